What follows belongs to an exercise in optimizing a design on an open flow for small area, a short achievable clock period and few clock cycles per item; a production flow would make more cautious choices.
Where RTL was checked, it was by simulation tests only, not by an equivalence proof against the original.
Order is by start time. A run may have started before the one above it ended, and the first run may already hold edits.
Some runs may be left out. An edit can pass the tests and still lose a function that they never use.
Only the layout flow was run in runs 2 to 8, 11, 12, 14 to 17, 19, 20, 22 to 24 and 28; the RTL was not checked for function there.
The clock cells of runs 30 to 39 come from the design's own scripts or RTL, not from TritonCTS.
The flow treats the clock pin as an ideal source. Dropping or thinning the clock tree relies on that and would not hold on a real chip.
No activity file was given, so power comes from the tool's default toggle rates.

<file path="design/flow/constraint.sdc">
create_clock -name core_clock -period 10.0 [get_ports {clk}]
set_input_delay 2.0000 -clock core_clock [delete_from_list [all_inputs] [get_ports {clk}]]
set_output_delay 2.0000 -clock core_clock [all_outputs]
set_load 0.01 [all_outputs]
</file>
<file path="design/flow/run.sh">
#!/bin/bash
# synth_recipe.tcl (not shown) runs the flow's synth.tcl, then flattens the netlist and writes it again
# the make line also repeats each setting of config.mk as NAME=value (left out here)
make -C /OpenROAD-flow-scripts/flow DESIGN_CONFIG=/design/flow/config.mk WORK_HOME=/design/flow/orfs CLKGATE_MAP_FILE= SYNTH_SCRIPT=/design/flow/synth_recipe.tcl finish
</file>
<file path="design/flow/config.mk">
export PLATFORM = sky130hd
export DESIGN_NAME = CompMul
export DESIGN_NICKNAME = CompMul
export VERILOG_FILES = /design/flow/design.v
export SDC_FILE = /design/flow/constraint.sdc
export NUM_CORES = 4
export LEC_CHECK = 0
export CAP_MARGIN = 20
export CORE_MARGIN = 2
export CORE_UTILIZATION = 40
export SLEW_MARGIN = 20
</file>
<file path="design/flow/design.v">
module ALU(
	input clk,  
	input [31:0] Source1,  
	input [31:0] Source2,  
	input [5:0] funct,  
	input [4:0] shamt,  
	output reg [31:0] result,  
	output zero,	 
	output reg carry  
	);
	reg [31:0] result_hold; 
	reg carry_hold; 
	reg [31:0] result_new;
	reg carry_new;
	reg hit;
	assign zero=(result==0)?1:0; 
	always@(*)begin
		hit=1'b1;
		carry_new=carry_hold;
		result_new=result_hold;
		case(funct[5:0]) 
			6'd27: {carry_new,result_new}=Source1+Source2; 
			6'd28: result_new=Source1-Source2; 
			6'd29: result_new=Source1>>shamt; 
			6'd30: result_new=Source1<<shamt; 
			6'd31: result_new=Source1^Source2; 
			6'd32: result_new=Source1&Source2; 
			default: hit=1'b0; 
		endcase
		result=result_new;
		carry=carry_new;
	end
	always@(posedge clk)begin
		if(hit)begin
			result_hold<=result_new;
			carry_hold<=carry_new;
		end
	end
endmodule
module Multiplicand(
	input clk,  
	input [31:0] Multiplicand_input,  
	input rst,  
	input wrctrl,  
	output reg [31:0] Multiplicand_output  
	);
always@(posedge clk or posedge rst)begin
	if(rst)Multiplicand_output<=32'd0; 
	else if(wrctrl)Multiplicand_output<=Multiplicand_input; 
end
endmodule
module Control(
	input run, 
	input rst, 
	input clk, 
	input lsb, 
	output reg ready, 
	output reg strctrl,  
	output reg wrctrl, 
	output reg [5:0] addctrl  
	);
	reg [2:0]state; 
	reg [2:0]next_state; 
	reg strctrl_wait; 
	reg [5:0]i; 
	always@(posedge clk or posedge rst)begin
		if(rst)begin 
			i<=0;
			ready<=0;
			strctrl<=0;
			strctrl_wait<=0;
			wrctrl<=0;
			addctrl<=6'd0;
			state<=3'd0;
			next_state<=3'd0;
		end
		else begin
			ready<=0; 
			strctrl<=0;
			wrctrl<=0;
			addctrl<=6'd0;
			state<=next_state;
			case(next_state)				
				3'd0:begin 
					i<=0;
					if(run) begin
						wrctrl<=1;
						next_state<=3'd1;
					end
				end
				3'd1:next_state<=3'd2;
				3'd2:begin 
					if(lsb) begin
						addctrl<=6'd27;
						strctrl_wait<=1;
					end
					next_state<=3'd3;
				end
				3'd3:begin 
					if(strctrl_wait) begin
						strctrl<=1;
						strctrl_wait<=0;
					end
					next_state<=3'd4;
				end
				3'd4:begin 
					i<=i+1;
					if(i==31) begin
						ready<=1;
						next_state<=3'd5;
					end
					else next_state<=3'd2;
				end
				3'd5:ready<=1; 
				default:;
			endcase
		end		
	end
endmodule
module Product(
	input [63:0] Product_input,  
	input wrctrl, 
	input strctrl, 
	input ready, 
	input rst, 
	input clk, 
	output reg [63:0] Product_output  
	);
	reg [2:0]state; 
	reg [2:0]next_state; 
	always@(posedge clk or posedge rst)begin
		if(rst)begin 
			Product_output<=64'd0;
			state<=3'd0;
	 		next_state<=3'd0;
		end
		else begin
			state<=next_state;
			case(next_state)
				3'd0:begin 
					if(wrctrl) begin
						Product_output[31:0]<=Product_input[31:0];
						Product_output[63:32]<=32'd0;
						next_state<=3'd1;
					end
				end
				3'd1:next_state<=3'd2; 
				3'd2:begin 
					Product_output<=Product_output>>1;
					next_state<=3'd3;
				end
				3'd3:begin 
					if(strctrl) Product_output[63:31]<=Product_input[63:31];
					next_state<=3'd4;
				end
				3'd4:begin 
					if(ready) begin
						Product_output<=Product_output;
						next_state<=3'd5;
					end
					else 	next_state<=3'd2;
				end
				3'd5:Product_output<=Product_output; 
				default:;
			endcase
		end
	end
endmodule
module CompMul(
	input [31:0] Multiplicand_input,  
	input [31:0] Multiplier_input,  
	input run,  
	input rst,  
	input clk,  
	output ready,  
	output [63:0] Product_output  
	);
	wire [31:0]Multiplicand_output; 
	wire [63:0]Product_input; 
	wire [32:0]Product_input_new;
	wire [5:0]addctrl; 
	wire [4:0]shamt=5'd0; 
	wire zero; 
	wire strctrl; 
	wire wrctrl; 
	reg state; 
	reg next_state; 
	assign Product_input=(state)?{Product_input_new[32:0],Product_output[30:0]}:{32'd0,Multiplier_input}; 
	Control ctr(run,rst,clk,Product_output[0],ready,strctrl,wrctrl,addctrl); 
	Multiplicand Mult(clk,Multiplicand_input,rst,wrctrl,Multiplicand_output); 
	Product Product(Product_input,wrctrl,strctrl,ready,rst,clk,Product_output); 
	ALU uut(clk,Multiplicand_output,Product_output[63:32],addctrl,shamt,Product_input_new[31:0],zero,Product_input_new[32]); 
	always@(posedge clk or posedge rst)begin
		if(rst)begin 
			state<=0;
			next_state<=0;
		end
		else begin
			state<=next_state;
			case(next_state)
				1'd0:if(run)next_state<=1'd1; 
				1'd1:if(ready) next_state<=1'd0; 
			endcase
		end
	end
endmodule
</file>
==> results.txt, run 1 <==
status=no timing/DRC/antenna violations; total CTS buffers=17; DP Area=0.00986 sq mm; fin crit period=3.47 ns; register area share after synthesis=46.4%; Yosys warning count=5; Worst Hold Endpoint=state; Worst Tran Pin Value=0.951 ns; Setup TNS Final=0 ns; async set-reset flop share out of synthesis=77.7%; Syn Area/Cell=9.91 sq um; post-DR vias/cell=5.51; io pins=132; clock latency on the worst-skew pair=0.44 ns; fillcell total=1910; post-synth cell types=69; first-pass GRT wire length=34100 um; # hold bufs at CTS=0; layout cell share with drive strength beyond 1=12.3%; Static Leakage=4.37 nW; post-route DRC violation count=0; Critical path buffers and inverters=1; Reg2Reg Depth=10; r2r setup slk=6.93 ns; die width=148 um; clk sinks=148; core area=0.0204 sq mm; hpwl dp=14500 um; Post-Syn Area=0.00834 sq mm; biggest cell delay along the critical path=0.59 ns; Hold Crit Start=next_state; Hold Slack=0.399 ns; DR WL/cell=17.2 um; critical path arrival=1.47 ns; Seq cells post-synth=148; Starting DRT DRC Count=370; largest net degree at the start of global routing=97; final hold violations=0; crit path cell chain=clkdlybuf4s50_1; Clock Skews=0.0161 ns; Worst setup SP type=register; Clock Pin Slew Worst Setup and Hold Paths=0.06 ns; VDD IR max=170 uV; Syn Inst Count=842; unrepaired setup endpoints after global routing=false; clk buf depth=2; setup bufs post-CTS=0; vias in the first global route=6436; CP Class=register to primary output; Remaining Overflow, GRT=0; TritonCTS clock tree=built; chip height=148 um; f_max=288 MHz; root buf cell=clkbuf_16; post-route ant nets=0; I/O Buffers=131; fin nets=1046; R2R Path End=uut.result_hold[30]; DR vias=6769; MaxCap Viol Count=0; die area=0.0220 sq mm; Std-Cell Rows=52; CP required=8.00 ns; Post-synth EDFFs=33; Power Density=244 mW/mm^2; ys flop type=dfrtp_1; CP Capture Type=primary output; Worst slew margin=36.6%; slowest CP cell=clkdlybuf4s50_1; Initial Utilization=41.0%; total wire length=21200 um; hold crit path type=register to register; Total Routing Usage GR=19.6%; Crit Path Max Fanout=5; routability congestion estimate=0.845; Area Overhead vs Synth=26.3%; RR Startpoint=Product.Product_output[32]; Slew Viols, Final=0; post-CTS sizing=0; Largest delay share family, worst path=buffers and inverters; first drt pass iteration count=5; initial antenna violation count=0; hold path depth=0; Final Setup Violations=0; fin crit share=34.7%; final instance area=0.0105 sq mm; Diodes inserted=0; Max H-tree Level=4
registers in the layout (all words and copies together), names as in the netlist, 3 cells and up:
register,cells
Mult.Multiplicand_output,32
Product.Product_output,64
Product.next_state,3
ctr.i,6
ctr.next_state,3
uut.result_hold,32
area by class of cell:
| class | count | area (sq um) | share of cell area, % |
|---|---|---|---|
| Clock buffer | 24 | 547 | 5.19 |
| Tap cell | 270 | 338 | 3.21 |
| Clock inverter | 8 | 104 | 0.986 |
| Multi-Input combinational cell | 626 | 4230 | 40.1 |
| Timing Repair Buffer | 141 | 1410 | 13.3 |
| Inverter | 11 | 43.8 | 0.416 |
| Sequential cell | 148 | 3870 | 36.7 |
worst max path at each step:
stage          startpoint                          end  slack, ns  cells past startpoint
2_1_floorplan         rst  Mult.Multiplicand_output[0]       4.96                      1
3_3_place_gp          rst               ctr.addctrl[3]       6.05                      3
3_5_place_dp          rst               ctr.addctrl[3]       6.08                      3
4_1_cts         ctr.ready                        ready       6.48                      1
5_1_grt               rst               ctr.addctrl[3]       6.34                      3
6_report        ctr.ready                        ready       6.53                      1
cell families (layout without fill, tap and decap cells):
| kind of cell | count (synthesis) | after routing | synth area share, % |
|---|---|---|---|
| simple gates | 260 | 260 | 15.4 |
| compound gates | 255 | 255 | 20.1 |
| flops | 148 | 148 | 46.4 |
| buf+inv | 68 | 184 | 3.30 |
| mux | 53 | 53 | 7.18 |
| fa+ha+maj | 34 | 34 | 5.19 |
| xor+xnor | 24 | 24 | 2.52 |
where the power goes:
group	total [W]	internal, W	switching, W
logic	0.00107	0.000448	0.000623
clock network	0.000699	0.000436	0.000263
registers	0.000804	0.000699	0.000105
cells in the mapped netlist (all sizes together) (3+ instances only):
master	count	share of area, %
a211oi	6	0.72
a21o	28	2.5
a21oi	79	4.9
a221oi	22	2.5
a22o	7	0.73
a22oi	5	0.45
a31oi	6	0.60
and2	3	0.22
and3	9	0.67
buf	11	0.73
clkbuf	46	2.1
dfrtp	115	34
edfxtp	33	12
ha	33	4.9
inv	11	0.49
mux2	49	6.7
mux2i	4	0.48
nand2	88	4.0
nand3	18	1.1
nand4	9	0.67
nor2	66	3.0
nor2b	13	0.97
nor3	8	0.48
nor3b	33	3.0
o21a	3	0.27
o21ai	65	3.9
o21bai	5	0.45
o2bb2ai	4	0.42
o31ai	6	0.60
or2	3	0.22
xnor2	16	1.7
xor2	8	0.84
through the flow:
stage / std cells / total power (W) / util [%] / setup slack, ns
floorplan: 842 / 0.00150 / - / 4.96
global placement: 1195 / 0.00186 / 48.4 / 6.05
detailed placement: 1195 / 0.00187 / 48.4 / 6.08
CTS: 1227 / 0.00257 / 51.6 / 6.48
global route: 1228 / 0.00274 / 51.7 / 6.34
finish: 1228 / 0.00257 / 51.7 / 6.53
layout by cell type (no fill, tap or decap), types with 5 or more instances in the layout:
master	netlist	routed
a22oi_1	5	5
xor2_1	8	8
xnor2_1	16	16
a22o_1	7	7
nor2b_1	13	13
mux2_2	47	47
and3_1	9	9
inv_1	11	10
nand4_1	9	9
edfxtp_1	33	33
dfrtp_1	115	114
o21bai_1	5	5
nor3b_1	33	33
a21o_1	28	28
nor3_1	8	7
nor2_1	65	65
buf_4	1	9
o31ai_1	5	5
a221oi_1	19	19
clkdlybuf4s50_1	0	131
clkbuf_16	0	21
o21ai_1	8	7
nand3_1	18	18
o21ai_0	57	57
ha_1	33	33
nand2_1	86	86
a21oi_1	76	75
layer usage:
| metal | global-route usage [%] | vias to the layer above | routed length, um |
|---|---|---|---|
| met2 | 31.1 | 144 | 10000 |
| met1 | 27.3 | 3314 | 9920 |
| met5 | 0 | - | 0 |
| li1 | - | 3292 | - |
| met4 | 5.86 | 0 | 255 |
| met3 | 4.05 | 19 | 978 |
Testbench counts, summed over its fixed seeds: cycles 235,200, items 2,400.
==> run 2: changes to the inputs <==
==> design/flow/design.v (replaced) <==
module CompMul(
	input [31:0] Multiplicand_input,
	input [31:0] Multiplier_input,
	input run,
	input rst,
	input clk,
	output ready,
	output [63:0] Product_output
	);
	reg [31:0] M;         
	reg [31:0] PL;        
	reg [31:0] S;         
	reg [31:0] C;         
	reg [7:0] LC;        
	reg iter, fin, done;
	reg [1:0] cnt;
	assign ready = done;
	assign Product_output = {S, PL};
	wire [8:0] lo_sum = {1'b0, PL[31:24]} + {1'b0, LC};
	wire lo_cout = lo_sum[8];
	wire [31:0] hi_sum = S + C + {31'd0, lo_cout};
  wire [31:0] pp0 = M & {32{PL[0]}};
  wire [31:0] pp1 = M & {32{PL[1]}};
  wire [31:0] pp2 = M & {32{PL[2]}};
  wire [31:0] pp3 = M & {32{PL[3]}};
  wire [31:0] pp4 = M & {32{PL[4]}};
  wire [31:0] pp5 = M & {32{PL[5]}};
  wire [31:0] pp6 = M & {32{PL[6]}};
  wire [31:0] pp7 = M & {32{PL[7]}};
  wire fs0, fc0;
  assign fs0 = C[0] ^ S[0] ^ pp0[0];
  assign fc0 = (C[0] & S[0]) | (C[0] & pp0[0]) | (S[0] & pp0[0]);
  wire fs1, fc1;
  assign fs1 = C[1] ^ S[1] ^ pp0[1];
  assign fc1 = (C[1] & S[1]) | (C[1] & pp0[1]) | (S[1] & pp0[1]);
  wire fs2, fc2;
  assign fs2 = pp1[0] ^ fc0 ^ fs1;
  assign fc2 = (pp1[0] & fc0) | (pp1[0] & fs1) | (fc0 & fs1);
  wire fs3, fc3;
  assign fs3 = C[2] ^ S[2] ^ pp0[2];
  assign fc3 = (C[2] & S[2]) | (C[2] & pp0[2]) | (S[2] & pp0[2]);
  wire fs4, fc4;
  assign fs4 = pp1[1] ^ pp2[0] ^ fc1;
  assign fc4 = (pp1[1] & pp2[0]) | (pp1[1] & fc1) | (pp2[0] & fc1);
  wire fs5, fc5;
  assign fs5 = fs3 ^ fs4 ^ fc2;
  assign fc5 = (fs3 & fs4) | (fs3 & fc2) | (fs4 & fc2);
  wire fs6, fc6;
  assign fs6 = C[3] ^ S[3] ^ pp0[3];
  assign fc6 = (C[3] & S[3]) | (C[3] & pp0[3]) | (S[3] & pp0[3]);
  wire fs7, fc7;
  assign fs7 = pp1[2] ^ pp2[1] ^ pp3[0];
  assign fc7 = (pp1[2] & pp2[1]) | (pp1[2] & pp3[0]) | (pp2[1] & pp3[0]);
  wire fs8, fc8;
  assign fs8 = fc3 ^ fs6 ^ fs7;
  assign fc8 = (fc3 & fs6) | (fc3 & fs7) | (fs6 & fs7);
  wire fs9, fc9;
  assign fs9 = fc4 ^ fs8 ^ fc5;
  assign fc9 = (fc4 & fs8) | (fc4 & fc5) | (fs8 & fc5);
  wire fs10, fc10;
  assign fs10 = C[4] ^ S[4] ^ pp0[4];
  assign fc10 = (C[4] & S[4]) | (C[4] & pp0[4]) | (S[4] & pp0[4]);
  wire fs11, fc11;
  assign fs11 = pp1[3] ^ pp2[2] ^ pp3[1];
  assign fc11 = (pp1[3] & pp2[2]) | (pp1[3] & pp3[1]) | (pp2[2] & pp3[1]);
  wire fs12, fc12;
  assign fs12 = pp4[0] ^ fc6 ^ fc7;
  assign fc12 = (pp4[0] & fc6) | (pp4[0] & fc7) | (fc6 & fc7);
  wire fs13, fc13;
  assign fs13 = fs10 ^ fs11 ^ fs12;
  assign fc13 = (fs10 & fs11) | (fs10 & fs12) | (fs11 & fs12);
  wire fs14, fc14;
  assign fs14 = fc8 ^ fs13 ^ fc9;
  assign fc14 = (fc8 & fs13) | (fc8 & fc9) | (fs13 & fc9);
  wire fs15, fc15;
  assign fs15 = C[5] ^ S[5] ^ pp0[5];
  assign fc15 = (C[5] & S[5]) | (C[5] & pp0[5]) | (S[5] & pp0[5]);
  wire fs16, fc16;
  assign fs16 = pp1[4] ^ pp2[3] ^ pp3[2];
  assign fc16 = (pp1[4] & pp2[3]) | (pp1[4] & pp3[2]) | (pp2[3] & pp3[2]);
  wire fs17, fc17;
  assign fs17 = pp4[1] ^ pp5[0] ^ fc10;
  assign fc17 = (pp4[1] & pp5[0]) | (pp4[1] & fc10) | (pp5[0] & fc10);
  wire fs18, fc18;
  assign fs18 = fc11 ^ fs15 ^ fs16;
  assign fc18 = (fc11 & fs15) | (fc11 & fs16) | (fs15 & fs16);
  wire fs19, fc19;
  assign fs19 = fc12 ^ fs17 ^ fs18;
  assign fc19 = (fc12 & fs17) | (fc12 & fs18) | (fs17 & fs18);
  wire fs20, fc20;
  assign fs20 = fc13 ^ fs19 ^ fc14;
  assign fc20 = (fc13 & fs19) | (fc13 & fc14) | (fs19 & fc14);
  wire fs21, fc21;
  assign fs21 = C[6] ^ S[6] ^ pp0[6];
  assign fc21 = (C[6] & S[6]) | (C[6] & pp0[6]) | (S[6] & pp0[6]);
  wire fs22, fc22;
  assign fs22 = pp1[5] ^ pp2[4] ^ pp3[3];
  assign fc22 = (pp1[5] & pp2[4]) | (pp1[5] & pp3[3]) | (pp2[4] & pp3[3]);
  wire fs23, fc23;
  assign fs23 = pp4[2] ^ pp5[1] ^ pp6[0];
  assign fc23 = (pp4[2] & pp5[1]) | (pp4[2] & pp6[0]) | (pp5[1] & pp6[0]);
  wire fs24, fc24;
  assign fs24 = fc15 ^ fc16 ^ fs21;
  assign fc24 = (fc15 & fc16) | (fc15 & fs21) | (fc16 & fs21);
  wire fs25, fc25;
  assign fs25 = fs22 ^ fs23 ^ fc17;
  assign fc25 = (fs22 & fs23) | (fs22 & fc17) | (fs23 & fc17);
  wire fs26, fc26;
  assign fs26 = fc18 ^ fs24 ^ fs25;
  assign fc26 = (fc18 & fs24) | (fc18 & fs25) | (fs24 & fs25);
  wire fs27, fc27;
  assign fs27 = fc19 ^ fs26 ^ fc20;
  assign fc27 = (fc19 & fs26) | (fc19 & fc20) | (fs26 & fc20);
  wire fs28, fc28;
  assign fs28 = C[7] ^ S[7] ^ pp0[7];
  assign fc28 = (C[7] & S[7]) | (C[7] & pp0[7]) | (S[7] & pp0[7]);
  wire fs29, fc29;
  assign fs29 = pp1[6] ^ pp2[5] ^ pp3[4];
  assign fc29 = (pp1[6] & pp2[5]) | (pp1[6] & pp3[4]) | (pp2[5] & pp3[4]);
  wire fs30, fc30;
  assign fs30 = pp4[3] ^ pp5[2] ^ pp6[1];
  assign fc30 = (pp4[3] & pp5[2]) | (pp4[3] & pp6[1]) | (pp5[2] & pp6[1]);
  wire fs31, fc31;
  assign fs31 = pp7[0] ^ fc21 ^ fc22;
  assign fc31 = (pp7[0] & fc21) | (pp7[0] & fc22) | (fc21 & fc22);
  wire fs32, fc32;
  assign fs32 = fc23 ^ fs28 ^ fs29;
  assign fc32 = (fc23 & fs28) | (fc23 & fs29) | (fs28 & fs29);
  wire fs33, fc33;
  assign fs33 = fs30 ^ fs31 ^ fc24;
  assign fc33 = (fs30 & fs31) | (fs30 & fc24) | (fs31 & fc24);
  wire fs34, fc34;
  assign fs34 = fs32 ^ fc25 ^ fs33;
  assign fc34 = (fs32 & fc25) | (fs32 & fs33) | (fc25 & fs33);
  wire fs35, fc35;
  assign fs35 = fc26 ^ fs34 ^ fc27;
  assign fc35 = (fc26 & fs34) | (fc26 & fc27) | (fs34 & fc27);
  wire fs36, fc36;
  assign fs36 = C[8] ^ S[8] ^ pp0[8];
  assign fc36 = (C[8] & S[8]) | (C[8] & pp0[8]) | (S[8] & pp0[8]);
  wire fs37, fc37;
  assign fs37 = pp1[7] ^ pp2[6] ^ pp3[5];
  assign fc37 = (pp1[7] & pp2[6]) | (pp1[7] & pp3[5]) | (pp2[6] & pp3[5]);
  wire fs38, fc38;
  assign fs38 = pp4[4] ^ pp5[3] ^ pp6[2];
  assign fc38 = (pp4[4] & pp5[3]) | (pp4[4] & pp6[2]) | (pp5[3] & pp6[2]);
  wire fs39, fc39;
  assign fs39 = pp7[1] ^ fc28 ^ fc29;
  assign fc39 = (pp7[1] & fc28) | (pp7[1] & fc29) | (fc28 & fc29);
  wire fs40, fc40;
  assign fs40 = fc30 ^ fs36 ^ fs37;
  assign fc40 = (fc30 & fs36) | (fc30 & fs37) | (fs36 & fs37);
  wire fs41, fc41;
  assign fs41 = fs38 ^ fc31 ^ fs39;
  assign fc41 = (fs38 & fc31) | (fs38 & fs39) | (fc31 & fs39);
  wire fs42, fc42;
  assign fs42 = fc32 ^ fs40 ^ fc33;
  assign fc42 = (fc32 & fs40) | (fc32 & fc33) | (fs40 & fc33);
  wire fs43, fc43;
  assign fs43 = fs41 ^ fc34 ^ fs42;
  assign fc43 = (fs41 & fc34) | (fs41 & fs42) | (fc34 & fs42);
  wire fs44, fc44;
  assign fs44 = C[9] ^ S[9] ^ pp0[9];
  assign fc44 = (C[9] & S[9]) | (C[9] & pp0[9]) | (S[9] & pp0[9]);
  wire fs45, fc45;
  assign fs45 = pp1[8] ^ pp2[7] ^ pp3[6];
  assign fc45 = (pp1[8] & pp2[7]) | (pp1[8] & pp3[6]) | (pp2[7] & pp3[6]);
  wire fs46, fc46;
  assign fs46 = pp4[5] ^ pp5[4] ^ pp6[3];
  assign fc46 = (pp4[5] & pp5[4]) | (pp4[5] & pp6[3]) | (pp5[4] & pp6[3]);
  wire fs47, fc47;
  assign fs47 = pp7[2] ^ fc36 ^ fc37;
  assign fc47 = (pp7[2] & fc36) | (pp7[2] & fc37) | (fc36 & fc37);
  wire fs48, fc48;
  assign fs48 = fc38 ^ fs44 ^ fs45;
  assign fc48 = (fc38 & fs44) | (fc38 & fs45) | (fs44 & fs45);
  wire fs49, fc49;
  assign fs49 = fs46 ^ fc39 ^ fs47;
  assign fc49 = (fs46 & fc39) | (fs46 & fs47) | (fc39 & fs47);
  wire fs50, fc50;
  assign fs50 = fc40 ^ fs48 ^ fc41;
  assign fc50 = (fc40 & fs48) | (fc40 & fc41) | (fs48 & fc41);
  wire fs51, fc51;
  assign fs51 = fs49 ^ fc42 ^ fs50;
  assign fc51 = (fs49 & fc42) | (fs49 & fs50) | (fc42 & fs50);
  wire fs52, fc52;
  assign fs52 = C[10] ^ S[10] ^ pp0[10];
  assign fc52 = (C[10] & S[10]) | (C[10] & pp0[10]) | (S[10] & pp0[10]);
  wire fs53, fc53;
  assign fs53 = pp1[9] ^ pp2[8] ^ pp3[7];
  assign fc53 = (pp1[9] & pp2[8]) | (pp1[9] & pp3[7]) | (pp2[8] & pp3[7]);
  wire fs54, fc54;
  assign fs54 = pp4[6] ^ pp5[5] ^ pp6[4];
  assign fc54 = (pp4[6] & pp5[5]) | (pp4[6] & pp6[4]) | (pp5[5] & pp6[4]);
  wire fs55, fc55;
  assign fs55 = pp7[3] ^ fc44 ^ fc45;
  assign fc55 = (pp7[3] & fc44) | (pp7[3] & fc45) | (fc44 & fc45);
  wire fs56, fc56;
  assign fs56 = fc46 ^ fs52 ^ fs53;
  assign fc56 = (fc46 & fs52) | (fc46 & fs53) | (fs52 & fs53);
  wire fs57, fc57;
  assign fs57 = fs54 ^ fc47 ^ fs55;
  assign fc57 = (fs54 & fc47) | (fs54 & fs55) | (fc47 & fs55);
  wire fs58, fc58;
  assign fs58 = fc48 ^ fs56 ^ fc49;
  assign fc58 = (fc48 & fs56) | (fc48 & fc49) | (fs56 & fc49);
  wire fs59, fc59;
  assign fs59 = fs57 ^ fc50 ^ fs58;
  assign fc59 = (fs57 & fc50) | (fs57 & fs58) | (fc50 & fs58);
  wire fs60, fc60;
  assign fs60 = C[11] ^ S[11] ^ pp0[11];
  assign fc60 = (C[11] & S[11]) | (C[11] & pp0[11]) | (S[11] & pp0[11]);
  wire fs61, fc61;
  assign fs61 = pp1[10] ^ pp2[9] ^ pp3[8];
  assign fc61 = (pp1[10] & pp2[9]) | (pp1[10] & pp3[8]) | (pp2[9] & pp3[8]);
  wire fs62, fc62;
  assign fs62 = pp4[7] ^ pp5[6] ^ pp6[5];
  assign fc62 = (pp4[7] & pp5[6]) | (pp4[7] & pp6[5]) | (pp5[6] & pp6[5]);
  wire fs63, fc63;
  assign fs63 = pp7[4] ^ fc52 ^ fc53;
  assign fc63 = (pp7[4] & fc52) | (pp7[4] & fc53) | (fc52 & fc53);
  wire fs64, fc64;
  assign fs64 = fc54 ^ fs60 ^ fs61;
  assign fc64 = (fc54 & fs60) | (fc54 & fs61) | (fs60 & fs61);
  wire fs65, fc65;
  assign fs65 = fs62 ^ fc55 ^ fs63;
  assign fc65 = (fs62 & fc55) | (fs62 & fs63) | (fc55 & fs63);
  wire fs66, fc66;
  assign fs66 = fc56 ^ fs64 ^ fc57;
  assign fc66 = (fc56 & fs64) | (fc56 & fc57) | (fs64 & fc57);
  wire fs67, fc67;
  assign fs67 = fs65 ^ fc58 ^ fs66;
  assign fc67 = (fs65 & fc58) | (fs65 & fs66) | (fc58 & fs66);
  wire fs68, fc68;
  assign fs68 = C[12] ^ S[12] ^ pp0[12];
  assign fc68 = (C[12] & S[12]) | (C[12] & pp0[12]) | (S[12] & pp0[12]);
  wire fs69, fc69;
  assign fs69 = pp1[11] ^ pp2[10] ^ pp3[9];
  assign fc69 = (pp1[11] & pp2[10]) | (pp1[11] & pp3[9]) | (pp2[10] & pp3[9]);
  wire fs70, fc70;
  assign fs70 = pp4[8] ^ pp5[7] ^ pp6[6];
  assign fc70 = (pp4[8] & pp5[7]) | (pp4[8] & pp6[6]) | (pp5[7] & pp6[6]);
  wire fs71, fc71;
  assign fs71 = pp7[5] ^ fc60 ^ fc61;
  assign fc71 = (pp7[5] & fc60) | (pp7[5] & fc61) | (fc60 & fc61);
  wire fs72, fc72;
  assign fs72 = fc62 ^ fs68 ^ fs69;
  assign fc72 = (fc62 & fs68) | (fc62 & fs69) | (fs68 & fs69);
  wire fs73, fc73;
  assign fs73 = fs70 ^ fc63 ^ fs71;
  assign fc73 = (fs70 & fc63) | (fs70 & fs71) | (fc63 & fs71);
  wire fs74, fc74;
  assign fs74 = fc64 ^ fs72 ^ fc65;
  assign fc74 = (fc64 & fs72) | (fc64 & fc65) | (fs72 & fc65);
  wire fs75, fc75;
  assign fs75 = fs73 ^ fc66 ^ fs74;
  assign fc75 = (fs73 & fc66) | (fs73 & fs74) | (fc66 & fs74);
  wire fs76, fc76;
  assign fs76 = C[13] ^ S[13] ^ pp0[13];
  assign fc76 = (C[13] & S[13]) | (C[13] & pp0[13]) | (S[13] & pp0[13]);
  wire fs77, fc77;
  assign fs77 = pp1[12] ^ pp2[11] ^ pp3[10];
  assign fc77 = (pp1[12] & pp2[11]) | (pp1[12] & pp3[10]) | (pp2[11] & pp3[10]);
  wire fs78, fc78;
  assign fs78 = pp4[9] ^ pp5[8] ^ pp6[7];
  assign fc78 = (pp4[9] & pp5[8]) | (pp4[9] & pp6[7]) | (pp5[8] & pp6[7]);
  wire fs79, fc79;
  assign fs79 = pp7[6] ^ fc68 ^ fc69;
  assign fc79 = (pp7[6] & fc68) | (pp7[6] & fc69) | (fc68 & fc69);
  wire fs80, fc80;
  assign fs80 = fc70 ^ fs76 ^ fs77;
  assign fc80 = (fc70 & fs76) | (fc70 & fs77) | (fs76 & fs77);
  wire fs81, fc81;
  assign fs81 = fs78 ^ fc71 ^ fs79;
  assign fc81 = (fs78 & fc71) | (fs78 & fs79) | (fc71 & fs79);
  wire fs82, fc82;
  assign fs82 = fc72 ^ fs80 ^ fc73;
  assign fc82 = (fc72 & fs80) | (fc72 & fc73) | (fs80 & fc73);
  wire fs83, fc83;
  assign fs83 = fs81 ^ fc74 ^ fs82;
  assign fc83 = (fs81 & fc74) | (fs81 & fs82) | (fc74 & fs82);
  wire fs84, fc84;
  assign fs84 = C[14] ^ S[14] ^ pp0[14];
  assign fc84 = (C[14] & S[14]) | (C[14] & pp0[14]) | (S[14] & pp0[14]);
  wire fs85, fc85;
  assign fs85 = pp1[13] ^ pp2[12] ^ pp3[11];
  assign fc85 = (pp1[13] & pp2[12]) | (pp1[13] & pp3[11]) | (pp2[12] & pp3[11]);
  wire fs86, fc86;
  assign fs86 = pp4[10] ^ pp5[9] ^ pp6[8];
  assign fc86 = (pp4[10] & pp5[9]) | (pp4[10] & pp6[8]) | (pp5[9] & pp6[8]);
  wire fs87, fc87;
  assign fs87 = pp7[7] ^ fc76 ^ fc77;
  assign fc87 = (pp7[7] & fc76) | (pp7[7] & fc77) | (fc76 & fc77);
  wire fs88, fc88;
  assign fs88 = fc78 ^ fs84 ^ fs85;
  assign fc88 = (fc78 & fs84) | (fc78 & fs85) | (fs84 & fs85);
  wire fs89, fc89;
  assign fs89 = fs86 ^ fc79 ^ fs87;
  assign fc89 = (fs86 & fc79) | (fs86 & fs87) | (fc79 & fs87);
  wire fs90, fc90;
  assign fs90 = fc80 ^ fs88 ^ fc81;
  assign fc90 = (fc80 & fs88) | (fc80 & fc81) | (fs88 & fc81);
  wire fs91, fc91;
  assign fs91 = fs89 ^ fc82 ^ fs90;
  assign fc91 = (fs89 & fc82) | (fs89 & fs90) | (fc82 & fs90);
  wire fs92, fc92;
  assign fs92 = C[15] ^ S[15] ^ pp0[15];
  assign fc92 = (C[15] & S[15]) | (C[15] & pp0[15]) | (S[15] & pp0[15]);
  wire fs93, fc93;
  assign fs93 = pp1[14] ^ pp2[13] ^ pp3[12];
  assign fc93 = (pp1[14] & pp2[13]) | (pp1[14] & pp3[12]) | (pp2[13] & pp3[12]);
  wire fs94, fc94;
  assign fs94 = pp4[11] ^ pp5[10] ^ pp6[9];
  assign fc94 = (pp4[11] & pp5[10]) | (pp4[11] & pp6[9]) | (pp5[10] & pp6[9]);
  wire fs95, fc95;
  assign fs95 = pp7[8] ^ fc84 ^ fc85;
  assign fc95 = (pp7[8] & fc84) | (pp7[8] & fc85) | (fc84 & fc85);
  wire fs96, fc96;
  assign fs96 = fc86 ^ fs92 ^ fs93;
  assign fc96 = (fc86 & fs92) | (fc86 & fs93) | (fs92 & fs93);
  wire fs97, fc97;
  assign fs97 = fs94 ^ fc87 ^ fs95;
  assign fc97 = (fs94 & fc87) | (fs94 & fs95) | (fc87 & fs95);
  wire fs98, fc98;
  assign fs98 = fc88 ^ fs96 ^ fc89;
  assign fc98 = (fc88 & fs96) | (fc88 & fc89) | (fs96 & fc89);
  wire fs99, fc99;
  assign fs99 = fs97 ^ fc90 ^ fs98;
  assign fc99 = (fs97 & fc90) | (fs97 & fs98) | (fc90 & fs98);
  wire fs100, fc100;
  assign fs100 = C[16] ^ S[16] ^ pp0[16];
  assign fc100 = (C[16] & S[16]) | (C[16] & pp0[16]) | (S[16] & pp0[16]);
  wire fs101, fc101;
  assign fs101 = pp1[15] ^ pp2[14] ^ pp3[13];
  assign fc101 = (pp1[15] & pp2[14]) | (pp1[15] & pp3[13]) | (pp2[14] & pp3[13]);
  wire fs102, fc102;
  assign fs102 = pp4[12] ^ pp5[11] ^ pp6[10];
  assign fc102 = (pp4[12] & pp5[11]) | (pp4[12] & pp6[10]) | (pp5[11] & pp6[10]);
  wire fs103, fc103;
  assign fs103 = pp7[9] ^ fc92 ^ fc93;
  assign fc103 = (pp7[9] & fc92) | (pp7[9] & fc93) | (fc92 & fc93);
  wire fs104, fc104;
  assign fs104 = fc94 ^ fs100 ^ fs101;
  assign fc104 = (fc94 & fs100) | (fc94 & fs101) | (fs100 & fs101);
  wire fs105, fc105;
  assign fs105 = fs102 ^ fc95 ^ fs103;
  assign fc105 = (fs102 & fc95) | (fs102 & fs103) | (fc95 & fs103);
  wire fs106, fc106;
  assign fs106 = fc96 ^ fs104 ^ fc97;
  assign fc106 = (fc96 & fs104) | (fc96 & fc97) | (fs104 & fc97);
  wire fs107, fc107;
  assign fs107 = fs105 ^ fc98 ^ fs106;
  assign fc107 = (fs105 & fc98) | (fs105 & fs106) | (fc98 & fs106);
  wire fs108, fc108;
  assign fs108 = C[17] ^ S[17] ^ pp0[17];
  assign fc108 = (C[17] & S[17]) | (C[17] & pp0[17]) | (S[17] & pp0[17]);
  wire fs109, fc109;
  assign fs109 = pp1[16] ^ pp2[15] ^ pp3[14];
  assign fc109 = (pp1[16] & pp2[15]) | (pp1[16] & pp3[14]) | (pp2[15] & pp3[14]);
  wire fs110, fc110;
  assign fs110 = pp4[13] ^ pp5[12] ^ pp6[11];
  assign fc110 = (pp4[13] & pp5[12]) | (pp4[13] & pp6[11]) | (pp5[12] & pp6[11]);
  wire fs111, fc111;
  assign fs111 = pp7[10] ^ fc100 ^ fc101;
  assign fc111 = (pp7[10] & fc100) | (pp7[10] & fc101) | (fc100 & fc101);
  wire fs112, fc112;
  assign fs112 = fc102 ^ fs108 ^ fs109;
  assign fc112 = (fc102 & fs108) | (fc102 & fs109) | (fs108 & fs109);
  wire fs113, fc113;
  assign fs113 = fs110 ^ fc103 ^ fs111;
  assign fc113 = (fs110 & fc103) | (fs110 & fs111) | (fc103 & fs111);
  wire fs114, fc114;
  assign fs114 = fc104 ^ fs112 ^ fc105;
  assign fc114 = (fc104 & fs112) | (fc104 & fc105) | (fs112 & fc105);
  wire fs115, fc115;
  assign fs115 = fs113 ^ fc106 ^ fs114;
  assign fc115 = (fs113 & fc106) | (fs113 & fs114) | (fc106 & fs114);
  wire fs116, fc116;
  assign fs116 = C[18] ^ S[18] ^ pp0[18];
  assign fc116 = (C[18] & S[18]) | (C[18] & pp0[18]) | (S[18] & pp0[18]);
  wire fs117, fc117;
  assign fs117 = pp1[17] ^ pp2[16] ^ pp3[15];
  assign fc117 = (pp1[17] & pp2[16]) | (pp1[17] & pp3[15]) | (pp2[16] & pp3[15]);
  wire fs118, fc118;
  assign fs118 = pp4[14] ^ pp5[13] ^ pp6[12];
  assign fc118 = (pp4[14] & pp5[13]) | (pp4[14] & pp6[12]) | (pp5[13] & pp6[12]);
  wire fs119, fc119;
  assign fs119 = pp7[11] ^ fc108 ^ fc109;
  assign fc119 = (pp7[11] & fc108) | (pp7[11] & fc109) | (fc108 & fc109);
  wire fs120, fc120;
  assign fs120 = fc110 ^ fs116 ^ fs117;
  assign fc120 = (fc110 & fs116) | (fc110 & fs117) | (fs116 & fs117);
  wire fs121, fc121;
  assign fs121 = fs118 ^ fc111 ^ fs119;
  assign fc121 = (fs118 & fc111) | (fs118 & fs119) | (fc111 & fs119);
  wire fs122, fc122;
  assign fs122 = fc112 ^ fs120 ^ fc113;
  assign fc122 = (fc112 & fs120) | (fc112 & fc113) | (fs120 & fc113);
  wire fs123, fc123;
  assign fs123 = fs121 ^ fc114 ^ fs122;
  assign fc123 = (fs121 & fc114) | (fs121 & fs122) | (fc114 & fs122);
  wire fs124, fc124;
  assign fs124 = C[19] ^ S[19] ^ pp0[19];
  assign fc124 = (C[19] & S[19]) | (C[19] & pp0[19]) | (S[19] & pp0[19]);
  wire fs125, fc125;
  assign fs125 = pp1[18] ^ pp2[17] ^ pp3[16];
  assign fc125 = (pp1[18] & pp2[17]) | (pp1[18] & pp3[16]) | (pp2[17] & pp3[16]);
  wire fs126, fc126;
  assign fs126 = pp4[15] ^ pp5[14] ^ pp6[13];
  assign fc126 = (pp4[15] & pp5[14]) | (pp4[15] & pp6[13]) | (pp5[14] & pp6[13]);
  wire fs127, fc127;
  assign fs127 = pp7[12] ^ fc116 ^ fc117;
  assign fc127 = (pp7[12] & fc116) | (pp7[12] & fc117) | (fc116 & fc117);
  wire fs128, fc128;
  assign fs128 = fc118 ^ fs124 ^ fs125;
  assign fc128 = (fc118 & fs124) | (fc118 & fs125) | (fs124 & fs125);
  wire fs129, fc129;
  assign fs129 = fs126 ^ fc119 ^ fs127;
  assign fc129 = (fs126 & fc119) | (fs126 & fs127) | (fc119 & fs127);
  wire fs130, fc130;
  assign fs130 = fc120 ^ fs128 ^ fc121;
  assign fc130 = (fc120 & fs128) | (fc120 & fc121) | (fs128 & fc121);
  wire fs131, fc131;
  assign fs131 = fs129 ^ fc122 ^ fs130;
  assign fc131 = (fs129 & fc122) | (fs129 & fs130) | (fc122 & fs130);
  wire fs132, fc132;
  assign fs132 = C[20] ^ S[20] ^ pp0[20];
  assign fc132 = (C[20] & S[20]) | (C[20] & pp0[20]) | (S[20] & pp0[20]);
  wire fs133, fc133;
  assign fs133 = pp1[19] ^ pp2[18] ^ pp3[17];
  assign fc133 = (pp1[19] & pp2[18]) | (pp1[19] & pp3[17]) | (pp2[18] & pp3[17]);
  wire fs134, fc134;
  assign fs134 = pp4[16] ^ pp5[15] ^ pp6[14];
  assign fc134 = (pp4[16] & pp5[15]) | (pp4[16] & pp6[14]) | (pp5[15] & pp6[14]);
  wire fs135, fc135;
  assign fs135 = pp7[13] ^ fc124 ^ fc125;
  assign fc135 = (pp7[13] & fc124) | (pp7[13] & fc125) | (fc124 & fc125);
  wire fs136, fc136;
  assign fs136 = fc126 ^ fs132 ^ fs133;
  assign fc136 = (fc126 & fs132) | (fc126 & fs133) | (fs132 & fs133);
  wire fs137, fc137;
  assign fs137 = fs134 ^ fc127 ^ fs135;
  assign fc137 = (fs134 & fc127) | (fs134 & fs135) | (fc127 & fs135);
  wire fs138, fc138;
  assign fs138 = fc128 ^ fs136 ^ fc129;
  assign fc138 = (fc128 & fs136) | (fc128 & fc129) | (fs136 & fc129);
  wire fs139, fc139;
  assign fs139 = fs137 ^ fc130 ^ fs138;
  assign fc139 = (fs137 & fc130) | (fs137 & fs138) | (fc130 & fs138);
  wire fs140, fc140;
  assign fs140 = C[21] ^ S[21] ^ pp0[21];
  assign fc140 = (C[21] & S[21]) | (C[21] & pp0[21]) | (S[21] & pp0[21]);
  wire fs141, fc141;
  assign fs141 = pp1[20] ^ pp2[19] ^ pp3[18];
  assign fc141 = (pp1[20] & pp2[19]) | (pp1[20] & pp3[18]) | (pp2[19] & pp3[18]);
  wire fs142, fc142;
  assign fs142 = pp4[17] ^ pp5[16] ^ pp6[15];
  assign fc142 = (pp4[17] & pp5[16]) | (pp4[17] & pp6[15]) | (pp5[16] & pp6[15]);
  wire fs143, fc143;
  assign fs143 = pp7[14] ^ fc132 ^ fc133;
  assign fc143 = (pp7[14] & fc132) | (pp7[14] & fc133) | (fc132 & fc133);
  wire fs144, fc144;
  assign fs144 = fc134 ^ fs140 ^ fs141;
  assign fc144 = (fc134 & fs140) | (fc134 & fs141) | (fs140 & fs141);
  wire fs145, fc145;
  assign fs145 = fs142 ^ fc135 ^ fs143;
  assign fc145 = (fs142 & fc135) | (fs142 & fs143) | (fc135 & fs143);
  wire fs146, fc146;
  assign fs146 = fc136 ^ fs144 ^ fc137;
  assign fc146 = (fc136 & fs144) | (fc136 & fc137) | (fs144 & fc137);
  wire fs147, fc147;
  assign fs147 = fs145 ^ fc138 ^ fs146;
  assign fc147 = (fs145 & fc138) | (fs145 & fs146) | (fc138 & fs146);
  wire fs148, fc148;
  assign fs148 = C[22] ^ S[22] ^ pp0[22];
  assign fc148 = (C[22] & S[22]) | (C[22] & pp0[22]) | (S[22] & pp0[22]);
  wire fs149, fc149;
  assign fs149 = pp1[21] ^ pp2[20] ^ pp3[19];
  assign fc149 = (pp1[21] & pp2[20]) | (pp1[21] & pp3[19]) | (pp2[20] & pp3[19]);
  wire fs150, fc150;
  assign fs150 = pp4[18] ^ pp5[17] ^ pp6[16];
  assign fc150 = (pp4[18] & pp5[17]) | (pp4[18] & pp6[16]) | (pp5[17] & pp6[16]);
  wire fs151, fc151;
  assign fs151 = pp7[15] ^ fc140 ^ fc141;
  assign fc151 = (pp7[15] & fc140) | (pp7[15] & fc141) | (fc140 & fc141);
  wire fs152, fc152;
  assign fs152 = fc142 ^ fs148 ^ fs149;
  assign fc152 = (fc142 & fs148) | (fc142 & fs149) | (fs148 & fs149);
  wire fs153, fc153;
  assign fs153 = fs150 ^ fc143 ^ fs151;
  assign fc153 = (fs150 & fc143) | (fs150 & fs151) | (fc143 & fs151);
  wire fs154, fc154;
  assign fs154 = fc144 ^ fs152 ^ fc145;
  assign fc154 = (fc144 & fs152) | (fc144 & fc145) | (fs152 & fc145);
  wire fs155, fc155;
  assign fs155 = fs153 ^ fc146 ^ fs154;
  assign fc155 = (fs153 & fc146) | (fs153 & fs154) | (fc146 & fs154);
  wire fs156, fc156;
  assign fs156 = C[23] ^ S[23] ^ pp0[23];
  assign fc156 = (C[23] & S[23]) | (C[23] & pp0[23]) | (S[23] & pp0[23]);
  wire fs157, fc157;
  assign fs157 = pp1[22] ^ pp2[21] ^ pp3[20];
  assign fc157 = (pp1[22] & pp2[21]) | (pp1[22] & pp3[20]) | (pp2[21] & pp3[20]);
  wire fs158, fc158;
  assign fs158 = pp4[19] ^ pp5[18] ^ pp6[17];
  assign fc158 = (pp4[19] & pp5[18]) | (pp4[19] & pp6[17]) | (pp5[18] & pp6[17]);
  wire fs159, fc159;
  assign fs159 = pp7[16] ^ fc148 ^ fc149;
  assign fc159 = (pp7[16] & fc148) | (pp7[16] & fc149) | (fc148 & fc149);
  wire fs160, fc160;
  assign fs160 = fc150 ^ fs156 ^ fs157;
  assign fc160 = (fc150 & fs156) | (fc150 & fs157) | (fs156 & fs157);
  wire fs161, fc161;
  assign fs161 = fs158 ^ fc151 ^ fs159;
  assign fc161 = (fs158 & fc151) | (fs158 & fs159) | (fc151 & fs159);
  wire fs162, fc162;
  assign fs162 = fc152 ^ fs160 ^ fc153;
  assign fc162 = (fc152 & fs160) | (fc152 & fc153) | (fs160 & fc153);
  wire fs163, fc163;
  assign fs163 = fs161 ^ fc154 ^ fs162;
  assign fc163 = (fs161 & fc154) | (fs161 & fs162) | (fc154 & fs162);
  wire fs164, fc164;
  assign fs164 = C[24] ^ S[24] ^ pp0[24];
  assign fc164 = (C[24] & S[24]) | (C[24] & pp0[24]) | (S[24] & pp0[24]);
  wire fs165, fc165;
  assign fs165 = pp1[23] ^ pp2[22] ^ pp3[21];
  assign fc165 = (pp1[23] & pp2[22]) | (pp1[23] & pp3[21]) | (pp2[22] & pp3[21]);
  wire fs166, fc166;
  assign fs166 = pp4[20] ^ pp5[19] ^ pp6[18];
  assign fc166 = (pp4[20] & pp5[19]) | (pp4[20] & pp6[18]) | (pp5[19] & pp6[18]);
  wire fs167, fc167;
  assign fs167 = pp7[17] ^ fc156 ^ fc157;
  assign fc167 = (pp7[17] & fc156) | (pp7[17] & fc157) | (fc156 & fc157);
  wire fs168, fc168;
  assign fs168 = fc158 ^ fs164 ^ fs165;
  assign fc168 = (fc158 & fs164) | (fc158 & fs165) | (fs164 & fs165);
  wire fs169, fc169;
  assign fs169 = fs166 ^ fc159 ^ fs167;
  assign fc169 = (fs166 & fc159) | (fs166 & fs167) | (fc159 & fs167);
  wire fs170, fc170;
  assign fs170 = fc160 ^ fs168 ^ fc161;
  assign fc170 = (fc160 & fs168) | (fc160 & fc161) | (fs168 & fc161);
  wire fs171, fc171;
  assign fs171 = fs169 ^ fc162 ^ fs170;
  assign fc171 = (fs169 & fc162) | (fs169 & fs170) | (fc162 & fs170);
  wire fs172, fc172;
  assign fs172 = C[25] ^ S[25] ^ pp0[25];
  assign fc172 = (C[25] & S[25]) | (C[25] & pp0[25]) | (S[25] & pp0[25]);
  wire fs173, fc173;
  assign fs173 = pp1[24] ^ pp2[23] ^ pp3[22];
  assign fc173 = (pp1[24] & pp2[23]) | (pp1[24] & pp3[22]) | (pp2[23] & pp3[22]);
  wire fs174, fc174;
  assign fs174 = pp4[21] ^ pp5[20] ^ pp6[19];
  assign fc174 = (pp4[21] & pp5[20]) | (pp4[21] & pp6[19]) | (pp5[20] & pp6[19]);
  wire fs175, fc175;
  assign fs175 = pp7[18] ^ fc164 ^ fc165;
  assign fc175 = (pp7[18] & fc164) | (pp7[18] & fc165) | (fc164 & fc165);
  wire fs176, fc176;
  assign fs176 = fc166 ^ fs172 ^ fs173;
  assign fc176 = (fc166 & fs172) | (fc166 & fs173) | (fs172 & fs173);
  wire fs177, fc177;
  assign fs177 = fs174 ^ fc167 ^ fs175;
  assign fc177 = (fs174 & fc167) | (fs174 & fs175) | (fc167 & fs175);
  wire fs178, fc178;
  assign fs178 = fc168 ^ fs176 ^ fc169;
  assign fc178 = (fc168 & fs176) | (fc168 & fc169) | (fs176 & fc169);
  wire fs179, fc179;
  assign fs179 = fs177 ^ fc170 ^ fs178;
  assign fc179 = (fs177 & fc170) | (fs177 & fs178) | (fc170 & fs178);
  wire fs180, fc180;
  assign fs180 = C[26] ^ S[26] ^ pp0[26];
  assign fc180 = (C[26] & S[26]) | (C[26] & pp0[26]) | (S[26] & pp0[26]);
  wire fs181, fc181;
  assign fs181 = pp1[25] ^ pp2[24] ^ pp3[23];
  assign fc181 = (pp1[25] & pp2[24]) | (pp1[25] & pp3[23]) | (pp2[24] & pp3[23]);
  wire fs182, fc182;
  assign fs182 = pp4[22] ^ pp5[21] ^ pp6[20];
  assign fc182 = (pp4[22] & pp5[21]) | (pp4[22] & pp6[20]) | (pp5[21] & pp6[20]);
  wire fs183, fc183;
  assign fs183 = pp7[19] ^ fc172 ^ fc173;
  assign fc183 = (pp7[19] & fc172) | (pp7[19] & fc173) | (fc172 & fc173);
  wire fs184, fc184;
  assign fs184 = fc174 ^ fs180 ^ fs181;
  assign fc184 = (fc174 & fs180) | (fc174 & fs181) | (fs180 & fs181);
  wire fs185, fc185;
  assign fs185 = fs182 ^ fc175 ^ fs183;
  assign fc185 = (fs182 & fc175) | (fs182 & fs183) | (fc175 & fs183);
  wire fs186, fc186;
  assign fs186 = fc176 ^ fs184 ^ fc177;
  assign fc186 = (fc176 & fs184) | (fc176 & fc177) | (fs184 & fc177);
  wire fs187, fc187;
  assign fs187 = fs185 ^ fc178 ^ fs186;
  assign fc187 = (fs185 & fc178) | (fs185 & fs186) | (fc178 & fs186);
  wire fs188, fc188;
  assign fs188 = C[27] ^ S[27] ^ pp0[27];
  assign fc188 = (C[27] & S[27]) | (C[27] & pp0[27]) | (S[27] & pp0[27]);
  wire fs189, fc189;
  assign fs189 = pp1[26] ^ pp2[25] ^ pp3[24];
  assign fc189 = (pp1[26] & pp2[25]) | (pp1[26] & pp3[24]) | (pp2[25] & pp3[24]);
  wire fs190, fc190;
  assign fs190 = pp4[23] ^ pp5[22] ^ pp6[21];
  assign fc190 = (pp4[23] & pp5[22]) | (pp4[23] & pp6[21]) | (pp5[22] & pp6[21]);
  wire fs191, fc191;
  assign fs191 = pp7[20] ^ fc180 ^ fc181;
  assign fc191 = (pp7[20] & fc180) | (pp7[20] & fc181) | (fc180 & fc181);
  wire fs192, fc192;
  assign fs192 = fc182 ^ fs188 ^ fs189;
  assign fc192 = (fc182 & fs188) | (fc182 & fs189) | (fs188 & fs189);
  wire fs193, fc193;
  assign fs193 = fs190 ^ fc183 ^ fs191;
  assign fc193 = (fs190 & fc183) | (fs190 & fs191) | (fc183 & fs191);
  wire fs194, fc194;
  assign fs194 = fc184 ^ fs192 ^ fc185;
  assign fc194 = (fc184 & fs192) | (fc184 & fc185) | (fs192 & fc185);
  wire fs195, fc195;
  assign fs195 = fs193 ^ fc186 ^ fs194;
  assign fc195 = (fs193 & fc186) | (fs193 & fs194) | (fc186 & fs194);
  wire fs196, fc196;
  assign fs196 = C[28] ^ S[28] ^ pp0[28];
  assign fc196 = (C[28] & S[28]) | (C[28] & pp0[28]) | (S[28] & pp0[28]);
  wire fs197, fc197;
  assign fs197 = pp1[27] ^ pp2[26] ^ pp3[25];
  assign fc197 = (pp1[27] & pp2[26]) | (pp1[27] & pp3[25]) | (pp2[26] & pp3[25]);
  wire fs198, fc198;
  assign fs198 = pp4[24] ^ pp5[23] ^ pp6[22];
  assign fc198 = (pp4[24] & pp5[23]) | (pp4[24] & pp6[22]) | (pp5[23] & pp6[22]);
  wire fs199, fc199;
  assign fs199 = pp7[21] ^ fc188 ^ fc189;
  assign fc199 = (pp7[21] & fc188) | (pp7[21] & fc189) | (fc188 & fc189);
  wire fs200, fc200;
  assign fs200 = fc190 ^ fs196 ^ fs197;
  assign fc200 = (fc190 & fs196) | (fc190 & fs197) | (fs196 & fs197);
  wire fs201, fc201;
  assign fs201 = fs198 ^ fc191 ^ fs199;
  assign fc201 = (fs198 & fc191) | (fs198 & fs199) | (fc191 & fs199);
  wire fs202, fc202;
  assign fs202 = fc192 ^ fs200 ^ fc193;
  assign fc202 = (fc192 & fs200) | (fc192 & fc193) | (fs200 & fc193);
  wire fs203, fc203;
  assign fs203 = fs201 ^ fc194 ^ fs202;
  assign fc203 = (fs201 & fc194) | (fs201 & fs202) | (fc194 & fs202);
  wire fs204, fc204;
  assign fs204 = C[29] ^ S[29] ^ pp0[29];
  assign fc204 = (C[29] & S[29]) | (C[29] & pp0[29]) | (S[29] & pp0[29]);
  wire fs205, fc205;
  assign fs205 = pp1[28] ^ pp2[27] ^ pp3[26];
  assign fc205 = (pp1[28] & pp2[27]) | (pp1[28] & pp3[26]) | (pp2[27] & pp3[26]);
  wire fs206, fc206;
  assign fs206 = pp4[25] ^ pp5[24] ^ pp6[23];
  assign fc206 = (pp4[25] & pp5[24]) | (pp4[25] & pp6[23]) | (pp5[24] & pp6[23]);
  wire fs207, fc207;
  assign fs207 = pp7[22] ^ fc196 ^ fc197;
  assign fc207 = (pp7[22] & fc196) | (pp7[22] & fc197) | (fc196 & fc197);
  wire fs208, fc208;
  assign fs208 = fc198 ^ fs204 ^ fs205;
  assign fc208 = (fc198 & fs204) | (fc198 & fs205) | (fs204 & fs205);
  wire fs209, fc209;
  assign fs209 = fs206 ^ fc199 ^ fs207;
  assign fc209 = (fs206 & fc199) | (fs206 & fs207) | (fc199 & fs207);
  wire fs210, fc210;
  assign fs210 = fc200 ^ fs208 ^ fc201;
  assign fc210 = (fc200 & fs208) | (fc200 & fc201) | (fs208 & fc201);
  wire fs211, fc211;
  assign fs211 = fs209 ^ fc202 ^ fs210;
  assign fc211 = (fs209 & fc202) | (fs209 & fs210) | (fc202 & fs210);
  wire fs212, fc212;
  assign fs212 = C[30] ^ S[30] ^ pp0[30];
  assign fc212 = (C[30] & S[30]) | (C[30] & pp0[30]) | (S[30] & pp0[30]);
  wire fs213, fc213;
  assign fs213 = pp1[29] ^ pp2[28] ^ pp3[27];
  assign fc213 = (pp1[29] & pp2[28]) | (pp1[29] & pp3[27]) | (pp2[28] & pp3[27]);
  wire fs214, fc214;
  assign fs214 = pp4[26] ^ pp5[25] ^ pp6[24];
  assign fc214 = (pp4[26] & pp5[25]) | (pp4[26] & pp6[24]) | (pp5[25] & pp6[24]);
  wire fs215, fc215;
  assign fs215 = pp7[23] ^ fc204 ^ fc205;
  assign fc215 = (pp7[23] & fc204) | (pp7[23] & fc205) | (fc204 & fc205);
  wire fs216, fc216;
  assign fs216 = fc206 ^ fs212 ^ fs213;
  assign fc216 = (fc206 & fs212) | (fc206 & fs213) | (fs212 & fs213);
  wire fs217, fc217;
  assign fs217 = fs214 ^ fc207 ^ fs215;
  assign fc217 = (fs214 & fc207) | (fs214 & fs215) | (fc207 & fs215);
  wire fs218, fc218;
  assign fs218 = fc208 ^ fs216 ^ fc209;
  assign fc218 = (fc208 & fs216) | (fc208 & fc209) | (fs216 & fc209);
  wire fs219, fc219;
  assign fs219 = fs217 ^ fc210 ^ fs218;
  assign fc219 = (fs217 & fc210) | (fs217 & fs218) | (fc210 & fs218);
  wire fs220, fc220;
  assign fs220 = C[31] ^ S[31] ^ pp0[31];
  assign fc220 = (C[31] & S[31]) | (C[31] & pp0[31]) | (S[31] & pp0[31]);
  wire fs221, fc221;
  assign fs221 = pp1[30] ^ pp2[29] ^ pp3[28];
  assign fc221 = (pp1[30] & pp2[29]) | (pp1[30] & pp3[28]) | (pp2[29] & pp3[28]);
  wire fs222, fc222;
  assign fs222 = pp4[27] ^ pp5[26] ^ pp6[25];
  assign fc222 = (pp4[27] & pp5[26]) | (pp4[27] & pp6[25]) | (pp5[26] & pp6[25]);
  wire fs223, fc223;
  assign fs223 = pp7[24] ^ fc212 ^ fc213;
  assign fc223 = (pp7[24] & fc212) | (pp7[24] & fc213) | (fc212 & fc213);
  wire fs224, fc224;
  assign fs224 = fc214 ^ fs220 ^ fs221;
  assign fc224 = (fc214 & fs220) | (fc214 & fs221) | (fs220 & fs221);
  wire fs225, fc225;
  assign fs225 = fs222 ^ fc215 ^ fs223;
  assign fc225 = (fs222 & fc215) | (fs222 & fs223) | (fc215 & fs223);
  wire fs226, fc226;
  assign fs226 = fc216 ^ fs224 ^ fc217;
  assign fc226 = (fc216 & fs224) | (fc216 & fc217) | (fs224 & fc217);
  wire fs227, fc227;
  assign fs227 = fs225 ^ fc218 ^ fs226;
  assign fc227 = (fs225 & fc218) | (fs225 & fs226) | (fc218 & fs226);
  wire fs228, fc228;
  assign fs228 = pp1[31] ^ pp2[30] ^ pp3[29];
  assign fc228 = (pp1[31] & pp2[30]) | (pp1[31] & pp3[29]) | (pp2[30] & pp3[29]);
  wire fs229, fc229;
  assign fs229 = pp4[28] ^ pp5[27] ^ pp6[26];
  assign fc229 = (pp4[28] & pp5[27]) | (pp4[28] & pp6[26]) | (pp5[27] & pp6[26]);
  wire fs230, fc230;
  assign fs230 = pp7[25] ^ fc220 ^ fc221;
  assign fc230 = (pp7[25] & fc220) | (pp7[25] & fc221) | (fc220 & fc221);
  wire fs231, fc231;
  assign fs231 = fc222 ^ fs228 ^ fs229;
  assign fc231 = (fc222 & fs228) | (fc222 & fs229) | (fs228 & fs229);
  wire fs232, fc232;
  assign fs232 = fc223 ^ fs230 ^ fc224;
  assign fc232 = (fc223 & fs230) | (fc223 & fc224) | (fs230 & fc224);
  wire fs233, fc233;
  assign fs233 = fs231 ^ fc225 ^ fs232;
  assign fc233 = (fs231 & fc225) | (fs231 & fs232) | (fc225 & fs232);
  wire fs234, fc234;
  assign fs234 = fc226 ^ fs233 ^ fc227;
  assign fc234 = (fc226 & fs233) | (fc226 & fc227) | (fs233 & fc227);
  wire fs235, fc235;
  assign fs235 = pp2[31] ^ pp3[30] ^ pp4[29];
  assign fc235 = (pp2[31] & pp3[30]) | (pp2[31] & pp4[29]) | (pp3[30] & pp4[29]);
  wire fs236, fc236;
  assign fs236 = pp5[28] ^ pp6[27] ^ pp7[26];
  assign fc236 = (pp5[28] & pp6[27]) | (pp5[28] & pp7[26]) | (pp6[27] & pp7[26]);
  wire fs237, fc237;
  assign fs237 = fc228 ^ fc229 ^ fs235;
  assign fc237 = (fc228 & fc229) | (fc228 & fs235) | (fc229 & fs235);
  wire fs238, fc238;
  assign fs238 = fs236 ^ fc230 ^ fc231;
  assign fc238 = (fs236 & fc230) | (fs236 & fc231) | (fc230 & fc231);
  wire fs239, fc239;
  assign fs239 = fs237 ^ fc232 ^ fs238;
  assign fc239 = (fs237 & fc232) | (fs237 & fs238) | (fc232 & fs238);
  wire fs240, fc240;
  assign fs240 = fc233 ^ fs239 ^ fc234;
  assign fc240 = (fc233 & fs239) | (fc233 & fc234) | (fs239 & fc234);
  wire fs241, fc241;
  assign fs241 = pp3[31] ^ pp4[30] ^ pp5[29];
  assign fc241 = (pp3[31] & pp4[30]) | (pp3[31] & pp5[29]) | (pp4[30] & pp5[29]);
  wire fs242, fc242;
  assign fs242 = pp6[28] ^ pp7[27] ^ fc235;
  assign fc242 = (pp6[28] & pp7[27]) | (pp6[28] & fc235) | (pp7[27] & fc235);
  wire fs243, fc243;
  assign fs243 = fc236 ^ fs241 ^ fs242;
  assign fc243 = (fc236 & fs241) | (fc236 & fs242) | (fs241 & fs242);
  wire fs244, fc244;
  assign fs244 = fc237 ^ fc238 ^ fs243;
  assign fc244 = (fc237 & fc238) | (fc237 & fs243) | (fc238 & fs243);
  wire fs245, fc245;
  assign fs245 = fc239 ^ fs244 ^ fc240;
  assign fc245 = (fc239 & fs244) | (fc239 & fc240) | (fs244 & fc240);
  wire fs246, fc246;
  assign fs246 = pp4[31] ^ pp5[30] ^ pp6[29];
  assign fc246 = (pp4[31] & pp5[30]) | (pp4[31] & pp6[29]) | (pp5[30] & pp6[29]);
  wire fs247, fc247;
  assign fs247 = pp7[28] ^ fc241 ^ fs246;
  assign fc247 = (pp7[28] & fc241) | (pp7[28] & fs246) | (fc241 & fs246);
  wire fs248, fc248;
  assign fs248 = fc242 ^ fs247 ^ fc243;
  assign fc248 = (fc242 & fs247) | (fc242 & fc243) | (fs247 & fc243);
  wire fs249, fc249;
  assign fs249 = fc244 ^ fs248 ^ fc245;
  assign fc249 = (fc244 & fs248) | (fc244 & fc245) | (fs248 & fc245);
  wire fs250, fc250;
  assign fs250 = pp5[31] ^ pp6[30] ^ pp7[29];
  assign fc250 = (pp5[31] & pp6[30]) | (pp5[31] & pp7[29]) | (pp6[30] & pp7[29]);
  wire fs251, fc251;
  assign fs251 = fc246 ^ fs250 ^ fc247;
  assign fc251 = (fc246 & fs250) | (fc246 & fc247) | (fs250 & fc247);
  wire fs252, fc252;
  assign fs252 = fs251 ^ fc248 ^ fc249;
  assign fc252 = (fs251 & fc248) | (fs251 & fc249) | (fc248 & fc249);
  wire fs253, fc253;
  assign fs253 = pp6[31] ^ pp7[30] ^ fc250;
  assign fc253 = (pp6[31] & pp7[30]) | (pp6[31] & fc250) | (pp7[30] & fc250);
  wire fs254, fc254;
  assign fs254 = fs253 ^ fc251 ^ fc252;
  assign fc254 = (fs253 & fc251) | (fs253 & fc252) | (fc251 & fc252);
  wire fs255, fc255;
  assign fs255 = pp7[31] ^ fc253 ^ fc254;
  assign fc255 = (pp7[31] & fc253) | (pp7[31] & fc254) | (fc253 & fc254);
	wire [39:0] TS = {fc255, fs255, fs254, fs252, fs249, fs245, fs240, fs234, fc219, fc211, fc203, fc195, fc187, fc179, fc171, fc163, fc155, fc147, fc139, fc131, fc123, fc115, fc107, fc99, fc91, fc83, fc75, fc67, fc59, fc51, fc43, fs43, fs35, fs27, fs20, fs14, fs9, fs5, fs2, fs0};
	wire [39:0] TC = {1'b0, 1'b0, 1'b0, 1'b0, 1'b0, 1'b0, 1'b0, 1'b0, fs227, fs219, fs211, fs203, fs195, fs187, fs179, fs171, fs163, fs155, fs147, fs139, fs131, fs123, fs115, fs107, fs99, fs91, fs83, fs75, fs67, fs59, fs51, fc35, 1'b0, 1'b0, 1'b0, 1'b0, 1'b0, 1'b0, 1'b0, lo_cout};
	always @(posedge clk or posedge rst) begin
		if (rst) begin
			iter <= 1'b0;
			fin <= 1'b0;
			done <= 1'b0;
			cnt <= 2'd0;
			S <= 32'd0;
		end else begin
			if (iter) S <= TS[39:8];
			else S <= hi_sum;
			if (!iter && !fin && !done) begin
				if (run) iter <= 1'b1;
				cnt <= 2'd0;
			end else if (iter) begin
				cnt <= cnt + 2'd1;
				if (cnt == 2'd3) begin
					iter <= 1'b0;
					fin <= 1'b1;
				end
			end else if (fin) begin
				fin <= 1'b0;
				done <= 1'b1;
			end
		end
	end
	always @(posedge clk) begin
		M <= Multiplicand_input;
		C <= iter ? TC[39:8] : 32'd0;
		LC <= iter ? TC[7:0] : 8'd0;
		if (iter) PL <= {TS[7:0], lo_sum[7:0], PL[23:8]};
		else if (fin || done) PL[31:24] <= lo_sum[7:0];
		else PL <= Multiplier_input;
	end
endmodule
==> results.txt, run 2 <==
setup bufs post-CTS=0; top post-synthesis cells by count=inv_1, fa_1, nand2_1; Max H-tree Level=4; Place WS=2.68 ns; Slew Viols, Final=0; Levels on crit path=19; Diodes inserted=0; crit path cell chain=nand2_1 > fa_1 > fa_1 > fa_1 > fa_1 > inv_1 > fa_1 > inv_1 > fa_1 > inv_1 > fa_1 > fa_1 > fa_1 > fa_1 > fa_1 > fa_1 > nand2_1 > o31a_1 > o311ai_2; net switching power=0.00121 W; fin nets=1792; total CTS buffers=17; Post-synth EDFFs=24; unrepaired setup endpoints after global routing=false; Crit Path Max Fanout=33; CP dominant cell by count=fa_1; root buf cell=clkbuf_16; async set-reset flop share out of synthesis=29.4%; Setup TNS Final=0 ns; Flop pwr share=26.3%; TritonCTS clock tree=built; Worst slew margin=36.2%; largest net degree at the start of global routing=91; CP Capture Type=register; clk buf depth=2; die width=185 um; DR WL/cell=19.1 um; top cell type by total area after synthesis=fa_1; hpwl dp=27800 um; most frequent cells in the layout=inv_1, fa_1, nand2_1; first drt pass iteration count=5; hold path depth=1; register area share after synthesis=22.6%; f_max=138 MHz; die area=0.0341 sq mm; Seq cells post-synth=126; post-route ant nets=0; Syn Inst Count=1330; biggest cell delay along the critical path=0.96 ns; clk sinks=126; status=no timing/DRC/antenna violations; ys flop type=dfxtp_1; post-route DRC violation count=0; Std-Cell Rows=66; Static Leakage=7.02 nW; Post-Syn Area=0.0131 sq mm; slowest CP cell=edfxtp_1; grt met2 use=38.2%; Critical path buffers and inverters=3; CP required=10.29 ns; DR vias=9327; Final Setup Violations=0; fillcell total=3119; post-synth top area share=38.3%; hold crit path type=register to register; Switching Share=42.6%; vias in the first global route=10400; Syn Area/Cell=9.81 sq um; Total Routing Usage GR=23.1%; post-CTS sizing=0; routability congestion estimate=0.835; first-pass GRT wire length=58300 um; post-synth cell types=57; core area=0.0324 sq mm; Clock Pin Slew Worst Setup and Hold Paths=0.07 ns; top post-synthesis cells by area=fa_1, dfxtp_1, and2_1; Worst Slack Setup Final=2.76 ns; critical path arrival=7.53 ns; Clock Skews=0.0151 ns; most common cell in the netlist=inv_1; Int Pwr=0.00163 W; Area Overhead vs Synth=17.8%; fin crit share=72.4%; Top Usage Layer GRT=met2; clock latency on the worst-skew pair=0.45 ns; Reg2Reg Depth=19; clock group share of total power=22.3%; Initial Utilization=40.3%; io pins=132; initial antenna violation count=0; met3 global-route usage=4.05%; Yosys warning count=1; fin crit period=7.24 ns; Comb pwr share=51.4%; grt met1 use=30.6%; layout cell share with drive strength beyond 1=5.16%; Largest regs=M (32), PL (32), S (32); final hold violations=0; Worst Tran Pin Value=0.958 ns; MaxCap Viol Count=0; # hold bufs at CTS=0; VDD IR max=120 uV; Power Density=185 mW/mm^2; Power, Total=0.00285 W; Largest delay share family, worst path=adder cells; total wire length=36300 um; Remaining Overflow, GRT=0; I/O Buffers=131; chip height=185 um; final core occ=47.5%; CP Class=register to register; post-DR vias/cell=4.92; Worst setup SP type=register; Starting DRT DRC Count=577
-- run 2: changes by cell type in the layout (fill, tap and decap cells not counted), moves of 17 or more --
| cell | change |
|---|---|
| nand2_1 | +97 |
| nor3b_1 | -33 |
| fa_1 | +249 |
| a221oi_1 | -18 |
| and2_1 | +171 |
| mux2_2 | -26 |
| dfxtp_1 | +65 |
| dfrtp_1 | -78 |
| inv_1 | +240 |
| a21oi_1 | -41 |
| a21o_1 | -17 |
| nor2_1 | -31 |
-- run 2: cell families after synthesis --
family          synth area share, %
compound gates                 7.19
flops                          22.6
buf+inv                        8.67
simple gates                   16.5
xor+xnor                       1.68
fa+ha+maj                      41.6
mux                            1.81
-- run 2: cell type report --
| class | instances | area [sq um] | share of cell area (%) |
|---|---|---|---|
| sequential | 126 | 2950 | 19.2 |
| multi-input combinational | 905 | 8970 | 58.4 |
| timing repair buffer | 139 | 1370 | 8.92 |
| inverter | 252 | 947 | 6.16 |
| tap | 442 | 553 | 3.60 |
| clock inverter | 15 | 150 | 0.977 |
| clock buffer | 17 | 425 | 2.77 |
-- run 2: through the flow --
step	hold WS [ns]	std cells	area, sq um
after floorplan	0.467	1330	13100
after global placement	0.481	1864	14800
after detailed placement	0.482	1864	14800
after CTS	0.498	1896	15400
after global routing	0.513	1896	15400
final	0.494	1896	15400
-- run 2: metal layers --
| metal | wire length (um) | vias up |
|---|---|---|
| met1 | 15600 | 4734 |
| met4 | 978 | 0 |
| met2 | 17600 | 282 |
| met3 | 1990 | 51 |
| met5 | 0 | - |
| li1 | - | 4260 |
-- run 2: final timing paths --
path | from | endpoint | slack, ns
max in group asynchronous | rst | iter | 7.37
hold / removal | done | done | 0.49
hold reg to reg | done | done | 0.49
min in group asynchronous | rst | S[6] | 2.03
setup reg to reg | PL[3] | S[30] | 2.76
setup / recovery | PL[3] | S[30] | 2.76
-- run 2: power by group through the flow --
stage	sequential [W]	combinational [W]	clock [W]
4_1_cts	0.000752	0.00148	0.000649
2_1_floorplan	0.000740	0.000902	0
3_3_place_gp	0.000764	0.00146	0
6_report	0.000749	0.00146	0.000636
3_5_place_dp	0.000762	0.00147	0
5_1_grt	0.000766	0.00168	0.000672
==> run 3: changes to the inputs <==
==> design/flow/design.v (replaced) <==
module CompMul(
	input [31:0] Multiplicand_input,
	input [31:0] Multiplier_input,
	input run,
	input rst,
	input clk,
	output ready,
	output [63:0] Product_output
	);
	reg [31:0] M;         
	reg [31:0] PL;        
	reg [31:0] S;         
	reg [31:0] C;         
	reg [3:0] LC;        
	reg CF;               
	reg iter, fin, done;
	reg [2:0] cnt;
	assign ready = done;
	assign Product_output = {S, PL};
	wire [4:0] lo_sum = {1'b0, PL[31:28]} + {1'b0, LC} + {4'd0, CF};
	wire lo_cout = lo_sum[4];
	wire [32:0] hi_sum = {S, 1'b1} + {C, lo_cout};
	wire [31:0] pp0 = M & {32{PL[0]}};
	wire [31:0] pp1 = M & {32{PL[1]}};
	wire [31:0] pp2 = M & {32{PL[2]}};
	wire [31:0] pp3 = M & {32{PL[3]}};
	wire hs0, hc0;
	HA u_hs0 (.a(C[2]), .b(S[2]), .s(hs0), .co(hc0));
	wire fs0, fc0;
	FA u_fs0 (.a(C[3]), .b(S[3]), .c(pp0[3]), .s(fs0), .co(fc0));
	wire hs1, hc1;
	HA u_hs1 (.a(pp1[2]), .b(pp2[1]), .s(hs1), .co(hc1));
	wire fs1, fc1;
	FA u_fs1 (.a(C[4]), .b(S[4]), .c(pp0[4]), .s(fs1), .co(fc1));
	wire fs2, fc2;
	FA u_fs2 (.a(pp1[3]), .b(pp2[2]), .c(pp3[1]), .s(fs2), .co(fc2));
	wire fs3, fc3;
	FA u_fs3 (.a(C[5]), .b(S[5]), .c(pp0[5]), .s(fs3), .co(fc3));
	wire fs4, fc4;
	FA u_fs4 (.a(pp1[4]), .b(pp2[3]), .c(pp3[2]), .s(fs4), .co(fc4));
	wire fs5, fc5;
	FA u_fs5 (.a(C[6]), .b(S[6]), .c(pp0[6]), .s(fs5), .co(fc5));
	wire fs6, fc6;
	FA u_fs6 (.a(pp1[5]), .b(pp2[4]), .c(pp3[3]), .s(fs6), .co(fc6));
	wire fs7, fc7;
	FA u_fs7 (.a(C[7]), .b(S[7]), .c(pp0[7]), .s(fs7), .co(fc7));
	wire fs8, fc8;
	FA u_fs8 (.a(pp1[6]), .b(pp2[5]), .c(pp3[4]), .s(fs8), .co(fc8));
	wire fs9, fc9;
	FA u_fs9 (.a(C[8]), .b(S[8]), .c(pp0[8]), .s(fs9), .co(fc9));
	wire fs10, fc10;
	FA u_fs10 (.a(pp1[7]), .b(pp2[6]), .c(pp3[5]), .s(fs10), .co(fc10));
	wire fs11, fc11;
	FA u_fs11 (.a(C[9]), .b(S[9]), .c(pp0[9]), .s(fs11), .co(fc11));
	wire fs12, fc12;
	FA u_fs12 (.a(pp1[8]), .b(pp2[7]), .c(pp3[6]), .s(fs12), .co(fc12));
	wire fs13, fc13;
	FA u_fs13 (.a(C[10]), .b(S[10]), .c(pp0[10]), .s(fs13), .co(fc13));
	wire fs14, fc14;
	FA u_fs14 (.a(pp1[9]), .b(pp2[8]), .c(pp3[7]), .s(fs14), .co(fc14));
	wire fs15, fc15;
	FA u_fs15 (.a(C[11]), .b(S[11]), .c(pp0[11]), .s(fs15), .co(fc15));
	wire fs16, fc16;
	FA u_fs16 (.a(pp1[10]), .b(pp2[9]), .c(pp3[8]), .s(fs16), .co(fc16));
	wire fs17, fc17;
	FA u_fs17 (.a(C[12]), .b(S[12]), .c(pp0[12]), .s(fs17), .co(fc17));
	wire fs18, fc18;
	FA u_fs18 (.a(pp1[11]), .b(pp2[10]), .c(pp3[9]), .s(fs18), .co(fc18));
	wire fs19, fc19;
	FA u_fs19 (.a(C[13]), .b(S[13]), .c(pp0[13]), .s(fs19), .co(fc19));
	wire fs20, fc20;
	FA u_fs20 (.a(pp1[12]), .b(pp2[11]), .c(pp3[10]), .s(fs20), .co(fc20));
	wire fs21, fc21;
	FA u_fs21 (.a(C[14]), .b(S[14]), .c(pp0[14]), .s(fs21), .co(fc21));
	wire fs22, fc22;
	FA u_fs22 (.a(pp1[13]), .b(pp2[12]), .c(pp3[11]), .s(fs22), .co(fc22));
	wire fs23, fc23;
	FA u_fs23 (.a(C[15]), .b(S[15]), .c(pp0[15]), .s(fs23), .co(fc23));
	wire fs24, fc24;
	FA u_fs24 (.a(pp1[14]), .b(pp2[13]), .c(pp3[12]), .s(fs24), .co(fc24));
	wire fs25, fc25;
	FA u_fs25 (.a(C[16]), .b(S[16]), .c(pp0[16]), .s(fs25), .co(fc25));
	wire fs26, fc26;
	FA u_fs26 (.a(pp1[15]), .b(pp2[14]), .c(pp3[13]), .s(fs26), .co(fc26));
	wire fs27, fc27;
	FA u_fs27 (.a(C[17]), .b(S[17]), .c(pp0[17]), .s(fs27), .co(fc27));
	wire fs28, fc28;
	FA u_fs28 (.a(pp1[16]), .b(pp2[15]), .c(pp3[14]), .s(fs28), .co(fc28));
	wire fs29, fc29;
	FA u_fs29 (.a(C[18]), .b(S[18]), .c(pp0[18]), .s(fs29), .co(fc29));
	wire fs30, fc30;
	FA u_fs30 (.a(pp1[17]), .b(pp2[16]), .c(pp3[15]), .s(fs30), .co(fc30));
	wire fs31, fc31;
	FA u_fs31 (.a(C[19]), .b(S[19]), .c(pp0[19]), .s(fs31), .co(fc31));
	wire fs32, fc32;
	FA u_fs32 (.a(pp1[18]), .b(pp2[17]), .c(pp3[16]), .s(fs32), .co(fc32));
	wire fs33, fc33;
	FA u_fs33 (.a(C[20]), .b(S[20]), .c(pp0[20]), .s(fs33), .co(fc33));
	wire fs34, fc34;
	FA u_fs34 (.a(pp1[19]), .b(pp2[18]), .c(pp3[17]), .s(fs34), .co(fc34));
	wire fs35, fc35;
	FA u_fs35 (.a(C[21]), .b(S[21]), .c(pp0[21]), .s(fs35), .co(fc35));
	wire fs36, fc36;
	FA u_fs36 (.a(pp1[20]), .b(pp2[19]), .c(pp3[18]), .s(fs36), .co(fc36));
	wire fs37, fc37;
	FA u_fs37 (.a(C[22]), .b(S[22]), .c(pp0[22]), .s(fs37), .co(fc37));
	wire fs38, fc38;
	FA u_fs38 (.a(pp1[21]), .b(pp2[20]), .c(pp3[19]), .s(fs38), .co(fc38));
	wire fs39, fc39;
	FA u_fs39 (.a(C[23]), .b(S[23]), .c(pp0[23]), .s(fs39), .co(fc39));
	wire fs40, fc40;
	FA u_fs40 (.a(pp1[22]), .b(pp2[21]), .c(pp3[20]), .s(fs40), .co(fc40));
	wire fs41, fc41;
	FA u_fs41 (.a(C[24]), .b(S[24]), .c(pp0[24]), .s(fs41), .co(fc41));
	wire fs42, fc42;
	FA u_fs42 (.a(pp1[23]), .b(pp2[22]), .c(pp3[21]), .s(fs42), .co(fc42));
	wire fs43, fc43;
	FA u_fs43 (.a(C[25]), .b(S[25]), .c(pp0[25]), .s(fs43), .co(fc43));
	wire fs44, fc44;
	FA u_fs44 (.a(pp1[24]), .b(pp2[23]), .c(pp3[22]), .s(fs44), .co(fc44));
	wire fs45, fc45;
	FA u_fs45 (.a(C[26]), .b(S[26]), .c(pp0[26]), .s(fs45), .co(fc45));
	wire fs46, fc46;
	FA u_fs46 (.a(pp1[25]), .b(pp2[24]), .c(pp3[23]), .s(fs46), .co(fc46));
	wire fs47, fc47;
	FA u_fs47 (.a(C[27]), .b(S[27]), .c(pp0[27]), .s(fs47), .co(fc47));
	wire fs48, fc48;
	FA u_fs48 (.a(pp1[26]), .b(pp2[25]), .c(pp3[24]), .s(fs48), .co(fc48));
	wire fs49, fc49;
	FA u_fs49 (.a(C[28]), .b(S[28]), .c(pp0[28]), .s(fs49), .co(fc49));
	wire fs50, fc50;
	FA u_fs50 (.a(pp1[27]), .b(pp2[26]), .c(pp3[25]), .s(fs50), .co(fc50));
	wire fs51, fc51;
	FA u_fs51 (.a(C[29]), .b(S[29]), .c(pp0[29]), .s(fs51), .co(fc51));
	wire fs52, fc52;
	FA u_fs52 (.a(pp1[28]), .b(pp2[27]), .c(pp3[26]), .s(fs52), .co(fc52));
	wire fs53, fc53;
	FA u_fs53 (.a(C[30]), .b(S[30]), .c(pp0[30]), .s(fs53), .co(fc53));
	wire fs54, fc54;
	FA u_fs54 (.a(pp1[29]), .b(pp2[28]), .c(pp3[27]), .s(fs54), .co(fc54));
	wire fs55, fc55;
	FA u_fs55 (.a(C[31]), .b(S[31]), .c(pp0[31]), .s(fs55), .co(fc55));
	wire fs56, fc56;
	FA u_fs56 (.a(pp1[30]), .b(pp2[29]), .c(pp3[28]), .s(fs56), .co(fc56));
	wire hs2, hc2;
	HA u_hs2 (.a(pp1[31]), .b(pp2[30]), .s(hs2), .co(hc2));
	wire hs3, hc3;
	HA u_hs3 (.a(C[1]), .b(S[1]), .s(hs3), .co(hc3));
	wire fs57, fc57;
	FA u_fs57 (.a(hs0), .b(pp0[2]), .c(pp1[1]), .s(fs57), .co(fc57));
	wire fs58, fc58;
	FA u_fs58 (.a(hc0), .b(pp3[0]), .c(hs1), .s(fs58), .co(fc58));
	wire fs59, fc59;
	FA u_fs59 (.a(hc1), .b(fc0), .c(fs1), .s(fs59), .co(fc59));
	wire fs60, fc60;
	FA u_fs60 (.a(fc1), .b(fc2), .c(fs3), .s(fs60), .co(fc60));
	wire fs61, fc61;
	FA u_fs61 (.a(fc3), .b(fc4), .c(fs5), .s(fs61), .co(fc61));
	wire fs62, fc62;
	FA u_fs62 (.a(fc5), .b(fc6), .c(fs7), .s(fs62), .co(fc62));
	wire fs63, fc63;
	FA u_fs63 (.a(fc7), .b(fc8), .c(fs10), .s(fs63), .co(fc63));
	wire fs64, fc64;
	FA u_fs64 (.a(fc10), .b(fc9), .c(fs11), .s(fs64), .co(fc64));
	wire fs65, fc65;
	FA u_fs65 (.a(fc11), .b(fc12), .c(fs13), .s(fs65), .co(fc65));
	wire fs66, fc66;
	FA u_fs66 (.a(fc13), .b(fc14), .c(fs15), .s(fs66), .co(fc66));
	wire fs67, fc67;
	FA u_fs67 (.a(fc15), .b(fc16), .c(fs17), .s(fs67), .co(fc67));
	wire fs68, fc68;
	FA u_fs68 (.a(fc17), .b(fc18), .c(fs19), .s(fs68), .co(fc68));
	wire fs69, fc69;
	FA u_fs69 (.a(fc19), .b(fc20), .c(fs21), .s(fs69), .co(fc69));
	wire fs70, fc70;
	FA u_fs70 (.a(fc21), .b(fc22), .c(fs23), .s(fs70), .co(fc70));
	wire fs71, fc71;
	FA u_fs71 (.a(fc23), .b(fc24), .c(fs25), .s(fs71), .co(fc71));
	wire fs72, fc72;
	FA u_fs72 (.a(fc25), .b(fc26), .c(fs27), .s(fs72), .co(fc72));
	wire fs73, fc73;
	FA u_fs73 (.a(fc27), .b(fc28), .c(fs29), .s(fs73), .co(fc73));
	wire fs74, fc74;
	FA u_fs74 (.a(fc29), .b(fc30), .c(fs31), .s(fs74), .co(fc74));
	wire fs75, fc75;
	FA u_fs75 (.a(fc31), .b(fc32), .c(fs33), .s(fs75), .co(fc75));
	wire fs76, fc76;
	FA u_fs76 (.a(fc33), .b(fc34), .c(fs35), .s(fs76), .co(fc76));
	wire fs77, fc77;
	FA u_fs77 (.a(fc35), .b(fc36), .c(fs37), .s(fs77), .co(fc77));
	wire fs78, fc78;
	FA u_fs78 (.a(fc37), .b(fc38), .c(fs39), .s(fs78), .co(fc78));
	wire fs79, fc79;
	FA u_fs79 (.a(fc39), .b(fc40), .c(fs41), .s(fs79), .co(fc79));
	wire fs80, fc80;
	FA u_fs80 (.a(fc41), .b(fc42), .c(fs43), .s(fs80), .co(fc80));
	wire fs81, fc81;
	FA u_fs81 (.a(fc43), .b(fc44), .c(fs45), .s(fs81), .co(fc81));
	wire fs82, fc82;
	FA u_fs82 (.a(fc45), .b(fc46), .c(fs47), .s(fs82), .co(fc82));
	wire fs83, fc83;
	FA u_fs83 (.a(fc47), .b(fc48), .c(fs49), .s(fs83), .co(fc83));
	wire fs84, fc84;
	FA u_fs84 (.a(fc49), .b(fc50), .c(fs51), .s(fs84), .co(fc84));
	wire fs85, fc85;
	FA u_fs85 (.a(fc51), .b(fc52), .c(fs53), .s(fs85), .co(fc85));
	wire fs86, fc86;
	FA u_fs86 (.a(fc53), .b(fc54), .c(fs55), .s(fs86), .co(fc86));
	wire fs87, fc87;
	FA u_fs87 (.a(pp3[29]), .b(hs2), .c(fc55), .s(fs87), .co(fc87));
	wire hs4, hc4;
	HA u_hs4 (.a(pp2[31]), .b(pp3[30]), .s(hs4), .co(hc4));
	wire hs5, hc5;
	HA u_hs5 (.a(C[0]), .b(S[0]), .s(hs5), .co(hc5));
	wire fs88, fc88;
	FA u_fs88 (.a(hs3), .b(pp0[1]), .c(pp1[0]), .s(fs88), .co(fc88));
	wire fs89, fc89;
	FA u_fs89 (.a(hc3), .b(pp2[0]), .c(fs57), .s(fs89), .co(fc89));
	wire fs90, fc90;
	FA u_fs90 (.a(fc57), .b(fs0), .c(fs58), .s(fs90), .co(fc90));
	wire fs91, fc91;
	FA u_fs91 (.a(fs2), .b(fc58), .c(fs59), .s(fs91), .co(fc91));
	wire fs92, fc92;
	FA u_fs92 (.a(fs4), .b(fc59), .c(fs60), .s(fs92), .co(fc92));
	wire fs93, fc93;
	FA u_fs93 (.a(fs6), .b(fc60), .c(fs61), .s(fs93), .co(fc93));
	wire fs94, fc94;
	FA u_fs94 (.a(fs8), .b(fc61), .c(fs62), .s(fs94), .co(fc94));
	wire fs95, fc95;
	FA u_fs95 (.a(fs9), .b(fc62), .c(fs63), .s(fs95), .co(fc95));
	wire fs96, fc96;
	FA u_fs96 (.a(fs12), .b(fc63), .c(fs64), .s(fs96), .co(fc96));
	wire fs97, fc97;
	FA u_fs97 (.a(fs14), .b(fc64), .c(fs65), .s(fs97), .co(fc97));
	wire fs98, fc98;
	FA u_fs98 (.a(fs16), .b(fc65), .c(fs66), .s(fs98), .co(fc98));
	wire fs99, fc99;
	FA u_fs99 (.a(fs18), .b(fc66), .c(fs67), .s(fs99), .co(fc99));
	wire fs100, fc100;
	FA u_fs100 (.a(fs20), .b(fc67), .c(fs68), .s(fs100), .co(fc100));
	wire fs101, fc101;
	FA u_fs101 (.a(fs22), .b(fc68), .c(fs69), .s(fs101), .co(fc101));
	wire fs102, fc102;
	FA u_fs102 (.a(fs24), .b(fc69), .c(fs70), .s(fs102), .co(fc102));
	wire fs103, fc103;
	FA u_fs103 (.a(fs26), .b(fc70), .c(fs71), .s(fs103), .co(fc103));
	wire fs104, fc104;
	FA u_fs104 (.a(fs28), .b(fc71), .c(fs72), .s(fs104), .co(fc104));
	wire fs105, fc105;
	FA u_fs105 (.a(fs30), .b(fc72), .c(fs73), .s(fs105), .co(fc105));
	wire fs106, fc106;
	FA u_fs106 (.a(fs32), .b(fc73), .c(fs74), .s(fs106), .co(fc106));
	wire fs107, fc107;
	FA u_fs107 (.a(fs34), .b(fc74), .c(fs75), .s(fs107), .co(fc107));
	wire fs108, fc108;
	FA u_fs108 (.a(fs36), .b(fc75), .c(fs76), .s(fs108), .co(fc108));
	wire fs109, fc109;
	FA u_fs109 (.a(fs38), .b(fc76), .c(fs77), .s(fs109), .co(fc109));
	wire fs110, fc110;
	FA u_fs110 (.a(fs40), .b(fc77), .c(fs78), .s(fs110), .co(fc110));
	wire fs111, fc111;
	FA u_fs111 (.a(fs42), .b(fc78), .c(fs79), .s(fs111), .co(fc111));
	wire fs112, fc112;
	FA u_fs112 (.a(fs44), .b(fc79), .c(fs80), .s(fs112), .co(fc112));
	wire fs113, fc113;
	FA u_fs113 (.a(fs46), .b(fc80), .c(fs81), .s(fs113), .co(fc113));
	wire fs114, fc114;
	FA u_fs114 (.a(fs48), .b(fc81), .c(fs82), .s(fs114), .co(fc114));
	wire fs115, fc115;
	FA u_fs115 (.a(fs50), .b(fc82), .c(fs83), .s(fs115), .co(fc115));
	wire fs116, fc116;
	FA u_fs116 (.a(fs52), .b(fc83), .c(fs84), .s(fs116), .co(fc116));
	wire fs117, fc117;
	FA u_fs117 (.a(fs54), .b(fc84), .c(fs85), .s(fs117), .co(fc117));
	wire fs118, fc118;
	FA u_fs118 (.a(fs56), .b(fc85), .c(fs86), .s(fs118), .co(fc118));
	wire fs119, fc119;
	FA u_fs119 (.a(fc56), .b(fc86), .c(fs87), .s(fs119), .co(fc119));
	wire fs120, fc120;
	FA u_fs120 (.a(hc2), .b(hs4), .c(fc87), .s(fs120), .co(fc120));
	wire hs6, hc6;
	HA u_hs6 (.a(pp3[31]), .b(hc4), .s(hs6), .co(hc6));
	wire [35:0] TS = {hc6, fc120, fc119, fc118, fc117, fc116, fc115, fc114, fc113, fc112, fc111, fc110, fc109, fc108, fc107, fc106, fc105, fc104, fc103, fc102, fc101, fc100, fc99, fc98, fc97, fc96, fc95, fc94, fc93, fc92, fc91, fc90, fc89, fc88, hc5, hs5};
	wire [35:0] TC = {1'b0, hs6, fs120, fs119, fs118, fs117, fs116, fs115, fs114, fs113, fs112, fs111, fs110, fs109, fs108, fs107, fs106, fs105, fs104, fs103, fs102, fs101, fs100, fs99, fs98, fs97, fs96, fs95, fs94, fs93, fs92, fs91, fs90, fs89, fs88, pp0[0]};
	always @(posedge clk or posedge rst) begin
		if (rst) begin
			iter <= 1'b0;
			fin <= 1'b0;
			done <= 1'b0;
			cnt <= 3'd0;
			S <= 32'd0;
		end else begin
			if (iter) S <= TS[35:4];
			else S <= hi_sum[32:1];
			if (!iter && !fin && !done) begin
				if (run) iter <= 1'b1;
				cnt <= 3'd0;
			end else if (iter) begin
				cnt <= cnt + 3'd1;
				if (cnt == 3'd7) begin
					iter <= 1'b0;
					fin <= 1'b1;
				end
			end else if (fin) begin
				fin <= 1'b0;
				done <= 1'b1;
			end
		end
	end
	always @(posedge clk) begin
		M <= Multiplicand_input;
		C <= iter ? TC[35:4] : 32'd0;
		LC <= iter ? TC[3:0] : 4'd0;
		CF <= iter & lo_cout;
		if (iter) PL <= {TS[3:0], lo_sum[3:0], PL[27:4]};
		else if (fin || done) PL[31:28] <= lo_sum[3:0];
		else PL <= Multiplier_input;
	end
endmodule
module FA(input a, input b, input c, output s, output co);
	assign s = a ^ b ^ c;
	assign co = (a & b) | (a & c) | (b & c);
endmodule
module HA(input a, input b, output s, output co);
	assign s = a ^ b;
	assign co = a & b;
endmodule
--- a/design/flow/config.mk
+++ b/design/flow/config.mk
@@ -9,3 +9,5 @@
 export CORE_MARGIN = 2
 export CORE_UTILIZATION = 40
 export SLEW_MARGIN = 20
+export SYNTH_HIERARCHICAL = 1
+export SYNTH_MINIMUM_KEEP_SIZE = 0
==> results.txt, run 3 <==
Int Pwr=0.00138 W; core area=0.0236 sq mm; Diodes inserted=0; Place WS=6.43 ns; most frequent cells in the layout=and2_1, clkdlybuf4s50_1, fa_1; post-CTS sizing=0; setup bufs post-CTS=0; CP required=8.00 ns; io pins=132; initial antenna violation count=0; Largest regs=M (32), PL (32), S (32); Slew Viols, Final=0; clk buf depth=2; first-pass GRT wire length=38500 um; Syn Inst Count=870; VDD IR max=84.9 uV; DR vias=6660; register area share after synthesis=33.4%; die width=160 um; Area Overhead vs Synth=23.4%; post-synth cell types=55; Syn Area/Cell=11.1 sq um; hold path depth=1; Crit Path Max Fanout=21; DR WL/cell=17.2 um; top post-synthesis cells by area=fa_1, dfxtp_1, and2_1; Final Setup Violations=0; f_max=251 MHz; CP Class=register to primary output; hpwl dp=17000 um; Worst Tran Pin Value=0.767 ns; Worst setup SP type=register; Worst slew margin=48.8%; post-route ant nets=0; die area=0.0255 sq mm; post-DR vias/cell=5.04; clock latency on the worst-skew pair=0.44 ns; Flop pwr share=33.5%; Clock Pin Slew Worst Setup and Hold Paths=0.07 ns; Std-Cell Rows=56; critical path arrival=1.99 ns; net switching power=0.000816 W; Switching Share=37.2%; Starting DRT DRC Count=286; fin crit share=39.9%; fin crit period=3.99 ns; Max H-tree Level=4; # hold bufs at CTS=0; TritonCTS clock tree=built; Power Density=184 mW/mm^2; r2r setup slk=6.39 ns; hold crit path type=register to register; MaxCap Viol Count=0; Worst Slack Setup Final=6.01 ns; status=no timing/DRC/antenna violations; Worst Hold Endpoint=cnt[0]; largest net degree at the start of global routing=70; clk sinks=138; Comb pwr share=36.6%; fin nets=1224; top cell type by total area after synthesis=fa_1; Hold Crit Start=cnt[0]; Total Routing Usage GR=18.8%; Reg2Reg Depth=14; Yosys warning count=7; first drt pass iteration count=5; Post-Syn Area=0.00968 sq mm; routability congestion estimate=0.818; most common cell in the netlist=and2_1; async set-reset flop share out of synthesis=27.5%; root buf cell=clkbuf_16; Clock Skews=0.0197 ns; most common cell after layout, fill and taps aside=and2_1; total CTS buffers=17; Static Leakage=4.99 nW; Hold Slack=0.495 ns; total wire length=22800 um; Seq cells post-synth=138; vias in the first global route=7353; CP Capture Type=primary output; unrepaired setup endpoints after global routing=false; I/O Buffers=131; clock group share of total power=30.0%; R2R Path End=S[17]; chip height=160 um; Remaining Overflow, GRT=0; layout cell share with drive strength beyond 1=7.68%; Post-synth EDFFs=28; final hold violations=0; top post-synthesis cells by count=and2_1, fa_1, dfxtp_1; Setup TNS Final=0 ns; Initial Utilization=41.0%; RR Startpoint=PL[28]; post-synth top area share=25.6%; ys flop type=dfxtp_1; post-route DRC violation count=0
-- run 3: changes by cell type in the layout (fill, tap and decap cells not counted), moves of 7 or more --
cell      change
mux2_2        +8
nand3_1       -7
fa_1        -126
and2_1       -10
dfxtp_1       +7
ha_1          +9
a21oi_1       +7
clkinv_8      +7
inv_1       -236
nor2_1        +9
nand2_1     -120
-- run 3: power groups by stage --
stage          registers (W)  clock network [W]  logic, W
6_report            0.000734           0.000658  0.000803
5_1_grt             0.000749           0.000693  0.000917
4_1_cts             0.000739           0.000672  0.000816
3_5_place_dp        0.000751                  0  0.000804
3_3_place_gp        0.000752                  0  0.000800
2_1_floorplan       0.000748                  0  0.000473
-- run 3: cell families after synthesis --
family / count (synthesis) / synth area share (%)
simple gates: 300 / 16.6
fa+ha+maj: 167 / 31.2
compound gates: 159 / 11.1
flops: 138 / 33.4
buf+inv: 51 / 1.99
mux: 32 / 3.68
xor+xnor: 22 / 1.99
other cells: 1 / 0.0387
-- run 3: critical path: stages, from the launching register on --
cell             delay [ns]
edfxtp_1               0.77
buf_16                 0.23
clkdlybuf4s50_1        0.55
-- run 3: area by class of cell --
class	count	area [sq um]
flip-flops and latches	138	3240
clock inverters	15	196
inverters	15	56.3
well taps	319	399
fillers	2124	11700
repair buffers	137	1380
multi-input cells	681	6250
clock buffers	17	425
-- run 3: per-module statistics from Yosys, one instance, submodules excluded --
module | area [sq um] | flip-flops and latches | copies in the design | cells inside
CompMul | 7170 | 138 | 1 | 742
FA | 20.0 | 0 | 121 | 1
HA | 12.5 | 0 | 7 | 1
-- run 3: per-layer routing --
metal / GRT usage [%] / vias up / part of all wire [%]
li1: - / 3200 / -
met1: 25.5 / 3277 / 46
met2: 30.2 / 158 / 47
met3: 4.79 / 25 / 5.5
met4: 5.12 / 0 / 1.3
met5: 0 / - / 0
-- run 3: worst max path at each step --
stage               slack (ns)   start                end
finish                    6.01   PL[1]  Product_output[1]
global route              5.95   PL[1]  Product_output[1]
CTS                       5.99   PL[1]  Product_output[1]
detailed placement        6.43  PL[28]              S[29]
global placement          6.14   PL[1]  Product_output[1]
floorplan                 6.64  PL[28]              S[17]
-- run 3: through the flow --
step	std cells	util (%)	instance area (sq um)	power, W
2_1_floorplan	870	-	9680	0.00122
3_5_place_dp	1290	47.9	11300	0.00155
3_3_place_gp	1289	47.8	11300	0.00155
6_report	1322	50.6	11900	0.00219
5_1_grt	1322	50.6	11900	0.00236
4_1_cts	1322	50.6	11900	0.00223
## Run 4: large edit since run 3, in outline
design/flow/design.v: 327 -> 587 lines; modules unchanged: 2
  CompMul: edited, 319 -> 579 lines, shown in part
==> module CompMul, changes in run 4, first 46 of 715 lines <==
@@ -11,293 +11,553 @@
 	reg [31:0] PL;        
 	reg [31:0] S;         
 	reg [31:0] C;         
-	reg [3:0] LC;        
+	reg [7:0] LC;        
 	reg CF;               
 	reg iter, fin, done;
-	reg [2:0] cnt;
+	reg [1:0] cnt;
 	assign ready = done;
 	assign Product_output = {S, PL};
-	wire [4:0] lo_sum = {1'b0, PL[31:28]} + {1'b0, LC} + {4'd0, CF};
-	wire lo_cout = lo_sum[4];
+	wire [8:0] lo_sum = {1'b0, PL[31:24]} + {1'b0, LC} + {8'd0, CF};
+	wire lo_cout = lo_sum[8];
 	wire [32:0] hi_sum = {S, 1'b1} + {C, lo_cout};
 	wire [31:0] pp0 = M & {32{PL[0]}};
 	wire [31:0] pp1 = M & {32{PL[1]}};
 	wire [31:0] pp2 = M & {32{PL[2]}};
 	wire [31:0] pp3 = M & {32{PL[3]}};
+	wire [31:0] pp4 = M & {32{PL[4]}};
+	wire [31:0] pp5 = M & {32{PL[5]}};
+	wire [31:0] pp6 = M & {32{PL[6]}};
+	wire [31:0] pp7 = M & {32{PL[7]}};
 	wire hs0, hc0;
-	HA u_hs0 (.a(C[2]), .b(S[2]), .s(hs0), .co(hc0));
+	HA u_hs0 (.a(C[7]), .b(S[7]), .s(hs0), .co(hc0));
 	wire fs0, fc0;
-	FA u_fs0 (.a(C[3]), .b(S[3]), .c(pp0[3]), .s(fs0), .co(fc0));
-	wire hs1, hc1;
-	HA u_hs1 (.a(pp1[2]), .b(pp2[1]), .s(hs1), .co(hc1));
+	FA u_fs0 (.a(C[8]), .b(S[8]), .c(pp0[8]), .s(fs0), .co(fc0));
 	wire fs1, fc1;
-	FA u_fs1 (.a(C[4]), .b(S[4]), .c(pp0[4]), .s(fs1), .co(fc1));
+	FA u_fs1 (.a(C[9]), .b(S[9]), .c(pp0[9]), .s(fs1), .co(fc1));
 	wire fs2, fc2;
-	FA u_fs2 (.a(pp1[3]), .b(pp2[2]), .c(pp3[1]), .s(fs2), .co(fc2));
+	FA u_fs2 (.a(C[10]), .b(S[10]), .c(pp0[10]), .s(fs2), .co(fc2));
 	wire fs3, fc3;
-	FA u_fs3 (.a(C[5]), .b(S[5]), .c(pp0[5]), .s(fs3), .co(fc3));
+	FA u_fs3 (.a(C[11]), .b(S[11]), .c(pp0[11]), .s(fs3), .co(fc3));
 	wire fs4, fc4;
-	FA u_fs4 (.a(pp1[4]), .b(pp2[3]), .c(pp3[2]), .s(fs4), .co(fc4));
+	FA u_fs4 (.a(C[12]), .b(S[12]), .c(pp0[12]), .s(fs4), .co(fc4));
 	wire fs5, fc5;
==> results.txt, run 4 <==
Initial Utilization=40.7%; most frequent cells in the layout=and2_1, fa_1, clkdlybuf4s50_1; Crit Path Max Fanout=5; hold crit path type=register to register; post-synth cell types=70; Power, Total=0.00265 W; Post-Syn Area=0.0133 sq mm; clk buf depth=2; fin nets=1637; CP Class=register to register; Largest regs=M (32), PL (32), S (32); Largest delay share family, worst path=compound AO/OA/AOI/OAI gates; post-route DRC violation count=0; Setup TNS Final=0 ns; Slew Viols, Final=0; CP Capture Type=register; Syn Area/Cell=11.4 sq um; area occupied by multi-input gates=0.00979 sq mm; die width=186 um; biggest cell delay along the critical path=0.46 ns; total CTS buffers=17; die area=0.0348 sq mm; DR WL/cell=20.3 um; Post-synth EDFFs=24; chip height=186 um; fin crit period=4.27 ns; post-CTS sizing=0; Clock Pin Slew Worst Setup and Hold Paths=0.07 ns; top cell type by total area after synthesis=fa_1; first-pass GRT wire length=56800 um; Yosys warning count=7; Max H-tree Level=4; Power Density=169 mW/mm^2; routability congestion estimate=0.877; DR vias=9018; MaxCap Viol Count=0; unrepaired setup endpoints after global routing=false; top post-synthesis cells by area=fa_1, and2_1, dfxtp_1; Worst slew margin=32.5%; Diodes inserted=0; Total Routing Usage GR=21.1%; Worst Tran Pin Value=1.01 ns; DP Area=0.0150 sq mm; hpwl dp=26700 um; Seq cells post-synth=141; top post-synthesis cells by count=and2_1, fa_1, dfxtp_1; Syn Inst Count=1164; Static Leakage=6.63 nW; clk sinks=141; Std-Cell Rows=66; I/O Buffers=131; post-DR vias/cell=5.22; Area Overhead vs Synth=17.6%; post-synth top area share=36.7%; # hold bufs at CTS=0; Worst setup SP type=register; Starting DRT DRC Count=481; layout cell share with drive strength beyond 1=6.85%; VDD IR max=139 uV; status=no timing/DRC/antenna violations; ys flop type=dfxtp_1; fillcell total=3035; first drt pass iteration count=5; most common cell after layout, fill and taps aside=and2_1; crit path cell chain=inv_1 > fa_1 > inv_1 > fa_1 > a21o_1 > a21oi_1 > o21ai_1 > a21boi_0 > fa_1 > a21oi_1 > o211a_1 > o21ai_2 > a221oi_4 > o31ai_2 > a211oi_2 > a21oi_1 > o221a_2; core area=0.0327 sq mm; final hold violations=0; CP required=10.32 ns; fin crit share=42.7%; critical path arrival=4.59 ns; register area share after synthesis=24.4%; root buf cell=clkbuf_16; Clock Skews=0.0194 ns; Final Setup Violations=0; most common cell in the netlist=and2_1; Remaining Overflow, GRT=0; Critical path buffers and inverters=2; vias in the first global route=9967; total wire length=35100 um; io pins=132; largest net degree at the start of global routing=74; final instance area=0.0157 sq mm; clock latency on the worst-skew pair=0.44 ns; sequential cell area=0.00325 sq mm; slowest CP cell=a221oi_4; f_max=234 MHz; final core occ=47.9%; setup bufs post-CTS=0; initial antenna violation count=1; async set-reset flop share out of synthesis=26.2%; post-route ant nets=0; TritonCTS clock tree=built
-- run 4: cell families (layout without fill, tap and decap cells) --
kind of cell	Yosys count	after routing	share of synthesized area [%]
AOI/OAI and AO/OA	171	171	8.86
muxes	34	34	2.79
other	1	1	0.0282
xor gates and xnor gates	26	26	1.71
and+or+nand+nor	420	420	18.4
adders and majority gates	298	298	41.8
DFF	141	141	24.4
buffers and inverters	73	194	2.10
-- run 4: per-stage QoR --
step	hold WS, ns	setup slack [ns]	instances
after floorplan	0.467	6.12	1164
after global placement	0.481	5.85	1693
after detailed placement	0.492	5.73	1693
after CTS	0.508	5.52	1725
after global routing	0.526	5.36	1727
final	0.504	5.73	1727
-- run 4: per-layer routing --
layer  share of wire, %  global-route usage (%)  vias up
met4               0.68                    3.63        0
met1                 46                    29.3     4747
met3                3.5                    3.35       15
li1                   -                       -     4077
met5                  0                       0        -
met2                 50                    35.5      179
-- run 4: layout make-up --
class | count | area share [%]
multi-input cells | 950 | 62.5
flip-flops and latches | 141 | 20.8
repair buffers | 140 | 8.90
well taps | 442 | 3.53
clock buffers | 17 | 2.72
clock inverters | 15 | 1.05
inverters | 22 | 0.527
-- run 4: final timing paths --
path	start	to	slack, ns	cells past startpoint
min	done	done	0.50	1
max reg2reg	PL[24]	S[31]	5.73	17
max	PL[24]	S[31]	5.73	17
min reg2reg	done	done	0.50	1
min in group asynchronous	rst	fin	2.06	2
max in group asynchronous	rst	iter	7.29	2
-- run 4: report_power, final --
part	internal [W]	switching [W]	total [W]	leakage (nW)
Sequential	0.000655	0.000122	0.000776	1.31
Combinational	0.000601	0.000613	0.00121	5.03
Clock	0.000357	0.000303	0.000661	0.292
-- run 4: modules after synthesis, one instance, submodules excluded --
module / cells / times used
CompMul: 908 / 1
FA: 1 / 241
HA: 1 / 15
==> run 5: changes to the inputs <==
--- a/design/flow/design.v
+++ b/design/flow/design.v
@@ -17,9 +17,12 @@
 	reg [1:0] cnt;
 	assign ready = done;
 	assign Product_output = {S, PL};
-	wire [8:0] lo_sum = {1'b0, PL[31:24]} + {1'b0, LC} + {8'd0, CF};
+	wire [9:0] lo_sum2 = {1'b0, PL[31:24], 1'b1} + {1'b0, LC, CF};
+	wire [8:0] lo_sum = lo_sum2[9:1];
 	wire lo_cout = lo_sum[8];
-	wire [32:0] hi_sum = {S, 1'b1} + {C, lo_cout};
+	wire [40:0] fin_sum2 = {S, PL[31:24], 1'b1} + {C, LC, CF};
+	wire [31:0] hi_sum = fin_sum2[40:9];
+	wire [7:0] fin_lo = fin_sum2[8:1];
 	wire [31:0] pp0 = M & {32{PL[0]}};
 	wire [31:0] pp1 = M & {32{PL[1]}};
 	wire [31:0] pp2 = M & {32{PL[2]}};
@@ -551,7 +554,7 @@
 			S <= 32'd0;
 		end else begin
 			if (iter) S <= TS[39:8];
-			else S <= hi_sum[32:1];
+			else S <= hi_sum;
 			if (!iter && !fin && !done) begin
 				if (run) iter <= 1'b1;
 				cnt <= 2'd0;
@@ -573,7 +576,7 @@
 		LC <= iter ? TC[7:0] : 8'd0;
 		CF <= iter & lo_cout;
 		if (iter) PL <= {TS[7:0], lo_sum[7:0], PL[23:8]};
-		else if (fin || done) PL[31:24] <= lo_sum[7:0];
+		else if (fin || done) PL[31:24] <= fin_lo;
 		else PL <= Multiplier_input;
 	end
 endmodule
==> design/flow/flow/run.sh (new file) <==
#!/bin/bash
# Own layout flow: the standard layout (standard.sh), with two changes:
#  - the port buffers that buffer_ports inserts are of the cell named in flow/knobs
#    (PORT_BUF) instead of the default pick;
#  - repair_timing aims for the setup margin named in flow/knobs (SETUP_MARGIN).
# Each make run writes its full output to a log file in this folder; ORFS's own
# per-step logs stay under orfs/logs/.
set -euo pipefail
source flow/knobs
bash standard.sh \
  "BUFFER_PORTS_ARGS=-buffer_cell $PORT_BUF" \
  "SETUP_SLACK_MARGIN=$SETUP_MARGIN" \
  finish > make_finish.log 2>&1
==> design/flow/flow/knobs (new file) <==
PORT_BUF=sky130_fd_sc_hd__buf_2
SETUP_MARGIN=6.5
==> design/flow/standard.sh (new file) <==
#!/bin/bash
# synth_recipe.tcl (not shown) runs the flow's synth.tcl, then flattens the netlist and writes it again
# the make line also repeats each setting of config.mk as NAME=value (left out here)
make -C /OpenROAD-flow-scripts/flow DESIGN_CONFIG=/design/flow/config.mk WORK_HOME=/design/flow/orfs CLKGATE_MAP_FILE= SYNTH_SCRIPT=/design/flow/synth_recipe.tcl "${@:-finish}"
removed: design/flow/run.sh
==> results.txt, run 5 <==
total CTS buffers=17; Total Routing Usage GR=21.7%; status=no timing/DRC/antenna violations; Starting DRT DRC Count=518; Area Overhead vs Synth=13.7%; routability congestion estimate=0.876; Std-Cell Rows=67; Clock Skews=0.0129 ns; CP dominant cell by count=fa_1; CP required=10.30 ns; post-synth cell types=66; Flop pwr share=29.2%; # hold bufs at CTS=0; Post-Syn Area=0.0134 sq mm; total wire length=36600 um; CP Class=register to register; hold path depth=1; clk buf depth=2; top cell type by total area after synthesis=fa_1; net switching power=0.00113 W; post-DR vias/cell=5.25; Final Setup Violations=0; Seq cells post-synth=141; first drt pass iteration count=4; Worst slew margin=32.9%; io pins=132; top post-synthesis cells by count=and2_1, fa_1, dfxtp_1; hpwl dp=27900 um; critical path arrival=3.75 ns; Comb pwr share=46.8%; DR WL/cell=20.7 um; chip height=187 um; crit path cell chain=buf_4 > clkbuf_16 > and2_1 > fa_1 > fa_1 > fa_1 > fa_1 > fa_1 > a21oi_1 > a211oi_1; most common cell in the netlist=and2_1; initial antenna violation count=2; Setup TNS Final=0 ns; layout cell share with drive strength beyond 1=17.7%; most frequent cells in the layout=and2_1, fa_1, buf_2; hold crit path type=register to register; Reg2Reg Depth=10; async set-reset flop share out of synthesis=26.2%; Yosys warning count=7; most common cell after layout, fill and taps aside=and2_1; Syn Inst Count=1191; Hold Slack=0.480 ns; fin crit period=3.45 ns; Static Leakage=6.68 nW; DR vias=9309; post-synth top area share=36.1%; post-route ant nets=0; core area=0.0333 sq mm; Remaining Overflow, GRT=0; slowest CP cell=fa_1; ys flop type=dfxtp_1; Power Density=178 mW/mm^2; Switching Share=41.6%; Initial Utilization=40.3%; final hold violations=0; die area=0.0350 sq mm; clk sinks=141; CP Capture Type=register; unrepaired setup endpoints after global routing=true; MaxCap Viol Count=0; Max H-tree Level=4; biggest cell delay along the critical path=0.51 ns; VDD IR max=118 uV; root buf cell=clkbuf_16; Clock Pin Slew Worst Setup and Hold Paths=0.06 ns; die width=187 um; register area share after synthesis=24.2%; vias in the first global route=10200; first-pass GRT wire length=58300 um; largest net degree at the start of global routing=73; clock group share of total power=23.9%; post-route DRC violation count=0; fin crit share=34.5%; f_max=290 MHz; Post-synth EDFFs=24; fin nets=1675; TritonCTS clock tree=built; Syn Area/Cell=11.3 sq um; Worst setup SP type=register; I/O Buffers=131; top post-synthesis cells by area=fa_1, and2_1, dfxtp_1; Worst Tran Pin Value=1.00 ns; Int Pwr=0.00159 W; Largest regs=M (32), PL (32), S (32); Crit Path Max Fanout=6; clock latency on the worst-skew pair=0.44 ns; Slew Viols, Final=0
## run 5: path summary, 6_finish.rpt
path,slack [ns],to,from
min in group asynchronous,1.73,done,rst
max in group asynchronous,7.62,iter,rst
worst min-delay path,0.48,cnt[0],cnt[0]
worst max-delay path,6.55,S[20],PL[0]
worst max register to register,6.55,S[20],PL[0]
worst min register to register,0.48,cnt[0],cnt[0]
## run 5: stage by stage
stage          cell area, sq um  total power, W  utilization, %  std cells  setup slack [ns]
3_5_place_dp              14600         0.00207            43.7       1726              6.21
4_1_cts                   15200         0.00274            45.7       1769              6.51
5_1_grt                   15300         0.00294            45.9       1773              6.47
6_report                  15300         0.00271            45.9       1773              6.55
3_3_place_gp              14500         0.00205            43.6       1724              6.04
2_1_floorplan             13400         0.00163               -       1191              6.73
## run 5: cells by family (layout without fill, tap and decap cells)
kind of cell             Yosys count  after routing  share of synthesized area, %
multiplexers                      33             33                          2.69
XOR/XNOR                          34             34                          2.22
AO/OA/AOI/OAI                    170            170                          8.30
adder cells (fa/ha/maj)          297            297                          41.2
flip-flops                       141            141                          24.2
AND/OR/NAND/NOR                  446            446                          19.3
other                              1              2                        0.0279
buffers and inverters             69            202                          1.99
## run 5: power by group through the flow
stage	Clock, W	Sequential, W	Combinational [W]
6_report	0.000649	0.000793	0.00127
5_1_grt	0.000684	0.000806	0.00145
2_1_floorplan	0	0.000782	0.000848
3_5_place_dp	0	0.000809	0.00126
3_3_place_gp	0	0.000809	0.00124
4_1_cts	0.000660	0.000797	0.00128
## run 5: per-layer routing
metal	track usage (%)	wire length, um	up-vias
li1	-	-	4211
met1	29.3	16400	4869
met2	36.2	18200	190
met3	3.79	1280	39
met4	5.34	743	0
met5	0	0	-
## run 5: layout make-up
cell class	count	area, sq um
Timing Repair Buffer	155	893
Fill cell	3165	18000
Antenna cell	1	2.50
Multi-Input combinational cell	981	9920
Sequential cell	141	3250
Clock buffer	17	425
Tap cell	448	561
Inverter	15	56.3
Clock inverter	15	153
## run 5: per-module statistics from Yosys, one instance, submodules excluded
| module | flops+latches | cells inside | cell area, sq um | copies in the design |
|---|---|---|---|---|
| FA | 0 | 1 | 20.0 | 241 |
| CompMul | 141 | 935 | 8410 | 1 |
| HA | 0 | 1 | 12.5 | 15 |
## run 5: worst max-delay path: cells and delay by family (launching register included)
kind	cells	cell delay [ns]
AO/OA/AOI/OAI	2	0.23
adder cells (fa/ha/maj)	5	2.22
AND/OR/NAND/NOR	1	0.17
buffers and inverters	2	0.35
flip-flops	1	0.35
## run 5: what timing repair did
action,CTS,global route
pin swaps,0,1
endpoints found under the setup margin,60,21
resized for setup,0,7
buffers inserted,11,1
hold endpoints to repair,0,0
gates cloned,0,2
==> run 6: changes to the inputs <==
==> design/flow/flow/knobs (replaced) <==
PORT_BUF=sky130_fd_sc_hd__buf_2
SETUP_MARGIN=0
==> results.txt, run 6 <==
status=no timing/DRC/antenna violations; Starting DRT DRC Count=460; Critical path buffers and inverters=2; Max H-tree Level=4; fin crit share=39.9%; final hold violations=0; clock latency on the worst-skew pair=0.44 ns; setup bufs post-CTS=0; clock group share of total power=24.0%; post-synth top area share=36.1%; Syn Inst Count=1191; Worst setup SP type=register; Largest delay share family, worst path=flip-flops; RR Startpoint=PL[1]; post-synth cell types=66; Levels on crit path=2; register area share after synthesis=24.2%; Top Usage Layer GRT=met2; Syn Area/Cell=11.3 sq um; fillcell total=3171; routability congestion estimate=0.876; clk sinks=141; CP Class=register to primary output; Hold Slack=0.482 ns; mux contribution to synthesized area=2.69%; Power Density=179 mW/mm^2; post-route DRC violation count=0; f_max=251 MHz; Initial Utilization=40.3%; DR vias=9236; ys flop type=dfxtp_1; grt met1 use=29.3%; largest net degree at the start of global routing=73; MaxCap Viol Count=0; I/O Buffers=131; CP Capture Type=primary output; CP required=8.00 ns; Int Pwr=0.00158 W; chip height=187 um; Diodes inserted=0; Clock Skews=0.0127 ns; die area=0.0350 sq mm; most common cell after layout, fill and taps aside=and2_1; Worst Tran Pin Value=0.986 ns; Std-Cell Rows=67; largest family of logic cells by synthesized area=adder cells; top post-synthesis cells by count=and2_1, fa_1, dfxtp_1; layout cell share with drive strength beyond 1=16.4%; DR WL/cell=20.6 um; unrepaired setup endpoints after global routing=false; Area Overhead vs Synth=12.7%; top post-synthesis cells by area=fa_1, and2_1, dfxtp_1; r2r setup slk=6.20 ns; net switching power=0.00112 W; crit path from=PL[1]; Remaining Overflow, GRT=0; Clock Pin Slew Worst Setup and Hold Paths=0.07 ns; async set-reset flop share out of synthesis=26.2%; most common cell in the netlist=and2_1; met3 global-route usage=3.79%; core area=0.0333 sq mm; die width=187 um; Compound-Gate Fraction of Synth Area=8.30%; first-pass GRT wire length=58100 um; Static Leakage=6.61 nW; post-DR vias/cell=5.25; root buf cell=clkbuf_16; hold crit path type=register to register; Crit Path Max Fanout=19; post-CTS sizing=0; grt met2 use=36.1%; Post-Syn Area=0.0134 sq mm; Post-synth EDFFs=24; Synth Area in Adders=41.2%; slowest CP cell=edfxtp_1; Largest regs=M (32), PL (32), S (32); post-route ant nets=0; top cell type by total area after synthesis=fa_1; Total Routing Usage GR=21.6%; Worst Setup EP=Product_output[1]; XOR/XNOR Fraction of Synth Area=2.22%; Comb pwr share=46.7%; fin nets=1661; Seq cells post-synth=141; critical path arrival=1.99 ns; Final Setup Violations=0; VDD IR max=118 uV; Switching Share=41.5%; hpwl dp=27900 um; Reg2Reg Depth=7; first drt pass iteration count=5; simple-gate area share of the yosys netlist=19.3%; Yosys warning count=7; total CTS buffers=17; clk buf depth=2; Slew Viols, Final=0; vias in the first global route=10200; # hold bufs at CTS=0; total wire length=36200 um; initial antenna violation count=0; biggest cell delay along the critical path=0.96 ns; Flop pwr share=29.4%; fin crit period=3.99 ns; io pins=132; Worst slew margin=34.0%; TritonCTS clock tree=built; Setup TNS Final=0 ns; most frequent cells in the layout=and2_1, fa_1, buf_2; crit path cell chain=buf_4 > buf_2; R2R Path End=C[0]
## run 6: cell counts after synthesis
Identical to the previous run, type by type.
## run 6: power groups by stage
stage / Clock (W) / Sequential, W / Combinational, W
after floorplan: 0 / 0.000782 / 0.000848
after global placement: 0 / 0.000809 / 0.00124
after detailed placement: 0 / 0.000809 / 0.00126
after CTS: 0.000660 / 0.000797 / 0.00128
after global routing: 0.000685 / 0.000806 / 0.00144
final: 0.000647 / 0.000794 / 0.00126
## run 6: worst min-delay path by stage
stage | from | endpoint | slack, ns | cells after the start
after floorplan | cnt[0] | cnt[0] | 0.46 | 1
after global placement | cnt[0] | cnt[0] | 0.47 | 1
after detailed placement | cnt[0] | cnt[0] | 0.48 | 1
after CTS | cnt[0] | cnt[0] | 0.49 | 1
after global routing | cnt[0] | cnt[0] | 0.49 | 1
final | cnt[0] | cnt[0] | 0.48 | 1
## run 6: Yosys stat by module, one instance, submodules excluded
module | area [sq um] | flops+latches | copies in the design | cells
HA | 12.5 | 0 | 15 | 1
FA | 20.0 | 0 | 241 | 1
CompMul | 8410 | 141 | 1 | 935
## run 6: logic make-up (layout without fill, tap and decap cells)
logic type | Yosys count | count (layout)
AND/OR/NAND/NOR | 446 | 446
flip-flops | 141 | 141
buffers and inverters | 69 | 188
multiplexers | 33 | 33
other | 1 | 1
adder cells (fa/ha/maj) | 297 | 297
XOR/XNOR | 34 | 34
AO/OA/AOI/OAI | 170 | 170
## run 6: stage by stage
stage / utilization [%] / power, W / setup slack [ns] / std cells / area [sq um]
2_1_floorplan: - / 0.00163 / 6.73 / 1191 / 13400
3_5_place_dp: 43.7 / 0.00207 / 6.21 / 1726 / 14600
5_1_grt: 45.5 / 0.00293 / 5.97 / 1758 / 15100
4_1_cts: 45.5 / 0.00274 / 6.08 / 1758 / 15100
3_3_place_gp: 43.6 / 0.00205 / 6.04 / 1724 / 14500
6_report: 45.5 / 0.00270 / 6.01 / 1758 / 15100
## run 6: worst reg2reg max path, stage by stage, from the launching register on
cell,delay (ns)
edfxtp_1,0.96
buf_4,0.40
and2_1,0.19
fa_1,0.45
fa_1,0.46
fa_1,0.57
fa_1,0.48
and2_1,0.18
## run 6: cell type report
class                   instances  area (sq um)  share of cell area [%]
flip-flops and latches        141          3250                    21.5
repair buffers                141           771                    5.09
multi-input cells             981          9910                    65.5
well taps                     448           561                    3.70
clock buffers                  17           425                    2.81
inverters                      15          56.3                   0.372
clock inverters                15           153                    1.01
## run 6: per-layer routing
| layer | share of wire [%] | up-vias | wire length [um] |
|---|---|---|---|
| li1 | - | 4177 | - |
| met4 | 1.9 | 0 | 672 |
| met5 | 0 | - | 0 |
| met1 | 45 | 4812 | 16200 |
| met2 | 49 | 210 | 17800 |
| met3 | 4.1 | 37 | 1490 |
==> run 7: changes to the inputs <==
==> design/flow/flow/knobs (replaced) <==
PORT_BUF=sky130_fd_sc_hd__buf_2
SETUP_MARGIN=7.2
--- a/design/flow/config.mk
+++ b/design/flow/config.mk
@@ -8,6 +8,7 @@
 export CAP_MARGIN = 20
 export CORE_MARGIN = 2
 export CORE_UTILIZATION = 40
+export CTS_BUF_LIST = sky130_fd_sc_hd__clkbuf_4 sky130_fd_sc_hd__clkbuf_8
 export SLEW_MARGIN = 20
 export SYNTH_HIERARCHICAL = 1
 export SYNTH_MINIMUM_KEEP_SIZE = 0
==> results.txt, run 7 <==
status=no timing/DRC/antenna violations; Worst Hold Endpoint=cnt[0]; Area Overhead vs Synth=21.6%; total wire length=38500 um; Post-synth EDFFs=24; Worst slew margin=30.4%; die area=0.0350 sq mm; post-DR vias/cell=5.24; unrepaired setup endpoints after global routing=true; RR Startpoint=PL[0]; top post-synthesis cells by area=fa_1, and2_1, dfxtp_1; final hold violations=0; CP required=10.38 ns; fin crit period=3.39 ns; MaxCap Viol Count=0; CP Capture Type=register; vias in the first global route=10300; clock latency on the worst-skew pair=0.48 ns; Setup TNS Final=0 ns; Total Routing Usage GR=22.6%; Worst Tran Pin Value=1.04 ns; Initial Utilization=40.3%; R2R Path End=S[24]; Clock Skews=0.0165 ns; CP Class=register to register; Final Setup Violations=0; initial antenna violation count=1; clk buf depth=2; Hold Crit Start=cnt[0]; I/O Buffers=131; DR vias=9544; root buf cell=clkbuf_8; post-synth cell types=66; post-route ant nets=0; most common cell in the netlist=and2_1; fin crit share=33.9%; Syn Inst Count=1191; post-synth top area share=36.1%; hold crit path type=register to register; routability congestion estimate=0.842; chip height=187 um; layout cell share with drive strength beyond 1=28.8%; core area=0.0333 sq mm; Crit Path Max Fanout=17; DR WL/cell=21.1 um; most common cell after layout, fill and taps aside=and2_1; critical path arrival=3.76 ns; first-pass GRT wire length=60300 um; Post-Syn Area=0.0134 sq mm; area occupied by multi-input gates=0.0102 sq mm; Std-Cell Rows=67; Reg2Reg Depth=9; Diodes inserted=0; hpwl dp=27500 um; register area share after synthesis=24.2%; Max H-tree Level=4; die width=187 um; Power Density=174 mW/mm^2; Starting DRT DRC Count=491; hold path depth=1; Largest regs=M (32), PL (32), S (32); Slew Viols, Final=0; first drt pass iteration count=5; f_max=295 MHz; ys flop type=dfxtp_1; async set-reset flop share out of synthesis=26.2%; Hold Slack=0.505 ns; VDD IR max=105 uV; Remaining Overflow, GRT=0; io pins=132; Yosys warning count=7; Seq cells post-synth=141; TritonCTS clock tree=built; fin nets=1725; post-route DRC violation count=0; most frequent cells in the layout=and2_1, fa_1, buf_2; top cell type by total area after synthesis=fa_1; fillcell total=2984; sequential cell area=0.00329 sq mm; largest net degree at the start of global routing=111; Syn Area/Cell=11.3 sq um; Static Leakage=6.98 nW; Worst setup SP type=register; total CTS buffers=17; clk sinks=141; r2r setup slk=6.61 ns; top post-synthesis cells by count=and2_1, fa_1, dfxtp_1; Clock Pin Slew Worst Setup and Hold Paths=0.10 ns
==> run 7: cells by family after synthesis <==
| group | count (synthesis) | synth area share, % |
|---|---|---|
| adder cells (fa/ha/maj) | 297 | 41.2 |
| XOR/XNOR | 34 | 2.22 |
| AO/OA/AOI/OAI | 170 | 8.30 |
| flip-flops | 141 | 24.2 |
| AND/OR/NAND/NOR | 446 | 19.3 |
| multiplexers | 33 | 2.69 |
| other | 1 | 0.0279 |
| buffers and inverters | 69 | 1.99 |
==> run 7: where the power goes <==
part / internal, W / switching, W
clock: 0.000276 / 0.000265
combinational: 0.000744 / 0.000755
sequential: 0.000674 / 0.000130
==> run 7: per-layer routing <==
layer	GRT usage (%)	wire length, um	vias up
met5	0	0	-
met4	3.69	444	0
met3	3.28	1420	33
met2	38.5	19400	231
met1	31.1	17200	4978
li1	-	-	4302
==> run 7: how the worst max path moves through the flow <==
stage / startpoint / end / slack [ns] / cells after the start
after global routing: PL[0] / S[24] / 6.50 / 9
after detailed placement: PL[0] / S[8] / 6.21 / 8
after floorplan: PL[0] / S[8] / 6.78 / 8
after CTS: PL[0] / C[24] / 6.62 / 8
final: PL[0] / S[24] / 6.61 / 9
after global placement: PL[0] / S[8] / 6.28 / 8
==> run 7: area by class of cell <==
cell class,instances,area share (%)
flip-flops and latches,141,20.2
repair buffers,205,10.6
inverters,15,0.368
clock buffers,17,1.43
multi-input cells,981,62.7
well taps,448,3.43
clock inverters,15,1.30
==> run 7: worst max-delay path: stages, from the launching register on <==
cell and delay (ns):
edfxtp_1 0.45, buf_6 0.19, and2_1 0.17, fa_1 0.51
fa_2 0.46, fa_2 0.35, fa_1 0.47, fa_1 0.43
o22ai_2 0.19, nor3_2 0.05
==> run 7: per-module statistics from Yosys, one instance, submodules excluded <==
| module | cell area [sq um] | flops+latches |
|---|---|---|
| FA | 20.0 | 0 |
| HA | 12.5 | 0 |
| CompMul | 8410 | 141 |
==> run 7: timing repair <==
item / CTS / global route
pin swaps: 9 / 18
gates cloned: 4 / 1
endpoints found under the setup margin: 135 / 128
setup buffers: 45 / 14
hold buffers: 0 / 0
gates resized for setup: 113 / 50
==> run 7: stage by stage <==
stage	instance area, sq um	instances	util, %	total power, W	setup slack, ns
after floorplan	13500	1191	-	0.00165	6.78
after global placement	14600	1725	43.9	0.00209	6.28
after detailed placement	14600	1726	44.0	0.00211	6.21
after CTS	16000	1807	47.9	0.00284	6.62
after global routing	16300	1822	49.1	0.00308	6.50
final	16300	1822	49.1	0.00284	6.61
==> run 8: changes to the inputs <==
--- a/design/flow/config.mk
+++ b/design/flow/config.mk
@@ -8,7 +8,6 @@
 export CAP_MARGIN = 20
 export CORE_MARGIN = 2
 export CORE_UTILIZATION = 40
-export CTS_BUF_LIST = sky130_fd_sc_hd__clkbuf_4 sky130_fd_sc_hd__clkbuf_8
 export SLEW_MARGIN = 20
 export SYNTH_HIERARCHICAL = 1
 export SYNTH_MINIMUM_KEEP_SIZE = 0
==> results.txt, run 8 <==
status=no timing/DRC/antenna violations; register area share after synthesis=24.2%; DP Area=0.0146 sq mm; Diodes inserted=0; first-pass GRT wire length=60500 um; Worst Slack Setup Final=6.61 ns; sequential cell area=0.00330 sq mm; routability congestion estimate=0.842; Starting DRT DRC Count=513; fin nets=1729; Post-Syn Area=0.0134 sq mm; top post-synthesis cells by area=fa_1, and2_1, dfxtp_1; final hold violations=0; Post-synth EDFFs=24; fin crit period=3.39 ns; Syn Inst Count=1191; Setup TNS Final=0 ns; Area Overhead vs Synth=24.5%; total wire length=39600 um; initial antenna violation count=1; largest net degree at the start of global routing=111; ys flop type=dfxtp_1; post-synth cell types=66; post-route ant nets=0; largest family of logic cells by synthesized area=adder cells; Largest regs=M (32), PL (32), S (32); Worst setup SP type=register; post-route DRC violation count=0; MaxCap Viol Count=0; Slew Viols, Final=0; die width=187 um; most common cell in the netlist=and2_1; Flop pwr share=27.0%; # hold bufs at CTS=0; Remaining Overflow, GRT=0; Clock Pin Slew Worst Setup and Hold Paths=0.06 ns; DR vias=9620; fin crit share=33.9%; Synth Area in Adders=41.2%; Worst slew margin=26.7%; Std-Cell Rows=67; unrepaired setup endpoints after global routing=true; most common cell after layout, fill and taps aside=and2_1; clock group share of total power=23.2%; CP Capture Type=register; XOR/XNOR Fraction of Synth Area=2.22%; Seq cells post-synth=141; post-DR vias/cell=5.27; Top Usage Layer GRT=met2; total CTS buffers=17; Static Leakage=7.12 nW; met3 global-route usage=3.28%; area occupied by multi-input gates=0.0103 sq mm; most frequent cells in the layout=and2_1, fa_1, buf_2; layout cell share with drive strength beyond 1=31.3%; Power Density=180 mW/mm^2; Total Routing Usage GR=22.6%; top post-synthesis cells by count=and2_1, fa_1, dfxtp_1; Syn Area/Cell=11.3 sq um; Switching Share=39.1%; hold crit path type=register to register; f_max=295 MHz; net switching power=0.00118 W; Int Pwr=0.00183 W; Worst Tran Pin Value=1.10 ns; clk sinks=141; chip height=187 um; clk buf depth=2; top cell type by total area after synthesis=fa_1; root buf cell=clkbuf_16; Clock Skews=0.0100 ns; Initial Utilization=40.3%; Crit Path Max Fanout=5; die area=0.0350 sq mm; Worst Hold Endpoint=cnt[0]; r2r setup slk=6.61 ns; I/O Buffers=131; Power, Total=0.00301 W; CP required=10.33 ns; final instance area=0.0167 sq mm; Reg2Reg Depth=9; hpwl dp=27500 um; VDD IR max=137 uV; async set-reset flop share out of synthesis=26.2%; vias in the first global route=10300; first drt pass iteration count=5; Place WS=6.21 ns; Final Setup Violations=0; RR Startpoint=PL[0]; grt met2 use=38.4%; io pins=132; Compound-Gate Fraction of Synth Area=8.30%; post-synth top area share=36.1%; Yosys warning count=7; simple-gate area share of the yosys netlist=19.3%; core area=0.0333 sq mm; grt met1 use=31.2%; Comb pwr share=49.8%; fillcell total=2916; critical path arrival=3.71 ns; mux contribution to synthesized area=2.69%; Hold Crit Start=cnt[0]; final core occ=50.2%; DR WL/cell=21.7 um; CP Class=register to register; clock latency on the worst-skew pair=0.43 ns; hold path depth=1; R2R Path End=C[4]; TritonCTS clock tree=built; Max H-tree Level=4
==> run 8: cell counts after synthesis <==
No cell type changed its count.
==> run 8: worst max path at each step <==
| stage | start | endpoint | slack [ns] |
|---|---|---|---|
| after floorplan | PL[0] | S[8] | 6.78 |
| after global placement | PL[0] | S[8] | 6.28 |
| after detailed placement | PL[0] | S[8] | 6.21 |
| after CTS | PL[0] | C[24] | 6.61 |
| after global routing | PL[0] | S[24] | 6.54 |
| final | PL[0] | C[4] | 6.61 |
==> run 8: timing repair <==
item / CTS / global route
gates resized for setup: 104 / 105
pin swaps: 6 / 31
setup endpoints to repair: 134 / 130
setup buffers: 37 / 21
gates cloned: 5 / 5
==> run 8: cells by family (layout without fill, tap and decap cells) <==
| family | count (synthesis) | in the layout |
|---|---|---|
| adder cells (fa/ha/maj) | 297 | 297 |
| XOR/XNOR | 34 | 34 |
| AO/OA/AOI/OAI | 170 | 170 |
| buffers and inverters | 69 | 256 |
| AND/OR/NAND/NOR | 446 | 446 |
| other | 1 | 1 |
| multiplexers | 33 | 33 |
| flip-flops | 141 | 141 |
==> run 8: critical path, cell delays in order (launching register included) <==
cell,delay (ns)
edfxtp_1,0.42
buf_6,0.16
clkbuf_16,0.15
and2_4,0.15
fa_1,0.50
fa_2,0.45
fa_2,0.35
fa_2,0.54
fa_1,0.40
and2_1,0.16
==> run 8: cell type report <==
type                    count  share of cell area (%)
multi-input cells         981                    61.6
flip-flops and latches    141                    19.7
repair buffers            209                    11.2
well taps                 448                    3.35
clock buffers              18                    2.70
clock inverters            14                    1.09
inverters                  15                   0.359
==> run 8: power by group through the flow <==
stage | Sequential (W) | Clock [W] | Combinational [W]
floorplan | 0.000782 | 0 | 0.000872
global placement | 0.000805 | 0 | 0.00128
detailed placement | 0.000805 | 0 | 0.00131
CTS | 0.000808 | 0.000711 | 0.00145
global route | 0.000823 | 0.000731 | 0.00169
finish | 0.000812 | 0.000697 | 0.00150
==> run 8: metrics by stage <==
| stage | cells | hold slack, ns |
|---|---|---|
| after floorplan | 1191 | 0.457 |
| after global placement | 1725 | 0.477 |
| after detailed placement | 1726 | 0.486 |
| after CTS | 1800 | 0.501 |
| after global routing | 1826 | 0.534 |
| final | 1826 | 0.501 |
==> run 8: routing by layer <==
metal / wire length (um) / part of all wire [%] / vias up
met3: 1660 / 4.2 / 27
met4: 420 / 1.1 / 0
li1: - / - / 4317
met1: 17600 / 44 / 5020
met2: 19900 / 50 / 256
met5: 0 / 0 / -
==> run 8: modules after synthesis (local to each module, per instance) <==
module   area, sq um  cells inside  times used
CompMul         8410           935           1
FA              20.0             1         241
HA              12.5             1          15
==> run 9: changes to the inputs <==
--- a/design/flow/design.v
+++ b/design/flow/design.v
@@ -7,12 +7,13 @@
 	output ready,
 	output [63:0] Product_output
 	);
-	reg [31:0] M;         
+	reg [31:0] Mn;        
 	reg [31:0] PL;        
 	reg [31:0] S;         
 	reg [31:0] C;         
 	reg [7:0] LC;        
 	reg CF;               
+	reg [7:0] BBn;       
 	reg iter, fin, done;
 	reg [1:0] cnt;
 	assign ready = done;
@@ -23,14 +24,14 @@
 	wire [40:0] fin_sum2 = {S, PL[31:24], 1'b1} + {C, LC, CF};
 	wire [31:0] hi_sum = fin_sum2[40:9];
 	wire [7:0] fin_lo = fin_sum2[8:1];
-	wire [31:0] pp0 = M & {32{PL[0]}};
-	wire [31:0] pp1 = M & {32{PL[1]}};
-	wire [31:0] pp2 = M & {32{PL[2]}};
-	wire [31:0] pp3 = M & {32{PL[3]}};
-	wire [31:0] pp4 = M & {32{PL[4]}};
-	wire [31:0] pp5 = M & {32{PL[5]}};
-	wire [31:0] pp6 = M & {32{PL[6]}};
-	wire [31:0] pp7 = M & {32{PL[7]}};
+	wire [31:0] pp0 = ~(Mn | {32{BBn[0]}});
+	wire [31:0] pp1 = ~(Mn | {32{BBn[1]}});
+	wire [31:0] pp2 = ~(Mn | {32{BBn[2]}});
+	wire [31:0] pp3 = ~(Mn | {32{BBn[3]}});
+	wire [31:0] pp4 = ~(Mn | {32{BBn[4]}});
+	wire [31:0] pp5 = ~(Mn | {32{BBn[5]}});
+	wire [31:0] pp6 = ~(Mn | {32{BBn[6]}});
+	wire [31:0] pp7 = ~(Mn | {32{BBn[7]}});
 	wire hs0, hc0;
 	HA u_hs0 (.a(C[7]), .b(S[7]), .s(hs0), .co(hc0));
 	wire fs0, fc0;
@@ -571,10 +572,11 @@
 		end
 	end
 	always @(posedge clk) begin
-		M <= Multiplicand_input;
+		Mn <= ~Multiplicand_input;
 		C <= iter ? TC[39:8] : 32'd0;
 		LC <= iter ? TC[7:0] : 8'd0;
 		CF <= iter & lo_cout;
+		BBn <= (iter || fin || done) ? ~PL[15:8] : ~Multiplier_input[7:0];
 		if (iter) PL <= {TS[7:0], lo_sum[7:0], PL[23:8]};
 		else if (fin || done) PL[31:24] <= fin_lo;
 		else PL <= Multiplier_input;
@@ -584,6 +586,9 @@
 	assign s = a ^ b ^ c;
 	assign co = (a & b) | (a & c) | (b & c);
 endmodule
+module INV(input a, output y);
+	assign y = ~a;
+endmodule
 module HA(input a, input b, output s, output co);
 	assign s = a ^ b;
 	assign co = a & b;
==> design/flow/flow/knobs (replaced) <==
PORT_BUF=sky130_fd_sc_hd__buf_2
SETUP_MARGIN=6.8
--- a/design/flow/config.mk
+++ b/design/flow/config.mk
@@ -8,6 +8,7 @@
 export CAP_MARGIN = 20
 export CORE_MARGIN = 2
 export CORE_UTILIZATION = 40
+export CTS_BUF_LIST = sky130_fd_sc_hd__clkbuf_4 sky130_fd_sc_hd__clkbuf_8
 export SLEW_MARGIN = 20
 export SYNTH_HIERARCHICAL = 1
 export SYNTH_MINIMUM_KEEP_SIZE = 0
==> results.txt, run 9 <==
Setup TNS Final=0 ns; Starting DRT DRC Count=612; Switching Share=43.1%; fin nets=1713; fin cells=1804; Syn Inst Count=1275; Std-Cell Rows=66; clock latency on the worst-skew pair=0.49 ns; chip height=186 um; post-synth cell types=65; slowest CP cell=fa_2; Total Routing Usage GR=21.8%; Seq cells post-synth=149; critical path arrival=3.65 ns; biggest cell delay along the critical path=0.56 ns; vias in the first global route=10200; Post-Syn Area=0.0133 sq mm; Int Pwr=0.00148 W; io pins=132; total CTS buffers=17; top post-synthesis cells by area=fa_1, dfxtp_1, nor2_1; DR vias=9603; post-synth top area share=36.5%; TritonCTS clock tree=built; total wire length=37800 um; Post-synth EDFFs=24; clock group share of total power=19.3%; Clock Pin Slew Worst Setup and Hold Paths=0.10 ns; top cell type by total area after synthesis=fa_1; Remaining Overflow, GRT=0; unrepaired setup endpoints after global routing=true; r2r setup slk=6.72 ns; fillcell total=3071; Area Overhead vs Synth=12.7%; ys flop type=dfxtp_1; fin crit period=3.28 ns; die area=0.0347 sq mm; Initial Utilization=40.7%; hold crit path type=register to register; Largest regs=Mn (32), PL (32), S (32); post-route DRC violation count=0; Synth Area in Adders=41.7%; MaxCap Viol Count=0; root buf cell=clkbuf_8; Compound-Gate Fraction of Synth Area=8.39%; die width=186 um; core area=0.0326 sq mm; Static Leakage=6.63 nW; status=no timing/DRC/antenna violations; post-DR vias/cell=5.32; Worst Tran Pin Value=1.05 ns; area occupied by multi-input gates=0.00946 sq mm; layout cell share with drive strength beyond 1=20.4%; clk buf depth=2; Final Setup Violations=0; Worst Slack Setup Final=6.72 ns; top post-synthesis cells by count=nor2_1, fa_1, dfxtp_1; CP Capture Type=register; most common cell after layout, fill and taps aside=nor2_1; Diodes inserted=0; Power, Total=0.00259 W; Slew Viols, Final=0; largest family of logic cells by synthesized area=adder cells; Syn Area/Cell=10.4 sq um; Yosys warning count=7; most common cell in the netlist=nor2_1; f_max=305 MHz; CP required=10.37 ns; most frequent cells in the layout=nor2_1, fa_1, buf_2; Clock Skews=0.0271 ns; CP dominant cell by count=fa_2; VDD IR max=84.7 uV; Power Density=173 mW/mm^2; register area share after synthesis=25.7%; hpwl dp=26900 um; clk sinks=149; mux contribution to synthesized area=3.33%; largest net degree at the start of global routing=73; CP Class=register to register; simple-gate area share of the yosys netlist=14.8%; Worst setup SP type=register; Worst slew margin=29.6%; Place WS=6.58 ns; async set-reset flop share out of synthesis=24.8%; I/O Buffers=131; post-route ant nets=0; crit path cell chain=buf_12 > nor2_1 > fa_1 > fa_2 > fa_2 > fa_2 > fa_2 > and2_1; placed cell count=1762; first drt pass iteration count=5; net switching power=0.00112 W; Crit Path Max Fanout=8; final core occ=45.9%; routability congestion estimate=0.868; first-pass GRT wire length=57000 um; Max H-tree Level=4; Comb pwr share=48.9%; final hold violations=0; Flop pwr share=31.8%; sequential cell area=0.00347 sq mm; XOR/XNOR Fraction of Synth Area=2.24%; initial antenna violation count=1; fin crit share=32.8%; DR WL/cell=21.0 um
==> run 9: cell count changes after synthesis <==
cell	before	now
and2_1	298	43
nor2_1	22	277
inv_1	14	47
buf_1	2	32
dfxtp_1	80	88
mux2i_1	8	16
clkbuf_1	49	53
nor3_1	6	8
and3_1	3	2
buf_2	1	2
clkinv_1	1	0
==> run 9: path summary, 6_finish.rpt <==
check,from,end,cells past startpoint
min in group asynchronous,rst,done,2
hold reg to reg,PL[12],BBn[4],1
setup reg to reg,BBn[0],C[22],8
hold / removal,PL[12],BBn[4],1
setup / recovery,BBn[0],C[22],8
max in group asynchronous,rst,iter,2
==> run 9: final cells by class <==
type                    count  share of cell area (%)
multi-input cells         990                    63.2
flip-flops and latches    149                    23.2
repair buffers            144                    5.97
inverters                  47                    1.18
well taps                 442                    3.70
clock inverters            15                    1.22
clock buffers              17                    1.56
==> run 9: routing by layer <==
| metal | vias to the layer above | GRT usage, % | share of wire [%] |
|---|---|---|---|
| li1 | 4305 | - | - |
| met1 | 4919 | 30.0 | 45 |
| met2 | 335 | 36.7 | 48 |
| met3 | 42 | 3.43 | 5.5 |
| met4 | 2 | 4.47 | 1.6 |
| met5 | - | 0 | 0.026 |
==> run 9: critical path: cells and delay by family (launching register included) <==
kind	cells	cell delay, ns
fa+ha+maj	5	2.34
simple gates	2	0.22
buf+inv	1	0.17
flops	1	0.44
==> run 9: power by group through the flow <==
stage | clock network [W] | logic, W | registers, W
2_1_floorplan | 0 | 0.000857 | 0.000809
3_3_place_gp | 0 | 0.00122 | 0.000839
3_5_place_dp | 0 | 0.00125 | 0.000838
4_1_cts | 0.000509 | 0.00126 | 0.000823
5_1_grt | 0.000535 | 0.00145 | 0.000837
6_report | 0.000499 | 0.00127 | 0.000824
==> run 9: kinds of logic (layout without fill, tap and decap cells) <==
| kind of cell | Yosys count | after routing |
|---|---|---|
| flops | 149 | 149 |
| simple gates | 447 | 447 |
| fa+ha+maj | 297 | 297 |
| compound gates | 170 | 170 |
| xor+xnor | 34 | 34 |
| buf+inv | 136 | 223 |
| other cells | 1 | 1 |
| mux | 41 | 41 |
==> run 9: Yosys stat by module, one instance, submodules excluded <==
module | area (sq um) | flops+latches | times used
CompMul | 8270 | 149 | 1
HA | 12.5 | 0 | 15
FA | 20.0 | 0 | 241
==> run 9: through the flow <==
step / cell area, sq um / hold WS, ns
2_1_floorplan: 13300 / 0.451
3_3_place_gp: 14200 / 0.454
3_5_place_dp: 14200 / 0.465
4_1_cts: 14700 / 0.492
5_1_grt: 15000 / 0.509
6_report: 15000 / 0.490
==> run 9: timing repair <==
| item | CTS | global route |
|---|---|---|
| setup endpoints to repair | 58 | 55 |
| buffers inserted | 0 | 8 |
| cloned | 1 | 1 |
| pin swaps | 0 | 2 |
| resized for setup | 22 | 45 |
| hold buffers | 0 | 0 |
Testbench counts for the RTL of run 9, summed over its fixed seeds: cycles 14,400, items 2,400.
==> run 10: changes to the inputs <==
==> design/flow/flow/knobs (replaced) <==
PORT_BUF=sky130_fd_sc_hd__buf_2
SETUP_MARGIN=6.5
==> results.txt, run 10 <==
clk buf depth=2; slowest CP cell=dfxtp_2; net switching power=0.00110 W; Initial Utilization=40.7%; post-synth top area share=36.5%; Diodes inserted=0; Worst Tran Pin Value=1.06 ns; fillcell total=3121; VDD IR max=84.0 uV; top post-synthesis cells by count=nor2_1, fa_1, dfxtp_1; clk sinks=149; crit path from=BBn[5]; unrepaired setup endpoints after global routing=true; CP Class=register to register; first-pass GRT wire length=56600 um; RR Startpoint=BBn[5]; final instance area=0.0146 sq mm; Slew Viols, Final=0; Area Overhead vs Synth=10.1%; register area share after synthesis=25.7%; initial antenna violation count=1; most common cell in the netlist=nor2_1; Power Density=175 mW/mm^2; die area=0.0347 sq mm; core area=0.0326 sq mm; Remaining Overflow, GRT=0; total CTS buffers=17; Hold Slack=0.491 ns; setup bufs post-CTS=0; root buf cell=clkbuf_8; Starting DRT DRC Count=570; fin nets=1703; DR WL/cell=19.7 um; Switching Share=43.0%; Post-Syn Area=0.0133 sq mm; Crit Path Max Fanout=32; Final Setup Violations=0; io pins=132; Total Routing Usage GR=21.6%; crit path cell chain=nor2_1 > fa_1 > fa_1 > fa_1 > fa_1 > and2_1; Int Pwr=0.00146 W; Hold Crit Start=cnt[0]; Power, Total=0.00256 W; I/O Buffers=131; post-route DRC violation count=0; Comb pwr share=48.5%; post-route ant nets=0; top cell type by total area after synthesis=fa_1; fin crit share=33.6%; hpwl dp=26900 um; critical path arrival=3.72 ns; MaxCap Viol Count=0; TritonCTS clock tree=built; fin cells=1794; status=no timing/DRC/antenna violations; routed wl met3=1670 um; Std-Cell Rows=66; Syn Area/Cell=10.4 sq um; f_max=298 MHz; chip height=186 um; most common cell after layout, fill and taps aside=nor2_1; clock latency on the worst-skew pair=0.49 ns; most frequent cells in the layout=nor2_1, fa_1, buf_2; routability congestion estimate=0.868; top post-synthesis cells by area=fa_1, dfxtp_1, nor2_1; Worst slew margin=29.2%; post-synth cell types=65; clock group share of total power=19.4%; Static Leakage=6.55 nW; Post-synth EDFFs=24; biggest cell delay along the critical path=0.93 ns; placed cell count=1762; DP Area=0.0142 sq mm; Max H-tree Level=4; die width=186 um; total wire length=35400 um; Yosys warning count=7; Worst setup SP type=register; r2r setup slk=6.64 ns; Syn Inst Count=1275; first drt pass iteration count=5; CP Capture Type=register; Setup TNS Final=0 ns; Flop pwr share=32.1%; metal2 WL=17100 um; ys flop type=dfxtp_1; Seq cells post-synth=149; Clock Skews=0.0257 ns; CP required=10.37 ns; vias in the first global route=10200; Largest regs=Mn (32), PL (32), S (32); Clock Pin Slew Worst Setup and Hold Paths=0.11 ns; DR vias=9490; final hold violations=0; post-DR vias/cell=5.29; fin crit period=3.36 ns; CP dominant cell by count=fa_1; hold crit path type=register to register; max layer used=met5; layout cell share with drive strength beyond 1=16.0%; met1 WL=16200 um; largest net degree at the start of global routing=73; async set-reset flop share out of synthesis=24.8%
run 10: cell counts after synthesis:
No cell type changed its count.
run 10: area by class of cell:
type	instances	area (sq um)	area share (%)
well taps	442	553	3.78
inverters	47	176	1.21
multi-input cells	990	9360	64.0
flip-flops and latches	149	3430	23.5
clock buffers	17	234	1.60
repair buffers	134	682	4.66
clock inverters	15	183	1.25
run 10: through the flow:
step | setup WS (ns) | utilization (%)
final | 6.64 | 44.8
after global routing | 6.50 | 44.8
after CTS | 6.55 | 44.8
after detailed placement | 6.58 | 43.5
after global placement | 6.60 | 43.5
after floorplan | 6.82 | -
run 10: what timing repair did:
item                                    CTS  global route
endpoints found under the setup margin    0            36
gates resized for setup                   0             5
endpoints found under the hold margin     0             0
hold buffers                              0             0
run 10: per-module statistics from Yosys (local to each module, per instance):
module	times used	flops+latches
FA	241	0
CompMul	1	149
HA	15	0
run 10: worst paths after layout:
kind                          end  cells past startpoint
max in group asynchronous    iter                      2
setup reg to reg            C[25]                      6
min in group asynchronous    done                      2
hold reg to reg            cnt[0]                      1
hold / removal             cnt[0]                      1
setup / recovery            C[25]                      6
run 10: cell families after synthesis:
group | count (synthesis) | synth area share (%)
AND/OR/NAND/NOR | 447 | 14.8
adder cells (fa/ha/maj) | 297 | 41.7
AO/OA/AOI/OAI | 170 | 8.39
flip-flops | 149 | 25.7
buffers and inverters | 136 | 3.92
multiplexers | 41 | 3.33
XOR/XNOR | 34 | 2.24
other | 1 | 0.0282
run 10: power groups by stage:
stage | clock network (W) | registers [W] | logic (W)
detailed placement | 0 | 0.000838 | 0.00125
global placement | 0 | 0.000839 | 0.00122
global route | 0.000536 | 0.000836 | 0.00142
floorplan | 0 | 0.000809 | 0.000857
CTS | 0.000509 | 0.000825 | 0.00126
finish | 0.000495 | 0.000822 | 0.00124
run 10: worst max-delay path: cells and delay by family (launching register included):
kind,cells,cell delay [ns]
flip-flops,1,0.93
AND/OR/NAND/NOR,2,0.32
adder cells (fa/ha/maj),4,1.98
run 10: routing by layer:
metal | vias to the layer above | GRT usage (%)
li1 | 4284 | -
met1 | 4891 | 29.7
met2 | 277 | 36.3
met3 | 36 | 3.35
met4 | 2 | 4.57
met5 | - | 0
==> run 11: changes to the inputs <==
--- a/design/flow/design.v
+++ b/design/flow/design.v
@@ -14,8 +14,10 @@
 	reg [7:0] LC;        
 	reg CF;               
 	reg [7:0] BBn;       
+	reg [7:0] BBp;       
 	reg iter, fin, done;
 	reg [1:0] cnt;
+	wire idle = ~(iter | fin | done);
 	assign ready = done;
 	assign Product_output = {S, PL};
 	wire [9:0] lo_sum2 = {1'b0, PL[31:24], 1'b1} + {1'b0, LC, CF};
@@ -24,14 +26,14 @@
 	wire [40:0] fin_sum2 = {S, PL[31:24], 1'b1} + {C, LC, CF};
 	wire [31:0] hi_sum = fin_sum2[40:9];
 	wire [7:0] fin_lo = fin_sum2[8:1];
-	wire [31:0] pp0 = ~(Mn | {32{BBn[0]}});
-	wire [31:0] pp1 = ~(Mn | {32{BBn[1]}});
-	wire [31:0] pp2 = ~(Mn | {32{BBn[2]}});
-	wire [31:0] pp3 = ~(Mn | {32{BBn[3]}});
-	wire [31:0] pp4 = ~(Mn | {32{BBn[4]}});
-	wire [31:0] pp5 = ~(Mn | {32{BBn[5]}});
-	wire [31:0] pp6 = ~(Mn | {32{BBn[6]}});
-	wire [31:0] pp7 = ~(Mn | {32{BBn[7]}});
+	wire [31:0] pp0 = {~Mn[31:16] & {16{BBp[0]}}, ~(Mn[15:0] | {16{BBn[0]}})};
+	wire [31:0] pp1 = {~Mn[31:16] & {16{BBp[1]}}, ~(Mn[15:0] | {16{BBn[1]}})};
+	wire [31:0] pp2 = {~Mn[31:16] & {16{BBp[2]}}, ~(Mn[15:0] | {16{BBn[2]}})};
+	wire [31:0] pp3 = {~Mn[31:16] & {16{BBp[3]}}, ~(Mn[15:0] | {16{BBn[3]}})};
+	wire [31:0] pp4 = {~Mn[31:16] & {16{BBp[4]}}, ~(Mn[15:0] | {16{BBn[4]}})};
+	wire [31:0] pp5 = {~Mn[31:16] & {16{BBp[5]}}, ~(Mn[15:0] | {16{BBn[5]}})};
+	wire [31:0] pp6 = {~Mn[31:16] & {16{BBp[6]}}, ~(Mn[15:0] | {16{BBn[6]}})};
+	wire [31:0] pp7 = {~Mn[31:16] & {16{BBp[7]}}, ~(Mn[15:0] | {16{BBn[7]}})};
 	wire hs0, hc0;
 	HA u_hs0 (.a(C[7]), .b(S[7]), .s(hs0), .co(hc0));
 	wire fs0, fc0;
@@ -552,11 +554,8 @@
 			fin <= 1'b0;
 			done <= 1'b0;
 			cnt <= 2'd0;
-			S <= 32'd0;
 		end else begin
-			if (iter) S <= TS[39:8];
-			else S <= hi_sum;
-			if (!iter && !fin && !done) begin
+			if (idle) begin
 				if (run) iter <= 1'b1;
 				cnt <= 2'd0;
 			end else if (iter) begin
@@ -573,22 +572,33 @@
 	end
 	always @(posedge clk) begin
 		Mn <= ~Multiplicand_input;
-		C <= iter ? TC[39:8] : 32'd0;
-		LC <= iter ? TC[7:0] : 8'd0;
-		CF <= iter & lo_cout;
-		BBn <= (iter || fin || done) ? ~PL[15:8] : ~Multiplier_input[7:0];
-		if (iter) PL <= {TS[7:0], lo_sum[7:0], PL[23:8]};
-		else if (fin || done) PL[31:24] <= fin_lo;
-		else PL <= Multiplier_input;
+		BBn <= idle ? ~Multiplier_input[7:0] : ~PL[15:8];
+		BBp <= idle ? Multiplier_input[7:0] : PL[15:8];
+		if (iter) begin
+			S <= TS[39:8];
+			C <= TC[39:8];
+			LC <= TC[7:0];
+			CF <= lo_cout;
+			PL <= {TS[7:0], lo_sum[7:0], PL[23:8]};
+		end else if (idle) begin
+			S <= 32'd0;
+			C <= 32'd0;
+			LC <= 8'd0;
+			CF <= 1'b0;
+			PL <= Multiplier_input;
+		end else begin
+			S <= hi_sum;
+			C <= 32'd0;
+			LC <= 8'd0;
+			CF <= 1'b0;
+			PL[31:24] <= fin_lo;
+		end
 	end
 endmodule
 module FA(input a, input b, input c, output s, output co);
 	assign s = a ^ b ^ c;
 	assign co = (a & b) | (a & c) | (b & c);
 endmodule
-module INV(input a, output y);
-	assign y = ~a;
-endmodule
 module HA(input a, input b, output s, output co);
 	assign s = a ^ b;
 	assign co = a & b;
==> results.txt, run 11 <==
status=no timing/DRC/antenna violations; Worst slew margin=29.8%; Yosys warning count=7; Setup TNS Final=0 ns; Worst Setup EP=C[9]; first-pass GRT wire length=55400 um; ys flop type=dfxtp_1; post-route DRC violation count=0; CP dominant cell by count=fa_1; post-route ant nets=0; routability congestion estimate=0.857; clock group share of total power=18.6%; io pins=132; top post-synthesis cells by area=fa_1, dfxtp_1, nor2b_1; hpwl dp=27100 um; crit path from=BBp[0]; f_max=295 MHz; Remaining Overflow, GRT=0; Critical path buffers and inverters=1; Post-Syn Area=0.0135 sq mm; first drt pass iteration count=5; largest net degree at the start of global routing=60; total CTS buffers=17; Final Setup Violations=0; RR Startpoint=BBp[0]; total wire length=35000 um; Total Routing Usage GR=20.4%; most common cell in the netlist=fa_1; top post-synthesis cells by count=fa_1, nor2_1, nor2b_1; unrepaired setup endpoints after global routing=false; slowest CP cell=fa_1; DR vias=9356; Std-Cell Rows=67; biggest cell delay along the critical path=0.51 ns; Diodes inserted=0; Switching Share=43.2%; Power, Total=0.00265 W; Initial Utilization=40.4%; post-DR vias/cell=5.19; Syn Area/Cell=10.7 sq um; Static Leakage=6.72 nW; TritonCTS clock tree=built; Area Overhead vs Synth=10.5%; CP Capture Type=register; core area=0.0334 sq mm; CP Class=register to register; sequential cell area=0.00343 sq mm; Hold Slack=0.503 ns; fin nets=1706; most common cell after layout, fill and taps aside=fa_1; vias in the first global route=10100; Largest delay share family, worst path=adder cells; Clock Skews=0.0257 ns; CP required=10.38 ns; Slew Viols, Final=0; Post-synth EDFFs=24; fillcell total=3232; clk sinks=157; Seq cells post-synth=157; Starting DRT DRC Count=524; Worst setup SP type=register; post-synth top area share=35.9%; hold crit path type=register to register; top cell type by total area after synthesis=fa_1; net switching power=0.00114 W; MaxCap Viol Count=0; VDD IR max=87.2 uV; Comb pwr share=48.8%; DR WL/cell=19.4 um; layout cell share with drive strength beyond 1=17.3%; area occupied by multi-input gates=0.00960 sq mm; clk buf depth=2; chip height=188 um; root buf cell=clkbuf_8; critical path arrival=3.78 ns; Worst Tran Pin Value=1.05 ns; register area share after synthesis=25.3%; final hold violations=0; Max H-tree Level=4; clock latency on the worst-skew pair=0.49 ns; fin crit period=3.39 ns; Largest regs=Mn (32), PL (32), S (32); Flop pwr share=32.6%; async set-reset flop share out of synthesis=3.18%; most frequent cells in the layout=fa_1, nor2_1, buf_2; post-synth cell types=69; Syn Inst Count=1256; Levels on crit path=8; Reg2Reg Depth=8; I/O Buffers=131; initial antenna violation count=0; R2R Path End=C[9]; die area=0.0352 sq mm; Int Pwr=0.00151 W; Clock Pin Slew Worst Setup and Hold Paths=0.10 ns; Power Density=178 mW/mm^2; die width=188 um; r2r setup slk=6.61 ns; fin crit share=33.9%; crit path cell chain=buf_2 > nor2b_1 > fa_1 > fa_1 > fa_1 > fa_1 > fa_1 > and2_1; Crit Path Max Fanout=7
[run 11: cell types whose count changed in the layout (fill, tap and decap cells not counted), moves of 6 or more]
cell and delta:
o21ai_1 +8, a211oi_1 -8, dfrtp_1 -32, a21oi_1 +6, o21ai_0 -18, inv_1 +10
a21o_1 +7, dfxtp_2 +9, dfxtp_1 +34, nor2b_1 +126, nor2_1 -131, nand4_1 -8
o31ai_1 +6
[run 11: what timing repair did]
item                                    in CTS  in global routing
endpoints found under the setup margin       4                  1
buffers inserted                             0                  3
gates resized for setup                      2                 13
hold buffers                                 0                  0
gates cloned                                 0                  0
[run 11: cell families after synthesis]
logic type,Yosys count,synth area share (%)
simple gates,421,15.7
fa+ha+maj,297,41.0
compound gates,179,8.99
flops,157,25.3
buf+inv,127,3.64
mux,39,3.12
xor+xnor,35,2.27
other cells,1,0.0278
[run 11: layer usage]
layer	up-vias	share of wire [%]	global-route usage (%)
met4	0	1.7	5.18
li1	4254	-	-
met5	-	0	0
met3	42	4.3	3.48
met1	4830	44	27.2
met2	230	50	34.6
[run 11: metrics by stage]
step	setup slack, ns	std cells	area [sq um]	utilization [%]
4_1_cts	6.50	1800	14900	44.6
2_1_floorplan	6.70	1256	13500	-
6_report	6.61	1803	14900	44.7
3_5_place_dp	6.31	1768	14500	43.3
5_1_grt	6.50	1803	14900	44.7
3_3_place_gp	6.34	1768	14500	43.3
[run 11: power groups by stage]
stage / Sequential, W / Combinational (W) / Clock, W
after floorplan: 0.000850 / 0.000864 / 0
after global placement: 0.000880 / 0.00128 / 0
after detailed placement: 0.000878 / 0.00131 / 0
after CTS: 0.000864 / 0.00131 / 0.000506
after global routing: 0.000876 / 0.00148 / 0.000533
final: 0.000864 / 0.00130 / 0.000493
[run 11: worst min path at each step]
stage            from     end  depth (start not counted)
2_1_floorplan  cnt[0]  cnt[0]                          1
3_3_place_gp   cnt[0]  cnt[0]                          1
3_5_place_dp   cnt[0]  cnt[0]                          1
4_1_cts        cnt[0]  cnt[0]                          1
5_1_grt        cnt[0]  cnt[0]                          1
6_report       cnt[0]  cnt[0]                          1
[run 11: worst reg2reg max path: cells and delay by family (launching register included)]
kind	cells	cell delay, ns
DFF	1	0.42
buffers and inverters	1	0.21
and+or+nand+nor	2	0.41
adders and majority gates	5	2.26
[run 11: final cells by class]
cell class	instances	share of cell area, %
Sequential cell	157	23.0
Multi-Input combinational cell	972	64.4
Clock inverter	15	1.15
Clock buffer	17	1.57
Timing Repair Buffer	137	4.68
Inverter	57	1.44
Tap cell	448	3.76
[run 11: Yosys stat by module, one instance, submodules excluded]
module | cells | cell area (sq um) | copies in the design | flops+latches
FA | 1 | 20.0 | 241 | 0
HA | 1 | 12.5 | 15 | 0
CompMul | 1000 | 8480 | 1 | 157
==> run 12: changes to the inputs <==
==> design/flow/design.v (replaced) <==
module CompMul(
	input [31:0] Multiplicand_input,
	input [31:0] Multiplier_input,
	input run,
	input rst,
	input clk,
	output ready,
	output [63:0] Product_output
	);
	reg [31:0] Mn;        
	reg [31:0] PL;        
	reg [31:0] S;         
	reg [31:0] C;         
	reg [5:0] LC;        
	reg CF;               
	reg [5:0] BBn;       
	reg [5:0] BBp;       
	reg iter, fin, done;
	reg [2:0] cnt;
	wire idle = ~(iter | fin | done);
	assign ready = done;
	assign Product_output = {S, PL};
	wire [7:0] lo_sum2 = {1'b0, PL[31:26], 1'b1} + {1'b0, LC, CF};
	wire [6:0] lo_sum = lo_sum2[7:1];
	wire lo_cout = lo_sum[6];
	wire [38:0] fin_sum2 = {S, PL[31:26], 1'b1} + {C, LC, CF};
	wire [31:0] hi_sum = fin_sum2[38:7];
	wire [5:0] fin_lo = fin_sum2[6:1];
	wire [31:0] pp0 = {~Mn[31:16] & {16{BBp[0]}}, ~(Mn[15:0] | {16{BBn[0]}})};
	wire [31:0] pp1 = {~Mn[31:16] & {16{BBp[1]}}, ~(Mn[15:0] | {16{BBn[1]}})};
	wire [31:0] pp2 = {~Mn[31:16] & {16{BBp[2]}}, ~(Mn[15:0] | {16{BBn[2]}})};
	wire [31:0] pp3 = {~Mn[31:16] & {16{BBp[3]}}, ~(Mn[15:0] | {16{BBn[3]}})};
	wire [31:0] pp4 = {~Mn[31:16] & {16{BBp[4]}}, ~(Mn[15:0] | {16{BBn[4]}})};
	wire [31:0] pp5 = {~Mn[31:16] & {16{BBp[5]}}, ~(Mn[15:0] | {16{BBn[5]}})};
	wire hs0, hc0;
	HA u_hs0 (.a(C[4]), .b(S[4]), .s(hs0), .co(hc0));
	wire fs0, fc0;
	FA u_fs0 (.a(C[5]), .b(S[5]), .c(pp0[5]), .s(fs0), .co(fc0));
	wire hs1, hc1;
	HA u_hs1 (.a(pp1[4]), .b(pp2[3]), .s(hs1), .co(hc1));
	wire fs1, fc1;
	FA u_fs1 (.a(C[6]), .b(S[6]), .c(pp0[6]), .s(fs1), .co(fc1));
	wire fs2, fc2;
	FA u_fs2 (.a(pp1[5]), .b(pp2[4]), .c(pp3[3]), .s(fs2), .co(fc2));
	wire fs3, fc3;
	FA u_fs3 (.a(C[7]), .b(S[7]), .c(pp0[7]), .s(fs3), .co(fc3));
	wire fs4, fc4;
	FA u_fs4 (.a(pp1[6]), .b(pp2[5]), .c(pp3[4]), .s(fs4), .co(fc4));
	wire fs5, fc5;
	FA u_fs5 (.a(C[8]), .b(S[8]), .c(pp0[8]), .s(fs5), .co(fc5));
	wire fs6, fc6;
	FA u_fs6 (.a(pp1[7]), .b(pp2[6]), .c(pp3[5]), .s(fs6), .co(fc6));
	wire fs7, fc7;
	FA u_fs7 (.a(C[9]), .b(S[9]), .c(pp0[9]), .s(fs7), .co(fc7));
	wire fs8, fc8;
	FA u_fs8 (.a(pp1[8]), .b(pp2[7]), .c(pp3[6]), .s(fs8), .co(fc8));
	wire fs9, fc9;
	FA u_fs9 (.a(C[10]), .b(S[10]), .c(pp0[10]), .s(fs9), .co(fc9));
	wire fs10, fc10;
	FA u_fs10 (.a(pp1[9]), .b(pp2[8]), .c(pp3[7]), .s(fs10), .co(fc10));
	wire fs11, fc11;
	FA u_fs11 (.a(C[11]), .b(S[11]), .c(pp0[11]), .s(fs11), .co(fc11));
	wire fs12, fc12;
	FA u_fs12 (.a(pp1[10]), .b(pp2[9]), .c(pp3[8]), .s(fs12), .co(fc12));
	wire fs13, fc13;
	FA u_fs13 (.a(C[12]), .b(S[12]), .c(pp0[12]), .s(fs13), .co(fc13));
	wire fs14, fc14;
	FA u_fs14 (.a(pp1[11]), .b(pp2[10]), .c(pp3[9]), .s(fs14), .co(fc14));
	wire fs15, fc15;
	FA u_fs15 (.a(C[13]), .b(S[13]), .c(pp0[13]), .s(fs15), .co(fc15));
	wire fs16, fc16;
	FA u_fs16 (.a(pp1[12]), .b(pp2[11]), .c(pp3[10]), .s(fs16), .co(fc16));
	wire fs17, fc17;
	FA u_fs17 (.a(C[14]), .b(S[14]), .c(pp0[14]), .s(fs17), .co(fc17));
	wire fs18, fc18;
	FA u_fs18 (.a(pp1[13]), .b(pp2[12]), .c(pp3[11]), .s(fs18), .co(fc18));
	wire fs19, fc19;
	FA u_fs19 (.a(C[15]), .b(S[15]), .c(pp0[15]), .s(fs19), .co(fc19));
	wire fs20, fc20;
	FA u_fs20 (.a(pp1[14]), .b(pp2[13]), .c(pp3[12]), .s(fs20), .co(fc20));
	wire fs21, fc21;
	FA u_fs21 (.a(C[16]), .b(S[16]), .c(pp0[16]), .s(fs21), .co(fc21));
	wire fs22, fc22;
	FA u_fs22 (.a(pp1[15]), .b(pp2[14]), .c(pp3[13]), .s(fs22), .co(fc22));
	wire fs23, fc23;
	FA u_fs23 (.a(C[17]), .b(S[17]), .c(pp0[17]), .s(fs23), .co(fc23));
	wire fs24, fc24;
	FA u_fs24 (.a(pp1[16]), .b(pp2[15]), .c(pp3[14]), .s(fs24), .co(fc24));
	wire fs25, fc25;
	FA u_fs25 (.a(C[18]), .b(S[18]), .c(pp0[18]), .s(fs25), .co(fc25));
	wire fs26, fc26;
	FA u_fs26 (.a(pp1[17]), .b(pp2[16]), .c(pp3[15]), .s(fs26), .co(fc26));
	wire fs27, fc27;
	FA u_fs27 (.a(C[19]), .b(S[19]), .c(pp0[19]), .s(fs27), .co(fc27));
	wire fs28, fc28;
	FA u_fs28 (.a(pp1[18]), .b(pp2[17]), .c(pp3[16]), .s(fs28), .co(fc28));
	wire fs29, fc29;
	FA u_fs29 (.a(C[20]), .b(S[20]), .c(pp0[20]), .s(fs29), .co(fc29));
	wire fs30, fc30;
	FA u_fs30 (.a(pp1[19]), .b(pp2[18]), .c(pp3[17]), .s(fs30), .co(fc30));
	wire fs31, fc31;
	FA u_fs31 (.a(C[21]), .b(S[21]), .c(pp0[21]), .s(fs31), .co(fc31));
	wire fs32, fc32;
	FA u_fs32 (.a(pp1[20]), .b(pp2[19]), .c(pp3[18]), .s(fs32), .co(fc32));
	wire fs33, fc33;
	FA u_fs33 (.a(C[22]), .b(S[22]), .c(pp0[22]), .s(fs33), .co(fc33));
	wire fs34, fc34;
	FA u_fs34 (.a(pp1[21]), .b(pp2[20]), .c(pp3[19]), .s(fs34), .co(fc34));
	wire fs35, fc35;
	FA u_fs35 (.a(C[23]), .b(S[23]), .c(pp0[23]), .s(fs35), .co(fc35));
	wire fs36, fc36;
	FA u_fs36 (.a(pp1[22]), .b(pp2[21]), .c(pp3[20]), .s(fs36), .co(fc36));
	wire fs37, fc37;
	FA u_fs37 (.a(C[24]), .b(S[24]), .c(pp0[24]), .s(fs37), .co(fc37));
	wire fs38, fc38;
	FA u_fs38 (.a(pp1[23]), .b(pp2[22]), .c(pp3[21]), .s(fs38), .co(fc38));
	wire fs39, fc39;
	FA u_fs39 (.a(C[25]), .b(S[25]), .c(pp0[25]), .s(fs39), .co(fc39));
	wire fs40, fc40;
	FA u_fs40 (.a(pp1[24]), .b(pp2[23]), .c(pp3[22]), .s(fs40), .co(fc40));
	wire fs41, fc41;
	FA u_fs41 (.a(C[26]), .b(S[26]), .c(pp0[26]), .s(fs41), .co(fc41));
	wire fs42, fc42;
	FA u_fs42 (.a(pp1[25]), .b(pp2[24]), .c(pp3[23]), .s(fs42), .co(fc42));
	wire fs43, fc43;
	FA u_fs43 (.a(C[27]), .b(S[27]), .c(pp0[27]), .s(fs43), .co(fc43));
	wire fs44, fc44;
	FA u_fs44 (.a(pp1[26]), .b(pp2[25]), .c(pp3[24]), .s(fs44), .co(fc44));
	wire fs45, fc45;
	FA u_fs45 (.a(C[28]), .b(S[28]), .c(pp0[28]), .s(fs45), .co(fc45));
	wire fs46, fc46;
	FA u_fs46 (.a(pp1[27]), .b(pp2[26]), .c(pp3[25]), .s(fs46), .co(fc46));
	wire fs47, fc47;
	FA u_fs47 (.a(C[29]), .b(S[29]), .c(pp0[29]), .s(fs47), .co(fc47));
	wire fs48, fc48;
	FA u_fs48 (.a(pp1[28]), .b(pp2[27]), .c(pp3[26]), .s(fs48), .co(fc48));
	wire fs49, fc49;
	FA u_fs49 (.a(C[30]), .b(S[30]), .c(pp0[30]), .s(fs49), .co(fc49));
	wire fs50, fc50;
	FA u_fs50 (.a(pp1[29]), .b(pp2[28]), .c(pp3[27]), .s(fs50), .co(fc50));
	wire fs51, fc51;
	FA u_fs51 (.a(C[31]), .b(S[31]), .c(pp0[31]), .s(fs51), .co(fc51));
	wire fs52, fc52;
	FA u_fs52 (.a(pp1[30]), .b(pp2[29]), .c(pp3[28]), .s(fs52), .co(fc52));
	wire hs2, hc2;
	HA u_hs2 (.a(pp1[31]), .b(pp2[30]), .s(hs2), .co(hc2));
	wire hs3, hc3;
	HA u_hs3 (.a(C[2]), .b(S[2]), .s(hs3), .co(hc3));
	wire fs53, fc53;
	FA u_fs53 (.a(C[3]), .b(S[3]), .c(pp0[3]), .s(fs53), .co(fc53));
	wire hs4, hc4;
	HA u_hs4 (.a(pp1[2]), .b(pp2[1]), .s(hs4), .co(hc4));
	wire fs54, fc54;
	FA u_fs54 (.a(hs0), .b(pp0[4]), .c(pp1[3]), .s(fs54), .co(fc54));
	wire fs55, fc55;
	FA u_fs55 (.a(pp2[2]), .b(pp3[1]), .c(pp4[0]), .s(fs55), .co(fc55));
	wire fs56, fc56;
	FA u_fs56 (.a(hc0), .b(pp3[2]), .c(pp4[1]), .s(fs56), .co(fc56));
	wire fs57, fc57;
	FA u_fs57 (.a(pp5[0]), .b(hs1), .c(fs0), .s(fs57), .co(fc57));
	wire fs58, fc58;
	FA u_fs58 (.a(pp4[2]), .b(pp5[1]), .c(hc1), .s(fs58), .co(fc58));
	wire fs59, fc59;
	FA u_fs59 (.a(fc0), .b(fs1), .c(fs2), .s(fs59), .co(fc59));
	wire fs60, fc60;
	FA u_fs60 (.a(pp4[3]), .b(pp5[2]), .c(fc1), .s(fs60), .co(fc60));
	wire fs61, fc61;
	FA u_fs61 (.a(fc2), .b(fs3), .c(fs4), .s(fs61), .co(fc61));
	wire fs62, fc62;
	FA u_fs62 (.a(pp4[4]), .b(pp5[3]), .c(fc3), .s(fs62), .co(fc62));
	wire fs63, fc63;
	FA u_fs63 (.a(fc4), .b(fs5), .c(fs6), .s(fs63), .co(fc63));
	wire fs64, fc64;
	FA u_fs64 (.a(pp4[5]), .b(pp5[4]), .c(fc5), .s(fs64), .co(fc64));
	wire fs65, fc65;
	FA u_fs65 (.a(fc6), .b(fs7), .c(fs8), .s(fs65), .co(fc65));
	wire fs66, fc66;
	FA u_fs66 (.a(pp4[6]), .b(pp5[5]), .c(fc7), .s(fs66), .co(fc66));
	wire fs67, fc67;
	FA u_fs67 (.a(fc8), .b(fs10), .c(fs9), .s(fs67), .co(fc67));
	wire fs68, fc68;
	FA u_fs68 (.a(pp4[7]), .b(pp5[6]), .c(fc10), .s(fs68), .co(fc68));
	wire fs69, fc69;
	FA u_fs69 (.a(fc9), .b(fs11), .c(fs12), .s(fs69), .co(fc69));
	wire fs70, fc70;
	FA u_fs70 (.a(pp4[8]), .b(pp5[7]), .c(fc11), .s(fs70), .co(fc70));
	wire fs71, fc71;
	FA u_fs71 (.a(fc12), .b(fs13), .c(fs14), .s(fs71), .co(fc71));
	wire fs72, fc72;
	FA u_fs72 (.a(pp4[9]), .b(pp5[8]), .c(fc13), .s(fs72), .co(fc72));
	wire fs73, fc73;
	FA u_fs73 (.a(fc14), .b(fs15), .c(fs16), .s(fs73), .co(fc73));
	wire fs74, fc74;
	FA u_fs74 (.a(pp4[10]), .b(pp5[9]), .c(fc15), .s(fs74), .co(fc74));
	wire fs75, fc75;
	FA u_fs75 (.a(fc16), .b(fs17), .c(fs18), .s(fs75), .co(fc75));
	wire fs76, fc76;
	FA u_fs76 (.a(pp4[11]), .b(pp5[10]), .c(fc17), .s(fs76), .co(fc76));
	wire fs77, fc77;
	FA u_fs77 (.a(fc18), .b(fs19), .c(fs20), .s(fs77), .co(fc77));
	wire fs78, fc78;
	FA u_fs78 (.a(pp4[12]), .b(pp5[11]), .c(fc19), .s(fs78), .co(fc78));
	wire fs79, fc79;
	FA u_fs79 (.a(fc20), .b(fs21), .c(fs22), .s(fs79), .co(fc79));
	wire fs80, fc80;
	FA u_fs80 (.a(pp4[13]), .b(pp5[12]), .c(fc21), .s(fs80), .co(fc80));
	wire fs81, fc81;
	FA u_fs81 (.a(fc22), .b(fs23), .c(fs24), .s(fs81), .co(fc81));
	wire fs82, fc82;
	FA u_fs82 (.a(pp4[14]), .b(pp5[13]), .c(fc23), .s(fs82), .co(fc82));
	wire fs83, fc83;
	FA u_fs83 (.a(fc24), .b(fs25), .c(fs26), .s(fs83), .co(fc83));
	wire fs84, fc84;
	FA u_fs84 (.a(pp4[15]), .b(pp5[14]), .c(fc25), .s(fs84), .co(fc84));
	wire fs85, fc85;
	FA u_fs85 (.a(fc26), .b(fs27), .c(fs28), .s(fs85), .co(fc85));
	wire fs86, fc86;
	FA u_fs86 (.a(pp4[16]), .b(pp5[15]), .c(fc27), .s(fs86), .co(fc86));
	wire fs87, fc87;
	FA u_fs87 (.a(fc28), .b(fs29), .c(fs30), .s(fs87), .co(fc87));
	wire fs88, fc88;
	FA u_fs88 (.a(pp4[17]), .b(pp5[16]), .c(fc29), .s(fs88), .co(fc88));
	wire fs89, fc89;
	FA u_fs89 (.a(fc30), .b(fs31), .c(fs32), .s(fs89), .co(fc89));
	wire fs90, fc90;
	FA u_fs90 (.a(pp4[18]), .b(pp5[17]), .c(fc31), .s(fs90), .co(fc90));
	wire fs91, fc91;
	FA u_fs91 (.a(fc32), .b(fs33), .c(fs34), .s(fs91), .co(fc91));
	wire fs92, fc92;
	FA u_fs92 (.a(pp4[19]), .b(pp5[18]), .c(fc33), .s(fs92), .co(fc92));
	wire fs93, fc93;
	FA u_fs93 (.a(fc34), .b(fs35), .c(fs36), .s(fs93), .co(fc93));
	wire fs94, fc94;
	FA u_fs94 (.a(pp4[20]), .b(pp5[19]), .c(fc35), .s(fs94), .co(fc94));
	wire fs95, fc95;
	FA u_fs95 (.a(fc36), .b(fs37), .c(fs38), .s(fs95), .co(fc95));
	wire fs96, fc96;
	FA u_fs96 (.a(pp4[21]), .b(pp5[20]), .c(fc37), .s(fs96), .co(fc96));
	wire fs97, fc97;
	FA u_fs97 (.a(fc38), .b(fs39), .c(fs40), .s(fs97), .co(fc97));
	wire fs98, fc98;
	FA u_fs98 (.a(pp4[22]), .b(pp5[21]), .c(fc39), .s(fs98), .co(fc98));
	wire fs99, fc99;
	FA u_fs99 (.a(fc40), .b(fs41), .c(fs42), .s(fs99), .co(fc99));
	wire fs100, fc100;
	FA u_fs100 (.a(pp4[23]), .b(pp5[22]), .c(fc41), .s(fs100), .co(fc100));
	wire fs101, fc101;
	FA u_fs101 (.a(fc42), .b(fs43), .c(fs44), .s(fs101), .co(fc101));
	wire fs102, fc102;
	FA u_fs102 (.a(pp4[24]), .b(pp5[23]), .c(fc43), .s(fs102), .co(fc102));
	wire fs103, fc103;
	FA u_fs103 (.a(fc44), .b(fs45), .c(fs46), .s(fs103), .co(fc103));
	wire fs104, fc104;
	FA u_fs104 (.a(pp4[25]), .b(pp5[24]), .c(fc45), .s(fs104), .co(fc104));
	wire fs105, fc105;
	FA u_fs105 (.a(fc46), .b(fs47), .c(fs48), .s(fs105), .co(fc105));
	wire fs106, fc106;
	FA u_fs106 (.a(pp4[26]), .b(pp5[25]), .c(fc47), .s(fs106), .co(fc106));
	wire fs107, fc107;
	FA u_fs107 (.a(fc48), .b(fs49), .c(fs50), .s(fs107), .co(fc107));
	wire fs108, fc108;
	FA u_fs108 (.a(pp4[27]), .b(pp5[26]), .c(fc49), .s(fs108), .co(fc108));
	wire fs109, fc109;
	FA u_fs109 (.a(fc50), .b(fs51), .c(fs52), .s(fs109), .co(fc109));
	wire fs110, fc110;
	FA u_fs110 (.a(pp3[29]), .b(pp4[28]), .c(pp5[27]), .s(fs110), .co(fc110));
	wire fs111, fc111;
	FA u_fs111 (.a(hs2), .b(fc51), .c(fc52), .s(fs111), .co(fc111));
	wire fs112, fc112;
	FA u_fs112 (.a(pp2[31]), .b(pp3[30]), .c(pp4[29]), .s(fs112), .co(fc112));
	wire hs5, hc5;
	HA u_hs5 (.a(pp5[28]), .b(hc2), .s(hs5), .co(hc5));
	wire hs6, hc6;
	HA u_hs6 (.a(pp3[31]), .b(pp4[30]), .s(hs6), .co(hc6));
	wire hs7, hc7;
	HA u_hs7 (.a(C[1]), .b(S[1]), .s(hs7), .co(hc7));
	wire fs113, fc113;
	FA u_fs113 (.a(hs3), .b(pp0[2]), .c(pp1[1]), .s(fs113), .co(fc113));
	wire fs114, fc114;
	FA u_fs114 (.a(hc3), .b(pp3[0]), .c(hs4), .s(fs114), .co(fc114));
	wire fs115, fc115;
	FA u_fs115 (.a(hc4), .b(fc53), .c(fs54), .s(fs115), .co(fc115));
	wire fs116, fc116;
	FA u_fs116 (.a(fc54), .b(fc55), .c(fs56), .s(fs116), .co(fc116));
	wire fs117, fc117;
	FA u_fs117 (.a(fc56), .b(fs58), .c(fc57), .s(fs117), .co(fc117));
	wire fs118, fc118;
	FA u_fs118 (.a(fc58), .b(fc59), .c(fs60), .s(fs118), .co(fc118));
	wire fs119, fc119;
	FA u_fs119 (.a(fc60), .b(fc61), .c(fs62), .s(fs119), .co(fc119));
	wire fs120, fc120;
	FA u_fs120 (.a(fc62), .b(fc63), .c(fs64), .s(fs120), .co(fc120));
	wire fs121, fc121;
	FA u_fs121 (.a(fc64), .b(fc65), .c(fs66), .s(fs121), .co(fc121));
	wire fs122, fc122;
	FA u_fs122 (.a(fc66), .b(fc67), .c(fs68), .s(fs122), .co(fc122));
	wire fs123, fc123;
	FA u_fs123 (.a(fc68), .b(fc69), .c(fs70), .s(fs123), .co(fc123));
	wire fs124, fc124;
	FA u_fs124 (.a(fc70), .b(fc71), .c(fs72), .s(fs124), .co(fc124));
	wire fs125, fc125;
	FA u_fs125 (.a(fc72), .b(fc73), .c(fs74), .s(fs125), .co(fc125));
	wire fs126, fc126;
	FA u_fs126 (.a(fc74), .b(fc75), .c(fs76), .s(fs126), .co(fc126));
	wire fs127, fc127;
	FA u_fs127 (.a(fc76), .b(fc77), .c(fs78), .s(fs127), .co(fc127));
	wire fs128, fc128;
	FA u_fs128 (.a(fc78), .b(fc79), .c(fs80), .s(fs128), .co(fc128));
	wire fs129, fc129;
	FA u_fs129 (.a(fc80), .b(fc81), .c(fs82), .s(fs129), .co(fc129));
	wire fs130, fc130;
	FA u_fs130 (.a(fc82), .b(fc83), .c(fs84), .s(fs130), .co(fc130));
	wire fs131, fc131;
	FA u_fs131 (.a(fc84), .b(fc85), .c(fs86), .s(fs131), .co(fc131));
	wire fs132, fc132;
	FA u_fs132 (.a(fc86), .b(fc87), .c(fs88), .s(fs132), .co(fc132));
	wire fs133, fc133;
	FA u_fs133 (.a(fc88), .b(fc89), .c(fs90), .s(fs133), .co(fc133));
	wire fs134, fc134;
	FA u_fs134 (.a(fc90), .b(fc91), .c(fs92), .s(fs134), .co(fc134));
	wire fs135, fc135;
	FA u_fs135 (.a(fc92), .b(fc93), .c(fs94), .s(fs135), .co(fc135));
	wire fs136, fc136;
	FA u_fs136 (.a(fc94), .b(fc95), .c(fs96), .s(fs136), .co(fc136));
	wire fs137, fc137;
	FA u_fs137 (.a(fc96), .b(fc97), .c(fs98), .s(fs137), .co(fc137));
	wire fs138, fc138;
	FA u_fs138 (.a(fc98), .b(fc99), .c(fs100), .s(fs138), .co(fc138));
	wire fs139, fc139;
	FA u_fs139 (.a(fc100), .b(fc101), .c(fs102), .s(fs139), .co(fc139));
	wire fs140, fc140;
	FA u_fs140 (.a(fc102), .b(fc103), .c(fs104), .s(fs140), .co(fc140));
	wire fs141, fc141;
	FA u_fs141 (.a(fc104), .b(fc105), .c(fs106), .s(fs141), .co(fc141));
	wire fs142, fc142;
	FA u_fs142 (.a(fc106), .b(fc107), .c(fs108), .s(fs142), .co(fc142));
	wire fs143, fc143;
	FA u_fs143 (.a(fs110), .b(fc108), .c(fc109), .s(fs143), .co(fc143));
	wire fs144, fc144;
	FA u_fs144 (.a(fc110), .b(fs112), .c(hs5), .s(fs144), .co(fc144));
	wire fs145, fc145;
	FA u_fs145 (.a(pp5[29]), .b(hs6), .c(fc112), .s(fs145), .co(fc145));
	wire hs8, hc8;
	HA u_hs8 (.a(pp4[31]), .b(pp5[30]), .s(hs8), .co(hc8));
	wire hs9, hc9;
	HA u_hs9 (.a(C[0]), .b(S[0]), .s(hs9), .co(hc9));
	wire fs146, fc146;
	FA u_fs146 (.a(hs7), .b(pp0[1]), .c(pp1[0]), .s(fs146), .co(fc146));
	wire fs147, fc147;
	FA u_fs147 (.a(hc7), .b(pp2[0]), .c(fs113), .s(fs147), .co(fc147));
	wire fs148, fc148;
	FA u_fs148 (.a(fc113), .b(fs53), .c(fs114), .s(fs148), .co(fc148));
	wire fs149, fc149;
	FA u_fs149 (.a(fs55), .b(fc114), .c(fs115), .s(fs149), .co(fc149));
	wire fs150, fc150;
	FA u_fs150 (.a(fc115), .b(fs116), .c(fs57), .s(fs150), .co(fc150));
	wire fs151, fc151;
	FA u_fs151 (.a(fc116), .b(fs59), .c(fs117), .s(fs151), .co(fc151));
	wire fs152, fc152;
	FA u_fs152 (.a(fs61), .b(fc117), .c(fs118), .s(fs152), .co(fc152));
	wire fs153, fc153;
	FA u_fs153 (.a(fs63), .b(fc118), .c(fs119), .s(fs153), .co(fc153));
	wire fs154, fc154;
	FA u_fs154 (.a(fs65), .b(fc119), .c(fs120), .s(fs154), .co(fc154));
	wire fs155, fc155;
	FA u_fs155 (.a(fs67), .b(fc120), .c(fs121), .s(fs155), .co(fc155));
	wire fs156, fc156;
	FA u_fs156 (.a(fs69), .b(fc121), .c(fs122), .s(fs156), .co(fc156));
	wire fs157, fc157;
	FA u_fs157 (.a(fs71), .b(fc122), .c(fs123), .s(fs157), .co(fc157));
	wire fs158, fc158;
	FA u_fs158 (.a(fs73), .b(fc123), .c(fs124), .s(fs158), .co(fc158));
	wire fs159, fc159;
	FA u_fs159 (.a(fs75), .b(fc124), .c(fs125), .s(fs159), .co(fc159));
	wire fs160, fc160;
	FA u_fs160 (.a(fs77), .b(fc125), .c(fs126), .s(fs160), .co(fc160));
	wire fs161, fc161;
	FA u_fs161 (.a(fs79), .b(fc126), .c(fs127), .s(fs161), .co(fc161));
	wire fs162, fc162;
	FA u_fs162 (.a(fs81), .b(fc127), .c(fs128), .s(fs162), .co(fc162));
	wire fs163, fc163;
	FA u_fs163 (.a(fs83), .b(fc128), .c(fs129), .s(fs163), .co(fc163));
	wire fs164, fc164;
	FA u_fs164 (.a(fs85), .b(fc129), .c(fs130), .s(fs164), .co(fc164));
	wire fs165, fc165;
	FA u_fs165 (.a(fs87), .b(fc130), .c(fs131), .s(fs165), .co(fc165));
	wire fs166, fc166;
	FA u_fs166 (.a(fs89), .b(fc131), .c(fs132), .s(fs166), .co(fc166));
	wire fs167, fc167;
	FA u_fs167 (.a(fs91), .b(fc132), .c(fs133), .s(fs167), .co(fc167));
	wire fs168, fc168;
	FA u_fs168 (.a(fs93), .b(fc133), .c(fs134), .s(fs168), .co(fc168));
	wire fs169, fc169;
	FA u_fs169 (.a(fs95), .b(fc134), .c(fs135), .s(fs169), .co(fc169));
	wire fs170, fc170;
	FA u_fs170 (.a(fs97), .b(fc135), .c(fs136), .s(fs170), .co(fc170));
	wire fs171, fc171;
	FA u_fs171 (.a(fs99), .b(fc136), .c(fs137), .s(fs171), .co(fc171));
	wire fs172, fc172;
	FA u_fs172 (.a(fs101), .b(fc137), .c(fs138), .s(fs172), .co(fc172));
	wire fs173, fc173;
	FA u_fs173 (.a(fs103), .b(fc138), .c(fs139), .s(fs173), .co(fc173));
	wire fs174, fc174;
	FA u_fs174 (.a(fs105), .b(fc139), .c(fs140), .s(fs174), .co(fc174));
	wire fs175, fc175;
	FA u_fs175 (.a(fs107), .b(fc140), .c(fs141), .s(fs175), .co(fc175));
	wire fs176, fc176;
	FA u_fs176 (.a(fs109), .b(fc141), .c(fs142), .s(fs176), .co(fc176));
	wire fs177, fc177;
	FA u_fs177 (.a(fs111), .b(fc142), .c(fs143), .s(fs177), .co(fc177));
	wire fs178, fc178;
	FA u_fs178 (.a(fc111), .b(fs144), .c(fc143), .s(fs178), .co(fc178));
	wire fs179, fc179;
	FA u_fs179 (.a(hc5), .b(fs145), .c(fc144), .s(fs179), .co(fc179));
	wire fs180, fc180;
	FA u_fs180 (.a(hc6), .b(hs8), .c(fc145), .s(fs180), .co(fc180));
	wire hs10, hc10;
	HA u_hs10 (.a(pp5[31]), .b(hc8), .s(hs10), .co(hc10));
	wire [37:0] TS = {hc10, fc180, fc179, fc178, fc177, fc176, fc175, fc174, fc173, fc172, fc171, fc170, fc169, fc168, fc167, fc166, fc165, fc164, fc163, fc162, fc161, fc160, fc159, fc158, fc157, fc156, fc155, fc154, fc153, fc152, fc151, fc150, fc149, fc148, fc147, fc146, hc9, hs9};
	wire [37:0] TC = {1'b0, hs10, fs180, fs179, fs178, fs177, fs176, fs175, fs174, fs173, fs172, fs171, fs170, fs169, fs168, fs167, fs166, fs165, fs164, fs163, fs162, fs161, fs160, fs159, fs158, fs157, fs156, fs155, fs154, fs153, fs152, fs151, fs150, fs149, fs148, fs147, fs146, pp0[0]};
	always @(posedge clk or posedge rst) begin
		if (rst) begin
			iter <= 1'b0;
			fin <= 1'b0;
			done <= 1'b0;
			cnt <= 3'd0;
		end else begin
			if (idle) begin
				if (run) iter <= 1'b1;
				cnt <= 3'd0;
			end else if (iter) begin
				cnt <= cnt + 3'd1;
				if (cnt == 3'd4) begin
					iter <= 1'b0;
					fin <= 1'b1;
				end
			end else if (fin) begin
				fin <= 1'b0;
				done <= 1'b1;
			end
		end
	end
	always @(posedge clk) begin
		Mn <= ~Multiplicand_input;
		BBn <= idle ? ~Multiplier_input[7:2] : ~PL[11:6];
		BBp <= idle ? Multiplier_input[7:2] : PL[11:6];
		if (iter) begin
			S <= TS[37:6];
			C <= TC[37:6];
			LC <= TC[5:0];
			CF <= lo_cout;
			PL <= {TS[5:0], lo_sum[5:0], PL[25:6]};
		end else if (idle) begin
			S <= {2'b00, Multiplicand_input[31:2] & {30{Multiplier_input[0]}}};
			C <= {1'b0, Multiplicand_input[31:1] & {31{Multiplier_input[1]}}};
			LC <= {Multiplicand_input[0] & Multiplier_input[1], 5'd0};
			CF <= 1'b0;
			PL <= {Multiplicand_input[1] & Multiplier_input[0], Multiplicand_input[0] & Multiplier_input[0], Multiplier_input[31:2]};
		end else begin
			S <= hi_sum;
			C <= 32'd0;
			LC <= 6'd0;
			CF <= 1'b0;
			PL[31:26] <= fin_lo;
		end
	end
endmodule
module FA(input a, input b, input c, output s, output co);
	assign s = a ^ b ^ c;
	assign co = (a & b) | (a & c) | (b & c);
endmodule
module HA(input a, input b, output s, output co);
	assign s = a ^ b;
	assign co = a & b;
endmodule
==> results.txt, run 12 <==
Static Leakage=5.81 nW; layout cell share with drive strength beyond 1=17.1%; biggest cell delay along the critical path=0.83 ns; CP required=10.34 ns; metal2 WL=15500 um; DR vias=8475; most frequent cells in the layout=fa_1, buf_2, dfxtp_1; Worst Tran Pin Value=0.837 ns; met1 WL=14300 um; clk sinks=152; # hold bufs at CTS=0; hold crit path type=register to register; Syn Inst Count=1091; Slew Viols, Final=0; Starting DRT DRC Count=640; fin crit share=33.0%; post-synth top area share=31.1%; unrepaired setup endpoints after global routing=false; final hold violations=0; root buf cell=clkbuf_8; Syn Area/Cell=10.8 sq um; Max H-tree Level=4; first drt pass iteration count=5; post-route DRC violation count=0; Crit Path Max Fanout=16; max layer used=met4; die width=175 um; final core occ=45.8%; routed wl met3=1220 um; VDD IR max=99.5 uV; fin nets=1493; I/O Buffers=131; most common cell after layout, fill and taps aside=fa_1; CP Capture Type=register; routability congestion estimate=0.847; Total Routing Usage GR=21.3%; Post-Syn Area=0.0117 sq mm; chip height=175 um; hpwl dp=24100 um; f_max=303 MHz; io pins=132; most common cell in the netlist=fa_1; Yosys warning count=7; setup bufs post-CTS=0; Seq cells post-synth=152; Area Overhead vs Synth=12.4%; Worst setup SP type=register; TritonCTS clock tree=built; vias in the first global route=9171; Worst slew margin=44.1%; first-pass GRT wire length=50600 um; total wire length=31400 um; CP Class=register to register; slowest CP cell=dfxtp_1; post-route ant nets=0; Std-Cell Rows=62; Final Setup Violations=0; Clock Pin Slew Worst Setup and Hold Paths=0.09 ns; async set-reset flop share out of synthesis=3.95%; top cell type by total area after synthesis=fa_1; initial antenna violation count=0; fin cells=1592; post-synth cell types=62; clk buf depth=2; CP dominant cell by count=fa_1; Hold Slack=0.506 ns; die area=0.0307 sq mm; clock latency on the worst-skew pair=0.48 ns; Largest regs=Mn (32), PL (32), S (32); post-DR vias/cell=5.32; DR WL/cell=19.7 um; status=no timing/DRC/antenna violations; ys flop type=dfxtp_1; register area share after synthesis=28.4%; core area=0.0288 sq mm; top post-synthesis cells by count=fa_1, dfxtp_1, nor2_1; Remaining Overflow, GRT=0; post-CTS sizing=0; placed cell count=1559; top post-synthesis cells by area=fa_1, dfxtp_1, edfxtp_1; Setup TNS Final=0 ns; crit path cell chain=nor2b_1 > fa_1 > fa_1 > fa_1 > fa_1 > a22oi_1 > o21ai_0; fin crit period=3.30 ns; Power Density=192 mW/mm^2; Post-synth EDFFs=26; Clock Skews=0.0211 ns; total CTS buffers=17; critical path arrival=3.64 ns; Initial Utilization=40.8%; MaxCap Viol Count=0; r2r setup slk=6.70 ns; largest net degree at the start of global routing=60; Power, Total=0.00253 W
==> run 12: cell types whose count changed in the layout (fill, tap and decap cells not counted), moves of 10 or more <==
| cell | delta |
|---|---|
| nor2b_1 | -34 |
| a22o_1 | +29 |
| a21oi_1 | -10 |
| dfxtp_2 | -12 |
| fa_1 | -59 |
| o21ai_0 | +16 |
| nand2_1 | -19 |
| nor2_1 | -28 |
| a22oi_1 | +24 |
| and2_1 | -35 |
==> run 12: logic make-up after synthesis <==
logic type / count (synthesis) / synth area share (%)
AND/OR/NAND/NOR: 307 / 13.0
other: 1 / 0.0320
buffers and inverters: 104 / 3.37
AO/OA/AOI/OAI: 224 / 12.8
XOR/XNOR: 37 / 2.76
flip-flops: 152 / 28.4
multiplexers: 34 / 3.18
adder cells (fa/ha/maj): 232 / 36.4
==> run 12: power breakdown <==
part	internal [W]	total (W)	switching, W
Combinational	0.000500	0.00111	0.000611
Clock	0.000317	0.000582	0.000265
Sequential	0.000712	0.000837	0.000125
==> run 12: critical path, delay by kind of cell (launching register included) <==
family / cells / cell delay [ns]
flip-flops: 1 / 0.83
AO/OA/AOI/OAI: 2 / 0.33
AND/OR/NAND/NOR: 1 / 0.29
adder cells (fa/ha/maj): 4 / 1.71
==> run 12: final cells by class <==
class	count	area, sq um
multi-input combinational	835	8010
clock buffer	21	277
sequential	152	3340
fill	2729	15600
antenna	1	2.50
inverter	53	199
clock inverter	11	195
tap	384	480
timing repair buffer	135	686
==> run 12: per-stage QoR <==
stage               worst slack (ns)  cell area [sq um]
global placement                6.53              12700
CTS                             6.70              13200
finish                          6.70              13200
global route                    6.55              13200
detailed placement              6.41              12700
floorplan                       6.94              11700
==> run 12: path summary, 6_finish.rpt <==
check	start	endpoint	cells after the start
min in group asynchronous	rst	cnt[0]	2
hold / removal	done	done	1
setup / recovery	BBp[1]	S[25]	7
max in group asynchronous	rst	iter	2
hold reg to reg	done	done	1
setup reg to reg	BBp[1]	S[25]	7
==> run 12: Yosys stat by module (local to each module, per instance) <==
module   cell area (sq um)  flops+latches  cells  times used
HA                    12.5              0      1          11
FA                    20.0              0      1         181
CompMul               7970            152    899           1
==> run 12: routing by layer <==
metal  up-vias  global-route usage [%]
li1       3894                       -
met1      4362                    29.2
met2       184                    35.5
met3        35                    3.46
met4         0                    5.17
met5         -                       0
==> run 13: changes to the inputs <==
==> design/flow/design.v: back to that of run 9 <==
--- a/design/flow/config.mk
+++ b/design/flow/config.mk
@@ -7,7 +7,7 @@
 export LEC_CHECK = 0
 export CAP_MARGIN = 20
 export CORE_MARGIN = 2
-export CORE_UTILIZATION = 40
+export CORE_UTILIZATION = 65
 export CTS_BUF_LIST = sky130_fd_sc_hd__clkbuf_4 sky130_fd_sc_hd__clkbuf_8
 export SLEW_MARGIN = 20
 export SYNTH_HIERARCHICAL = 1
==> results.txt, run 13 <==
CP Class=register to register; Total Routing Usage GR=32.8%; Worst slew margin=38.0%; unrepaired setup endpoints after global routing=false; critical path arrival=3.73 ns; post-DR vias/cell=5.98; most common cell after layout, fill and taps aside=nor2_1; final hold violations=0; most common cell in the netlist=nor2_1; initial antenna violation count=0; fillcell total=1530; register area share after synthesis=25.7%; MaxCap Viol Count=0; total CTS buffers=17; I/O Buffers=131; ys flop type=dfxtp_1; first drt pass iteration count=5; top cell type by total area after synthesis=fa_1; total wire length=33400 um; largest net degree at the start of global routing=77; die width=147 um; post-synth cell types=65; Hold Crit Start=PL[13]; Syn Inst Count=1275; post-route DRC violation count=0; Syn Area/Cell=10.4 sq um; most frequent cells in the layout=nor2_1, fa_1, buf_2; chip height=147 um; routability congestion estimate=0.910; TritonCTS clock tree=built; post-synth top area share=36.5%; Post-synth EDFFs=24; fin crit period=3.37 ns; f_max=296 MHz; async set-reset flop share out of synthesis=24.8%; vias in the first global route=10400; Setup TNS Final=0 ns; Worst Tran Pin Value=0.927 ns; Diodes inserted=0; Crit Path Max Fanout=32; Post-Syn Area=0.0133 sq mm; fin crit share=33.7%; Yosys warning count=7; root buf cell=clkbuf_8; crit path from=BBn[0]; top post-synthesis cells by count=nor2_1, fa_1, dfxtp_1; post-route ant nets=0; Slew Viols, Final=0; Remaining Overflow, GRT=0; Std-Cell Rows=52; CP Capture Type=register; clock latency on the worst-skew pair=0.48 ns; Initial Utilization=65.9%; first-pass GRT wire length=54600 um; fin nets=1707; die area=0.0216 sq mm; Power, Total=0.00260 W; clk buf depth=2; layout cell share with drive strength beyond 1=16.0%; DR WL/cell=20.6 um; fin cells=1626; Starting DRT DRC Count=617; VDD IR max=84.1 uV; CP required=10.35 ns; Seq cells post-synth=149; Max H-tree Level=4; top post-synthesis cells by area=fa_1, dfxtp_1, nor2_1; placed cell count=1594; Clock Skews=0.0209 ns; hpwl dp=25000 um; Static Leakage=6.59 nW; setup bufs post-CTS=0; Largest regs=Mn (32), PL (32), S (32); io pins=132; DR vias=9725; Final Setup Violations=0; clk sinks=149; Clock Pin Slew Worst Setup and Hold Paths=0.10 ns; Worst setup SP type=register; Power Density=180 mW/mm^2; hold crit path type=register to register; status=no timing/DRC/antenna violations; RR Startpoint=BBn[0]; Area Overhead vs Synth=8.86%; core area=0.0202 sq mm
## run 13: layer usage
metal	up-vias	GRT usage, %	wire length [um]
met1	5029	44.7	13900
li1	4290	-	-
met5	-	0	0
met4	0	9.86	798
met2	344	54.8	16700
met3	62	5.71	1970
## run 13: final cells by class
class	instances	area [sq um]	area share, %
Multi-Input combinational cell	990	9360	64.7
Clock inverter	15	214	1.48
Inverter	47	176	1.22
Sequential cell	149	3420	23.7
Timing Repair Buffer	138	716	4.95
Clock buffer	17	234	1.62
Tap cell	270	338	2.34
## run 13: worst max-delay path: stages (launching register included)
cell     delay [ns]
dfxtp_1        0.36
buf_8          0.26
nor2_1         0.09
fa_1           0.54
fa_1           0.45
fa_1           0.40
fa_1           0.54
fa_1           0.42
and2_1         0.18
## run 13: final timing paths
kind,to,slack [ns],cells after the start
worst min-delay path,BBn[5],0.47,1
max in group asynchronous,iter,7.90,3
worst max register to register,C[16],6.63,8
worst max-delay path,C[16],6.63,8
worst min register to register,BBn[5],0.47,1
min in group asynchronous,S[30],1.66,3
## run 13: what timing repair did
| action | in CTS | in global routing |
|---|---|---|
| hold buffers | 0 | 0 |
| setup endpoints to repair | 0 | 39 |
| gates resized for setup | 0 | 6 |
## run 13: Yosys stat by module (local to each module, per instance)
| module | cells | flip-flops and latches |
|---|---|---|
| HA | 1 | 0 |
| CompMul | 1019 | 149 |
| FA | 1 | 0 |
## run 13: cell families after synthesis
kind of cell / share of synthesized area (%)
flops: 25.7
mux: 3.33
buf+inv: 3.92
other cells: 0.0282
simple gates: 14.8
xor+xnor: 2.24
fa+ha+maj: 41.7
compound gates: 8.39
## run 13: power by group
part	leakage, nW	switching [W]	total [W]	internal [W]
registers	1.39	0.000127	0.000819	0.000692
clock network	0.226	0.000277	0.000536	0.000259
logic	4.98	0.000688	0.00124	0.000554
total	6.59	0.00109	0.00260	0.00151
## run 13: stage by stage
stage	util (%)	hold slack, ns	area, sq um	setup WS (ns)
5_1_grt	71.7	0.500	14500	6.51
4_1_cts	71.6	0.477	14400	6.52
3_3_place_gp	69.4	0.450	14000	6.63
6_report	71.7	0.471	14500	6.63
3_5_place_dp	69.4	0.459	14000	6.59
2_1_floorplan	-	0.451	13300	6.82
Testbench counts for the RTL of run 13, summed over its fixed seeds: cycles 14,400, items 2,400.
==> run 14: changes to the inputs <==
==> design/flow/design.v: back to that of run 12 <==
==> design/flow/flow/knobs (replaced) <==
PORT_BUF=sky130_fd_sc_hd__buf_2
SETUP_MARGIN=7.0
--- a/design/flow/config.mk
+++ b/design/flow/config.mk
@@ -7,7 +7,7 @@
 export LEC_CHECK = 0
 export CAP_MARGIN = 20
 export CORE_MARGIN = 2
-export CORE_UTILIZATION = 65
+export CORE_UTILIZATION = 40
 export CTS_BUF_LIST = sky130_fd_sc_hd__clkbuf_4 sky130_fd_sc_hd__clkbuf_8
 export SLEW_MARGIN = 20
 export SYNTH_HIERARCHICAL = 1
==> results.txt, run 14 <==
status=no timing/DRC/antenna violations; Flop pwr share=31.5%; core area=0.0288 sq mm; clk buf depth=2; clock group share of total power=18.3%; R2R Path End=S[18]; Area Overhead vs Synth=20.5%; Power Density=193 mW/mm^2; VDD IR max=116 uV; die area=0.0307 sq mm; ys flop type=dfxtp_1; Static Leakage=6.14 nW; first-pass GRT wire length=51200 um; CP required=8.00 ns; most common cell in the netlist=fa_1; first drt pass iteration count=5; final hold violations=0; Levels on crit path=1; critical path arrival=1.06 ns; fin crit period=3.06 ns; layout cell share with drive strength beyond 1=29.2%; Slew Viols, Final=0; Worst setup SP type=register; unrepaired setup endpoints after global routing=true; fin cells=1647; net switching power=0.00107 W; Worst slew margin=55.2%; Total Routing Usage GR=21.8%; routability congestion estimate=0.836; Max H-tree Level=4; fin crit share=30.6%; vias in the first global route=9172; Clock Pin Slew Worst Setup and Hold Paths=0.09 ns; Final Setup Violations=0; chip height=175 um; crit path cell chain=buf_2; Post-Syn Area=0.0117 sq mm; io pins=132; Yosys warning count=7; Comb pwr share=50.2%; async set-reset flop share out of synthesis=3.95%; Clock Skews=0.0170 ns; post-route DRC violation count=0; Int Pwr=0.00166 W; root buf cell=clkbuf_8; slowest CP cell=edfxtp_1; Critical path buffers and inverters=1; RR Startpoint=BBp[1]; MaxCap Viol Count=0; Post-synth EDFFs=26; r2r setup slk=7.06 ns; Std-Cell Rows=62; final core occ=49.1%; total CTS buffers=17; f_max=327 MHz; hpwl dp=24100 um; # hold bufs at CTS=0; Place WS=6.38 ns; Starting DRT DRC Count=473; die width=175 um; Largest delay share family, worst path=flip-flops; hold path depth=1; TritonCTS clock tree=built; total wire length=32800 um; placed cell count=1559; I/O Buffers=131; post-DR vias/cell=5.26; hold crit path type=register to register; Worst Setup EP=Product_output[20]; DR WL/cell=19.9 um; clock latency on the worst-skew pair=0.49 ns; Power, Total=0.00273 W; Hold Crit Start=cnt[0]; post-synth top area share=31.1%; top post-synthesis cells by count=fa_1, dfxtp_1, nor2_1; most frequent cells in the layout=fa_1, nor2_1, buf_2; DR vias=8665; Remaining Overflow, GRT=0; post-synth cell types=62; Setup TNS Final=0 ns; crit path from=PL[20]; Initial Utilization=40.8%; Syn Area/Cell=10.8 sq um; top cell type by total area after synthesis=fa_1; Seq cells post-synth=152; Worst Slack Setup Final=6.94 ns; area occupied by multi-input gates=0.00821 sq mm; register area share after synthesis=28.4%; Syn Inst Count=1091; Reg2Reg Depth=8; fin nets=1548; largest net degree at the start of global routing=59; most common cell after layout, fill and taps aside=fa_1; initial antenna violation count=1; Largest regs=Mn (32), PL (32), S (32); post-route ant nets=0; Switching Share=39.3%; CP Capture Type=primary output; Worst Tran Pin Value=0.673 ns; biggest cell delay along the critical path=0.42 ns; sequential cell area=0.00349 sq mm; top post-synthesis cells by area=fa_1, dfxtp_1, edfxtp_1; CP Class=register to primary output; clk sinks=152; fillcell total=2631; Crit Path Max Fanout=2
## run 14: worst min path at each step
stage / to
floorplan: cnt[0]
global placement: done
detailed placement: done
CTS: cnt[0]
global route: cnt[0]
finish: cnt[0]
## run 14: power by group through the flow
stage	logic (W)	registers [W]	clock network (W)
final	0.00137	0.000859	0.000500
after global routing	0.00152	0.000869	0.000539
after CTS	0.00133	0.000854	0.000512
after detailed placement	0.00112	0.000855	0
after global placement	0.00112	0.000856	0
after floorplan	0.000729	0.000845	0
## run 14: per-stage QoR
step                hold WS, ns  area, sq um
global placement          0.475        12700
floorplan                 0.475        11700
detailed placement        0.483        12700
global route              0.566        14100
CTS                       0.525        13700
finish                    0.527        14100
## run 14: metal layers
| metal | routed length [um] | vias to the layer above | global-route usage [%] |
|---|---|---|---|
| li1 | - | 4009 | - |
| met1 | 14600 | 4401 | 29.2 |
| met2 | 16200 | 214 | 35.8 |
| met3 | 1360 | 41 | 4.44 |
| met4 | 638 | 0 | 6.67 |
| met5 | 0 | - | 0 |
## run 14: what timing repair did
action | 4_1_cts | 5_1_grt
hold endpoints to repair | 0 | 0
endpoints found under the setup margin | 120 | 107
pin swaps | 0 | 11
resized for setup | 103 | 93
setup buffers | 39 | 16
## run 14: logic make-up after synthesis
logic type / after synthesis / synth area share [%]
AND/OR/NAND/NOR: 307 / 13.0
adder cells (fa/ha/maj): 232 / 36.4
AO/OA/AOI/OAI: 224 / 12.8
flip-flops: 152 / 28.4
buffers and inverters: 104 / 3.37
XOR/XNOR: 37 / 2.76
multiplexers: 34 / 3.18
other: 1 / 0.0320
## run 14: modules after synthesis, one instance, submodules excluded
module   cells inside  copies in the design
CompMul           899                     1
HA                  1                    11
FA                  1                   181
## run 14: cell type report
class	instances	area share, %
tap	384	3.40
timing repair buffer	190	9.54
multi-input combinational	835	58.1
inverter	53	1.41
clock inverter	13	1.03
clock buffer	19	1.81
antenna	1	0.0177
sequential	152	24.7
## Run 15: large edit since run 14, in outline
design/flow/design.v: 475 -> 608 lines; modules unchanged: 2
  CompMul: edited, 467 -> 600 lines, shown in part
==> module CompMul, changes in run 15, first 42 of 819 lines <==
@@ -11,426 +11,557 @@
 	reg [31:0] PL;        
 	reg [31:0] S;         
 	reg [31:0] C;         
-	reg [5:0] LC;        
+	reg [7:0] LC;        
 	reg CF;               
-	reg [5:0] BBn;       
-	reg [5:0] BBp;       
+	reg [7:0] BBn;       
+	reg [7:0] BBp;       
+	reg B0pz, B0nz;       
 	reg iter, fin, done;
-	reg [2:0] cnt;
+	reg [1:0] cnt;
 	wire idle = ~(iter | fin | done);
 	assign ready = done;
 	assign Product_output = {S, PL};
-	wire [7:0] lo_sum2 = {1'b0, PL[31:26], 1'b1} + {1'b0, LC, CF};
-	wire [6:0] lo_sum = lo_sum2[7:1];
-	wire lo_cout = lo_sum[6];
-	wire [38:0] fin_sum2 = {S, PL[31:26], 1'b1} + {C, LC, CF};
-	wire [31:0] hi_sum = fin_sum2[38:7];
-	wire [5:0] fin_lo = fin_sum2[6:1];
-	wire [31:0] pp0 = {~Mn[31:16] & {16{BBp[0]}}, ~(Mn[15:0] | {16{BBn[0]}})};
+	wire [9:0] lo_sum2 = {1'b0, PL[31:24], 1'b1} + {1'b0, LC, CF};
+	wire [8:0] lo_sum = lo_sum2[9:1];
+	wire lo_cout = lo_sum[8];
+	wire [40:0] fin_sum2 = {S, PL[31:24], 1'b1} + {C, LC, CF};
+	wire [31:0] hi_sum = fin_sum2[40:9];
+	wire [7:0] fin_lo = fin_sum2[8:1];
+	wire [31:0] pp0 = {~Mn[31:24] & {8{B0pz}}, ~(Mn[23:16] | {8{B0nz}}), ~Mn[15:8] & {8{BBp[0]}}, ~(Mn[7:0] | {8{BBn[0]}})};
 	wire [31:0] pp1 = {~Mn[31:16] & {16{BBp[1]}}, ~(Mn[15:0] | {16{BBn[1]}})};
 	wire [31:0] pp2 = {~Mn[31:16] & {16{BBp[2]}}, ~(Mn[15:0] | {16{BBn[2]}})};
 	wire [31:0] pp3 = {~Mn[31:16] & {16{BBp[3]}}, ~(Mn[15:0] | {16{BBn[3]}})};
 	wire [31:0] pp4 = {~Mn[31:16] & {16{BBp[4]}}, ~(Mn[15:0] | {16{BBn[4]}})};
 	wire [31:0] pp5 = {~Mn[31:16] & {16{BBp[5]}}, ~(Mn[15:0] | {16{BBn[5]}})};
-	wire hs0, hc0;
-	HA u_hs0 (.a(C[4]), .b(S[4]), .s(hs0), .co(hc0));
+	wire [31:0] pp6 = {~Mn[31:16] & {16{BBp[6]}}, ~(Mn[15:0] | {16{BBn[6]}})};
+	wire [31:0] pp7 = {~Mn[31:16] & {16{BBp[7]}}, ~(Mn[15:0] | {16{BBn[7]}})};
 	wire fs0, fc0;
==> results.txt, run 15 <==
largest net degree at the start of global routing=88; io pins=132; Worst slew margin=40.0%; final instance area=0.0161 sq mm; placed cell count=1788; post-route ant nets=0; Synth Area in Adders=40.8%; Starting DRT DRC Count=460; Area Overhead vs Synth=19.3%; routability congestion estimate=0.880; post-DR vias/cell=5.18; Crit Path Max Fanout=8; Power Density=182 mW/mm^2; Compound-Gate Fraction of Synth Area=9.16%; fin crit period=3.22 ns; Slew Viols, Final=0; total CTS buffers=17; DR WL/cell=19.9 um; unrepaired setup endpoints after global routing=true; Setup TNS Final=0 ns; r2r setup slk=6.78 ns; simple-gate area share of the yosys netlist=16.3%; Post-Syn Area=0.0135 sq mm; CP Capture Type=register; initial antenna violation count=3; register area share after synthesis=25.3%; Std-Cell Rows=67; RR Startpoint=B0nz; final core occ=48.3%; XOR/XNOR Fraction of Synth Area=2.07%; Worst setup SP type=register; R2R Path End=C[12]; fillcell total=3063; CP Class=register to register; vias in the first global route=10500; ys flop type=dfxtp_1; Syn Inst Count=1281; mux contribution to synthesized area=2.87%; VDD IR max=118 uV; most common cell after layout, fill and taps aside=nor2_1; top post-synthesis cells by area=fa_1, dfxtp_1, nor2b_1; total wire length=36800 um; post-synth top area share=35.8%; Worst Setup EP=C[12]; critical path arrival=3.61 ns; Max H-tree Level=4; TritonCTS clock tree=built; Syn Area/Cell=10.6 sq um; DR vias=9573; Clock Pin Slew Worst Setup and Hold Paths=0.11 ns; status=no timing/DRC/antenna violations; first drt pass iteration count=5; first-pass GRT wire length=58900 um; clock latency on the worst-skew pair=0.50 ns; Total Routing Usage GR=21.7%; most common cell in the netlist=fa_1; Reg2Reg Depth=8; hold crit path type=register to register; DP Area=0.0148 sq mm; final hold violations=0; chip height=188 um; die width=188 um; largest family of logic cells by synthesized area=adder cells; CP required=10.39 ns; fin cells=1848; fin crit share=32.2%; Remaining Overflow, GRT=0; I/O Buffers=131; Yosys warning count=7; f_max=311 MHz; Largest regs=Mn (32), PL (32), S (32); Post-synth EDFFs=24; Seq cells post-synth=158; clk buf depth=2; die area=0.0353 sq mm; crit path from=B0nz; async set-reset flop share out of synthesis=3.16%; most frequent cells in the layout=nor2_1, fa_2, fa_1; MaxCap Viol Count=0; clk sinks=158; Static Leakage=6.81 nW; Final Setup Violations=0; post-route DRC violation count=0; hpwl dp=27700 um; top cell type by total area after synthesis=fa_1; post-synth cell types=57; Initial Utilization=40.5%; layout cell share with drive strength beyond 1=33.9%; core area=0.0334 sq mm; Clock Skews=0.0197 ns; root buf cell=clkbuf_8; top post-synthesis cells by count=fa_1, nor2_1, nor2b_1; Worst Tran Pin Value=0.897 ns; fin nets=1749
==> run 15: cell types whose count changed in the layout (fill, tap and decap cells not counted), sizes merged, moves of 24 or more <==
cell / delta
a22o: -31
a22oi: -24
and2: +33
buf: -30
fa: +60
nor2: +36
nor2b: +35
==> run 15: metrics by stage <==
step	hold WS (ns)	worst slack (ns)	total power, W
2_1_floorplan	0.468	6.97	0.00176
3_3_place_gp	0.479	6.64	0.00221
3_5_place_dp	0.483	6.61	0.00221
4_1_cts	0.529	6.80	0.00293
5_1_grt	0.563	6.71	0.00318
6_report	0.526	6.78	0.00293
==> run 15: how the worst min path moves through the flow <==
| stage | slack [ns] | cells past startpoint | startpoint | end |
|---|---|---|---|---|
| after global placement | 0.48 | 1 | done | done |
| final | 0.53 | 1 | cnt[0] | cnt[0] |
| after CTS | 0.53 | 1 | cnt[0] | cnt[0] |
| after floorplan | 0.47 | 1 | cnt[0] | cnt[0] |
| after detailed placement | 0.48 | 1 | done | done |
| after global routing | 0.56 | 1 | cnt[0] | cnt[0] |
==> run 15: layout make-up <==
cell class	instances	area, sq um	area share [%]
Antenna cell	1	2.50	0.0155
Clock inverter	15	195	1.21
Clock buffer	17	234	1.45
Sequential cell	158	3680	22.8
Timing Repair Buffer	159	1110	6.86
Multi-Input combinational cell	996	10200	62.9
Inverter	54	205	1.27
Tap cell	448	561	3.47
==> run 15: worst max-delay path, cell delays in order (launching register included) <==
cell and delay [ns]:
dfxtp_4 0.46, buf_6 0.13, nor2_4 0.03, fa_1 0.52, fa_2 0.46, fa_2 0.38
fa_2 0.56, fa_2 0.42, and2_1 0.14
==> run 15: cells by family (layout without fill, tap and decap cells) <==
group           Yosys count  after routing
flops                   158            158
other cells               1              2
buf+inv                 127            245
simple gates            441            441
mux                      36             36
xor+xnor                 32             32
compound gates          190            190
fa+ha+maj               296            296
==> run 15: timing repair <==
action,4_1_cts,5_1_grt
resized for setup,220,58
hold buffers,0,0
buffers inserted,15,12
pin swaps,79,22
endpoints found under the setup margin,124,120
==> run 15: routing by layer <==
metal  vias up  GRT usage [%]  routed length [um]
li1       4402              -                   -
met1      4913           29.4               16300
met2       219           36.2               18200
met3        39           3.61                1550
met4         0           5.78                 701
met5         -              0                   0
==> run 15: power by group <==
part	switching, W	internal (W)	leakage, nW
Combinational	0.000758	0.000730	5.23
Sequential	0.000149	0.000775	1.37
Clock	0.000305	0.000216	0.217
Total	0.00121	0.00172	6.81
==> run 15: modules after synthesis, one instance, submodules excluded <==
module,copies in the design,cells inside
CompMul,1,1025
FA,242,1
HA,14,1
==> run 16: changes to the inputs <==
==> design/flow/design.v: back to that of run 12 <==
--- a/design/flow/config.mk
+++ b/design/flow/config.mk
@@ -8,7 +8,9 @@
 export CAP_MARGIN = 20
 export CORE_MARGIN = 2
 export CORE_UTILIZATION = 40
-export CTS_BUF_LIST = sky130_fd_sc_hd__clkbuf_4 sky130_fd_sc_hd__clkbuf_8
+export CTS_BUF_LIST = sky130_fd_sc_hd__clkbuf_16
+export CTS_CLUSTER_DIAMETER = 300
+export CTS_CLUSTER_SIZE = 40
 export SLEW_MARGIN = 20
 export SYNTH_HIERARCHICAL = 1
 export SYNTH_MINIMUM_KEEP_SIZE = 0
==> results.txt, run 16 <==
status=no timing/DRC/antenna violations; Yosys warning count=7; Initial Utilization=40.8%; first-pass GRT wire length=49900 um; clk buf depth=2; RR Startpoint=BBp[0]; DR vias=8456; die area=0.0307 sq mm; most frequent cells in the layout=fa_1, buf_2, nor2_1; met1 WL=14400 um; crit path from=PL[6]; hpwl dp=24100 um; net switching power=0.00104 W; CP Capture Type=primary output; Int Pwr=0.00160 W; post-route DRC violation count=0; slowest CP cell=edfxtp_1; clk sinks=152; layout cell share with drive strength beyond 1=25.7%; critical path arrival=1.03 ns; Post-synth EDFFs=26; top cell type by total area after synthesis=fa_1; unrepaired setup endpoints after global routing=true; CP required=8.00 ns; Total Routing Usage GR=21.1%; total wire length=32000 um; Comb pwr share=43.5%; Worst Tran Pin Value=0.798 ns; fin nets=1514; Syn Inst Count=1091; root buf cell=clkbuf_16; most common cell after layout, fill and taps aside=fa_1; initial antenna violation count=1; XOR/XNOR Fraction of Synth Area=2.76%; register area share after synthesis=28.4%; routability congestion estimate=0.836; fin crit share=30.3%; Worst setup SP type=register; Compound-Gate Fraction of Synth Area=12.8%; Clock Pin Slew Worst Setup and Hold Paths=0.07 ns; post-synth cell types=62; f_max=330 MHz; post-route ant nets=0; Final Setup Violations=0; routed wl met3=1240 um; mux contribution to synthesized area=3.18%; sequential cell area=0.00343 sq mm; I/O Buffers=131; VDD IR max=107 uV; metal2 WL=15700 um; Power Density=192 mW/mm^2; Flop pwr share=32.6%; fillcell total=2656; crit path cell chain=buf_6; Starting DRT DRC Count=501; vias in the first global route=8942; clock group share of total power=24.0%; Crit Path Max Fanout=3; Hold Crit Start=cnt[0]; largest family of logic cells by synthesized area=adder cells; top post-synthesis cells by count=fa_1, dfxtp_1, nor2_1; Syn Area/Cell=10.8 sq um; Worst slew margin=46.7%; CP Class=register to primary output; Post-Syn Area=0.0117 sq mm; Largest delay share family, worst path=flip-flops; chip height=175 um; area occupied by multi-input gates=0.00817 sq mm; die width=175 um; Seq cells post-synth=152; TritonCTS clock tree=built; hold crit path type=register to register; most common cell in the netlist=fa_1; Remaining Overflow, GRT=0; largest net degree at the start of global routing=59; Max H-tree Level=4; core area=0.0288 sq mm; Hold Slack=0.524 ns; # hold bufs at CTS=0; DR WL/cell=19.8 um; r2r setup slk=7.08 ns; Switching Share=39.3%; biggest cell delay along the critical path=0.44 ns; final hold violations=0; Clock Skews=0.0133 ns; Critical path buffers and inverters=1; post-DR vias/cell=5.24; MaxCap Viol Count=0; total CTS buffers=17; fin crit period=3.03 ns; simple-gate area share of the yosys netlist=13.0%; Synth Area in Adders=36.4%; post-synth top area share=31.1%; top post-synthesis cells by area=fa_1, dfxtp_1, edfxtp_1; clock latency on the worst-skew pair=0.44 ns; first drt pass iteration count=4; io pins=132; Std-Cell Rows=62; ys flop type=dfxtp_1; Static Leakage=5.98 nW; Slew Viols, Final=0; max layer used=met4; Area Overhead vs Synth=17.2%; async set-reset flop share out of synthesis=3.95%; Largest regs=Mn (32), PL (32), S (32); Setup TNS Final=0 ns
-- run 16: changes by cell type in the layout (fill, tap and decap cells not counted), moves of 20 or more --
cell     delta
and2_1     -33
dfxtp_1    +35
fa_2      -104
a22oi_1    +20
nor2b_1    -41
fa_1       +44
buf_2      +34
buf_6      -39
dfxtp_4    -40
nor2_1     -25
a22o_1     +31
-- run 16: final cells by class --
class | instances | area share (%)
multi-input cells | 835 | 59.4
flip-flops and latches | 152 | 24.9
repair buffers | 156 | 6.53
well taps | 384 | 3.49
clock buffers | 19 | 3.46
inverters | 53 | 1.45
clock inverters | 13 | 0.673
diodes | 1 | 0.0182
-- run 16: modules after synthesis, one instance, submodules excluded --
| module | times used | area [sq um] | cells inside |
|---|---|---|---|
| CompMul | 1 | 7970 | 899 |
| FA | 181 | 20.0 | 1 |
| HA | 11 | 12.5 | 1 |
-- run 16: per-stage QoR --
stage | cell area, sq um | total power (W) | utilization (%) | setup WS (ns) | std cells
6_report | 13700 | 0.00264 | 47.8 | 6.97 | 1613
4_1_cts | 13400 | 0.00264 | 46.5 | 6.97 | 1597
3_3_place_gp | 12700 | 0.00198 | 44.2 | 6.51 | 1559
3_5_place_dp | 12700 | 0.00198 | 44.2 | 6.38 | 1559
5_1_grt | 13700 | 0.00283 | 47.8 | 6.94 | 1613
2_1_floorplan | 11700 | 0.00157 | - | 7.01 | 1091
-- run 16: path summary, 6_finish.rpt --
kind / to / cells past startpoint
max reg2reg: C[12] / 7
max: Product_output[6] / 1
min reg2reg: cnt[0] / 1
max in group asynchronous: iter / 2
min: cnt[0] / 1
min in group asynchronous: iter / 2
-- run 16: cell families (layout without fill, tap and decap cells) --
kind of cell / count (synthesis) / count (layout)
adders and majority gates: 232 / 232
other: 1 / 2
AOI/OAI and AO/OA: 224 / 224
DFF: 152 / 152
muxes: 34 / 34
and+or+nand+nor: 307 / 307
buffers and inverters: 104 / 241
xor gates and xnor gates: 37 / 37
-- run 16: power groups by stage --
stage	Sequential, W	Clock [W]	Combinational [W]
3_5_place_dp	0.000855	0	0.00112
5_1_grt	0.000872	0.000670	0.00129
2_1_floorplan	0.000845	0	0.000729
6_report	0.000859	0.000632	0.00115
4_1_cts	0.000857	0.000645	0.00113
3_3_place_gp	0.000856	0	0.00112
-- run 16: metal layers --
metal,vias up,global-route usage [%]
met3,37,4.26
met1,4279,28.3
li1,3939,-
met4,0,4.90
met5,-,0
met2,201,35.3
-- run 16: what timing repair did --
action                                  4_1_cts  5_1_grt
gates cloned                                  0        0
gates resized for setup                      46       71
endpoints found under the setup margin      100       77
buffers inserted                              6       15
pin swaps                                     0       15
==> run 17: changes to the inputs <==
--- a/design/flow/config.mk
+++ b/design/flow/config.mk
@@ -7,10 +7,10 @@
 export LEC_CHECK = 0
 export CAP_MARGIN = 20
 export CORE_MARGIN = 2
-export CORE_UTILIZATION = 40
+export CORE_UTILIZATION = 60
 export CTS_BUF_LIST = sky130_fd_sc_hd__clkbuf_16
-export CTS_CLUSTER_DIAMETER = 300
-export CTS_CLUSTER_SIZE = 40
+export CTS_CLUSTER_DIAMETER = 500
+export CTS_CLUSTER_SIZE = 50
 export SLEW_MARGIN = 20
 export SYNTH_HIERARCHICAL = 1
 export SYNTH_MINIMUM_KEEP_SIZE = 0
==> results.txt, run 17 <==
Syn Inst Count=1091; initial antenna violation count=0; clk sinks=152; post-route DRC violation count=0; Largest regs=Mn (32), PL (32), S (32); met3 global-route usage=7.16%; vias in the first global route=8971; most common cell after layout, fill and taps aside=fa_1; most common cell in the netlist=fa_1; Slew Viols, Final=0; async set-reset flop share out of synthesis=3.95%; register area share after synthesis=28.4%; post-synth top area share=31.1%; Diodes inserted=0; Top Usage Layer GRT=met2; Worst slew margin=41.6%; CP Capture Type=primary output; DP Area=0.0126 sq mm; top cell type by total area after synthesis=fa_1; CP Class=register to primary output; top post-synthesis cells by count=fa_1, dfxtp_1, nor2_1; Seq cells post-synth=152; first-pass GRT wire length=48400 um; CP required=8.00 ns; critical path arrival=1.07 ns; f_max=326 MHz; die width=144 um; fin nets=1519; core area=0.0193 sq mm; die area=0.0207 sq mm; Syn Area/Cell=10.8 sq um; fin crit share=30.7%; slowest CP cell=edfxtp_1; post-route ant nets=0; most frequent cells in the layout=fa_1, buf_2, nor2_1; Max H-tree Level=4; first drt pass iteration count=5; fin crit period=3.07 ns; hold crit path type=register to register; top post-synthesis cells by area=fa_1, dfxtp_1, edfxtp_1; unrepaired setup endpoints after global routing=true; crit path cell chain=buf_2; Yosys warning count=7; Setup TNS Final=0 ns; VDD IR max=140 uV; io pins=132; Remaining Overflow, GRT=0; DR WL/cell=20.5 um; grt met2 use=49.9%; Static Leakage=6.02 nW; Area Overhead vs Synth=16.1%; Total Routing Usage GR=31.0%; post-DR vias/cell=5.78; Worst setup SP type=register; ys flop type=dfxtp_1; Largest delay share family, worst path=flip-flops; Starting DRT DRC Count=515; routability congestion estimate=0.873; Initial Utilization=60.7%; final instance area=0.0136 sq mm; Final Setup Violations=0; Clock Pin Slew Worst Setup and Hold Paths=0.07 ns; layout cell share with drive strength beyond 1=24.5%; chip height=144 um; largest net degree at the start of global routing=80; final core occ=70.5%; clock latency on the worst-skew pair=0.45 ns; clk buf depth=2; Std-Cell Rows=51; total wire length=30700 um; Power Density=197 mW/mm^2; final hold violations=0; hpwl dp=23100 um; total CTS buffers=17; Critical path buffers and inverters=1; DR vias=8655; status=no timing/DRC/antenna violations; MaxCap Viol Count=0; I/O Buffers=131; Crit Path Max Fanout=2; post-synth cell types=62; biggest cell delay along the critical path=0.45 ns; Post-synth EDFFs=26; TritonCTS clock tree=built; Worst Tran Pin Value=0.876 ns; Clock Skews=0.0156 ns; grt met1 use=42.1%; Post-Syn Area=0.0117 sq mm; root buf cell=clkbuf_16
run 17: cell counts after synthesis:
No cell type changed its count.
run 17: area by class of cell:
class	count	area [sq um]
flip-flops and latches	152	3450
clock inverters	15	203
fillers	1502	5710
clock buffers	17	425
repair buffers	161	931
multi-input cells	835	8090
inverters	53	199
well taps	265	332
run 17: modules after synthesis, one instance, submodules excluded:
module	times used	cell area, sq um	flip-flops and latches	cells
FA	181	20.0	0	1
CompMul	1	7970	152	899
HA	11	12.5	0	1
run 17: per-stage QoR:
stage               total power, W  worst slack (ns)  hold slack (ns)  std cells
floorplan                  0.00157              7.01            0.475       1091
global placement           0.00197              6.58            0.481       1440
detailed placement         0.00197              6.45            0.491       1440
CTS                        0.00266              6.94            0.527       1483
global route               0.00288              6.92            0.570       1498
finish                     0.00268              6.93            0.530       1498
run 17: per-layer routing:
layer / wire [um] / vias up / share of wire (%)
li1: - / 3947 / -
met1: 13600 / 4406 / 44
met2: 14800 / 252 / 48
met3: 1780 / 50 / 5.8
met4: 598 / 0 / 1.9
met5: 0 / - / 0
run 17: timing repair:
| item | 4_1_cts | 5_1_grt |
|---|---|---|
| hold buffers | 0 | 0 |
| endpoints found under the setup margin | 110 | 89 |
| hold endpoints to repair | 0 | 0 |
| pin swaps | 0 | 6 |
| setup buffers | 11 | 15 |
| resized for setup | 43 | 55 |
run 17: path summary, 6_finish.rpt:
kind / start / end / slack, ns / depth (start not counted)
worst max-delay path: PL[24] / Product_output[24] / 6.93 / 1
worst min-delay path: cnt[0] / cnt[0] / 0.53 / 1
worst max register to register: BBp[2] / S[19] / 7.05 / 9
worst min register to register: cnt[0] / cnt[0] / 0.53 / 1
max in group asynchronous: rst / iter / 8.30 / 2
min in group asynchronous: rst / cnt[1] / 1.47 / 2
run 17: cell families after synthesis:
group                    synth area share, %
buffers and inverters                   3.37
other                                 0.0320
flip-flops                              28.4
AND/OR/NAND/NOR                         13.0
adder cells (fa/ha/maj)                 36.4
XOR/XNOR                                2.76
multiplexers                            3.18
AO/OA/AOI/OAI                           12.8
run 17: where the power goes:
part           switching [W]  leakage, nW  internal (W)
clock network       0.000325        0.297      0.000341
logic               0.000628         4.42      0.000516
registers           0.000128         1.31      0.000740
==> run 18: changes to the inputs <==
==> design/flow/design.v: back to that of run 9 <==
==> design/flow/flow/knobs (replaced) <==
PORT_BUF=sky130_fd_sc_hd__buf_2
SETUP_MARGIN=6.8
--- a/design/flow/config.mk
+++ b/design/flow/config.mk
@@ -7,10 +7,10 @@
 export LEC_CHECK = 0
 export CAP_MARGIN = 20
 export CORE_MARGIN = 2
-export CORE_UTILIZATION = 60
+export CORE_UTILIZATION = 40
 export CTS_BUF_LIST = sky130_fd_sc_hd__clkbuf_16
-export CTS_CLUSTER_DIAMETER = 500
-export CTS_CLUSTER_SIZE = 50
+export CTS_CLUSTER_DIAMETER = 300
+export CTS_CLUSTER_SIZE = 40
 export SLEW_MARGIN = 20
 export SYNTH_HIERARCHICAL = 1
 export SYNTH_MINIMUM_KEEP_SIZE = 0
==> results.txt, run 18 <==
# hold bufs at CTS=0; post-synth top area share=36.5%; post-synth cell types=65; die width=186 um; Post-synth EDFFs=24; root buf cell=clkbuf_16; total wire length=38000 um; CP Capture Type=register; Worst setup SP type=register; Remaining Overflow, GRT=0; Post-Syn Area=0.0133 sq mm; CP required=10.33 ns; critical path arrival=3.62 ns; TritonCTS clock tree=built; VDD IR max=129 uV; Std-Cell Rows=66; clk sinks=149; Clock Pin Slew Worst Setup and Hold Paths=0.07 ns; Static Leakage=6.72 nW; fin nets=1716; unrepaired setup endpoints after global routing=true; most frequent cells in the layout=nor2_1, fa_1, buf_2; vias in the first global route=10300; Power Density=183 mW/mm^2; die area=0.0347 sq mm; ys flop type=dfxtp_1; Yosys warning count=7; sequential cell area=0.00346 sq mm; initial antenna violation count=1; biggest cell delay along the critical path=0.57 ns; top post-synthesis cells by area=fa_1, dfxtp_1, nor2_1; top post-synthesis cells by count=nor2_1, fa_1, dfxtp_1; Max H-tree Level=4; most common cell after layout, fill and taps aside=nor2_1; CP Class=register to register; Total Routing Usage GR=22.0%; Syn Inst Count=1275; first drt pass iteration count=5; Largest regs=Mn (32), PL (32), S (32); DR vias=9619; Slew Viols, Final=0; layout cell share with drive strength beyond 1=21.6%; fin crit share=32.9%; post-route DRC violation count=0; Crit Path Max Fanout=8; hpwl dp=26900 um; clk buf depth=2; Initial Utilization=40.7%; async set-reset flop share out of synthesis=24.8%; slowest CP cell=fa_2; Worst slew margin=29.7%; register area share after synthesis=25.7%; Area Overhead vs Synth=14.7%; top cell type by total area after synthesis=fa_1; first-pass GRT wire length=57400 um; largest net degree at the start of global routing=73; Flop pwr share=29.6%; fillcell total=3054; Syn Area/Cell=10.4 sq um; Seq cells post-synth=149; Clock Skews=0.0170 ns; hold crit path type=register to register; Setup TNS Final=0 ns; clock group share of total power=24.1%; Diodes inserted=0; most common cell in the netlist=nor2_1; chip height=186 um; core area=0.0326 sq mm; io pins=132; total CTS buffers=17; CP dominant cell by count=fa_2; routability congestion estimate=0.868; Int Pwr=0.00164 W; Comb pwr share=46.4%; Worst Tran Pin Value=1.05 ns; placed cell count=1762; post-route ant nets=0; Final Setup Violations=0; Switching Share=41.3%; DR WL/cell=21.0 um; fin crit period=3.29 ns; fin cells=1807; area occupied by multi-input gates=0.00951 sq mm; crit path cell chain=buf_12 > nor2_1 > fa_1 > fa_2 > fa_2 > fa_2 > fa_2 > and2_1; clock latency on the worst-skew pair=0.45 ns; final hold violations=0; f_max=304 MHz; status=no timing/DRC/antenna violations; post-DR vias/cell=5.32; MaxCap Viol Count=0; net switching power=0.00115 W; Starting DRT DRC Count=653; I/O Buffers=131
## run 18: cell types whose count changed in the layout (fill, tap and decap cells not counted), sizes merged, moves of 6 or more
cell,delta
nor2,+159
nor2b,-92
fa,+60
and2,+37
a22o,-32
dfxtp,-32
dfrtp,+31
a22oi,-25
nand2,+21
buf,-15
nand4,+10
mux2i,+8
clkinv,-6
## run 18: per-stage QoR
step           power (W)  setup slack (ns)  instance area [sq um]  hold WS (ns)  util, %
2_1_floorplan    0.00167              6.82                  13300         0.451        -
3_3_place_gp     0.00206              6.60                  14200         0.454     43.5
3_5_place_dp     0.00209              6.58                  14200         0.465     43.5
4_1_cts          0.00277              6.73                  14900         0.488     45.6
5_1_grt          0.00302              6.64                  15200         0.504     46.7
6_report         0.00279              6.71                  15200         0.488     46.7
## run 18: cell families (layout without fill, tap and decap cells)
kind of cell	after synthesis	count (layout)	share of synthesized area, %
AND/OR/NAND/NOR	447	447	14.8
adder cells (fa/ha/maj)	297	297	41.7
AO/OA/AOI/OAI	170	170	8.39
flip-flops	149	149	25.7
buffers and inverters	136	226	3.92
multiplexers	41	41	3.33
XOR/XNOR	34	34	2.24
other	1	1	0.0282
## run 18: path summary, 6_finish.rpt
| path | cells after the start | startpoint | endpoint | slack [ns] |
|---|---|---|---|---|
| max in group asynchronous | 2 | rst | iter | 7.59 |
| max | 8 | BBn[0] | C[22] | 6.71 |
| min reg2reg | 1 | PL[10] | BBn[2] | 0.49 |
| min | 1 | PL[10] | BBn[2] | 0.49 |
| max reg2reg | 8 | BBn[0] | C[22] | 6.71 |
| min in group asynchronous | 2 | rst | done | 1.75 |
## run 18: metal layers
| metal | GRT usage (%) | vias to the layer above | routed length, um |
|---|---|---|---|
| met5 | 0 | - | 10 |
| met4 | 5.17 | 2 | 795 |
| met3 | 4.09 | 48 | 2380 |
| met2 | 36.8 | 301 | 18200 |
| met1 | 29.9 | 4961 | 16700 |
| li1 | - | 4307 | - |
## run 18: critical path, delay by kind of cell, from the launching register on
kind / cells / cell delay (ns)
flops: 1 / 0.43
fa+ha+maj: 5 / 2.36
simple gates: 2 / 0.22
buf+inv: 1 / 0.17
## run 18: repair_timing
item | in CTS | in global routing
pin swaps | 0 | 4
setup buffers | 0 | 11
cloned | 1 | 1
resized for setup | 21 | 62
endpoints found under the setup margin | 58 | 51
## run 18: final cells by class
cell class	count	share of cell area [%]
Timing Repair Buffer	147	6.09
Sequential cell	149	22.7
Inverter	47	1.16
Tap cell	442	3.63
Clock inverter	15	1.20
Multi-Input combinational cell	990	62.4
Clock buffer	17	2.79
## run 18: power groups by stage
| stage | Sequential, W | Combinational (W) | Clock [W] |
|---|---|---|---|
| 6_report | 0.000824 | 0.00129 | 0.000671 |
| 3_3_place_gp | 0.000839 | 0.00122 | 0 |
| 2_1_floorplan | 0.000809 | 0.000857 | 0 |
| 5_1_grt | 0.000837 | 0.00148 | 0.000710 |
| 3_5_place_dp | 0.000838 | 0.00125 | 0 |
| 4_1_cts | 0.000824 | 0.00126 | 0.000682 |
## run 18: per-module statistics from Yosys (local to each module, per instance)
module   cells  flops+latches
CompMul   1019            149
HA           1              0
FA           1              0
Testbench counts for the RTL of run 18, summed over its fixed seeds: cycles 14,400, items 2,400.
==> run 19: changes to the inputs <==
==> design/flow/design.v: back to that of run 12 <==
==> design/flow/flow/knobs (replaced) <==
PORT_BUF=sky130_fd_sc_hd__buf_1
SETUP_MARGIN=7.0
==> results.txt, run 19 <==
status=no timing/DRC/antenna violations; Total Routing Usage GR=21.1%; Crit Path Max Fanout=2; die width=175 um; post-DR vias/cell=5.33; most common cell in the netlist=fa_1; Area Overhead vs Synth=15.8%; Setup TNS Final=0 ns; fin nets=1516; hpwl dp=24200 um; vias in the first global route=9150; slowest CP cell=edfxtp_1; Initial Utilization=40.8%; CP Class=register to primary output; post-synth top area share=31.1%; sequential cell area=0.00342 sq mm; Largest regs=Mn (32), PL (32), S (32); initial antenna violation count=0; clk sinks=152; final hold violations=0; Worst slew margin=46.8%; Final Setup Violations=0; root buf cell=clkbuf_16; max layer used=met4; metal2 WL=16100 um; Largest delay share family, worst path=flip-flops; TritonCTS clock tree=built; total wire length=32100 um; post-route DRC violation count=0; Remaining Overflow, GRT=0; fillcell total=2739; Slew Viols, Final=0; Max H-tree Level=4; Diodes inserted=0; Post-synth EDFFs=26; largest net degree at the start of global routing=65; chip height=175 um; post-route ant nets=0; VDD IR max=108 uV; Std-Cell Rows=62; Post-Syn Area=0.0117 sq mm; DR vias=8600; first-pass GRT wire length=50300 um; Clock Skews=0.0134 ns; top post-synthesis cells by count=fa_1, dfxtp_1, nor2_1; top post-synthesis cells by area=fa_1, dfxtp_1, edfxtp_1; Worst setup SP type=register; clk buf depth=2; CP required=8.00 ns; layout cell share with drive strength beyond 1=16.3%; top cell type by total area after synthesis=fa_1; fin crit period=3.00 ns; met1 WL=14200 um; clock latency on the worst-skew pair=0.43 ns; async set-reset flop share out of synthesis=3.95%; critical path arrival=1.00 ns; I/O Buffers=131; final instance area=0.0136 sq mm; die area=0.0307 sq mm; unrepaired setup endpoints after global routing=true; r2r setup slk=7.06 ns; most common cell after layout, fill and taps aside=fa_1; crit path cell chain=buf_6; ys flop type=dfxtp_1; DP Area=0.0125 sq mm; # hold bufs at CTS=0; Critical path buffers and inverters=1; io pins=132; Syn Area/Cell=10.8 sq um; hold crit path type=register to register; Yosys warning count=7; register area share after synthesis=28.4%; Worst Tran Pin Value=0.798 ns; post-synth cell types=62; CP Capture Type=primary output; most frequent cells in the layout=fa_1, nor2_1, buf_1; Static Leakage=5.75 nW; DR WL/cell=19.9 um; routability congestion estimate=0.852; area occupied by multi-input gates=0.00809 sq mm; routed wl met3=1230 um; core area=0.0288 sq mm; Starting DRT DRC Count=539; Clock Pin Slew Worst Setup and Hold Paths=0.07 ns; Power, Total=0.00262 W; fin crit share=30.0%; Syn Inst Count=1091; total CTS buffers=17; first drt pass iteration count=5; MaxCap Viol Count=0; biggest cell delay along the critical path=0.42 ns; Seq cells post-synth=152; f_max=333 MHz; Power Density=193 mW/mm^2
run 19: through the flow:
| step | hold slack (ns) | worst slack [ns] | util (%) | cells |
|---|---|---|---|---|
| finish | 0.517 | 7.00 | 47.2 | 1614 |
| global route | 0.538 | 6.96 | 47.2 | 1614 |
| CTS | 0.520 | 6.95 | 46.0 | 1596 |
| detailed placement | 0.488 | 6.17 | 43.6 | 1559 |
| global placement | 0.476 | 6.36 | 43.6 | 1559 |
| floorplan | 0.475 | 7.01 | - | 1091 |
run 19: logic make-up (layout without fill, tap and decap cells):
logic type	after synthesis	in the layout	share of synthesized area, %
flip-flops	152	152	28.4
buffers and inverters	104	243	3.37
XOR/XNOR	37	37	2.76
multiplexers	34	34	3.18
AND/OR/NAND/NOR	307	307	13.0
AO/OA/AOI/OAI	224	224	12.8
adder cells (fa/ha/maj)	232	232	36.4
other	1	1	0.0320
run 19: power by group:
| group | switching [W] | internal (W) | leakage [nW] |
|---|---|---|---|
| Clock | 0.000281 | 0.000342 | 0.263 |
| Sequential | 0.000126 | 0.000733 | 1.30 |
| Combinational | 0.000628 | 0.000506 | 4.18 |
run 19: Yosys stat by module, one instance, submodules excluded:
module / cell area [sq um] / flops+latches / times used / cells
HA: 12.5 / 0 / 11 / 1
FA: 20.0 / 0 / 181 / 1
CompMul: 7970 / 152 / 1 / 899
run 19: final timing paths:
check,from,cells after the start,end
max,PL[6],1,Product_output[6]
min,cnt[0],1,cnt[0]
max reg2reg,PL[29],10,S[28]
min reg2reg,cnt[0],1,cnt[0]
max in group asynchronous,rst,2,iter
min in group asynchronous,rst,2,cnt[0]
run 19: timing repair:
item	4_1_cts	5_1_grt
gates cloned	0	0
gates resized for setup	68	64
pin swaps	0	3
setup buffers	5	18
setup endpoints to repair	101	83
run 19: layer usage:
metal | vias up | GRT usage [%]
met5 | - | 0
met4 | 0 | 5.56
met3 | 31 | 3.38
met2 | 205 | 35.5
met1 | 4430 | 28.4
li1 | 3934 | -
run 19: layout make-up:
type	count	area share, %
Sequential cell	152	25.2
Inverter	53	1.46
Multi-Input combinational cell	835	59.5
Clock inverter	15	0.949
Tap cell	384	3.54
Clock buffer	17	3.13
Timing Repair Buffer	158	6.17
## Run 20: large edit since run 19, in outline
design/flow/design.v: 475 -> 764 lines; modules unchanged: 2
  CompMul: edited, 467 -> 756 lines, shown in part
==> module CompMul, changes in run 20, first 45 of 991 lines <==
@@ -7,430 +7,716 @@
 	output ready,
 	output [63:0] Product_output
 	);
-	reg [31:0] Mn;        
+	reg [31:0] M;         
 	reg [31:0] PL;        
-	reg [31:0] S;         
-	reg [31:0] C;         
-	reg [5:0] LC;        
+	reg [32:0] S;         
+	reg [32:0] C;         
+	reg [15:0] LC;        
 	reg CF;               
-	reg [5:0] BBn;       
-	reg [5:0] BBp;       
+	reg [7:0] ONE, TWO, NEG;    
+	reg LAST;             
+	reg T31;              
 	reg iter, fin, done;
-	reg [2:0] cnt;
+	reg [0:0] cnt;
 	wire idle = ~(iter | fin | done);
 	assign ready = done;
-	assign Product_output = {S, PL};
-	wire [7:0] lo_sum2 = {1'b0, PL[31:26], 1'b1} + {1'b0, LC, CF};
-	wire [6:0] lo_sum = lo_sum2[7:1];
-	wire lo_cout = lo_sum[6];
-	wire [38:0] fin_sum2 = {S, PL[31:26], 1'b1} + {C, LC, CF};
-	wire [31:0] hi_sum = fin_sum2[38:7];
-	wire [5:0] fin_lo = fin_sum2[6:1];
-	wire [31:0] pp0 = {~Mn[31:16] & {16{BBp[0]}}, ~(Mn[15:0] | {16{BBn[0]}})};
-	wire [31:0] pp1 = {~Mn[31:16] & {16{BBp[1]}}, ~(Mn[15:0] | {16{BBn[1]}})};
-	wire [31:0] pp2 = {~Mn[31:16] & {16{BBp[2]}}, ~(Mn[15:0] | {16{BBn[2]}})};
-	wire [31:0] pp3 = {~Mn[31:16] & {16{BBp[3]}}, ~(Mn[15:0] | {16{BBn[3]}})};
-	wire [31:0] pp4 = {~Mn[31:16] & {16{BBp[4]}}, ~(Mn[15:0] | {16{BBn[4]}})};
-	wire [31:0] pp5 = {~Mn[31:16] & {16{BBp[5]}}, ~(Mn[15:0] | {16{BBn[5]}})};
+	assign Product_output = {S[31:0], PL};
+	wire [17:0] lo_sum2 = {1'b0, PL[31:16], 1'b1} + {1'b0, LC, CF};
+	wire [16:0] lo_sum = lo_sum2[17:1];
+	wire lo_cout = lo_sum[16];
+	wire [48:0] fin_sum2 = {S[31:0], PL[31:16], 1'b1} + {C[31:0], LC, CF};
+	wire [31:0] hi_sum = fin_sum2[48:17];
+	wire [15:0] fin_lo = fin_sum2[16:1];
+	wire [33:0] r0 = {~NEG[0], {33{NEG[0]}} ^ (({33{ONE[0]}} & {1'b0, M}) | ({33{TWO[0]}} & {M, 1'b0}))};
==> design/flow/flow/knobs (replaced) <==
PORT_BUF=sky130_fd_sc_hd__buf_1
SETUP_MARGIN=6.8
==> results.txt, run 20 <==
status=no timing/DRC/antenna violations; die area=0.0512 sq mm; Remaining Overflow, GRT=0; f_max=273 MHz; fin nets=2380; layout cell share with drive strength beyond 1=21.8%; ys flop type=dfxtp_1; MaxCap Viol Count=0; Post-synth EDFFs=16; Worst setup SP type=register; fin crit period=3.66 ns; fin crit share=36.6%; TritonCTS clock tree=built; met3 global-route usage=6.66%; Syn Inst Count=1910; grt met1 use=36.6%; post-route DRC violation count=0; Clock Pin Slew Worst Setup and Hold Paths=0.08 ns; most common cell after layout, fill and taps aside=xnor2_1; total wire length=77000 um; Clock Skews=0.0204 ns; post-synth top area share=30.2%; post-synth cell types=71; Initial Utilization=40.5%; I/O Buffers=131; CP dominant cell by count=fa_1; routability congestion estimate=0.958; vias in the first global route=16400; clk sinks=176; async set-reset flop share out of synthesis=2.27%; Yosys warning count=7; register area share after synthesis=18.7%; Final Setup Violations=0; Critical path buffers and inverters=1; DR vias=16000; fillcell total=4561; die width=226 um; first drt pass iteration count=5; biggest cell delay along the critical path=0.57 ns; total CTS buffers=17; Diodes inserted=0; Std-Cell Rows=81; Max H-tree Level=4; largest net degree at the start of global routing=80; slowest CP cell=fa_1; first-pass GRT wire length=109000 um; final hold violations=0; Largest delay share family, worst path=adder cells; sequential cell area=0.00389 sq mm; grt met2 use=47.4%; post-route ant nets=0; Crit Path Max Fanout=16; top cell type by total area after synthesis=fa_1; Top Usage Layer GRT=met2; CP Capture Type=register; post-DR vias/cell=6.14; chip height=226 um; top post-synthesis cells by area=fa_1, dfxtp_1, xnor2_1; unrepaired setup endpoints after global routing=true; Worst slew margin=50.7%; top post-synthesis cells by count=fa_1, xnor2_1, a22oi_1; Post-Syn Area=0.0198 sq mm; Seq cells post-synth=176; crit path cell chain=bufbuf_16 > a22oi_2 > xnor2_1 > fa_1 > fa_1 > fa_2 > fa_1 > fa_2 > and2_1; CP Class=register to register; critical path arrival=4.06 ns; clock latency on the worst-skew pair=0.51 ns; io pins=132; hpwl dp=48600 um; Largest Register=S; most frequent cells in the layout=xnor2_1, fa_1, a22oi_1; DR WL/cell=29.5 um; initial antenna violation count=0; Area Overhead vs Synth=16.9%; most common cell in the netlist=fa_1; Total Routing Usage GR=29.6%; Syn Area/Cell=10.3 sq um; root buf cell=clkbuf_16; area occupied by multi-input gates=0.0158 sq mm; Setup TNS Final=0 ns; Slew Viols, Final=0; Worst Tran Pin Value=0.739 ns; Starting DRT DRC Count=1825; hold crit path type=register to register; CP required=10.40 ns; clk buf depth=2; core area=0.0488 sq mm; # hold bufs at CTS=0; max reg flops=33
==> run 20: cell types whose count changed in the layout (fill, tap and decap cells not counted), moves of 24 or more <==
cell     delta
a22o_1     -32
ha_1       +35
dfxtp_4    +24
fa_2       +86
xnor2_2    +24
a22oi_2    +63
nor2b_1    -80
nand2_1    +47
a22oi_1   +162
nor2_1     -93
xnor2_1   +239
buf_1      +42
and2_1     +76
fa_1       +30
==> run 20: worst paths after layout <==
path                             start   end  slack, ns  cells after the start
min in group asynchronous          rst  iter       1.33                      2
worst min-delay path               cnt  LAST       0.50                      1
max in group asynchronous          rst  iter       8.49                      2
worst min register to register     cnt  LAST       0.50                      1
worst max register to register  ONE[0]  C[5]       6.34                      9
worst max-delay path            ONE[0]  C[5]       6.34                      9
==> run 20: layer usage <==
| layer | up-vias | routed length [um] |
|---|---|---|
| met5 | - | 0 |
| met4 | 0 | 5190 |
| met3 | 248 | 7290 |
| met2 | 1025 | 35200 |
| met1 | 8116 | 29300 |
| li1 | 6594 | - |
==> run 20: kinds of logic after synthesis <==
family / Yosys count / synth area share (%)
other: 1 / 0.0190
flip-flops: 176 / 18.7
AO/OA/AOI/OAI: 463 / 16.7
buffers and inverters: 251 / 5.61
adder cells (fa/ha/maj): 385 / 35.7
multiplexers: 46 / 2.44
AND/OR/NAND/NOR: 284 / 7.35
XOR/XNOR: 304 / 13.5
==> run 20: per-stage QoR <==
step | setup WS (ns) | area, sq um | instances | hold slack (ns) | util (%)
final | 6.34 | 23100 | 2605 | 0.499 | 47.3
after floorplan | 6.63 | 20700 | 1910 | 0.456 | -
after global placement | 5.94 | 20700 | 2519 | 0.489 | 42.4
after global routing | 6.29 | 23100 | 2605 | 0.532 | 47.3
after detailed placement | 5.95 | 20700 | 2519 | 0.492 | 42.4
after CTS | 6.37 | 22400 | 2578 | 0.498 | 46.0
==> run 20: layout make-up <==
cell class	instances	area share (%)
clock buffers	17	1.84
clock inverters	15	0.693
inverters	37	0.612
multi-input cells	1483	68.3
flip-flops and latches	176	16.8
well taps	664	3.60
repair buffers	213	8.13
==> run 20: what timing repair did <==
item | 4_1_cts | 5_1_grt
setup endpoints to repair | 108 | 86
pin swaps | 43 | 45
setup buffers | 14 | 21
cloned | 13 | 6
gates resized for setup | 216 | 78
==> run 20: modules after synthesis (local to each module, per instance) <==
| module | flip-flops and latches | cells | times used | area [sq um] |
|---|---|---|---|---|
| CompMul | 176 | 1581 | 1 | 13400 |
| HA | 0 | 1 | 32 | 12.5 |
| FA | 0 | 1 | 297 | 20.0 |
Power of run 20 is left out: the tool's default activity adds up to more than one toggle a clock period on the data nets, which glitch-free logic cannot reach.
## Run 21: large edit since run 20, in outline
design/flow/design.v: 764 -> 492 lines; modules unchanged: 2
  CompMul: edited, 756 -> 484 lines, shown in part
==> module CompMul, changes in run 21, first 36 of 991 lines <==
@@ -11,712 +11,440 @@
 	reg [31:0] PL;        
 	reg [32:0] S;         
 	reg [32:0] C;         
-	reg [15:0] LC;        
+	reg [7:0] LC;        
 	reg CF;               
-	reg [7:0] ONE, TWO, NEG;    
+	reg [3:0] ONE, TWO, NEG;    
 	reg LAST;             
 	reg T31;              
 	reg iter, fin, done;
-	reg [0:0] cnt;
+	reg [1:0] cnt;
 	wire idle = ~(iter | fin | done);
 	assign ready = done;
 	assign Product_output = {S[31:0], PL};
-	wire [17:0] lo_sum2 = {1'b0, PL[31:16], 1'b1} + {1'b0, LC, CF};
-	wire [16:0] lo_sum = lo_sum2[17:1];
-	wire lo_cout = lo_sum[16];
-	wire [48:0] fin_sum2 = {S[31:0], PL[31:16], 1'b1} + {C[31:0], LC, CF};
-	wire [31:0] hi_sum = fin_sum2[48:17];
-	wire [15:0] fin_lo = fin_sum2[16:1];
+	wire [9:0] lo_sum2 = {1'b0, PL[31:24], 1'b1} + {1'b0, LC, CF};
+	wire [8:0] lo_sum = lo_sum2[9:1];
+	wire lo_cout = lo_sum[8];
+	wire [40:0] fin_sum2 = {S[31:0], PL[31:24], 1'b1} + {C[31:0], LC, CF};
+	wire [31:0] hi_sum = fin_sum2[40:9];
+	wire [7:0] fin_lo = fin_sum2[8:1];
 	wire [33:0] r0 = {~NEG[0], {33{NEG[0]}} ^ (({33{ONE[0]}} & {1'b0, M}) | ({33{TWO[0]}} & {M, 1'b0}))};
 	wire [33:0] r1 = {~NEG[1], {33{NEG[1]}} ^ (({33{ONE[1]}} & {1'b0, M}) | ({33{TWO[1]}} & {M, 1'b0}))};
 	wire [33:0] r2 = {~NEG[2], {33{NEG[2]}} ^ (({33{ONE[2]}} & {1'b0, M}) | ({33{TWO[2]}} & {M, 1'b0}))};
 	wire [33:0] r3 = {~NEG[3], {33{NEG[3]}} ^ (({33{ONE[3]}} & {1'b0, M}) | ({33{TWO[3]}} & {M, 1'b0}))};
-	wire [33:0] r4 = {~NEG[4], {33{NEG[4]}} ^ (({33{ONE[4]}} & {1'b0, M}) | ({33{TWO[4]}} & {M, 1'b0}))};
-	wire [33:0] r5 = {~NEG[5], {33{NEG[5]}} ^ (({33{ONE[5]}} & {1'b0, M}) | ({33{TWO[5]}} & {M, 1'b0}))};
-	wire [33:0] r6 = {~NEG[6], {33{NEG[6]}} ^ (({33{ONE[6]}} & {1'b0, M}) | ({33{TWO[6]}} & {M, 1'b0}))};
==> design/flow/flow/knobs (replaced) <==
PORT_BUF=sky130_fd_sc_hd__buf_1
SETUP_MARGIN=7.0
==> results.txt, run 21 <==
top post-synthesis cells by count=fa_1, xnor2_1, dfxtp_1; most common cell after layout, fill and taps aside=fa_1; most frequent cells in the layout=fa_1, xnor2_1, a22oi_1; Int Pwr=0.00163 W; Crit Path Max Fanout=2; status=no timing/DRC/antenna violations; async set-reset flop share out of synthesis=3.18%; Worst Tran Pin Value=0.918 ns; DR WL/cell=22.7 um; die area=0.0355 sq mm; Slew Viols, Final=0; io pins=132; core area=0.0335 sq mm; Std-Cell Rows=67; Worst slew margin=38.5%; top post-synthesis cells by area=fa_1, dfxtp_1, xnor2_1; chip height=188 um; Switching Share=39.8%; post-synth cell types=56; final hold violations=0; top cell type by total area after synthesis=fa_1; RR Startpoint=TWO[0]; first drt pass iteration count=6; CP required=8.00 ns; Syn Inst Count=1307; f_max=329 MHz; Post-Syn Area=0.0136 sq mm; max reg flops=33; crit path cell chain=clkbuf_2; fin crit share=30.4%; hpwl dp=29400 um; Largest Register=S; Power Density=173 mW/mm^2; biggest cell delay along the critical path=0.43 ns; Clock Pin Slew Worst Setup and Hold Paths=0.07 ns; Area Overhead vs Synth=14.6%; slowest CP cell=edfxtp_1; Worst Setup EP=Product_output[14]; hold crit path type=register to register; VDD IR max=135 uV; post-route DRC violation count=0; Syn Area/Cell=10.4 sq um; fin crit period=3.04 ns; area occupied by multi-input gates=0.00962 sq mm; Power, Total=0.00270 W; final core occ=46.5%; r2r setup slk=6.99 ns; MaxCap Viol Count=0; vias in the first global route=10800; # hold bufs at CTS=0; Critical path buffers and inverters=1; I/O Buffers=131; unrepaired setup endpoints after global routing=true; first-pass GRT wire length=64100 um; Initial Utilization=40.5%; R2R Path End=C[17]; post-DR vias/cell=5.62; CP Capture Type=primary output; initial antenna violation count=1; total wire length=41800 um; register area share after synthesis=25.1%; Total Routing Usage GR=23.9%; most common cell in the netlist=fa_1; Post-synth EDFFs=24; Largest delay share family, worst path=flip-flops; Max H-tree Level=4; clk sinks=157; total CTS buffers=17; clock group share of total power=24.9%; post-route ant nets=0; Setup TNS Final=0 ns; root buf cell=clkbuf_16; Final Setup Violations=0; Clock Skews=0.0131 ns; sequential cell area=0.00358 sq mm; DR vias=10400; critical path arrival=1.04 ns; Worst setup SP type=register; fillcell total=3175; clock latency on the worst-skew pair=0.46 ns; Flop pwr share=33.5%; Hold Slack=0.558 ns; post-synth top area share=25.6%; Remaining Overflow, GRT=0; Static Leakage=6.27 nW; crit path from=PL[14]; TritonCTS clock tree=built; largest net degree at the start of global routing=73; Starting DRT DRC Count=789; fin nets=1689; net switching power=0.00108 W; layout cell share with drive strength beyond 1=20.4%; die width=188 um; CP Class=register to primary output; Levels on crit path=1; Reg2Reg Depth=8; Comb pwr share=41.6%; ys flop type=dfxtp_1; routability congestion estimate=0.911; Seq cells post-synth=157; clk buf depth=2; Yosys warning count=7
run 21: area by class of cell:
| type | instances | area share (%) |
|---|---|---|
| Multi-Input combinational cell | 992 | 61.7 |
| Sequential cell | 157 | 23.0 |
| Timing Repair Buffer | 186 | 7.39 |
| Tap cell | 448 | 3.60 |
| Clock buffer | 17 | 2.73 |
| Clock inverter | 15 | 0.972 |
| Inverter | 25 | 0.602 |
| Antenna cell | 2 | 0.0321 |
run 21: stage by stage:
stage	cells	cell area, sq um	setup slack, ns
6_report	1842	15600	6.96
5_1_grt	1840	15600	6.91
4_1_cts	1823	15200	6.95
3_5_place_dp	1765	14100	6.34
3_3_place_gp	1765	14100	6.34
2_1_floorplan	1307	13600	7.03
run 21: cells by family after synthesis:
| kind of cell | Yosys count | share of synthesized area (%) |
|---|---|---|
| other cells | 1 | 0.0276 |
| xor+xnor | 165 | 10.6 |
| simple gates | 245 | 9.16 |
| mux | 40 | 3.18 |
| buf+inv | 158 | 5.25 |
| flops | 157 | 25.1 |
| fa+ha+maj | 243 | 32.0 |
| compound gates | 298 | 14.7 |
run 21: repair_timing:
| action | in CTS | in global routing |
|---|---|---|
| endpoints found under the hold margin | 0 | 0 |
| setup endpoints to repair | 115 | 98 |
| pin swaps | 9 | 15 |
| resized for setup | 131 | 78 |
| cloned | 1 | 2 |
| buffers inserted | 25 | 15 |
run 21: modules after synthesis (local to each module, per instance):
| module | flip-flops and latches | times used | cells |
|---|---|---|---|
| FA | 0 | 173 | 1 |
| CompMul | 157 | 1 | 1110 |
| HA | 0 | 24 | 1 |
run 21: layer usage:
| layer | global-route usage, % | up-vias | share of wire (%) |
|---|---|---|---|
| met1 | 32.8 | 5192 | 43 |
| met3 | 4.75 | 73 | 7.7 |
| met5 | 0 | - | 0 |
| met2 | 38.3 | 462 | 47 |
| met4 | 7.24 | 0 | 2.7 |
| li1 | - | 4632 | - |
run 21: worst min-delay path by stage:
stage          endpoint  cells after the start  slack, ns    from
6_report         cnt[0]                      1       0.56  cnt[0]
5_1_grt          cnt[0]                      1       0.58  cnt[0]
4_1_cts          cnt[1]                      2       0.56  cnt[1]
3_5_place_dp     cnt[0]                      1       0.54  cnt[0]
3_3_place_gp     cnt[0]                      1       0.51  cnt[0]
2_1_floorplan    cnt[0]                      1       0.49  cnt[0]
run 21: power groups by stage:
stage | registers, W | clock network (W) | logic, W
2_1_floorplan | 0.000819 | 0 | 0.000835
4_1_cts | 0.000895 | 0.000686 | 0.00109
3_5_place_dp | 0.000888 | 0 | 0.00105
6_report | 0.000904 | 0.000673 | 0.00112
3_3_place_gp | 0.000891 | 0 | 0.00104
5_1_grt | 0.000913 | 0.000713 | 0.00127
Testbench counts for the RTL of run 21, summed over its fixed seeds: cycles 14,400, items 2,400.
## Run 22: large edit since run 21, in outline
design/flow/design.v: 492 -> 556 lines; modules unchanged: 2
  CompMul: edited, 484 -> 548 lines, shown in part
==> module CompMul, changes in run 22, first 41 of 777 lines <==
@@ -11,9 +11,9 @@
 	reg [31:0] PL;        
 	reg [32:0] S;         
 	reg [32:0] C;         
-	reg [7:0] LC;        
+	reg [9:0] LC;        
 	reg CF;               
-	reg [3:0] ONE, TWO, NEG;    
+	reg [4:0] ONE, TWO, NEG;    
 	reg LAST;             
 	reg T31;              
 	reg iter, fin, done;
@@ -21,417 +21,481 @@
 	wire idle = ~(iter | fin | done);
 	assign ready = done;
 	assign Product_output = {S[31:0], PL};
-	wire [9:0] lo_sum2 = {1'b0, PL[31:24], 1'b1} + {1'b0, LC, CF};
-	wire [8:0] lo_sum = lo_sum2[9:1];
-	wire lo_cout = lo_sum[8];
-	wire [40:0] fin_sum2 = {S[31:0], PL[31:24], 1'b1} + {C[31:0], LC, CF};
-	wire [31:0] hi_sum = fin_sum2[40:9];
-	wire [7:0] fin_lo = fin_sum2[8:1];
+	wire [11:0] lo_sum2 = {1'b0, PL[31:22], 1'b1} + {1'b0, LC, CF};
+	wire [10:0] lo_sum = lo_sum2[11:1];
+	wire lo_cout = lo_sum[10];
+	wire [42:0] fin_sum2 = {S[31:0], PL[31:22], 1'b1} + {C[31:0], LC, CF};
+	wire [31:0] hi_sum = fin_sum2[42:11];
+	wire [9:0] fin_lo = fin_sum2[10:1];
 	wire [33:0] r0 = {~NEG[0], {33{NEG[0]}} ^ (({33{ONE[0]}} & {1'b0, M}) | ({33{TWO[0]}} & {M, 1'b0}))};
 	wire [33:0] r1 = {~NEG[1], {33{NEG[1]}} ^ (({33{ONE[1]}} & {1'b0, M}) | ({33{TWO[1]}} & {M, 1'b0}))};
 	wire [33:0] r2 = {~NEG[2], {33{NEG[2]}} ^ (({33{ONE[2]}} & {1'b0, M}) | ({33{TWO[2]}} & {M, 1'b0}))};
 	wire [33:0] r3 = {~NEG[3], {33{NEG[3]}} ^ (({33{ONE[3]}} & {1'b0, M}) | ({33{TWO[3]}} & {M, 1'b0}))};
+	wire [33:0] r4 = {~NEG[4], {33{NEG[4]}} ^ (({33{ONE[4]}} & {1'b0, M}) | ({33{TWO[4]}} & {M, 1'b0}))};
 	wire [31:0] lr = M & {32{T31}};
 	wire hs0, hc0;
 	HA u_hs0 (.a(C[6]), .b(S[6]), .s(hs0), .co(hc0));
 	wire hs1, hc1;
 	HA u_hs1 (.a(C[7]), .b(S[7]), .s(hs1), .co(hc1));
 	wire fs0, fc0;
-	FA u_fs0 (.a(C[8]), .b(S[8]), .c(lr[0]), .s(fs0), .co(fc0));
-	wire fs1, fc1;
==> results.txt, run 22 <==
sequential cell area=0.00374 sq mm; Total Routing Usage GR=27.5%; Post-Syn Area=0.0155 sq mm; register area share after synthesis=22.4%; # hold bufs at CTS=0; async set-reset flop share out of synthesis=3.09%; post-DR vias/cell=6.13; top cell type by total area after synthesis=fa_1; fin crit share=31.7%; ys flop type=dfxtp_1; hpwl dp=37300 um; Power Density=155 mW/mm^2; Worst setup SP type=register; root buf cell=clkbuf_16; DR WL/cell=27.3 um; Slew Viols, Final=0; most frequent cells in the layout=fa_1, xnor2_1, a22oi_2; post-synth top area share=26.3%; clock latency on the worst-skew pair=0.46 ns; unrepaired setup endpoints after global routing=true; Syn Inst Count=1479; slowest CP cell=fa_2; Static Leakage=7.60 nW; CP dominant cell by count=fa_2; Std-Cell Rows=72; CP required=10.34 ns; largest net degree at the start of global routing=86; die area=0.0405 sq mm; most common cell in the netlist=fa_1; final hold violations=0; max reg flops=33; routability congestion estimate=0.873; post-route DRC violation count=0; total wire length=57400 um; die width=201 um; most common cell after layout, fill and taps aside=fa_1; fin crit period=3.17 ns; Clock Pin Slew Worst Setup and Hold Paths=0.07 ns; final core occ=50.7%; Setup TNS Final=0 ns; Final Setup Violations=0; VDD IR max=101 uV; Area Overhead vs Synth=25.4%; fin nets=1910; Seq cells post-synth=162; DR vias=12900; I/O Buffers=131; top post-synthesis cells by count=fa_1, xnor2_1, a22oi_1; post-synth cell types=72; Post-synth EDFFs=22; area occupied by multi-input gates=0.0125 sq mm; vias in the first global route=13000; fillcell total=3383; initial antenna violation count=1; Max H-tree Level=4; Worst slew margin=26.9%; Initial Utilization=40.4%; post-route ant nets=0; Syn Area/Cell=10.5 sq um; Largest Register=S; core area=0.0385 sq mm; biggest cell delay along the critical path=0.52 ns; TritonCTS clock tree=built; clk sinks=162; crit path cell chain=buf_12 > a22oi_2 > xnor2_1 > fa_2 > fa_2 > fa_1 > fa_2 > a22o_1; f_max=315 MHz; critical path arrival=3.51 ns; total CTS buffers=17; Yosys warning count=7; Clock Skews=0.0161 ns; Crit Path Max Fanout=8; chip height=201 um; MaxCap Viol Count=0; CP Capture Type=register; Remaining Overflow, GRT=0; first-pass GRT wire length=83600 um; hold crit path type=register to register; CP Class=register to register; top post-synthesis cells by area=fa_1, dfxtp_1, xnor2_1; Worst Tran Pin Value=1.09 ns; io pins=132; Starting DRT DRC Count=1471; first drt pass iteration count=7; status=no timing/DRC/antenna violations; layout cell share with drive strength beyond 1=36.2%; clk buf depth=2
==> run 22: cell types whose count changed after synthesis, moves of 30 or more <==
cell,delta
a22o_1,+32
a22oi_1,+53
and2_1,-30
clkbuf_1,+42
xnor2_1,+34
fa_1,+30
==> run 22: cells by family after synthesis <==
| group | share of synthesized area (%) |
|---|---|
| xor gates and xnor gates | 11.4 |
| other | 0.0241 |
| adders and majority gates | 32.2 |
| AOI/OAI and AO/OA | 18.9 |
| DFF | 22.4 |
| and+or+nand+nor | 6.46 |
| buffers and inverters | 5.71 |
| muxes | 2.91 |
==> run 22: final cells by class <==
cell class	instances	share of cell area, %
Timing Repair Buffer	227	9.78
Sequential cell	162	19.2
Clock inverter	15	0.802
Tap cell	518	3.33
Inverter	28	0.539
Multi-Input combinational cell	1130	64.2
Clock buffer	17	2.18
Antenna cell	1	0.0128
==> run 22: metal layers <==
layer | GRT usage [%] | vias to the layer above | wire, um
met5 | 0 | - | 0
li1 | - | 5376 | -
met2 | 44.3 | 758 | 26700
met4 | 12.4 | 0 | 2940
met1 | 36.3 | 6557 | 22500
met3 | 4.91 | 172 | 5200
==> run 22: worst max-delay path, delay by kind of cell (launching register included) <==
| family | cells | cell delay (ns) |
|---|---|---|
| adder cells (fa/ha/maj) | 4 | 1.84 |
| flip-flops | 1 | 0.45 |
| AO/OA/AOI/OAI | 2 | 0.34 |
| XOR/XNOR | 1 | 0.26 |
| buffers and inverters | 1 | 0.17 |
==> run 22: final timing paths <==
kind                             start  slack, ns  depth (start not counted)      to
worst max-delay path            ONE[1]       6.83                          8    C[8]
worst min-delay path            cnt[0]       0.52                          1  cnt[0]
worst max register to register  ONE[1]       6.83                          8    C[8]
worst min register to register  cnt[0]       0.52                          1  cnt[0]
max in group asynchronous          rst       8.38                          2    iter
min in group asynchronous          rst       1.41                          2  cnt[1]
==> run 22: power by group <==
group	internal [W]	switching, W	total (W)
combinational	0.000619	0.000750	0.00137
sequential	0.000785	0.000162	0.000947
clock	0.000371	0.000326	0.000697
==> run 22: repair_timing <==
item                                    in CTS  in global routing
cloned                                      12                  4
resized for setup                          303                226
endpoints found under the setup margin     115                100
pin swaps                                   85                113
endpoints found under the hold margin        0                  0
buffers inserted                            38                 21
==> run 22: per-module statistics from Yosys, one instance, submodules excluded <==
module / cells / flip-flops and latches / times used / cell area [sq um]
FA: 1 / 0 / 203 / 20.0
HA: 1 / 0 / 25 / 12.5
CompMul: 1251 / 162 / 1 / 11200
==> run 22: through the flow <==
stage          instances  hold WS, ns  cell area, sq um  setup WS, ns  total power, W
6_report            2098        0.518             19500          6.83         0.00301
4_1_cts             2071        0.528             18200          6.87         0.00290
3_5_place_dp        1989        0.495             16100          6.29         0.00212
2_1_floorplan       1479        0.475             15600          6.98         0.00176
5_1_grt             2098        0.555             19500          6.78         0.00320
3_3_place_gp        1989        0.491             16100          6.26         0.00211
## Run 23: large edit since run 22, in outline
design/flow/design.v: 556 -> 496 lines; modules unchanged: 2
  CompMul: edited, 548 -> 488 lines, shown in part
==> module CompMul, changes in run 23, first 35 of 785 lines <==
@@ -11,9 +11,10 @@
 	reg [31:0] PL;        
 	reg [32:0] S;         
 	reg [32:0] C;         
-	reg [9:0] LC;        
+	reg [7:0] LC;        
 	reg CF;               
-	reg [4:0] ONE, TWO, NEG;    
+	reg [3:0] ONE, TWO, NEG;    
+	reg [3:0] ONEn, TWOn, NEGn;    
 	reg LAST;             
 	reg T31;              
 	reg iter, fin, done;
@@ -21,481 +22,417 @@
 	wire idle = ~(iter | fin | done);
 	assign ready = done;
 	assign Product_output = {S[31:0], PL};
-	wire [11:0] lo_sum2 = {1'b0, PL[31:22], 1'b1} + {1'b0, LC, CF};
-	wire [10:0] lo_sum = lo_sum2[11:1];
-	wire lo_cout = lo_sum[10];
-	wire [42:0] fin_sum2 = {S[31:0], PL[31:22], 1'b1} + {C[31:0], LC, CF};
-	wire [31:0] hi_sum = fin_sum2[42:11];
-	wire [9:0] fin_lo = fin_sum2[10:1];
-	wire [33:0] r0 = {~NEG[0], {33{NEG[0]}} ^ (({33{ONE[0]}} & {1'b0, M}) | ({33{TWO[0]}} & {M, 1'b0}))};
-	wire [33:0] r1 = {~NEG[1], {33{NEG[1]}} ^ (({33{ONE[1]}} & {1'b0, M}) | ({33{TWO[1]}} & {M, 1'b0}))};
-	wire [33:0] r2 = {~NEG[2], {33{NEG[2]}} ^ (({33{ONE[2]}} & {1'b0, M}) | ({33{TWO[2]}} & {M, 1'b0}))};
-	wire [33:0] r3 = {~NEG[3], {33{NEG[3]}} ^ (({33{ONE[3]}} & {1'b0, M}) | ({33{TWO[3]}} & {M, 1'b0}))};
-	wire [33:0] r4 = {~NEG[4], {33{NEG[4]}} ^ (({33{ONE[4]}} & {1'b0, M}) | ({33{TWO[4]}} & {M, 1'b0}))};
+	wire [9:0] lo_sum2 = {1'b0, PL[31:24], 1'b1} + {1'b0, LC, CF};
+	wire [8:0] lo_sum = lo_sum2[9:1];
+	wire lo_cout = lo_sum[8];
+	wire [40:0] fin_sum2 = {S[31:0], PL[31:24], 1'b1} + {C[31:0], LC, CF};
+	wire [31:0] hi_sum = fin_sum2[40:9];
+	wire [7:0] fin_lo = fin_sum2[8:1];
+	wire [33:0] r0 = {NEGn[0], ~({16{NEGn[0]}} ^ (~({16{ONEn[0]}} | ~{1'b0, M[31:17]}) | ~({16{TWOn[0]}} | ~M[31:16]))), {17{NEG[0]}} ^ (({17{ONE[0]}} & M[16:0]) | ({17{TWO[0]}} & {M[15:0], 1'b0}))};
==> results.txt, run 23 <==
status=no timing/DRC/antenna violations; Yosys warning count=7; first drt pass iteration count=6; fin crit share=30.2%; hpwl dp=30200 um; Starting DRT DRC Count=758; largest net degree at the start of global routing=63; Largest delay share family, worst path=flip-flops; Initial Utilization=40.6%; critical path arrival=1.02 ns; register area share after synthesis=26.1%; Worst slew margin=53.2%; Post-Syn Area=0.0140 sq mm; Total Routing Usage GR=22.7%; layout cell share with drive strength beyond 1=20.2%; root buf cell=clkbuf_16; Reg2Reg Depth=8; first-pass GRT wire length=62200 um; top cell type by total area after synthesis=fa_1; Max H-tree Level=4; DP Area=0.0146 sq mm; Syn Inst Count=1337; clk sinks=169; post-synth cell types=73; area occupied by multi-input gates=0.00970 sq mm; post-route ant nets=0; most common cell in the netlist=fa_1; f_max=332 MHz; async set-reset flop share out of synthesis=2.96%; Final Setup Violations=0; DR vias=10400; Worst Tran Pin Value=0.699 ns; Worst setup SP type=register; slowest CP cell=edfxtp_1; Clock Skews=0.0138 ns; fin nets=1726; clock latency on the worst-skew pair=0.45 ns; max reg flops=33; post-DR vias/cell=5.51; routability congestion estimate=0.904; MaxCap Viol Count=0; crit path cell chain=buf_2; Std-Cell Rows=68; Power Density=174 mW/mm^2; CP Capture Type=primary output; CP required=8.00 ns; Largest Register=S; sequential cell area=0.00383 sq mm; Syn Area/Cell=10.5 sq um; Clock Pin Slew Worst Setup and Hold Paths=0.07 ns; die area=0.0365 sq mm; post-synth top area share=24.9%; most frequent cells in the layout=fa_1, xnor2_1, nand2_1, and2_1, buf_1; DR WL/cell=21.8 um; hold path depth=1; unrepaired setup endpoints after global routing=true; Power, Total=0.00276 W; io pins=132; Levels on crit path=1; Area Overhead vs Synth=13.6%; fin crit period=3.02 ns; chip height=191 um; Remaining Overflow, GRT=0; vias in the first global route=10700; die width=191 um; initial antenna violation count=0; top post-synthesis cells by count=fa_1, xnor2_1, dfxtp_1; Static Leakage=6.48 nW; # hold bufs at CTS=0; VDD IR max=124 uV; total wire length=41000 um; Post-synth EDFFs=24; total CTS buffers=17; Seq cells post-synth=169; clk buf depth=2; I/O Buffers=131; top post-synthesis cells by area=fa_1, dfxtp_1, xnor2_1; post-route DRC violation count=0; final instance area=0.0159 sq mm; TritonCTS clock tree=built; Setup TNS Final=0 ns; Slew Viols, Final=0; fillcell total=3282; most common cell after layout, fill and taps aside=fa_1; Critical path buffers and inverters=1; Crit Path Max Fanout=2; biggest cell delay along the critical path=0.40 ns; Diodes inserted=0; core area=0.0345 sq mm; final hold violations=0; CP Class=register to primary output; ys flop type=dfxtp_1; hold crit path type=register to register
[run 23: changes by cell type after synthesis, sizes merged, moves of 11 or more]
cell / before / now
a22o: 32 / 1
a22oi: 177 / 64
and2: 45 / 78
buf: 49 / 38
clkbuf: 108 / 85
fa: 204 / 174
inv: 27 / 47
nand2: 59 / 77
o22ai: 4 / 62
xnor2: 187 / 150
[run 23: per-layer routing]
| layer | wire, um | vias to the layer above | global-route usage (%) |
|---|---|---|---|
| met5 | 0 | - | 0 |
| met4 | 1130 | 0 | 7.72 |
| met3 | 2460 | 75 | 4.50 |
| met2 | 20100 | 396 | 37.9 |
| met1 | 17300 | 5157 | 29.5 |
| li1 | - | 4744 | - |
[run 23: worst paths after layout]
| path | start | endpoint | slack [ns] |
|---|---|---|---|
| setup / recovery | PL[9] | Product_output[9] | 6.98 |
| setup reg to reg | ONEn[0] | S[23] | 7.00 |
| max in group asynchronous | rst | iter | 8.41 |
| hold / removal | fin | done | 0.53 |
| hold reg to reg | fin | done | 0.53 |
| min in group asynchronous | rst | cnt[1] | 1.40 |
[run 23: logic make-up after synthesis]
family,count (synthesis),share of synthesized area (%)
compound gates,297,14.6
simple gates,254,9.49
fa+ha+maj,243,31.1
buf+inv,170,5.43
flops,169,26.1
xor+xnor,163,10.2
mux,40,3.10
other cells,1,0.0268
[run 23: timing repair]
action | in CTS | in global routing
setup buffers | 16 | 25
pin swaps | 0 | 9
setup endpoints to repair | 105 | 96
cloned | 1 | 0
gates resized for setup | 128 | 84
[run 23: per-stage QoR]
stage / hold slack (ns) / instances / util (%) / setup WS, ns
4_1_cts: 0.527 / 1859 / 45.0 / 6.95
2_1_floorplan: 0.475 / 1337 / - / 7.00
5_1_grt: 0.557 / 1884 / 46.1 / 6.91
6_report: 0.527 / 1884 / 46.1 / 6.98
3_3_place_gp: 0.479 / 1810 / 42.2 / 6.65
3_5_place_dp: 0.504 / 1810 / 42.2 / 6.54
[run 23: where the power goes]
group / leakage, nW / internal (W) / switching, W / total [W]
Sequential: 1.46 / 0.000814 / 0.000121 / 0.000935
Combinational: 4.75 / 0.000521 / 0.000647 / 0.00117
Clock: 0.282 / 0.000348 / 0.000313 / 0.000661
[run 23: final cells by class]
cell class / count / share of cell area [%]
flip-flops and latches: 169 / 24.1
multi-input cells: 998 / 61.0
clock buffers: 17 / 2.68
well taps: 455 / 3.58
repair buffers: 183 / 6.54
clock inverters: 15 / 0.874
inverters: 47 / 1.24
[run 23: per-module statistics from Yosys (local to each module, per instance)]
module | cell area, sq um | cells
CompMul | 10200 | 1140
FA | 20.0 | 1
HA | 12.5 | 1
==> run 24: changes to the inputs <==
==> design/flow/design.v: back to that of run 22 <==
==> design/flow/flow/knobs (replaced) <==
PORT_BUF=sky130_fd_sc_hd__buf_1
SETUP_MARGIN=6.7
==> results.txt, run 24 <==
first drt pass iteration count=6; Yosys warning count=7; total wire length=52600 um; clock latency on the worst-skew pair=0.46 ns; Syn Area/Cell=10.5 sq um; Starting DRT DRC Count=1269; grt met1 use=35.2%; clk buf depth=2; Slew Viols, Final=0; status=no timing/DRC/antenna violations; Std-Cell Rows=72; max reg flops=33; core area=0.0385 sq mm; Remaining Overflow, GRT=0; hpwl dp=37700 um; DR WL/cell=25.8 um; root buf cell=clkbuf_16; Clock Pin Slew Worst Setup and Hold Paths=0.07 ns; post-synth top area share=26.3%; Clock Skews=0.0190 ns; CP Class=input port to register; Static Leakage=6.73 nW; fin crit period=3.31 ns; f_max=302 MHz; most frequent cells in the layout=fa_1, xnor2_1, a22oi_1; grt met2 use=41.7%; Power Density=163 mW/mm^2; first-pass GRT wire length=78300 um; VDD IR max=97.8 uV; post-route ant nets=0; Area Overhead vs Synth=10.4%; total CTS buffers=17; unrepaired setup endpoints after global routing=true; critical path arrival=3.70 ns; Worst slew margin=41.8%; initial antenna violation count=0; io pins=132; largest net degree at the start of global routing=73; Total Routing Usage GR=25.7%; most common cell in the netlist=fa_1; CP required=10.38 ns; CP Capture Type=register; fin nets=1850; Top Usage Layer GRT=met2; Crit Path Max Fanout=14; post-DR vias/cell=6.01; Seq cells post-synth=162; die area=0.0405 sq mm; met3 global-route usage=3.50%; Max H-tree Level=4; clock group share of total power=24.3%; ys flop type=dfxtp_1; r2r setup slk=6.77 ns; Int Pwr=0.00160 W; async set-reset flop share out of synthesis=3.09%; vias in the first global route=12400; hold crit path type=register to register; chip height=201 um; Post-synth EDFFs=22; top post-synthesis cells by count=fa_1, xnor2_1, a22oi_1; top post-synthesis cells by area=fa_1, dfxtp_1, xnor2_1; post-route DRC violation count=0; final core occ=44.6%; routability congestion estimate=0.918; fillcell total=3642; I/O Buffers=131; # hold bufs at CTS=0; Worst setup SP type=input port; register area share after synthesis=22.4%; Syn Inst Count=1479; net switching power=0.00120 W; top cell type by total area after synthesis=fa_1; Diodes inserted=0; final hold violations=0; Initial Utilization=40.4%; die width=201 um; fin cells=2037; fin crit share=33.1%; post-synth cell types=72; Comb pwr share=42.8%; Largest Register=S; Flop pwr share=32.8%; most common cell after layout, fill and taps aside=fa_1; MaxCap Viol Count=0; Switching Share=42.9%; Final Setup Violations=0; Worst Tran Pin Value=0.867 ns; layout cell share with drive strength beyond 1=10.7%; Post-Syn Area=0.0155 sq mm; Setup TNS Final=0 ns; DR vias=12200; TritonCTS clock tree=built; clk sinks=162; placed cell count=1990
## run 24: changes by cell type in the layout (fill, tap and decap cells not counted), moves of 33 or more
cell	change
a22oi_1	+107
dfxtp_4	-33
buf_1	+56
o22ai_1	-52
fa_1	+36
xnor2_1	+41
and2_1	-33
## run 24: timing repair
item,CTS,global route
gates resized for setup,35,52
setup endpoints to repair,58,53
pin swaps,2,10
buffers inserted,4,6
cloned,0,5
## run 24: modules after synthesis (local to each module, per instance)
module / copies in the design / cell area [sq um] / flip-flops and latches
HA: 25 / 12.5 / 0
CompMul: 1 / 11200 / 162
FA: 203 / 20.0 / 0
## run 24: path summary, 6_finish.rpt
| path | from | to | cells after the start |
|---|---|---|---|
| setup / recovery | Multiplier_input[0] | S[13] | 5 |
| hold / removal | done | done | 1 |
| hold reg to reg | done | done | 1 |
| min in group asynchronous | rst | iter | 2 |
| setup reg to reg | PL[30] | S[30] | 10 |
| max in group asynchronous | rst | iter | 2 |
## run 24: power by group through the flow
| stage | Sequential (W) | Clock (W) | Combinational (W) |
|---|---|---|---|
| floorplan | 0.000840 | 0 | 0.000923 |
| global placement | 0.000932 | 0 | 0.00118 |
| detailed placement | 0.000933 | 0 | 0.00119 |
| CTS | 0.000918 | 0.000687 | 0.00120 |
| global route | 0.000930 | 0.000715 | 0.00134 |
| finish | 0.000918 | 0.000680 | 0.00120 |
## run 24: cell type report
class | instances | area, sq um | share of cell area (%)
timing repair buffer | 167 | 1020 | 5.97
tap | 518 | 648 | 3.78
clock inverter | 15 | 163 | 0.948
inverter | 28 | 105 | 0.612
multi-input combinational | 1130 | 11200 | 65.5
clock buffer | 17 | 425 | 2.48
sequential | 162 | 3550 | 20.7
## run 24: per-layer routing
metal	share of wire, %	vias to the layer above	routed length, um
li1	-	5247	-
met1	42	6311	22200
met2	47	579	24800
met3	7.0	102	3690
met4	3.6	0	1910
met5	0	-	0
## run 24: worst max-delay path, cell delays in order
cell	delay (ns)
buf_1	0.55
and3_2	0.53
buf_4	0.32
a221oi_1	0.13
a21oi_1	0.14
## run 24: cells by family after synthesis
logic type / after synthesis / synth area share, %
AOI/OAI and AO/OA: 409 / 18.9
xor gates and xnor gates: 202 / 11.4
adders and majority gates: 277 / 32.2
buffers and inverters: 187 / 5.71
DFF: 162 / 22.4
muxes: 42 / 2.91
other: 1 / 0.0241
and+or+nand+nor: 199 / 6.46
## run 24: metrics by stage
| stage | total power (W) | setup slack (ns) | cell area [sq um] | hold slack (ns) |
|---|---|---|---|---|
| detailed placement | 0.00213 | 6.16 | 16100 | 0.500 |
| global placement | 0.00211 | 6.24 | 16100 | 0.493 |
| CTS | 0.00280 | 6.66 | 16800 | 0.516 |
| floorplan | 0.00176 | 6.70 | 15600 | 0.475 |
| global route | 0.00298 | 6.67 | 17200 | 0.535 |
| finish | 0.00280 | 6.69 | 17200 | 0.507 |
==> run 25: changes to the inputs <==
==> design/flow/design.v: back to that of run 21 <==
==> design/flow/flow/knobs (replaced) <==
PORT_BUF=sky130_fd_sc_hd__buf_1
SETUP_MARGIN=6.85
==> results.txt, run 25 <==
Diodes inserted=0; VDD IR max=124 uV; biggest cell delay along the critical path=0.48 ns; area occupied by multi-input gates=0.00953 sq mm; Post-Syn Area=0.0136 sq mm; Syn Area/Cell=10.4 sq um; Total Routing Usage GR=22.8%; CP Class=register to primary output; largest net degree at the start of global routing=71; Area Overhead vs Synth=10.2%; Syn Inst Count=1307; Critical path buffers and inverters=1; most common cell in the netlist=fa_1; Setup TNS Final=0 ns; Max H-tree Level=4; Hold Slack=0.527 ns; top cell type by total area after synthesis=fa_1; hpwl dp=29300 um; fin crit period=3.13 ns; Crit Path Max Fanout=3; Seq cells post-synth=157; most common cell after layout, fill and taps aside=fa_1; io pins=132; Largest Register=S; max reg flops=33; root buf cell=clkbuf_16; Comb pwr share=40.8%; vias in the first global route=10600; Post-synth EDFFs=24; final instance area=0.0150 sq mm; crit path cell chain=buf_1; Std-Cell Rows=67; post-route ant nets=0; register area share after synthesis=25.1%; Largest delay share family, worst path=flip-flops; slowest CP cell=dfxtp_1; Static Leakage=5.92 nW; post-synth cell types=56; Clock Skews=0.0168 ns; Clock Pin Slew Worst Setup and Hold Paths=0.07 ns; most frequent cells in the layout=fa_1, xnor2_1, buf_1; post-synth top area share=25.6%; I/O Buffers=131; Worst setup SP type=register; Worst Slack Setup Final=6.87 ns; die area=0.0355 sq mm; async set-reset flop share out of synthesis=3.18%; sequential cell area=0.00345 sq mm; Final Setup Violations=0; CP required=8.00 ns; Place WS=6.54 ns; unrepaired setup endpoints after global routing=true; chip height=188 um; Int Pwr=0.00153 W; Power, Total=0.00261 W; core area=0.0335 sq mm; DP Area=0.0142 sq mm; Switching Share=41.6%; fillcell total=3259; clk sinks=157; net switching power=0.00109 W; hold crit path type=register to register; layout cell share with drive strength beyond 1=9.35%; fin nets=1655; die width=188 um; Power Density=174 mW/mm^2; fin crit share=31.3%; DR vias=10100; clock latency on the worst-skew pair=0.47 ns; total CTS buffers=17; Remaining Overflow, GRT=0; post-DR vias/cell=5.59; first drt pass iteration count=5; Yosys warning count=7; CP Capture Type=primary output; routability congestion estimate=0.970; critical path arrival=1.13 ns; DR WL/cell=22.0 um; clk buf depth=2; initial antenna violation count=0; Worst Tran Pin Value=0.899 ns; MaxCap Viol Count=0; Initial Utilization=40.5%; Starting DRT DRC Count=710; status=no timing/DRC/antenna violations; Worst slew margin=39.8%; post-route DRC violation count=0; Slew Viols, Final=0; final hold violations=0; Flop pwr share=33.4%; clock group share of total power=25.8%; ys flop type=dfxtp_1; f_max=320 MHz; top post-synthesis cells by count=fa_1, xnor2_1, dfxtp_1; TritonCTS clock tree=built; total wire length=39800 um; top post-synthesis cells by area=fa_1, dfxtp_1, xnor2_1; first-pass GRT wire length=61700 um
-- run 25: cell types whose count changed in the layout (fill, tap and decap cells not counted), sizes merged, moves of 7 or more --
cell,delta
a21o,-7
dfxtp,-7
a22o,-32
buf,-10
nand3,-9
nand2,+21
a22oi,-53
fa,-30
and2,+29
xnor2,-34
-- run 25: logic make-up (layout without fill, tap and decap cells) --
logic type                 Yosys count  in the layout  share of synthesized area, %
buffers and inverters              158            209                          5.25
AOI/OAI and AO/OA                  298            298                          14.7
xor gates and xnor gates           165            165                          10.6
adders and majority gates          243            243                          32.0
other                                1              1                        0.0276
and+or+nand+nor                    245            245                          9.16
DFF                                157            157                          25.1
muxes                               40             40                          3.18
-- run 25: per-stage QoR --
step / cells / utilization (%)
6_report: 1806 / 44.7
5_1_grt: 1806 / 44.7
4_1_cts: 1801 / 44.1
3_5_place_dp: 1769 / 42.2
3_3_place_gp: 1769 / 42.2
2_1_floorplan: 1307 / -
-- run 25: power groups by stage --
stage / Combinational (W) / Sequential (W) / Clock, W
finish: 0.00107 / 0.000872 / 0.000674
global route: 0.00122 / 0.000881 / 0.000719
CTS: 0.00107 / 0.000867 / 0.000689
detailed placement: 0.00107 / 0.000882 / 0
global placement: 0.00106 / 0.000882 / 0
floorplan: 0.000835 / 0.000819 / 0
-- run 25: path summary, 6_finish.rpt --
kind                             start            endpoint  slack, ns  cells after the start
worst max register to register  PL[24]               S[25]       6.91                     11
max in group asynchronous          rst                iter       8.41                      2
worst max-delay path             S[25]  Product_output[57]       6.87                      1
min in group asynchronous          rst                done       1.40                      2
worst min-delay path            cnt[0]              cnt[0]       0.53                      1
worst min register to register  cnt[0]              cnt[0]       0.53                      1
-- run 25: Yosys stat by module (local to each module, per instance) --
| module | cells inside | flops+latches |
|---|---|---|
| CompMul | 1110 | 157 |
| FA | 1 | 0 |
| HA | 1 | 0 |
-- run 25: layout make-up --
cell class | count | area share, %
clock buffers | 17 | 2.84
inverters | 25 | 0.626
clock inverters | 15 | 1.12
repair buffers | 152 | 5.06
flip-flops and latches | 157 | 23.0
well taps | 448 | 3.74
multi-input cells | 992 | 63.6
-- run 25: what timing repair did --
| item | CTS | global route |
|---|---|---|
| setup buffers | 0 | 4 |
| gates cloned | 0 | 1 |
| endpoints found under the setup margin | 53 | 51 |
| hold buffers | 0 | 0 |
| endpoints found under the hold margin | 0 | 0 |
| gates resized for setup | 12 | 41 |
| pin swaps | 0 | 3 |
-- run 25: routing by layer --
| metal | share of wire [%] | vias to the layer above | track usage, % |
|---|---|---|---|
| li1 | - | 4548 | - |
| met1 | 43 | 5105 | 30.3 |
| met2 | 48 | 382 | 37.3 |
| met3 | 6.7 | 56 | 4.88 |
| met4 | 2.1 | 0 | 7.15 |
| met5 | 0 | - | 0 |
Testbench counts for the RTL of run 25, summed over its fixed seeds: cycles 14,400, items 2,400.
==> run 26: changes to the inputs <==
==> design/flow/design.v (replaced) <==
module CompMul(
	input [31:0] Multiplicand_input,
	input [31:0] Multiplier_input,
	input run,
	input rst,
	input clk,
	output ready,
	output [63:0] Product_output
	);
	reg [31:0] M;         
	reg [31:0] PL;        
	reg [33:0] S;         
	reg [33:0] C;         
	reg [7:0] LC;        
	reg CF;               
	reg [3:0] ONE, TWO, NEG;    
	reg LAST;             
	reg iter, fin, done;
	reg [1:0] cnt;
	wire idle = ~(iter | fin | done);
	wire lastn = iter & (cnt == 2'd2);    
	assign ready = done;
	assign Product_output = {S[31:0], PL};
	wire [9:0] lo_sum2 = {1'b0, PL[31:24], 1'b1} + {1'b0, LC, CF};
	wire [8:0] lo_sum = lo_sum2[9:1];
	wire lo_cout = lo_sum[8];
	wire [40:0] fin_sum2 = {S[31:0], PL[31:24], 1'b1} + {C[31:0], LC, CF};
	wire [31:0] hi_sum = fin_sum2[40:9];
	wire [7:0] fin_lo = fin_sum2[8:1];
	wire [33:0] r0 = {~NEG[0], {33{NEG[0]}} ^ (({33{ONE[0]}} & {1'b0, M}) | ({33{TWO[0]}} & {M, 1'b0}))};
	wire [33:0] r1 = {~NEG[1], {33{NEG[1]}} ^ (({33{ONE[1]}} & {1'b0, M}) | ({33{TWO[1]}} & {M, 1'b0}))};
	wire [33:0] r2 = {~NEG[2], {33{NEG[2]}} ^ (({33{ONE[2]}} & {1'b0, M}) | ({33{TWO[2]}} & {M, 1'b0}))};
	wire [33:0] r3 = {~NEG[3], {33{NEG[3]}} ^ (({33{ONE[3]}} & {1'b0, M}) | ({33{TWO[3]}} & {M, 1'b0}))};
	wire hs0, hc0;
	HA u_hs0 (.a(C[7]), .b(S[7]), .s(hs0), .co(hc0));
	wire hs1, hc1;
	HA u_hs1 (.a(C[8]), .b(S[8]), .s(hs1), .co(hc1));
	wire hs2, hc2;
	HA u_hs2 (.a(C[9]), .b(S[9]), .s(hs2), .co(hc2));
	wire fs0, fc0;
	FA u_fs0 (.a(C[10]), .b(LAST), .c(S[10]), .s(fs0), .co(fc0));
	wire fs1, fc1;
	FA u_fs1 (.a(C[11]), .b(LAST), .c(S[11]), .s(fs1), .co(fc1));
	wire hs3, hc3;
	HA u_hs3 (.a(C[12]), .b(S[12]), .s(hs3), .co(hc3));
	wire fs2, fc2;
	FA u_fs2 (.a(C[13]), .b(LAST), .c(S[13]), .s(fs2), .co(fc2));
	wire hs4, hc4;
	HA u_hs4 (.a(C[14]), .b(S[14]), .s(hs4), .co(hc4));
	wire fs3, fc3;
	FA u_fs3 (.a(C[15]), .b(LAST), .c(S[15]), .s(fs3), .co(fc3));
	wire hs5, hc5;
	HA u_hs5 (.a(C[16]), .b(S[16]), .s(hs5), .co(hc5));
	wire fs4, fc4;
	FA u_fs4 (.a(C[17]), .b(LAST), .c(S[17]), .s(fs4), .co(fc4));
	wire hs6, hc6;
	HA u_hs6 (.a(C[18]), .b(S[18]), .s(hs6), .co(hc6));
	wire fs5, fc5;
	FA u_fs5 (.a(C[19]), .b(LAST), .c(S[19]), .s(fs5), .co(fc5));
	wire hs7, hc7;
	HA u_hs7 (.a(C[20]), .b(S[20]), .s(hs7), .co(hc7));
	wire fs6, fc6;
	FA u_fs6 (.a(C[21]), .b(LAST), .c(S[21]), .s(fs6), .co(fc6));
	wire hs8, hc8;
	HA u_hs8 (.a(C[22]), .b(S[22]), .s(hs8), .co(hc8));
	wire fs7, fc7;
	FA u_fs7 (.a(C[23]), .b(LAST), .c(S[23]), .s(fs7), .co(fc7));
	wire hs9, hc9;
	HA u_hs9 (.a(C[24]), .b(S[24]), .s(hs9), .co(hc9));
	wire fs8, fc8;
	FA u_fs8 (.a(C[25]), .b(LAST), .c(S[25]), .s(fs8), .co(fc8));
	wire hs10, hc10;
	HA u_hs10 (.a(C[26]), .b(S[26]), .s(hs10), .co(hc10));
	wire fs9, fc9;
	FA u_fs9 (.a(C[27]), .b(LAST), .c(S[27]), .s(fs9), .co(fc9));
	wire hs11, hc11;
	HA u_hs11 (.a(C[28]), .b(S[28]), .s(hs11), .co(hc11));
	wire fs10, fc10;
	FA u_fs10 (.a(C[29]), .b(LAST), .c(S[29]), .s(fs10), .co(fc10));
	wire hs12, hc12;
	HA u_hs12 (.a(C[30]), .b(S[30]), .s(hs12), .co(hc12));
	wire fs11, fc11;
	FA u_fs11 (.a(C[31]), .b(LAST), .c(S[31]), .s(fs11), .co(fc11));
	wire hs13, hc13;
	HA u_hs13 (.a(C[32]), .b(S[32]), .s(hs13), .co(hc13));
	wire fs12, fc12;
	FA u_fs12 (.a(C[33]), .b(LAST), .c(S[33]), .s(fs12), .co(fc12));
	wire hs14, hc14;
	HA u_hs14 (.a(C[3]), .b(S[3]), .s(hs14), .co(hc14));
	wire hs15, hc15;
	HA u_hs15 (.a(C[4]), .b(S[4]), .s(hs15), .co(hc15));
	wire fs13, fc13;
	FA u_fs13 (.a(C[5]), .b(S[5]), .c(NEG[2]), .s(fs13), .co(fc13));
	wire hs16, hc16;
	HA u_hs16 (.a(r0[4]), .b(r1[2]), .s(hs16), .co(hc16));
	wire fs14, fc14;
	FA u_fs14 (.a(C[6]), .b(S[6]), .c(r0[5]), .s(fs14), .co(fc14));
	wire hs17, hc17;
	HA u_hs17 (.a(r1[3]), .b(r2[1]), .s(hs17), .co(hc17));
	wire fs15, fc15;
	FA u_fs15 (.a(NEG[3]), .b(hs0), .c(r0[6]), .s(fs15), .co(fc15));
	wire fs16, fc16;
	FA u_fs16 (.a(r1[4]), .b(r2[2]), .c(r3[0]), .s(fs16), .co(fc16));
	wire fs17, fc17;
	FA u_fs17 (.a(hc0), .b(hs1), .c(r0[7]), .s(fs17), .co(fc17));
	wire fs18, fc18;
	FA u_fs18 (.a(r1[5]), .b(r2[3]), .c(r3[1]), .s(fs18), .co(fc18));
	wire fs19, fc19;
	FA u_fs19 (.a(hc1), .b(hs2), .c(r0[8]), .s(fs19), .co(fc19));
	wire fs20, fc20;
	FA u_fs20 (.a(r1[6]), .b(r2[4]), .c(r3[2]), .s(fs20), .co(fc20));
	wire fs21, fc21;
	FA u_fs21 (.a(hc2), .b(fs0), .c(r0[9]), .s(fs21), .co(fc21));
	wire fs22, fc22;
	FA u_fs22 (.a(r1[7]), .b(r2[5]), .c(r3[3]), .s(fs22), .co(fc22));
	wire fs23, fc23;
	FA u_fs23 (.a(fc0), .b(fs1), .c(r0[10]), .s(fs23), .co(fc23));
	wire fs24, fc24;
	FA u_fs24 (.a(r1[8]), .b(r2[6]), .c(r3[4]), .s(fs24), .co(fc24));
	wire fs25, fc25;
	FA u_fs25 (.a(hs3), .b(fc1), .c(r0[11]), .s(fs25), .co(fc25));
	wire fs26, fc26;
	FA u_fs26 (.a(r1[9]), .b(r2[7]), .c(r3[5]), .s(fs26), .co(fc26));
	wire fs27, fc27;
	FA u_fs27 (.a(hc3), .b(fs2), .c(r0[12]), .s(fs27), .co(fc27));
	wire fs28, fc28;
	FA u_fs28 (.a(r1[10]), .b(r2[8]), .c(r3[6]), .s(fs28), .co(fc28));
	wire fs29, fc29;
	FA u_fs29 (.a(hs4), .b(fc2), .c(r0[13]), .s(fs29), .co(fc29));
	wire fs30, fc30;
	FA u_fs30 (.a(r1[11]), .b(r2[9]), .c(r3[7]), .s(fs30), .co(fc30));
	wire fs31, fc31;
	FA u_fs31 (.a(hc4), .b(fs3), .c(r0[14]), .s(fs31), .co(fc31));
	wire fs32, fc32;
	FA u_fs32 (.a(r1[12]), .b(r2[10]), .c(r3[8]), .s(fs32), .co(fc32));
	wire fs33, fc33;
	FA u_fs33 (.a(hs5), .b(fc3), .c(r0[15]), .s(fs33), .co(fc33));
	wire fs34, fc34;
	FA u_fs34 (.a(r1[13]), .b(r2[11]), .c(r3[9]), .s(fs34), .co(fc34));
	wire fs35, fc35;
	FA u_fs35 (.a(hc5), .b(fs4), .c(r0[16]), .s(fs35), .co(fc35));
	wire fs36, fc36;
	FA u_fs36 (.a(r1[14]), .b(r2[12]), .c(r3[10]), .s(fs36), .co(fc36));
	wire fs37, fc37;
	FA u_fs37 (.a(hs6), .b(fc4), .c(r0[17]), .s(fs37), .co(fc37));
	wire fs38, fc38;
	FA u_fs38 (.a(r1[15]), .b(r2[13]), .c(r3[11]), .s(fs38), .co(fc38));
	wire fs39, fc39;
	FA u_fs39 (.a(hc6), .b(fs5), .c(r0[18]), .s(fs39), .co(fc39));
	wire fs40, fc40;
	FA u_fs40 (.a(r1[16]), .b(r2[14]), .c(r3[12]), .s(fs40), .co(fc40));
	wire fs41, fc41;
	FA u_fs41 (.a(hs7), .b(fc5), .c(r0[19]), .s(fs41), .co(fc41));
	wire fs42, fc42;
	FA u_fs42 (.a(r1[17]), .b(r2[15]), .c(r3[13]), .s(fs42), .co(fc42));
	wire fs43, fc43;
	FA u_fs43 (.a(hc7), .b(fs6), .c(r0[20]), .s(fs43), .co(fc43));
	wire fs44, fc44;
	FA u_fs44 (.a(r1[18]), .b(r2[16]), .c(r3[14]), .s(fs44), .co(fc44));
	wire fs45, fc45;
	FA u_fs45 (.a(hs8), .b(fc6), .c(r0[21]), .s(fs45), .co(fc45));
	wire fs46, fc46;
	FA u_fs46 (.a(r1[19]), .b(r2[17]), .c(r3[15]), .s(fs46), .co(fc46));
	wire fs47, fc47;
	FA u_fs47 (.a(hc8), .b(fs7), .c(r0[22]), .s(fs47), .co(fc47));
	wire fs48, fc48;
	FA u_fs48 (.a(r1[20]), .b(r2[18]), .c(r3[16]), .s(fs48), .co(fc48));
	wire fs49, fc49;
	FA u_fs49 (.a(hs9), .b(fc7), .c(r0[23]), .s(fs49), .co(fc49));
	wire fs50, fc50;
	FA u_fs50 (.a(r1[21]), .b(r2[19]), .c(r3[17]), .s(fs50), .co(fc50));
	wire fs51, fc51;
	FA u_fs51 (.a(hc9), .b(fs8), .c(r0[24]), .s(fs51), .co(fc51));
	wire fs52, fc52;
	FA u_fs52 (.a(r1[22]), .b(r2[20]), .c(r3[18]), .s(fs52), .co(fc52));
	wire fs53, fc53;
	FA u_fs53 (.a(hs10), .b(fc8), .c(r0[25]), .s(fs53), .co(fc53));
	wire fs54, fc54;
	FA u_fs54 (.a(r1[23]), .b(r2[21]), .c(r3[19]), .s(fs54), .co(fc54));
	wire fs55, fc55;
	FA u_fs55 (.a(hc10), .b(fs9), .c(r0[26]), .s(fs55), .co(fc55));
	wire fs56, fc56;
	FA u_fs56 (.a(r1[24]), .b(r2[22]), .c(r3[20]), .s(fs56), .co(fc56));
	wire fs57, fc57;
	FA u_fs57 (.a(hs11), .b(fc9), .c(r0[27]), .s(fs57), .co(fc57));
	wire fs58, fc58;
	FA u_fs58 (.a(r1[25]), .b(r2[23]), .c(r3[21]), .s(fs58), .co(fc58));
	wire fs59, fc59;
	FA u_fs59 (.a(hc11), .b(fs10), .c(r0[28]), .s(fs59), .co(fc59));
	wire fs60, fc60;
	FA u_fs60 (.a(r1[26]), .b(r2[24]), .c(r3[22]), .s(fs60), .co(fc60));
	wire fs61, fc61;
	FA u_fs61 (.a(hs12), .b(fc10), .c(r0[29]), .s(fs61), .co(fc61));
	wire fs62, fc62;
	FA u_fs62 (.a(r1[27]), .b(r2[25]), .c(r3[23]), .s(fs62), .co(fc62));
	wire fs63, fc63;
	FA u_fs63 (.a(hc12), .b(fs11), .c(r0[30]), .s(fs63), .co(fc63));
	wire fs64, fc64;
	FA u_fs64 (.a(r1[28]), .b(r2[26]), .c(r3[24]), .s(fs64), .co(fc64));
	wire fs65, fc65;
	FA u_fs65 (.a(hs13), .b(fc11), .c(r0[31]), .s(fs65), .co(fc65));
	wire fs66, fc66;
	FA u_fs66 (.a(r1[29]), .b(r2[27]), .c(r3[25]), .s(fs66), .co(fc66));
	wire fs67, fc67;
	FA u_fs67 (.a(hc13), .b(fs12), .c(r0[32]), .s(fs67), .co(fc67));
	wire fs68, fc68;
	FA u_fs68 (.a(r1[30]), .b(r2[28]), .c(r3[26]), .s(fs68), .co(fc68));
	wire fs69, fc69;
	FA u_fs69 (.a(fc12), .b(r0[33]), .c(r1[31]), .s(fs69), .co(fc69));
	wire hs18, hc18;
	HA u_hs18 (.a(r2[29]), .b(r3[27]), .s(hs18), .co(hc18));
	wire fs70, fc70;
	FA u_fs70 (.a(LAST), .b(r1[32]), .c(r2[30]), .s(fs70), .co(fc70));
	wire hs19, hc19;
	HA u_hs19 (.a(C[1]), .b(S[1]), .s(hs19), .co(hc19));
	wire hs20, hc20;
	HA u_hs20 (.a(C[2]), .b(S[2]), .s(hs20), .co(hc20));
	wire fs71, fc71;
	FA u_fs71 (.a(NEG[1]), .b(hs14), .c(r0[2]), .s(fs71), .co(fc71));
	wire fs72, fc72;
	FA u_fs72 (.a(hc14), .b(hs15), .c(r0[3]), .s(fs72), .co(fc72));
	wire fs73, fc73;
	FA u_fs73 (.a(hc15), .b(r2[0]), .c(fs13), .s(fs73), .co(fc73));
	wire fs74, fc74;
	FA u_fs74 (.a(fc13), .b(hc16), .c(hs17), .s(fs74), .co(fc74));
	wire fs75, fc75;
	FA u_fs75 (.a(hc17), .b(fc14), .c(fs15), .s(fs75), .co(fc75));
	wire fs76, fc76;
	FA u_fs76 (.a(fc15), .b(fc16), .c(fs17), .s(fs76), .co(fc76));
	wire fs77, fc77;
	FA u_fs77 (.a(fc17), .b(fc18), .c(fs19), .s(fs77), .co(fc77));
	wire fs78, fc78;
	FA u_fs78 (.a(fc19), .b(fc20), .c(fs21), .s(fs78), .co(fc78));
	wire fs79, fc79;
	FA u_fs79 (.a(fc21), .b(fc22), .c(fs23), .s(fs79), .co(fc79));
	wire fs80, fc80;
	FA u_fs80 (.a(fc23), .b(fc24), .c(fs25), .s(fs80), .co(fc80));
	wire fs81, fc81;
	FA u_fs81 (.a(fc25), .b(fc26), .c(fs27), .s(fs81), .co(fc81));
	wire fs82, fc82;
	FA u_fs82 (.a(fc27), .b(fc28), .c(fs29), .s(fs82), .co(fc82));
	wire fs83, fc83;
	FA u_fs83 (.a(fc29), .b(fc30), .c(fs31), .s(fs83), .co(fc83));
	wire fs84, fc84;
	FA u_fs84 (.a(fc31), .b(fc32), .c(fs33), .s(fs84), .co(fc84));
	wire fs85, fc85;
	FA u_fs85 (.a(fc33), .b(fc34), .c(fs35), .s(fs85), .co(fc85));
	wire fs86, fc86;
	FA u_fs86 (.a(fc35), .b(fc36), .c(fs37), .s(fs86), .co(fc86));
	wire fs87, fc87;
	FA u_fs87 (.a(fc37), .b(fc38), .c(fs39), .s(fs87), .co(fc87));
	wire fs88, fc88;
	FA u_fs88 (.a(fc39), .b(fc40), .c(fs41), .s(fs88), .co(fc88));
	wire fs89, fc89;
	FA u_fs89 (.a(fc41), .b(fc42), .c(fs43), .s(fs89), .co(fc89));
	wire fs90, fc90;
	FA u_fs90 (.a(fc43), .b(fc44), .c(fs45), .s(fs90), .co(fc90));
	wire fs91, fc91;
	FA u_fs91 (.a(fc45), .b(fc46), .c(fs47), .s(fs91), .co(fc91));
	wire fs92, fc92;
	FA u_fs92 (.a(fc47), .b(fc48), .c(fs49), .s(fs92), .co(fc92));
	wire fs93, fc93;
	FA u_fs93 (.a(fc49), .b(fc50), .c(fs51), .s(fs93), .co(fc93));
	wire fs94, fc94;
	FA u_fs94 (.a(fc51), .b(fc52), .c(fs53), .s(fs94), .co(fc94));
	wire fs95, fc95;
	FA u_fs95 (.a(fc53), .b(fc54), .c(fs55), .s(fs95), .co(fc95));
	wire fs96, fc96;
	FA u_fs96 (.a(fc55), .b(fc56), .c(fs57), .s(fs96), .co(fc96));
	wire fs97, fc97;
	FA u_fs97 (.a(fc57), .b(fc58), .c(fs59), .s(fs97), .co(fc97));
	wire fs98, fc98;
	FA u_fs98 (.a(fc59), .b(fc60), .c(fs61), .s(fs98), .co(fc98));
	wire fs99, fc99;
	FA u_fs99 (.a(fc61), .b(fc62), .c(fs63), .s(fs99), .co(fc99));
	wire fs100, fc100;
	FA u_fs100 (.a(fc63), .b(fc64), .c(fs65), .s(fs100), .co(fc100));
	wire fs101, fc101;
	FA u_fs101 (.a(fc65), .b(fc66), .c(fs67), .s(fs101), .co(fc101));
	wire fs102, fc102;
	FA u_fs102 (.a(hs18), .b(fc67), .c(fc68), .s(fs102), .co(fc102));
	wire fs103, fc103;
	FA u_fs103 (.a(r3[28]), .b(hc18), .c(fc69), .s(fs103), .co(fc103));
	wire fs104, fc104;
	FA u_fs104 (.a(r1[33]), .b(r2[31]), .c(r3[29]), .s(fs104), .co(fc104));
	wire hs21, hc21;
	HA u_hs21 (.a(LAST), .b(r2[32]), .s(hs21), .co(hc21));
	wire hs22, hc22;
	HA u_hs22 (.a(NEG[0]), .b(hs19), .s(hs22), .co(hc22));
	wire fs105, fc105;
	FA u_fs105 (.a(hc19), .b(hs20), .c(r0[1]), .s(fs105), .co(fc105));
	wire fs106, fc106;
	FA u_fs106 (.a(hc20), .b(r1[0]), .c(fs71), .s(fs106), .co(fc106));
	wire fs107, fc107;
	FA u_fs107 (.a(r1[1]), .b(fc71), .c(fs72), .s(fs107), .co(fc107));
	wire fs108, fc108;
	FA u_fs108 (.a(hs16), .b(fc72), .c(fs73), .s(fs108), .co(fc108));
	wire fs109, fc109;
	FA u_fs109 (.a(fs14), .b(fc73), .c(fs74), .s(fs109), .co(fc109));
	wire fs110, fc110;
	FA u_fs110 (.a(fs16), .b(fc74), .c(fs75), .s(fs110), .co(fc110));
	wire fs111, fc111;
	FA u_fs111 (.a(fs18), .b(fc75), .c(fs76), .s(fs111), .co(fc111));
	wire fs112, fc112;
	FA u_fs112 (.a(fs20), .b(fc76), .c(fs77), .s(fs112), .co(fc112));
	wire fs113, fc113;
	FA u_fs113 (.a(fs22), .b(fc77), .c(fs78), .s(fs113), .co(fc113));
	wire fs114, fc114;
	FA u_fs114 (.a(fs24), .b(fc78), .c(fs79), .s(fs114), .co(fc114));
	wire fs115, fc115;
	FA u_fs115 (.a(fs26), .b(fc79), .c(fs80), .s(fs115), .co(fc115));
	wire fs116, fc116;
	FA u_fs116 (.a(fs28), .b(fc80), .c(fs81), .s(fs116), .co(fc116));
	wire fs117, fc117;
	FA u_fs117 (.a(fs30), .b(fc81), .c(fs82), .s(fs117), .co(fc117));
	wire fs118, fc118;
	FA u_fs118 (.a(fs32), .b(fc82), .c(fs83), .s(fs118), .co(fc118));
	wire fs119, fc119;
	FA u_fs119 (.a(fs34), .b(fc83), .c(fs84), .s(fs119), .co(fc119));
	wire fs120, fc120;
	FA u_fs120 (.a(fs36), .b(fc84), .c(fs85), .s(fs120), .co(fc120));
	wire fs121, fc121;
	FA u_fs121 (.a(fs38), .b(fc85), .c(fs86), .s(fs121), .co(fc121));
	wire fs122, fc122;
	FA u_fs122 (.a(fs40), .b(fc86), .c(fs87), .s(fs122), .co(fc122));
	wire fs123, fc123;
	FA u_fs123 (.a(fs42), .b(fc87), .c(fs88), .s(fs123), .co(fc123));
	wire fs124, fc124;
	FA u_fs124 (.a(fs44), .b(fc88), .c(fs89), .s(fs124), .co(fc124));
	wire fs125, fc125;
	FA u_fs125 (.a(fs46), .b(fc89), .c(fs90), .s(fs125), .co(fc125));
	wire fs126, fc126;
	FA u_fs126 (.a(fs48), .b(fc90), .c(fs91), .s(fs126), .co(fc126));
	wire fs127, fc127;
	FA u_fs127 (.a(fs50), .b(fc91), .c(fs92), .s(fs127), .co(fc127));
	wire fs128, fc128;
	FA u_fs128 (.a(fs52), .b(fc92), .c(fs93), .s(fs128), .co(fc128));
	wire fs129, fc129;
	FA u_fs129 (.a(fs54), .b(fc93), .c(fs94), .s(fs129), .co(fc129));
	wire fs130, fc130;
	FA u_fs130 (.a(fs56), .b(fc94), .c(fs95), .s(fs130), .co(fc130));
	wire fs131, fc131;
	FA u_fs131 (.a(fs58), .b(fc95), .c(fs96), .s(fs131), .co(fc131));
	wire fs132, fc132;
	FA u_fs132 (.a(fs60), .b(fc96), .c(fs97), .s(fs132), .co(fc132));
	wire fs133, fc133;
	FA u_fs133 (.a(fs62), .b(fc97), .c(fs98), .s(fs133), .co(fc133));
	wire fs134, fc134;
	FA u_fs134 (.a(fs64), .b(fc98), .c(fs99), .s(fs134), .co(fc134));
	wire fs135, fc135;
	FA u_fs135 (.a(fs66), .b(fc99), .c(fs100), .s(fs135), .co(fc135));
	wire fs136, fc136;
	FA u_fs136 (.a(fs68), .b(fc100), .c(fs101), .s(fs136), .co(fc136));
	wire fs137, fc137;
	FA u_fs137 (.a(fs69), .b(fc101), .c(fs102), .s(fs137), .co(fc137));
	wire fs138, fc138;
	FA u_fs138 (.a(fs70), .b(fc102), .c(fs103), .s(fs138), .co(fc138));
	wire fs139, fc139;
	FA u_fs139 (.a(fc70), .b(fs104), .c(fc103), .s(fs139), .co(fc139));
	wire fs140, fc140;
	FA u_fs140 (.a(r3[30]), .b(hs21), .c(fc104), .s(fs140), .co(fc140));
	wire fs141, fc141;
	FA u_fs141 (.a(r2[33]), .b(r3[31]), .c(hc21), .s(fs141), .co(fc141));
	wire hs23, hc23;
	HA u_hs23 (.a(LAST), .b(r3[32]), .s(hs23), .co(hc23));
	wire [41:0] TS = {1'b0, hc23, fc141, fc140, fc139, fc138, fc137, fc136, fc135, fc134, fc133, fc132, fc131, fc130, fc129, fc128, fc127, fc126, fc125, fc124, fc123, fc122, fc121, fc120, fc119, fc118, fc117, fc116, fc115, fc114, fc113, fc112, fc111, fc110, fc109, fc108, fc107, fc106, fc105, hc22, hs22, C[0]};
	wire [41:0] TC = {1'b0, r3[33], hs23, fs141, fs140, fs139, fs138, fs137, fs136, fs135, fs134, fs133, fs132, fs131, fs130, fs129, fs128, fs127, fs126, fs125, fs124, fs123, fs122, fs121, fs120, fs119, fs118, fs117, fs116, fs115, fs114, fs113, fs112, fs111, fs110, fs109, fs108, fs107, fs106, fs105, r0[0], S[0]};
	wire [2:0] dn0 = idle ? {Multiplier_input[2], Multiplier_input[1], 1'b0} : {PL[10], PL[9], PL[8]};
	wire [2:0] dn1 = idle ? {Multiplier_input[4], Multiplier_input[3], Multiplier_input[2]} : {PL[12], PL[11], PL[10]};
	wire [2:0] dn2 = idle ? {Multiplier_input[6], Multiplier_input[5], Multiplier_input[4]} : {PL[14], PL[13], PL[12]};
	wire [2:0] dn3 = idle ? {Multiplier_input[8], Multiplier_input[7], Multiplier_input[6]} : {(~lastn & PL[16]), PL[15], PL[14]};
	always @(posedge clk or posedge rst) begin
		if (rst) begin
			iter <= 1'b0;
			fin <= 1'b0;
			done <= 1'b0;
			cnt <= 2'd0;
		end else begin
			if (idle) begin
				if (run) iter <= 1'b1;
				cnt <= 2'd0;
			end else if (iter) begin
				cnt <= cnt + 2'd1;
				if (cnt == 2'd3) begin
					iter <= 1'b0;
					fin <= 1'b1;
				end
			end else if (fin) begin
				fin <= 1'b0;
				done <= 1'b1;
			end
		end
	end
	always @(posedge clk) begin
		M <= Multiplicand_input;
		ONE <= {dn3[1] ^ dn3[0], dn2[1] ^ dn2[0], dn1[1] ^ dn1[0], dn0[1] ^ dn0[0]};
		TWO <= {(dn3[2] & ~dn3[1] & ~dn3[0]) | (~dn3[2] & dn3[1] & dn3[0]), (dn2[2] & ~dn2[1] & ~dn2[0]) | (~dn2[2] & dn2[1] & dn2[0]), (dn1[2] & ~dn1[1] & ~dn1[0]) | (~dn1[2] & dn1[1] & dn1[0]), (dn0[2] & ~dn0[1] & ~dn0[0]) | (~dn0[2] & dn0[1] & dn0[0])};
		NEG <= {dn3[2] & ~(dn3[1] & dn3[0]), dn2[2] & ~(dn2[1] & dn2[0]), dn1[2] & ~(dn1[1] & dn1[0]), dn0[2] & ~(dn0[1] & dn0[0])};
		LAST <= lastn;
		if (iter) begin
			S <= TS[41:8];
			C <= TC[41:8];
			LC <= TC[7:0];
			CF <= lo_cout;
			PL <= {TS[7:0], lo_sum[7:0], PL[23:8]};
		end else if (idle) begin
			S <= 34'd0;
			C <= {2'd0, Multiplicand_input & {32{Multiplier_input[0]}}};
			LC <= 8'd0;
			CF <= 1'b0;
			PL <= Multiplier_input;
		end else begin
			S <= {2'd0, hi_sum};
			C <= 34'd0;
			LC <= 8'd0;
			CF <= 1'b0;
			PL[31:24] <= fin_lo;
		end
	end
endmodule
module FA(input a, input b, input c, output s, output co);
	assign s = a ^ b ^ c;
	assign co = (a & b) | (a & c) | (b & c);
endmodule
module HA(input a, input b, output s, output co);
	assign s = a ^ b;
	assign co = a & b;
endmodule
==> results.txt, run 26 <==
Comb pwr share=42.8%; TritonCTS clock tree=built; fin crit period=3.13 ns; post-DR vias/cell=5.65; layout cell share with drive strength beyond 1=7.84%; post-route ant nets=0; die area=0.0342 sq mm; register area share after synthesis=26.0%; hold crit path type=register to register; top post-synthesis cells by count=xnor2_1, fa_1, dfxtp_1; hpwl dp=28900 um; die width=185 um; CP Capture Type=primary output; top cell type by total area after synthesis=fa_1; crit path cell chain=buf_1; Area Overhead vs Synth=8.05%; met1 WL=16400 um; Initial Utilization=40.5%; max reg flops=33; critical path arrival=1.13 ns; net switching power=0.00106 W; most common cell after layout, fill and taps aside=xnor2_1; Max H-tree Level=4; initial antenna violation count=0; DR vias=9927; Switching Share=40.8%; Syn Area/Cell=10.3 sq um; slowest CP cell=dfxtp_1; Worst setup SP type=register; MaxCap Viol Count=0; Post-Syn Area=0.0131 sq mm; top post-synthesis cells by area=fa_1, dfxtp_1, xnor2_1; post-synth top area share=21.8%; DR WL/cell=22.0 um; clock group share of total power=24.5%; Yosys warning count=7; Largest delay share family, worst path=flip-flops; Power Density=183 mW/mm^2; clk buf depth=2; CP required=8.00 ns; Flop pwr share=32.7%; DP Area=0.0136 sq mm; RR Startpoint=ONE[1]; Remaining Overflow, GRT=0; post-synth cell types=67; setup bufs post-CTS=0; Seq cells post-synth=157; Static Leakage=5.43 nW; first-pass GRT wire length=60100 um; I/O Buffers=131; Final Setup Violations=0; Worst slew margin=44.3%; unrepaired setup endpoints after global routing=true; Setup TNS Final=0 ns; core area=0.0324 sq mm; io pins=132; fin nets=1580; Worst Tran Pin Value=0.835 ns; most frequent cells in the layout=xnor2_1, fa_1, buf_1; Clock Skews=0.0169 ns; total CTS buffers=17; async set-reset flop share out of synthesis=3.18%; Critical path buffers and inverters=1; Largest Register=C; routed wl met3=2480 um; root buf cell=clkbuf_16; final instance area=0.0142 sq mm; biggest cell delay along the critical path=0.42 ns; largest net degree at the start of global routing=72; VDD IR max=94.4 uV; Post-synth EDFFs=24; Clock Pin Slew Worst Setup and Hold Paths=0.07 ns; clk sinks=157; CP Class=register to primary output; Crit Path Max Fanout=3; clock latency on the worst-skew pair=0.45 ns; fin crit share=31.3%; crit path from=Product_output[61]; most common cell in the netlist=xnor2_1; Int Pwr=0.00154 W; # hold bufs at CTS=0; f_max=320 MHz; Std-Cell Rows=66; metal2 WL=18900 um; ys flop type=dfxtp_1; Syn Inst Count=1271; vias in the first global route=10400; routability congestion estimate=0.887; chip height=185 um; Starting DRT DRC Count=960; status=no timing/DRC/antenna violations; post-route DRC violation count=0; Diodes inserted=0; first drt pass iteration count=6; Slew Viols, Final=0; total wire length=38600 um; Total Routing Usage GR=23.1%; max layer used=met4; Hold Crit Start=done; final hold violations=0
[run 26: cell type report]
| type | count | area [sq um] |
|---|---|---|
| inverters | 25 | 93.8 |
| multi-input cells | 954 | 8910 |
| flip-flops and latches | 157 | 3440 |
| well taps | 442 | 553 |
| clock buffers | 18 | 450 |
| fillers | 3169 | 18200 |
| repair buffers | 146 | 604 |
| clock inverters | 14 | 105 |
[run 26: per-module statistics from Yosys, one instance, submodules excluded]
module   flops+latches  cells  area [sq um]
FA                   0      1          20.0
CompMul            157   1105          9960
HA                   0      1          12.5
[run 26: kinds of logic (layout without fill, tap and decap cells)]
group | after synthesis | in the layout | share of synthesized area [%]
compound gates | 339 | 339 | 18.4
xor+xnor | 168 | 168 | 11.2
fa+ha+maj | 212 | 212 | 28.4
buf+inv | 161 | 203 | 6.00
flops | 157 | 157 | 26.0
mux | 37 | 37 | 3.07
other cells | 1 | 2 | 0.0286
simple gates | 196 | 196 | 6.87
[run 26: power groups by stage]
| stage | logic, W | clock network (W) | registers, W |
|---|---|---|---|
| 5_1_grt | 0.00125 | 0.000669 | 0.000860 |
| 3_3_place_gp | 0.00108 | 0 | 0.000863 |
| 3_5_place_dp | 0.00110 | 0 | 0.000862 |
| 2_1_floorplan | 0.000871 | 0 | 0.000811 |
| 6_report | 0.00111 | 0.000636 | 0.000849 |
| 4_1_cts | 0.00111 | 0.000644 | 0.000848 |
[run 26: worst paths after layout]
check                                      to  slack, ns  cells past startpoint
max                        Product_output[61]       6.87                      1
min                                      done       0.50                      1
max reg2reg                              C[7]       6.91                      7
min reg2reg                              done       0.50                      1
max in group asynchronous                iter       8.38                      2
min in group asynchronous                done       1.42                      2
[run 26: metal layers]
metal | track usage, % | vias to the layer above
li1 | - | 4500
met1 | 30.3 | 4977
met2 | 39.3 | 399
met3 | 3.83 | 51
met4 | 6.67 | 0
met5 | 0 | -
[run 26: through the flow]
step	util (%)	std cells	setup WS [ns]	power (W)	hold WS, ns
6_report	43.7	1756	6.87	0.00260	0.499
5_1_grt	43.7	1756	6.84	0.00278	0.527
4_1_cts	43.7	1756	6.87	0.00261	0.503
3_5_place_dp	42.0	1724	6.74	0.00197	0.487
3_3_place_gp	42.0	1724	6.79	0.00194	0.490
2_1_floorplan	-	1272	7.02	0.00168	0.462
[run 26: repair_timing]
item,in CTS,in global routing
gates resized for setup,4,5
pin swaps,0,0
endpoints found under the setup margin,39,38
Testbench counts for the RTL of run 26, summed over its fixed seeds: cycles 14,400, items 2,400.
==> run 27: changes to the inputs <==
==> design/flow/flow/knobs (replaced) <==
PORT_BUF=sky130_fd_sc_hd__buf_1
SETUP_MARGIN=7.0
==> results.txt, run 27 <==
Clock Skews=0.0156 ns; most common cell after layout, fill and taps aside=xnor2_1; hpwl dp=28900 um; CP Capture Type=primary output; unrepaired setup endpoints after global routing=true; final core occ=44.5%; TritonCTS clock tree=built; CP required=8.00 ns; VDD IR max=95.1 uV; fin crit share=30.3%; fin nets=1592; post-route DRC violation count=0; Final Setup Violations=0; max reg flops=33; Total Routing Usage GR=23.2%; Critical path buffers and inverters=1; fin crit period=3.03 ns; clock latency on the worst-skew pair=0.44 ns; clk buf depth=2; critical path arrival=1.03 ns; root buf cell=clkbuf_16; initial antenna violation count=0; ys flop type=dfxtp_1; post-synth top area share=21.8%; chip height=185 um; hold crit path type=register to register; total wire length=38700 um; Diodes inserted=0; total CTS buffers=17; fillcell total=3143; Clock Pin Slew Worst Setup and Hold Paths=0.07 ns; Largest Register=C; layout cell share with drive strength beyond 1=15.1%; Largest delay share family, worst path=flip-flops; top post-synthesis cells by area=fa_1, dfxtp_1, xnor2_1; Yosys warning count=7; top cell type by total area after synthesis=fa_1; post-synth cell types=67; post-route ant nets=0; DP Area=0.0136 sq mm; Setup TNS Final=0 ns; top post-synthesis cells by count=xnor2_1, fa_1, dfxtp_1; first-pass GRT wire length=60300 um; biggest cell delay along the critical path=0.42 ns; die width=185 um; Worst Tran Pin Value=0.801 ns; Worst setup SP type=register; MaxCap Viol Count=0; post-DR vias/cell=5.64; DR WL/cell=21.9 um; Remaining Overflow, GRT=0; I/O Buffers=131; die area=0.0342 sq mm; largest net degree at the start of global routing=72; core area=0.0324 sq mm; Slew Viols, Final=0; Syn Inst Count=1271; Starting DRT DRC Count=870; Seq cells post-synth=157; CP Class=register to primary output; Static Leakage=5.64 nW; slowest CP cell=edfxtp_1; vias in the first global route=10400; Max H-tree Level=4; Power Density=183 mW/mm^2; DR vias=9970; status=no timing/DRC/antenna violations; clk sinks=157; io pins=132; final hold violations=0; Crit Path Max Fanout=3; Post-synth EDFFs=24; most common cell in the netlist=xnor2_1; Initial Utilization=40.5%; register area share after synthesis=26.0%; async set-reset flop share out of synthesis=3.18%; Power, Total=0.00263 W; crit path cell chain=buf_1; Worst Slack Setup Final=6.97 ns; Std-Cell Rows=66; Worst slew margin=46.4%; most frequent cells in the layout=xnor2_1, fa_1, a22oi_1; first drt pass iteration count=6; Post-Syn Area=0.0131 sq mm; # hold bufs at CTS=0; f_max=330 MHz; Syn Area/Cell=10.3 sq um; final instance area=0.0144 sq mm; routability congestion estimate=0.887; Area Overhead vs Synth=9.85%; Place WS=6.74 ns
==> run 27: cell counts after synthesis <==
Identical to the previous run, type by type.
==> run 27: final timing paths <==
kind	from	to	slack, ns	cells past startpoint
max	PL[16]	Product_output[16]	6.97	1
min	fin	done	0.52	1
max reg2reg	LAST	C[23]	7.06	5
min reg2reg	fin	done	0.52	1
max in group asynchronous	rst	iter	8.38	2
min in group asynchronous	rst	done	1.42	2
==> run 27: logic make-up after synthesis <==
logic type / Yosys count / share of synthesized area [%]
muxes: 37 / 3.07
and+or+nand+nor: 196 / 6.87
DFF: 157 / 26.0
adders and majority gates: 212 / 28.4
AOI/OAI and AO/OA: 339 / 18.4
xor gates and xnor gates: 168 / 11.2
buffers and inverters: 161 / 6.00
other: 1 / 0.0286
==> run 27: modules after synthesis, one instance, submodules excluded <==
module	copies in the design	cell area, sq um	cells	flops+latches
CompMul	1	9960	1105	157
FA	142	20.0	1	0
HA	24	12.5	1	0
==> run 27: what timing repair did <==
item	CTS	global route
resized for setup	58	48
buffers inserted	8	4
endpoints found under the setup margin	107	63
==> run 27: through the flow <==
step                      cells  hold WS, ns
after floorplan            1272        0.462
after global placement     1724        0.490
after detailed placement   1724        0.487
after CTS                  1764        0.517
after global routing       1768        0.540
final                      1768        0.515
==> run 27: power by group <==
group          switching [W]  total, W  internal [W]  leakage, nW
Combinational       0.000643   0.00113      0.000489         4.02
Clock               0.000299  0.000636      0.000337        0.283
Sequential          0.000116  0.000864      0.000748         1.34
==> run 27: cell type report <==
class | count | area, sq um | share of cell area, %
inverter | 25 | 93.8 | 0.652
clock buffer | 18 | 450 | 3.13
multi-input combinational | 954 | 8910 | 61.9
sequential | 157 | 3490 | 24.2
clock inverter | 14 | 105 | 0.730
timing repair buffer | 158 | 788 | 5.48
tap | 442 | 553 | 3.84
==> run 27: metal layers <==
metal / vias to the layer above / part of all wire, % / GRT usage [%]
li1: 4530 / - / -
met1: 4995 / 43 / 30.6
met2: 398 / 49 / 39.3
met3: 47 / 6.0 / 3.91
met4: 0 / 1.8 / 6.29
met5: - / 0 / 0
==> run 28: changes to the inputs <==
--- a/design/flow/design.v
+++ b/design/flow/design.v
@@ -404,8 +404,8 @@
 			CF <= lo_cout;
 			PL <= {TS[7:0], lo_sum[7:0], PL[23:8]};
 		end else if (idle) begin
-			S <= 34'd0;
-			C <= {2'd0, Multiplicand_input & {32{Multiplier_input[0]}}};
+			S <= {2'd0, Multiplicand_input & {32{Multiplier_input[0]}}};
+			C <= 34'd0;
 			LC <= 8'd0;
 			CF <= 1'b0;
 			PL <= Multiplier_input;
==> results.txt, run 28 <==
Syn Area/Cell=10.2 sq um; Final Setup Violations=0; clk buf depth=2; total CTS buffers=17; largest net degree at the start of global routing=61; fin crit share=30.4%; chip height=186 um; initial antenna violation count=0; Crit Path Max Fanout=3; most common cell in the netlist=xnor2_1; fin nets=1618; Max H-tree Level=4; Worst Setup EP=Product_output[12]; Area Overhead vs Synth=11.1%; root buf cell=clkbuf_16; f_max=329 MHz; crit path cell chain=buf_1; Largest delay share family, worst path=flip-flops; ys flop type=dfxtp_1; crit path from=PL[12]; Critical path buffers and inverters=1; biggest cell delay along the critical path=0.44 ns; CP Capture Type=primary output; placed cell count=1742; die width=186 um; Diodes inserted=0; max reg flops=33; fin cells=1794; post-route ant nets=0; fillcell total=3084; post-DR vias/cell=5.64; slowest CP cell=edfxtp_1; Std-Cell Rows=66; clk sinks=157; Worst Tran Pin Value=0.718 ns; final hold violations=0; Post-Syn Area=0.0133 sq mm; Total Routing Usage GR=23.5%; clock latency on the worst-skew pair=0.45 ns; top post-synthesis cells by count=xnor2_1, fa_1, a22oi_1; Slew Viols, Final=0; Clock Pin Slew Worst Setup and Hold Paths=0.07 ns; io pins=132; routability congestion estimate=0.879; TritonCTS clock tree=built; post-route DRC violation count=0; layout cell share with drive strength beyond 1=15.2%; Setup TNS Final=0 ns; fin crit period=3.04 ns; core area=0.0326 sq mm; Reg2Reg Depth=7; RR Startpoint=LAST; Syn Inst Count=1296; r2r setup slk=7.06 ns; total wire length=39800 um; Worst slew margin=51.8%; CP required=8.00 ns; area occupied by multi-input gates=0.00906 sq mm; async set-reset flop share out of synthesis=3.18%; Static Leakage=5.88 nW; Clock Skews=0.0170 ns; DR WL/cell=22.2 um; final core occ=45.2%; top post-synthesis cells by area=fa_1, dfxtp_1, xnor2_1; die area=0.0346 sq mm; status=no timing/DRC/antenna violations; DR vias=10100; I/O Buffers=131; most common cell after layout, fill and taps aside=xnor2_1; post-synth top area share=21.6%; VDD IR max=101 uV; MaxCap Viol Count=0; register area share after synthesis=25.7%; Post-synth EDFFs=24; Initial Utilization=40.6%; Yosys warning count=7; unrepaired setup endpoints after global routing=true; Worst setup SP type=register; Seq cells post-synth=157; first drt pass iteration count=5; R2R Path End=Product_output[53]; hpwl dp=29100 um; first-pass GRT wire length=60900 um; Largest Register=C; post-synth cell types=71; vias in the first global route=10300; Levels on crit path=1; sequential cell area=0.00349 sq mm; top cell type by total area after synthesis=fa_1; most frequent cells in the layout=xnor2_1, a22oi_1, fa_1; Power Density=176 mW/mm^2; Starting DRT DRC Count=914; hold crit path type=register to register; CP Class=register to primary output; critical path arrival=1.04 ns; Remaining Overflow, GRT=0
==> run 28: per-module statistics from Yosys, one instance, submodules excluded <==
module | flip-flops and latches | area [sq um] | cells
CompMul | 157 | 10100 | 1130
HA | 0 | 12.5 | 1
FA | 0 | 20.0 | 1
==> run 28: cell type report <==
type	instances	share of cell area, %
multi-input combinational	965	61.5
sequential	157	23.7
timing repair buffer	167	6.43
tap	442	3.75
clock buffer	17	2.89
clock inverter	15	0.926
inverter	31	0.807
==> run 28: per-stage QoR <==
stage / power (W) / hold WS [ns] / setup slack, ns / cell area (sq um)
2_1_floorplan: 0.00160 / 0.462 / 7.04 / 13300
3_3_place_gp: 0.00190 / 0.501 / 6.32 / 13700
3_5_place_dp: 0.00190 / 0.507 / 6.31 / 13700
4_1_cts: 0.00259 / 0.517 / 6.93 / 14600
5_1_grt: 0.00276 / 0.535 / 6.93 / 14700
6_report: 0.00259 / 0.513 / 6.96 / 14700
==> run 28: metal layers <==
metal	vias up	GRT usage (%)	wire length, um
met3	43	4.11	2700
met5	-	0	0
met2	366	37.6	18700
li1	4598	-	-
met1	5105	32.6	17600
met4	0	6.93	780
==> run 28: how the worst min path moves through the flow <==
stage | to | start | cells past startpoint
6_report | LC[0] | Product_output[32] | 1
5_1_grt | LC[0] | Product_output[32] | 1
4_1_cts | LC[0] | Product_output[32] | 1
3_5_place_dp | cnt[0] | cnt[0] | 1
3_3_place_gp | cnt[0] | cnt[0] | 1
2_1_floorplan | LC[0] | Product_output[32] | 1
==> run 28: timing repair <==
| action | 4_1_cts | 5_1_grt |
|---|---|---|
| setup buffers | 16 | 4 |
| gates resized for setup | 77 | 45 |
| hold buffers | 0 | 0 |
| endpoints found under the setup margin | 140 | 62 |
| pin swaps | 1 | 0 |
==> run 28: kinds of logic (layout without fill, tap and decap cells) <==
family,after synthesis,after routing,synth area share (%)
other cells,1,2,0.0283
buf+inv,175,230,6.49
simple gates,206,206,7.74
flops,157,157,25.7
mux,33,33,2.70
xor+xnor,166,166,11.0
compound gates,346,346,18.2
fa+ha+maj,212,212,28.1
==> run 28: where the power goes <==
group | total, W | internal (W) | switching, W
sequential | 0.000852 | 0.000746 | 0.000106
combinational | 0.00109 | 0.000466 | 0.000622
clock | 0.000652 | 0.000347 | 0.000305
total | 0.00259 | 0.00156 | 0.00103
==> run 29: changes to the inputs <==
--- a/design/flow/design.v
+++ b/design/flow/design.v
@@ -404,8 +404,8 @@
 			CF <= lo_cout;
 			PL <= {TS[7:0], lo_sum[7:0], PL[23:8]};
 		end else if (idle) begin
-			S <= {2'd0, Multiplicand_input & {32{Multiplier_input[0]}}};
-			C <= 34'd0;
+			S <= 34'd0;
+			C <= {2'd0, Multiplicand_input & {32{Multiplier_input[0]}}};
 			LC <= 8'd0;
 			CF <= 1'b0;
 			PL <= Multiplier_input;
==> design/flow/flow/knobs (replaced) <==
PORT_BUF=sky130_fd_sc_hd__buf_1
SETUP_MARGIN=7.15
==> results.txt, run 29 <==
Clock Skews=0.0205 ns; f_max=332 MHz; critical path arrival=1.01 ns; most common cell in the netlist=xnor2_1; clk sinks=157; fin nets=1650; Setup TNS Final=0 ns; fin crit share=30.1%; unrepaired setup endpoints after global routing=true; chip height=185 um; Critical path buffers and inverters=1; Area Overhead vs Synth=17.4%; most common cell after layout, fill and taps aside=xnor2_1; initial antenna violation count=0; placed cell count=1725; Max H-tree Level=4; layout cell share with drive strength beyond 1=22.0%; sequential cell area=0.00353 sq mm; I/O Buffers=131; top post-synthesis cells by area=fa_1, dfxtp_1, xnor2_1; post-synth cell types=67; Syn Inst Count=1271; Crit Path Max Fanout=2; hpwl dp=28600 um; TritonCTS clock tree=built; crit path cell chain=clkbuf_2; Seq cells post-synth=157; Syn Area/Cell=10.3 sq um; routability congestion estimate=0.921; total wire length=39700 um; Yosys warning count=7; Total Routing Usage GR=23.5%; Slew Viols, Final=0; fillcell total=3043; Static Leakage=6.07 nW; Remaining Overflow, GRT=0; status=no timing/DRC/antenna violations; clock latency on the worst-skew pair=0.45 ns; die width=185 um; die area=0.0342 sq mm; Starting DRT DRC Count=842; ys flop type=dfxtp_1; Worst setup SP type=register; biggest cell delay along the critical path=0.42 ns; fin crit period=3.01 ns; post-route ant nets=0; Std-Cell Rows=66; Post-synth EDFFs=24; DR WL/cell=21.8 um; async set-reset flop share out of synthesis=3.18%; Final Setup Violations=0; register area share after synthesis=26.0%; VDD IR max=115 uV; Post-Syn Area=0.0131 sq mm; max reg flops=33; clk buf depth=2; Largest delay share family, worst path=flip-flops; CP Class=register to primary output; Initial Utilization=40.5%; hold crit path type=register to register; top post-synthesis cells by count=xnor2_1, fa_1, dfxtp_1; vias in the first global route=10600; r2r setup slk=7.08 ns; total CTS buffers=17; first drt pass iteration count=6; Diodes inserted=0; largest net degree at the start of global routing=73; io pins=132; Worst slew margin=48.3%; # hold bufs at CTS=0; Worst Tran Pin Value=0.773 ns; first-pass GRT wire length=60800 um; Largest Register=C; Clock Pin Slew Worst Setup and Hold Paths=0.07 ns; fin cells=1826; CP required=8.00 ns; slowest CP cell=edfxtp_1; root buf cell=clkbuf_16; MaxCap Viol Count=0; area occupied by multi-input gates=0.00901 sq mm; core area=0.0324 sq mm; final hold violations=0; top cell type by total area after synthesis=fa_1; Power Density=188 mW/mm^2; post-route DRC violation count=0; DR vias=10300; CP Capture Type=primary output; most frequent cells in the layout=xnor2_1, fa_1, a22oi_1; post-DR vias/cell=5.63; post-synth top area share=21.8%
-- run 29: area by class of cell --
class | instances | share of cell area, %
multi-input cells | 954 | 58.5
flip-flops and latches | 157 | 22.9
repair buffers | 216 | 10.7
well taps | 442 | 3.59
clock buffers | 17 | 2.76
clock inverters | 15 | 0.878
inverters | 25 | 0.610
-- run 29: per-stage QoR --
stage / utilization [%] / power, W / hold slack [ns] / instance area (sq um) / worst slack (ns)
floorplan: - / 0.00168 / 0.462 / 13100 / 7.15
global placement: 42.0 / 0.00194 / 0.491 / 13600 / 6.71
detailed placement: 42.0 / 0.00196 / 0.492 / 13600 / 6.75
CTS: 46.4 / 0.00288 / 0.525 / 15000 / 6.98
global route: 47.5 / 0.00309 / 0.547 / 15400 / 6.96
finish: 47.5 / 0.00290 / 0.525 / 15400 / 6.99
-- run 29: what timing repair did --
item / 4_1_cts / 5_1_grt
resized for setup: 167 / 62
cloned: 0 / 1
pin swaps: 0 / 18
endpoints found under the setup margin: 126 / 114
buffers inserted: 51 / 17
-- run 29: kinds of logic after synthesis --
logic type                 synth area share, %
other                                   0.0286
muxes                                     3.07
DFF                                       26.0
adders and majority gates                 28.4
AOI/OAI and AO/OA                         18.4
buffers and inverters                     6.00
xor gates and xnor gates                  11.2
and+or+nand+nor                           6.87
-- run 29: power by group --
| part | internal, W | total (W) | switching [W] |
|---|---|---|---|
| logic | 0.000683 | 0.00139 | 0.000704 |
| registers | 0.000761 | 0.000861 | 0.000100 |
| clock network | 0.000346 | 0.000647 | 0.000301 |
-- run 29: worst paths after layout --
kind | start | end | depth (start not counted)
max in group asynchronous | rst | iter | 2
worst min register to register | fin | done | 1
worst max-delay path | PL[19] | Product_output[19] | 1
worst max register to register | LAST | C[25] | 7
min in group asynchronous | rst | iter | 2
worst min-delay path | fin | done | 1
-- run 29: per-module statistics from Yosys (local to each module, per instance) --
module | area [sq um] | cells
CompMul | 9960 | 1105
HA | 12.5 | 1
FA | 20.0 | 1
-- run 29: metal layers --
layer  vias to the layer above  global-route usage [%]  wire (um)
li1                       4645                       -          -
met1                      5177                    30.4      16800
met2                       388                    39.9      19400
met3                        72                    3.62       2360
met4                         0                    8.22       1130
met5                         -                       0          0
-- run 29: worst register-to-register path, stage by stage (launching register included) --
cell	delay, ns
dfxtp_4	0.36
buf_12	0.15
buf_8	0.13
fa_1	0.47
fa_2	0.51
fa_2	0.56
fa_2	0.42
a22o_1	0.23
Testbench counts for the RTL of run 29, summed over its fixed seeds: cycles 14,400, items 2,400.
==> run 30: changes to the inputs <==
==> design/flow/flow/run.sh (replaced) <==
#!/bin/bash
# Own layout flow: the standard layout (standard.sh) with these changes:
#  - the port buffers that buffer_ports inserts are of the cell named in flow/knobs
#    (PORT_BUF) instead of the default pick;
#  - repair_timing aims for the setup margin named in flow/knobs (SETUP_MARGIN);
#  - the clock tree step runs flow/cts_manual.tcl: the clock port drives
#    CLOCK_ROOTS clkbuf_16 buffers, each driving CLOCK_LEAVES clkbuf_16 buffers that
#    drive the registers of one region each (every register two buffers away),
#    instead of TritonCTS's tree (then the same repair as ORFS's step).
# Each make run writes its full output to a log file of its own in this folder;
# ORFS's own per-step logs stay under orfs/logs/.
set -euo pipefail
source flow/knobs
export OWN_FLOW_DIR="$PWD/flow"
export CLOCK_ROOTS CLOCK_LEAVES
ARGS=("BUFFER_PORTS_ARGS=-buffer_cell $PORT_BUF" "SETUP_SLACK_MARGIN=$SETUP_MARGIN")
bash standard.sh "${ARGS[@]}" place > make_place.log 2>&1
bash standard.sh "${ARGS[@]}" run RUN_SCRIPT="$PWD/flow/cts_manual.tcl" RUN_LOG_NAME_STEM=4_1_cts > make_cts.log 2>&1
bash standard.sh "${ARGS[@]}" finish > make_finish.log 2>&1
==> design/flow/flow/cts_manual.tcl (new file) <==
# Clock tree step of the own flow, in place of ORFS's cts.tcl: the same steps, except
# that the clock tree is two levels of clkbuf_16 buffers built by build_clock_tree
# (mktree.tcl) instead of TritonCTS's H-tree, with fewer, closer buffers, so the clock reaches the
# registers sooner.  The tree is balanced: every register is two buffers from the port.
utl::set_metrics_stage "cts__{}"
source $::env(SCRIPTS_DIR)/load.tcl
erase_non_stage_variables cts
load_design 3_place.odb 3_place.sdc

source $::env(OWN_FLOW_DIR)/mktree.tcl
build_clock_tree $::env(CLOCK_ROOTS) $::env(CLOCK_LEAVES)
set_propagated_clock [all_clocks]

set_dont_use $::env(DONT_USE_CELLS)
log_cmd estimate_parasitics -placement

set_placement_padding -global \
  -left $::env(CELL_PAD_IN_SITES_DETAIL_PLACEMENT) \
  -right $::env(CELL_PAD_IN_SITES_DETAIL_PLACEMENT)
detailed_placement
log_cmd estimate_parasitics -placement

repair_timing_helper
detailed_placement
check_placement -verbose

report_clock_skew
report_metrics 4 "cts final"

orfs_write_db $::env(RESULTS_DIR)/4_1_cts.odb
orfs_write_sdc $::env(RESULTS_DIR)/4_cts.sdc
==> design/flow/flow/knobs (replaced) <==
PORT_BUF=sky130_fd_sc_hd__buf_1
SETUP_MARGIN=7.0
CLOCK_ROOTS=4
CLOCK_LEAVES=2
==> design/flow/flow/mktree.tcl (new file) <==
# Build a two-level clock tree: the clock port drives NROOT clkbuf_16 buffers, each of
# which drives NLEAF clkbuf_16 buffers, each driving the registers of one region.
# The regions come from splitting the registers at the median y, then x, and so on,
# so every register is exactly two buffers from the port (a balanced tree).
proc split_groups { items n } {
  set groups [list $items]
  set axis 2
  while {[llength $groups] < $n} {
    set ng {}
    foreach g $groups {
      set s [lsort -integer -index $axis $g]
      set h [expr {[llength $s] / 2}]
      lappend ng [lrange $s 0 [expr {$h - 1}]] [lrange $s $h end]
    }
    set groups $ng
    set axis [expr {3 - $axis}]
  }
  return $groups
}

proc centroid { g } {
  set sx 0; set sy 0
  foreach s $g { set sx [expr {$sx + [lindex $s 1]}]; set sy [expr {$sy + [lindex $s 2]}] }
  set n [llength $g]
  return [list [expr {$sx / $n}] [expr {$sy / $n}]]
}

proc add_buffer { block master name x y in_net } {
  set inst [odb::dbInst_create $block $master $name]
  $inst setLocation $x $y
  $inst setPlacementStatus PLACED
  set net [odb::dbNet_create $block "${name}_net"]
  $net setSigType CLOCK
  [$inst findITerm A] connect $in_net
  [$inst findITerm X] connect $net
  return $net
}

proc build_clock_tree { nroot nleaf } {
  set block [ord::get_db_block]
  set clk_net [$block findNet clk]
  set master [[ord::get_db] findMaster sky130_fd_sc_hd__clkbuf_16]
  set sinks {}
  foreach it [$clk_net getITerms] {
    set loc [[$it getInst] getLocation]
    lappend sinks [list $it [lindex $loc 0] [lindex $loc 1]]
  }
  set leaves [split_groups $sinks [expr {$nroot * $nleaf}]]
  for {set r 0} {$r < $nroot} {incr r} {
    set mine [lrange $leaves [expr {$r * $nleaf}] [expr {($r + 1) * $nleaf - 1}]]
    set all {}
    foreach g $mine { set all [concat $all $g] }
    lassign [centroid $all] rx ry
    set rnet [add_buffer $block $master "clkroot_$r" $rx $ry $clk_net]
    set l 0
    foreach g $mine {
      lassign [centroid $g] lx ly
      set lnet [add_buffer $block $master "clkleaf_${r}_$l" $lx $ly $rnet]
      foreach s $g { set it [lindex $s 0]; $it disconnect; $it connect $lnet }
      puts "clock leaf $r.$l: [llength $g] registers"
      incr l
    }
  }
}
==> results.txt, run 30 <==
slowest CP cell=dfxtp_1; post-DR vias/cell=5.67; Syn Area/Cell=10.3 sq um; top post-synthesis cells by area=fa_1, dfxtp_1, xnor2_1; crit path from=Product_output[61]; Total Routing Usage GR=22.3%; initial antenna violation count=0; post-route DRC violation count=0; Clock Skews=0.0197 ns; unrepaired setup endpoints after global routing=true; top cell type by total area after synthesis=fa_1; Setup TNS Final=0 ns; register area share after synthesis=26.0%; fin crit period=2.97 ns; Worst slew margin=47.7%; die area=0.0342 sq mm; top post-synthesis cells by count=xnor2_1, fa_1, dfxtp_1; Critical path buffers and inverters=1; Yosys warning count=7; Area Overhead vs Synth=6.66%; hold path depth=1; CP Class=register to primary output; Clock Pin Slew Worst Setup and Hold Paths=0.09 ns; Final Setup Violations=0; Slew Viols, Final=0; Reg2Reg Depth=7; first-pass GRT wire length=59600 um; CP Capture Type=primary output; grt met1 use=30.0%; Seq cells post-synth=157; total wire length=38500 um; crit path cell chain=buf_1; Std-Cell Rows=66; Initial Utilization=40.5%; ys flop type=dfxtp_1; Static Leakage=5.32 nW; async set-reset flop share out of synthesis=3.18%; Hold Crit Start=done; critical path arrival=0.97 ns; clock latency on the worst-skew pair=0.29 ns; hpwl dp=28900 um; Starting DRT DRC Count=901; status=no timing/DRC/antenna violations; DR vias=9864; grt met2 use=38.7%; final hold violations=0; layout cell share with drive strength beyond 1=6.78%; r2r setup slk=7.10 ns; most common cell after layout, fill and taps aside=xnor2_1; fin nets=1578; CP required=8.00 ns; Largest delay share family, worst path=flip-flops; MaxCap Viol Count=0; Crit Path Max Fanout=3; # hold bufs at CTS=0; Post-synth EDFFs=24; post-route ant nets=0; DR WL/cell=22.1 um; most common cell in the netlist=xnor2_1; I/O Buffers=131; f_max=336 MHz; biggest cell delay along the critical path=0.42 ns; fin cells=1739; max reg flops=33; largest net degree at the start of global routing=72; core area=0.0324 sq mm; io pins=132; Syn Inst Count=1271; placed cell count=1724; hold crit path type=register to register; chip height=185 um; Worst Tran Pin Value=0.782 ns; routability congestion estimate=0.887; Remaining Overflow, GRT=0; vias in the first global route=10300; Top Usage Layer GRT=met2; Power Density=171 mW/mm^2; post-synth top area share=21.8%; Diodes inserted=0; R2R Path End=C[12]; Worst Hold Endpoint=done; VDD IR max=108 uV; die width=185 um; met3 global-route usage=2.32%; Largest Register=C; first drt pass iteration count=6; post-synth cell types=67; RR Startpoint=TWO[0]; Worst setup SP type=register; most frequent cells in the layout=xnor2_1, fa_1, buf_1; fin crit share=29.7%; Post-Syn Area=0.0131 sq mm
[run 30: cell counts after synthesis]
No cell type changed its count.
[run 30: cells by family (layout without fill, tap and decap cells)]
kind of cell / count (synthesis) / after routing / synth area share [%]
AOI/OAI and AO/OA: 339 / 339 / 18.4
adders and majority gates: 212 / 212 / 28.4
and+or+nand+nor: 196 / 196 / 6.87
xor gates and xnor gates: 168 / 168 / 11.2
buffers and inverters: 161 / 186 / 6.00
DFF: 157 / 157 / 26.0
muxes: 37 / 37 / 3.07
other: 1 / 2 / 0.0286
[run 30: report_power, final]
part | leakage [nW] | switching [W] | internal [W]
Clock | 0.148 | 0.000215 | 0.000215
Combinational | 3.83 | 0.000641 | 0.000466
Sequential | 1.34 | 0.000116 | 0.000730
[run 30: what timing repair did]
item                       in CTS  in global routing
resized for setup              10                  9
setup endpoints to repair      58                 29
pin swaps                       0                  0
setup buffers                   0                  3
[run 30: per-stage QoR]
step                cell area [sq um]  total power [W]  util (%)  setup WS, ns  hold WS [ns]
global placement                13600          0.00194      42.0          6.79         0.490
floorplan                       13100          0.00168         -          7.02         0.462
global route                    14000          0.00256      43.2          6.99         0.531
finish                          14000          0.00238      43.2          7.03         0.507
detailed placement              13600          0.00197      42.0          6.74         0.487
[run 30: cell type report]
| cell class | instances | area (sq um) |
|---|---|---|
| Multi-Input combinational cell | 954 | 8910 |
| Sequential cell | 157 | 3440 |
| Inverter | 25 | 93.8 |
| Timing Repair Buffer | 149 | 669 |
| Buffer | 12 | 300 |
| Tap cell | 442 | 553 |
| Fill cell | 3184 | 18400 |
[run 30: worst max path at each step]
| stage | to | cells after the start |
|---|---|---|
| final | Product_output[61] | 1 |
| after global routing | C[13] | 7 |
| after CTS | C[14] | 7 |
| after detailed placement | C[1] | 7 |
| after global placement | C[1] | 7 |
| after floorplan | C[10] | 7 |
[run 30: routing by layer]
metal	wire length, um	part of all wire [%]
met1	16400	43
met2	18800	49
met5	0	0
met3	2340	6.1
met4	918	2.4
[run 30: modules after synthesis, one instance, submodules excluded]
module   cell area, sq um  flip-flops and latches  cells  times used
CompMul              9960                     157   1105           1
FA                   20.0                       0      1         142
HA                   12.5                       0      1          24
==> run 31: changes to the inputs <==
==> design/flow/flow/knobs (replaced) <==
PORT_BUF=sky130_fd_sc_hd__buf_1
SETUP_MARGIN=7.1
CLOCK_ROOTS=4
CLOCK_LEAVES=2
==> results.txt, run 31 <==
routability congestion estimate=0.890; DR vias=9887; Clock Skews=0.0177 ns; chip height=185 um; XOR/XNOR Fraction of Synth Area=11.2%; Reg2Reg Depth=7; Worst Hold Endpoint=done; area occupied by multi-input gates=0.00894 sq mm; top post-synthesis cells by count=xnor2_1, fa_1, dfxtp_1; Worst slew margin=57.6%; top cell type by total area after synthesis=fa_1; I/O Buffers=131; post-DR vias/cell=5.63; Worst Tran Pin Value=0.630 ns; Post-Syn Area=0.0131 sq mm; Synth Area in Adders=28.4%; Seq cells post-synth=157; metal2 WL=18500 um; CP Class=register to register; status=no timing/DRC/antenna violations; fillcell total=3169; CP Capture Type=register; die area=0.0342 sq mm; fin crit share=29.1%; Hold Crit Start=done; Slew Viols, Final=0; critical path arrival=3.10 ns; post-route DRC violation count=0; Diodes inserted=0; sequential cell area=0.00347 sq mm; Power Density=168 mW/mm^2; unrepaired setup endpoints after global routing=true; initial antenna violation count=0; VDD IR max=103 uV; register area share after synthesis=26.0%; Static Leakage=5.45 nW; Worst setup SP type=register; largest net degree at the start of global routing=75; total wire length=38200 um; die width=185 um; mux contribution to synthesized area=3.07%; vias in the first global route=10300; Syn Area/Cell=10.3 sq um; MaxCap Viol Count=0; Area Overhead vs Synth=8.93%; async set-reset flop share out of synthesis=3.18%; hold path depth=1; Initial Utilization=40.5%; most frequent cells in the layout=xnor2_1, fa_1, a22oi_1; met1 WL=16500 um; Post-synth EDFFs=24; fin crit period=2.91 ns; CP required=10.19 ns; Syn Inst Count=1271; layout cell share with drive strength beyond 1=11.1%; most common cell in the netlist=xnor2_1; Clock Pin Slew Worst Setup and Hold Paths=0.09 ns; post-synth top area share=21.8%; Final Setup Violations=0; R2R Path End=C[15]; ys flop type=dfxtp_1; top post-synthesis cells by area=fa_1, dfxtp_1, xnor2_1; Compound-Gate Fraction of Synth Area=18.4%; Setup TNS Final=0 ns; Std-Cell Rows=66; max layer used=met4; first drt pass iteration count=5; final core occ=44.1%; io pins=132; simple-gate area share of the yosys netlist=6.87%; final hold violations=0; DR WL/cell=21.8 um; RR Startpoint=LAST; Total Routing Usage GR=22.4%; post-synth cell types=67; Remaining Overflow, GRT=0; hpwl dp=28600 um; largest family of logic cells by synthesized area=adder cells; Yosys warning count=7; core area=0.0324 sq mm; first-pass GRT wire length=59400 um; most common cell after layout, fill and taps aside=xnor2_1; Largest Register=C; clock latency on the worst-skew pair=0.29 ns; Crit Path Max Fanout=5; routed wl met3=2140 um; post-route ant nets=0; f_max=343 MHz; hold crit path type=register to register; fin nets=1594; r2r setup slk=7.09 ns; max reg flops=33; Starting DRT DRC Count=714
-- run 31: report_power, final --
part	switching (W)	internal, W	leakage (nW)
registers	0.000118	0.000741	1.35
logic	0.000637	0.000473	3.96
clock network	0.000211	0.000215	0.148
-- run 31: per-module statistics from Yosys (local to each module, per instance) --
module	flip-flops and latches	cell area, sq um	times used
HA	0	12.5	24
CompMul	157	9960	1
FA	0	20.0	142
-- run 31: repair_timing --
action | 4_1_cts | 5_1_grt
buffers inserted | 9 | 9
endpoints found under the hold margin | 0 | 0
hold buffers | 0 | 0
resized for setup | 33 | 41
endpoints found under the setup margin | 74 | 60
pin swaps | 5 | 8
-- run 31: kinds of logic after synthesis --
| kind of cell | after synthesis |
|---|---|
| compound gates | 339 |
| xor+xnor | 168 |
| fa+ha+maj | 212 |
| buf+inv | 161 |
| flops | 157 |
| mux | 37 |
| other cells | 1 |
| simple gates | 196 |
-- run 31: per-stage QoR --
step	cell area, sq um	total power, W	worst slack (ns)	instances	hold slack, ns
2_1_floorplan	13100	0.00168	7.10	1272	0.462
3_3_place_gp	13600	0.00194	6.75	1725	0.492
3_5_place_dp	13600	0.00196	6.72	1725	0.493
5_1_grt	14300	0.00258	7.03	1755	0.533
6_report	14300	0.00240	7.09	1755	0.510
-- run 31: worst max path at each step --
| stage | start | to | slack (ns) | cells after the start |
|---|---|---|---|---|
| 2_1_floorplan | NEG[3] | C[21] | 7.10 | 7 |
| 3_3_place_gp | TWO[1] | C[1] | 6.75 | 7 |
| 3_5_place_dp | TWO[1] | C[5] | 6.72 | 7 |
| 4_1_cts | LAST | C[25] | 7.09 | 7 |
| 5_1_grt | LAST | C[15] | 7.03 | 7 |
| 6_report | LAST | C[15] | 7.09 | 7 |
-- run 31: layout make-up --
type	instances	area share, %
inverters	25	0.657
repair buffers	165	6.37
well taps	442	3.87
plain buffers	12	2.10
multi-input cells	954	62.6
flip-flops and latches	157	24.3
-- run 31: per-layer routing --
| layer | GRT usage [%] | vias up |
|---|---|---|
| met5 | 0 | - |
| met1 | 30.3 | 4924 |
| met2 | 38.3 | 385 |
| li1 | - | 4509 |
| met4 | 5.62 | 0 |
| met3 | 2.36 | 69 |
-- run 31: critical path: stages, from the launching register on --
cell     delay, ns
dfxtp_4       0.37
buf_12        0.14
buf_12        0.12
fa_1          0.47
fa_1          0.60
fa_1          0.44
fa_1          0.43
a22o_1        0.24
==> run 32: changes to the inputs <==
==> design/flow/flow/knobs (replaced) <==
PORT_BUF=sky130_fd_sc_hd__buf_1
SETUP_MARGIN=7.0
CLOCK_ROOTS=4
CLOCK_LEAVES=2
--- a/design/flow/config.mk
+++ b/design/flow/config.mk
@@ -7,7 +7,7 @@
 export LEC_CHECK = 0
 export CAP_MARGIN = 20
 export CORE_MARGIN = 2
-export CORE_UTILIZATION = 40
+export CORE_UTILIZATION = 55
 export CTS_BUF_LIST = sky130_fd_sc_hd__clkbuf_16
 export CTS_CLUSTER_DIAMETER = 300
 export CTS_CLUSTER_SIZE = 40
==> results.txt, run 32 <==
status=no timing/DRC/antenna violations; post-synth cell types=67; fillcell total=2115; Remaining Overflow, GRT=0; Hold Slack=0.499 ns; CP required=10.19 ns; Post-synth EDFFs=24; top post-synthesis cells by count=xnor2_1, fa_1, dfxtp_1; clock latency on the worst-skew pair=0.29 ns; area occupied by multi-input gates=0.00891 sq mm; first drt pass iteration count=5; die area=0.0251 sq mm; max reg flops=33; crit path from=LAST; r2r setup slk=7.07 ns; Clock Skews=0.0208 ns; die width=158 um; Syn Area/Cell=10.3 sq um; core area=0.0234 sq mm; Power Density=171 mW/mm^2; CP Class=register to register; Worst Slack Setup Final=7.07 ns; DR vias=9749; Clock Pin Slew Worst Setup and Hold Paths=0.09 ns; most common cell after layout, fill and taps aside=xnor2_1; Total Routing Usage GR=29.2%; post-DR vias/cell=6.06; Area Overhead vs Synth=4.95%; critical path arrival=3.12 ns; post-route ant nets=0; Static Leakage=5.29 nW; fin crit share=29.3%; top post-synthesis cells by area=fa_1, dfxtp_1, xnor2_1; most frequent cells in the layout=xnor2_1, fa_1, buf_1; Worst slew margin=30.9%; Std-Cell Rows=56; Largest Register=C; # hold bufs at CTS=0; Starting DRT DRC Count=775; total wire length=36100 um; CP Capture Type=register; final hold violations=0; Post-Syn Area=0.0131 sq mm; most common cell in the netlist=xnor2_1; fin crit period=2.93 ns; post-route DRC violation count=0; vias in the first global route=9947; f_max=341 MHz; layout cell share with drive strength beyond 1=6.66%; io pins=132; hpwl dp=26900 um; Crit Path Max Fanout=13; Final Setup Violations=0; unrepaired setup endpoints after global routing=true; ys flop type=dfxtp_1; register area share after synthesis=26.0%; Hold Crit Start=done; RR Startpoint=LAST; DR WL/cell=22.4 um; Place WS=6.77 ns; Syn Inst Count=1271; Slew Viols, Final=0; initial antenna violation count=0; chip height=158 um; Initial Utilization=56.0%; VDD IR max=100 uV; first-pass GRT wire length=56400 um; hold crit path type=register to register; MaxCap Viol Count=0; Worst setup SP type=register; routability congestion estimate=0.908; largest net degree at the start of global routing=97; I/O Buffers=131; top cell type by total area after synthesis=fa_1; Worst Tran Pin Value=1.03 ns; sequential cell area=0.00345 sq mm; fin nets=1572; async set-reset flop share out of synthesis=3.18%; Yosys warning count=7; Setup TNS Final=0 ns; Diodes inserted=0; Seq cells post-synth=157; post-synth top area share=21.8%
## run 32: path summary, 6_finish.rpt
kind,end,depth (start not counted)
max in group asynchronous,iter,2
min,done,1
min in group asynchronous,cnt[0],2
min reg2reg,done,1
max reg2reg,C[17],5
max,C[17],5
## run 32: Yosys stat by module (local to each module, per instance)
module	times used	area (sq um)	flip-flops and latches	cells inside
FA	142	20.0	0	1
CompMul	1	9960	157	1105
HA	24	12.5	0	1
## run 32: kinds of logic after synthesis
family                   synth area share, %
AND/OR/NAND/NOR                         6.87
multiplexers                            3.07
adder cells (fa/ha/maj)                 28.4
AO/OA/AOI/OAI                           18.4
XOR/XNOR                                11.2
flip-flops                              26.0
buffers and inverters                   6.00
other                                 0.0286
## run 32: timing repair
action,4_1_cts,5_1_grt
resized for setup,11,4
hold endpoints to repair,0,0
setup endpoints to repair,57,36
setup buffers,2,0
## run 32: stage by stage
| stage | instances | power [W] | instance area [sq um] | utilization (%) |
|---|---|---|---|---|
| 2_1_floorplan | 1272 | 0.00168 | 13100 | - |
| 3_3_place_gp | 1596 | 0.00192 | 13400 | 57.2 |
| 3_5_place_dp | 1596 | 0.00193 | 13400 | 57.2 |
| 5_1_grt | 1610 | 0.00253 | 13800 | 58.8 |
| 6_report | 1610 | 0.00235 | 13800 | 58.8 |
## run 32: cell type report
class,count,area share (%)
Tap cell,319,2.90
Multi-Input combinational cell,954,64.8
Sequential cell,157,25.1
Inverter,25,0.682
Timing Repair Buffer,143,4.31
Buffer,12,2.18
## run 32: metal layers
layer  global-route usage [%]  share of wire (%)  vias up
li1                         -                  -     4485
met1                     41.4                 45     4863
met5                        0                  0        -
met4                     8.62                3.0        0
met3                     1.91                5.2       64
met2                     48.4                 47      337
## run 32: report_power, final
part	total, W	switching (W)	internal, W	leakage [nW]
Clock	0.000429	0.000213	0.000215	0.148
Sequential	0.000844	0.000114	0.000730	1.35
Combinational	0.00107	0.000614	0.000460	3.80
Total	0.00235	0.000942	0.00140	5.29
## run 32: worst max-delay path, stage by stage, from the launching register on
cell and delay [ns]:
dfxtp_4 0.59, fa_1 0.52, fa_1 0.51, fa_1 0.53
fa_1 0.43, a22o_1 0.25
==> run 33: changes to the inputs <==
==> design/flow/flow/knobs (replaced) <==
PORT_BUF=sky130_fd_sc_hd__buf_1
SETUP_MARGIN=6.9
CLOCK_ROOTS=4
CLOCK_LEAVES=2
--- a/design/flow/config.mk
+++ b/design/flow/config.mk
@@ -7,7 +7,7 @@
 export LEC_CHECK = 0
 export CAP_MARGIN = 20
 export CORE_MARGIN = 2
-export CORE_UTILIZATION = 55
+export CORE_UTILIZATION = 40
 export CTS_BUF_LIST = sky130_fd_sc_hd__clkbuf_16
 export CTS_CLUSTER_DIAMETER = 300
 export CTS_CLUSTER_SIZE = 40
==> results.txt, run 33 <==
status=no timing/DRC/antenna violations; Area Overhead vs Synth=6.15%; Worst Tran Pin Value=0.838 ns; f_max=336 MHz; fin nets=1575; post-DR vias/cell=5.67; first-pass GRT wire length=59600 um; final hold violations=0; top post-synthesis cells by count=xnor2_1, fa_1, dfxtp_1; layout cell share with drive strength beyond 1=6.57%; # hold bufs at CTS=0; R2R Path End=C[1]; Worst Setup EP=C[1]; DP Area=0.0136 sq mm; Syn Area/Cell=10.3 sq um; max reg flops=33; total wire length=38100 um; most common cell after layout, fill and taps aside=xnor2_1; Slew Viols, Final=0; core area=0.0324 sq mm; crit path from=TWO[1]; post-synth cell types=67; fin crit period=2.98 ns; post-synth top area share=21.8%; Static Leakage=5.30 nW; r2r setup slk=7.02 ns; CP Class=register to register; Reg2Reg Depth=7; Diodes inserted=0; I/O Buffers=131; final instance area=0.0139 sq mm; unrepaired setup endpoints after global routing=true; Clock Skews=0.0216 ns; area occupied by multi-input gates=0.00891 sq mm; Power, Total=0.00238 W; fillcell total=3188; Post-Syn Area=0.0131 sq mm; clock latency on the worst-skew pair=0.29 ns; Largest delay share family, worst path=adder cells; MaxCap Viol Count=0; register area share after synthesis=26.0%; initial antenna violation count=0; most common cell in the netlist=xnor2_1; crit path cell chain=buf_4 > a22oi_1 > xnor2_1 > fa_1 > fa_1 > fa_1 > a22o_1; post-route DRC violation count=0; top cell type by total area after synthesis=fa_1; Power Density=171 mW/mm^2; Yosys warning count=7; most frequent cells in the layout=xnor2_1, fa_1, buf_1; Levels on crit path=7; Std-Cell Rows=66; final core occ=43.0%; Worst slew margin=44.1%; top post-synthesis cells by area=fa_1, dfxtp_1, xnor2_1; CP dominant cell by count=fa_1; DR vias=9838; Worst setup SP type=register; CP required=10.19 ns; Total Routing Usage GR=22.3%; Final Setup Violations=0; ys flop type=dfxtp_1; Remaining Overflow, GRT=0; Post-synth EDFFs=24; VDD IR max=108 uV; slowest CP cell=dfxtp_2; vias in the first global route=10300; critical path arrival=3.17 ns; async set-reset flop share out of synthesis=3.18%; chip height=185 um; Setup TNS Final=0 ns; sequential cell area=0.00344 sq mm; setup bufs post-CTS=0; DR WL/cell=21.9 um; Initial Utilization=40.5%; io pins=132; CP Capture Type=register; Critical path buffers and inverters=1; Clock Pin Slew Worst Setup and Hold Paths=0.09 ns; Seq cells post-synth=157; routability congestion estimate=0.887; hold crit path type=register to register; first drt pass iteration count=5; biggest cell delay along the critical path=0.56 ns; post-route ant nets=0; die width=185 um; Crit Path Max Fanout=18; die area=0.0342 sq mm; Syn Inst Count=1271; RR Startpoint=TWO[1]; Largest Register=C; Starting DRT DRC Count=903; hpwl dp=28900 um; fin crit share=29.8%; largest net degree at the start of global routing=72
-- run 33: metrics by stage --
stage | instances | setup slack (ns) | hold WS (ns)
final | 1736 | 7.02 | 0.507
after global placement | 1724 | 6.79 | 0.490
after global routing | 1736 | 6.90 | 0.531
after detailed placement | 1724 | 6.74 | 0.487
after floorplan | 1272 | 7.02 | 0.462
-- run 33: Yosys stat by module, one instance, submodules excluded --
module	cells inside	times used
FA	1	142
CompMul	1105	1
HA	1	24
-- run 33: routing by layer --
metal	global-route usage (%)	vias up	wire (um)	part of all wire (%)
li1	-	4477	-	-
met1	30.0	4936	16300	43
met2	38.7	363	18500	49
met3	2.32	62	2380	6.2
met4	5.21	0	956	2.5
met5	0	-	0	0
-- run 33: area by class of cell --
| cell class | count | area share [%] |
|---|---|---|
| inverter | 25 | 0.675 |
| multi-input combinational | 954 | 64.1 |
| timing repair buffer | 146 | 4.37 |
| sequential | 157 | 24.7 |
| tap | 442 | 3.98 |
| buffer | 12 | 2.16 |
-- run 33: cells by family (layout without fill, tap and decap cells) --
| family | Yosys count | after routing | share of synthesized area [%] |
|---|---|---|---|
| other cells | 1 | 2 | 0.0286 |
| compound gates | 339 | 339 | 18.4 |
| mux | 37 | 37 | 3.07 |
| flops | 157 | 157 | 26.0 |
| buf+inv | 161 | 183 | 6.00 |
| fa+ha+maj | 212 | 212 | 28.4 |
| simple gates | 196 | 196 | 6.87 |
| xor+xnor | 168 | 168 | 11.2 |
-- run 33: timing repair --
item	CTS	global route
cloned	0	0
gates resized for setup	5	6
endpoints found under the setup margin	47	51
-- run 33: how the worst min path moves through the flow --
stage,startpoint,endpoint,slack (ns),cells after the start
CTS,done,done,0.51,1
finish,done,done,0.51,1
detailed placement,done,done,0.49,1
global route,done,done,0.53,1
global placement,done,done,0.49,1
floorplan,Product_output[32],LC[0],0.46,1
-- run 33: power breakdown --
group / internal, W / total [W] / switching (W)
Combinational: 0.000465 / 0.00110 / 0.000640
Clock: 0.000215 / 0.000428 / 0.000213
Sequential: 0.000731 / 0.000847 / 0.000116
Total: 0.00141 / 0.00238 / 0.000969
==> run 34: changes to the inputs <==
==> design/flow/flow/knobs (replaced) <==
PORT_BUF=sky130_fd_sc_hd__buf_1
SETUP_MARGIN=7.0
CLOCK_ROOTS=4
CLOCK_LEAVES=2
--- a/design/flow/config.mk
+++ b/design/flow/config.mk
@@ -7,7 +7,7 @@
 export LEC_CHECK = 0
 export CAP_MARGIN = 20
 export CORE_MARGIN = 2
-export CORE_UTILIZATION = 40
+export CORE_UTILIZATION = 65
 export CTS_BUF_LIST = sky130_fd_sc_hd__clkbuf_16
 export CTS_CLUSTER_DIAMETER = 300
 export CTS_CLUSTER_SIZE = 40
==> results.txt, run 34 <==
clock latency on the worst-skew pair=0.29 ns; post-route ant nets=0; post-route DRC violation count=0; Worst slew margin=42.6%; top cell type by total area after synthesis=fa_1; total wire length=37300 um; chip height=146 um; Std-Cell Rows=51; I/O Buffers=131; ys flop type=dfxtp_1; register area share after synthesis=26.0%; CP Class=register to primary output; most common cell after layout, fill and taps aside=xnor2_1; largest net degree at the start of global routing=69; Yosys warning count=7; Largest delay share family, worst path=flip-flops; max reg flops=33; f_max=341 MHz; fin crit share=29.3%; hpwl dp=26900 um; async set-reset flop share out of synthesis=3.18%; Diodes inserted=0; first-pass GRT wire length=57700 um; unrepaired setup endpoints after global routing=true; most frequent cells in the layout=xnor2_1, fa_1, buf_1; crit path cell chain=buf_1; # hold bufs at CTS=0; first drt pass iteration count=6; Largest Register=C; final core occ=69.6%; Hold Crit Start=done; Critical path buffers and inverters=1; Total Routing Usage GR=34.5%; Static Leakage=5.29 nW; critical path arrival=0.93 ns; Seq cells post-synth=157; RR Startpoint=LAST; initial antenna violation count=0; Starting DRT DRC Count=1013; Clock Skews=0.0162 ns; Initial Utilization=66.7%; DR vias=10200; hold crit path type=register to register; Syn Area/Cell=10.3 sq um; routability congestion estimate=0.922; Power Density=172 mW/mm^2; die area=0.0213 sq mm; Syn Inst Count=1271; post-synth cell types=67; Final Setup Violations=0; most common cell in the netlist=xnor2_1; core area=0.0197 sq mm; Worst Tran Pin Value=0.852 ns; Area Overhead vs Synth=4.44%; final hold violations=0; fin crit period=2.93 ns; Levels on crit path=1; R2R Path End=C[25]; MaxCap Viol Count=0; Post-Syn Area=0.0131 sq mm; top post-synthesis cells by count=xnor2_1, fa_1, dfxtp_1; Post-synth EDFFs=24; status=no timing/DRC/antenna violations; Setup TNS Final=0 ns; crit path from=Product_output[47]; top post-synthesis cells by area=fa_1, dfxtp_1, xnor2_1; vias in the first global route=10200; post-synth top area share=21.8%; Reg2Reg Depth=6; slowest CP cell=dfxtp_1; Worst setup SP type=register; Worst Setup EP=Product_output[47]; DR WL/cell=24.0 um; CP Capture Type=primary output; layout cell share with drive strength beyond 1=6.43%; VDD IR max=119 uV; fin nets=1571; io pins=132; die width=146 um; biggest cell delay along the critical path=0.46 ns; post-DR vias/cell=6.56; Remaining Overflow, GRT=0; Slew Viols, Final=0; r2r setup slk=7.07 ns; CP required=8.00 ns; Crit Path Max Fanout=3; Clock Pin Slew Worst Setup and Hold Paths=0.09 ns
[run 34: stage by stage]
step | cells | instance area, sq um | total power (W) | setup slack (ns) | hold slack (ns)
after global routing | 1555 | 13700 | 0.00252 | 6.97 | 0.530
after global placement | 1542 | 13300 | 0.00190 | 6.65 | 0.482
final | 1555 | 13700 | 0.00235 | 7.07 | 0.505
after detailed placement | 1542 | 13300 | 0.00193 | 6.67 | 0.489
after floorplan | 1272 | 13100 | 0.00168 | 7.02 | 0.462
[run 34: worst min-delay path by stage]
stage / end / slack (ns) / cells after the start
4_1_cts: done / 0.51 / 1
6_report: done / 0.51 / 1
3_3_place_gp: LC[0] / 0.48 / 1
3_5_place_dp: done / 0.49 / 1
2_1_floorplan: LC[0] / 0.46 / 1
5_1_grt: done / 0.53 / 1
[run 34: Yosys stat by module (local to each module, per instance)]
| module | cells | cell area [sq um] | flip-flops and latches | times used |
|---|---|---|---|---|
| FA | 1 | 20.0 | 0 | 142 |
| CompMul | 1105 | 9960 | 157 | 1 |
| HA | 1 | 12.5 | 0 | 24 |
[run 34: cells by family (layout without fill, tap and decap cells)]
group	Yosys count	count (layout)	share of synthesized area, %
multiplexers	37	37	3.07
XOR/XNOR	168	168	11.2
flip-flops	157	157	26.0
buffers and inverters	161	179	6.00
AND/OR/NAND/NOR	196	196	6.87
AO/OA/AOI/OAI	339	339	18.4
adder cells (fa/ha/maj)	212	212	28.4
other	1	2	0.0286
[run 34: metal layers]
layer	track usage [%]	routed length [um]	vias to the layer above
li1	-	-	4481
met1	48.5	15100	5039
met2	55.0	17100	592
met3	6.74	3730	93
met4	10.0	1290	0
met5	0	0	-
[run 34: timing repair]
item,4_1_cts,5_1_grt
setup endpoints to repair,56,21
gates resized for setup,9,6
buffers inserted,0,1
[run 34: report_power, final]
group          switching, W  internal, W  leakage, nW
combinational      0.000618     0.000458         3.79
sequential         0.000121     0.000731         1.34
clock              0.000211     0.000215        0.148
[run 34: cell type report]
class / count / area [sq um]
tap: 265 / 332
buffer: 12 / 300
timing repair buffer: 142 / 593
fill: 1622 / 5970
multi-input combinational: 954 / 8920
sequential: 157 / 3440
inverter: 25 / 96.3
==> run 35: changes to the inputs <==
--- a/design/flow/config.mk
+++ b/design/flow/config.mk
@@ -7,10 +7,11 @@
 export LEC_CHECK = 0
 export CAP_MARGIN = 20
 export CORE_MARGIN = 2
-export CORE_UTILIZATION = 65
+export CORE_UTILIZATION = 40
 export CTS_BUF_LIST = sky130_fd_sc_hd__clkbuf_16
 export CTS_CLUSTER_DIAMETER = 300
 export CTS_CLUSTER_SIZE = 40
+export GPL_TIMING_DRIVEN = 1
 export SLEW_MARGIN = 20
 export SYNTH_HIERARCHICAL = 1
 export SYNTH_MINIMUM_KEEP_SIZE = 0
==> results.txt, run 35 <==
status=no timing/DRC/antenna violations; Levels on crit path=1; first drt pass iteration count=6; post-route DRC violation count=0; Clock Skews=0.0197 ns; crit path cell chain=buf_1; most common cell after layout, fill and taps aside=xnor2_1; crit path from=Product_output[61]; Post-synth EDFFs=24; Worst Tran Pin Value=0.782 ns; Diodes inserted=0; hold crit path type=register to register; critical path arrival=0.97 ns; fin nets=1578; biggest cell delay along the critical path=0.42 ns; register area share after synthesis=26.0%; CP Capture Type=primary output; CP required=8.00 ns; post-DR vias/cell=5.67; core area=0.0324 sq mm; die width=185 um; final hold violations=0; Syn Area/Cell=10.3 sq um; RR Startpoint=TWO[0]; Static Leakage=5.32 nW; unrepaired setup endpoints after global routing=true; routability congestion estimate=0.887; max reg flops=33; Worst slew margin=47.7%; Starting DRT DRC Count=901; Initial Utilization=40.5%; slowest CP cell=dfxtp_1; Final Setup Violations=0; Slew Viols, Final=0; largest net degree at the start of global routing=72; post-synth top area share=21.8%; Largest delay share family, worst path=flip-flops; layout cell share with drive strength beyond 1=6.78%; I/O Buffers=131; Yosys warning count=7; top cell type by total area after synthesis=fa_1; total wire length=38500 um; f_max=336 MHz; Critical path buffers and inverters=1; final instance area=0.0140 sq mm; most common cell in the netlist=xnor2_1; vias in the first global route=10300; DR WL/cell=22.1 um; Power, Total=0.00238 W; Power Density=171 mW/mm^2; post-route ant nets=0; hold path depth=1; hpwl dp=28900 um; fin crit period=2.97 ns; top post-synthesis cells by count=xnor2_1, fa_1, dfxtp_1; clock latency on the worst-skew pair=0.29 ns; Clock Pin Slew Worst Setup and Hold Paths=0.09 ns; VDD IR max=108 uV; Worst setup SP type=register; Remaining Overflow, GRT=0; Std-Cell Rows=66; Crit Path Max Fanout=3; chip height=185 um; Area Overhead vs Synth=6.66%; Seq cells post-synth=157; die area=0.0342 sq mm; MaxCap Viol Count=0; post-synth cell types=67; Syn Inst Count=1271; most frequent cells in the layout=xnor2_1, fa_1, buf_1; fin crit share=29.7%; Reg2Reg Depth=7; async set-reset flop share out of synthesis=3.18%; Total Routing Usage GR=22.3%; DR vias=9864; top post-synthesis cells by area=fa_1, dfxtp_1, xnor2_1; Hold Crit Start=done; final core occ=43.2%; Setup TNS Final=0 ns; first-pass GRT wire length=59600 um; ys flop type=dfxtp_1; DP Area=0.0136 sq mm; CP Class=register to primary output; initial antenna violation count=0; io pins=132; Largest Register=C; Post-Syn Area=0.0131 sq mm
==> run 35: changes by cell type in the layout (fill, tap and decap cells not counted), sizes merged <==
cell | before | now
buf | 142 | 149
clkinv | 0 | 1
inv | 25 | 24
==> run 35: kinds of logic after synthesis <==
| logic type | after synthesis | synth area share (%) |
|---|---|---|
| xor+xnor | 168 | 11.2 |
| other cells | 1 | 0.0286 |
| simple gates | 196 | 6.87 |
| fa+ha+maj | 212 | 28.4 |
| compound gates | 339 | 18.4 |
| flops | 157 | 26.0 |
| buf+inv | 161 | 6.00 |
| mux | 37 | 3.07 |
==> run 35: area by class of cell <==
| class | instances | area (sq um) |
|---|---|---|
| inverters | 25 | 93.8 |
| well taps | 442 | 553 |
| fillers | 3184 | 18400 |
| flip-flops and latches | 157 | 3440 |
| repair buffers | 149 | 669 |
| plain buffers | 12 | 300 |
| multi-input cells | 954 | 8910 |
==> run 35: Yosys stat by module (local to each module, per instance) <==
| module | flops+latches | cells | times used |
|---|---|---|---|
| CompMul | 157 | 1105 | 1 |
| FA | 0 | 1 | 142 |
| HA | 0 | 1 | 24 |
==> run 35: routing by layer <==
| metal | up-vias | wire, um | global-route usage [%] |
|---|---|---|---|
| li1 | 4483 | - | - |
| met1 | 4950 | 16400 | 30.0 |
| met2 | 371 | 18800 | 38.7 |
| met3 | 60 | 2340 | 2.32 |
| met4 | 0 | 918 | 5.21 |
| met5 | - | 0 | 0 |
==> run 35: per-stage QoR <==
step | hold WS, ns | setup slack, ns | std cells
floorplan | 0.462 | 7.02 | 1272
global placement | 0.490 | 6.79 | 1724
detailed placement | 0.487 | 6.74 | 1724
global route | 0.531 | 6.99 | 1739
finish | 0.507 | 7.03 | 1739
==> run 35: power breakdown <==
group	internal (W)	switching [W]
logic	0.000466	0.000641
clock network	0.000215	0.000215
registers	0.000730	0.000116
==> run 35: path summary, 6_finish.rpt <==
check | endpoint | slack [ns]
max | Product_output[61] | 7.03
min | done | 0.51
max reg2reg | C[12] | 7.10
min reg2reg | done | 0.51
max in group asynchronous | iter | 8.22
min in group asynchronous | done | 1.58
==> run 35: worst register-to-register path, stage by stage, from the launching register on <==
cell and delay [ns]:
dfxtp_1 0.34, buf_6 0.30, a22oi_1 0.15, xnor2_1 0.31
fa_1 0.53, fa_1 0.53, fa_1 0.41, a22o_1 0.24
==> run 35: what timing repair did <==
action                     in CTS  in global routing
buffers inserted                0                  3
resized for setup              10                  9
cloned                          0                  0
hold buffers                    0                  0
setup endpoints to repair      58                 29
==> run 36: changes to the inputs <==
==> design/flow/flow/knobs (replaced) <==
PORT_BUF=sky130_fd_sc_hd__buf_2
SETUP_MARGIN=7.0
CLOCK_ROOTS=4
CLOCK_LEAVES=2
--- a/design/flow/config.mk
+++ b/design/flow/config.mk
@@ -7,11 +7,10 @@
 export LEC_CHECK = 0
 export CAP_MARGIN = 20
 export CORE_MARGIN = 2
-export CORE_UTILIZATION = 40
+export CORE_UTILIZATION = 55
 export CTS_BUF_LIST = sky130_fd_sc_hd__clkbuf_16
 export CTS_CLUSTER_DIAMETER = 300
 export CTS_CLUSTER_SIZE = 40
-export GPL_TIMING_DRIVEN = 1
 export SLEW_MARGIN = 20
 export SYNTH_HIERARCHICAL = 1
 export SYNTH_MINIMUM_KEEP_SIZE = 0
==> results.txt, run 36 <==
Setup TNS Final=0 ns; largest net degree at the start of global routing=61; Area Overhead vs Synth=6.19%; total wire length=36400 um; CP required=10.20 ns; Yosys warning count=7; vias in the first global route=9894; Largest Register=C; top post-synthesis cells by area=fa_1, dfxtp_1, xnor2_1; die area=0.0251 sq mm; Place WS=6.79 ns; Clock Skews=0.0223 ns; fin crit period=2.96 ns; clock latency on the worst-skew pair=0.29 ns; most frequent cells in the layout=xnor2_1, fa_1, buf_2; CP Class=register to register; area occupied by multi-input gates=0.00891 sq mm; VDD IR max=85.5 uV; DP Area=0.0136 sq mm; Syn Area/Cell=10.3 sq um; top cell type by total area after synthesis=fa_1; Worst setup SP type=register; post-route DRC violation count=0; Worst slew margin=31.4%; max reg flops=33; post-synth top area share=21.8%; biggest cell delay along the critical path=0.52 ns; Diodes inserted=0; Power Density=170 mW/mm^2; Initial Utilization=56.0%; core area=0.0234 sq mm; CP Capture Type=register; slowest CP cell=fa_1; Final Setup Violations=0; post-synth cell types=67; first-pass GRT wire length=56500 um; die width=158 um; final instance area=0.0139 sq mm; MaxCap Viol Count=0; Total Routing Usage GR=29.2%; chip height=158 um; Post-synth EDFFs=24; status=no timing/DRC/antenna violations; post-route ant nets=0; async set-reset flop share out of synthesis=3.18%; fillcell total=2113; post-DR vias/cell=6.05; Post-Syn Area=0.0131 sq mm; Worst Slack Setup Final=7.04 ns; Clock Pin Slew Worst Setup and Hold Paths=0.10 ns; io pins=132; Syn Inst Count=1271; fin nets=1571; Std-Cell Rows=56; most common cell in the netlist=xnor2_1; sequential cell area=0.00345 sq mm; Remaining Overflow, GRT=0; routability congestion estimate=0.901; first drt pass iteration count=5; crit path cell chain=buf_4 > a22oi_1 > xnor2_1 > fa_1 > fa_1 > fa_1 > a22o_1; CP dominant cell by count=fa_1; unrepaired setup endpoints after global routing=true; Seq cells post-synth=157; ys flop type=dfxtp_1; top post-synthesis cells by count=xnor2_1, fa_1, dfxtp_1; fin crit share=29.6%; Static Leakage=5.64 nW; Worst Tran Pin Value=1.03 ns; Starting DRT DRC Count=711; Critical path buffers and inverters=1; Crit Path Max Fanout=32; I/O Buffers=131; critical path arrival=3.16 ns; final hold violations=0; DR vias=9742; initial antenna violation count=0; Slew Viols, Final=0; layout cell share with drive strength beyond 1=16.7%; register area share after synthesis=26.0%; Largest delay share family, worst path=adder cells; hold crit path type=register to register; DR WL/cell=22.6 um; most common cell after layout, fill and taps aside=xnor2_1; hpwl dp=27200 um; f_max=338 MHz
[run 36: metrics by stage]
step | hold WS, ns | utilization [%] | total power, W | instances
6_report | 0.499 | 59.5 | 0.00237 | 1609
5_1_grt | 0.532 | 59.5 | 0.00255 | 1609
3_5_place_dp | 0.484 | 58.0 | 0.00195 | 1596
3_3_place_gp | 0.473 | 58.0 | 0.00194 | 1596
2_1_floorplan | 0.462 | - | 0.00168 | 1272
[run 36: worst register-to-register path, cell delays in order (launching register included)]
cell,delay (ns)
dfxtp_1,0.31
buf_4,0.39
a22oi_1,0.16
xnor2_1,0.34
fa_1,0.51
fa_1,0.52
fa_1,0.41
a22o_1,0.23
[run 36: worst paths after layout]
check | from | cells after the start | to | slack, ns
worst max register to register | TWO[0] | 7 | C[11] | 7.04
worst max-delay path | TWO[0] | 7 | C[11] | 7.04
min in group asynchronous | rst | 2 | cnt[1] | 1.61
worst min register to register | done | 1 | done | 0.50
worst min-delay path | done | 1 | done | 0.50
max in group asynchronous | rst | 2 | iter | 8.17
[run 36: layout make-up]
type	count	share of cell area [%]
Inverter	25	0.674
Timing Repair Buffer	142	5.44
Buffer	12	2.16
Multi-Input combinational cell	954	64.1
Sequential cell	157	24.8
Tap cell	319	2.87
[run 36: Yosys stat by module, one instance, submodules excluded]
module | cell area [sq um] | times used | flip-flops and latches | cells inside
CompMul | 9960 | 1 | 157 | 1105
FA | 20.0 | 142 | 0 | 1
HA | 12.5 | 24 | 0 | 1
[run 36: kinds of logic after synthesis]
kind of cell,after synthesis,share of synthesized area (%)
AO/OA/AOI/OAI,339,18.4
XOR/XNOR,168,11.2
adder cells (fa/ha/maj),212,28.4
buffers and inverters,161,6.00
flip-flops,157,26.0
multiplexers,37,3.07
other,1,0.0286
AND/OR/NAND/NOR,196,6.87
[run 36: repair_timing]
item / CTS / global route
endpoints found under the hold margin: 0 / 0
resized for setup: 10 / 6
hold buffers: 0 / 0
setup endpoints to repair: 53 / 31
setup buffers: 0 / 1
[run 36: where the power goes]
group	internal (W)	switching, W
Combinational	0.000485	0.000615
Sequential	0.000730	0.000110
Clock	0.000215	0.000215
Total	0.00143	0.000941
[run 36: layer usage]
layer  routed length (um)  vias up  global-route usage [%]
met3                 2120       62                    2.45
met4                 1070        0                    8.45
li1                     -     4476                       -
met5                    0        -                       0
met2                17300      354                    48.4
met1                16000     4850                    41.3
==> run 37: changes to the inputs <==
==> design/flow/flow/knobs (replaced) <==
PORT_BUF=sky130_fd_sc_hd__buf_1
SETUP_MARGIN=7.05
CLOCK_ROOTS=4
CLOCK_LEAVES=2
==> results.txt, run 37 <==
Worst Tran Pin Value=1.08 ns; clock latency on the worst-skew pair=0.30 ns; Hold Slack=0.501 ns; Largest Register=C; most common cell in the netlist=xnor2_1; fin crit share=29.2%; top cell type by total area after synthesis=fa_1; most common cell after layout, fill and taps aside=xnor2_1; Reg2Reg Depth=7; Seq cells post-synth=157; post-DR vias/cell=5.97; Initial Utilization=56.0%; Compound-Gate Fraction of Synth Area=18.4%; most frequent cells in the layout=xnor2_1, fa_1, buf_1; Worst setup SP type=register; # hold bufs at CTS=0; Synth Area in Adders=28.4%; post-route ant nets=0; chip height=158 um; Power Density=171 mW/mm^2; post-synth top area share=21.8%; mux contribution to synthesized area=3.07%; Clock Pin Slew Worst Setup and Hold Paths=0.09 ns; XOR/XNOR Fraction of Synth Area=11.2%; Worst Hold Endpoint=done; I/O Buffers=131; routability congestion estimate=0.911; Area Overhead vs Synth=5.27%; CP Capture Type=register; hold path depth=1; initial antenna violation count=0; f_max=343 MHz; Setup TNS Final=0 ns; Std-Cell Rows=56; core area=0.0234 sq mm; Post-Syn Area=0.0131 sq mm; Remaining Overflow, GRT=0; first drt pass iteration count=5; final core occ=58.9%; Starting DRT DRC Count=786; VDD IR max=91.1 uV; unrepaired setup endpoints after global routing=false; status=no timing/DRC/antenna violations; DR vias=9611; simple-gate area share of the yosys netlist=6.87%; Syn Area/Cell=10.3 sq um; register area share after synthesis=26.0%; hpwl dp=27000 um; Hold Crit Start=done; hold crit path type=register to register; Yosys warning count=7; Final Setup Violations=0; Crit Path Max Fanout=6; Static Leakage=5.30 nW; vias in the first global route=9776; CP required=10.18 ns; Post-synth EDFFs=24; io pins=132; fin nets=1573; first-pass GRT wire length=56200 um; total wire length=36300 um; post-route DRC violation count=0; fin crit period=2.92 ns; Diodes inserted=0; Syn Inst Count=1271; top post-synthesis cells by count=xnor2_1, fa_1, dfxtp_1; ys flop type=dfxtp_1; largest family of logic cells by synthesized area=adder cells; RR Startpoint=LAST; largest net degree at the start of global routing=97; CP Class=register to register; top post-synthesis cells by area=fa_1, dfxtp_1, xnor2_1; Total Routing Usage GR=29.2%; Clock Skews=0.0243 ns; Slew Viols, Final=0; max reg flops=33; Power, Total=0.00235 W; critical path arrival=3.10 ns; R2R Path End=C[25]; r2r setup slk=7.08 ns; DR WL/cell=22.6 um; post-synth cell types=67; MaxCap Viol Count=0; Worst slew margin=28.1%; die area=0.0251 sq mm; layout cell share with drive strength beyond 1=6.73%; final hold violations=0; async set-reset flop share out of synthesis=3.18%; die width=158 um
run 37: cell count changes in the layout (fill, tap and decap cells not counted):
cell / change
dfxtp_2: +1
buf_6: +2
buf_8: +1
buf_4: -2
buf_1: +131
buf_12: +1
buf_2: -131
dfxtp_1: -1
run 37: what timing repair did:
item / in CTS / in global routing
setup endpoints to repair: 60 / 29
buffers inserted: 1 / 2
pin swaps: 0 / 1
hold endpoints to repair: 0 / 0
gates resized for setup: 13 / 7
run 37: per-layer routing:
metal,GRT usage (%),up-vias,routed length (um)
li1,-,4484,-
met1,42.5,4761,16500
met2,49.8,332,17500
met3,1.33,34,1850
met4,3.95,0,485
met5,0,-,0
run 37: worst max-delay path by stage:
| stage | startpoint | endpoint | slack (ns) |
|---|---|---|---|
| 6_report | LAST | C[25] | 7.08 |
| 5_1_grt | LAST | C[26] | 7.04 |
| 2_1_floorplan | NEG[1] | C[19] | 7.05 |
| 3_5_place_dp | ONE[1] | C[16] | 6.73 |
| 3_3_place_gp | ONE[1] | C[17] | 6.78 |
| 4_1_cts | NEG[1] | C[0] | 7.07 |
run 37: final cells by class:
type                    instances  area (sq um)
well taps                     319           399
fillers                      2169          9610
flip-flops and latches        157          3450
repair buffers                144           636
multi-input cells             954          8910
plain buffers                  12           300
inverters                      25          93.8
run 37: report_power, final:
| part | internal [W] | total, W | switching (W) | leakage (nW) |
|---|---|---|---|---|
| Combinational | 0.000463 | 0.00108 | 0.000621 | 3.81 |
| Clock | 0.000215 | 0.000425 | 0.000210 | 0.148 |
| Sequential | 0.000730 | 0.000844 | 0.000114 | 1.35 |
run 37: logic make-up after synthesis:
group | count (synthesis)
and+or+nand+nor | 196
DFF | 157
other | 1
adders and majority gates | 212
xor gates and xnor gates | 168
buffers and inverters | 161
AOI/OAI and AO/OA | 339
muxes | 37
run 37: critical path: stages (launching register included):
cell,delay (ns)
dfxtp_4,0.36
buf_6,0.16
buf_4,0.17
fa_1,0.47
fa_1,0.49
fa_1,0.52
fa_1,0.41
a22o_1,0.23
run 37: per-module statistics from Yosys, one instance, submodules excluded:
| module | area, sq um | flip-flops and latches | cells inside |
|---|---|---|---|
| CompMul | 9960 | 157 | 1105 |
| FA | 20.0 | 0 | 1 |
| HA | 12.5 | 0 | 1 |
run 37: stage by stage:
| stage | instances | cell area (sq um) | worst slack, ns |
|---|---|---|---|
| 2_1_floorplan | 1272 | 13100 | 7.05 |
| 3_3_place_gp | 1596 | 13400 | 6.78 |
| 3_5_place_dp | 1596 | 13400 | 6.73 |
| 5_1_grt | 1611 | 13800 | 7.04 |
| 6_report | 1611 | 13800 | 7.08 |
==> run 38: changes to the inputs <==
==> design/flow/flow/knobs (replaced) <==
PORT_BUF=sky130_fd_sc_hd__buf_1
SETUP_MARGIN=7.05
CLOCK_ROOTS=4
CLOCK_LEAVES=4
==> results.txt, run 38 <==
Post-synth EDFFs=24; Worst Setup EP=Product_output[38]; R2R Path End=C[18]; Static Leakage=5.40 nW; sequential cell area=0.00345 sq mm; biggest cell delay along the critical path=0.43 ns; Reg2Reg Depth=6; # hold bufs at CTS=0; simple-gate area share of the yosys netlist=6.87%; final hold violations=0; Area Overhead vs Synth=6.77%; Levels on crit path=1; first drt pass iteration count=5; largest family of logic cells by synthesized area=adder cells; Compound-Gate Fraction of Synth Area=18.4%; r2r setup slk=7.11 ns; Diodes inserted=0; CP Class=register to primary output; VDD IR max=102 uV; DR WL/cell=22.6 um; Largest Register=C; Critical path buffers and inverters=1; Crit Path Max Fanout=3; Worst Slack Setup Final=7.09 ns; post-route DRC violation count=0; critical path arrival=0.91 ns; Slew Viols, Final=0; mux contribution to synthesized area=3.07%; XOR/XNOR Fraction of Synth Area=11.2%; total wire length=36600 um; post-route ant nets=0; layout cell share with drive strength beyond 1=7.31%; Place WS=6.73 ns; Top Usage Layer GRT=met2; CP Capture Type=primary output; first-pass GRT wire length=56800 um; Clock Pin Slew Worst Setup and Hold Paths=0.06 ns; die area=0.0251 sq mm; Remaining Overflow, GRT=0; DR vias=9718; crit path cell chain=buf_1; top cell type by total area after synthesis=fa_1; fin crit share=29.1%; hold crit path type=register to register; routability congestion estimate=0.911; top post-synthesis cells by area=fa_1, dfxtp_1, xnor2_1; Total Routing Usage GR=29.4%; Post-Syn Area=0.0131 sq mm; chip height=158 um; I/O Buffers=131; initial antenna violation count=0; slowest CP cell=dfxtp_1; grt met2 use=50.0%; largest net degree at the start of global routing=97; core area=0.0234 sq mm; Worst setup SP type=register; Starting DRT DRC Count=810; most common cell in the netlist=xnor2_1; most common cell after layout, fill and taps aside=xnor2_1; Power Density=181 mW/mm^2; vias in the first global route=9890; MaxCap Viol Count=0; grt met1 use=42.1%; area occupied by multi-input gates=0.00891 sq mm; top post-synthesis cells by count=xnor2_1, fa_1, dfxtp_1; fin crit period=2.91 ns; Std-Cell Rows=56; f_max=344 MHz; clock latency on the worst-skew pair=0.29 ns; Yosys warning count=7; status=no timing/DRC/antenna violations; most frequent cells in the layout=xnor2_1, fa_1, buf_1; die width=158 um; Worst slew margin=30.0%; post-synth cell types=67; Seq cells post-synth=157; post-DR vias/cell=6.00; RR Startpoint=NEG[3]; post-synth top area share=21.8%; Final Setup Violations=0; Initial Utilization=56.0%; fin nets=1581; fillcell total=2145; crit path from=Product_output[38]; unrepaired setup endpoints after global routing=true; met3 global-route usage=1.88%; Syn Inst Count=1271; Clock Skews=0.0185 ns; hpwl dp=27000 um; io pins=132; Worst Tran Pin Value=1.05 ns; Largest delay share family, worst path=flip-flops; Synth Area in Adders=28.4%; Setup TNS Final=0 ns; max reg flops=33; ys flop type=dfxtp_1; async set-reset flop share out of synthesis=3.18%; CP required=8.00 ns; Syn Area/Cell=10.3 sq um; register area share after synthesis=26.0%
==> run 38: cell counts after synthesis <==
No cell type changed its count.
==> run 38: kinds of logic (layout without fill, tap and decap cells) <==
kind of cell    after synthesis  in the layout
xor+xnor                    168            168
flops                       157            157
compound gates              339            339
buf+inv                     161            189
mux                          37             37
simple gates                196            196
other cells                   1              2
fa+ha+maj                   212            212
==> run 38: final cells by class <==
cell class | instances | share of cell area [%]
flip-flops and latches | 157 | 24.7
repair buffers | 144 | 4.52
well taps | 319 | 2.85
multi-input cells | 954 | 63.7
inverters | 25 | 0.671
plain buffers | 20 | 3.58
==> run 38: how the worst min path moves through the flow <==
stage / start / to / cells after the start
2_1_floorplan: Product_output[32] / LC[0] / 1
3_3_place_gp: Product_output[32] / LC[0] / 1
3_5_place_dp: Product_output[32] / LC[0] / 1
4_1_cts: done / done / 1
5_1_grt: cnt[0] / cnt[0] / 1
6_report: done / done / 1
==> run 38: metal layers <==
layer,part of all wire [%],vias up
met2,48,323
met1,45,4834
li1,-,4507
met3,4.8,54
met5,0,-
met4,1.9,0
==> run 38: modules after synthesis (local to each module, per instance) <==
module   cell area (sq um)  flip-flops and latches
FA                    20.0                       0
CompMul               9960                     157
HA                    12.5                       0
==> run 38: through the flow <==
step	hold WS (ns)	total power, W	util, %	area, sq um	std cells
2_1_floorplan	0.462	0.00168	-	13100	1272
3_3_place_gp	0.478	0.00192	57.2	13400	1596
3_5_place_dp	0.486	0.00194	57.2	13400	1596
5_1_grt	0.523	0.00272	59.8	14000	1619
6_report	0.498	0.00253	59.8	14000	1619
==> run 38: what timing repair did <==
item,4_1_cts,5_1_grt
endpoints found under the setup margin,60,30
gates resized for setup,13,6
setup buffers,1,2
hold endpoints to repair,0,0
==> run 38: power breakdown <==
group	internal, W	leakage, nW	switching, W	total, W
Clock	0.000353	0.246	0.000243	0.000596
Sequential	0.000732	1.35	0.000115	0.000847
Combinational	0.000463	3.81	0.000623	0.00109
Total	0.00155	5.40	0.000981	0.00253
==> run 39: changes to the inputs <==
==> design/flow/flow/knobs (replaced) <==
PORT_BUF=sky130_fd_sc_hd__buf_1
SETUP_MARGIN=7.05
CLOCK_ROOTS=4
CLOCK_LEAVES=2
--- a/design/flow/config.mk
+++ b/design/flow/config.mk
@@ -7,7 +7,7 @@
 export LEC_CHECK = 0
 export CAP_MARGIN = 20
 export CORE_MARGIN = 2
-export CORE_UTILIZATION = 55
+export CORE_UTILIZATION = 65
 export CTS_BUF_LIST = sky130_fd_sc_hd__clkbuf_16
 export CTS_CLUSTER_DIAMETER = 300
 export CTS_CLUSTER_SIZE = 40
==> results.txt, run 39 <==
status=no timing/DRC/antenna violations; fin crit period=2.94 ns; Syn Area/Cell=10.3 sq um; total wire length=37900 um; Worst Setup EP=Product_output[42]; vias in the first global route=10400; Seq cells post-synth=157; most frequent cells in the layout=xnor2_1, fa_1, buf_1; first-pass GRT wire length=58400 um; Reg2Reg Depth=6; Worst slew margin=39.3%; MaxCap Viol Count=0; chip height=146 um; core area=0.0197 sq mm; critical path arrival=0.94 ns; Static Leakage=5.33 nW; post-route DRC violation count=0; top post-synthesis cells by count=xnor2_1, fa_1, dfxtp_1; first drt pass iteration count=6; post-synth top area share=21.8%; register area share after synthesis=26.0%; post-route ant nets=0; CP Class=register to primary output; Yosys warning count=7; Total Routing Usage GR=34.5%; layout cell share with drive strength beyond 1=6.87%; Largest delay share family, worst path=flip-flops; Slew Viols, Final=0; post-DR vias/cell=6.58; RR Startpoint=TWO[2]; Crit Path Max Fanout=3; final core occ=70.1%; routability congestion estimate=1.01; max reg flops=33; Clock Skews=0.0192 ns; most common cell in the netlist=xnor2_1; clock latency on the worst-skew pair=0.29 ns; Area Overhead vs Synth=5.08%; Remaining Overflow, GRT=0; f_max=340 MHz; Std-Cell Rows=51; Post-synth EDFFs=24; Syn Inst Count=1271; VDD IR max=114 uV; crit path from=Product_output[42]; Worst setup SP type=register; Initial Utilization=66.7%; Largest Register=C; Clock Pin Slew Worst Setup and Hold Paths=0.09 ns; ys flop type=dfxtp_1; # hold bufs at CTS=0; Worst Tran Pin Value=0.910 ns; hold crit path type=register to register; Levels on crit path=1; post-synth cell types=67; CP required=8.00 ns; Diodes inserted=0; slowest CP cell=dfxtp_1; top cell type by total area after synthesis=fa_1; largest net degree at the start of global routing=80; Post-Syn Area=0.0131 sq mm; fin nets=1576; hpwl dp=26800 um; unrepaired setup endpoints after global routing=true; Power Density=171 mW/mm^2; crit path cell chain=buf_1; Starting DRT DRC Count=943; biggest cell delay along the critical path=0.47 ns; io pins=132; Setup TNS Final=0 ns; die area=0.0213 sq mm; Final Setup Violations=0; initial antenna violation count=0; final hold violations=0; async set-reset flop share out of synthesis=3.18%; most common cell after layout, fill and taps aside=xnor2_1; die width=146 um; R2R Path End=C[0]; CP Capture Type=primary output; I/O Buffers=131; hold path depth=1; DR WL/cell=24.3 um; DR vias=10300; fin crit share=29.4%; top post-synthesis cells by area=fa_1, dfxtp_1, xnor2_1; r2r setup slk=7.10 ns; Critical path buffers and inverters=1
-- run 39: cell types whose count changed in the layout (fill, tap and decap cells not counted) --
cell / change
buf_4: -1
dfxtp_4: -3
buf_6: +2
buf_12: +2
dfxtp_1: +1
clkbuf_16: -8
dfxtp_2: +2
-- run 39: repair_timing --
action,in CTS,in global routing
setup buffers,0,5
setup endpoints to repair,55,31
gates resized for setup,6,10
-- run 39: area by class of cell --
| cell class | count | area (sq um) |
|---|---|---|
| Sequential cell | 157 | 3440 |
| Multi-Input combinational cell | 954 | 8910 |
| Tap cell | 265 | 332 |
| Inverter | 25 | 93.8 |
| Timing Repair Buffer | 147 | 687 |
| Buffer | 12 | 300 |
| Fill cell | 1595 | 5890 |
-- run 39: logic make-up after synthesis --
logic type | count (synthesis) | synth area share, %
AO/OA/AOI/OAI | 339 | 18.4
buffers and inverters | 161 | 6.00
adder cells (fa/ha/maj) | 212 | 28.4
XOR/XNOR | 168 | 11.2
AND/OR/NAND/NOR | 196 | 6.87
flip-flops | 157 | 26.0
other | 1 | 0.0286
multiplexers | 37 | 3.07
-- run 39: modules after synthesis (local to each module, per instance) --
module / cells / area [sq um] / flip-flops and latches / times used
CompMul: 1105 / 9960 / 157 / 1
FA: 1 / 20.0 / 0 / 142
HA: 1 / 12.5 / 0 / 24
-- run 39: how the worst min path moves through the flow --
stage                       start  endpoint  slack (ns)
4_1_cts                      done      done        0.51
3_3_place_gp                 done      done        0.48
6_report                     done      done        0.52
3_5_place_dp                 done      done        0.49
5_1_grt                      C[0]    PL[24]        0.54
2_1_floorplan  Product_output[32]     LC[0]        0.46
-- run 39: layer usage --
| layer | track usage [%] | vias up | part of all wire (%) |
|---|---|---|---|
| li1 | - | 4483 | - |
| met1 | 49.6 | 5095 | 42 |
| met2 | 55.5 | 585 | 46 |
| met3 | 3.89 | 99 | 8.4 |
| met4 | 10.4 | 0 | 3.9 |
| met5 | 0 | - | 0 |
-- run 39: power breakdown --
part	internal [W]	total (W)	leakage, nW	switching, W
clock	0.000215	0.000423	0.148	0.000209
combinational	0.000454	0.00108	3.83	0.000622
sequential	0.000732	0.000856	1.34	0.000124
-- run 39: stage by stage --
step	area (sq um)	hold slack (ns)	total power [W]	cells	setup WS [ns]
6_report	13800	0.515	0.00236	1560	7.06
5_1_grt	13800	0.539	0.00251	1560	7.02
2_1_floorplan	13100	0.462	0.00168	1272	7.05
3_3_place_gp	13300	0.476	0.00189	1542	6.82
3_5_place_dp	13300	0.493	0.00192	1542	6.78

re-timing with driven ports:
The flow's constraints put no driver on any port. The routed layouts listed below were extracted and timed again, unchanged, in two steps. Step 1 assumes that a clkbuf_16 drives the clock port and a buf_2 every other input. Step 2 also shifts input and output timing later by t, the mid clock arrival at the registers, as if the neighbouring blocks saw the same clock. Three values: no drivers, after step 1, after step 2; two values: the first two.
run	shift t [ns]	slack for setup (ns)	worst setup path at the end
run 1	0.477	6.525 / 6.476 / 6.225	input, reset recovery
run 2	0.491	2.756 / 2.756 / 2.756	register to register
run 3	0.476	6.013 / 5.967 / 6.395	register to register
run 4	0.485	5.728 / 5.695 / 5.728	register to register
run 5	0.484	6.548 / 6.548 / 6.548	register to register
run 6	0.484	6.009 / 5.954 / 6.205	register to register
run 7	0.520	6.614 / 6.605 / 6.614	register to register
run 8	0.479	6.613 / 6.613 / 6.613	register to register
run 9	0.520	6.721 / 6.721 / 6.721	register to register
run 10	0.517	6.645 / 6.645 / 6.645	register to register
run 11	0.520	6.607 / 6.607 / 6.607	register to register
run 12	0.518	6.700 / 6.700 / 6.700	register to register
run 13	0.512	6.627 / 6.627 / 6.627	register to register
run 14	0.530	6.940 / 6.892 / 6.770	input to register
run 15	0.536	6.780 / 6.780 / 6.780	register to register
run 16	0.478	6.974 / 6.924 / 6.807	input to register
run 17	0.491	6.930 / 6.882 / 6.804	input to register
run 18	0.488	6.706 / 6.706 / 6.706	register to register
run 19	0.478	7.001 / 6.952 / 6.736	input to register
run 20	0.556	6.341 / 6.341 / 6.341	register to register
run 21	0.506	6.957 / 6.905 / 6.994	register to register
run 22	0.504	6.827 / 6.827 / 6.553	input to register
run 23	0.498	6.984 / 6.932 / 6.759	input to register
run 24	0.499	6.688 / 6.711 / 6.212	input to register
run 25	0.514	6.872 / 6.816 / 6.906	register to register
run 26	0.492	6.873 / 6.823 / 6.909	input to register
run 27	0.486	6.972 / 6.922 / 6.901	input to register
run 28	0.489	6.956 / 6.908 / 6.609	input to register
run 29	0.489	6.989 / 6.938 / 6.923	input to register
run 30	0.384	7.028 / 6.926 / 6.901	input to register
run 31	0.388	7.086 / 7.012 / 6.929	input to register
run 32	0.389	7.066 / 6.979 / 6.938	input to register
run 33	0.384	7.022 / 6.930 / 6.904	input to register
run 34	0.386	7.071 / 6.967 / 6.770	input to register
run 35	0.384	7.028 / 6.926 / 6.901	input to register
run 36	0.389	7.038 / 6.975 / 6.910	input to register
run 37	0.388	7.083 / 6.984 / 6.864	input to register
run 38	0.387	7.091 / 6.989 / 6.863	input to register
run 39	0.381	7.059 / 6.955 / 6.834	input to register
After both steps setup and hold are still met in every run listed. The setup slack of run 24, which loses most, moves by +0.023 ns with the drivers and by -0.476 ns with both steps. Setup slack includes reset recovery checks.
